What follows belongs to an exercise in optimizing a design on an open flow for small area, a short achievable clock period and few clock cycles per item; a production flow would make more cautious choices. At most, simulation tests tie the RTL to the original design; equivalence was not proved. The runs stand in the order in which they began. Some may have run side by side, so a run need not build on the results above it, and the first need not be the original design. The series may have gaps, and a smaller design here may also do less where the tests do not look. The RTL of runs 2, 4, 6 to 11, 13, 18 and 20 was laid out without a check of its function.

$ cat flow/run.sh
#!/bin/bash
# synth_recipe.tcl (not shown) runs the flow's synth.tcl, then flattens the netlist and writes it again
# the make line also repeats each setting of config.mk as NAME=value (left out here)
make -C /OpenROAD-flow-scripts/flow DESIGN_CONFIG=/design/flow/config.mk WORK_HOME=/design/flow/orfs CLKGATE_MAP_FILE= SYNTH_SCRIPT=/design/flow/synth_recipe.tcl finish
$ cat flow/config.mk
export PLATFORM = sky130hd
export DESIGN_NAME = fe_mul51_core
export DESIGN_NICKNAME = fe_mul51_core
export VERILOG_FILES = /design/flow/design.v
export SDC_FILE = /design/flow/constraint.sdc
export NUM_CORES = 8
export LEC_CHECK = 0
export CAP_MARGIN = 20
export CORE_MARGIN = 2
export CORE_UTILIZATION = 40
export SLEW_MARGIN = 20
$ cat flow/constraint.sdc
create_clock -name core_clock -period 21.0 [get_ports {clk}]
set_input_delay 4.2000 -clock core_clock [delete_from_list [all_inputs] [get_ports {clk}]]
set_output_delay 4.2000 -clock core_clock [all_outputs]
set_load 0.01 [all_outputs]
$ cat flow/design.v
typedef logic [63:0] limb_t;
typedef limb_t [4:0] fe51_t;
typedef struct packed {
    fe51_t X;
    fe51_t Y;
    fe51_t Z;
    fe51_t T;
} point_ext_t;
module mul_schedule_rom (
    input  wire [4:0] k,
    output reg  [2:0] i_out,
    output reg  [2:0] j_out
);
    always @(*) begin
        case (k)
            5'd0:  begin i_out = 0; j_out = 0; end
            5'd1:  begin i_out = 0; j_out = 1; end
            5'd2:  begin i_out = 0; j_out = 2; end
            5'd3:  begin i_out = 0; j_out = 3; end
            5'd4:  begin i_out = 0; j_out = 4; end
            5'd5:  begin i_out = 1; j_out = 0; end
            5'd6:  begin i_out = 1; j_out = 1; end
            5'd7:  begin i_out = 1; j_out = 2; end
            5'd8:  begin i_out = 1; j_out = 3; end
            5'd9:  begin i_out = 1; j_out = 4; end
            5'd10: begin i_out = 2; j_out = 0; end
            5'd11: begin i_out = 2; j_out = 1; end
            5'd12: begin i_out = 2; j_out = 2; end
            5'd13: begin i_out = 2; j_out = 3; end
            5'd14: begin i_out = 2; j_out = 4; end
            5'd15: begin i_out = 3; j_out = 0; end
            5'd16: begin i_out = 3; j_out = 1; end
            5'd17: begin i_out = 3; j_out = 2; end
            5'd18: begin i_out = 3; j_out = 3; end
            5'd19: begin i_out = 3; j_out = 4; end
            5'd20: begin i_out = 4; j_out = 0; end
            5'd21: begin i_out = 4; j_out = 1; end
            5'd22: begin i_out = 4; j_out = 2; end
            5'd23: begin i_out = 4; j_out = 3; end
            5'd24: begin i_out = 4; j_out = 4; end
            default: begin i_out = 0; j_out = 0; end
        endcase
    end
endmodule
module fe_mul51_core (
    input  wire         clk,
    input  wire         rst_n,
    input  wire         start,
    input  wire [319:0] a,
    input  wire [319:0] b,
    output reg          ready,
    output wire [319:0] out
);
    localparam [63:0] LIMB_MASK = 64'h0007FFFFFFFFFFFF;  
    fe51_t a_l, b_l, out_l;
    assign a_l = a;
    assign b_l = b;
    assign out = out_l;
    reg [127:0] acc [0:8];
    wire [2:0] sched_i, sched_j;
    reg  [4:0] step_cnt;
    localparam S_IDLE    = 3'd0,
               S_ACCUM   = 3'd1,
               S_FOLD    = 3'd2,
               S_CARRY1  = 3'd3,
               S_CARRY2  = 3'd4,
               S_DONE    = 3'd5;
    reg [2:0] state;
    mul_schedule_rom u_sched (
        .k(step_cnt),
        .i_out(sched_i),
        .j_out(sched_j)
    );
    reg [127:0] c [0:4];
    reg [127:0] carry;
    reg         top_carry;    
    reg [255:0] fr_v;
    reg [255:0] fr_w;
    integer idx;
    always @(posedge clk or negedge rst_n) begin
        if (!rst_n) begin
            state     <= S_IDLE;
            ready     <= 1'b0;
            step_cnt  <= 5'd0;
            top_carry <= 1'b0;
            for (idx = 0; idx < 9; idx = idx + 1) acc[idx] <= 128'd0;
            for (idx = 0; idx < 5; idx = idx + 1) begin
                c[idx]     <= 128'd0;
                out_l[idx] <= 64'd0;
            end
        end else begin
            case (state)
                S_IDLE: begin
                    ready <= 1'b0;
                    if (start) begin
                        step_cnt <= 5'd0;
                        for (idx = 0; idx < 9; idx = idx + 1) acc[idx] <= 128'd0;
                        state <= S_ACCUM;
                    end
                end
                S_ACCUM: begin
                    acc[{1'b0, sched_i} + {1'b0, sched_j}] <= acc[{1'b0, sched_i} + {1'b0, sched_j}] + (a_l[sched_i] * b_l[sched_j]);
                    if (step_cnt == 5'd24) begin
                        state <= S_FOLD;
                    end else begin
                        step_cnt <= step_cnt + 1'b1;
                    end
                end
                S_FOLD: begin
                    c[0] <= acc[0] + 128'd19 * acc[5];
                    c[1] <= acc[1] + 128'd19 * acc[6];
                    c[2] <= acc[2] + 128'd19 * acc[7];
                    c[3] <= acc[3] + 128'd19 * acc[8];
                    c[4] <= acc[4];  
                    state <= S_CARRY1;
                end
                S_CARRY1: begin
                    carry = c[0] >> 51; c[0] = c[0] & {64'd0, LIMB_MASK};
                    c[1] = c[1] + carry;
                    carry = c[1] >> 51; c[1] = c[1] & {64'd0, LIMB_MASK};
                    c[2] = c[2] + carry;
                    carry = c[2] >> 51; c[2] = c[2] & {64'd0, LIMB_MASK};
                    c[3] = c[3] + carry;
                    carry = c[3] >> 51; c[3] = c[3] & {64'd0, LIMB_MASK};
                    c[4] = c[4] + carry;
                    carry = c[4] >> 51; c[4] = c[4] & {64'd0, LIMB_MASK};
                    c[0] = c[0] + carry * 128'd19;
                    state <= S_CARRY2;
                end
                S_CARRY2: begin
                    carry = c[0] >> 51;
                    out_l[0] <= c[0][63:0] & LIMB_MASK;
                    c[1] = c[1] + carry;
                    carry = c[1] >> 51;
                    out_l[1] <= c[1][63:0] & LIMB_MASK;
                    c[2] = c[2] + carry;
                    carry = c[2] >> 51;
                    out_l[2] <= c[2][63:0] & LIMB_MASK;
                    c[3] = c[3] + carry;
                    carry = c[3] >> 51;
                    out_l[3] <= c[3][63:0] & LIMB_MASK;
                    c[4] = c[4] + carry;
                    out_l[4] <= c[4][63:0] & LIMB_MASK;
                    top_carry <= c[4][51];
                    state <= S_DONE;
                end
                S_DONE: begin
                    fr_v = {1'b0, out_l[4][50:0], out_l[3][50:0], out_l[2][50:0],
                            out_l[1][50:0], out_l[0][50:0]} + (top_carry ? 256'd19 : 256'd0);
                    fr_w = fr_v + 256'd19;
                    if (fr_w[255]) fr_v = {1'b0, fr_w[254:0]};
                    for (idx = 0; idx < 5; idx = idx + 1)
                        out_l[idx] <= {13'd0, fr_v[51*idx +: 51]};
                    ready <= 1'b1;
                    state <= S_IDLE;
                end
            endcase
        end
    end
endmodule
==> results of run 1 <==
==> area by class of cell <==
type                       instances  area, µm²  area share
multi-input combinational      28730     249300      0.6691
sequential                      2057      51490      0.1382
timing repair buffer            3725      31240     0.08383
inverter                        4370      16420     0.04405
tap                            10590      13250     0.03557
clock buffer                     378       8064     0.02164
clock inverter                   140       2133    0.005725
antenna                          284      710.7    0.001907
==> path summary, 6_finish.rpt <==
| kind | end | startpoint | cells after the start | slack (ns) |
|---|---|---|---|---|
| setup / recovery | c[0][74] | c[1][1] | 95 | 0.49 |
| hold / removal | c[1][45] | c[1][45] | 2 | 0.49 |
| setup reg to reg | c[0][74] | c[1][1] | 95 | 0.49 |
| hold reg to reg | c[1][45] | c[1][45] | 2 | 0.49 |
| max in group asynchronous | acc[5][38] | rst_n | 5 | 14.16 |
| min in group asynchronous | out_l[263] | rst_n | 1 | 3.01 |
==> registers in the layout, summed over array words and instances, names as in the netlist <==
register,cells
acc,1152
c,640
out_l,255
ready,1
state,3
step_cnt,5
top_carry,1
==> per-stage QoR <==
step	TNS, ns	instance area (µm²)	hold slack, ns	utilization	cells
detailed placement	-97.07	360600	0.4804	0.4492	49460
CTS	0	371100	0.4921	0.4623	49980
global route	-0.7494	372100	0.5151	0.4636	50080
floorplan	0	322400	0.4538	-	37610
global placement	-150.55	360400	0.4686	0.4490	49450
finish	0	372600	0.4933	0.4642	50280
==> cells in the mapped netlist (69+ instances only) <==
library cell and number:
sky130_fd_sc_hd__a22o_1 306, sky130_fd_sc_hd__or3_1 136, sky130_fd_sc_hd__buf_1 117, sky130_fd_sc_hd__and3_1 289, sky130_fd_sc_hd__nand3_1 685, sky130_fd_sc_hd__ha_1 2207, sky130_fd_sc_hd__fa_1 5054, sky130_fd_sc_hd__and4_1 102
sky130_fd_sc_hd__a41oi_1 90, sky130_fd_sc_hd__o31ai_1 361, sky130_fd_sc_hd__nor4_1 179, sky130_fd_sc_hd__or4_1 73, sky130_fd_sc_hd__a21boi_0 69, sky130_fd_sc_hd__xor2_1 610, sky130_fd_sc_hd__o22ai_1 121, sky130_fd_sc_hd__nand2b_1 164
sky130_fd_sc_hd__o21a_1 124, sky130_fd_sc_hd__nand4_1 574, sky130_fd_sc_hd__xnor2_1 886, sky130_fd_sc_hd__dfrtp_1 2057, sky130_fd_sc_hd__a31oi_1 304, sky130_fd_sc_hd__inv_1 4366, sky130_fd_sc_hd__a211oi_1 144, sky130_fd_sc_hd__and2_1 248
sky130_fd_sc_hd__a21o_1 801, sky130_fd_sc_hd__nand2_1 6704, sky130_fd_sc_hd__o211ai_1 88, sky130_fd_sc_hd__nor2_1 2312, sky130_fd_sc_hd__nor3_1 355, sky130_fd_sc_hd__o21bai_1 232, sky130_fd_sc_hd__a21oi_1 1873, sky130_fd_sc_hd__clkbuf_1 2238
sky130_fd_sc_hd__a22oi_1 266, sky130_fd_sc_hd__o21ai_0 1987, sky130_fd_sc_hd__a221oi_1 307, sky130_fd_sc_hd__nor2b_1 122
==> what timing repair did <==
item                                    in CTS  in global routing
endpoints found under the setup margin      68                 49
endpoints found under the hold margin        0                  0
resized for setup                           63                 97
pin swaps                                   13                 34
setup buffers                                2                  8
==> worst max-delay path, delay by kind of cell, from the launching register on <==
| kind | cells | cell delay, ns |
|---|---|---|
| xor gates and xnor gates | 6 | 0.93 |
| buffers and inverters | 21 | 3.36 |
| DFF | 1 | 0.40 |
| and+or+nand+nor | 16 | 3.92 |
| AOI/OAI and AO/OA | 44 | 9.07 |
| adders and majority gates | 8 | 2.65 |
==> layout by cell type (no fill, tap or decap), types with 122 or more instances in the layout <==
cell type / instances
sky130_fd_sc_hd__nand2_1: 6653
sky130_fd_sc_hd__fa_1: 5054
sky130_fd_sc_hd__inv_1: 4361
sky130_fd_sc_hd__buf_4: 2742
sky130_fd_sc_hd__nor2_1: 2272
sky130_fd_sc_hd__ha_1: 2204
sky130_fd_sc_hd__dfrtp_1: 2048
sky130_fd_sc_hd__o21ai_0: 1952
sky130_fd_sc_hd__a21oi_1: 1807
sky130_fd_sc_hd__clkdlybuf4s50_1: 897
sky130_fd_sc_hd__a21o_1: 778
sky130_fd_sc_hd__xnor2_1: 746
sky130_fd_sc_hd__nand3_1: 679
sky130_fd_sc_hd__nand4_1: 574
sky130_fd_sc_hd__xor2_1: 538
sky130_fd_sc_hd__o31ai_1: 348
sky130_fd_sc_hd__nor3_1: 336
sky130_fd_sc_hd__a221oi_1: 303
sky130_fd_sc_hd__a31oi_1: 296
sky130_fd_sc_hd__a22o_1: 295
sky130_fd_sc_hd__clkbuf_16: 295
sky130_fd_sc_hd__and3_1: 287
sky130_fd_sc_hd__diode_2: 284
sky130_fd_sc_hd__a22oi_1: 255
sky130_fd_sc_hd__and2_1: 233
sky130_fd_sc_hd__o21bai_1: 230
sky130_fd_sc_hd__nand2b_1: 162
sky130_fd_sc_hd__nor4_1: 162
sky130_fd_sc_hd__a211oi_1: 135
sky130_fd_sc_hd__or3_1: 135
sky130_fd_sc_hd__xnor2_2: 134
sky130_fd_sc_hd__o21a_1: 122
sky130_fd_sc_hd__nor2b_1: 122
==> kinds of logic after synthesis <==
| family | count (synthesis) | share of synthesized area |
|---|---|---|
| simple gates | 12140 | 0.1637 |
| compound gates | 7707 | 0.1538 |
| fa+ha+maj | 7261 | 0.3997 |
| buf+inv | 6825 | 0.08042 |
| flops | 2057 | 0.1598 |
| xor+xnor | 1496 | 0.04067 |
| mux | 58 | 0.001876 |
| other cells | 1 | 0.00001164 |
==> metal layers <==
metal	part of all wire	GRT usage	vias to the layer above
li1	-	-	127400
met1	0.37	0.5757	160900
met2	0.41	0.6601	21180
met3	0.13	0.1736	5097
met4	0.089	0.3275	222
met5	0.0016	0.009675	-
==> run notes, run 1 <==
- Worst Max-Slew Pin Slew: 1.442 ns
* Count of final hold-check violations: 0
- Worst setup timing slack at the placement stage: -2.878 ns
* Clock Pin Slew Worst Setup and Hold Paths: 0.06 ns
- Slowest cell delay on critical path: 0.57 ns
- Count of mapped cells out of synthesis: 37.55k
- DRC Markers: 0
- STA classifies the critical path endpoint as a flop.
- Once routing completed, OpenROAD measured the worst setup slack at 0.4889 ns.
- In the post-synthesis netlist, the biggest area contributors are sky130_fd_sc_hd__fa_1 (31%), sky130_fd_sc_hd__dfrtp_1 (16%), sky130_fd_sc_hd__ha_1 (8.6%).
- Measured against its own limit, the worst slew margin works out to 0.03193.
- Post-synth ARST share: 1.000
- The floorplan step defined a die boundary enclosing 0.8126 mm².
* Count of boundary I/O pins: 964
- Initial antenna violation count: 343
* Combined global-route utilization of all metal layers: 0.4628
- For this block, the initial DRC count from the detailed router was 38.67k.
- The first global-routing pass estimated 2617 mm of wire.
- The floorplan has 329 rows.
- Wirelength, routed: 1922 mm
* Post-layout minimum cycle time: 20.51 ns
* Number of enable-type register cells in the synthesized netlist: 0
* Library cell occupying the most area in the post-synthesis netlist: sky130_fd_sc_hd__fa_1
- Input and output buffers added on the ports amount to 898.
- Final setup violation count: 0
* CORE AREA: 0.8027 mm²
* Number of vias per cell after detailed routing: 6.262
* Maximum level of the CTS H-tree: 5
- Share of final-layout standard cells stronger than drive strength 1: 0.1038
* DIE WIDTH: 901.5 µm
- First drt pass iteration count: 14
* Gp weighted congestion: 1.118
- Netlist area before placement: 0.3222 mm²
- Mean cell area of the mapped netlist: 8.581 µm²
* Final-report max-slew violation count: 0
- Measured along the y axis, the die boundary spans 901.5 µm.
* Average routed wire per standard cell: 38.24 µm
- Hold-fix buffers at CTS: 0
* Cell seen most often among critical-path stages: sky130_fd_sc_hd__buf_4
- Slowest stage cell, crit path: sky130_fd_sc_hd__or4_1
- Detailed placement finished with a half-perimeter wire length of 1610 mm.
- F_max: 48.75 MHz
- Dividing the final minimum period by the clock period gives 0.9767.
- Total number of vias: 314.8k
* Vias in the first global route: 310.0k
* Clock tree from TritonCTS: yes
* Largest net degree at the start of global routing: 157
- Synth-to-layout area growth: 15.66%
- Leftover overflow at the end of global routing: 0
* Clock skew after layout: 0.1762 ns
* Launching element type of the critical path: flop
- Filler instances: 78.52k
- Final net count: 47.08k
- The synthesized netlist contains 93 unique library cells.
* Number of buffers between clock root and the deepest sink: 4
* HP Class: reg -> reg
- The root buffer cell chosen for the clock tree is sky130_fd_sc_hd__clkbuf_16.
* Antenna-violating nets left: 0
- In the synthesized netlist the dominant register cell turns out to be sky130_fd_sc_hd__dfrtp_1.
- At the worst endpoint, the required time is 21.95 ns.
* Effective utilization at floorplan: 0.4014
- Of the post-synthesis cell area, the dominant cell type holds 0.3140.
* Arrival time worst endpoint: 21.46 ns
* Number of sinks driven by the clock tree: 2,057
- Clock latency (worst-skew pair): 1.11 ns
- In this run, synthesis produced a sequential element count of 2,057.
* Synth warnings: 4
* Total clock buffers created by CTS: 292
* Sequential-to-total area share from yosys stat: 0.1598
* Critical path fanouts, max: 5
* Worst Path Class, Setup: reg -> reg
* Max-cap violation count: 0
* Run status: no timing/DRC/antenna violations
Testbench counts, summed over its fixed seeds: cycles 28,800, ops 960.
Power of run 1 is not shown: default switching activity piles up to over one toggle a cycle in this logic, so the estimate is an artifact.
==> run 2: too many edits to list; what changed since run 1 <==
flow/design.v: 160 -> 12897 lines; modules unchanged: 1
  fe_mul51_core: edited, 116 -> 12845 lines, shown in part
  csa_fa: new, 4 lines
  csa_ha: new, 4 lines
==> module fe_mul51_core as of run 2, first 66 of 12845 lines <==
module fe_mul51_core (
    input  wire         clk,
    input  wire         rst_n,
    input  wire         start,
    input  wire [319:0] a,
    input  wire [319:0] b,
    output reg          ready,
    output wire [319:0] out
);
  wire [254:0] av, bv;
  assign av[50:0] = a[50:0];
  assign bv[50:0] = b[50:0];
  assign av[101:51] = a[114:64];
  assign bv[101:51] = b[114:64];
  assign av[152:102] = a[178:128];
  assign bv[152:102] = b[178:128];
  assign av[203:153] = a[242:192];
  assign bv[203:153] = b[242:192];
  assign av[254:204] = a[306:256];
  assign bv[254:204] = b[306:256];
  reg [254:0] R;
  assign out = {13'd0, R[254:204], 13'd0, R[203:153], 13'd0, R[152:102], 13'd0, R[101:51], 13'd0, R[50:0]};
  reg busy;
  reg [3:0] cnt;
  reg [31:0] D;
  reg [287:0] S, C;
  reg [1:0] uq;
  wire go   = start & ~busy;
  wire step = busy & (cnt != 4'd0) & (cnt <= 4'd8);
  wire cv1  = busy & (cnt == 4'd9);
  wire cv2  = busy & (cnt == 4'd10);
  always @(posedge clk or negedge rst_n) begin
    if (!rst_n) begin
      busy  <= 1'b0;
      cnt   <= 4'd0;
      ready <= 1'b0;
    end else begin
      ready <= cv2;
      if (go) begin
        busy <= 1'b1;
        cnt  <= 4'd1;
      end else if (cv2) begin
        busy <= 1'b0;
        cnt  <= 4'd0;
      end else if (busy) begin
        cnt  <= cnt + 4'd1;
      end
    end
  end
  reg [31:0] dnext;
  always @(*) begin
    dnext = 32'd0;
    if (go) dnext = bv[254:224];
    else case (cnt)
      4'd1: dnext = bv[223:192];
      4'd2: dnext = bv[191:160];
      4'd3: dnext = bv[159:128];
      4'd4: dnext = bv[127:96];
      4'd5: dnext = bv[95:64];
      4'd6: dnext = bv[63:32];
      4'd7: dnext = bv[31:0];
      default: dnext = D;
    endcase
  end
  always @(posedge clk) D <= dnext;
  wire one0 = D[0] ^ 1'b0;
==> module csa_fa as of run 2 <==
module csa_fa (input wire x, input wire y, input wire z, output wire s, output wire c);
  assign s = x ^ y ^ z;
  assign c = (x & y) | (z & (x ^ y));
endmodule
==> module csa_ha as of run 2 <==
module csa_ha (input wire x, input wire y, output wire s, output wire c);
  assign s = x ^ y;
  assign c = x & y;
endmodule
--- a/flow/config.mk
+++ b/flow/config.mk
@@ -9,3 +9,5 @@
 export CORE_MARGIN = 2
 export CORE_UTILIZATION = 40
 export SLEW_MARGIN = 20
+export SYNTH_HIERARCHICAL = 1
+export SYNTH_MINIMUM_KEEP_SIZE = 0
==> run 2 against run 1 <==
  * Critical path depth fell by 68
  * Via count decreased by 36%
  * Core utilization decreased by 3.3 points
  * Maximum frequency up 77%
  * Sequential share of layout area shrank 5.6 points
  * Synthesized cell count is 41% lower
  * Worst hold slack better by 0.11 ns
  * Setup slack gained 8.9 ns
  * Cell count decreased by 43%
  * Critical endpoint is now R[68]
  * Largest cell class unchanged
==> run notes, run 2 <==
- The flow ran to the end and the layout has no timing, DRC or antenna violations.
- Master cell of the clock root buffer: sky130_fd_sc_hd__clkbuf_16
- Min-Delay Path Depth: 1 (-1)
- The post-route antenna net violation count was 0 (unchanged).
- Combined global-route utilization of all metal layers: 0.4055 (-0.05731)
- The Yosys warning count is 7 (+3).
* Commonest cells after routing, fill and taps aside: sky130_fd_sc_hd__fa_1 (4,973), sky130_fd_sc_hd__xnor2_1 (4,031), sky130_fd_sc_hd__a22oi_1 (3,904)
- Final clock period utilization by the worst path: 0.5534 (-0.4234)
- The number of cells upsized or downsized after cts came to 0 (-100%).
- Mean cell area of the mapped netlist: 10.35 µm² (+21%)
- The die width was 763.3 µm (-15%).
* Placement Rows: 278 (-16%)
- The tightest min-delay check is of the reg -> reg type.
- Count of final hold-check violations: 0 (unchanged)
* Most numerous cell in the Yosys netlist: sky130_fd_sc_hd__fa_1
- Number of sinks driven by the clock tree: 870 (-58%)
* Maximum level of the CTS H-tree: 3 (-2)
* Flop and latch count out of synthesis: 870 (-58%)
- Leftover overflow at the end of global routing: 0 (unchanged)
- Clock Pin Slew Worst Setup and Hold Paths: 0.07 ns (about the same)
- The count of boundary I/O pins is 964 (unchanged).
- Worst Path Class, Setup: reg -> reg
- The remaining design rule violation count was 0 (unchanged).
* Synth-to-layout area growth: 7.351%
* Effective utilization at floorplan: 0.4020 (+0.0006656)
* Share of final-layout standard cells stronger than drive strength 1: 0.04415 (-0.05966)
* F_max: 86.05 MHz (+77%)
- Slowest stage cell, crit path: sky130_fd_sc_hd__nor3_1
- Total clock buffers created by CTS: 123 (-58%)
* Largest net degree at the start of global routing: 220 (+40%)
- The area share of the largest cell type after synthesis is 0.4317 (+0.1177).
* Die extent in y: 763.3 µm (-15%)
* Library cell occupying the most area in the post-synthesis netlist: sky130_fd_sc_hd__fa_1
- Leaving out fill and tap cells, the most frequent cell in the layout is sky130_fd_sc_hd__fa_1.
* Final Hold Slack: 0.5993 ns (+0.1060 ns)
- Worst Max-Slew Pin Slew: 1.363 ns (-0.07918 ns)
- Count of mapped cells out of synthesis: 22.27k (-41%)
- Ranked by total cell area, the synthesized netlist is headed by sky130_fd_sc_hd__fa_1 (43%), sky130_fd_sc_hd__xnor2_1 (15%), sky130_fd_sc_hd__a22oi_1 (13%).
- Wirelength, routed: 1213 mm (-37%)
- The number of buffers on the longest clock path was 4 (unchanged).
- The clock tree skew after final layout is 0.1345 ns (-0.04169 ns).
- Half-perimeter wire length after detailed placement: 816.8 mm (-49%)
- Final Instance Count excl. Fillers: 28.85k (-43%)
* Launching element type of the critical path: flop
* Area of the die: 0.5826 mm² (-28%)
* Arrival time worst endpoint: 12.50 ns (-8.96 ns)
- Starting DRC count in detailed routing: 32.53k (-16%)
* Post-synth ARST share: 0.006897 (-0.9931)
* Crit path required time: 21.87 ns (-0.08 ns)
- The number of global-route vias before repair came to 206.8k (-33%).
* Relative slew margins: 0.09163 (+0.05969)
- First drt pass iteration count: 10 (-4)
- The time the final worst path needs with I/O delays and setup was 11.62 ns (-8.891 ns).
- The global placer's final weighted congestion came to 1.021 (-8.7%).
* CORE AREA: 0.5736 mm² (-29%)
- The number of distinct library cells after synthesis was 76 (-18%).
- Unrepaired setup endpoints after global routing: false
* Top reg by flops: S
- Leading registers by flop count: S (288), C (287), R (255)
- The final setup violation count was 0 (unchanged).
- Total number of vias: 201.6k (-36%)
* Max-cap violation count: 0 (unchanged)
- Buffers added on ports: 768 (-14%)
- The routed length per instance came to 42.03 µm (+9.9%).
- Most used DFF post-synth: sky130_fd_sc_hd__dfxtp_1
* Hold-fix buffers at CTS: 0 (unchanged)
- The peak per-stage delay on the critical path came to 1.12 ns (+0.55 ns).
* Count of placed standard cells including taps: 28.51k (-42%)
* # Post-CTS Setup Buffers: 0 (-2)
- The area of the mapped netlist is 0.2306 mm² (-28%).
- Depth of the most critical reg-to-reg path: 27 (-72%)
* Critical path fanouts, max: 40 (+35)
- First-pass GRT wire length: 1664 mm (-36%)
- The setup TNS came to 0 ns (unchanged).
* Clock tree from TritonCTS: yes
- Post-layout util: 0.4316 (-0.03262)
- Initial antenna violation count: 141 (-59%)
- The count of nets after finishing is 27.51k (-42%).
- Sequential-to-total area share from yosys stat: 0.08816 (-0.07161)
- The final max-slew violation count was 0 (unchanged).
* Number of vias per cell after detailed routing: 6.987 (+12%)
- The number of synthesized flops with an enable pin is 288 (+288).
- The filler cell count is 54.17k (-31%).
* Flip-flop count of the largest register after layout: 288 (-75%)
* Clock latency (worst-skew pair): 1.07 ns (-0.04 ns)
* Critical Path End Type: flop
* Most frequent cells after synthesis: sky130_fd_sc_hd__fa_1 (4,973), sky130_fd_sc_hd__xnor2_1 (4,032), sky130_fd_sc_hd__a22oi_1 (3,906)
-- run 2: changes by cell type in the layout (fill, tap and decap cells not counted), sizes merged, moves of 436 or more --
cell   previous run  this run
a21o            801       107
a21oi          1873       389
a22oi           266      3906
buf            2828       637
dfrtp          2057         6
dfxtp             0       576
ha             2207       812
inv            4390       680
nand2          6704       937
nand4           575        94
nor2           2312       334
o21ai          2021       563
xnor2           886      4032
xor2            610       174
-- run 2: final timing paths --
path / start / end / slack, ns
min reg2reg: cnt[0] / cnt[0] / 0.60
max reg2reg: R[75] / R[68] / 9.38
max in group asynchronous: rst_n / busy / 17.34
min: cnt[0] / cnt[0] / 0.60
max: R[75] / R[68] / 9.38
min in group asynchronous: rst_n / ready / 3.11
-- run 2: cell families after synthesis --
logic type / Yosys count / synth area share
compound gates: 5164 / 0.1579
xor+xnor: 4206 / 0.1597
fa+ha+maj: 5785 / 0.4758
buf+inv: 3458 / 0.05766
flops: 870 / 0.08816
mux: 23 / 0.001085
other cells: 2 / 0.00003257
simple gates: 2763 / 0.05959
-- run 2: layer usage --
layer / part of all wire / vias to the layer above / GRT usage
li1: - / 73040 / -
met1: 0.34 / 102700 / 0.4823
met2: 0.40 / 20390 / 0.5555
met3: 0.17 / 5340 / 0.2025
met4: 0.098 / 117 / 0.3091
met5: 0.0012 / - / 0.005898
-- run 2: final cells by class --
cell class	count	area [µm²]	area share
Sequential cell	870	20340	0.08215
Timing Repair Buffer	1404	12830	0.05184
Tap cell	7560	9459	0.03821
Antenna cell	107	267.8	0.001082
Inverter	668	2522	0.01019
Multi-Input combinational cell	18010	197800	0.7992
Clock buffer	167	3600	0.01454
Clock inverter	59	685.7	0.002770
-- run 2: worst max-delay path: cells and delay by family, from the launching register on --
kind / cells / cell delay (ns)
AND/OR/NAND/NOR: 11 / 6.50
buffers and inverters: 4 / 1.32
adder cells (fa/ha/maj): 5 / 1.84
XOR/XNOR: 2 / 0.29
AO/OA/AOI/OAI: 5 / 1.14
flip-flops: 1 / 0.32
-- run 2: metrics by stage --
step / instance area [µm²] / setup slack (ns)
global placement: 243000 / 10.17
detailed placement: 243000 / 10.11
global route: 247300 / 9.417
finish: 247600 / 9.380
CTS: 247300 / 10.11
floorplan: 230900 / 9.457
-- run 2: Yosys stat by module (local to each module, per instance) --
module	copies in the design	cells	cell area, µm²
csa_ha	369	1	12.51
fe_mul51_core	1	17060	129000
csa_fa	4842	1	20.02
Power of run 2 is left out for the same reason.
## Run 3: large edit since run 2, in outline
flow/design.v: 12897 -> 13361 lines; modules unchanged: 3
  fe_mul51_core: edited, 12845 -> 13254 lines, shown in part
  bctl: new, 51 lines
  pg_node: new, 4 lines
==> module fe_mul51_core, changes in run 3, first 59 of 11721 lines <==
@@ -19,27 +19,25 @@
   assign av[254:204] = a[306:256];
   assign bv[254:204] = b[306:256];
   reg [254:0] R;
-  assign out = {13'd0, R[254:204], 13'd0, R[203:153], 13'd0, R[152:102], 13'd0, R[101:51], 13'd0, R[50:0]};
+  reg [254:0] Q;    
+  assign out = {13'd0, Q[254:204], 13'd0, Q[203:153], 13'd0, Q[152:102], 13'd0, Q[101:51], 13'd0, Q[50:0]};
   reg busy;
   reg [3:0] cnt;
-  reg [31:0] D;
   reg [287:0] S, C;
-  reg [1:0] uq;
   wire go   = start & ~busy;
-  wire step = busy & (cnt != 4'd0) & (cnt <= 4'd8);
-  wire cv1  = busy & (cnt == 4'd9);
-  wire cv2  = busy & (cnt == 4'd10);
+  wire step = busy & (cnt <= 4'd8);
+  wire cv   = busy & (cnt == 4'd9);
   always @(posedge clk or negedge rst_n) begin
     if (!rst_n) begin
       busy  <= 1'b0;
       cnt   <= 4'd0;
       ready <= 1'b0;
     end else begin
-      ready <= cv2;
+      ready <= cv;
       if (go) begin
         busy <= 1'b1;
         cnt  <= 4'd1;
-      end else if (cv2) begin
+      end else if (cv) begin
         busy <= 1'b0;
         cnt  <= 4'd0;
       end else if (busy) begin
@@ -49,8 +47,7 @@
   end
   reg [31:0] dnext;
   always @(*) begin
-    dnext = 32'd0;
-    if (go) dnext = bv[254:224];
+    if (!busy) dnext = bv[254:224];
     else case (cnt)
       4'd1: dnext = bv[223:192];
       4'd2: dnext = bv[191:160];
@@ -59,1071 +56,1157 @@
       4'd5: dnext = bv[95:64];
       4'd6: dnext = bv[63:32];
       4'd7: dnext = bv[31:0];
-      default: dnext = D;
+      default: dnext = bv[31:0];
     endcase
   end
-  always @(posedge clk) D <= dnext;
-  wire one0 = D[0] ^ 1'b0;
-  wire two0 = D[1] ? (~D[0] & ~1'b0) : (D[0] & 1'b0);
-  wire neg0 = D[1];
-  wire [255:0] pp0;
-  assign pp0 = (({1'b0, R} & {256{one0}}) | ({R, 1'b0} & {256{two0}})) ^ {256{neg0}};
-  wire one1 = D[2] ^ D[1];
==> module bctl as of run 3 <==
module bctl (input wire [31:0] d, output wire [48:0] e);
  assign e[0] = d[0] ^ 1'b0;
  assign e[1] = d[1] ? (~d[0] & ~1'b0) : (d[0] & 1'b0);
  assign e[2] = d[1];
  assign e[3] = d[2] ^ d[1];
  assign e[4] = d[3] ? (~d[2] & ~d[1]) : (d[2] & d[1]);
  assign e[5] = d[3];
  assign e[6] = d[4] ^ d[3];
  assign e[7] = d[5] ? (~d[4] & ~d[3]) : (d[4] & d[3]);
  assign e[8] = d[5];
  assign e[9] = d[6] ^ d[5];
  assign e[10] = d[7] ? (~d[6] & ~d[5]) : (d[6] & d[5]);
  assign e[11] = d[7];
  assign e[12] = d[8] ^ d[7];
  assign e[13] = d[9] ? (~d[8] & ~d[7]) : (d[8] & d[7]);
  assign e[14] = d[9];
  assign e[15] = d[10] ^ d[9];
  assign e[16] = d[11] ? (~d[10] & ~d[9]) : (d[10] & d[9]);
  assign e[17] = d[11];
  assign e[18] = d[12] ^ d[11];
  assign e[19] = d[13] ? (~d[12] & ~d[11]) : (d[12] & d[11]);
  assign e[20] = d[13];
  assign e[21] = d[14] ^ d[13];
  assign e[22] = d[15] ? (~d[14] & ~d[13]) : (d[14] & d[13]);
  assign e[23] = d[15];
  assign e[24] = d[16] ^ d[15];
  assign e[25] = d[17] ? (~d[16] & ~d[15]) : (d[16] & d[15]);
  assign e[26] = d[17];
  assign e[27] = d[18] ^ d[17];
  assign e[28] = d[19] ? (~d[18] & ~d[17]) : (d[18] & d[17]);
  assign e[29] = d[19];
  assign e[30] = d[20] ^ d[19];
  assign e[31] = d[21] ? (~d[20] & ~d[19]) : (d[20] & d[19]);
  assign e[32] = d[21];
  assign e[33] = d[22] ^ d[21];
  assign e[34] = d[23] ? (~d[22] & ~d[21]) : (d[22] & d[21]);
  assign e[35] = d[23];
  assign e[36] = d[24] ^ d[23];
  assign e[37] = d[25] ? (~d[24] & ~d[23]) : (d[24] & d[23]);
  assign e[38] = d[25];
  assign e[39] = d[26] ^ d[25];
  assign e[40] = d[27] ? (~d[26] & ~d[25]) : (d[26] & d[25]);
  assign e[41] = d[27];
  assign e[42] = d[28] ^ d[27];
  assign e[43] = d[29] ? (~d[28] & ~d[27]) : (d[28] & d[27]);
  assign e[44] = d[29];
  assign e[45] = d[30] ^ d[29];
  assign e[46] = d[31] ? (~d[30] & ~d[29]) : (d[30] & d[29]);
  assign e[47] = d[31];
  assign e[48] = d[31];
endmodule
==> module pg_node as of run 3 <==
module pg_node (input wire gi, input wire pi, input wire gj, input wire pj, output wire g, output wire p);
  assign g = gi | (pi & gj);
  assign p = pi & pj;
endmodule
removed: flow/run.sh
==> flow/flow/run.sh (new file) <==
#!/bin/bash
# Own flow: the standard layout (standard.sh) unchanged, except that
# repair_timing is asked to keep a setup slack margin of 15 ns, so that it
# optimises towards a shorter period than the constraint. The SDC, the clock
# period and all other settings are the standard flow's.
set -euo pipefail
export SETUP_SLACK_MARGIN=15
bash standard.sh > standard.log 2>&1
==> flow/standard.sh (new file) <==
#!/bin/bash
# synth_recipe.tcl (not shown) runs the flow's synth.tcl, then flattens the netlist and writes it again
# the make line also repeats each setting of config.mk as NAME=value (left out here)
make -C /OpenROAD-flow-scripts/flow DESIGN_CONFIG=/design/flow/config.mk WORK_HOME=/design/flow/orfs CLKGATE_MAP_FILE= SYNTH_SCRIPT=/design/flow/synth_recipe.tcl "${@:-finish}"
==> run 3 against run 2 <==
  * Setup slack improved by 5.2 ns
  * Core utilization rose by 1.1 points
  * Area after synthesis rose by 7.0%
  * Global-route usage fell by 4.7 points
  * Wire length fell by 4.5%
  * Maximum frequency rose by 81%
  * Cell count rose by 2.4%
  * Worst hold slack improved by 0.0034 ns
  * Largest cell class unchanged
==> run notes, run 3 <==
- The clock tree skew after final layout was 0.1246 ns (-0.009968 ns).
* Synth warnings: 7 (unchanged)
- The sink count of the clock tree came to 1,483 (+70%).
- The via count of the routed design came to 196.0k (-2.8%).
* Worst Path Class, Setup: reg -> reg
- The worst max-slew margin expressed relative to the limit is 0.1096 (+0.01793).
- Min-Delay Path Depth: 2 (+1)
- Run status: no timing/DRC/antenna violations
- Maximum level of the CTS H-tree: 4 (+1)
- Die extent in y: 789.5 µm (+3.4%)
- The post-route antenna net violation count came to 0 (unchanged).
* Final clock period utilization by the worst path: 0.3058 (-0.2475)
- Clock tree from TritonCTS: yes
- The global-route wire length before repair came to 1591 mm (-4.4%).
* Count of mapped cells out of synthesis: 21.99k (-1.3%)
* Leading registers by flop count: S (288), C (287)
- Filler instances: 56.94k (+5.1%)
- Worst Max-Slew Pin Slew: 1.336 ns (-0.02689 ns)
- The die width came to 789.5 µm (+3.4%).
- F_max: 155.7 MHz (+81%)
* Number of vias per cell after detailed routing: 6.635 (-5.0%)
* Total clock buffers created by CTS: 201 (+63%)
* Commonest cells after routing, fill and taps aside: sky130_fd_sc_hd__fa_1 (4,811), sky130_fd_sc_hd__xnor2_1 (4,281), sky130_fd_sc_hd__a22oi_1 (4,067)
* Critical path fanouts, max: 8 (-80%)
- Top reg by flops: S
- DRC Markers: 0 (unchanged)
* Critical Path End Type: flop
- The number of I/O port buffers came to 768 (unchanged).
- Number of buffers between clock root and the deepest sink: 4 (unchanged)
- Initial antenna violation count: 130 (-7.8%)
* Crit path required time: 21.73 ns (-0.14 ns)
- Slowest stage cell, crit path: sky130_fd_sc_hd__dfxtp_1
- Final setup violation count: 0 (unchanged)
* Gp weighted congestion: 1.001 (-1.9%)
- By instance count, the cell type seen most on the critical path is sky130_fd_sc_hd__a21o_1.
* Hold-fix buffers at CTS: 0 (unchanged)
* Unrepaired setup endpoints after global routing: true
- Average routed wire per standard cell: 39.19 µm (-6.8%)
* Mean cell area of the mapped netlist: 11.22 µm² (+8.4%)
* Final-report max-slew violation count: 0 (unchanged)
* Multi-input gate area: 0.2065 mm² (+4.4%)
- Placement Rows: 288 (+3.6%)
* Clock latency (worst-skew pair): 1.08 ns (about the same)
- Leaving out fill and tap cells, the most frequent cell in the layout is sky130_fd_sc_hd__fa_1.
- Slowest cell delay on critical path: 0.64 ns (-0.48 ns)
- Effective utilization at floorplan: 0.4013 (-0.0007611)
- The area of the mapped netlist was 0.2468 mm² (+7.0%).
- The area growth from synthesis to layout is 10.41%.
- Starting DRC count in detailed routing: 27.97k (-14%)
- The flip-flop count of the largest register after layout came to 288 (unchanged).
* Wirelength, routed: 1158 mm (-4.5%)
* CORE AREA: 0.6151 mm² (+7.2%)
- The number of cells traversed by the worst register-to-register path is 26 (-3.7%).
- Share of final-layout standard cells stronger than drive strength 1: 0.1106 (+0.06643)
- The global-route usage over all layers was 0.3587 (-0.04676).
- Arrival time worst endpoint: 7.16 ns (-5.34 ns)
- The detailed placer's ending HPWL was 764.2 mm (-6.4%).
- STA classifies the critical path startpoint as a flop.
* Master cell of the clock root buffer: sky130_fd_sc_hd__clkbuf_16
- The count of nets after finishing was 27.86k (+1.3%).
- HP Class: reg -> reg
* Post-layout minimum cycle time: 6.422 ns (-5.198 ns)
- Leftover overflow at the end of global routing: 0 (unchanged)
* Max-cap violation count: 0 (unchanged)
- The number of global-route vias before repair came to 206.3k (-0.23%).
- The final-report hold violation count came to 0 (unchanged).
- The sequential cell area was 0.03325 mm² (+63%).
- The clock edge transition at the registers on the reported setup and hold paths was 0.06 ns (about the same).
* First drt pass iteration count: 10 (unchanged)
- The largest net degree at the start of global routing is 129 (-41%).
- The count of boundary I/O pins came to 964 (unchanged).
- The setup TNS was 0 ns (unchanged).
- The die area is 0.6234 mm² (+7.0%).
## run 3: worst max-delay path, delay by kind of cell (launching register included)
family	cells	cell delay, ns
compound gates	14	2.80
buf+inv	7	1.15
fa+ha+maj	3	0.94
flops	1	0.64
xor+xnor	1	0.39
simple gates	1	0.13
## run 3: area by class of cell
cell class / instances / area share
timing repair buffer: 1549 / 0.05321
clock buffer: 265 / 0.02083
inverter: 272 / 0.003746
sequential: 1483 / 0.1220
antenna: 106 / 0.0009733
clock inverter: 106 / 0.004421
tap: 8120 / 0.03728
multi-input combinational: 17640 / 0.7576
## run 3: stage by stage
step	utilization	cell area [µm²]	hold WS, ns	setup slack (ns)	std cells
finish	0.4431	272500	0.6027	14.58	29540
global route	0.4428	272400	0.6391	14.58	29490
CTS	0.4386	269800	0.6032	14.61	29360
detailed placement	0.4212	259100	0.5882	11.40	28850
global placement	0.4212	259100	0.5657	11.40	28850
floorplan	-	247300	0.5167	15.00	22070
## run 3: path summary, 6_finish.rpt
check,from,endpoint,slack (ns)
max,C[159],Q[175],14.58
min,cnt[1],cnt[1],0.60
max reg2reg,C[159],Q[175],14.58
min reg2reg,cnt[1],cnt[1],0.60
max in group asynchronous,rst_n,busy,17.27
min in group asynchronous,rst_n,ready,3.45
## run 3: metal layers
layer	share of wire	up-vias	track usage
met5	0.0011	-	0.007858
met4	0.097	107	0.2746
met3	0.16	4834	0.1772
met2	0.40	17870	0.5028
met1	0.34	100400	0.4177
li1	-	72850	-
## run 3: what timing repair did
action	CTS	global route
setup endpoints to repair	727	348
buffers inserted	117	63
hold endpoints to repair	0	0
gates resized for setup	1061	288
cloned	22	14
pin swaps	166	127
Testbench counts for the RTL of run 3, summed over its fixed seeds: cycles 9,600, ops 960.
Power of run 3 is left out for the same reason.
--- run 4: outline of the changes from run 3 ---
flow/design.v: 13361 -> 12602 lines; modules unchanged: 4
  fe_mul51_core: edited, 13254 -> 12486 lines, shown in part
  bctl: edited, 51 -> 50 lines
  hold_mux: new, 3 lines
  rbit: new, 3 lines
  tsel: new, 4 lines
==> module fe_mul51_core, changes in run 4, first 31 of 20481 lines <==
@@ -45,51 +45,76 @@
       end
     end
   end
-  reg [31:0] dnext;
-  always @(*) begin
-    if (!busy) dnext = bv[254:224];
-    else case (cnt)
-      4'd1: dnext = bv[223:192];
-      4'd2: dnext = bv[191:160];
-      4'd3: dnext = bv[159:128];
-      4'd4: dnext = bv[127:96];
-      4'd5: dnext = bv[95:64];
-      4'd6: dnext = bv[63:32];
-      4'd7: dnext = bv[31:0];
-      default: dnext = bv[31:0];
-    endcase
+  reg [7:0] dsel;    
+  always @(posedge clk or negedge rst_n) begin
+    if (!rst_n) dsel <= 8'd128;
+    else dsel <= go ? 8'd64 : ((busy & ~cv) ? (dsel >> 1) : 8'd128);
   end
-  wire [48:0] enc0;
-  bctl u_bctl0 (.d(dnext), .e(enc0));
-  reg [48:0] E0;
+  wire [31:0] dnext;
+  assign dnext[0] = (dsel[0] & bv[0]) | (dsel[1] & bv[32]) | (dsel[2] & bv[64]) | (dsel[3] & bv[96]) | (dsel[4] & bv[128]) | (dsel[5] & bv[160]) | (dsel[6] & bv[192]) | (dsel[7] & bv[224]);
+  assign dnext[1] = (dsel[0] & bv[1]) | (dsel[1] & bv[33]) | (dsel[2] & bv[65]) | (dsel[3] & bv[97]) | (dsel[4] & bv[129]) | (dsel[5] & bv[161]) | (dsel[6] & bv[193]) | (dsel[7] & bv[225]);
+  assign dnext[2] = (dsel[0] & bv[2]) | (dsel[1] & bv[34]) | (dsel[2] & bv[66]) | (dsel[3] & bv[98]) | (dsel[4] & bv[130]) | (dsel[5] & bv[162]) | (dsel[6] & bv[194]) | (dsel[7] & bv[226]);
+  assign dnext[3] = (dsel[0] & bv[3]) | (dsel[1] & bv[35]) | (dsel[2] & bv[67]) | (dsel[3] & bv[99]) | (dsel[4] & bv[131]) | (dsel[5] & bv[163]) | (dsel[6] & bv[195]) | (dsel[7] & bv[227]);
+  assign dnext[4] = (dsel[0] & bv[4]) | (dsel[1] & bv[36]) | (dsel[2] & bv[68]) | (dsel[3] & bv[100]) | (dsel[4] & bv[132]) | (dsel[5] & bv[164]) | (dsel[6] & bv[196]) | (dsel[7] & bv[228]);
==> module bctl as of run 4 <==
module bctl (input wire [32:0] d, output wire [47:0] e);
  assign e[0] = d[1] ^ d[0];
  assign e[1] = d[2] ? (~d[1] & ~d[0]) : (d[1] & d[0]);
  assign e[2] = d[2];
  assign e[3] = d[3] ^ d[2];
  assign e[4] = d[4] ? (~d[3] & ~d[2]) : (d[3] & d[2]);
  assign e[5] = d[4];
  assign e[6] = d[5] ^ d[4];
  assign e[7] = d[6] ? (~d[5] & ~d[4]) : (d[5] & d[4]);
  assign e[8] = d[6];
  assign e[9] = d[7] ^ d[6];
  assign e[10] = d[8] ? (~d[7] & ~d[6]) : (d[7] & d[6]);
  assign e[11] = d[8];
  assign e[12] = d[9] ^ d[8];
  assign e[13] = d[10] ? (~d[9] & ~d[8]) : (d[9] & d[8]);
  assign e[14] = d[10];
  assign e[15] = d[11] ^ d[10];
  assign e[16] = d[12] ? (~d[11] & ~d[10]) : (d[11] & d[10]);
  assign e[17] = d[12];
  assign e[18] = d[13] ^ d[12];
  assign e[19] = d[14] ? (~d[13] & ~d[12]) : (d[13] & d[12]);
  assign e[20] = d[14];
  assign e[21] = d[15] ^ d[14];
  assign e[22] = d[16] ? (~d[15] & ~d[14]) : (d[15] & d[14]);
  assign e[23] = d[16];
  assign e[24] = d[17] ^ d[16];
  assign e[25] = d[18] ? (~d[17] & ~d[16]) : (d[17] & d[16]);
  assign e[26] = d[18];
  assign e[27] = d[19] ^ d[18];
  assign e[28] = d[20] ? (~d[19] & ~d[18]) : (d[19] & d[18]);
  assign e[29] = d[20];
  assign e[30] = d[21] ^ d[20];
  assign e[31] = d[22] ? (~d[21] & ~d[20]) : (d[21] & d[20]);
  assign e[32] = d[22];
  assign e[33] = d[23] ^ d[22];
  assign e[34] = d[24] ? (~d[23] & ~d[22]) : (d[23] & d[22]);
  assign e[35] = d[24];
  assign e[36] = d[25] ^ d[24];
  assign e[37] = d[26] ? (~d[25] & ~d[24]) : (d[25] & d[24]);
  assign e[38] = d[26];
  assign e[39] = d[27] ^ d[26];
  assign e[40] = d[28] ? (~d[27] & ~d[26]) : (d[27] & d[26]);
  assign e[41] = d[28];
  assign e[42] = d[29] ^ d[28];
  assign e[43] = d[30] ? (~d[29] & ~d[28]) : (d[29] & d[28]);
  assign e[44] = d[30];
  assign e[45] = d[31] ^ d[30];
  assign e[46] = d[32] ? (~d[31] & ~d[30]) : (d[31] & d[30]);
  assign e[47] = d[32];
endmodule
==> module hold_mux as of run 4 <==
module hold_mux (input wire s, input wire [254:0] a, input wire [254:0] b, output wire [254:0] y);
  assign y = s ? a : b;
endmodule
==> module rbit as of run 4 <==
module rbit (input wire u, input wire g, input wire p, input wire t, output wire r);
  assign r = u ^ (g | (p & t));
endmodule
==> module tsel as of run 4 <==
module tsel (input wire ty, input wire tx, input wire g, input wire p, output wire y, output wire t);
  assign y = g | (p & ty);
  assign t = y ? ty : tx;
endmodule
==> flow/flow/run.sh (replaced) <==
#!/bin/bash
# Own flow: the standard layout (standard.sh: same synthesis, same SDC and
# clock period, same steps), with three optimisation settings changed:
#  - repair_timing keeps a setup slack margin of 15 ns, so that it optimises
#    towards a shorter period than the constraint;
#  - the port buffers that the flow inserts on every input and output are
#    sky130_fd_sc_hd__buf_2 instead of the delay cell buffer_ports picks by default;
#  - MATCH_CELL_FOOTPRINT=0 lets the resizer change a cell's size freely.
# Tool output goes to standard.log here and to ORFS's logs under orfs/logs.
set -euo pipefail
export SETUP_SLACK_MARGIN=15
export BUFFER_PORTS_ARGS="-buffer_cell sky130_fd_sc_hd__buf_2"
bash standard.sh MATCH_CELL_FOOTPRINT=0 finish > standard.log 2>&1
==> run 4 against run 3 <==
  * Wire length shrank 3.2%
  * Die area shrank 1.7%
  * Cell count shrank 1.1%
  * Critical path type unchanged
==> run notes, run 4 <==
- Total clock buffers created by CTS: 198 (-1.5%)
- Count of mapped cells out of synthesis: 21.64k (-1.6%)
- Gp weighted congestion: 0.9825 (-1.9%)
- The worst max-slew margin expressed relative to the limit is 0.1211 (+0.01152).
- The global-route wire length before repair is 1554 mm (-2.3%).
* Post-layout minimum cycle time: 6.362 ns (-0.05980 ns)
- Total number of vias: 192.4k (-1.8%)
* Ordered list of cells on the worst path: ha_4 -> fa_1 -> fa_1 -> fa_1 -> fa_1 -> ha_1 -> ha_4 -> and2_1 -> and2_1 -> a21o_1 -> a21o_1 -> a21o_4 -> nor2_4 -> a21oi_2 -> o32a_4 -> buf_12 -> o21ai_4 -> o21ai_4 -> buf_12 -> buf_4 -> a21oi_4 -> xnor2_4 -> mux2_2
* Vias in the first global route: 199.5k (-3.3%)
- For hold timing, the worst endpoint is Q[40].
* Share of final-layout standard cells stronger than drive strength 1: 0.1542 (+0.04363)
- The largest net degree at the start of global routing is 97 (-25%).
- The filler cell count was 56.98k (+0.068%).
- The detailed placer's ending HPWL was 750.6 mm (-1.8%).
- Crit path required time: 21.85 ns (+0.12 ns)
* Synth-to-layout area growth: 7.333%
- Combined global-route utilization of all metal layers: 0.3547 (-0.004078)
- Arrival time worst endpoint: 7.21 ns (+0.05 ns)
- Leftover overflow at the end of global routing: 0 (unchanged)
- Final-report max-slew violation count: 0 (unchanged)
- The largest registers in the layout are S (287), C (286).
- Flip-flop count of the largest register after layout: 287 (-0.35%)
* Cell seen most often among critical-path stages: sky130_fd_sc_hd__fa_1
- Clock tree from TritonCTS: yes
* Mean cell area of the mapped netlist: 11.21 µm² (-0.11%)
- The count of boundary I/O pins is 964 (unchanged).
- The number of antenna violations at the first check in global routing is 149 (+15%).
* Max-cap violation count: 0 (unchanged)
* Slowest stage cell, crit path: sky130_fd_sc_hd__fa_1
* Slowest cell delay on critical path: 0.59 ns (-0.05 ns)
- The H-tree depth came to 4 (unchanged).
* Clock skew after layout: 0.1488 ns (+0.02420 ns)
- Die extent in y: 782.8 µm (-0.85%)
- The post-route antenna net violation count was 0 (unchanged).
- Count of final hold-check violations: 0 (unchanged)
* Depth of the most critical reg-to-reg path: 23 (-12%)
- Launching element type of the critical path: flop
* Worst Path Class, Setup: reg -> reg
- The transition at the pin with the smallest max-transition slack is 1.318 ns (-0.01729 ns).
- Final setup violation count: 0 (unchanged)
- Starting DRC count in detailed routing: 27.24k (-2.6%)
- End of the worst register-to-register path: Q[252]
- Average routed wire per standard cell: 38.35 µm (-2.1%)
* Final clock period utilization by the worst path: 0.3030 (-0.002848)
- Unrepaired setup endpoints after global routing: true
* Hold-fix buffers at CTS: 0 (unchanged)
- The worst register-to-register path begins at S[254].
* First drt pass iteration count: 12 (+2)
* Run status: no timing/DRC/antenna violations
- The worst hold path begins at Q[40].
- The area of the mapped netlist was 0.2426 mm² (-1.7%).
- Top reg by flops: S
* Number of sinks driven by the clock tree: 1,482 (-0.067%)
- Critical Path End Type: flop
- The critical path buffer and inverter count is 3 (-4).
* Min-Delay Path Depth: 1 (-1)
- Placement Rows: 286 (-0.69%)
* Sequential cell area: 0.03045 mm² (-8.4%)
- The multi-input gate area in the final layout was 0.2030 mm² (-1.7%).
* Commonest cells after routing, fill and taps aside: sky130_fd_sc_hd__fa_1 (4,590), sky130_fd_sc_hd__xnor2_1 (4,293), sky130_fd_sc_hd__a22oi_1 (4,132)
- Number of buffers between clock root and the deepest sink: 4 (unchanged)
- The placeable core region is 0.6055 mm² (-1.6%).
- Leaving out fill and tap cells, the most frequent cell in the layout is sky130_fd_sc_hd__fa_1.
- Effective utilization at floorplan: 0.4007 (-0.0005840)
* Wirelength, routed: 1120 mm (-3.2%)
- The setup TNS is 0 ns (unchanged).
- DIE WIDTH: 782.8 µm (-0.85%)
* HP Class: reg -> reg
* Number of vias per cell after detailed routing: 6.586 (-0.74%)
* Master cell of the clock root buffer: sky130_fd_sc_hd__clkbuf_16
* Area of the die: 0.6128 mm² (-1.7%)
- Clock Pin Slew Worst Setup and Hold Paths: 0.06 ns (about the same)
* F_max: 157.2 MHz (+0.94%)
- Register-to-register path setup slack: 14.64 ns (+0.06 ns)
- DRC Markers: 0 (unchanged)
- Final net count: 27.10k (-2.7%)
* Family of cells with the greatest summed delay on the critical path: adder cells
- The Yosys warning count came to 7 (unchanged).
* Buffers added on ports: 768 (unchanged)
- Critical path fanouts, max: 8 (unchanged)
* Clock latency (worst-skew pair): 1.08 ns (about the same)
==> run 4: final cells by class <==
class	count	area share
multi-input combinational	17580	0.7794
sequential	1482	0.1169
clock inverter	120	0.006155
timing repair buffer	1288	0.03234
tap	8064	0.03875
inverter	294	0.004262
clock buffer	246	0.02080
antenna	140	0.001345
==> run 4: worst max-delay path by stage <==
stage,startpoint,to,slack (ns),depth (start not counted)
6_report,S[254],Q[252],14.64,23
3_5_place_dp,C[254],Q[120],13.34,23
3_3_place_gp,C[254],Q[120],13.36,23
4_1_cts,S[254],Q[250],14.76,24
2_1_floorplan,C[254],Q[100],14.26,21
5_1_grt,S[286],Q[252],14.59,23
==> run 4: per-layer routing <==
| metal | up-vias | part of all wire | global-route usage |
|---|---|---|---|
| met4 | 80 | 0.089 | 0.2543 |
| met5 | - | 0.00075 | 0.001018 |
| met2 | 17030 | 0.41 | 0.4960 |
| met1 | 98590 | 0.35 | 0.4289 |
| met3 | 4483 | 0.15 | 0.1628 |
| li1 | 72230 | - | - |
==> run 4: worst reg2reg max path, cell delays in order (launching register included) <==
cell,delay [ns]
sky130_fd_sc_hd__dfxtp_2,0.34
sky130_fd_sc_hd__ha_4,0.16
sky130_fd_sc_hd__fa_1,0.41
sky130_fd_sc_hd__fa_1,0.54
sky130_fd_sc_hd__fa_1,0.45
sky130_fd_sc_hd__fa_1,0.59
sky130_fd_sc_hd__ha_1,0.48
sky130_fd_sc_hd__ha_4,0.27
sky130_fd_sc_hd__and2_1,0.16
sky130_fd_sc_hd__and2_1,0.19
sky130_fd_sc_hd__a21o_1,0.25
sky130_fd_sc_hd__a21o_1,0.22
sky130_fd_sc_hd__a21o_4,0.28
sky130_fd_sc_hd__nor2_4,0.12
sky130_fd_sc_hd__a21oi_2,0.04
sky130_fd_sc_hd__o32a_4,0.25
sky130_fd_sc_hd__buf_12,0.17
sky130_fd_sc_hd__o21ai_4,0.09
sky130_fd_sc_hd__o21ai_4,0.19
sky130_fd_sc_hd__buf_12,0.23
sky130_fd_sc_hd__buf_4,0.18
sky130_fd_sc_hd__a21oi_4,0.17
sky130_fd_sc_hd__xnor2_4,0.15
sky130_fd_sc_hd__mux2_2,0.29
==> run 4: through the flow <==
stage	utilization	cell area, µm²	setup WS, ns	hold slack, ns	std cells
final	0.4301	260400	14.64	0.4740	29220
after global placement	0.4116	249200	13.36	0.4591	28660
after global routing	0.4299	260300	14.59	0.4901	29170
after CTS	0.4273	258700	14.76	0.4788	29060
after detailed placement	0.4117	249200	13.34	0.4648	28660
after floorplan	-	243500	14.26	0.4507	21730
==> run 4: timing repair <==
action / in CTS / in global routing
cloned: 14 / 3
buffers inserted: 24 / 7
pin swaps: 25 / 44
resized for setup: 354 / 210
endpoints found under the setup margin: 365 / 285
Power of run 4 is left out for the same reason.
==> run 5: changes to the inputs <==
--- a/flow/design.v
+++ b/flow/design.v
@@ -12252,7 +12252,7 @@
   wire ty1 = (ky1 >= 3'd2) | ((ky1 == 3'd1) & cp[41]);
   wire ty = lyxg10457 ? ty1 : ty0;
   wire by = lyxg10457 ? ky1[0] : ky0[0];
-  wire [7:0] ysel, tsel;
+  wire [15:0] ysel, tsel;
   tsel u_tsel0 (.ty(ty), .tx(tx), .g(uqg11747), .p(uqp11748), .y(ysel[0]), .t(tsel[0]));
   tsel u_tsel1 (.ty(ty), .tx(tx), .g(uqg11747), .p(uqp11748), .y(ysel[1]), .t(tsel[1]));
   tsel u_tsel2 (.ty(ty), .tx(tx), .g(uqg11747), .p(uqp11748), .y(ysel[2]), .t(tsel[2]));
@@ -12261,6 +12261,14 @@
   tsel u_tsel5 (.ty(ty), .tx(tx), .g(uqg11747), .p(uqp11748), .y(ysel[5]), .t(tsel[5]));
   tsel u_tsel6 (.ty(ty), .tx(tx), .g(uqg11747), .p(uqp11748), .y(ysel[6]), .t(tsel[6]));
   tsel u_tsel7 (.ty(ty), .tx(tx), .g(uqg11747), .p(uqp11748), .y(ysel[7]), .t(tsel[7]));
+  tsel u_tsel8 (.ty(ty), .tx(tx), .g(uqg11747), .p(uqp11748), .y(ysel[8]), .t(tsel[8]));
+  tsel u_tsel9 (.ty(ty), .tx(tx), .g(uqg11747), .p(uqp11748), .y(ysel[9]), .t(tsel[9]));
+  tsel u_tsel10 (.ty(ty), .tx(tx), .g(uqg11747), .p(uqp11748), .y(ysel[10]), .t(tsel[10]));
+  tsel u_tsel11 (.ty(ty), .tx(tx), .g(uqg11747), .p(uqp11748), .y(ysel[11]), .t(tsel[11]));
+  tsel u_tsel12 (.ty(ty), .tx(tx), .g(uqg11747), .p(uqp11748), .y(ysel[12]), .t(tsel[12]));
+  tsel u_tsel13 (.ty(ty), .tx(tx), .g(uqg11747), .p(uqp11748), .y(ysel[13]), .t(tsel[13]));
+  tsel u_tsel14 (.ty(ty), .tx(tx), .g(uqg11747), .p(uqp11748), .y(ysel[14]), .t(tsel[14]));
+  tsel u_tsel15 (.ty(ty), .tx(tx), .g(uqg11747), .p(uqp11748), .y(ysel[15]), .t(tsel[15]));
   wire [254:0] res;
   assign res[0] = ysel[0] ? lys[0] : lxs[0];
   assign res[1] = ysel[0] ? lys[1] : lxs[1];
@@ -12278,245 +12286,245 @@
   assign res[13] = ysel[0] ? lys[13] : lxs[13];
   assign res[14] = ysel[0] ? lys[14] : lxs[14];
   assign res[15] = ysel[0] ? lys[15] : lxs[15];
-  assign res[16] = ysel[0] ? lys[16] : lxs[16];
-  assign res[17] = ysel[0] ? lys[17] : lxs[17];
-  assign res[18] = ysel[0] ? lys[18] : lxs[18];
-  assign res[19] = ysel[0] ? lys[19] : lxs[19];
-  assign res[20] = ysel[0] ? lys[20] : lxs[20];
-  assign res[21] = ysel[0] ? lys[21] : lxs[21];
-  assign res[22] = ysel[0] ? lys[22] : lxs[22];
-  assign res[23] = ysel[0] ? lys[23] : lxs[23];
-  assign res[24] = ysel[0] ? lys[24] : lxs[24];
-  assign res[25] = ysel[0] ? lys[25] : lxs[25];
-  assign res[26] = ysel[0] ? lys[26] : lxs[26];
-  assign res[27] = ysel[0] ? lys[27] : lxs[27];
-  assign res[28] = ysel[0] ? lys[28] : lxs[28];
-  assign res[29] = ysel[0] ? lys[29] : lxs[29];
-  assign res[30] = ysel[0] ? lys[30] : lxs[30];
-  assign res[31] = ysel[0] ? lys[31] : lxs[31];
-  assign res[32] = ysel[1] ? lys[32] : lxs[32];
-  assign res[33] = ysel[1] ? lys[33] : lxs[33];
-  assign res[34] = ysel[1] ? lys[34] : lxs[34];
-  assign res[35] = ysel[1] ? lys[35] : lxs[35];
-  assign res[36] = ysel[1] ? lys[36] : lxs[36];
-  assign res[37] = ysel[1] ? lys[37] : lxs[37];
-  assign res[38] = ysel[1] ? lys[38] : lxs[38];
-  assign res[39] = ysel[1] ? lys[39] : lxs[39];
-  assign res[40] = ysel[1] ? lys[40] : lxs[40];
-  assign res[41] = cp[41] ^ (ysel[1] ? by : bx);
-  assign res[42] = up[0] ^ tsel[1];
-  rbit u_rbit1 (.u(up[1]), .g(ug[0]), .p(up[0]), .t(tsel[1]), .r(res[43]));
-  rbit u_rbit2 (.u(up[2]), .g(uqg10463), .p(uqp10464), .t(tsel[1]), .r(res[44]));
-  rbit u_rbit3 (.u(up[3]), .g(uqg10675), .p(uqp10676), .t(tsel[1]), .r(res[45]));
-  rbit u_rbit4 (.u(up[4]), .g(uqg10677), .p(uqp10678), .t(tsel[1]), .r(res[46]));
-  rbit u_rbit5 (.u(up[5]), .g(uqg10887), .p(uqp10888), .t(tsel[1]), .r(res[47]));
-  rbit u_rbit6 (.u(up[6]), .g(uqg10889), .p(uqp10890), .t(tsel[1]), .r(res[48]));
-  rbit u_rbit7 (.u(up[7]), .g(uqg10891), .p(uqp10892), .t(tsel[1]), .r(res[49]));
-  rbit u_rbit8 (.u(up[8]), .g(uqg10893), .p(uqp10894), .t(tsel[1]), .r(res[50]));
-  rbit u_rbit9 (.u(up[9]), .g(uqg11097), .p(uqp11098), .t(tsel[1]), .r(res[51]));
-  rbit u_rbit10 (.u(up[10]), .g(uqg11099), .p(uqp11100), .t(tsel[1]), .r(res[52]));
-  rbit u_rbit11 (.u(up[11]), .g(uqg11101), .p(uqp11102), .t(tsel[1]), .r(res[53]));
-  rbit u_rbit12 (.u(up[12]), .g(uqg11103), .p(uqp11104), .t(tsel[1]), .r(res[54]));
-  rbit u_rbit13 (.u(up[13]), .g(uqg11105), .p(uqp11106), .t(tsel[1]), .r(res[55]));
-  rbit u_rbit14 (.u(up[14]), .g(uqg11107), .p(uqp11108), .t(tsel[1]), .r(res[56]));
-  rbit u_rbit15 (.u(up[15]), .g(uqg11109), .p(uqp11110), .t(tsel[1]), .r(res[57]));
-  rbit u_rbit16 (.u(up[16]), .g(uqg11111), .p(uqp11112), .t(tsel[1]), .r(res[58]));
-  rbit u_rbit17 (.u(up[17]), .g(uqg11355), .p(uqp11356), .t(tsel[1]), .r(res[59]));
-  rbit u_rbit18 (.u(up[18]), .g(uqg11357), .p(uqp11358), .t(tsel[1]), .r(res[60]));
-  rbit u_rbit19 (.u(up[19]), .g(uqg11359), .p(uqp11360), .t(tsel[1]), .r(res[61]));
-  rbit u_rbit20 (.u(up[20]), .g(uqg11361), .p(uqp11362), .t(tsel[1]), .r(res[62]));
-  rbit u_rbit21 (.u(up[21]), .g(uqg11363), .p(uqp11364), .t(tsel[1]), .r(res[63]));
-  rbit u_rbit22 (.u(up[22]), .g(uqg11365), .p(uqp11366), .t(tsel[2]), .r(res[64]));
-  rbit u_rbit23 (.u(up[23]), .g(uqg11367), .p(uqp11368), .t(tsel[2]), .r(res[65]));
-  rbit u_rbit24 (.u(up[24]), .g(uqg11369), .p(uqp11370), .t(tsel[2]), .r(res[66]));
-  rbit u_rbit25 (.u(up[25]), .g(uqg11371), .p(uqp11372), .t(tsel[2]), .r(res[67]));
-  rbit u_rbit26 (.u(up[26]), .g(uqg11373), .p(uqp11374), .t(tsel[2]), .r(res[68]));
-  rbit u_rbit27 (.u(up[27]), .g(uqg11375), .p(uqp11376), .t(tsel[2]), .r(res[69]));
-  rbit u_rbit28 (.u(up[28]), .g(uqg11377), .p(uqp11378), .t(tsel[2]), .r(res[70]));
-  rbit u_rbit29 (.u(up[29]), .g(uqg11379), .p(uqp11380), .t(tsel[2]), .r(res[71]));
-  rbit u_rbit30 (.u(up[30]), .g(uqg11381), .p(uqp11382), .t(tsel[2]), .r(res[72]));
-  rbit u_rbit31 (.u(up[31]), .g(uqg11383), .p(uqp11384), .t(tsel[2]), .r(res[73]));
-  rbit u_rbit32 (.u(up[32]), .g(uqg11385), .p(uqp11386), .t(tsel[2]), .r(res[74]));
-  rbit u_rbit33 (.u(up[33]), .g(uqg11387), .p(uqp11388), .t(tsel[2]), .r(res[75]));
-  rbit u_rbit34 (.u(up[34]), .g(uqg11389), .p(uqp11390), .t(tsel[2]), .r(res[76]));
-  rbit u_rbit35 (.u(up[35]), .g(uqg11391), .p(uqp11392), .t(tsel[2]), .r(res[77]));
-  rbit u_rbit36 (.u(up[36]), .g(uqg11393), .p(uqp11394), .t(tsel[2]), .r(res[78]));
-  rbit u_rbit37 (.u(up[37]), .g(uqg11395), .p(uqp11396), .t(tsel[2]), .r(res[79]));
-  rbit u_rbit38 (.u(up[38]), .g(uqg11397), .p(uqp11398), .t(tsel[2]), .r(res[80]));
-  rbit u_rbit39 (.u(up[39]), .g(uqg11399), .p(uqp11400), .t(tsel[2]), .r(res[81]));
-  rbit u_rbit40 (.u(up[40]), .g(uqg11401), .p(uqp11402), .t(tsel[2]), .r(res[82]));
-  rbit u_rbit41 (.u(up[41]), .g(uqg11403), .p(uqp11404), .t(tsel[2]), .r(res[83]));
-  rbit u_rbit42 (.u(up[42]), .g(uqg11405), .p(uqp11406), .t(tsel[2]), .r(res[84]));
-  rbit u_rbit43 (.u(up[43]), .g(uqg11407), .p(uqp11408), .t(tsel[2]), .r(res[85]));
-  rbit u_rbit44 (.u(up[44]), .g(uqg11409), .p(uqp11410), .t(tsel[2]), .r(res[86]));
-  rbit u_rbit45 (.u(up[45]), .g(uqg11411), .p(uqp11412), .t(tsel[2]), .r(res[87]));
-  rbit u_rbit46 (.u(up[46]), .g(uqg11413), .p(uqp11414), .t(tsel[2]), .r(res[88]));
-  rbit u_rbit47 (.u(up[47]), .g(uqg11415), .p(uqp11416), .t(tsel[2]), .r(res[89]));
-  rbit u_rbit48 (.u(up[48]), .g(uqg11417), .p(uqp11418), .t(tsel[2]), .r(res[90]));
-  rbit u_rbit49 (.u(up[49]), .g(uqg11419), .p(uqp11420), .t(tsel[2]), .r(res[91]));
-  rbit u_rbit50 (.u(up[50]), .g(uqg11421), .p(uqp11422), .t(tsel[2]), .r(res[92]));
-  rbit u_rbit51 (.u(up[51]), .g(uqg11423), .p(uqp11424), .t(tsel[2]), .r(res[93]));
-  rbit u_rbit52 (.u(up[52]), .g(uqg11425), .p(uqp11426), .t(tsel[2]), .r(res[94]));
-  rbit u_rbit53 (.u(up[53]), .g(uqg11427), .p(uqp11428), .t(tsel[2]), .r(res[95]));
-  rbit u_rbit54 (.u(up[54]), .g(uqg11429), .p(uqp11430), .t(tsel[3]), .r(res[96]));
-  rbit u_rbit55 (.u(up[55]), .g(uqg11431), .p(uqp11432), .t(tsel[3]), .r(res[97]));
-  rbit u_rbit56 (.u(up[56]), .g(uqg11433), .p(uqp11434), .t(tsel[3]), .r(res[98]));
-  rbit u_rbit57 (.u(up[57]), .g(uqg11435), .p(uqp11436), .t(tsel[3]), .r(res[99]));
-  rbit u_rbit58 (.u(up[58]), .g(uqg11437), .p(uqp11438), .t(tsel[3]), .r(res[100]));
-  rbit u_rbit59 (.u(up[59]), .g(uqg11439), .p(uqp11440), .t(tsel[3]), .r(res[101]));
-  rbit u_rbit60 (.u(up[60]), .g(uqg11441), .p(uqp11442), .t(tsel[3]), .r(res[102]));
-  rbit u_rbit61 (.u(up[61]), .g(uqg11443), .p(uqp11444), .t(tsel[3]), .r(res[103]));
-  rbit u_rbit62 (.u(up[62]), .g(uqg11445), .p(uqp11446), .t(tsel[3]), .r(res[104]));
-  rbit u_rbit63 (.u(up[63]), .g(uqg11447), .p(uqp11448), .t(tsel[3]), .r(res[105]));
-  rbit u_rbit64 (.u(up[64]), .g(uqg11449), .p(uqp11450), .t(tsel[3]), .r(res[106]));
-  rbit u_rbit65 (.u(up[65]), .g(uqg11451), .p(uqp11452), .t(tsel[3]), .r(res[107]));
-  rbit u_rbit66 (.u(up[66]), .g(uqg11453), .p(uqp11454), .t(tsel[3]), .r(res[108]));
-  rbit u_rbit67 (.u(up[67]), .g(uqg11455), .p(uqp11456), .t(tsel[3]), .r(res[109]));
-  rbit u_rbit68 (.u(up[68]), .g(uqg11457), .p(uqp11458), .t(tsel[3]), .r(res[110]));
-  rbit u_rbit69 (.u(up[69]), .g(uqg11459), .p(uqp11460), .t(tsel[3]), .r(res[111]));
-  rbit u_rbit70 (.u(up[70]), .g(uqg11461), .p(uqp11462), .t(tsel[3]), .r(res[112]));
-  rbit u_rbit71 (.u(up[71]), .g(uqg11463), .p(uqp11464), .t(tsel[3]), .r(res[113]));
-  rbit u_rbit72 (.u(up[72]), .g(uqg11465), .p(uqp11466), .t(tsel[3]), .r(res[114]));
-  rbit u_rbit73 (.u(up[73]), .g(uqg11467), .p(uqp11468), .t(tsel[3]), .r(res[115]));
-  rbit u_rbit74 (.u(up[74]), .g(uqg11469), .p(uqp11470), .t(tsel[3]), .r(res[116]));
-  rbit u_rbit75 (.u(up[75]), .g(uqg11471), .p(uqp11472), .t(tsel[3]), .r(res[117]));
-  rbit u_rbit76 (.u(up[76]), .g(uqg11473), .p(uqp11474), .t(tsel[3]), .r(res[118]));
-  rbit u_rbit77 (.u(up[77]), .g(uqg11475), .p(uqp11476), .t(tsel[3]), .r(res[119]));
-  rbit u_rbit78 (.u(up[78]), .g(uqg11477), .p(uqp11478), .t(tsel[3]), .r(res[120]));
-  rbit u_rbit79 (.u(up[79]), .g(uqg11479), .p(uqp11480), .t(tsel[3]), .r(res[121]));
-  rbit u_rbit80 (.u(up[80]), .g(uqg11481), .p(uqp11482), .t(tsel[3]), .r(res[122]));
-  rbit u_rbit81 (.u(up[81]), .g(uqg11483), .p(uqp11484), .t(tsel[3]), .r(res[123]));
-  rbit u_rbit82 (.u(up[82]), .g(uqg11485), .p(uqp11486), .t(tsel[3]), .r(res[124]));
-  rbit u_rbit83 (.u(up[83]), .g(uqg11487), .p(uqp11488), .t(tsel[3]), .r(res[125]));
-  rbit u_rbit84 (.u(up[84]), .g(uqg11489), .p(uqp11490), .t(tsel[3]), .r(res[126]));
-  rbit u_rbit85 (.u(up[85]), .g(uqg11491), .p(uqp11492), .t(tsel[3]), .r(res[127]));
-  rbit u_rbit86 (.u(up[86]), .g(uqg11493), .p(uqp11494), .t(tsel[4]), .r(res[128]));
-  rbit u_rbit87 (.u(up[87]), .g(uqg11495), .p(uqp11496), .t(tsel[4]), .r(res[129]));
-  rbit u_rbit88 (.u(up[88]), .g(uqg11497), .p(uqp11498), .t(tsel[4]), .r(res[130]));
-  rbit u_rbit89 (.u(up[89]), .g(uqg11499), .p(uqp11500), .t(tsel[4]), .r(res[131]));
-  rbit u_rbit90 (.u(up[90]), .g(uqg11501), .p(uqp11502), .t(tsel[4]), .r(res[132]));
-  rbit u_rbit91 (.u(up[91]), .g(uqg11503), .p(uqp11504), .t(tsel[4]), .r(res[133]));
-  rbit u_rbit92 (.u(up[92]), .g(uqg11505), .p(uqp11506), .t(tsel[4]), .r(res[134]));
-  rbit u_rbit93 (.u(up[93]), .g(uqg11507), .p(uqp11508), .t(tsel[4]), .r(res[135]));
-  rbit u_rbit94 (.u(up[94]), .g(uqg11509), .p(uqp11510), .t(tsel[4]), .r(res[136]));
-  rbit u_rbit95 (.u(up[95]), .g(uqg11511), .p(uqp11512), .t(tsel[4]), .r(res[137]));
-  rbit u_rbit96 (.u(up[96]), .g(uqg11513), .p(uqp11514), .t(tsel[4]), .r(res[138]));
-  rbit u_rbit97 (.u(up[97]), .g(uqg11515), .p(uqp11516), .t(tsel[4]), .r(res[139]));
-  rbit u_rbit98 (.u(up[98]), .g(uqg11517), .p(uqp11518), .t(tsel[4]), .r(res[140]));
-  rbit u_rbit99 (.u(up[99]), .g(uqg11519), .p(uqp11520), .t(tsel[4]), .r(res[141]));
-  rbit u_rbit100 (.u(up[100]), .g(uqg11521), .p(uqp11522), .t(tsel[4]), .r(res[142]));
-  rbit u_rbit101 (.u(up[101]), .g(uqg11523), .p(uqp11524), .t(tsel[4]), .r(res[143]));
-  rbit u_rbit102 (.u(up[102]), .g(uqg11525), .p(uqp11526), .t(tsel[4]), .r(res[144]));
-  rbit u_rbit103 (.u(up[103]), .g(uqg11527), .p(uqp11528), .t(tsel[4]), .r(res[145]));
-  rbit u_rbit104 (.u(up[104]), .g(uqg11529), .p(uqp11530), .t(tsel[4]), .r(res[146]));
-  rbit u_rbit105 (.u(up[105]), .g(uqg11531), .p(uqp11532), .t(tsel[4]), .r(res[147]));
-  rbit u_rbit106 (.u(up[106]), .g(uqg11533), .p(uqp11534), .t(tsel[4]), .r(res[148]));
-  rbit u_rbit107 (.u(up[107]), .g(uqg11535), .p(uqp11536), .t(tsel[4]), .r(res[149]));
-  rbit u_rbit108 (.u(up[108]), .g(uqg11537), .p(uqp11538), .t(tsel[4]), .r(res[150]));
-  rbit u_rbit109 (.u(up[109]), .g(uqg11539), .p(uqp11540), .t(tsel[4]), .r(res[151]));
-  rbit u_rbit110 (.u(up[110]), .g(uqg11541), .p(uqp11542), .t(tsel[4]), .r(res[152]));
-  rbit u_rbit111 (.u(up[111]), .g(uqg11543), .p(uqp11544), .t(tsel[4]), .r(res[153]));
-  rbit u_rbit112 (.u(up[112]), .g(uqg11545), .p(uqp11546), .t(tsel[4]), .r(res[154]));
-  rbit u_rbit113 (.u(up[113]), .g(uqg11547), .p(uqp11548), .t(tsel[4]), .r(res[155]));
-  rbit u_rbit114 (.u(up[114]), .g(uqg11549), .p(uqp11550), .t(tsel[4]), .r(res[156]));
-  rbit u_rbit115 (.u(up[115]), .g(uqg11551), .p(uqp11552), .t(tsel[4]), .r(res[157]));
-  rbit u_rbit116 (.u(up[116]), .g(uqg11553), .p(uqp11554), .t(tsel[4]), .r(res[158]));
-  rbit u_rbit117 (.u(up[117]), .g(uqg11555), .p(uqp11556), .t(tsel[4]), .r(res[159]));
-  rbit u_rbit118 (.u(up[118]), .g(uqg11557), .p(uqp11558), .t(tsel[5]), .r(res[160]));
-  rbit u_rbit119 (.u(up[119]), .g(uqg11559), .p(uqp11560), .t(tsel[5]), .r(res[161]));
-  rbit u_rbit120 (.u(up[120]), .g(uqg11561), .p(uqp11562), .t(tsel[5]), .r(res[162]));
-  rbit u_rbit121 (.u(up[121]), .g(uqg11563), .p(uqp11564), .t(tsel[5]), .r(res[163]));
-  rbit u_rbit122 (.u(up[122]), .g(uqg11565), .p(uqp11566), .t(tsel[5]), .r(res[164]));
-  rbit u_rbit123 (.u(up[123]), .g(uqg11567), .p(uqp11568), .t(tsel[5]), .r(res[165]));
-  rbit u_rbit124 (.u(up[124]), .g(uqg11569), .p(uqp11570), .t(tsel[5]), .r(res[166]));
-  rbit u_rbit125 (.u(up[125]), .g(uqg11571), .p(uqp11572), .t(tsel[5]), .r(res[167]));
-  rbit u_rbit126 (.u(up[126]), .g(uqg11573), .p(uqp11574), .t(tsel[5]), .r(res[168]));
-  rbit u_rbit127 (.u(up[127]), .g(uqg11575), .p(uqp11576), .t(tsel[5]), .r(res[169]));
-  rbit u_rbit128 (.u(up[128]), .g(uqg11577), .p(uqp11578), .t(tsel[5]), .r(res[170]));
-  rbit u_rbit129 (.u(up[129]), .g(uqg11579), .p(uqp11580), .t(tsel[5]), .r(res[171]));
-  rbit u_rbit130 (.u(up[130]), .g(uqg11581), .p(uqp11582), .t(tsel[5]), .r(res[172]));
-  rbit u_rbit131 (.u(up[131]), .g(uqg11583), .p(uqp11584), .t(tsel[5]), .r(res[173]));
-  rbit u_rbit132 (.u(up[132]), .g(uqg11585), .p(uqp11586), .t(tsel[5]), .r(res[174]));
-  rbit u_rbit133 (.u(up[133]), .g(uqg11587), .p(uqp11588), .t(tsel[5]), .r(res[175]));
-  rbit u_rbit134 (.u(up[134]), .g(uqg11589), .p(uqp11590), .t(tsel[5]), .r(res[176]));
-  rbit u_rbit135 (.u(up[135]), .g(uqg11591), .p(uqp11592), .t(tsel[5]), .r(res[177]));
-  rbit u_rbit136 (.u(up[136]), .g(uqg11593), .p(uqp11594), .t(tsel[5]), .r(res[178]));
-  rbit u_rbit137 (.u(up[137]), .g(uqg11595), .p(uqp11596), .t(tsel[5]), .r(res[179]));
-  rbit u_rbit138 (.u(up[138]), .g(uqg11597), .p(uqp11598), .t(tsel[5]), .r(res[180]));
-  rbit u_rbit139 (.u(up[139]), .g(uqg11599), .p(uqp11600), .t(tsel[5]), .r(res[181]));
-  rbit u_rbit140 (.u(up[140]), .g(uqg11601), .p(uqp11602), .t(tsel[5]), .r(res[182]));
-  rbit u_rbit141 (.u(up[141]), .g(uqg11603), .p(uqp11604), .t(tsel[5]), .r(res[183]));
-  rbit u_rbit142 (.u(up[142]), .g(uqg11605), .p(uqp11606), .t(tsel[5]), .r(res[184]));
-  rbit u_rbit143 (.u(up[143]), .g(uqg11607), .p(uqp11608), .t(tsel[5]), .r(res[185]));
-  rbit u_rbit144 (.u(up[144]), .g(uqg11609), .p(uqp11610), .t(tsel[5]), .r(res[186]));
-  rbit u_rbit145 (.u(up[145]), .g(uqg11611), .p(uqp11612), .t(tsel[5]), .r(res[187]));
-  rbit u_rbit146 (.u(up[146]), .g(uqg11613), .p(uqp11614), .t(tsel[5]), .r(res[188]));
-  rbit u_rbit147 (.u(up[147]), .g(uqg11615), .p(uqp11616), .t(tsel[5]), .r(res[189]));
-  rbit u_rbit148 (.u(up[148]), .g(uqg11617), .p(uqp11618), .t(tsel[5]), .r(res[190]));
-  rbit u_rbit149 (.u(up[149]), .g(uqg11619), .p(uqp11620), .t(tsel[5]), .r(res[191]));
-  rbit u_rbit150 (.u(up[150]), .g(uqg11621), .p(uqp11622), .t(tsel[6]), .r(res[192]));
-  rbit u_rbit151 (.u(up[151]), .g(uqg11623), .p(uqp11624), .t(tsel[6]), .r(res[193]));
-  rbit u_rbit152 (.u(up[152]), .g(uqg11625), .p(uqp11626), .t(tsel[6]), .r(res[194]));
-  rbit u_rbit153 (.u(up[153]), .g(uqg11627), .p(uqp11628), .t(tsel[6]), .r(res[195]));
-  rbit u_rbit154 (.u(up[154]), .g(uqg11629), .p(uqp11630), .t(tsel[6]), .r(res[196]));
-  rbit u_rbit155 (.u(up[155]), .g(uqg11631), .p(uqp11632), .t(tsel[6]), .r(res[197]));
-  rbit u_rbit156 (.u(up[156]), .g(uqg11633), .p(uqp11634), .t(tsel[6]), .r(res[198]));
-  rbit u_rbit157 (.u(up[157]), .g(uqg11635), .p(uqp11636), .t(tsel[6]), .r(res[199]));
-  rbit u_rbit158 (.u(up[158]), .g(uqg11637), .p(uqp11638), .t(tsel[6]), .r(res[200]));
-  rbit u_rbit159 (.u(up[159]), .g(uqg11639), .p(uqp11640), .t(tsel[6]), .r(res[201]));
-  rbit u_rbit160 (.u(up[160]), .g(uqg11641), .p(uqp11642), .t(tsel[6]), .r(res[202]));
-  rbit u_rbit161 (.u(up[161]), .g(uqg11643), .p(uqp11644), .t(tsel[6]), .r(res[203]));
-  rbit u_rbit162 (.u(up[162]), .g(uqg11645), .p(uqp11646), .t(tsel[6]), .r(res[204]));
-  rbit u_rbit163 (.u(up[163]), .g(uqg11647), .p(uqp11648), .t(tsel[6]), .r(res[205]));
-  rbit u_rbit164 (.u(up[164]), .g(uqg11649), .p(uqp11650), .t(tsel[6]), .r(res[206]));
-  rbit u_rbit165 (.u(up[165]), .g(uqg11651), .p(uqp11652), .t(tsel[6]), .r(res[207]));
-  rbit u_rbit166 (.u(up[166]), .g(uqg11653), .p(uqp11654), .t(tsel[6]), .r(res[208]));
-  rbit u_rbit167 (.u(up[167]), .g(uqg11655), .p(uqp11656), .t(tsel[6]), .r(res[209]));
-  rbit u_rbit168 (.u(up[168]), .g(uqg11657), .p(uqp11658), .t(tsel[6]), .r(res[210]));
-  rbit u_rbit169 (.u(up[169]), .g(uqg11659), .p(uqp11660), .t(tsel[6]), .r(res[211]));
-  rbit u_rbit170 (.u(up[170]), .g(uqg11661), .p(uqp11662), .t(tsel[6]), .r(res[212]));
-  rbit u_rbit171 (.u(up[171]), .g(uqg11663), .p(uqp11664), .t(tsel[6]), .r(res[213]));
-  rbit u_rbit172 (.u(up[172]), .g(uqg11665), .p(uqp11666), .t(tsel[6]), .r(res[214]));
-  rbit u_rbit173 (.u(up[173]), .g(uqg11667), .p(uqp11668), .t(tsel[6]), .r(res[215]));
-  rbit u_rbit174 (.u(up[174]), .g(uqg11669), .p(uqp11670), .t(tsel[6]), .r(res[216]));
-  rbit u_rbit175 (.u(up[175]), .g(uqg11671), .p(uqp11672), .t(tsel[6]), .r(res[217]));
-  rbit u_rbit176 (.u(up[176]), .g(uqg11673), .p(uqp11674), .t(tsel[6]), .r(res[218]));
-  rbit u_rbit177 (.u(up[177]), .g(uqg11675), .p(uqp11676), .t(tsel[6]), .r(res[219]));
-  rbit u_rbit178 (.u(up[178]), .g(uqg11677), .p(uqp11678), .t(tsel[6]), .r(res[220]));
-  rbit u_rbit179 (.u(up[179]), .g(uqg11679), .p(uqp11680), .t(tsel[6]), .r(res[221]));
-  rbit u_rbit180 (.u(up[180]), .g(uqg11681), .p(uqp11682), .t(tsel[6]), .r(res[222]));
-  rbit u_rbit181 (.u(up[181]), .g(uqg11683), .p(uqp11684), .t(tsel[6]), .r(res[223]));
-  rbit u_rbit182 (.u(up[182]), .g(uqg11685), .p(uqp11686), .t(tsel[7]), .r(res[224]));
-  rbit u_rbit183 (.u(up[183]), .g(uqg11687), .p(uqp11688), .t(tsel[7]), .r(res[225]));
-  rbit u_rbit184 (.u(up[184]), .g(uqg11689), .p(uqp11690), .t(tsel[7]), .r(res[226]));
-  rbit u_rbit185 (.u(up[185]), .g(uqg11691), .p(uqp11692), .t(tsel[7]), .r(res[227]));
-  rbit u_rbit186 (.u(up[186]), .g(uqg11693), .p(uqp11694), .t(tsel[7]), .r(res[228]));
-  rbit u_rbit187 (.u(up[187]), .g(uqg11695), .p(uqp11696), .t(tsel[7]), .r(res[229]));
-  rbit u_rbit188 (.u(up[188]), .g(uqg11697), .p(uqp11698), .t(tsel[7]), .r(res[230]));
-  rbit u_rbit189 (.u(up[189]), .g(uqg11699), .p(uqp11700), .t(tsel[7]), .r(res[231]));
-  rbit u_rbit190 (.u(up[190]), .g(uqg11701), .p(uqp11702), .t(tsel[7]), .r(res[232]));
-  rbit u_rbit191 (.u(up[191]), .g(uqg11703), .p(uqp11704), .t(tsel[7]), .r(res[233]));
-  rbit u_rbit192 (.u(up[192]), .g(uqg11705), .p(uqp11706), .t(tsel[7]), .r(res[234]));
-  rbit u_rbit193 (.u(up[193]), .g(uqg11707), .p(uqp11708), .t(tsel[7]), .r(res[235]));
-  rbit u_rbit194 (.u(up[194]), .g(uqg11709), .p(uqp11710), .t(tsel[7]), .r(res[236]));
-  rbit u_rbit195 (.u(up[195]), .g(uqg11711), .p(uqp11712), .t(tsel[7]), .r(res[237]));
-  rbit u_rbit196 (.u(up[196]), .g(uqg11713), .p(uqp11714), .t(tsel[7]), .r(res[238]));
-  rbit u_rbit197 (.u(up[197]), .g(uqg11715), .p(uqp11716), .t(tsel[7]), .r(res[239]));
-  rbit u_rbit198 (.u(up[198]), .g(uqg11717), .p(uqp11718), .t(tsel[7]), .r(res[240]));
-  rbit u_rbit199 (.u(up[199]), .g(uqg11719), .p(uqp11720), .t(tsel[7]), .r(res[241]));
-  rbit u_rbit200 (.u(up[200]), .g(uqg11721), .p(uqp11722), .t(tsel[7]), .r(res[242]));
-  rbit u_rbit201 (.u(up[201]), .g(uqg11723), .p(uqp11724), .t(tsel[7]), .r(res[243]));
-  rbit u_rbit202 (.u(up[202]), .g(uqg11725), .p(uqp11726), .t(tsel[7]), .r(res[244]));
-  rbit u_rbit203 (.u(up[203]), .g(uqg11727), .p(uqp11728), .t(tsel[7]), .r(res[245]));
-  rbit u_rbit204 (.u(up[204]), .g(uqg11729), .p(uqp11730), .t(tsel[7]), .r(res[246]));
-  rbit u_rbit205 (.u(up[205]), .g(uqg11731), .p(uqp11732), .t(tsel[7]), .r(res[247]));
-  rbit u_rbit206 (.u(up[206]), .g(uqg11733), .p(uqp11734), .t(tsel[7]), .r(res[248]));
-  rbit u_rbit207 (.u(up[207]), .g(uqg11735), .p(uqp11736), .t(tsel[7]), .r(res[249]));
-  rbit u_rbit208 (.u(up[208]), .g(uqg11737), .p(uqp11738), .t(tsel[7]), .r(res[250]));
-  rbit u_rbit209 (.u(up[209]), .g(uqg11739), .p(uqp11740), .t(tsel[7]), .r(res[251]));
-  rbit u_rbit210 (.u(up[210]), .g(uqg11741), .p(uqp11742), .t(tsel[7]), .r(res[252]));
-  rbit u_rbit211 (.u(up[211]), .g(uqg11743), .p(uqp11744), .t(tsel[7]), .r(res[253]));
-  rbit u_rbit212 (.u(up[212]), .g(uqg11745), .p(uqp11746), .t(tsel[7]), .r(res[254]));
+  assign res[16] = ysel[1] ? lys[16] : lxs[16];
+  assign res[17] = ysel[1] ? lys[17] : lxs[17];
+  assign res[18] = ysel[1] ? lys[18] : lxs[18];
+  assign res[19] = ysel[1] ? lys[19] : lxs[19];
+  assign res[20] = ysel[1] ? lys[20] : lxs[20];
+  assign res[21] = ysel[1] ? lys[21] : lxs[21];
+  assign res[22] = ysel[1] ? lys[22] : lxs[22];
+  assign res[23] = ysel[1] ? lys[23] : lxs[23];
+  assign res[24] = ysel[1] ? lys[24] : lxs[24];
+  assign res[25] = ysel[1] ? lys[25] : lxs[25];
+  assign res[26] = ysel[1] ? lys[26] : lxs[26];
+  assign res[27] = ysel[1] ? lys[27] : lxs[27];
+  assign res[28] = ysel[1] ? lys[28] : lxs[28];
+  assign res[29] = ysel[1] ? lys[29] : lxs[29];
+  assign res[30] = ysel[1] ? lys[30] : lxs[30];
+  assign res[31] = ysel[1] ? lys[31] : lxs[31];
+  assign res[32] = ysel[2] ? lys[32] : lxs[32];
+  assign res[33] = ysel[2] ? lys[33] : lxs[33];
+  assign res[34] = ysel[2] ? lys[34] : lxs[34];
+  assign res[35] = ysel[2] ? lys[35] : lxs[35];
+  assign res[36] = ysel[2] ? lys[36] : lxs[36];
+  assign res[37] = ysel[2] ? lys[37] : lxs[37];
+  assign res[38] = ysel[2] ? lys[38] : lxs[38];
+  assign res[39] = ysel[2] ? lys[39] : lxs[39];
+  assign res[40] = ysel[2] ? lys[40] : lxs[40];
+  assign res[41] = cp[41] ^ (ysel[2] ? by : bx);
+  assign res[42] = up[0] ^ tsel[2];
+  rbit u_rbit1 (.u(up[1]), .g(ug[0]), .p(up[0]), .t(tsel[2]), .r(res[43]));
+  rbit u_rbit2 (.u(up[2]), .g(uqg10463), .p(uqp10464), .t(tsel[2]), .r(res[44]));
+  rbit u_rbit3 (.u(up[3]), .g(uqg10675), .p(uqp10676), .t(tsel[2]), .r(res[45]));
+  rbit u_rbit4 (.u(up[4]), .g(uqg10677), .p(uqp10678), .t(tsel[2]), .r(res[46]));
+  rbit u_rbit5 (.u(up[5]), .g(uqg10887), .p(uqp10888), .t(tsel[2]), .r(res[47]));
+  rbit u_rbit6 (.u(up[6]), .g(uqg10889), .p(uqp10890), .t(tsel[3]), .r(res[48]));
+  rbit u_rbit7 (.u(up[7]), .g(uqg10891), .p(uqp10892), .t(tsel[3]), .r(res[49]));
+  rbit u_rbit8 (.u(up[8]), .g(uqg10893), .p(uqp10894), .t(tsel[3]), .r(res[50]));
+  rbit u_rbit9 (.u(up[9]), .g(uqg11097), .p(uqp11098), .t(tsel[3]), .r(res[51]));
+  rbit u_rbit10 (.u(up[10]), .g(uqg11099), .p(uqp11100), .t(tsel[3]), .r(res[52]));
+  rbit u_rbit11 (.u(up[11]), .g(uqg11101), .p(uqp11102), .t(tsel[3]), .r(res[53]));
+  rbit u_rbit12 (.u(up[12]), .g(uqg11103), .p(uqp11104), .t(tsel[3]), .r(res[54]));
+  rbit u_rbit13 (.u(up[13]), .g(uqg11105), .p(uqp11106), .t(tsel[3]), .r(res[55]));
+  rbit u_rbit14 (.u(up[14]), .g(uqg11107), .p(uqp11108), .t(tsel[3]), .r(res[56]));
+  rbit u_rbit15 (.u(up[15]), .g(uqg11109), .p(uqp11110), .t(tsel[3]), .r(res[57]));
+  rbit u_rbit16 (.u(up[16]), .g(uqg11111), .p(uqp11112), .t(tsel[3]), .r(res[58]));
+  rbit u_rbit17 (.u(up[17]), .g(uqg11355), .p(uqp11356), .t(tsel[3]), .r(res[59]));
+  rbit u_rbit18 (.u(up[18]), .g(uqg11357), .p(uqp11358), .t(tsel[3]), .r(res[60]));
+  rbit u_rbit19 (.u(up[19]), .g(uqg11359), .p(uqp11360), .t(tsel[3]), .r(res[61]));
+  rbit u_rbit20 (.u(up[20]), .g(uqg11361), .p(uqp11362), .t(tsel[3]), .r(res[62]));
+  rbit u_rbit21 (.u(up[21]), .g(uqg11363), .p(uqp11364), .t(tsel[3]), .r(res[63]));
+  rbit u_rbit22 (.u(up[22]), .g(uqg11365), .p(uqp11366), .t(tsel[4]), .r(res[64]));
+  rbit u_rbit23 (.u(up[23]), .g(uqg11367), .p(uqp11368), .t(tsel[4]), .r(res[65]));
+  rbit u_rbit24 (.u(up[24]), .g(uqg11369), .p(uqp11370), .t(tsel[4]), .r(res[66]));
+  rbit u_rbit25 (.u(up[25]), .g(uqg11371), .p(uqp11372), .t(tsel[4]), .r(res[67]));
+  rbit u_rbit26 (.u(up[26]), .g(uqg11373), .p(uqp11374), .t(tsel[4]), .r(res[68]));
+  rbit u_rbit27 (.u(up[27]), .g(uqg11375), .p(uqp11376), .t(tsel[4]), .r(res[69]));
+  rbit u_rbit28 (.u(up[28]), .g(uqg11377), .p(uqp11378), .t(tsel[4]), .r(res[70]));
+  rbit u_rbit29 (.u(up[29]), .g(uqg11379), .p(uqp11380), .t(tsel[4]), .r(res[71]));
+  rbit u_rbit30 (.u(up[30]), .g(uqg11381), .p(uqp11382), .t(tsel[4]), .r(res[72]));
+  rbit u_rbit31 (.u(up[31]), .g(uqg11383), .p(uqp11384), .t(tsel[4]), .r(res[73]));
+  rbit u_rbit32 (.u(up[32]), .g(uqg11385), .p(uqp11386), .t(tsel[4]), .r(res[74]));
+  rbit u_rbit33 (.u(up[33]), .g(uqg11387), .p(uqp11388), .t(tsel[4]), .r(res[75]));
+  rbit u_rbit34 (.u(up[34]), .g(uqg11389), .p(uqp11390), .t(tsel[4]), .r(res[76]));
+  rbit u_rbit35 (.u(up[35]), .g(uqg11391), .p(uqp11392), .t(tsel[4]), .r(res[77]));
+  rbit u_rbit36 (.u(up[36]), .g(uqg11393), .p(uqp11394), .t(tsel[4]), .r(res[78]));
+  rbit u_rbit37 (.u(up[37]), .g(uqg11395), .p(uqp11396), .t(tsel[4]), .r(res[79]));
+  rbit u_rbit38 (.u(up[38]), .g(uqg11397), .p(uqp11398), .t(tsel[5]), .r(res[80]));
+  rbit u_rbit39 (.u(up[39]), .g(uqg11399), .p(uqp11400), .t(tsel[5]), .r(res[81]));
+  rbit u_rbit40 (.u(up[40]), .g(uqg11401), .p(uqp11402), .t(tsel[5]), .r(res[82]));
+  rbit u_rbit41 (.u(up[41]), .g(uqg11403), .p(uqp11404), .t(tsel[5]), .r(res[83]));
+  rbit u_rbit42 (.u(up[42]), .g(uqg11405), .p(uqp11406), .t(tsel[5]), .r(res[84]));
+  rbit u_rbit43 (.u(up[43]), .g(uqg11407), .p(uqp11408), .t(tsel[5]), .r(res[85]));
+  rbit u_rbit44 (.u(up[44]), .g(uqg11409), .p(uqp11410), .t(tsel[5]), .r(res[86]));
+  rbit u_rbit45 (.u(up[45]), .g(uqg11411), .p(uqp11412), .t(tsel[5]), .r(res[87]));
+  rbit u_rbit46 (.u(up[46]), .g(uqg11413), .p(uqp11414), .t(tsel[5]), .r(res[88]));
+  rbit u_rbit47 (.u(up[47]), .g(uqg11415), .p(uqp11416), .t(tsel[5]), .r(res[89]));
+  rbit u_rbit48 (.u(up[48]), .g(uqg11417), .p(uqp11418), .t(tsel[5]), .r(res[90]));
+  rbit u_rbit49 (.u(up[49]), .g(uqg11419), .p(uqp11420), .t(tsel[5]), .r(res[91]));
+  rbit u_rbit50 (.u(up[50]), .g(uqg11421), .p(uqp11422), .t(tsel[5]), .r(res[92]));
+  rbit u_rbit51 (.u(up[51]), .g(uqg11423), .p(uqp11424), .t(tsel[5]), .r(res[93]));
+  rbit u_rbit52 (.u(up[52]), .g(uqg11425), .p(uqp11426), .t(tsel[5]), .r(res[94]));
+  rbit u_rbit53 (.u(up[53]), .g(uqg11427), .p(uqp11428), .t(tsel[5]), .r(res[95]));
+  rbit u_rbit54 (.u(up[54]), .g(uqg11429), .p(uqp11430), .t(tsel[6]), .r(res[96]));
+  rbit u_rbit55 (.u(up[55]), .g(uqg11431), .p(uqp11432), .t(tsel[6]), .r(res[97]));
+  rbit u_rbit56 (.u(up[56]), .g(uqg11433), .p(uqp11434), .t(tsel[6]), .r(res[98]));
+  rbit u_rbit57 (.u(up[57]), .g(uqg11435), .p(uqp11436), .t(tsel[6]), .r(res[99]));
+  rbit u_rbit58 (.u(up[58]), .g(uqg11437), .p(uqp11438), .t(tsel[6]), .r(res[100]));
+  rbit u_rbit59 (.u(up[59]), .g(uqg11439), .p(uqp11440), .t(tsel[6]), .r(res[101]));
+  rbit u_rbit60 (.u(up[60]), .g(uqg11441), .p(uqp11442), .t(tsel[6]), .r(res[102]));
+  rbit u_rbit61 (.u(up[61]), .g(uqg11443), .p(uqp11444), .t(tsel[6]), .r(res[103]));
+  rbit u_rbit62 (.u(up[62]), .g(uqg11445), .p(uqp11446), .t(tsel[6]), .r(res[104]));
+  rbit u_rbit63 (.u(up[63]), .g(uqg11447), .p(uqp11448), .t(tsel[6]), .r(res[105]));
+  rbit u_rbit64 (.u(up[64]), .g(uqg11449), .p(uqp11450), .t(tsel[6]), .r(res[106]));
+  rbit u_rbit65 (.u(up[65]), .g(uqg11451), .p(uqp11452), .t(tsel[6]), .r(res[107]));
+  rbit u_rbit66 (.u(up[66]), .g(uqg11453), .p(uqp11454), .t(tsel[6]), .r(res[108]));
+  rbit u_rbit67 (.u(up[67]), .g(uqg11455), .p(uqp11456), .t(tsel[6]), .r(res[109]));
+  rbit u_rbit68 (.u(up[68]), .g(uqg11457), .p(uqp11458), .t(tsel[6]), .r(res[110]));
+  rbit u_rbit69 (.u(up[69]), .g(uqg11459), .p(uqp11460), .t(tsel[6]), .r(res[111]));
+  rbit u_rbit70 (.u(up[70]), .g(uqg11461), .p(uqp11462), .t(tsel[7]), .r(res[112]));
+  rbit u_rbit71 (.u(up[71]), .g(uqg11463), .p(uqp11464), .t(tsel[7]), .r(res[113]));
+  rbit u_rbit72 (.u(up[72]), .g(uqg11465), .p(uqp11466), .t(tsel[7]), .r(res[114]));
+  rbit u_rbit73 (.u(up[73]), .g(uqg11467), .p(uqp11468), .t(tsel[7]), .r(res[115]));
+  rbit u_rbit74 (.u(up[74]), .g(uqg11469), .p(uqp11470), .t(tsel[7]), .r(res[116]));
+  rbit u_rbit75 (.u(up[75]), .g(uqg11471), .p(uqp11472), .t(tsel[7]), .r(res[117]));
+  rbit u_rbit76 (.u(up[76]), .g(uqg11473), .p(uqp11474), .t(tsel[7]), .r(res[118]));
+  rbit u_rbit77 (.u(up[77]), .g(uqg11475), .p(uqp11476), .t(tsel[7]), .r(res[119]));
+  rbit u_rbit78 (.u(up[78]), .g(uqg11477), .p(uqp11478), .t(tsel[7]), .r(res[120]));
+  rbit u_rbit79 (.u(up[79]), .g(uqg11479), .p(uqp11480), .t(tsel[7]), .r(res[121]));
+  rbit u_rbit80 (.u(up[80]), .g(uqg11481), .p(uqp11482), .t(tsel[7]), .r(res[122]));
+  rbit u_rbit81 (.u(up[81]), .g(uqg11483), .p(uqp11484), .t(tsel[7]), .r(res[123]));
+  rbit u_rbit82 (.u(up[82]), .g(uqg11485), .p(uqp11486), .t(tsel[7]), .r(res[124]));
+  rbit u_rbit83 (.u(up[83]), .g(uqg11487), .p(uqp11488), .t(tsel[7]), .r(res[125]));
+  rbit u_rbit84 (.u(up[84]), .g(uqg11489), .p(uqp11490), .t(tsel[7]), .r(res[126]));
+  rbit u_rbit85 (.u(up[85]), .g(uqg11491), .p(uqp11492), .t(tsel[7]), .r(res[127]));
+  rbit u_rbit86 (.u(up[86]), .g(uqg11493), .p(uqp11494), .t(tsel[8]), .r(res[128]));
+  rbit u_rbit87 (.u(up[87]), .g(uqg11495), .p(uqp11496), .t(tsel[8]), .r(res[129]));
+  rbit u_rbit88 (.u(up[88]), .g(uqg11497), .p(uqp11498), .t(tsel[8]), .r(res[130]));
+  rbit u_rbit89 (.u(up[89]), .g(uqg11499), .p(uqp11500), .t(tsel[8]), .r(res[131]));
+  rbit u_rbit90 (.u(up[90]), .g(uqg11501), .p(uqp11502), .t(tsel[8]), .r(res[132]));
+  rbit u_rbit91 (.u(up[91]), .g(uqg11503), .p(uqp11504), .t(tsel[8]), .r(res[133]));
+  rbit u_rbit92 (.u(up[92]), .g(uqg11505), .p(uqp11506), .t(tsel[8]), .r(res[134]));
+  rbit u_rbit93 (.u(up[93]), .g(uqg11507), .p(uqp11508), .t(tsel[8]), .r(res[135]));
+  rbit u_rbit94 (.u(up[94]), .g(uqg11509), .p(uqp11510), .t(tsel[8]), .r(res[136]));
+  rbit u_rbit95 (.u(up[95]), .g(uqg11511), .p(uqp11512), .t(tsel[8]), .r(res[137]));
+  rbit u_rbit96 (.u(up[96]), .g(uqg11513), .p(uqp11514), .t(tsel[8]), .r(res[138]));
+  rbit u_rbit97 (.u(up[97]), .g(uqg11515), .p(uqp11516), .t(tsel[8]), .r(res[139]));
+  rbit u_rbit98 (.u(up[98]), .g(uqg11517), .p(uqp11518), .t(tsel[8]), .r(res[140]));
+  rbit u_rbit99 (.u(up[99]), .g(uqg11519), .p(uqp11520), .t(tsel[8]), .r(res[141]));
+  rbit u_rbit100 (.u(up[100]), .g(uqg11521), .p(uqp11522), .t(tsel[8]), .r(res[142]));
+  rbit u_rbit101 (.u(up[101]), .g(uqg11523), .p(uqp11524), .t(tsel[8]), .r(res[143]));
+  rbit u_rbit102 (.u(up[102]), .g(uqg11525), .p(uqp11526), .t(tsel[9]), .r(res[144]));
+  rbit u_rbit103 (.u(up[103]), .g(uqg11527), .p(uqp11528), .t(tsel[9]), .r(res[145]));
+  rbit u_rbit104 (.u(up[104]), .g(uqg11529), .p(uqp11530), .t(tsel[9]), .r(res[146]));
+  rbit u_rbit105 (.u(up[105]), .g(uqg11531), .p(uqp11532), .t(tsel[9]), .r(res[147]));
+  rbit u_rbit106 (.u(up[106]), .g(uqg11533), .p(uqp11534), .t(tsel[9]), .r(res[148]));
+  rbit u_rbit107 (.u(up[107]), .g(uqg11535), .p(uqp11536), .t(tsel[9]), .r(res[149]));
+  rbit u_rbit108 (.u(up[108]), .g(uqg11537), .p(uqp11538), .t(tsel[9]), .r(res[150]));
+  rbit u_rbit109 (.u(up[109]), .g(uqg11539), .p(uqp11540), .t(tsel[9]), .r(res[151]));
+  rbit u_rbit110 (.u(up[110]), .g(uqg11541), .p(uqp11542), .t(tsel[9]), .r(res[152]));
+  rbit u_rbit111 (.u(up[111]), .g(uqg11543), .p(uqp11544), .t(tsel[9]), .r(res[153]));
+  rbit u_rbit112 (.u(up[112]), .g(uqg11545), .p(uqp11546), .t(tsel[9]), .r(res[154]));
+  rbit u_rbit113 (.u(up[113]), .g(uqg11547), .p(uqp11548), .t(tsel[9]), .r(res[155]));
+  rbit u_rbit114 (.u(up[114]), .g(uqg11549), .p(uqp11550), .t(tsel[9]), .r(res[156]));
+  rbit u_rbit115 (.u(up[115]), .g(uqg11551), .p(uqp11552), .t(tsel[9]), .r(res[157]));
+  rbit u_rbit116 (.u(up[116]), .g(uqg11553), .p(uqp11554), .t(tsel[9]), .r(res[158]));
+  rbit u_rbit117 (.u(up[117]), .g(uqg11555), .p(uqp11556), .t(tsel[9]), .r(res[159]));
+  rbit u_rbit118 (.u(up[118]), .g(uqg11557), .p(uqp11558), .t(tsel[10]), .r(res[160]));
+  rbit u_rbit119 (.u(up[119]), .g(uqg11559), .p(uqp11560), .t(tsel[10]), .r(res[161]));
+  rbit u_rbit120 (.u(up[120]), .g(uqg11561), .p(uqp11562), .t(tsel[10]), .r(res[162]));
+  rbit u_rbit121 (.u(up[121]), .g(uqg11563), .p(uqp11564), .t(tsel[10]), .r(res[163]));
+  rbit u_rbit122 (.u(up[122]), .g(uqg11565), .p(uqp11566), .t(tsel[10]), .r(res[164]));
+  rbit u_rbit123 (.u(up[123]), .g(uqg11567), .p(uqp11568), .t(tsel[10]), .r(res[165]));
+  rbit u_rbit124 (.u(up[124]), .g(uqg11569), .p(uqp11570), .t(tsel[10]), .r(res[166]));
+  rbit u_rbit125 (.u(up[125]), .g(uqg11571), .p(uqp11572), .t(tsel[10]), .r(res[167]));
+  rbit u_rbit126 (.u(up[126]), .g(uqg11573), .p(uqp11574), .t(tsel[10]), .r(res[168]));
+  rbit u_rbit127 (.u(up[127]), .g(uqg11575), .p(uqp11576), .t(tsel[10]), .r(res[169]));
+  rbit u_rbit128 (.u(up[128]), .g(uqg11577), .p(uqp11578), .t(tsel[10]), .r(res[170]));
+  rbit u_rbit129 (.u(up[129]), .g(uqg11579), .p(uqp11580), .t(tsel[10]), .r(res[171]));
+  rbit u_rbit130 (.u(up[130]), .g(uqg11581), .p(uqp11582), .t(tsel[10]), .r(res[172]));
+  rbit u_rbit131 (.u(up[131]), .g(uqg11583), .p(uqp11584), .t(tsel[10]), .r(res[173]));
+  rbit u_rbit132 (.u(up[132]), .g(uqg11585), .p(uqp11586), .t(tsel[10]), .r(res[174]));
+  rbit u_rbit133 (.u(up[133]), .g(uqg11587), .p(uqp11588), .t(tsel[10]), .r(res[175]));
+  rbit u_rbit134 (.u(up[134]), .g(uqg11589), .p(uqp11590), .t(tsel[11]), .r(res[176]));
+  rbit u_rbit135 (.u(up[135]), .g(uqg11591), .p(uqp11592), .t(tsel[11]), .r(res[177]));
+  rbit u_rbit136 (.u(up[136]), .g(uqg11593), .p(uqp11594), .t(tsel[11]), .r(res[178]));
+  rbit u_rbit137 (.u(up[137]), .g(uqg11595), .p(uqp11596), .t(tsel[11]), .r(res[179]));
+  rbit u_rbit138 (.u(up[138]), .g(uqg11597), .p(uqp11598), .t(tsel[11]), .r(res[180]));
+  rbit u_rbit139 (.u(up[139]), .g(uqg11599), .p(uqp11600), .t(tsel[11]), .r(res[181]));
+  rbit u_rbit140 (.u(up[140]), .g(uqg11601), .p(uqp11602), .t(tsel[11]), .r(res[182]));
+  rbit u_rbit141 (.u(up[141]), .g(uqg11603), .p(uqp11604), .t(tsel[11]), .r(res[183]));
+  rbit u_rbit142 (.u(up[142]), .g(uqg11605), .p(uqp11606), .t(tsel[11]), .r(res[184]));
+  rbit u_rbit143 (.u(up[143]), .g(uqg11607), .p(uqp11608), .t(tsel[11]), .r(res[185]));
+  rbit u_rbit144 (.u(up[144]), .g(uqg11609), .p(uqp11610), .t(tsel[11]), .r(res[186]));
+  rbit u_rbit145 (.u(up[145]), .g(uqg11611), .p(uqp11612), .t(tsel[11]), .r(res[187]));
+  rbit u_rbit146 (.u(up[146]), .g(uqg11613), .p(uqp11614), .t(tsel[11]), .r(res[188]));
+  rbit u_rbit147 (.u(up[147]), .g(uqg11615), .p(uqp11616), .t(tsel[11]), .r(res[189]));
+  rbit u_rbit148 (.u(up[148]), .g(uqg11617), .p(uqp11618), .t(tsel[11]), .r(res[190]));
+  rbit u_rbit149 (.u(up[149]), .g(uqg11619), .p(uqp11620), .t(tsel[11]), .r(res[191]));
+  rbit u_rbit150 (.u(up[150]), .g(uqg11621), .p(uqp11622), .t(tsel[12]), .r(res[192]));
+  rbit u_rbit151 (.u(up[151]), .g(uqg11623), .p(uqp11624), .t(tsel[12]), .r(res[193]));
+  rbit u_rbit152 (.u(up[152]), .g(uqg11625), .p(uqp11626), .t(tsel[12]), .r(res[194]));
+  rbit u_rbit153 (.u(up[153]), .g(uqg11627), .p(uqp11628), .t(tsel[12]), .r(res[195]));
+  rbit u_rbit154 (.u(up[154]), .g(uqg11629), .p(uqp11630), .t(tsel[12]), .r(res[196]));
+  rbit u_rbit155 (.u(up[155]), .g(uqg11631), .p(uqp11632), .t(tsel[12]), .r(res[197]));
+  rbit u_rbit156 (.u(up[156]), .g(uqg11633), .p(uqp11634), .t(tsel[12]), .r(res[198]));
+  rbit u_rbit157 (.u(up[157]), .g(uqg11635), .p(uqp11636), .t(tsel[12]), .r(res[199]));
+  rbit u_rbit158 (.u(up[158]), .g(uqg11637), .p(uqp11638), .t(tsel[12]), .r(res[200]));
+  rbit u_rbit159 (.u(up[159]), .g(uqg11639), .p(uqp11640), .t(tsel[12]), .r(res[201]));
+  rbit u_rbit160 (.u(up[160]), .g(uqg11641), .p(uqp11642), .t(tsel[12]), .r(res[202]));
+  rbit u_rbit161 (.u(up[161]), .g(uqg11643), .p(uqp11644), .t(tsel[12]), .r(res[203]));
+  rbit u_rbit162 (.u(up[162]), .g(uqg11645), .p(uqp11646), .t(tsel[12]), .r(res[204]));
+  rbit u_rbit163 (.u(up[163]), .g(uqg11647), .p(uqp11648), .t(tsel[12]), .r(res[205]));
+  rbit u_rbit164 (.u(up[164]), .g(uqg11649), .p(uqp11650), .t(tsel[12]), .r(res[206]));
+  rbit u_rbit165 (.u(up[165]), .g(uqg11651), .p(uqp11652), .t(tsel[12]), .r(res[207]));
+  rbit u_rbit166 (.u(up[166]), .g(uqg11653), .p(uqp11654), .t(tsel[13]), .r(res[208]));
+  rbit u_rbit167 (.u(up[167]), .g(uqg11655), .p(uqp11656), .t(tsel[13]), .r(res[209]));
+  rbit u_rbit168 (.u(up[168]), .g(uqg11657), .p(uqp11658), .t(tsel[13]), .r(res[210]));
+  rbit u_rbit169 (.u(up[169]), .g(uqg11659), .p(uqp11660), .t(tsel[13]), .r(res[211]));
+  rbit u_rbit170 (.u(up[170]), .g(uqg11661), .p(uqp11662), .t(tsel[13]), .r(res[212]));
+  rbit u_rbit171 (.u(up[171]), .g(uqg11663), .p(uqp11664), .t(tsel[13]), .r(res[213]));
+  rbit u_rbit172 (.u(up[172]), .g(uqg11665), .p(uqp11666), .t(tsel[13]), .r(res[214]));
+  rbit u_rbit173 (.u(up[173]), .g(uqg11667), .p(uqp11668), .t(tsel[13]), .r(res[215]));
+  rbit u_rbit174 (.u(up[174]), .g(uqg11669), .p(uqp11670), .t(tsel[13]), .r(res[216]));
+  rbit u_rbit175 (.u(up[175]), .g(uqg11671), .p(uqp11672), .t(tsel[13]), .r(res[217]));
+  rbit u_rbit176 (.u(up[176]), .g(uqg11673), .p(uqp11674), .t(tsel[13]), .r(res[218]));
+  rbit u_rbit177 (.u(up[177]), .g(uqg11675), .p(uqp11676), .t(tsel[13]), .r(res[219]));
+  rbit u_rbit178 (.u(up[178]), .g(uqg11677), .p(uqp11678), .t(tsel[13]), .r(res[220]));
+  rbit u_rbit179 (.u(up[179]), .g(uqg11679), .p(uqp11680), .t(tsel[13]), .r(res[221]));
+  rbit u_rbit180 (.u(up[180]), .g(uqg11681), .p(uqp11682), .t(tsel[13]), .r(res[222]));
+  rbit u_rbit181 (.u(up[181]), .g(uqg11683), .p(uqp11684), .t(tsel[13]), .r(res[223]));
+  rbit u_rbit182 (.u(up[182]), .g(uqg11685), .p(uqp11686), .t(tsel[14]), .r(res[224]));
+  rbit u_rbit183 (.u(up[183]), .g(uqg11687), .p(uqp11688), .t(tsel[14]), .r(res[225]));
+  rbit u_rbit184 (.u(up[184]), .g(uqg11689), .p(uqp11690), .t(tsel[14]), .r(res[226]));
+  rbit u_rbit185 (.u(up[185]), .g(uqg11691), .p(uqp11692), .t(tsel[14]), .r(res[227]));
+  rbit u_rbit186 (.u(up[186]), .g(uqg11693), .p(uqp11694), .t(tsel[14]), .r(res[228]));
+  rbit u_rbit187 (.u(up[187]), .g(uqg11695), .p(uqp11696), .t(tsel[14]), .r(res[229]));
+  rbit u_rbit188 (.u(up[188]), .g(uqg11697), .p(uqp11698), .t(tsel[14]), .r(res[230]));
+  rbit u_rbit189 (.u(up[189]), .g(uqg11699), .p(uqp11700), .t(tsel[14]), .r(res[231]));
+  rbit u_rbit190 (.u(up[190]), .g(uqg11701), .p(uqp11702), .t(tsel[14]), .r(res[232]));
+  rbit u_rbit191 (.u(up[191]), .g(uqg11703), .p(uqp11704), .t(tsel[14]), .r(res[233]));
+  rbit u_rbit192 (.u(up[192]), .g(uqg11705), .p(uqp11706), .t(tsel[14]), .r(res[234]));
+  rbit u_rbit193 (.u(up[193]), .g(uqg11707), .p(uqp11708), .t(tsel[14]), .r(res[235]));
+  rbit u_rbit194 (.u(up[194]), .g(uqg11709), .p(uqp11710), .t(tsel[14]), .r(res[236]));
+  rbit u_rbit195 (.u(up[195]), .g(uqg11711), .p(uqp11712), .t(tsel[14]), .r(res[237]));
+  rbit u_rbit196 (.u(up[196]), .g(uqg11713), .p(uqp11714), .t(tsel[14]), .r(res[238]));
+  rbit u_rbit197 (.u(up[197]), .g(uqg11715), .p(uqp11716), .t(tsel[14]), .r(res[239]));
+  rbit u_rbit198 (.u(up[198]), .g(uqg11717), .p(uqp11718), .t(tsel[15]), .r(res[240]));
+  rbit u_rbit199 (.u(up[199]), .g(uqg11719), .p(uqp11720), .t(tsel[15]), .r(res[241]));
+  rbit u_rbit200 (.u(up[200]), .g(uqg11721), .p(uqp11722), .t(tsel[15]), .r(res[242]));
+  rbit u_rbit201 (.u(up[201]), .g(uqg11723), .p(uqp11724), .t(tsel[15]), .r(res[243]));
+  rbit u_rbit202 (.u(up[202]), .g(uqg11725), .p(uqp11726), .t(tsel[15]), .r(res[244]));
+  rbit u_rbit203 (.u(up[203]), .g(uqg11727), .p(uqp11728), .t(tsel[15]), .r(res[245]));
+  rbit u_rbit204 (.u(up[204]), .g(uqg11729), .p(uqp11730), .t(tsel[15]), .r(res[246]));
+  rbit u_rbit205 (.u(up[205]), .g(uqg11731), .p(uqp11732), .t(tsel[15]), .r(res[247]));
+  rbit u_rbit206 (.u(up[206]), .g(uqg11733), .p(uqp11734), .t(tsel[15]), .r(res[248]));
+  rbit u_rbit207 (.u(up[207]), .g(uqg11735), .p(uqp11736), .t(tsel[15]), .r(res[249]));
+  rbit u_rbit208 (.u(up[208]), .g(uqg11737), .p(uqp11738), .t(tsel[15]), .r(res[250]));
+  rbit u_rbit209 (.u(up[209]), .g(uqg11739), .p(uqp11740), .t(tsel[15]), .r(res[251]));
+  rbit u_rbit210 (.u(up[210]), .g(uqg11741), .p(uqp11742), .t(tsel[15]), .r(res[252]));
+  rbit u_rbit211 (.u(up[211]), .g(uqg11743), .p(uqp11744), .t(tsel[15]), .r(res[253]));
+  rbit u_rbit212 (.u(up[212]), .g(uqg11745), .p(uqp11746), .t(tsel[15]), .r(res[254]));
   wire [254:0] qnext;
   hold_mux u_qmux (.s(cv), .a(res), .b(Q), .y(qnext));
   always @(posedge clk) begin
--- a/flow/config.mk
+++ b/flow/config.mk
@@ -7,7 +7,8 @@
 export LEC_CHECK = 0
 export CAP_MARGIN = 20
 export CORE_MARGIN = 2
-export CORE_UTILIZATION = 40
+export CORE_UTILIZATION = 55
+export PLACE_DENSITY = 0.65
 export SLEW_MARGIN = 20
 export SYNTH_HIERARCHICAL = 1
 export SYNTH_MINIMUM_KEEP_SIZE = 0
==> run 5 against run 4 <==
  * Design area decreased by 1.6%
  * Cell count decreased by 7.7%
  * Non-clock buffer count decreased by 21
  * Sequential share of layout area increased by 0.24 points
  * Worst hold slack improved by 0.0015 ns
  * Highest routed layer unchanged
  * Setup slack improved by 0.28 ns
  * Maximum frequency increased by 4.6%
==> run notes, run 5 <==
* Run status: no timing/DRC/antenna violations
- Min-Delay Path Depth: 1 (unchanged)
- Half-perimeter wire length after detailed placement: 693.6 mm (-7.6%)
- STA classifies the critical path endpoint as a flop.
* Startpoint of the most critical register-to-register path: C[254]
* Commonest non-fill, non-tap cell in the layout: sky130_fd_sc_hd__fa_1
* Worst Path Class, Setup: reg -> reg
* Count of boundary I/O pins: 964 (unchanged)
- The worst hold path terminates at Q[83].
* Antenna-violating nets left: 0 (unchanged)
* Final-report max-slew violation count: 0 (unchanged)
- The die height is 668.3 µm (-15%).
- Relative slew margins: 0.1123 (-0.008767)
- Mean cell area of the mapped netlist: 11.20 µm² (about the same)
- Number of sinks driven by the clock tree: 1,482 (unchanged)
- Gp weighted congestion: 1.006 (+2.4%)
- Met1 Track Usage GR: 0.5505 (+0.1216)
- The clock edge transition at the registers on the reported setup and hold paths came to 0.06 ns (about the same).
* Number of buffers between clock root and the deepest sink: 4 (unchanged)
* Crit path buf inv count: 5 (+2)
- The via count of the routed design is 197.0k (+2.4%).
- The number of antenna violations at the first check in global routing is 115 (-23%).
- Final setup violation count: 0 (unchanged)
- Starting DRC count in detailed routing: 29.64k (+8.8%)
- Count of final hold-check violations: 0 (unchanged)
* CORE AREA: 0.4387 mm² (-28%)
- The critical path arrival was 6.95 ns (-0.26 ns).
- The die width is 668.3 µm (-15%).
* Clock latency (worst-skew pair): 1.04 ns (-0.04 ns)
- The slowest stage of the critical path is the sky130_fd_sc_hd__fa_1 cell.
* First-pass GRT wire length: 1504 mm (-3.2%)
- The register with the most flip-flops in the final layout is S.
* Register-to-register path setup slack: 14.92 ns (+0.28 ns)
- Top Usage Layer GRT: met2
* Area of the die: 0.4466 mm² (-27%)
- Critical path fanouts, max: 8 (unchanged)
- Largest net degree at the start of global routing: 131 (+35%)
- Clock skew after layout: 0.1108 ns (-0.03794 ns)
- Count of mapped cells out of synthesis: 21.66k (+0.10%)
- The time the final worst path needs with I/O delays and setup came to 6.081 ns (-0.2814 ns).
- DRC Markers: 0 (unchanged)
* F_max: 164.5 MHz (+4.6%)
- The multi-input gate area in the final layout was 0.2023 mm² (-0.35%).
- The met3 layer usage reported by global route was 0.2591 (+0.09630).
* Flip-flop count of the largest register after layout: 287 (unchanged)
- Final clock period utilization by the worst path: 0.2896 (-0.01340)
* Wirelength, routed: 1080 mm (-3.6%)
- Crit path required time: 21.87 ns (+0.02 ns)
- Unrepaired setup endpoints after global routing: true
- Netlist area before placement: 0.2427 mm² (about the same)
* Vias in the first global route: 204.1k (+2.3%)
- The number of buffers inserted during clock tree synthesis was 193 (-2.5%).
- Filler instances: 36.95k (-35%)
* Placement Rows: 243 (-15%)
* Average routed wire per standard cell: 40.03 µm (+4.4%)
* Buffers added on ports: 768 (unchanged)
- Max-cap violation count: 0 (unchanged)
- End of the worst register-to-register path: Q[179]
* Depth of the most critical reg-to-reg path: 24 (+4.3%)
* Slowest cell delay on critical path: 0.58 ns (about the same)
- Share of final-layout standard cells stronger than drive strength 1: 0.1482 (-0.006050)
- The setup TNS was 0 ns (unchanged).
- HP Class: reg -> reg
* Synth-to-layout area growth: 5.609%
* First drt pass iteration count: 13 (+1)
- Final net count: 27.10k (unchanged)
- Worst Max-Slew Pin Slew: 1.332 ns (+0.01315 ns)
* Master cell of the clock root buffer: sky130_fd_sc_hd__clkbuf_16
* Clock tree from TritonCTS: yes
- The met2 layer usage reported by global route came to 0.6278 (+0.1318).
- Sequential cell area: 0.03059 mm² (+0.44%)
* Leftover overflow at the end of global routing: 0 (unchanged)
- The largest registers in the layout are S (287), C (286).
- In this design, the largest share of critical-path delay is due to adder cells.
- Maximum level of the CTS H-tree: 4 (unchanged)
- The signal on the critical path passes through ha_4 -> fa_1 -> fa_1 -> fa_1 -> fa_1 -> inv_2 -> ha_4 -> inv_2 -> ha_4 -> a21o_1 -> a21o_1 -> a21o_1 -> a21o_1 -> a21o_4 -> a21oi_2 -> o32a_4 -> buf_12 -> clkbuf_16 -> o21ai_4 -> o21ai_4 -> buf_12 -> a21oi_4 -> xnor2_1 -> mux2_2.
- In this run the most critical hold path is launched from Q[83].
- The worst setup path is launched from a flop.
- The initial core utilization came to 0.5532 (+0.1525).
* Synth warnings: 7 (unchanged)
- Leaving out fill and tap cells, the most frequent cells in the layout are sky130_fd_sc_hd__fa_1 (4,578), sky130_fd_sc_hd__xnor2_1 (4,315), sky130_fd_sc_hd__a22oi_1 (4,157).
- Combined global-route utilization of all metal layers: 0.4730 (+0.1183)
- The via-per-instance ratio was 7.302 (+11%).
-- run 5: metrics by stage --
step | setup slack [ns] | cells | cell area (µm²) | utilization | hold WS [ns]
after floorplan | 14.73 | 21750 | 243300 | - | 0.4960
after global placement | 12.74 | 26450 | 245900 | 0.5605 | 0.4598
after detailed placement | 12.86 | 26450 | 245900 | 0.5606 | 0.4640
after CTS | 15.00 | 26850 | 254400 | 0.5799 | 0.4770
after global routing | 14.85 | 26910 | 256100 | 0.5838 | 0.4849
final | 14.92 | 26980 | 256300 | 0.5842 | 0.4754
-- run 5: timing repair --
action / in CTS / in global routing
pin swaps: 26 / 75
endpoints found under the setup margin: 335 / 321
gates resized for setup: 275 / 205
gates cloned: 6 / 8
setup buffers: 36 / 28
hold buffers: 0 / 0
-- run 5: worst max path at each step --
stage | slack [ns] | to | start | cells past startpoint
4_1_cts | 15.00 | Q[220] | C[254] | 24
5_1_grt | 14.85 | Q[188] | C[29] | 22
6_report | 14.92 | Q[179] | C[254] | 24
3_3_place_gp | 12.74 | Q[247] | C[42] | 18
3_5_place_dp | 12.86 | Q[154] | C[42] | 19
2_1_floorplan | 14.73 | E0[16] | b[86] | 4
-- run 5: cell type report --
type	instances	share of cell area
well taps	5880	0.02870
diodes	93	0.0009080
clock inverters	111	0.005067
multi-input cells	17600	0.7891
flip-flops and latches	1482	0.1193
repair buffers	1267	0.03192
inverters	302	0.004423
clock buffers	244	0.02057
-- run 5: worst reg2reg max path, cell delays in order, from the launching register on --
cell                        delay (ns)
sky130_fd_sc_hd__dfxtp_2          0.33
sky130_fd_sc_hd__ha_4             0.17
sky130_fd_sc_hd__fa_1             0.45
sky130_fd_sc_hd__fa_1             0.51
sky130_fd_sc_hd__fa_1             0.45
sky130_fd_sc_hd__fa_1             0.58
sky130_fd_sc_hd__inv_2            0.06
sky130_fd_sc_hd__ha_4             0.30
sky130_fd_sc_hd__inv_2            0.05
sky130_fd_sc_hd__ha_4             0.22
sky130_fd_sc_hd__a21o_1           0.18
sky130_fd_sc_hd__a21o_1           0.17
sky130_fd_sc_hd__a21o_1           0.17
sky130_fd_sc_hd__a21o_1           0.20
sky130_fd_sc_hd__a21o_4           0.25
sky130_fd_sc_hd__a21oi_2          0.16
sky130_fd_sc_hd__o32a_4           0.21
sky130_fd_sc_hd__buf_12           0.15
sky130_fd_sc_hd__clkbuf_16        0.35
sky130_fd_sc_hd__o21ai_4          0.12
sky130_fd_sc_hd__o21ai_4          0.16
sky130_fd_sc_hd__buf_12           0.23
sky130_fd_sc_hd__a21oi_4          0.09
sky130_fd_sc_hd__xnor2_1          0.15
sky130_fd_sc_hd__mux2_2           0.27
-- run 5: metal layers --
metal	vias up	wire length (µm)
met5	-	1320
met1	98740	358600
met4	116	115800
met3	6090	184600
li1	72200	-
met2	19860	419500
Testbench counts for the RTL of run 5, summed over its fixed seeds: cycles 9,600, ops 960.
Power of run 5 is left out for the same reason.
==> run 6: too many edits to list; what changed since run 5 <==
flow/design.v: 12610 -> 13615 lines; modules unchanged: 8
  fe_mul51_core: edited, 12494 -> 13486 lines, shown in part
  go_gate: new, 3 lines
  tselq: new, 5 lines
  rbitq: new, 5 lines
==> module fe_mul51_core, changes in run 6, first 38 of 4830 lines <==
@@ -244,14 +244,606 @@
   wire [31:0] pp15_5 = ((R[191:160] & {32{E5[45]}}) | (R[190:159] & {32{E5[46]}})) ^ {32{E5[47]}};
   wire [31:0] pp15_6 = ((R[223:192] & {32{E6[45]}}) | (R[222:191] & {32{E6[46]}})) ^ {32{E6[47]}};
   wire [31:0] pp15_7 = (({1'b0, R[254:224]} & {32{E7[45]}}) | (R[254:223] & {32{E7[46]}})) ^ {32{E7[47]}};
-  reg first;
+  wire [15:0] gos;
+  reg [15:0] first;
+  go_gate u_go0 (.s(start), .b(busy), .g(gos[0]));
+  go_gate u_go1 (.s(start), .b(busy), .g(gos[1]));
+  go_gate u_go2 (.s(start), .b(busy), .g(gos[2]));
+  go_gate u_go3 (.s(start), .b(busy), .g(gos[3]));
+  go_gate u_go4 (.s(start), .b(busy), .g(gos[4]));
+  go_gate u_go5 (.s(start), .b(busy), .g(gos[5]));
+  go_gate u_go6 (.s(start), .b(busy), .g(gos[6]));
+  go_gate u_go7 (.s(start), .b(busy), .g(gos[7]));
+  go_gate u_go8 (.s(start), .b(busy), .g(gos[8]));
+  go_gate u_go9 (.s(start), .b(busy), .g(gos[9]));
+  go_gate u_go10 (.s(start), .b(busy), .g(gos[10]));
+  go_gate u_go11 (.s(start), .b(busy), .g(gos[11]));
+  go_gate u_go12 (.s(start), .b(busy), .g(gos[12]));
+  go_gate u_go13 (.s(start), .b(busy), .g(gos[13]));
+  go_gate u_go14 (.s(start), .b(busy), .g(gos[14]));
+  go_gate u_go15 (.s(start), .b(busy), .g(gos[15]));
   always @(posedge clk or negedge rst_n) begin
-    if (!rst_n) first <= 1'b0;
-    else first <= go;
+    if (!rst_n) first <= 16'd0;
+    else first <= gos;
   end
   localparam [287:0] INIT = 288'h2aaaaaaaaaaaaaaaaaaaaaaaaaaaaaaaaaaaaaaaaaaaaaaaaaaaaaaaaaaaaa98;
-  wire [287:0] sa = first ? INIT : S;
-  wire [287:0] ca = first ? 288'd0 : C;
+  wire [287:0] sa, ca;
+  assign sa[0] = first[0] ? 1'b0 : S[0];
+  assign ca[0] = ~first[0] & C[0];
+  assign sa[1] = first[0] ? 1'b0 : S[1];
+  assign ca[1] = ~first[0] & C[1];
+  assign sa[2] = first[0] ? 1'b0 : S[2];
==> module go_gate as of run 6 <==
module go_gate (input wire s, input wire b, output wire g);
  assign g = s & ~b;
endmodule
==> module tselq as of run 6 <==
module tselq (input wire ty, input wire tx, input wire g, input wire p, input wire cv, output wire y, output wire yq, output wire t);
  assign y = g | (p & ty);
  assign yq = cv & y;
  assign t = cv & (y ? ty : tx);
endmodule
==> module rbitq as of run 6 <==
module rbitq (input wire u, input wire g, input wire p, input wire t, input wire q, input wire cv, output wire r);
  wire uq = cv ? u : q;
  wire gq = cv & g;
  assign r = uq ^ (gq | (p & t));
endmodule
==> run 6 against run 5 <==
  * Critical path depth is 18 lower
  * Setup slack better by 0.060 ns
  * Non-clock buffer count is 24 lower
  * Clock skew increased by 0.025 ns
  * Sequential share of layout area about the same
  * Still clean on timing, DRC and antenna
  * Core utilization shrank 0.46 points
  * Synthesized cell count grew 2.8%
  * Highest routed layer unchanged
==> run notes, run 6 <==
* Clock Pin Slew Worst Setup and Hold Paths: 0.06 ns (about the same)
* Final clock period utilization by the worst path: 0.2867 (-0.002838)
* Antenna-violating nets left: 0 (unchanged)
- TritonCTS built the clock tree.
* Count of boundary I/O pins: 964 (unchanged)
* Netlist area before placement: 0.2499 mm² (+3.0%)
* Combined global-route utilization of all metal layers: 0.4609 (-0.01210)
- Buffers added on ports: 768 (unchanged)
* F_max: 166.1 MHz (+0.99%)
- Die extent in y: 678.1 µm (+1.5%)
- Total clock buffers created by CTS: 194 (+0.52%)
* Critical Path End Type: flop
* Largest net degree at the start of global routing: 66 (-50%)
- The final setup violation count came to 0 (unchanged).
- The number of maximum-capacitance constraint violations came to 0 (unchanged).
* Slowest stage cell, crit path: sky130_fd_sc_hd__nand4_1
- CORE AREA: 0.4524 mm² (+3.1%)
- Hold-fix buffers at CTS: 0 (unchanged)
* Synth-to-layout area growth: 4.945%
- The setup TNS came to 0 ns (unchanged).
- The critical path buffer and inverter count is 2 (-3).
* Flip-flop count of the largest register after layout: 287 (unchanged)
* Depth of the most critical reg-to-reg path: 19 (-21%)
* Arrival time worst endpoint: 6.83 ns (-0.12 ns)
- The detailed placer's ending HPWL is 724.3 mm (+4.4%).
- The min-delay analysis places its worst path in the category reg -> reg.
* Post-layout minimum cycle time: 6.021 ns (-0.05960 ns)
* Average routed wire per standard cell: 38.86 µm (-2.9%)
- Leftover overflow at the end of global routing: 0 (unchanged)
- The global-route wire length before repair was 1522 mm (+1.2%).
- Family of cells with the greatest summed delay on the critical path: simple AND/OR/NAND/NOR gates
- Final net count: 27.97k (+3.2%)
* Worst Path Class, Setup: in -> reg
- Number of sinks driven by the clock tree: 1,497 (+1.0%)
- The via count of the routed design is 198.2k (+0.58%).
- Leaving out fill and tap cells, the most frequent cells in the layout are sky130_fd_sc_hd__fa_1 (4,792), sky130_fd_sc_hd__a22oi_1 (4,144), sky130_fd_sc_hd__xnor2_1 (4,137).
- Worst Max-Slew Pin Slew: 1.330 ns (-0.001139 ns)
- Area of the die: 0.4598 mm² (+2.9%)
* Gp weighted congestion: 1.038 (+3.2%)
* Number of vias per cell after detailed routing: 7.138 (-2.2%)
- The remaining design rule violation count came to 0 (unchanged).
* Wirelength, routed: 1079 mm (-0.11%)
- Effective utilization at floorplan: 0.5523 (-0.0008500)
- Launching element type of the critical path: primary input
- The final-report hold violation count was 0 (unchanged).
- Critical path fanouts, max: 27 (+19)
- DIE WIDTH: 678.1 µm (+1.5%)
- Unrepaired setup endpoints after global routing: false
* Placement Rows: 247 (+1.6%)
* Path length in cells of the critical path: 6 (-75%)
- The number of stages on the worst hold path is 1 (unchanged).
- The number of global-route vias before repair is 207.3k (+1.6%).
* Run status: no timing/DRC/antenna violations
* Clock skew after layout: 0.1359 ns (+0.02506 ns)
- Final-report max-slew violation count: 0 (unchanged)
- The DRC violation total after the first TritonRoute iteration was 28.26k (-4.7%).
- The H-tree depth was 4 (unchanged).
* Relative slew margins: 0.1131 (+0.0007600)
- Top reg by flops: S
- The peak per-stage delay on the critical path is 0.94 ns (+0.36 ns).
- Number of buffers between clock root and the deepest sink: 4 (unchanged)
- The number of instances in the synthesized netlist was 22.27k (+2.8%).
- Clock latency (worst-skew pair): 1.03 ns (about the same)
- Crit path required time: 21.81 ns (-0.06 ns)
- Synth warnings: 7 (unchanged)
- The average cell area after synthesis was 11.22 µm² (+0.15%).
- Walking the worst path, the cells encountered are buf_2 -> a22oi_2 -> nand4_1 -> buf_4 -> ha_1 -> mux2_4.
- First drt pass iteration count: 12 (-1)
- The proportion of layout cells with a drive suffix above 1 was 0.1300 (-0.01812).
- Initial antenna violation count: 133 (+16%)
- Leading registers by flop count: S (287), C (286)
- The tree is rooted in a sky130_fd_sc_hd__clkbuf_16.
- The library cell used most frequently in the layout, excluding fill and tap cells, is sky130_fd_sc_hd__fa_1.
==> run 6: cell types whose count changed in the layout (fill, tap and decap cells not counted), sizes merged, moves of 16 or more <==
cell and change:
dfxtp -42, mux2 -254, nor2b -63, diode +43, mux2i +214, fa +201, xor2 +425, xnor2 -212
inv -18, edfxtp +42, ha +36, and2b +77, buf -16, nand2 +226
==> run 6: worst paths after layout <==
kind                            slack, ns  endpoint  startpoint
max in group asynchronous           16.85   dsel[1]       rst_n
worst min register to register       0.53    cnt[3]      cnt[3]
worst max register to register      15.04      Q[0]       C[42]
worst max-delay path                14.98    E7[19]       b[43]
worst min-delay path                 0.53    cnt[3]      cnt[3]
min in group asynchronous            3.38  first[3]       rst_n
==> run 6: layer usage <==
metal | GRT usage | vias to the layer above | part of all wire
met4 | 0.3758 | 78 | 0.10
met3 | 0.2167 | 5139 | 0.16
met2 | 0.6327 | 18320 | 0.40
met1 | 0.5472 | 100400 | 0.34
li1 | - | 74260 | -
met5 | 0.01208 | - | 0.0010
==> run 6: cell type report <==
cell class,instances,area [µm²]
diodes,136,340.3
clock buffers,247,5436
clock inverters,115,1535
fillers,38500,190200
inverters,285,1086
multi-input cells,18260,207300
flip-flops and latches,1497,31370
well taps,5976,7477
repair buffers,1243,7751
==> run 6: stage by stage <==
step | area (µm²) | hold slack [ns] | instances | worst slack [ns] | utilization
after global placement | 254000 | 0.5181 | 27220 | 13.77 | 0.5614
final | 262300 | 0.5316 | 27760 | 14.98 | 0.5796
after CTS | 261600 | 0.5277 | 27610 | 15.00 | 0.5781
after detailed placement | 254000 | 0.5189 | 27220 | 13.72 | 0.5614
after global routing | 262100 | 0.5654 | 27700 | 14.99 | 0.5793
after floorplan | 250600 | 0.4949 | 22360 | 14.73 | -
==> run 6: what timing repair did <==
item                                    4_1_cts  5_1_grt
endpoints found under the setup margin      317      296
pin swaps                                    15        2
setup buffers                                25        6
hold endpoints to repair                      0        0
cloned                                        4        1
gates resized for setup                     128       88
Power of run 6 is left out for the same reason.
==> run 7: changes to the inputs <==
--- a/flow/design.v
+++ b/flow/design.v
@@ -13304,219 +13304,432 @@
   assign qnext[39] = yqsel[2] ? lys[39] : qlx[39];
   assign qnext[40] = yqsel[2] ? lys[40] : qlx[40];
   assign qnext[41] = cv ? (cp[41] ^ (ysel[2] ? by : bx)) : Q[41];
-  rbitq u_rbitq0 (.u(up[0]), .g(1'b0), .p(1'b1), .t(tsel[2]), .q(Q[42]), .cv(cv), .r(qnext[42]));
-  rbitq u_rbitq1 (.u(up[1]), .g(ug[0]), .p(up[0]), .t(tsel[2]), .q(Q[43]), .cv(cv), .r(qnext[43]));
-  rbitq u_rbitq2 (.u(up[2]), .g(uqg10947), .p(uqp10948), .t(tsel[2]), .q(Q[44]), .cv(cv), .r(qnext[44]));
-  rbitq u_rbitq3 (.u(up[3]), .g(uqg11159), .p(uqp11160), .t(tsel[2]), .q(Q[45]), .cv(cv), .r(qnext[45]));
-  rbitq u_rbitq4 (.u(up[4]), .g(uqg11161), .p(uqp11162), .t(tsel[2]), .q(Q[46]), .cv(cv), .r(qnext[46]));
-  rbitq u_rbitq5 (.u(up[5]), .g(uqg11371), .p(uqp11372), .t(tsel[2]), .q(Q[47]), .cv(cv), .r(qnext[47]));
-  rbitq u_rbitq6 (.u(up[6]), .g(uqg11373), .p(uqp11374), .t(tsel[3]), .q(Q[48]), .cv(cv), .r(qnext[48]));
-  rbitq u_rbitq7 (.u(up[7]), .g(uqg11375), .p(uqp11376), .t(tsel[3]), .q(Q[49]), .cv(cv), .r(qnext[49]));
-  rbitq u_rbitq8 (.u(up[8]), .g(uqg11377), .p(uqp11378), .t(tsel[3]), .q(Q[50]), .cv(cv), .r(qnext[50]));
-  rbitq u_rbitq9 (.u(up[9]), .g(uqg11581), .p(uqp11582), .t(tsel[3]), .q(Q[51]), .cv(cv), .r(qnext[51]));
-  rbitq u_rbitq10 (.u(up[10]), .g(uqg11583), .p(uqp11584), .t(tsel[3]), .q(Q[52]), .cv(cv), .r(qnext[52]));
-  rbitq u_rbitq11 (.u(up[11]), .g(uqg11585), .p(uqp11586), .t(tsel[3]), .q(Q[53]), .cv(cv), .r(qnext[53]));
-  rbitq u_rbitq12 (.u(up[12]), .g(uqg11587), .p(uqp11588), .t(tsel[3]), .q(Q[54]), .cv(cv), .r(qnext[54]));
-  rbitq u_rbitq13 (.u(up[13]), .g(uqg11589), .p(uqp11590), .t(tsel[3]), .q(Q[55]), .cv(cv), .r(qnext[55]));
-  rbitq u_rbitq14 (.u(up[14]), .g(uqg11591), .p(uqp11592), .t(tsel[3]), .q(Q[56]), .cv(cv), .r(qnext[56]));
-  rbitq u_rbitq15 (.u(up[15]), .g(uqg11593), .p(uqp11594), .t(tsel[3]), .q(Q[57]), .cv(cv), .r(qnext[57]));
-  rbitq u_rbitq16 (.u(up[16]), .g(uqg11595), .p(uqp11596), .t(tsel[3]), .q(Q[58]), .cv(cv), .r(qnext[58]));
-  rbitq u_rbitq17 (.u(up[17]), .g(uqg11839), .p(uqp11840), .t(tsel[3]), .q(Q[59]), .cv(cv), .r(qnext[59]));
-  rbitq u_rbitq18 (.u(up[18]), .g(uqg11841), .p(uqp11842), .t(tsel[3]), .q(Q[60]), .cv(cv), .r(qnext[60]));
-  rbitq u_rbitq19 (.u(up[19]), .g(uqg11843), .p(uqp11844), .t(tsel[3]), .q(Q[61]), .cv(cv), .r(qnext[61]));
-  rbitq u_rbitq20 (.u(up[20]), .g(uqg11845), .p(uqp11846), .t(tsel[3]), .q(Q[62]), .cv(cv), .r(qnext[62]));
-  rbitq u_rbitq21 (.u(up[21]), .g(uqg11847), .p(uqp11848), .t(tsel[3]), .q(Q[63]), .cv(cv), .r(qnext[63]));
-  rbitq u_rbitq22 (.u(up[22]), .g(uqg11849), .p(uqp11850), .t(tsel[4]), .q(Q[64]), .cv(cv), .r(qnext[64]));
-  rbitq u_rbitq23 (.u(up[23]), .g(uqg11851), .p(uqp11852), .t(tsel[4]), .q(Q[65]), .cv(cv), .r(qnext[65]));
-  rbitq u_rbitq24 (.u(up[24]), .g(uqg11853), .p(uqp11854), .t(tsel[4]), .q(Q[66]), .cv(cv), .r(qnext[66]));
-  rbitq u_rbitq25 (.u(up[25]), .g(uqg11855), .p(uqp11856), .t(tsel[4]), .q(Q[67]), .cv(cv), .r(qnext[67]));
-  rbitq u_rbitq26 (.u(up[26]), .g(uqg11857), .p(uqp11858), .t(tsel[4]), .q(Q[68]), .cv(cv), .r(qnext[68]));
-  rbitq u_rbitq27 (.u(up[27]), .g(uqg11859), .p(uqp11860), .t(tsel[4]), .q(Q[69]), .cv(cv), .r(qnext[69]));
-  rbitq u_rbitq28 (.u(up[28]), .g(uqg11861), .p(uqp11862), .t(tsel[4]), .q(Q[70]), .cv(cv), .r(qnext[70]));
-  rbitq u_rbitq29 (.u(up[29]), .g(uqg11863), .p(uqp11864), .t(tsel[4]), .q(Q[71]), .cv(cv), .r(qnext[71]));
-  rbitq u_rbitq30 (.u(up[30]), .g(uqg11865), .p(uqp11866), .t(tsel[4]), .q(Q[72]), .cv(cv), .r(qnext[72]));
-  rbitq u_rbitq31 (.u(up[31]), .g(uqg11867), .p(uqp11868), .t(tsel[4]), .q(Q[73]), .cv(cv), .r(qnext[73]));
-  rbitq u_rbitq32 (.u(up[32]), .g(uqg11869), .p(uqp11870), .t(tsel[4]), .q(Q[74]), .cv(cv), .r(qnext[74]));
-  rbitq u_rbitq33 (.u(up[33]), .g(uqg11871), .p(uqp11872), .t(tsel[4]), .q(Q[75]), .cv(cv), .r(qnext[75]));
-  rbitq u_rbitq34 (.u(up[34]), .g(uqg11873), .p(uqp11874), .t(tsel[4]), .q(Q[76]), .cv(cv), .r(qnext[76]));
-  rbitq u_rbitq35 (.u(up[35]), .g(uqg11875), .p(uqp11876), .t(tsel[4]), .q(Q[77]), .cv(cv), .r(qnext[77]));
-  rbitq u_rbitq36 (.u(up[36]), .g(uqg11877), .p(uqp11878), .t(tsel[4]), .q(Q[78]), .cv(cv), .r(qnext[78]));
-  rbitq u_rbitq37 (.u(up[37]), .g(uqg11879), .p(uqp11880), .t(tsel[4]), .q(Q[79]), .cv(cv), .r(qnext[79]));
-  rbitq u_rbitq38 (.u(up[38]), .g(uqg11881), .p(uqp11882), .t(tsel[5]), .q(Q[80]), .cv(cv), .r(qnext[80]));
-  rbitq u_rbitq39 (.u(up[39]), .g(uqg11883), .p(uqp11884), .t(tsel[5]), .q(Q[81]), .cv(cv), .r(qnext[81]));
-  rbitq u_rbitq40 (.u(up[40]), .g(uqg11885), .p(uqp11886), .t(tsel[5]), .q(Q[82]), .cv(cv), .r(qnext[82]));
-  rbitq u_rbitq41 (.u(up[41]), .g(uqg11887), .p(uqp11888), .t(tsel[5]), .q(Q[83]), .cv(cv), .r(qnext[83]));
-  rbitq u_rbitq42 (.u(up[42]), .g(uqg11889), .p(uqp11890), .t(tsel[5]), .q(Q[84]), .cv(cv), .r(qnext[84]));
-  rbitq u_rbitq43 (.u(up[43]), .g(uqg11891), .p(uqp11892), .t(tsel[5]), .q(Q[85]), .cv(cv), .r(qnext[85]));
-  rbitq u_rbitq44 (.u(up[44]), .g(uqg11893), .p(uqp11894), .t(tsel[5]), .q(Q[86]), .cv(cv), .r(qnext[86]));
-  rbitq u_rbitq45 (.u(up[45]), .g(uqg11895), .p(uqp11896), .t(tsel[5]), .q(Q[87]), .cv(cv), .r(qnext[87]));
-  rbitq u_rbitq46 (.u(up[46]), .g(uqg11897), .p(uqp11898), .t(tsel[5]), .q(Q[88]), .cv(cv), .r(qnext[88]));
-  rbitq u_rbitq47 (.u(up[47]), .g(uqg11899), .p(uqp11900), .t(tsel[5]), .q(Q[89]), .cv(cv), .r(qnext[89]));
-  rbitq u_rbitq48 (.u(up[48]), .g(uqg11901), .p(uqp11902), .t(tsel[5]), .q(Q[90]), .cv(cv), .r(qnext[90]));
-  rbitq u_rbitq49 (.u(up[49]), .g(uqg11903), .p(uqp11904), .t(tsel[5]), .q(Q[91]), .cv(cv), .r(qnext[91]));
-  rbitq u_rbitq50 (.u(up[50]), .g(uqg11905), .p(uqp11906), .t(tsel[5]), .q(Q[92]), .cv(cv), .r(qnext[92]));
-  rbitq u_rbitq51 (.u(up[51]), .g(uqg11907), .p(uqp11908), .t(tsel[5]), .q(Q[93]), .cv(cv), .r(qnext[93]));
-  rbitq u_rbitq52 (.u(up[52]), .g(uqg11909), .p(uqp11910), .t(tsel[5]), .q(Q[94]), .cv(cv), .r(qnext[94]));
-  rbitq u_rbitq53 (.u(up[53]), .g(uqg11911), .p(uqp11912), .t(tsel[5]), .q(Q[95]), .cv(cv), .r(qnext[95]));
-  rbitq u_rbitq54 (.u(up[54]), .g(uqg11913), .p(uqp11914), .t(tsel[6]), .q(Q[96]), .cv(cv), .r(qnext[96]));
-  rbitq u_rbitq55 (.u(up[55]), .g(uqg11915), .p(uqp11916), .t(tsel[6]), .q(Q[97]), .cv(cv), .r(qnext[97]));
-  rbitq u_rbitq56 (.u(up[56]), .g(uqg11917), .p(uqp11918), .t(tsel[6]), .q(Q[98]), .cv(cv), .r(qnext[98]));
-  rbitq u_rbitq57 (.u(up[57]), .g(uqg11919), .p(uqp11920), .t(tsel[6]), .q(Q[99]), .cv(cv), .r(qnext[99]));
-  rbitq u_rbitq58 (.u(up[58]), .g(uqg11921), .p(uqp11922), .t(tsel[6]), .q(Q[100]), .cv(cv), .r(qnext[100]));
-  rbitq u_rbitq59 (.u(up[59]), .g(uqg11923), .p(uqp11924), .t(tsel[6]), .q(Q[101]), .cv(cv), .r(qnext[101]));
-  rbitq u_rbitq60 (.u(up[60]), .g(uqg11925), .p(uqp11926), .t(tsel[6]), .q(Q[102]), .cv(cv), .r(qnext[102]));
-  rbitq u_rbitq61 (.u(up[61]), .g(uqg11927), .p(uqp11928), .t(tsel[6]), .q(Q[103]), .cv(cv), .r(qnext[103]));
-  rbitq u_rbitq62 (.u(up[62]), .g(uqg11929), .p(uqp11930), .t(tsel[6]), .q(Q[104]), .cv(cv), .r(qnext[104]));
-  rbitq u_rbitq63 (.u(up[63]), .g(uqg11931), .p(uqp11932), .t(tsel[6]), .q(Q[105]), .cv(cv), .r(qnext[105]));
-  rbitq u_rbitq64 (.u(up[64]), .g(uqg11933), .p(uqp11934), .t(tsel[6]), .q(Q[106]), .cv(cv), .r(qnext[106]));
-  rbitq u_rbitq65 (.u(up[65]), .g(uqg11935), .p(uqp11936), .t(tsel[6]), .q(Q[107]), .cv(cv), .r(qnext[107]));
-  rbitq u_rbitq66 (.u(up[66]), .g(uqg11937), .p(uqp11938), .t(tsel[6]), .q(Q[108]), .cv(cv), .r(qnext[108]));
-  rbitq u_rbitq67 (.u(up[67]), .g(uqg11939), .p(uqp11940), .t(tsel[6]), .q(Q[109]), .cv(cv), .r(qnext[109]));
-  rbitq u_rbitq68 (.u(up[68]), .g(uqg11941), .p(uqp11942), .t(tsel[6]), .q(Q[110]), .cv(cv), .r(qnext[110]));
-  rbitq u_rbitq69 (.u(up[69]), .g(uqg11943), .p(uqp11944), .t(tsel[6]), .q(Q[111]), .cv(cv), .r(qnext[111]));
-  rbitq u_rbitq70 (.u(up[70]), .g(uqg11945), .p(uqp11946), .t(tsel[7]), .q(Q[112]), .cv(cv), .r(qnext[112]));
-  rbitq u_rbitq71 (.u(up[71]), .g(uqg11947), .p(uqp11948), .t(tsel[7]), .q(Q[113]), .cv(cv), .r(qnext[113]));
-  rbitq u_rbitq72 (.u(up[72]), .g(uqg11949), .p(uqp11950), .t(tsel[7]), .q(Q[114]), .cv(cv), .r(qnext[114]));
-  rbitq u_rbitq73 (.u(up[73]), .g(uqg11951), .p(uqp11952), .t(tsel[7]), .q(Q[115]), .cv(cv), .r(qnext[115]));
-  rbitq u_rbitq74 (.u(up[74]), .g(uqg11953), .p(uqp11954), .t(tsel[7]), .q(Q[116]), .cv(cv), .r(qnext[116]));
-  rbitq u_rbitq75 (.u(up[75]), .g(uqg11955), .p(uqp11956), .t(tsel[7]), .q(Q[117]), .cv(cv), .r(qnext[117]));
-  rbitq u_rbitq76 (.u(up[76]), .g(uqg11957), .p(uqp11958), .t(tsel[7]), .q(Q[118]), .cv(cv), .r(qnext[118]));
-  rbitq u_rbitq77 (.u(up[77]), .g(uqg11959), .p(uqp11960), .t(tsel[7]), .q(Q[119]), .cv(cv), .r(qnext[119]));
-  rbitq u_rbitq78 (.u(up[78]), .g(uqg11961), .p(uqp11962), .t(tsel[7]), .q(Q[120]), .cv(cv), .r(qnext[120]));
-  rbitq u_rbitq79 (.u(up[79]), .g(uqg11963), .p(uqp11964), .t(tsel[7]), .q(Q[121]), .cv(cv), .r(qnext[121]));
-  rbitq u_rbitq80 (.u(up[80]), .g(uqg11965), .p(uqp11966), .t(tsel[7]), .q(Q[122]), .cv(cv), .r(qnext[122]));
-  rbitq u_rbitq81 (.u(up[81]), .g(uqg11967), .p(uqp11968), .t(tsel[7]), .q(Q[123]), .cv(cv), .r(qnext[123]));
-  rbitq u_rbitq82 (.u(up[82]), .g(uqg11969), .p(uqp11970), .t(tsel[7]), .q(Q[124]), .cv(cv), .r(qnext[124]));
-  rbitq u_rbitq83 (.u(up[83]), .g(uqg11971), .p(uqp11972), .t(tsel[7]), .q(Q[125]), .cv(cv), .r(qnext[125]));
-  rbitq u_rbitq84 (.u(up[84]), .g(uqg11973), .p(uqp11974), .t(tsel[7]), .q(Q[126]), .cv(cv), .r(qnext[126]));
-  rbitq u_rbitq85 (.u(up[85]), .g(uqg11975), .p(uqp11976), .t(tsel[7]), .q(Q[127]), .cv(cv), .r(qnext[127]));
-  rbitq u_rbitq86 (.u(up[86]), .g(uqg11977), .p(uqp11978), .t(tsel[8]), .q(Q[128]), .cv(cv), .r(qnext[128]));
-  rbitq u_rbitq87 (.u(up[87]), .g(uqg11979), .p(uqp11980), .t(tsel[8]), .q(Q[129]), .cv(cv), .r(qnext[129]));
-  rbitq u_rbitq88 (.u(up[88]), .g(uqg11981), .p(uqp11982), .t(tsel[8]), .q(Q[130]), .cv(cv), .r(qnext[130]));
-  rbitq u_rbitq89 (.u(up[89]), .g(uqg11983), .p(uqp11984), .t(tsel[8]), .q(Q[131]), .cv(cv), .r(qnext[131]));
-  rbitq u_rbitq90 (.u(up[90]), .g(uqg11985), .p(uqp11986), .t(tsel[8]), .q(Q[132]), .cv(cv), .r(qnext[132]));
-  rbitq u_rbitq91 (.u(up[91]), .g(uqg11987), .p(uqp11988), .t(tsel[8]), .q(Q[133]), .cv(cv), .r(qnext[133]));
-  rbitq u_rbitq92 (.u(up[92]), .g(uqg11989), .p(uqp11990), .t(tsel[8]), .q(Q[134]), .cv(cv), .r(qnext[134]));
-  rbitq u_rbitq93 (.u(up[93]), .g(uqg11991), .p(uqp11992), .t(tsel[8]), .q(Q[135]), .cv(cv), .r(qnext[135]));
-  rbitq u_rbitq94 (.u(up[94]), .g(uqg11993), .p(uqp11994), .t(tsel[8]), .q(Q[136]), .cv(cv), .r(qnext[136]));
-  rbitq u_rbitq95 (.u(up[95]), .g(uqg11995), .p(uqp11996), .t(tsel[8]), .q(Q[137]), .cv(cv), .r(qnext[137]));
-  rbitq u_rbitq96 (.u(up[96]), .g(uqg11997), .p(uqp11998), .t(tsel[8]), .q(Q[138]), .cv(cv), .r(qnext[138]));
-  rbitq u_rbitq97 (.u(up[97]), .g(uqg11999), .p(uqp12000), .t(tsel[8]), .q(Q[139]), .cv(cv), .r(qnext[139]));
-  rbitq u_rbitq98 (.u(up[98]), .g(uqg12001), .p(uqp12002), .t(tsel[8]), .q(Q[140]), .cv(cv), .r(qnext[140]));
-  rbitq u_rbitq99 (.u(up[99]), .g(uqg12003), .p(uqp12004), .t(tsel[8]), .q(Q[141]), .cv(cv), .r(qnext[141]));
-  rbitq u_rbitq100 (.u(up[100]), .g(uqg12005), .p(uqp12006), .t(tsel[8]), .q(Q[142]), .cv(cv), .r(qnext[142]));
-  rbitq u_rbitq101 (.u(up[101]), .g(uqg12007), .p(uqp12008), .t(tsel[8]), .q(Q[143]), .cv(cv), .r(qnext[143]));
-  rbitq u_rbitq102 (.u(up[102]), .g(uqg12009), .p(uqp12010), .t(tsel[9]), .q(Q[144]), .cv(cv), .r(qnext[144]));
-  rbitq u_rbitq103 (.u(up[103]), .g(uqg12011), .p(uqp12012), .t(tsel[9]), .q(Q[145]), .cv(cv), .r(qnext[145]));
-  rbitq u_rbitq104 (.u(up[104]), .g(uqg12013), .p(uqp12014), .t(tsel[9]), .q(Q[146]), .cv(cv), .r(qnext[146]));
-  rbitq u_rbitq105 (.u(up[105]), .g(uqg12015), .p(uqp12016), .t(tsel[9]), .q(Q[147]), .cv(cv), .r(qnext[147]));
-  rbitq u_rbitq106 (.u(up[106]), .g(uqg12017), .p(uqp12018), .t(tsel[9]), .q(Q[148]), .cv(cv), .r(qnext[148]));
-  rbitq u_rbitq107 (.u(up[107]), .g(uqg12019), .p(uqp12020), .t(tsel[9]), .q(Q[149]), .cv(cv), .r(qnext[149]));
-  rbitq u_rbitq108 (.u(up[108]), .g(uqg12021), .p(uqp12022), .t(tsel[9]), .q(Q[150]), .cv(cv), .r(qnext[150]));
-  rbitq u_rbitq109 (.u(up[109]), .g(uqg12023), .p(uqp12024), .t(tsel[9]), .q(Q[151]), .cv(cv), .r(qnext[151]));
-  rbitq u_rbitq110 (.u(up[110]), .g(uqg12025), .p(uqp12026), .t(tsel[9]), .q(Q[152]), .cv(cv), .r(qnext[152]));
-  rbitq u_rbitq111 (.u(up[111]), .g(uqg12027), .p(uqp12028), .t(tsel[9]), .q(Q[153]), .cv(cv), .r(qnext[153]));
-  rbitq u_rbitq112 (.u(up[112]), .g(uqg12029), .p(uqp12030), .t(tsel[9]), .q(Q[154]), .cv(cv), .r(qnext[154]));
-  rbitq u_rbitq113 (.u(up[113]), .g(uqg12031), .p(uqp12032), .t(tsel[9]), .q(Q[155]), .cv(cv), .r(qnext[155]));
-  rbitq u_rbitq114 (.u(up[114]), .g(uqg12033), .p(uqp12034), .t(tsel[9]), .q(Q[156]), .cv(cv), .r(qnext[156]));
-  rbitq u_rbitq115 (.u(up[115]), .g(uqg12035), .p(uqp12036), .t(tsel[9]), .q(Q[157]), .cv(cv), .r(qnext[157]));
-  rbitq u_rbitq116 (.u(up[116]), .g(uqg12037), .p(uqp12038), .t(tsel[9]), .q(Q[158]), .cv(cv), .r(qnext[158]));
-  rbitq u_rbitq117 (.u(up[117]), .g(uqg12039), .p(uqp12040), .t(tsel[9]), .q(Q[159]), .cv(cv), .r(qnext[159]));
-  rbitq u_rbitq118 (.u(up[118]), .g(uqg12041), .p(uqp12042), .t(tsel[10]), .q(Q[160]), .cv(cv), .r(qnext[160]));
-  rbitq u_rbitq119 (.u(up[119]), .g(uqg12043), .p(uqp12044), .t(tsel[10]), .q(Q[161]), .cv(cv), .r(qnext[161]));
-  rbitq u_rbitq120 (.u(up[120]), .g(uqg12045), .p(uqp12046), .t(tsel[10]), .q(Q[162]), .cv(cv), .r(qnext[162]));
-  rbitq u_rbitq121 (.u(up[121]), .g(uqg12047), .p(uqp12048), .t(tsel[10]), .q(Q[163]), .cv(cv), .r(qnext[163]));
-  rbitq u_rbitq122 (.u(up[122]), .g(uqg12049), .p(uqp12050), .t(tsel[10]), .q(Q[164]), .cv(cv), .r(qnext[164]));
-  rbitq u_rbitq123 (.u(up[123]), .g(uqg12051), .p(uqp12052), .t(tsel[10]), .q(Q[165]), .cv(cv), .r(qnext[165]));
-  rbitq u_rbitq124 (.u(up[124]), .g(uqg12053), .p(uqp12054), .t(tsel[10]), .q(Q[166]), .cv(cv), .r(qnext[166]));
-  rbitq u_rbitq125 (.u(up[125]), .g(uqg12055), .p(uqp12056), .t(tsel[10]), .q(Q[167]), .cv(cv), .r(qnext[167]));
-  rbitq u_rbitq126 (.u(up[126]), .g(uqg12057), .p(uqp12058), .t(tsel[10]), .q(Q[168]), .cv(cv), .r(qnext[168]));
-  rbitq u_rbitq127 (.u(up[127]), .g(uqg12059), .p(uqp12060), .t(tsel[10]), .q(Q[169]), .cv(cv), .r(qnext[169]));
-  rbitq u_rbitq128 (.u(up[128]), .g(uqg12061), .p(uqp12062), .t(tsel[10]), .q(Q[170]), .cv(cv), .r(qnext[170]));
-  rbitq u_rbitq129 (.u(up[129]), .g(uqg12063), .p(uqp12064), .t(tsel[10]), .q(Q[171]), .cv(cv), .r(qnext[171]));
-  rbitq u_rbitq130 (.u(up[130]), .g(uqg12065), .p(uqp12066), .t(tsel[10]), .q(Q[172]), .cv(cv), .r(qnext[172]));
-  rbitq u_rbitq131 (.u(up[131]), .g(uqg12067), .p(uqp12068), .t(tsel[10]), .q(Q[173]), .cv(cv), .r(qnext[173]));
-  rbitq u_rbitq132 (.u(up[132]), .g(uqg12069), .p(uqp12070), .t(tsel[10]), .q(Q[174]), .cv(cv), .r(qnext[174]));
-  rbitq u_rbitq133 (.u(up[133]), .g(uqg12071), .p(uqp12072), .t(tsel[10]), .q(Q[175]), .cv(cv), .r(qnext[175]));
-  rbitq u_rbitq134 (.u(up[134]), .g(uqg12073), .p(uqp12074), .t(tsel[11]), .q(Q[176]), .cv(cv), .r(qnext[176]));
-  rbitq u_rbitq135 (.u(up[135]), .g(uqg12075), .p(uqp12076), .t(tsel[11]), .q(Q[177]), .cv(cv), .r(qnext[177]));
-  rbitq u_rbitq136 (.u(up[136]), .g(uqg12077), .p(uqp12078), .t(tsel[11]), .q(Q[178]), .cv(cv), .r(qnext[178]));
-  rbitq u_rbitq137 (.u(up[137]), .g(uqg12079), .p(uqp12080), .t(tsel[11]), .q(Q[179]), .cv(cv), .r(qnext[179]));
-  rbitq u_rbitq138 (.u(up[138]), .g(uqg12081), .p(uqp12082), .t(tsel[11]), .q(Q[180]), .cv(cv), .r(qnext[180]));
-  rbitq u_rbitq139 (.u(up[139]), .g(uqg12083), .p(uqp12084), .t(tsel[11]), .q(Q[181]), .cv(cv), .r(qnext[181]));
-  rbitq u_rbitq140 (.u(up[140]), .g(uqg12085), .p(uqp12086), .t(tsel[11]), .q(Q[182]), .cv(cv), .r(qnext[182]));
-  rbitq u_rbitq141 (.u(up[141]), .g(uqg12087), .p(uqp12088), .t(tsel[11]), .q(Q[183]), .cv(cv), .r(qnext[183]));
-  rbitq u_rbitq142 (.u(up[142]), .g(uqg12089), .p(uqp12090), .t(tsel[11]), .q(Q[184]), .cv(cv), .r(qnext[184]));
-  rbitq u_rbitq143 (.u(up[143]), .g(uqg12091), .p(uqp12092), .t(tsel[11]), .q(Q[185]), .cv(cv), .r(qnext[185]));
-  rbitq u_rbitq144 (.u(up[144]), .g(uqg12093), .p(uqp12094), .t(tsel[11]), .q(Q[186]), .cv(cv), .r(qnext[186]));
-  rbitq u_rbitq145 (.u(up[145]), .g(uqg12095), .p(uqp12096), .t(tsel[11]), .q(Q[187]), .cv(cv), .r(qnext[187]));
-  rbitq u_rbitq146 (.u(up[146]), .g(uqg12097), .p(uqp12098), .t(tsel[11]), .q(Q[188]), .cv(cv), .r(qnext[188]));
-  rbitq u_rbitq147 (.u(up[147]), .g(uqg12099), .p(uqp12100), .t(tsel[11]), .q(Q[189]), .cv(cv), .r(qnext[189]));
-  rbitq u_rbitq148 (.u(up[148]), .g(uqg12101), .p(uqp12102), .t(tsel[11]), .q(Q[190]), .cv(cv), .r(qnext[190]));
-  rbitq u_rbitq149 (.u(up[149]), .g(uqg12103), .p(uqp12104), .t(tsel[11]), .q(Q[191]), .cv(cv), .r(qnext[191]));
-  rbitq u_rbitq150 (.u(up[150]), .g(uqg12105), .p(uqp12106), .t(tsel[12]), .q(Q[192]), .cv(cv), .r(qnext[192]));
-  rbitq u_rbitq151 (.u(up[151]), .g(uqg12107), .p(uqp12108), .t(tsel[12]), .q(Q[193]), .cv(cv), .r(qnext[193]));
-  rbitq u_rbitq152 (.u(up[152]), .g(uqg12109), .p(uqp12110), .t(tsel[12]), .q(Q[194]), .cv(cv), .r(qnext[194]));
-  rbitq u_rbitq153 (.u(up[153]), .g(uqg12111), .p(uqp12112), .t(tsel[12]), .q(Q[195]), .cv(cv), .r(qnext[195]));
-  rbitq u_rbitq154 (.u(up[154]), .g(uqg12113), .p(uqp12114), .t(tsel[12]), .q(Q[196]), .cv(cv), .r(qnext[196]));
-  rbitq u_rbitq155 (.u(up[155]), .g(uqg12115), .p(uqp12116), .t(tsel[12]), .q(Q[197]), .cv(cv), .r(qnext[197]));
-  rbitq u_rbitq156 (.u(up[156]), .g(uqg12117), .p(uqp12118), .t(tsel[12]), .q(Q[198]), .cv(cv), .r(qnext[198]));
-  rbitq u_rbitq157 (.u(up[157]), .g(uqg12119), .p(uqp12120), .t(tsel[12]), .q(Q[199]), .cv(cv), .r(qnext[199]));
-  rbitq u_rbitq158 (.u(up[158]), .g(uqg12121), .p(uqp12122), .t(tsel[12]), .q(Q[200]), .cv(cv), .r(qnext[200]));
-  rbitq u_rbitq159 (.u(up[159]), .g(uqg12123), .p(uqp12124), .t(tsel[12]), .q(Q[201]), .cv(cv), .r(qnext[201]));
-  rbitq u_rbitq160 (.u(up[160]), .g(uqg12125), .p(uqp12126), .t(tsel[12]), .q(Q[202]), .cv(cv), .r(qnext[202]));
-  rbitq u_rbitq161 (.u(up[161]), .g(uqg12127), .p(uqp12128), .t(tsel[12]), .q(Q[203]), .cv(cv), .r(qnext[203]));
-  rbitq u_rbitq162 (.u(up[162]), .g(uqg12129), .p(uqp12130), .t(tsel[12]), .q(Q[204]), .cv(cv), .r(qnext[204]));
-  rbitq u_rbitq163 (.u(up[163]), .g(uqg12131), .p(uqp12132), .t(tsel[12]), .q(Q[205]), .cv(cv), .r(qnext[205]));
-  rbitq u_rbitq164 (.u(up[164]), .g(uqg12133), .p(uqp12134), .t(tsel[12]), .q(Q[206]), .cv(cv), .r(qnext[206]));
-  rbitq u_rbitq165 (.u(up[165]), .g(uqg12135), .p(uqp12136), .t(tsel[12]), .q(Q[207]), .cv(cv), .r(qnext[207]));
-  rbitq u_rbitq166 (.u(up[166]), .g(uqg12137), .p(uqp12138), .t(tsel[13]), .q(Q[208]), .cv(cv), .r(qnext[208]));
-  rbitq u_rbitq167 (.u(up[167]), .g(uqg12139), .p(uqp12140), .t(tsel[13]), .q(Q[209]), .cv(cv), .r(qnext[209]));
-  rbitq u_rbitq168 (.u(up[168]), .g(uqg12141), .p(uqp12142), .t(tsel[13]), .q(Q[210]), .cv(cv), .r(qnext[210]));
-  rbitq u_rbitq169 (.u(up[169]), .g(uqg12143), .p(uqp12144), .t(tsel[13]), .q(Q[211]), .cv(cv), .r(qnext[211]));
-  rbitq u_rbitq170 (.u(up[170]), .g(uqg12145), .p(uqp12146), .t(tsel[13]), .q(Q[212]), .cv(cv), .r(qnext[212]));
-  rbitq u_rbitq171 (.u(up[171]), .g(uqg12147), .p(uqp12148), .t(tsel[13]), .q(Q[213]), .cv(cv), .r(qnext[213]));
-  rbitq u_rbitq172 (.u(up[172]), .g(uqg12149), .p(uqp12150), .t(tsel[13]), .q(Q[214]), .cv(cv), .r(qnext[214]));
-  rbitq u_rbitq173 (.u(up[173]), .g(uqg12151), .p(uqp12152), .t(tsel[13]), .q(Q[215]), .cv(cv), .r(qnext[215]));
-  rbitq u_rbitq174 (.u(up[174]), .g(uqg12153), .p(uqp12154), .t(tsel[13]), .q(Q[216]), .cv(cv), .r(qnext[216]));
-  rbitq u_rbitq175 (.u(up[175]), .g(uqg12155), .p(uqp12156), .t(tsel[13]), .q(Q[217]), .cv(cv), .r(qnext[217]));
-  rbitq u_rbitq176 (.u(up[176]), .g(uqg12157), .p(uqp12158), .t(tsel[13]), .q(Q[218]), .cv(cv), .r(qnext[218]));
-  rbitq u_rbitq177 (.u(up[177]), .g(uqg12159), .p(uqp12160), .t(tsel[13]), .q(Q[219]), .cv(cv), .r(qnext[219]));
-  rbitq u_rbitq178 (.u(up[178]), .g(uqg12161), .p(uqp12162), .t(tsel[13]), .q(Q[220]), .cv(cv), .r(qnext[220]));
-  rbitq u_rbitq179 (.u(up[179]), .g(uqg12163), .p(uqp12164), .t(tsel[13]), .q(Q[221]), .cv(cv), .r(qnext[221]));
-  rbitq u_rbitq180 (.u(up[180]), .g(uqg12165), .p(uqp12166), .t(tsel[13]), .q(Q[222]), .cv(cv), .r(qnext[222]));
-  rbitq u_rbitq181 (.u(up[181]), .g(uqg12167), .p(uqp12168), .t(tsel[13]), .q(Q[223]), .cv(cv), .r(qnext[223]));
-  rbitq u_rbitq182 (.u(up[182]), .g(uqg12169), .p(uqp12170), .t(tsel[14]), .q(Q[224]), .cv(cv), .r(qnext[224]));
-  rbitq u_rbitq183 (.u(up[183]), .g(uqg12171), .p(uqp12172), .t(tsel[14]), .q(Q[225]), .cv(cv), .r(qnext[225]));
-  rbitq u_rbitq184 (.u(up[184]), .g(uqg12173), .p(uqp12174), .t(tsel[14]), .q(Q[226]), .cv(cv), .r(qnext[226]));
-  rbitq u_rbitq185 (.u(up[185]), .g(uqg12175), .p(uqp12176), .t(tsel[14]), .q(Q[227]), .cv(cv), .r(qnext[227]));
-  rbitq u_rbitq186 (.u(up[186]), .g(uqg12177), .p(uqp12178), .t(tsel[14]), .q(Q[228]), .cv(cv), .r(qnext[228]));
-  rbitq u_rbitq187 (.u(up[187]), .g(uqg12179), .p(uqp12180), .t(tsel[14]), .q(Q[229]), .cv(cv), .r(qnext[229]));
-  rbitq u_rbitq188 (.u(up[188]), .g(uqg12181), .p(uqp12182), .t(tsel[14]), .q(Q[230]), .cv(cv), .r(qnext[230]));
-  rbitq u_rbitq189 (.u(up[189]), .g(uqg12183), .p(uqp12184), .t(tsel[14]), .q(Q[231]), .cv(cv), .r(qnext[231]));
-  rbitq u_rbitq190 (.u(up[190]), .g(uqg12185), .p(uqp12186), .t(tsel[14]), .q(Q[232]), .cv(cv), .r(qnext[232]));
-  rbitq u_rbitq191 (.u(up[191]), .g(uqg12187), .p(uqp12188), .t(tsel[14]), .q(Q[233]), .cv(cv), .r(qnext[233]));
-  rbitq u_rbitq192 (.u(up[192]), .g(uqg12189), .p(uqp12190), .t(tsel[14]), .q(Q[234]), .cv(cv), .r(qnext[234]));
-  rbitq u_rbitq193 (.u(up[193]), .g(uqg12191), .p(uqp12192), .t(tsel[14]), .q(Q[235]), .cv(cv), .r(qnext[235]));
-  rbitq u_rbitq194 (.u(up[194]), .g(uqg12193), .p(uqp12194), .t(tsel[14]), .q(Q[236]), .cv(cv), .r(qnext[236]));
-  rbitq u_rbitq195 (.u(up[195]), .g(uqg12195), .p(uqp12196), .t(tsel[14]), .q(Q[237]), .cv(cv), .r(qnext[237]));
-  rbitq u_rbitq196 (.u(up[196]), .g(uqg12197), .p(uqp12198), .t(tsel[14]), .q(Q[238]), .cv(cv), .r(qnext[238]));
-  rbitq u_rbitq197 (.u(up[197]), .g(uqg12199), .p(uqp12200), .t(tsel[14]), .q(Q[239]), .cv(cv), .r(qnext[239]));
-  rbitq u_rbitq198 (.u(up[198]), .g(uqg12201), .p(uqp12202), .t(tsel[15]), .q(Q[240]), .cv(cv), .r(qnext[240]));
-  rbitq u_rbitq199 (.u(up[199]), .g(uqg12203), .p(uqp12204), .t(tsel[15]), .q(Q[241]), .cv(cv), .r(qnext[241]));
-  rbitq u_rbitq200 (.u(up[200]), .g(uqg12205), .p(uqp12206), .t(tsel[15]), .q(Q[242]), .cv(cv), .r(qnext[242]));
-  rbitq u_rbitq201 (.u(up[201]), .g(uqg12207), .p(uqp12208), .t(tsel[15]), .q(Q[243]), .cv(cv), .r(qnext[243]));
-  rbitq u_rbitq202 (.u(up[202]), .g(uqg12209), .p(uqp12210), .t(tsel[15]), .q(Q[244]), .cv(cv), .r(qnext[244]));
-  rbitq u_rbitq203 (.u(up[203]), .g(uqg12211), .p(uqp12212), .t(tsel[15]), .q(Q[245]), .cv(cv), .r(qnext[245]));
-  rbitq u_rbitq204 (.u(up[204]), .g(uqg12213), .p(uqp12214), .t(tsel[15]), .q(Q[246]), .cv(cv), .r(qnext[246]));
-  rbitq u_rbitq205 (.u(up[205]), .g(uqg12215), .p(uqp12216), .t(tsel[15]), .q(Q[247]), .cv(cv), .r(qnext[247]));
-  rbitq u_rbitq206 (.u(up[206]), .g(uqg12217), .p(uqp12218), .t(tsel[15]), .q(Q[248]), .cv(cv), .r(qnext[248]));
-  rbitq u_rbitq207 (.u(up[207]), .g(uqg12219), .p(uqp12220), .t(tsel[15]), .q(Q[249]), .cv(cv), .r(qnext[249]));
-  rbitq u_rbitq208 (.u(up[208]), .g(uqg12221), .p(uqp12222), .t(tsel[15]), .q(Q[250]), .cv(cv), .r(qnext[250]));
-  rbitq u_rbitq209 (.u(up[209]), .g(uqg12223), .p(uqp12224), .t(tsel[15]), .q(Q[251]), .cv(cv), .r(qnext[251]));
-  rbitq u_rbitq210 (.u(up[210]), .g(uqg12225), .p(uqp12226), .t(tsel[15]), .q(Q[252]), .cv(cv), .r(qnext[252]));
-  rbitq u_rbitq211 (.u(up[211]), .g(uqg12227), .p(uqp12228), .t(tsel[15]), .q(Q[253]), .cv(cv), .r(qnext[253]));
-  rbitq u_rbitq212 (.u(up[212]), .g(uqg12229), .p(uqp12230), .t(tsel[15]), .q(Q[254]), .cv(cv), .r(qnext[254]));
+  wire [212:0] uq = cv ? up[212:0] : Q[254:42];
+  rbit u_rbitq0 (.u(uq[0]), .g(1'b0), .p(1'b1), .t(tsel[2]), .r(qnext[42]));
+  wire gq1 = cv & ug[0];
+  rbit u_rbitq1 (.u(uq[1]), .g(gq1), .p(up[0]), .t(tsel[2]), .r(qnext[43]));
+  wire gq2 = cv & uqg10947;
+  rbit u_rbitq2 (.u(uq[2]), .g(gq2), .p(uqp10948), .t(tsel[2]), .r(qnext[44]));
+  wire gq3 = cv & uqg11159;
+  rbit u_rbitq3 (.u(uq[3]), .g(gq3), .p(uqp11160), .t(tsel[2]), .r(qnext[45]));
+  wire gq4 = cv & uqg11161;
+  rbit u_rbitq4 (.u(uq[4]), .g(gq4), .p(uqp11162), .t(tsel[2]), .r(qnext[46]));
+  wire gq5 = cv & uqg11371;
+  rbit u_rbitq5 (.u(uq[5]), .g(gq5), .p(uqp11372), .t(tsel[2]), .r(qnext[47]));
+  wire gq6 = cv & uqg11373;
+  rbit u_rbitq6 (.u(uq[6]), .g(gq6), .p(uqp11374), .t(tsel[3]), .r(qnext[48]));
+  wire gq7 = cv & uqg11375;
+  rbit u_rbitq7 (.u(uq[7]), .g(gq7), .p(uqp11376), .t(tsel[3]), .r(qnext[49]));
+  wire gq8 = cv & uqg11377;
+  rbit u_rbitq8 (.u(uq[8]), .g(gq8), .p(uqp11378), .t(tsel[3]), .r(qnext[50]));
+  wire gq9 = cv & uqg11581;
+  rbit u_rbitq9 (.u(uq[9]), .g(gq9), .p(uqp11582), .t(tsel[3]), .r(qnext[51]));
+  wire gq10 = cv & uqg11583;
+  rbit u_rbitq10 (.u(uq[10]), .g(gq10), .p(uqp11584), .t(tsel[3]), .r(qnext[52]));
+  wire gq11 = cv & uqg11585;
+  rbit u_rbitq11 (.u(uq[11]), .g(gq11), .p(uqp11586), .t(tsel[3]), .r(qnext[53]));
+  wire gq12 = cv & uqg11587;
+  rbit u_rbitq12 (.u(uq[12]), .g(gq12), .p(uqp11588), .t(tsel[3]), .r(qnext[54]));
+  wire gq13 = cv & uqg11589;
+  rbit u_rbitq13 (.u(uq[13]), .g(gq13), .p(uqp11590), .t(tsel[3]), .r(qnext[55]));
+  wire gq14 = cv & uqg11591;
+  rbit u_rbitq14 (.u(uq[14]), .g(gq14), .p(uqp11592), .t(tsel[3]), .r(qnext[56]));
+  wire gq15 = cv & uqg11593;
+  rbit u_rbitq15 (.u(uq[15]), .g(gq15), .p(uqp11594), .t(tsel[3]), .r(qnext[57]));
+  wire gq16 = cv & uqg11595;
+  rbit u_rbitq16 (.u(uq[16]), .g(gq16), .p(uqp11596), .t(tsel[3]), .r(qnext[58]));
+  wire gq17 = cv & uqg11839;
+  rbit u_rbitq17 (.u(uq[17]), .g(gq17), .p(uqp11840), .t(tsel[3]), .r(qnext[59]));
+  wire gq18 = cv & uqg11841;
+  rbit u_rbitq18 (.u(uq[18]), .g(gq18), .p(uqp11842), .t(tsel[3]), .r(qnext[60]));
+  wire gq19 = cv & uqg11843;
+  rbit u_rbitq19 (.u(uq[19]), .g(gq19), .p(uqp11844), .t(tsel[3]), .r(qnext[61]));
+  wire gq20 = cv & uqg11845;
+  rbit u_rbitq20 (.u(uq[20]), .g(gq20), .p(uqp11846), .t(tsel[3]), .r(qnext[62]));
+  wire gq21 = cv & uqg11847;
+  rbit u_rbitq21 (.u(uq[21]), .g(gq21), .p(uqp11848), .t(tsel[3]), .r(qnext[63]));
+  wire gq22 = cv & uqg11849;
+  rbit u_rbitq22 (.u(uq[22]), .g(gq22), .p(uqp11850), .t(tsel[4]), .r(qnext[64]));
+  wire gq23 = cv & uqg11851;
+  rbit u_rbitq23 (.u(uq[23]), .g(gq23), .p(uqp11852), .t(tsel[4]), .r(qnext[65]));
+  wire gq24 = cv & uqg11853;
+  rbit u_rbitq24 (.u(uq[24]), .g(gq24), .p(uqp11854), .t(tsel[4]), .r(qnext[66]));
+  wire gq25 = cv & uqg11855;
+  rbit u_rbitq25 (.u(uq[25]), .g(gq25), .p(uqp11856), .t(tsel[4]), .r(qnext[67]));
+  wire gq26 = cv & uqg11857;
+  rbit u_rbitq26 (.u(uq[26]), .g(gq26), .p(uqp11858), .t(tsel[4]), .r(qnext[68]));
+  wire gq27 = cv & uqg11859;
+  rbit u_rbitq27 (.u(uq[27]), .g(gq27), .p(uqp11860), .t(tsel[4]), .r(qnext[69]));
+  wire gq28 = cv & uqg11861;
+  rbit u_rbitq28 (.u(uq[28]), .g(gq28), .p(uqp11862), .t(tsel[4]), .r(qnext[70]));
+  wire gq29 = cv & uqg11863;
+  rbit u_rbitq29 (.u(uq[29]), .g(gq29), .p(uqp11864), .t(tsel[4]), .r(qnext[71]));
+  wire gq30 = cv & uqg11865;
+  rbit u_rbitq30 (.u(uq[30]), .g(gq30), .p(uqp11866), .t(tsel[4]), .r(qnext[72]));
+  wire gq31 = cv & uqg11867;
+  rbit u_rbitq31 (.u(uq[31]), .g(gq31), .p(uqp11868), .t(tsel[4]), .r(qnext[73]));
+  wire gq32 = cv & uqg11869;
+  rbit u_rbitq32 (.u(uq[32]), .g(gq32), .p(uqp11870), .t(tsel[4]), .r(qnext[74]));
+  wire gq33 = cv & uqg11871;
+  rbit u_rbitq33 (.u(uq[33]), .g(gq33), .p(uqp11872), .t(tsel[4]), .r(qnext[75]));
+  wire gq34 = cv & uqg11873;
+  rbit u_rbitq34 (.u(uq[34]), .g(gq34), .p(uqp11874), .t(tsel[4]), .r(qnext[76]));
+  wire gq35 = cv & uqg11875;
+  rbit u_rbitq35 (.u(uq[35]), .g(gq35), .p(uqp11876), .t(tsel[4]), .r(qnext[77]));
+  wire gq36 = cv & uqg11877;
+  rbit u_rbitq36 (.u(uq[36]), .g(gq36), .p(uqp11878), .t(tsel[4]), .r(qnext[78]));
+  wire gq37 = cv & uqg11879;
+  rbit u_rbitq37 (.u(uq[37]), .g(gq37), .p(uqp11880), .t(tsel[4]), .r(qnext[79]));
+  wire gq38 = cv & uqg11881;
+  rbit u_rbitq38 (.u(uq[38]), .g(gq38), .p(uqp11882), .t(tsel[5]), .r(qnext[80]));
+  wire gq39 = cv & uqg11883;
+  rbit u_rbitq39 (.u(uq[39]), .g(gq39), .p(uqp11884), .t(tsel[5]), .r(qnext[81]));
+  wire gq40 = cv & uqg11885;
+  rbit u_rbitq40 (.u(uq[40]), .g(gq40), .p(uqp11886), .t(tsel[5]), .r(qnext[82]));
+  wire gq41 = cv & uqg11887;
+  rbit u_rbitq41 (.u(uq[41]), .g(gq41), .p(uqp11888), .t(tsel[5]), .r(qnext[83]));
+  wire gq42 = cv & uqg11889;
+  rbit u_rbitq42 (.u(uq[42]), .g(gq42), .p(uqp11890), .t(tsel[5]), .r(qnext[84]));
+  wire gq43 = cv & uqg11891;
+  rbit u_rbitq43 (.u(uq[43]), .g(gq43), .p(uqp11892), .t(tsel[5]), .r(qnext[85]));
+  wire gq44 = cv & uqg11893;
+  rbit u_rbitq44 (.u(uq[44]), .g(gq44), .p(uqp11894), .t(tsel[5]), .r(qnext[86]));
+  wire gq45 = cv & uqg11895;
+  rbit u_rbitq45 (.u(uq[45]), .g(gq45), .p(uqp11896), .t(tsel[5]), .r(qnext[87]));
+  wire gq46 = cv & uqg11897;
+  rbit u_rbitq46 (.u(uq[46]), .g(gq46), .p(uqp11898), .t(tsel[5]), .r(qnext[88]));
+  wire gq47 = cv & uqg11899;
+  rbit u_rbitq47 (.u(uq[47]), .g(gq47), .p(uqp11900), .t(tsel[5]), .r(qnext[89]));
+  wire gq48 = cv & uqg11901;
+  rbit u_rbitq48 (.u(uq[48]), .g(gq48), .p(uqp11902), .t(tsel[5]), .r(qnext[90]));
+  wire gq49 = cv & uqg11903;
+  rbit u_rbitq49 (.u(uq[49]), .g(gq49), .p(uqp11904), .t(tsel[5]), .r(qnext[91]));
+  wire gq50 = cv & uqg11905;
+  rbit u_rbitq50 (.u(uq[50]), .g(gq50), .p(uqp11906), .t(tsel[5]), .r(qnext[92]));
+  wire gq51 = cv & uqg11907;
+  rbit u_rbitq51 (.u(uq[51]), .g(gq51), .p(uqp11908), .t(tsel[5]), .r(qnext[93]));
+  wire gq52 = cv & uqg11909;
+  rbit u_rbitq52 (.u(uq[52]), .g(gq52), .p(uqp11910), .t(tsel[5]), .r(qnext[94]));
+  wire gq53 = cv & uqg11911;
+  rbit u_rbitq53 (.u(uq[53]), .g(gq53), .p(uqp11912), .t(tsel[5]), .r(qnext[95]));
+  wire gq54 = cv & uqg11913;
+  rbit u_rbitq54 (.u(uq[54]), .g(gq54), .p(uqp11914), .t(tsel[6]), .r(qnext[96]));
+  wire gq55 = cv & uqg11915;
+  rbit u_rbitq55 (.u(uq[55]), .g(gq55), .p(uqp11916), .t(tsel[6]), .r(qnext[97]));
+  wire gq56 = cv & uqg11917;
+  rbit u_rbitq56 (.u(uq[56]), .g(gq56), .p(uqp11918), .t(tsel[6]), .r(qnext[98]));
+  wire gq57 = cv & uqg11919;
+  rbit u_rbitq57 (.u(uq[57]), .g(gq57), .p(uqp11920), .t(tsel[6]), .r(qnext[99]));
+  wire gq58 = cv & uqg11921;
+  rbit u_rbitq58 (.u(uq[58]), .g(gq58), .p(uqp11922), .t(tsel[6]), .r(qnext[100]));
+  wire gq59 = cv & uqg11923;
+  rbit u_rbitq59 (.u(uq[59]), .g(gq59), .p(uqp11924), .t(tsel[6]), .r(qnext[101]));
+  wire gq60 = cv & uqg11925;
+  rbit u_rbitq60 (.u(uq[60]), .g(gq60), .p(uqp11926), .t(tsel[6]), .r(qnext[102]));
+  wire gq61 = cv & uqg11927;
+  rbit u_rbitq61 (.u(uq[61]), .g(gq61), .p(uqp11928), .t(tsel[6]), .r(qnext[103]));
+  wire gq62 = cv & uqg11929;
+  rbit u_rbitq62 (.u(uq[62]), .g(gq62), .p(uqp11930), .t(tsel[6]), .r(qnext[104]));
+  wire gq63 = cv & uqg11931;
+  rbit u_rbitq63 (.u(uq[63]), .g(gq63), .p(uqp11932), .t(tsel[6]), .r(qnext[105]));
+  wire gq64 = cv & uqg11933;
+  rbit u_rbitq64 (.u(uq[64]), .g(gq64), .p(uqp11934), .t(tsel[6]), .r(qnext[106]));
+  wire gq65 = cv & uqg11935;
+  rbit u_rbitq65 (.u(uq[65]), .g(gq65), .p(uqp11936), .t(tsel[6]), .r(qnext[107]));
+  wire gq66 = cv & uqg11937;
+  rbit u_rbitq66 (.u(uq[66]), .g(gq66), .p(uqp11938), .t(tsel[6]), .r(qnext[108]));
+  wire gq67 = cv & uqg11939;
+  rbit u_rbitq67 (.u(uq[67]), .g(gq67), .p(uqp11940), .t(tsel[6]), .r(qnext[109]));
+  wire gq68 = cv & uqg11941;
+  rbit u_rbitq68 (.u(uq[68]), .g(gq68), .p(uqp11942), .t(tsel[6]), .r(qnext[110]));
+  wire gq69 = cv & uqg11943;
+  rbit u_rbitq69 (.u(uq[69]), .g(gq69), .p(uqp11944), .t(tsel[6]), .r(qnext[111]));
+  wire gq70 = cv & uqg11945;
+  rbit u_rbitq70 (.u(uq[70]), .g(gq70), .p(uqp11946), .t(tsel[7]), .r(qnext[112]));
+  wire gq71 = cv & uqg11947;
+  rbit u_rbitq71 (.u(uq[71]), .g(gq71), .p(uqp11948), .t(tsel[7]), .r(qnext[113]));
+  wire gq72 = cv & uqg11949;
+  rbit u_rbitq72 (.u(uq[72]), .g(gq72), .p(uqp11950), .t(tsel[7]), .r(qnext[114]));
+  wire gq73 = cv & uqg11951;
+  rbit u_rbitq73 (.u(uq[73]), .g(gq73), .p(uqp11952), .t(tsel[7]), .r(qnext[115]));
+  wire gq74 = cv & uqg11953;
+  rbit u_rbitq74 (.u(uq[74]), .g(gq74), .p(uqp11954), .t(tsel[7]), .r(qnext[116]));
+  wire gq75 = cv & uqg11955;
+  rbit u_rbitq75 (.u(uq[75]), .g(gq75), .p(uqp11956), .t(tsel[7]), .r(qnext[117]));
+  wire gq76 = cv & uqg11957;
+  rbit u_rbitq76 (.u(uq[76]), .g(gq76), .p(uqp11958), .t(tsel[7]), .r(qnext[118]));
+  wire gq77 = cv & uqg11959;
+  rbit u_rbitq77 (.u(uq[77]), .g(gq77), .p(uqp11960), .t(tsel[7]), .r(qnext[119]));
+  wire gq78 = cv & uqg11961;
+  rbit u_rbitq78 (.u(uq[78]), .g(gq78), .p(uqp11962), .t(tsel[7]), .r(qnext[120]));
+  wire gq79 = cv & uqg11963;
+  rbit u_rbitq79 (.u(uq[79]), .g(gq79), .p(uqp11964), .t(tsel[7]), .r(qnext[121]));
+  wire gq80 = cv & uqg11965;
+  rbit u_rbitq80 (.u(uq[80]), .g(gq80), .p(uqp11966), .t(tsel[7]), .r(qnext[122]));
+  wire gq81 = cv & uqg11967;
+  rbit u_rbitq81 (.u(uq[81]), .g(gq81), .p(uqp11968), .t(tsel[7]), .r(qnext[123]));
+  wire gq82 = cv & uqg11969;
+  rbit u_rbitq82 (.u(uq[82]), .g(gq82), .p(uqp11970), .t(tsel[7]), .r(qnext[124]));
+  wire gq83 = cv & uqg11971;
+  rbit u_rbitq83 (.u(uq[83]), .g(gq83), .p(uqp11972), .t(tsel[7]), .r(qnext[125]));
+  wire gq84 = cv & uqg11973;
+  rbit u_rbitq84 (.u(uq[84]), .g(gq84), .p(uqp11974), .t(tsel[7]), .r(qnext[126]));
+  wire gq85 = cv & uqg11975;
+  rbit u_rbitq85 (.u(uq[85]), .g(gq85), .p(uqp11976), .t(tsel[7]), .r(qnext[127]));
+  wire gq86 = cv & uqg11977;
+  rbit u_rbitq86 (.u(uq[86]), .g(gq86), .p(uqp11978), .t(tsel[8]), .r(qnext[128]));
+  wire gq87 = cv & uqg11979;
+  rbit u_rbitq87 (.u(uq[87]), .g(gq87), .p(uqp11980), .t(tsel[8]), .r(qnext[129]));
+  wire gq88 = cv & uqg11981;
+  rbit u_rbitq88 (.u(uq[88]), .g(gq88), .p(uqp11982), .t(tsel[8]), .r(qnext[130]));
+  wire gq89 = cv & uqg11983;
+  rbit u_rbitq89 (.u(uq[89]), .g(gq89), .p(uqp11984), .t(tsel[8]), .r(qnext[131]));
+  wire gq90 = cv & uqg11985;
+  rbit u_rbitq90 (.u(uq[90]), .g(gq90), .p(uqp11986), .t(tsel[8]), .r(qnext[132]));
+  wire gq91 = cv & uqg11987;
+  rbit u_rbitq91 (.u(uq[91]), .g(gq91), .p(uqp11988), .t(tsel[8]), .r(qnext[133]));
+  wire gq92 = cv & uqg11989;
+  rbit u_rbitq92 (.u(uq[92]), .g(gq92), .p(uqp11990), .t(tsel[8]), .r(qnext[134]));
+  wire gq93 = cv & uqg11991;
+  rbit u_rbitq93 (.u(uq[93]), .g(gq93), .p(uqp11992), .t(tsel[8]), .r(qnext[135]));
+  wire gq94 = cv & uqg11993;
+  rbit u_rbitq94 (.u(uq[94]), .g(gq94), .p(uqp11994), .t(tsel[8]), .r(qnext[136]));
+  wire gq95 = cv & uqg11995;
+  rbit u_rbitq95 (.u(uq[95]), .g(gq95), .p(uqp11996), .t(tsel[8]), .r(qnext[137]));
+  wire gq96 = cv & uqg11997;
+  rbit u_rbitq96 (.u(uq[96]), .g(gq96), .p(uqp11998), .t(tsel[8]), .r(qnext[138]));
+  wire gq97 = cv & uqg11999;
+  rbit u_rbitq97 (.u(uq[97]), .g(gq97), .p(uqp12000), .t(tsel[8]), .r(qnext[139]));
+  wire gq98 = cv & uqg12001;
+  rbit u_rbitq98 (.u(uq[98]), .g(gq98), .p(uqp12002), .t(tsel[8]), .r(qnext[140]));
+  wire gq99 = cv & uqg12003;
+  rbit u_rbitq99 (.u(uq[99]), .g(gq99), .p(uqp12004), .t(tsel[8]), .r(qnext[141]));
+  wire gq100 = cv & uqg12005;
+  rbit u_rbitq100 (.u(uq[100]), .g(gq100), .p(uqp12006), .t(tsel[8]), .r(qnext[142]));
+  wire gq101 = cv & uqg12007;
+  rbit u_rbitq101 (.u(uq[101]), .g(gq101), .p(uqp12008), .t(tsel[8]), .r(qnext[143]));
+  wire gq102 = cv & uqg12009;
+  rbit u_rbitq102 (.u(uq[102]), .g(gq102), .p(uqp12010), .t(tsel[9]), .r(qnext[144]));
+  wire gq103 = cv & uqg12011;
+  rbit u_rbitq103 (.u(uq[103]), .g(gq103), .p(uqp12012), .t(tsel[9]), .r(qnext[145]));
+  wire gq104 = cv & uqg12013;
+  rbit u_rbitq104 (.u(uq[104]), .g(gq104), .p(uqp12014), .t(tsel[9]), .r(qnext[146]));
+  wire gq105 = cv & uqg12015;
+  rbit u_rbitq105 (.u(uq[105]), .g(gq105), .p(uqp12016), .t(tsel[9]), .r(qnext[147]));
+  wire gq106 = cv & uqg12017;
+  rbit u_rbitq106 (.u(uq[106]), .g(gq106), .p(uqp12018), .t(tsel[9]), .r(qnext[148]));
+  wire gq107 = cv & uqg12019;
+  rbit u_rbitq107 (.u(uq[107]), .g(gq107), .p(uqp12020), .t(tsel[9]), .r(qnext[149]));
+  wire gq108 = cv & uqg12021;
+  rbit u_rbitq108 (.u(uq[108]), .g(gq108), .p(uqp12022), .t(tsel[9]), .r(qnext[150]));
+  wire gq109 = cv & uqg12023;
+  rbit u_rbitq109 (.u(uq[109]), .g(gq109), .p(uqp12024), .t(tsel[9]), .r(qnext[151]));
+  wire gq110 = cv & uqg12025;
+  rbit u_rbitq110 (.u(uq[110]), .g(gq110), .p(uqp12026), .t(tsel[9]), .r(qnext[152]));
+  wire gq111 = cv & uqg12027;
+  rbit u_rbitq111 (.u(uq[111]), .g(gq111), .p(uqp12028), .t(tsel[9]), .r(qnext[153]));
+  wire gq112 = cv & uqg12029;
+  rbit u_rbitq112 (.u(uq[112]), .g(gq112), .p(uqp12030), .t(tsel[9]), .r(qnext[154]));
+  wire gq113 = cv & uqg12031;
+  rbit u_rbitq113 (.u(uq[113]), .g(gq113), .p(uqp12032), .t(tsel[9]), .r(qnext[155]));
+  wire gq114 = cv & uqg12033;
+  rbit u_rbitq114 (.u(uq[114]), .g(gq114), .p(uqp12034), .t(tsel[9]), .r(qnext[156]));
+  wire gq115 = cv & uqg12035;
+  rbit u_rbitq115 (.u(uq[115]), .g(gq115), .p(uqp12036), .t(tsel[9]), .r(qnext[157]));
+  wire gq116 = cv & uqg12037;
+  rbit u_rbitq116 (.u(uq[116]), .g(gq116), .p(uqp12038), .t(tsel[9]), .r(qnext[158]));
+  wire gq117 = cv & uqg12039;
+  rbit u_rbitq117 (.u(uq[117]), .g(gq117), .p(uqp12040), .t(tsel[9]), .r(qnext[159]));
+  wire gq118 = cv & uqg12041;
+  rbit u_rbitq118 (.u(uq[118]), .g(gq118), .p(uqp12042), .t(tsel[10]), .r(qnext[160]));
+  wire gq119 = cv & uqg12043;
+  rbit u_rbitq119 (.u(uq[119]), .g(gq119), .p(uqp12044), .t(tsel[10]), .r(qnext[161]));
+  wire gq120 = cv & uqg12045;
+  rbit u_rbitq120 (.u(uq[120]), .g(gq120), .p(uqp12046), .t(tsel[10]), .r(qnext[162]));
+  wire gq121 = cv & uqg12047;
+  rbit u_rbitq121 (.u(uq[121]), .g(gq121), .p(uqp12048), .t(tsel[10]), .r(qnext[163]));
+  wire gq122 = cv & uqg12049;
+  rbit u_rbitq122 (.u(uq[122]), .g(gq122), .p(uqp12050), .t(tsel[10]), .r(qnext[164]));
+  wire gq123 = cv & uqg12051;
+  rbit u_rbitq123 (.u(uq[123]), .g(gq123), .p(uqp12052), .t(tsel[10]), .r(qnext[165]));
+  wire gq124 = cv & uqg12053;
+  rbit u_rbitq124 (.u(uq[124]), .g(gq124), .p(uqp12054), .t(tsel[10]), .r(qnext[166]));
+  wire gq125 = cv & uqg12055;
+  rbit u_rbitq125 (.u(uq[125]), .g(gq125), .p(uqp12056), .t(tsel[10]), .r(qnext[167]));
+  wire gq126 = cv & uqg12057;
+  rbit u_rbitq126 (.u(uq[126]), .g(gq126), .p(uqp12058), .t(tsel[10]), .r(qnext[168]));
+  wire gq127 = cv & uqg12059;
+  rbit u_rbitq127 (.u(uq[127]), .g(gq127), .p(uqp12060), .t(tsel[10]), .r(qnext[169]));
+  wire gq128 = cv & uqg12061;
+  rbit u_rbitq128 (.u(uq[128]), .g(gq128), .p(uqp12062), .t(tsel[10]), .r(qnext[170]));
+  wire gq129 = cv & uqg12063;
+  rbit u_rbitq129 (.u(uq[129]), .g(gq129), .p(uqp12064), .t(tsel[10]), .r(qnext[171]));
+  wire gq130 = cv & uqg12065;
+  rbit u_rbitq130 (.u(uq[130]), .g(gq130), .p(uqp12066), .t(tsel[10]), .r(qnext[172]));
+  wire gq131 = cv & uqg12067;
+  rbit u_rbitq131 (.u(uq[131]), .g(gq131), .p(uqp12068), .t(tsel[10]), .r(qnext[173]));
+  wire gq132 = cv & uqg12069;
+  rbit u_rbitq132 (.u(uq[132]), .g(gq132), .p(uqp12070), .t(tsel[10]), .r(qnext[174]));
+  wire gq133 = cv & uqg12071;
+  rbit u_rbitq133 (.u(uq[133]), .g(gq133), .p(uqp12072), .t(tsel[10]), .r(qnext[175]));
+  wire gq134 = cv & uqg12073;
+  rbit u_rbitq134 (.u(uq[134]), .g(gq134), .p(uqp12074), .t(tsel[11]), .r(qnext[176]));
+  wire gq135 = cv & uqg12075;
+  rbit u_rbitq135 (.u(uq[135]), .g(gq135), .p(uqp12076), .t(tsel[11]), .r(qnext[177]));
+  wire gq136 = cv & uqg12077;
+  rbit u_rbitq136 (.u(uq[136]), .g(gq136), .p(uqp12078), .t(tsel[11]), .r(qnext[178]));
+  wire gq137 = cv & uqg12079;
+  rbit u_rbitq137 (.u(uq[137]), .g(gq137), .p(uqp12080), .t(tsel[11]), .r(qnext[179]));
+  wire gq138 = cv & uqg12081;
+  rbit u_rbitq138 (.u(uq[138]), .g(gq138), .p(uqp12082), .t(tsel[11]), .r(qnext[180]));
+  wire gq139 = cv & uqg12083;
+  rbit u_rbitq139 (.u(uq[139]), .g(gq139), .p(uqp12084), .t(tsel[11]), .r(qnext[181]));
+  wire gq140 = cv & uqg12085;
+  rbit u_rbitq140 (.u(uq[140]), .g(gq140), .p(uqp12086), .t(tsel[11]), .r(qnext[182]));
+  wire gq141 = cv & uqg12087;
+  rbit u_rbitq141 (.u(uq[141]), .g(gq141), .p(uqp12088), .t(tsel[11]), .r(qnext[183]));
+  wire gq142 = cv & uqg12089;
+  rbit u_rbitq142 (.u(uq[142]), .g(gq142), .p(uqp12090), .t(tsel[11]), .r(qnext[184]));
+  wire gq143 = cv & uqg12091;
+  rbit u_rbitq143 (.u(uq[143]), .g(gq143), .p(uqp12092), .t(tsel[11]), .r(qnext[185]));
+  wire gq144 = cv & uqg12093;
+  rbit u_rbitq144 (.u(uq[144]), .g(gq144), .p(uqp12094), .t(tsel[11]), .r(qnext[186]));
+  wire gq145 = cv & uqg12095;
+  rbit u_rbitq145 (.u(uq[145]), .g(gq145), .p(uqp12096), .t(tsel[11]), .r(qnext[187]));
+  wire gq146 = cv & uqg12097;
+  rbit u_rbitq146 (.u(uq[146]), .g(gq146), .p(uqp12098), .t(tsel[11]), .r(qnext[188]));
+  wire gq147 = cv & uqg12099;
+  rbit u_rbitq147 (.u(uq[147]), .g(gq147), .p(uqp12100), .t(tsel[11]), .r(qnext[189]));
+  wire gq148 = cv & uqg12101;
+  rbit u_rbitq148 (.u(uq[148]), .g(gq148), .p(uqp12102), .t(tsel[11]), .r(qnext[190]));
+  wire gq149 = cv & uqg12103;
+  rbit u_rbitq149 (.u(uq[149]), .g(gq149), .p(uqp12104), .t(tsel[11]), .r(qnext[191]));
+  wire gq150 = cv & uqg12105;
+  rbit u_rbitq150 (.u(uq[150]), .g(gq150), .p(uqp12106), .t(tsel[12]), .r(qnext[192]));
+  wire gq151 = cv & uqg12107;
+  rbit u_rbitq151 (.u(uq[151]), .g(gq151), .p(uqp12108), .t(tsel[12]), .r(qnext[193]));
+  wire gq152 = cv & uqg12109;
+  rbit u_rbitq152 (.u(uq[152]), .g(gq152), .p(uqp12110), .t(tsel[12]), .r(qnext[194]));
+  wire gq153 = cv & uqg12111;
+  rbit u_rbitq153 (.u(uq[153]), .g(gq153), .p(uqp12112), .t(tsel[12]), .r(qnext[195]));
+  wire gq154 = cv & uqg12113;
+  rbit u_rbitq154 (.u(uq[154]), .g(gq154), .p(uqp12114), .t(tsel[12]), .r(qnext[196]));
+  wire gq155 = cv & uqg12115;
+  rbit u_rbitq155 (.u(uq[155]), .g(gq155), .p(uqp12116), .t(tsel[12]), .r(qnext[197]));
+  wire gq156 = cv & uqg12117;
+  rbit u_rbitq156 (.u(uq[156]), .g(gq156), .p(uqp12118), .t(tsel[12]), .r(qnext[198]));
+  wire gq157 = cv & uqg12119;
+  rbit u_rbitq157 (.u(uq[157]), .g(gq157), .p(uqp12120), .t(tsel[12]), .r(qnext[199]));
+  wire gq158 = cv & uqg12121;
+  rbit u_rbitq158 (.u(uq[158]), .g(gq158), .p(uqp12122), .t(tsel[12]), .r(qnext[200]));
+  wire gq159 = cv & uqg12123;
+  rbit u_rbitq159 (.u(uq[159]), .g(gq159), .p(uqp12124), .t(tsel[12]), .r(qnext[201]));
+  wire gq160 = cv & uqg12125;
+  rbit u_rbitq160 (.u(uq[160]), .g(gq160), .p(uqp12126), .t(tsel[12]), .r(qnext[202]));
+  wire gq161 = cv & uqg12127;
+  rbit u_rbitq161 (.u(uq[161]), .g(gq161), .p(uqp12128), .t(tsel[12]), .r(qnext[203]));
+  wire gq162 = cv & uqg12129;
+  rbit u_rbitq162 (.u(uq[162]), .g(gq162), .p(uqp12130), .t(tsel[12]), .r(qnext[204]));
+  wire gq163 = cv & uqg12131;
+  rbit u_rbitq163 (.u(uq[163]), .g(gq163), .p(uqp12132), .t(tsel[12]), .r(qnext[205]));
+  wire gq164 = cv & uqg12133;
+  rbit u_rbitq164 (.u(uq[164]), .g(gq164), .p(uqp12134), .t(tsel[12]), .r(qnext[206]));
+  wire gq165 = cv & uqg12135;
+  rbit u_rbitq165 (.u(uq[165]), .g(gq165), .p(uqp12136), .t(tsel[12]), .r(qnext[207]));
+  wire gq166 = cv & uqg12137;
+  rbit u_rbitq166 (.u(uq[166]), .g(gq166), .p(uqp12138), .t(tsel[13]), .r(qnext[208]));
+  wire gq167 = cv & uqg12139;
+  rbit u_rbitq167 (.u(uq[167]), .g(gq167), .p(uqp12140), .t(tsel[13]), .r(qnext[209]));
+  wire gq168 = cv & uqg12141;
+  rbit u_rbitq168 (.u(uq[168]), .g(gq168), .p(uqp12142), .t(tsel[13]), .r(qnext[210]));
+  wire gq169 = cv & uqg12143;
+  rbit u_rbitq169 (.u(uq[169]), .g(gq169), .p(uqp12144), .t(tsel[13]), .r(qnext[211]));
+  wire gq170 = cv & uqg12145;
+  rbit u_rbitq170 (.u(uq[170]), .g(gq170), .p(uqp12146), .t(tsel[13]), .r(qnext[212]));
+  wire gq171 = cv & uqg12147;
+  rbit u_rbitq171 (.u(uq[171]), .g(gq171), .p(uqp12148), .t(tsel[13]), .r(qnext[213]));
+  wire gq172 = cv & uqg12149;
+  rbit u_rbitq172 (.u(uq[172]), .g(gq172), .p(uqp12150), .t(tsel[13]), .r(qnext[214]));
+  wire gq173 = cv & uqg12151;
+  rbit u_rbitq173 (.u(uq[173]), .g(gq173), .p(uqp12152), .t(tsel[13]), .r(qnext[215]));
+  wire gq174 = cv & uqg12153;
+  rbit u_rbitq174 (.u(uq[174]), .g(gq174), .p(uqp12154), .t(tsel[13]), .r(qnext[216]));
+  wire gq175 = cv & uqg12155;
+  rbit u_rbitq175 (.u(uq[175]), .g(gq175), .p(uqp12156), .t(tsel[13]), .r(qnext[217]));
+  wire gq176 = cv & uqg12157;
+  rbit u_rbitq176 (.u(uq[176]), .g(gq176), .p(uqp12158), .t(tsel[13]), .r(qnext[218]));
+  wire gq177 = cv & uqg12159;
+  rbit u_rbitq177 (.u(uq[177]), .g(gq177), .p(uqp12160), .t(tsel[13]), .r(qnext[219]));
+  wire gq178 = cv & uqg12161;
+  rbit u_rbitq178 (.u(uq[178]), .g(gq178), .p(uqp12162), .t(tsel[13]), .r(qnext[220]));
+  wire gq179 = cv & uqg12163;
+  rbit u_rbitq179 (.u(uq[179]), .g(gq179), .p(uqp12164), .t(tsel[13]), .r(qnext[221]));
+  wire gq180 = cv & uqg12165;
+  rbit u_rbitq180 (.u(uq[180]), .g(gq180), .p(uqp12166), .t(tsel[13]), .r(qnext[222]));
+  wire gq181 = cv & uqg12167;
+  rbit u_rbitq181 (.u(uq[181]), .g(gq181), .p(uqp12168), .t(tsel[13]), .r(qnext[223]));
+  wire gq182 = cv & uqg12169;
+  rbit u_rbitq182 (.u(uq[182]), .g(gq182), .p(uqp12170), .t(tsel[14]), .r(qnext[224]));
+  wire gq183 = cv & uqg12171;
+  rbit u_rbitq183 (.u(uq[183]), .g(gq183), .p(uqp12172), .t(tsel[14]), .r(qnext[225]));
+  wire gq184 = cv & uqg12173;
+  rbit u_rbitq184 (.u(uq[184]), .g(gq184), .p(uqp12174), .t(tsel[14]), .r(qnext[226]));
+  wire gq185 = cv & uqg12175;
+  rbit u_rbitq185 (.u(uq[185]), .g(gq185), .p(uqp12176), .t(tsel[14]), .r(qnext[227]));
+  wire gq186 = cv & uqg12177;
+  rbit u_rbitq186 (.u(uq[186]), .g(gq186), .p(uqp12178), .t(tsel[14]), .r(qnext[228]));
+  wire gq187 = cv & uqg12179;
+  rbit u_rbitq187 (.u(uq[187]), .g(gq187), .p(uqp12180), .t(tsel[14]), .r(qnext[229]));
+  wire gq188 = cv & uqg12181;
+  rbit u_rbitq188 (.u(uq[188]), .g(gq188), .p(uqp12182), .t(tsel[14]), .r(qnext[230]));
+  wire gq189 = cv & uqg12183;
+  rbit u_rbitq189 (.u(uq[189]), .g(gq189), .p(uqp12184), .t(tsel[14]), .r(qnext[231]));
+  wire gq190 = cv & uqg12185;
+  rbit u_rbitq190 (.u(uq[190]), .g(gq190), .p(uqp12186), .t(tsel[14]), .r(qnext[232]));
+  wire gq191 = cv & uqg12187;
+  rbit u_rbitq191 (.u(uq[191]), .g(gq191), .p(uqp12188), .t(tsel[14]), .r(qnext[233]));
+  wire gq192 = cv & uqg12189;
+  rbit u_rbitq192 (.u(uq[192]), .g(gq192), .p(uqp12190), .t(tsel[14]), .r(qnext[234]));
+  wire gq193 = cv & uqg12191;
+  rbit u_rbitq193 (.u(uq[193]), .g(gq193), .p(uqp12192), .t(tsel[14]), .r(qnext[235]));
+  wire gq194 = cv & uqg12193;
+  rbit u_rbitq194 (.u(uq[194]), .g(gq194), .p(uqp12194), .t(tsel[14]), .r(qnext[236]));
+  wire gq195 = cv & uqg12195;
+  rbit u_rbitq195 (.u(uq[195]), .g(gq195), .p(uqp12196), .t(tsel[14]), .r(qnext[237]));
+  wire gq196 = cv & uqg12197;
+  rbit u_rbitq196 (.u(uq[196]), .g(gq196), .p(uqp12198), .t(tsel[14]), .r(qnext[238]));
+  wire gq197 = cv & uqg12199;
+  rbit u_rbitq197 (.u(uq[197]), .g(gq197), .p(uqp12200), .t(tsel[14]), .r(qnext[239]));
+  wire gq198 = cv & uqg12201;
+  rbit u_rbitq198 (.u(uq[198]), .g(gq198), .p(uqp12202), .t(tsel[15]), .r(qnext[240]));
+  wire gq199 = cv & uqg12203;
+  rbit u_rbitq199 (.u(uq[199]), .g(gq199), .p(uqp12204), .t(tsel[15]), .r(qnext[241]));
+  wire gq200 = cv & uqg12205;
+  rbit u_rbitq200 (.u(uq[200]), .g(gq200), .p(uqp12206), .t(tsel[15]), .r(qnext[242]));
+  wire gq201 = cv & uqg12207;
+  rbit u_rbitq201 (.u(uq[201]), .g(gq201), .p(uqp12208), .t(tsel[15]), .r(qnext[243]));
+  wire gq202 = cv & uqg12209;
+  rbit u_rbitq202 (.u(uq[202]), .g(gq202), .p(uqp12210), .t(tsel[15]), .r(qnext[244]));
+  wire gq203 = cv & uqg12211;
+  rbit u_rbitq203 (.u(uq[203]), .g(gq203), .p(uqp12212), .t(tsel[15]), .r(qnext[245]));
+  wire gq204 = cv & uqg12213;
+  rbit u_rbitq204 (.u(uq[204]), .g(gq204), .p(uqp12214), .t(tsel[15]), .r(qnext[246]));
+  wire gq205 = cv & uqg12215;
+  rbit u_rbitq205 (.u(uq[205]), .g(gq205), .p(uqp12216), .t(tsel[15]), .r(qnext[247]));
+  wire gq206 = cv & uqg12217;
+  rbit u_rbitq206 (.u(uq[206]), .g(gq206), .p(uqp12218), .t(tsel[15]), .r(qnext[248]));
+  wire gq207 = cv & uqg12219;
+  rbit u_rbitq207 (.u(uq[207]), .g(gq207), .p(uqp12220), .t(tsel[15]), .r(qnext[249]));
+  wire gq208 = cv & uqg12221;
+  rbit u_rbitq208 (.u(uq[208]), .g(gq208), .p(uqp12222), .t(tsel[15]), .r(qnext[250]));
+  wire gq209 = cv & uqg12223;
+  rbit u_rbitq209 (.u(uq[209]), .g(gq209), .p(uqp12224), .t(tsel[15]), .r(qnext[251]));
+  wire gq210 = cv & uqg12225;
+  rbit u_rbitq210 (.u(uq[210]), .g(gq210), .p(uqp12226), .t(tsel[15]), .r(qnext[252]));
+  wire gq211 = cv & uqg12227;
+  rbit u_rbitq211 (.u(uq[211]), .g(gq211), .p(uqp12228), .t(tsel[15]), .r(qnext[253]));
+  wire gq212 = cv & uqg12229;
+  rbit u_rbitq212 (.u(uq[212]), .g(gq212), .p(uqp12230), .t(tsel[15]), .r(qnext[254]));
   wire [254:0] res;
   assign res = qnext;
   always @(posedge clk) begin
==> run 7 against run 6 <==
  * First-iteration DRC count fell by 0.69%
  * Clock skew increased by 0.0094 ns
  * Maximum frequency is 0.27% lower
  * Die area shrank 1.2%
  * Register-to-register slack worse by 0.02 ns
  * Via count is 0.71% lower
  * Area after synthesis decreased by 1.2%
  * Largest cell class unchanged
  * Highest routed layer unchanged
==> run notes, run 7 <==
- DIE WIDTH: 674.0 µm (-0.60%)
- The number of buffers inserted during clock tree synthesis was 193 (-0.52%).
- Clock tree from TritonCTS: yes
- The via-per-instance ratio is 7.073 (-0.91%).
- The global-route usage over all layers came to 0.4620 (+0.001151).
- The largest registers in the layout are S (287), C (286).
* Final setup margin: 14.96 ns (-0.01650 ns)
* Filler instances: 38.14k (-0.96%)
* Count of boundary I/O pins: 964 (unchanged)
- The post-route antenna net violation count is 0 (unchanged).
- Cell area after placement: 0.2522 mm² (-0.71%)
- Effective utilization at floorplan: 0.5513 (-0.001016)
* Slowest cell delay on critical path: 0.58 ns (-0.36 ns)
* Gp weighted congestion: 1.039 (about the same)
- Vias in the first global route: 204.4k (-1.4%)
- Wirelength, routed: 1063 mm (-1.5%)
* Family of cells with the greatest summed delay on the critical path: flip-flops
- Crit path buf inv count: 1 (-1)
- Final-report max-slew violation count: 0 (unchanged)
* Final standard cell area without fillers: 0.2597 mm² (-0.98%)
* Final clock period utilization by the worst path: 0.2875 (+0.0007857)
- The largest net degree at the start of global routing was 141 (+110%).
* Sequential cell area: 0.03130 mm² (-0.22%)
* Leftover overflow at the end of global routing: 0 (unchanged)
- Master cell of the clock root buffer: sky130_fd_sc_hd__clkbuf_16
* Flip-flop count of the largest register after layout: 287 (unchanged)
- The highest attainable clock frequency was 165.6 MHz (-0.27%).
* Die extent in y: 674.0 µm (-0.60%)
- The via count of the routed design was 196.8k (-0.71%).
- In this run the worst hold path is classified as reg -> reg.
- Half-perimeter wire length after detailed placement: 735.2 mm (+1.5%)
- Final Instance Count excl. Fillers: 27.82k (+0.21%)
- First-pass GRT wire length: 1501 mm (-1.4%)
* Multi-input gate area: 0.2055 mm² (-0.83%)
- Relative slew margins: 0.1170 (+0.003903)
* Clock latency (worst-skew pair): 1.06 ns (+0.03 ns)
- Critical path fanouts, max: 2 (-93%)
* Maximum level of the CTS H-tree: 4 (unchanged)
- The number of antenna violations at the first check in global routing is 83 (-38%).
- The DRC violation total after the first TritonRoute iteration was 28.06k (-0.69%).
* Hold-fix buffers at CTS: 0 (unchanged)
- Worst setup timing slack at the placement stage: 14.04 ns (+0.3125 ns)
- The count of nets after finishing came to 28.14k (+0.58%).
* Netlist area before placement: 0.2469 mm² (-1.2%)
* Number of buffers between clock root and the deepest sink: 4 (unchanged)
- Walking the worst path, the cells encountered are buf_2.
- The setup TNS is 0 ns (unchanged).
- The critical path arrival is 1.84 ns (-4.99 ns).
- Average routed wire per standard cell: 38.21 µm (-1.7%)
- Commonest cells after routing, fill and taps aside: sky130_fd_sc_hd__fa_1 (4,792), sky130_fd_sc_hd__xnor2_1 (4,350), sky130_fd_sc_hd__a22oi_1 (4,186)
- The flow ran to the end and the layout has no timing, DRC or antenna violations.
- The clock edge transition at the registers on the reported setup and hold paths is 0.06 ns (about the same).
- Share of final-layout standard cells stronger than drive strength 1: 0.1224 (-0.007643)
- The remaining design rule violation count was 0 (unchanged).
- Final setup violation count: 0 (unchanged)
- Number of sinks driven by the clock tree: 1,497 (unchanged)
- Launching element type of the critical path: flop
- The placeable core region is 0.4478 mm² (-1.0%).
- The time the final worst path needs with I/O delays and setup was 6.038 ns (+0.01650 ns).
* Placement Rows: 246 (-0.40%)
- Unrepaired setup endpoints after global routing: true
- Slowest stage cell, crit path: sky130_fd_sc_hd__dfxtp_1
* Count of placed standard cells including taps: 27.39k (+0.62%)
- The number of instances in the synthesized netlist is 22.56k (+1.3%).
- The number of I/O port buffers came to 768 (unchanged).
- The required time at the endpoint of the critical path was 16.80 ns (-5.01 ns).
* Worst Max-Slew Pin Slew: 1.325 ns (-0.005855 ns)
- The number of maximum-capacitance constraint violations was 0 (unchanged).
- The clock tree skew after final layout is 0.1453 ns (+0.009428 ns).
- The critical path in this run is classified as reg -> out.
- Count of final hold-check violations: 0 (unchanged)
* Critical Path End Type: primary output
- Commonest non-fill, non-tap cell in the layout: sky130_fd_sc_hd__fa_1
- First drt pass iteration count: 13 (+1)
* Synth-to-layout area growth: 5.180%
- The Yosys warning count was 7 (unchanged).
- Mean cell area of the mapped netlist: 10.95 µm² (-2.4%)
* Top reg by flops: S
- The die area is 0.4543 mm² (-1.2%).
==> run 7: final timing paths <==
path / start / endpoint / slack [ns] / cells after the start
setup / recovery: Q[105] / out[131] / 14.96 / 1
hold / removal: cnt[3] / cnt[3] / 0.52 / 1
setup reg to reg: S[122] / Q[0] / 15.02 / 17
hold reg to reg: cnt[3] / cnt[3] / 0.52 / 1
max in group asynchronous: rst_n / first[0] / 16.96 / 2
min in group asynchronous: rst_n / first[3] / 3.35 / 2
==> run 7: stage by stage <==
step	utilization	hold WS [ns]
after CTS	0.5794	0.5141
after floorplan	-	0.4718
final	0.5799	0.5164
after global placement	0.5631	0.4895
after global routing	0.5797	0.5332
after detailed placement	0.5632	0.5061
==> run 7: timing repair <==
item                                    in CTS  in global routing
setup buffers                               11                  0
endpoints found under the setup margin     308                135
gates cloned                                 0                  0
resized for setup                           95                 25
pin swaps                                    6                  0
==> run 7: layout make-up <==
| type | count | area share |
|---|---|---|
| well taps | 5952 | 0.02868 |
| multi-input cells | 18470 | 0.7915 |
| repair buffers | 1201 | 0.02774 |
| clock inverters | 126 | 0.006890 |
| inverters | 285 | 0.004182 |
| clock buffers | 231 | 0.01994 |
| diodes | 59 | 0.0005685 |
| flip-flops and latches | 1497 | 0.1205 |
==> run 7: layer usage <==
| layer | part of all wire | track usage |
|---|---|---|
| met3 | 0.15 | 0.2017 |
| met4 | 0.099 | 0.3681 |
| met1 | 0.35 | 0.5604 |
| met2 | 0.40 | 0.6366 |
| met5 | 0.00068 | 0.01095 |
Power of run 7 is left out for the same reason.
## Run 8: large edit since run 7, in outline
flow/design.v: 13828 -> 13988 lines; modules unchanged: 11
  fe_mul51_core: edited, 13699 -> 13859 lines, shown in part
==> module fe_mul51_core, changes in run 8, first 21 of 5150 lines <==
@@ -116,134 +116,294 @@
   bctl u_bctl7 (.d({dnext, dlow}), .e(enc7));
   reg [47:0] E7;
   always @(posedge clk) E7 <= enc7;
-  wire [31:0] pp0_0 = ((R[31:0] & {32{E0[0]}}) | ({R[30:0], 1'b0} & {32{E0[1]}})) ^ {32{E0[2]}};
-  wire [31:0] pp0_1 = ((R[63:32] & {32{E1[0]}}) | (R[62:31] & {32{E1[1]}})) ^ {32{E1[2]}};
-  wire [31:0] pp0_2 = ((R[95:64] & {32{E2[0]}}) | (R[94:63] & {32{E2[1]}})) ^ {32{E2[2]}};
-  wire [31:0] pp0_3 = ((R[127:96] & {32{E3[0]}}) | (R[126:95] & {32{E3[1]}})) ^ {32{E3[2]}};
-  wire [31:0] pp0_4 = ((R[159:128] & {32{E4[0]}}) | (R[158:127] & {32{E4[1]}})) ^ {32{E4[2]}};
-  wire [31:0] pp0_5 = ((R[191:160] & {32{E5[0]}}) | (R[190:159] & {32{E5[1]}})) ^ {32{E5[2]}};
-  wire [31:0] pp0_6 = ((R[223:192] & {32{E6[0]}}) | (R[222:191] & {32{E6[1]}})) ^ {32{E6[2]}};
-  wire [31:0] pp0_7 = (({1'b0, R[254:224]} & {32{E7[0]}}) | (R[254:223] & {32{E7[1]}})) ^ {32{E7[2]}};
-  wire [31:0] pp1_0 = ((R[31:0] & {32{E0[3]}}) | ({R[30:0], 1'b0} & {32{E0[4]}})) ^ {32{E0[5]}};
-  wire [31:0] pp1_1 = ((R[63:32] & {32{E1[3]}}) | (R[62:31] & {32{E1[4]}})) ^ {32{E1[5]}};
-  wire [31:0] pp1_2 = ((R[95:64] & {32{E2[3]}}) | (R[94:63] & {32{E2[4]}})) ^ {32{E2[5]}};
-  wire [31:0] pp1_3 = ((R[127:96] & {32{E3[3]}}) | (R[126:95] & {32{E3[4]}})) ^ {32{E3[5]}};
-  wire [31:0] pp1_4 = ((R[159:128] & {32{E4[3]}}) | (R[158:127] & {32{E4[4]}})) ^ {32{E4[5]}};
-  wire [31:0] pp1_5 = ((R[191:160] & {32{E5[3]}}) | (R[190:159] & {32{E5[4]}})) ^ {32{E5[5]}};
-  wire [31:0] pp1_6 = ((R[223:192] & {32{E6[3]}}) | (R[222:191] & {32{E6[4]}})) ^ {32{E6[5]}};
-  wire [31:0] pp1_7 = (({1'b0, R[254:224]} & {32{E7[3]}}) | (R[254:223] & {32{E7[4]}})) ^ {32{E7[5]}};
-  wire [31:0] pp2_0 = ((R[31:0] & {32{E0[6]}}) | ({R[30:0], 1'b0} & {32{E0[7]}})) ^ {32{E0[8]}};
==> run 8 against run 7 <==
  * Die area increased by 6.4%
  * Critical endpoint is now E1[46]
  * Cell count increased by 5.3%
  * Sequential share of layout area up 2.0 points
  * Largest cell class unchanged
  * Area after synthesis increased by 6.4%
  * Core utilization fell by 0.24 points
  * Global-route usage down 3.4 points
  * Still clean
  * Register-to-register slack improved by 0.03 ns
  * Critical path depth increased by 8
  * Clock-buffer cell count is 70 higher
==> run notes, run 8 <==
- The Yosys warning count was 7 (unchanged).
* Gp weighted congestion: 1.038 (-0.14%)
- Worst setup timing slack at the placement stage: 13.69 ns (-0.3501 ns)
* Combined global-route utilization of all metal layers: 0.4279 (-0.03413)
- Clock Pin Slew Worst Setup and Hold Paths: 0.06 ns (about the same)
- Slowest stage cell, crit path: sky130_fd_sc_hd__buf_4
- Final setup margin: 14.99 ns (+0.02500 ns)
* Final standard cell area without fillers: 0.2744 mm² (+5.7%)
- Final-report max-slew violation count: 0 (unchanged)
- The critical path goes through buf_2 -> a22oi_2 -> nand4_1 -> buf_6 -> buf_6 -> buf_4 -> inv_1 -> ha_1 -> mux2_4.
* Starting DRC count in detailed routing: 25.48k (-9.2%)
* Maximum level of the CTS H-tree: 4 (unchanged)
- Setup repair after global routing could not meet its margin everywhere.
* Post-layout minimum cycle time: 6.013 ns (-0.02500 ns)
- The number of I/O port buffers came to 768 (unchanged).
- The clock latency reported for the late side of the worst-skew pair is 1.06 ns (about the same).
- Leading registers by flop count: S (287), C (286)
- The routed length per instance is 35.63 µm (-6.7%).
- Initial antenna violation count: 141 (+70%)
- Total number of vias: 195.7k (-0.54%)
- CP endpoint: E1[46]
- The number of buffers inserted for hold repair after clock tree synthesis came to 0 (unchanged).
- Leftover overflow at the end of global routing: 0 (unchanged)
- Register-to-register path setup slack: 15.05 ns (+0.03 ns)
- Setup tns final: 0 ns (unchanged)
- Worst Path Class, Setup: in -> reg
- The largest net degree at the start of global routing is 110 (-22%).
- The number of cell rows was 253 (+2.8%).
- The via-per-instance ratio came to 6.680 (-5.6%).
- Max-cap violation count: 0 (unchanged)
- Die extent in y: 695.1 µm (+3.1%)
- The final-report hold violation count was 0 (unchanged).
* Top reg by flops: S
* Cell area after placement: 0.2657 mm² (+5.3%)
- Area of the die: 0.4832 mm² (+6.4%)
* Half-perimeter wire length after detailed placement: 786.5 mm (+7.0%)
* Critical path fanouts, max: 28 (+26)
* Run status: no timing/DRC/antenna violations
- In this run the critical register-to-register path is captured at Q[68].
* Synth-to-layout area growth: 4.439%
* Commonest non-fill, non-tap cell in the layout: sky130_fd_sc_hd__fa_1
- The flip-flop count of the largest register after layout is 287 (unchanged).
* Count of boundary I/O pins: 964 (unchanged)
* Share of final-layout standard cells stronger than drive strength 1: 0.1077 (-0.01472)
* Multi-input gate area: 0.2109 mm² (+2.6%)
* Number of buffers between clock root and the deepest sink: 4 (unchanged)
- The peak per-stage delay on the critical path came to 0.60 ns (+0.02 ns).
- Worst Max-Slew Pin Slew: 1.223 ns (-0.1016 ns)
* Startpoint of the worst setup timing path: b[151]
- Clock skew after layout: 0.1137 ns (-0.03164 ns)
- The number of buffers inserted during clock tree synthesis was 230 (+19%).
* DRC Markers: 0 (unchanged)
* Critical Path End Type: flop
* Effective utilization at floorplan: 0.5529 (+0.001589)
- Final net count: 29.37k (+4.4%)
* Startpoint of the most critical register-to-register path: C[109]
- The tree is rooted in a sky130_fd_sc_hd__clkbuf_16.
* Clock tree from TritonCTS: yes
- First-pass GRT wire length: 1486 mm (-1.0%)
* Launching element type of the critical path: primary input
- Antenna-violating nets left: 0 (unchanged)
- The number of stages on the worst hold path came to 1 (unchanged).
- The area of the mapped netlist is 0.2627 mm² (+6.4%).
* Crit path required time: 21.88 ns (+5.08 ns)
- In this design, the critical path's most frequently occurring cell is sky130_fd_sc_hd__buf_6.
* Relative slew margins: 0.1847 (+0.06770)
- The filler cell count is 40.50k (+6.2%).
* Sequential cell area: 0.03858 mm² (+23%)
- The library cells used most frequently in the layout, excluding fill and tap cells, are sky130_fd_sc_hd__fa_1 (4,792), sky130_fd_sc_hd__xnor2_1 (4,350), sky130_fd_sc_hd__a22oi_1 (4,141).
* Mean cell area of the mapped netlist: 10.98 µm² (+0.28%)
- The critical path arrival came to 6.89 ns (+5.05 ns).
- The wire length after detailed routing was 1044 mm (-1.8%).
- Count of mapped cells out of synthesis: 23.93k (+6.1%)
- Final setup violation count: 0 (unchanged)
- The number of cells traversed by the worst register-to-register path came to 18 (+1).
- The highest attainable clock frequency was 166.3 MHz (+0.42%).
- Vias in the first global route: 200.4k (-1.9%)
* HP Class: reg -> reg
- The final worst-path cycle share is 0.2863 (-0.001190).
* Number of sinks driven by the clock tree: 1,881 (+26%)
- DIE WIDTH: 695.1 µm (+3.1%)
- The placeable core region is 0.4751 mm² (+6.1%).
- First drt pass iteration count: 9 (-4)
-- run 8: cell types whose count changed in the layout (fill, tap and decap cells not counted), moves of 95 or more --
| cell | change |
|---|---|
| sky130_fd_sc_hd__inv_1 | +256 |
| sky130_fd_sc_hd__dfxtp_2 | -337 |
| sky130_fd_sc_hd__mux2_4 | +128 |
| sky130_fd_sc_hd__ha_1 | +287 |
| sky130_fd_sc_hd__buf_4 | -95 |
| sky130_fd_sc_hd__dfxtp_1 | +717 |
-- run 8: worst min path at each step --
stage | from | endpoint | slack (ns)
5_1_grt | cnt[3] | cnt[3] | 0.53
4_1_cts | cnt[3] | cnt[3] | 0.51
2_1_floorplan | cnt[3] | cnt[3] | 0.47
3_3_place_gp | cnt[3] | cnt[3] | 0.49
3_5_place_dp | cnt[3] | cnt[3] | 0.50
6_report | cnt[3] | cnt[3] | 0.51
-- run 8: area by class of cell --
cell class                 instances  share of cell area
clock buffer                     301             0.02346
clock inverter                   123            0.005518
tap                             6375             0.02907
sequential                      1881              0.1406
multi-input combinational      18850              0.7686
antenna                          109           0.0009941
timing repair buffer            1113             0.02432
inverter                         541            0.007460
-- run 8: per-stage QoR --
step                        util  hold slack, ns  instances
final                     0.5775          0.5070      29300
after CTS                 0.5766          0.5068      29190
after floorplan                -          0.4718      24020
after global placement    0.5591          0.4868      28750
after detailed placement  0.5591          0.4986      28750
after global routing      0.5771          0.5315      29230
-- run 8: critical path, delay by kind of cell --
kind	cells	cell delay [ns]
AO/OA/AOI/OAI	1	0.06
adder cells (fa/ha/maj)	1	0.21
buffers and inverters	5	1.82
multiplexers	1	0.25
AND/OR/NAND/NOR	1	0.15
-- run 8: what timing repair did --
| item | CTS | global route |
|---|---|---|
| buffers inserted | 10 | 0 |
| resized for setup | 131 | 45 |
| cloned | 1 | 0 |
| setup endpoints to repair | 347 | 226 |
| pin swaps | 5 | 1 |
-- run 8: routing by layer --
metal  GRT usage  wire [µm]
met2      0.6095     439200
met3      0.1591     137500
met4      0.2812      83740
met1      0.5443     382800
met5           0        508
Power of run 8 is left out for the same reason.
==> run 9: changes to the inputs <==
==> flow/design.v: back to that of run 7 <==
==> flow/flow/run.sh (replaced) <==
#!/bin/bash
# Own flow: the standard layout (standard.sh: same synthesis, same SDC and
# clock period, same steps), with three optimisation settings changed:
#  - repair_timing keeps a setup slack margin of 15.5 ns, so that it optimises
#    towards a shorter period than the constraint;
#  - the port buffers that the flow inserts on every input and output are
#    sky130_fd_sc_hd__buf_2 instead of the delay cell buffer_ports picks by default;
#  - MATCH_CELL_FOOTPRINT=0 lets the resizer change a cell's size freely.
# Tool output goes to standard.log here and to ORFS's logs under orfs/logs.
set -euo pipefail
export SETUP_SLACK_MARGIN=15.5
export BUFFER_PORTS_ARGS="-buffer_cell sky130_fd_sc_hd__buf_2"
bash standard.sh MATCH_CELL_FOOTPRINT=0 finish > standard.log 2>&1
==> run 9 against run 8 <==
  * Sequential share of layout area fell by 2.0 points
  * Synthesized cell count fell by 5.7%
  * Global-route usage rose by 3.3 points
  * Still clean
  * Largest cell class unchanged
  * Worst hold slack got worse by 0.00076 ns
  * Highest routed layer unchanged
==> run notes, run 9 <==
- DIE WIDTH: 674.0 µm (-3.0%)
- The count of nets after finishing came to 28.37k (-3.4%).
* Netlist area before placement: 0.2469 mm² (-6.0%)
- Synth-to-layout area growth: 7.629%
- The placeable core region came to 0.4478 mm² (-5.7%).
- The number of cells traversed by the worst register-to-register path is 16 (-2).
- Min-Delay Path Depth: 1 (unchanged)
- Clock tree from TritonCTS: yes
- Vias in the first global route: 204.0k (+1.8%)
- The largest net degree at the start of global routing was 99 (-10%).
* Antenna-violating nets left: 0 (unchanged)
- Setup tns final: 0 ns (unchanged)
* HP Class: reg -> reg
* Max-cap violation count: 0 (unchanged)
- Commonest cells after routing, fill and taps aside: sky130_fd_sc_hd__fa_1 (4,709), sky130_fd_sc_hd__xnor2_1 (4,346), sky130_fd_sc_hd__a22oi_1 (4,176)
* Clock skew after layout: 0.1070 ns (-0.006721 ns)
- The final max-slew violation count was 0 (unchanged).
- Die extent in y: 674.0 µm (-3.0%)
- The clock latency reported for the late side of the worst-skew pair is 1.03 ns (-0.03 ns).
- The proportion of layout cells with a drive suffix above 1 was 0.1530 (+0.04537).
- DRC Markers: 0 (unchanged)
- The average cell area after synthesis is 10.95 µm² (-0.28%).
- The worst setup path is captured at a primary output.
- The count of boundary I/O pins was 964 (unchanged).
- The detailed placer's ending HPWL was 726.4 mm (-7.6%).
- The final-report hold violation count is 0 (unchanged).
- The flow ran to the end and the layout has no timing, DRC or antenna violations.
- The critical path arrival came to 1.61 ns (-5.28 ns).
* Clock Pin Slew Worst Setup and Hold Paths: 0.06 ns (about the same)
* Commonest non-fill, non-tap cell in the layout: sky130_fd_sc_hd__fa_1
* Combined global-route utilization of all metal layers: 0.4611 (+0.03326)
* Number of sinks driven by the clock tree: 1,497 (-20%)
* Total clock buffers created by CTS: 194 (-16%)
- The transition at the pin with the smallest max-transition slack is 1.363 ns (+0.1405 ns).
- Number of vias per cell after detailed routing: 7.081 (+6.0%)
* Effective utilization at floorplan: 0.5513 (-0.001589)
* Placement Rows: 246 (-2.8%)
- The required time at the endpoint of the critical path is 16.80 ns (-5.08 ns).
* Relative slew margins: 0.08913 (-0.09555)
- First-pass GRT wire length: 1501 mm (+0.98%)
- The number of buffers inserted for hold repair after clock tree synthesis was 0 (unchanged).
* F_max: 172.0 MHz (+3.4%)
- Leading registers by flop count: S (287), C (286)
- Setup repair after global routing could not meet its margin everywhere.
- Launching element type of the critical path: flop
- The critical path in this run is classified as reg -> out.
- Filler instances: 37.45k (-7.5%)
- Starting DRC count in detailed routing: 28.67k (+12%)
- Top reg by flops: S
* Crit path buf inv count: 1 (-4)
- Number of buffers between clock root and the deepest sink: 4 (unchanged)
- Master cell of the clock root buffer: sky130_fd_sc_hd__clkbuf_16
* Buffers added on ports: 768 (unchanged)
* Final setup violation count: 0 (unchanged)
* Critical path fanouts, max: 1 (-96%)
* Area of the die: 0.4543 mm² (-6.0%)
- The number of stages on the worst setup path was 1 (-8).
* Gp weighted congestion: 1.027 (-0.98%)
- The H-tree depth is 4 (unchanged).
* Count of mapped cells out of synthesis: 22.56k (-5.7%)
* First drt pass iteration count: 15 (+6)
- The final worst-path cycle share came to 0.2769 (-0.009433).
* Flip-flop count of the largest register after layout: 287 (unchanged)
- The wire length after detailed routing came to 1068 mm (+2.3%).
* Leftover overflow at the end of global routing: 0 (unchanged)
- The time the final worst path needs with I/O delays and setup was 5.815 ns (-0.1981 ns).
* Ordered list of cells on the worst path: buf_6
- The number of antenna violations at the first check in global routing is 92 (-35%).
* Family of cells with the greatest summed delay on the critical path: flip-flops
- Slowest cell delay on critical path: 0.49 ns (-0.11 ns)
- Total number of vias: 198.5k (+1.4%)
- The Yosys warning count is 7 (unchanged).
- Slowest stage cell, crit path: sky130_fd_sc_hd__dfrtp_2
- The routed length per instance is 38.09 µm (+6.9%).
[run 9: cell count changes in the layout (fill, tap and decap cells not counted), sizes merged]
cell	delta
diode	-64
buf	+308
clkinv	-3
nand2b	+2
clkbuf	-49
bufinv	-1
inv	-253
clkinvlp	-12
ha	-256
and2	+6
mux2	-128
dfxtp	-384
[run 9: metrics by stage]
stage,area [µm²],utilization,hold slack [ns],cells,setup slack (ns)
2_1_floorplan,247500,-,0.4718,22650,14.73
3_3_place_gp,252300,0.5635,0.4868,27410,13.68
3_5_place_dp,252400,0.5636,0.5018,27410,13.67
4_1_cts,262700,0.5865,0.5093,27850,15.16
5_1_grt,265700,0.5932,0.5510,28000,15.19
6_report,265700,0.5934,0.5063,28040,15.19
[run 9: final timing paths]
check / start / endpoint / slack, ns
max: ready / ready / 15.19
min: cnt[3] / cnt[3] / 0.51
max reg2reg: C[122] / Q[17] / 15.43
min reg2reg: cnt[3] / cnt[3] / 0.51
max in group asynchronous: rst_n / busy / 16.72
min in group asynchronous: rst_n / first[7] / 3.40
[run 9: repair_timing]
action | CTS | global route
cloned | 9 | 5
setup buffers | 70 | 142
resized for setup | 938 | 381
pin swaps | 35 | 152
setup endpoints to repair | 559 | 579
[run 9: metal layers]
| metal | GRT usage | vias to the layer above | wire length (µm) |
|---|---|---|---|
| met2 | 0.6353 | 17900 | 429900 |
| met1 | 0.5684 | 101200 | 371800 |
| met3 | 0.1976 | 4480 | 163400 |
| met5 | 0.006909 | - | 921 |
| li1 | - | 74910 | - |
| met4 | 0.3519 | 86 | 101900 |
[run 9: area by class of cell]
type / count / area [µm²] / area share
Clock inverter: 110 / 1423 / 0.005353
Tap cell: 5952 / 7447 / 0.02802
Inverter: 285 / 1086 / 0.004087
Timing Repair Buffer: 1424 / 10880 / 0.04096
Sequential cell: 1497 / 31960 / 0.1203
Multi-Input combinational cell: 18480 / 207400 / 0.7804
Clock buffer: 249 / 5438 / 0.02046
Antenna cell: 45 / 112.6 / 0.0004238
Power of run 9 is left out for the same reason.
==> run 10: too many edits to list; what changed since run 9 <==
flow/design.v: 13828 -> 13748 lines; modules unchanged: 11
  fe_mul51_core: edited, 13699 -> 13619 lines, shown in part
==> module fe_mul51_core, changes in run 10, first 32 of 4562 lines <==
@@ -100,150 +100,70 @@
   bctl u_bctl3 (.d({dnext, dlow}), .e(enc3));
   reg [47:0] E3;
   always @(posedge clk) E3 <= enc3;
-  wire [47:0] enc4;
-  bctl u_bctl4 (.d({dnext, dlow}), .e(enc4));
-  reg [47:0] E4;
-  always @(posedge clk) E4 <= enc4;
-  wire [47:0] enc5;
-  bctl u_bctl5 (.d({dnext, dlow}), .e(enc5));
-  reg [47:0] E5;
-  always @(posedge clk) E5 <= enc5;
-  wire [47:0] enc6;
-  bctl u_bctl6 (.d({dnext, dlow}), .e(enc6));
-  reg [47:0] E6;
-  always @(posedge clk) E6 <= enc6;
-  wire [47:0] enc7;
-  bctl u_bctl7 (.d({dnext, dlow}), .e(enc7));
-  reg [47:0] E7;
-  always @(posedge clk) E7 <= enc7;
-  wire [31:0] pp0_0 = ((R[31:0] & {32{E0[0]}}) | ({R[30:0], 1'b0} & {32{E0[1]}})) ^ {32{E0[2]}};
-  wire [31:0] pp0_1 = ((R[63:32] & {32{E1[0]}}) | (R[62:31] & {32{E1[1]}})) ^ {32{E1[2]}};
-  wire [31:0] pp0_2 = ((R[95:64] & {32{E2[0]}}) | (R[94:63] & {32{E2[1]}})) ^ {32{E2[2]}};
-  wire [31:0] pp0_3 = ((R[127:96] & {32{E3[0]}}) | (R[126:95] & {32{E3[1]}})) ^ {32{E3[2]}};
-  wire [31:0] pp0_4 = ((R[159:128] & {32{E4[0]}}) | (R[158:127] & {32{E4[1]}})) ^ {32{E4[2]}};
-  wire [31:0] pp0_5 = ((R[191:160] & {32{E5[0]}}) | (R[190:159] & {32{E5[1]}})) ^ {32{E5[2]}};
-  wire [31:0] pp0_6 = ((R[223:192] & {32{E6[0]}}) | (R[222:191] & {32{E6[1]}})) ^ {32{E6[2]}};
-  wire [31:0] pp0_7 = (({1'b0, R[254:224]} & {32{E7[0]}}) | (R[254:223] & {32{E7[1]}})) ^ {32{E7[2]}};
-  wire [31:0] pp1_0 = ((R[31:0] & {32{E0[3]}}) | ({R[30:0], 1'b0} & {32{E0[4]}})) ^ {32{E0[5]}};
-  wire [31:0] pp1_1 = ((R[63:32] & {32{E1[3]}}) | (R[62:31] & {32{E1[4]}})) ^ {32{E1[5]}};
-  wire [31:0] pp1_2 = ((R[95:64] & {32{E2[3]}}) | (R[94:63] & {32{E2[4]}})) ^ {32{E2[5]}};
-  wire [31:0] pp1_3 = ((R[127:96] & {32{E3[3]}}) | (R[126:95] & {32{E3[4]}})) ^ {32{E3[5]}};
==> flow/flow/run.sh (replaced) <==
#!/bin/bash
# Own flow: the standard layout (standard.sh: same synthesis, same SDC and
# clock period, same steps), with three optimisation settings changed:
#  - repair_timing keeps a setup slack margin of 15 ns, so that it optimises
#    towards a shorter period than the constraint;
#  - the port buffers that the flow inserts on every input and output are
#    sky130_fd_sc_hd__buf_2 instead of the delay cell buffer_ports picks by default;
#  - MATCH_CELL_FOOTPRINT=0 lets the resizer change a cell's size freely.
# Tool output goes to standard.log here and to ORFS's logs under orfs/logs.
set -euo pipefail
export SETUP_SLACK_MARGIN=15
export BUFFER_PORTS_ARGS="-buffer_cell sky130_fd_sc_hd__buf_2"
bash standard.sh MATCH_CELL_FOOTPRINT=0 finish > standard.log 2>&1
==> run 10 against run 9 <==
  * Still clean on timing, DRC and antenna
  * Design area is 5.1% lower
  * Setup slack worse by 0.21 ns
  * Die area is 2.8% lower
  * Critical endpoint is now Q[0]
==> run notes, run 10 <==
- In this run the critical register-to-register path is captured at Q[0].
- The proportion of layout cells with a drive suffix above 1 is 0.1128 (-0.04027).
* Final-report max-slew violation count: 0 (unchanged)
* Buffers added on ports: 768 (unchanged)
- The detailed-routing iteration count for the pre-antenna-repair pass is 14 (-1).
- The detailed placer's ending HPWL came to 707.7 mm (-2.6%).
- Leftover overflow at the end of global routing: 0 (unchanged)
* First-pass GRT wire length: 1506 mm (+0.39%)
- The H-tree depth is 4 (unchanged).
- Leaving out fill and tap cells, the most frequent cells in the layout are sky130_fd_sc_hd__fa_1 (4,792), sky130_fd_sc_hd__xnor2_1 (4,350), sky130_fd_sc_hd__a22oi_1 (4,191).
- The number of non-filler instances in the completed layout was 27.11k (-3.3%).
* Mean cell area of the mapped netlist: 10.89 µm² (-0.53%)
* Total clock buffers created by CTS: 178 (-8.2%)
- The number of maximum-capacitance constraint violations came to 0 (unchanged).
* Vias in the first global route: 207.4k (+1.7%)
- The count of boundary I/O pins is 964 (unchanged).
* Count of placed standard cells including taps: 26.73k (-2.5%)
* Min-Delay Path Depth: 1 (unchanged)
- Placement Rows: 242 (-1.6%)
* Number of sinks driven by the clock tree: 1,305 (-13%)
- Synth-to-layout area growth: 5.065%
* HP Class: reg -> reg
* Run status: no timing/DRC/antenna violations
* Relative slew margins: 0.1248 (+0.03571)
- CORE AREA: 0.4345 mm² (-3.0%)
- Count of mapped cells out of synthesis: 22.04k (-2.3%)
* Register-to-register path setup slack: 14.98 ns (-0.45 ns)
- F_max: 166.0 MHz (-3.5%)
* Die extent in y: 664.6 µm (-1.4%)
- The number of buffers inserted for hold repair after clock tree synthesis is 0 (unchanged).
- Final setup violation count: 0 (unchanged)
- The largest registers in the layout are S (287), C (286).
* Clock tree from TritonCTS: yes
- Worst Max-Slew Pin Slew: 1.313 ns (-0.05076 ns)
- Master cell of the clock root buffer: sky130_fd_sc_hd__clkbuf_16
- Depth of the most critical reg-to-reg path: 16 (unchanged)
- The die area is 0.4417 mm² (-2.8%).
- Worst-case hold path end point: cnt[3]
- Count of final hold-check violations: 0 (unchanged)
- The via count of the routed design was 198.3k (-0.12%).
- Synth warnings: 7 (unchanged)
- Commonest non-fill, non-tap cell in the layout: sky130_fd_sc_hd__fa_1
- The largest driver fanout on the critical path came to 33 (+32).
- Clock latency (worst-skew pair): 1.03 ns (about the same)
- STA classifies the critical path endpoint as a flop.
- Final net count: 27.55k (-2.9%)
- Antenna-violating nets left: 0 (unchanged)
* Largest net degree at the start of global routing: 213 (+120%)
* Combined global-route utilization of all metal layers: 0.4739 (+0.01274)
- Min-Delay Startpoint: cnt[3]
- Number of vias per cell after detailed routing: 7.314 (+3.3%)
- The DRC violation total after the first TritonRoute iteration came to 32.09k (+12%).
- Wirelength, routed: 1069 mm (+0.12%)
- Unrepaired setup endpoints after global routing: false
* Crit path required time: 21.64 ns (+4.84 ns)
- The register with the most flip-flops in the final layout is S.
- Startpoint of the most critical register-to-register path: S[189]
- The number of antenna violations at the first check in global routing was 96 (+4.3%).
* Setup tns final: 0 ns (unchanged)
* Average routed wire per standard cell: 39.44 µm (+3.5%)
- Netlist area before placement: 0.2400 mm² (-2.8%)
- Final clock period utilization by the worst path: 0.2869 (+0.009976)
- Filler instances: 36.79k (-1.8%)
- Worst Path Class, Setup: reg -> reg
- Clock skew after layout: 0.1429 ns (+0.03599 ns)
* Effective utilization at floorplan: 0.5524 (+0.001109)
- Launching element type of the critical path: flop
- The most critical setup path has its startpoint at S[189].
* DIE WIDTH: 664.6 µm (-1.4%)
- The flip-flop count of the largest register after layout is 287 (unchanged).
- The number of buffers on the longest clock path was 4 (unchanged).
- The time the final worst path needs with I/O delays and setup is 6.024 ns (+0.2095 ns).
- The remaining design rule violation count came to 0 (unchanged).
- The critical path arrival is 6.67 ns (+5.06 ns).
* Gp weighted congestion: 1.016 (-1.1%)
* Clock Pin Slew Worst Setup and Hold Paths: 0.06 ns (about the same)
-- run 10: cell types whose count changed in the layout (fill, tap and decap cells not counted), moves of 35 or more --
| cell | change |
|---|---|
| sky130_fd_sc_hd__buf_2 | +216 |
| sky130_fd_sc_hd__fa_1 | +83 |
| sky130_fd_sc_hd__inv_1 | -128 |
| sky130_fd_sc_hd__dfxtp_4 | -82 |
| sky130_fd_sc_hd__mux2_4 | -65 |
| sky130_fd_sc_hd__a21oi_4 | -49 |
| sky130_fd_sc_hd__dfxtp_2 | -360 |
| sky130_fd_sc_hd__ha_1 | -35 |
| sky130_fd_sc_hd__fa_2 | -83 |
| sky130_fd_sc_hd__ha_4 | -59 |
| sky130_fd_sc_hd__dfxtp_1 | +250 |
| sky130_fd_sc_hd__buf_4 | -140 |
| sky130_fd_sc_hd__a21oi_2 | +49 |
| sky130_fd_sc_hd__buf_6 | -183 |
-- run 10: how the worst max path moves through the flow --
stage          endpoint  slack, ns  cells after the start
3_3_place_gp       Q[0]      14.23                     17
2_1_floorplan    E0[16]      15.34                      4
5_1_grt          Q[254]      14.99                     18
4_1_cts          Q[206]      15.00                     18
6_report           Q[0]      14.98                     16
3_5_place_dp     Q[154]      14.14                     17
-- run 10: area by class of cell --
class                   count  area [µm²]  area share
clock buffers             222        4872     0.01932
repair buffers           1264        7909     0.03136
clock inverters           102        1225    0.004857
multi-input cells       18280      202900      0.8046
flip-flops and latches   1305       27370      0.1085
well taps                5734        7174     0.02845
inverters                 157       605.6    0.002401
diodes                     48       120.1   0.0004763
-- run 10: critical path, cell delays in order, from the launching register on --
cell and delay [ns]:
sky130_fd_sc_hd__dfxtp_1 0.72, sky130_fd_sc_hd__ha_1 0.41, sky130_fd_sc_hd__ha_1 0.35, sky130_fd_sc_hd__and2_1 0.15, sky130_fd_sc_hd__and2_1 0.21, sky130_fd_sc_hd__and2_1 0.38
sky130_fd_sc_hd__and2_1 0.25, sky130_fd_sc_hd__and2_1 0.62, sky130_fd_sc_hd__and2_1 0.34, sky130_fd_sc_hd__and2_1 0.33, sky130_fd_sc_hd__and2_1 0.31, sky130_fd_sc_hd__and2_2 0.20
sky130_fd_sc_hd__buf_6 0.43, sky130_fd_sc_hd__a21o_1 0.18, sky130_fd_sc_hd__and2_1 0.13, sky130_fd_sc_hd__buf_6 0.24, sky130_fd_sc_hd__mux2_2 0.37
-- run 10: what timing repair did --
item / 4_1_cts / 5_1_grt
endpoints found under the hold margin: 0 / 0
pin swaps: 2 / 1
endpoints found under the setup margin: 314 / 314
cloned: 2 / 1
setup buffers: 1 / 2
gates resized for setup: 85 / 65
-- run 10: per-layer routing --
metal / GRT usage / wire length [µm] / vias to the layer above
met4: 0.3854 / 109500 / 99
met1: 0.5700 / 359800 / 99120
met3: 0.2254 / 176600 / 5672
met2: 0.6407 / 422000 / 20410
li1: - / - / 73000
met5: 0.01129 / 1202 / -
-- run 10: per-stage QoR --
| stage | area [µm²] | utilization | hold WS [ns] | worst slack [ns] |
|---|---|---|---|---|
| 2_1_floorplan | 240400 | - | 0.4718 | 15.34 |
| 3_3_place_gp | 245300 | 0.5646 | 0.4911 | 14.23 |
| 3_5_place_dp | 245400 | 0.5647 | 0.5036 | 14.14 |
| 4_1_cts | 251700 | 0.5792 | 0.5113 | 15.00 |
| 5_1_grt | 252100 | 0.5802 | 0.5444 | 14.99 |
| 6_report | 252200 | 0.5804 | 0.5131 | 14.98 |
Power of run 10 is left out for the same reason.
==> run 11: changes to the inputs <==
==> flow/design.v: back to that of run 7 <==
==> flow/flow/run.sh (replaced) <==
#!/bin/bash
# Own flow: the standard layout (standard.sh: same synthesis, same SDC and
# clock period, same steps), with three optimisation settings changed:
#  - repair_timing keeps a setup slack margin of 16 ns, so that it optimises
#    towards a shorter period than the constraint;
#  - the port buffers that the flow inserts on every input and output are
#    sky130_fd_sc_hd__buf_2 instead of the delay cell buffer_ports picks by default;
#  - MATCH_CELL_FOOTPRINT=0 lets the resizer change a cell's size freely.
# Tool output goes to standard.log here and to ORFS's logs under orfs/logs.
set -euo pipefail
export SETUP_SLACK_MARGIN=16
export BUFFER_PORTS_ARGS="-buffer_cell sky130_fd_sc_hd__buf_2"
bash standard.sh MATCH_CELL_FOOTPRINT=0 finish > standard.log 2>&1
==> run 11 against run 10 <==
  * Still clean
  * Worst hold slack barely moved
  * Wire length is 2.0% higher
  * Non-clock buffer count up 241
  * Clock skew decreased by 0.012 ns
  * Design area up 7.3%
  * Die area up 2.8%
  * Via count grew 0.49%
  * Synthesized cell count increased by 2.3%
==> run notes, run 11 <==
* Run status: no timing/DRC/antenna violations
- The remaining design rule violation count came to 0 (unchanged).
- The die area is 0.4543 mm² (+2.8%).
* Commonest non-fill, non-tap cell in the layout: sky130_fd_sc_hd__fa_1
* First-pass GRT wire length: 1515 mm (+0.56%)
- The tightest min-delay check is of the reg -> reg type.
- Maximum level of the CTS H-tree: 4 (unchanged)
* Largest net degree at the start of global routing: 161 (-24%)
- The sink count of the clock tree came to 1,497 (+15%).
* Combined global-route utilization of all metal layers: 0.4660 (-0.007932)
* First drt pass iteration count: 13 (-1)
- Initial antenna violation count: 81 (-16%)
- Total number of vias: 199.3k (+0.49%)
* Master cell of the clock root buffer: sky130_fd_sc_hd__clkbuf_16
- Leading registers by flop count: S (287), C (286)
- The worst setup path is captured at a primary output.
- Number of vias per cell after detailed routing: 7.079 (-3.2%)
* Flip-flop count of the largest register after layout: 287 (unchanged)
- Starting DRC count in detailed routing: 28.00k (-13%)
* Synth-to-layout area growth: 9.576%
- Mean cell area of the mapped netlist: 10.95 µm² (+0.53%)
- Synth warnings: 7 (unchanged)
- Clock skew after layout: 0.1306 ns (-0.01232 ns)
- Hold-fix buffers at CTS: 0 (unchanged)
* Arrival time worst endpoint: 1.64 ns (-5.03 ns)
- The number of stages on the worst setup path came to 1 (-15).
* Depth of the most critical reg-to-reg path: 24 (+8)
- TritonCTS built the clock tree.
* Slowest cell delay on critical path: 0.48 ns (-0.24 ns)
- Final standard cell area without fillers: 0.2705 mm² (+7.3%)
- By startpoint and endpoint, the worst setup path is classified as reg -> out.
- The final worst-path cycle share came to 0.2781 (-0.008767).
- The critical path buffer and inverter count came to 1 (-1).
- The worst max-slew margin expressed relative to the limit came to 0.1801 (+0.05529).
- Worst Max-Slew Pin Slew: 1.230 ns (-0.08294 ns)
* Setup tns final: 0 ns (unchanged)
- Wirelength, routed: 1090 mm (+2.0%)
- Average routed wire per standard cell: 38.73 µm (-1.8%)
* Clock latency (worst-skew pair): 1.06 ns (+0.03 ns)
* Top reg by flops: S
* End of the worst register-to-register path: Q[117]
- The post-route antenna net violation count came to 0 (unchanged).
- The proportion of layout cells with a drive suffix above 1 came to 0.1606 (+0.04783).
* Final-report max-slew violation count: 0 (unchanged)
- Buffers added on ports: 768 (unchanged)
* Final setup violation count: 0 (unchanged)
- Worst setup timing slack at the placement stage: 13.54 ns (-0.6024 ns)
- The number of instances in the synthesized netlist was 22.56k (+2.3%).
* Count of boundary I/O pins: 964 (unchanged)
* Commonest cells after routing, fill and taps aside: sky130_fd_sc_hd__fa_1 (4,683), sky130_fd_sc_hd__xnor2_1 (4,329), sky130_fd_sc_hd__a22oi_1 (4,164)
- Count of final hold-check violations: 0 (unchanged)
- Slowest stage cell, crit path: sky130_fd_sc_hd__dfxtp_4
- Register-to-register path setup slack: 15.40 ns (+0.42 ns)
* Post-layout minimum cycle time: 5.840 ns (-0.1841 ns)
- The clock edge transition at the registers on the reported setup and hold paths is 0.07 ns (about the same).
- Vias in the first global route: 207.6k (+0.091%)
- DIE WIDTH: 674.0 µm (+1.4%)
- The placeable core region came to 0.4478 mm² (+3.1%).
* Final setup margin: 15.16 ns (+0.1841 ns)
- Final net count: 28.46k (+3.3%)
* Critical path fanouts, max: 2 (-94%)
* Effective utilization at floorplan: 0.5513 (-0.001109)
* Die extent in y: 674.0 µm (+1.4%)
* CP endpoint: out[173]
* Family of cells with the greatest summed delay on the critical path: flip-flops
* Total clock buffers created by CTS: 196 (+10%)
* Cell area after placement: 0.2529 mm² (+3.1%)
- The critical path goes through buf_6.
- Min-Delay Startpoint: cnt[3]
- Leftover overflow at the end of global routing: 0 (unchanged)
- The global placer's final weighted congestion is 1.014 (-0.20%).
* Startpoint of the most critical register-to-register path: C[282]
- Crit path required time: 16.80 ns (-4.84 ns)
* Number of buffers between clock root and the deepest sink: 4 (unchanged)
* Startpoint of the worst setup timing path: Q[147]
- Netlist area before placement: 0.2469 mm² (+2.9%)
- The number of maximum-capacitance constraint violations is 0 (unchanged).
* F_max: 171.2 MHz (+3.2%)
* Placement Rows: 246 (+1.7%)
- Unrepaired setup endpoints after global routing: true
* Launching element type of the critical path: flop
* Half-perimeter wire length after detailed placement: 731.0 mm (+3.3%)
run 11: worst min-delay path by stage:
stage	slack, ns	end	depth (start not counted)
after floorplan	0.47	cnt[3]	1
after global placement	0.49	cnt[3]	1
after detailed placement	0.49	cnt[3]	1
after CTS	0.51	cnt[3]	1
after global routing	0.54	cnt[3]	1
final	0.51	cnt[3]	1
run 11: timing repair:
item | 4_1_cts | 5_1_grt
setup endpoints to repair | 760 | 715
endpoints found under the hold margin | 0 | 0
resized for setup | 1394 | 506
cloned | 17 | 26
setup buffers | 159 | 108
pin swaps | 99 | 107
run 11: per-stage QoR:
step	instances	hold slack (ns)	util
3_5_place_dp	27410	0.4943	0.5648
2_1_floorplan	22650	0.4718	-
4_1_cts	27940	0.5110	0.5950
6_report	28150	0.5128	0.6041
3_3_place_gp	27410	0.4899	0.5647
5_1_grt	28100	0.5421	0.6039
run 11: area by class of cell:
cell class	instances	area, µm²
multi-input cells	18480	209100
inverters	285	1086
clock buffers	243	5323
clock inverters	114	1421
fillers	36860	177300
repair buffers	1505	13850
flip-flops and latches	1497	32180
well taps	5952	7447
diodes	74	185.2
run 11: layer usage:
metal | share of wire | GRT usage | vias up
met3 | 0.15 | 0.2050 | 4642
met1 | 0.34 | 0.5596 | 101500
met2 | 0.40 | 0.6441 | 17890
li1 | - | - | 75120
met5 | 0.0014 | 0.02158 | -
met4 | 0.10 | 0.3758 | 77
Power of run 11 is left out for the same reason.
## Run 12: large edit since run 11, in outline
flow/design.v: 13828 -> 13756 lines; modules unchanged: 11
  fe_mul51_core: edited, 13699 -> 13621 lines, shown in part
  hold_mux_low: new, 3 lines
  hold_mux1: new, 3 lines
==> module fe_mul51_core, changes in run 12, first 32 of 4582 lines <==
@@ -100,150 +100,70 @@
   bctl u_bctl3 (.d({dnext, dlow}), .e(enc3));
   reg [47:0] E3;
   always @(posedge clk) E3 <= enc3;
-  wire [47:0] enc4;
-  bctl u_bctl4 (.d({dnext, dlow}), .e(enc4));
-  reg [47:0] E4;
-  always @(posedge clk) E4 <= enc4;
-  wire [47:0] enc5;
-  bctl u_bctl5 (.d({dnext, dlow}), .e(enc5));
-  reg [47:0] E5;
-  always @(posedge clk) E5 <= enc5;
-  wire [47:0] enc6;
-  bctl u_bctl6 (.d({dnext, dlow}), .e(enc6));
-  reg [47:0] E6;
-  always @(posedge clk) E6 <= enc6;
-  wire [47:0] enc7;
-  bctl u_bctl7 (.d({dnext, dlow}), .e(enc7));
-  reg [47:0] E7;
-  always @(posedge clk) E7 <= enc7;
-  wire [31:0] pp0_0 = ((R[31:0] & {32{E0[0]}}) | ({R[30:0], 1'b0} & {32{E0[1]}})) ^ {32{E0[2]}};
-  wire [31:0] pp0_1 = ((R[63:32] & {32{E1[0]}}) | (R[62:31] & {32{E1[1]}})) ^ {32{E1[2]}};
-  wire [31:0] pp0_2 = ((R[95:64] & {32{E2[0]}}) | (R[94:63] & {32{E2[1]}})) ^ {32{E2[2]}};
-  wire [31:0] pp0_3 = ((R[127:96] & {32{E3[0]}}) | (R[126:95] & {32{E3[1]}})) ^ {32{E3[2]}};
-  wire [31:0] pp0_4 = ((R[159:128] & {32{E4[0]}}) | (R[158:127] & {32{E4[1]}})) ^ {32{E4[2]}};
-  wire [31:0] pp0_5 = ((R[191:160] & {32{E5[0]}}) | (R[190:159] & {32{E5[1]}})) ^ {32{E5[2]}};
-  wire [31:0] pp0_6 = ((R[223:192] & {32{E6[0]}}) | (R[222:191] & {32{E6[1]}})) ^ {32{E6[2]}};
-  wire [31:0] pp0_7 = (({1'b0, R[254:224]} & {32{E7[0]}}) | (R[254:223] & {32{E7[1]}})) ^ {32{E7[2]}};
-  wire [31:0] pp1_0 = ((R[31:0] & {32{E0[3]}}) | ({R[30:0], 1'b0} & {32{E0[4]}})) ^ {32{E0[5]}};
-  wire [31:0] pp1_1 = ((R[63:32] & {32{E1[3]}}) | (R[62:31] & {32{E1[4]}})) ^ {32{E1[5]}};
-  wire [31:0] pp1_2 = ((R[95:64] & {32{E2[3]}}) | (R[94:63] & {32{E2[4]}})) ^ {32{E2[5]}};
-  wire [31:0] pp1_3 = ((R[127:96] & {32{E3[3]}}) | (R[126:95] & {32{E3[4]}})) ^ {32{E3[5]}};
==> module hold_mux_low as of run 12 <==
module hold_mux_low (input wire s, input wire [40:0] a, input wire [40:0] b, output wire [40:0] y);
  assign y = s ? a : b;
endmodule
==> module hold_mux1 as of run 12 <==
module hold_mux1 (input wire s, input wire a, input wire b, output wire y);
  assign y = s ? a : b;
endmodule
==> flow/flow/run.sh (replaced) <==
#!/bin/bash
# Own flow: the standard layout (standard.sh: same synthesis, same SDC and
# clock period, same steps), with three optimisation settings changed:
#  - repair_timing keeps a setup slack margin of 15.5 ns, so that it optimises
#    towards a shorter period than the constraint;
#  - the port buffers that the flow inserts on every input and output are
#    sky130_fd_sc_hd__buf_2 instead of the delay cell buffer_ports picks by default;
#  - MATCH_CELL_FOOTPRINT=0 lets the resizer change a cell's size freely.
# Tool output goes to standard.log here and to ORFS's logs under orfs/logs.
set -euo pipefail
export SETUP_SLACK_MARGIN=15.5
export BUFFER_PORTS_ARGS="-buffer_cell sky130_fd_sc_hd__buf_2"
bash standard.sh MATCH_CELL_FOOTPRINT=0 finish > standard.log 2>&1
==> run 12 against run 11 <==
  * Die area down 2.7%
  * Synthesized cell count down 2.1%
  * Non-clock buffer count down 42
  * Clock skew down 0.031 ns
  * Sequential cell count down 192
  * Critical path type unchanged
  * Largest cell class unchanged
==> run notes, run 12 <==
- The transition at the pin with the smallest max-transition slack is 1.393 ns (+0.1627 ns).
- The met3 layer usage reported by global route was 0.2300 (+0.02503).
- Commonest non-fill, non-tap cell in the layout: sky130_fd_sc_hd__fa_1
- The time the final worst path needs with I/O delays and setup is 5.807 ns (-0.03310 ns).
- Relative slew margins: 0.07165 (-0.1085)
- In this run the critical register-to-register path is launched from S[254].
- The highest attainable clock frequency was 172.2 MHz (+0.57%).
- The count of nets after finishing came to 27.78k (-2.4%).
- HP Class: reg -> reg
- Count of final hold-check violations: 0 (unchanged)
- Total number of vias: 200.3k (+0.51%)
* Final setup violation count: 0 (unchanged)
- Half-perimeter wire length after detailed placement: 717.5 mm (-1.8%)
- The clock latency reported for the late side of the worst-skew pair is 1.02 ns (-0.04 ns).
* Crit path buf inv count: 1 (unchanged)
- The average cell area after synthesis came to 10.88 µm² (-0.63%).
- Slowest cell delay on critical path: 0.45 ns (-0.03 ns)
* Share of final-layout standard cells stronger than drive strength 1: 0.1476 (-0.01295)
- The Yosys warning count was 7 (unchanged).
- The placed instance count is 26.78k (-2.3%).
* Number of vias per cell after detailed routing: 7.327 (+3.5%)
* Number of sinks driven by the clock tree: 1,305 (-13%)
- The reg-to-reg setup timing slack was 15.31 ns (-0.09 ns).
- In this run the critical register-to-register path is captured at Q[208].
- The number of buffers inserted during clock tree synthesis was 175 (-11%).
* Area of the die: 0.4421 mm² (-2.7%)
* Starting DRC count in detailed routing: 31.32k (+12%)
- TritonCTS built the clock tree.
* Commonest cells after routing, fill and taps aside: sky130_fd_sc_hd__fa_1 (4,742), sky130_fd_sc_hd__xnor2_1 (4,341), sky130_fd_sc_hd__a22oi_1 (4,130)
- Flip-flop count of the largest register after layout: 287 (unchanged)
* Leading registers by flop count: S (287), C (286)
* Vias in the first global route: 210.0k (+1.1%)
* Min-Delay Path Depth: 3 (+2)
* DIE WIDTH: 664.9 µm (-1.3%)
- In this run the clock root is driven by a sky130_fd_sc_hd__clkbuf_16.
- The slowest stage of the critical path belongs to the cell sky130_fd_sc_hd__dfxtp_4.
* First drt pass iteration count: 13 (unchanged)
* Placement Rows: 242 (-1.6%)
- The remaining design rule violation count was 0 (unchanged).
- The number of maximum-capacitance constraint violations is 0 (unchanged).
- Wirelength, routed: 1088 mm (-0.25%)
- The number of cells traversed by the worst register-to-register path came to 20 (-17%).
- The path with the worst hold slack has its endpoint at Q[105].
* Run status: no timing/DRC/antenna violations
- Clock skew after layout: 0.09981 ns (-0.03082 ns)
- Crit path required time: 16.80 ns (about the same)
* Launching element type of the critical path: flop
- Compared with the post-synthesis result, the final layout area differs by 8.117%.
- Combined global-route utilization of all metal layers: 0.4813 (+0.01534)
- Netlist area before placement: 0.2403 mm² (-2.7%)
- Top reg by flops: S
* Final Instance Count excl. Fillers: 27.34k (-2.9%)
- M2 GR Usage: 0.6545 (+0.01043)
- Arrival time worst endpoint: 1.61 ns (-0.03 ns)
- By startpoint and endpoint, the worst setup path is classified as reg -> out.
- The largest driver fanout on the critical path was 2 (unchanged).
* Initial antenna violation count: 73 (-9.9%)
- The setup TNS was 0 ns (unchanged).
- First-pass GRT wire length: 1526 mm (+0.76%)
- Final-report max-slew violation count: 0 (unchanged)
* Min-Delay Startpoint: Q[105]
* Clock Pin Slew Worst Setup and Hold Paths: 0.07 ns (about the same)
* Gp weighted congestion: 1.017 (+0.32%)
* Final Hold Slack: 0.5465 ns (+0.03366 ns)
- The initial core utilization was 0.5526 (+0.001231).
* Final clock period utilization by the worst path: 0.2765 (-0.001576)
- Hold-fix buffers at CTS: 0 (unchanged)
- Critical Path End Type: primary output
* Unrepaired setup endpoints after global routing: true
* Maximum level of the CTS H-tree: 4 (unchanged)
- The count of boundary I/O pins is 964 (unchanged).
* Average routed wire per standard cell: 39.79 µm (+2.7%)
- Number of buffers between clock root and the deepest sink: 4 (unchanged)
- The number of instances in the synthesized netlist came to 22.09k (-2.1%).
- Leftover overflow at the end of global routing: 0 (unchanged)
* Met1 Track Usage GR: 0.5763 (+0.01666)
- Buffers added on ports: 768 (unchanged)
* Die extent in y: 664.9 µm (-1.3%)
* Largest net degree at the start of global routing: 88 (-45%)
* Top Usage Layer GRT: met2
- The cell family contributing the most delay on the critical path is flip-flops.
* Ordered list of cells on the worst path: buf_6
- The post-route antenna net violation count came to 0 (unchanged).
* CORE AREA: 0.4348 mm² (-2.9%)
==> run 12: changes by cell type in the layout (fill, tap and decap cells not counted), sizes merged, moves of 13 or more <==
cell	delta
diode	-30
nor2	+40
buf	-13
dfxtp	-150
o21ai	-40
nand2	-40
inv	-130
clkinv	-17
clkbuf	-46
ha	-128
a21oi	+40
edfxtp	-42
mux2	-22
==> run 12: worst register-to-register path: stages, from the launching register on <==
cell and delay (ns):
sky130_fd_sc_hd__dfxtp_2 0.34, sky130_fd_sc_hd__ha_4 0.22, sky130_fd_sc_hd__buf_6 0.14, sky130_fd_sc_hd__fa_1 0.48, sky130_fd_sc_hd__fa_1 0.58, sky130_fd_sc_hd__fa_1 0.45, sky130_fd_sc_hd__fa_2 0.61, sky130_fd_sc_hd__ha_4 0.23
sky130_fd_sc_hd__a21o_1 0.18, sky130_fd_sc_hd__a21o_1 0.19, sky130_fd_sc_hd__a21o_1 0.21, sky130_fd_sc_hd__a21o_4 0.22, sky130_fd_sc_hd__a21o_4 0.23, sky130_fd_sc_hd__maj3_4 0.45, sky130_fd_sc_hd__buf_12 0.23, sky130_fd_sc_hd__buf_4 0.20
sky130_fd_sc_hd__nand2_1 0.08, sky130_fd_sc_hd__o21ai_2 0.08, sky130_fd_sc_hd__buf_12 0.17, sky130_fd_sc_hd__a21oi_4 0.21, sky130_fd_sc_hd__xnor2_1 0.13
==> run 12: area by class of cell <==
class / count / area [µm²]
multi-input combinational: 18320 / 206000
fill: 36470 / 175100
sequential: 1305 / 27720
timing repair buffer: 1463 / 12110
tap: 5734 / 7174
clock buffer: 226 / 4885
clock inverter: 90 / 1129
inverter: 157 / 596.8
antenna: 44 / 110.1
==> run 12: how the worst max path moves through the flow <==
| stage | from | to | slack, ns | cells past startpoint |
|---|---|---|---|---|
| final | Q[163] | out[202] | 15.19 | 1 |
| after global routing | Q[237] | out[289] | 15.20 | 1 |
| after CTS | Q[163] | out[202] | 15.20 | 1 |
| after detailed placement | C[254] | Q[154] | 14.15 | 17 |
| after global placement | C[254] | Q[154] | 14.13 | 17 |
| after floorplan | b[141] | E0[31] | 15.39 | 4 |
==> run 12: routing by layer <==
layer | routed length, µm | up-vias
met3 | 178200 | 5787
li1 | - | 73510
met1 | 365400 | 100700
met5 | 733 | -
met4 | 112200 | 67
met2 | 431100 | 20220
==> run 12: timing repair <==
action	in CTS	in global routing
gates cloned	5	7
setup buffers	73	114
pin swaps	27	73
endpoints found under the setup margin	604	666
resized for setup	1113	452
==> run 12: per-stage QoR <==
stage / utilization / setup WS (ns) / area, µm²
finish: 0.5974 / 15.19 / 259800
global route: 0.5972 / 15.20 / 259700
CTS: 0.5894 / 15.20 / 256300
detailed placement: 0.5659 / 14.15 / 246100
global placement: 0.5658 / 14.13 / 246000
floorplan: - / 15.39 / 241100
Testbench counts for the RTL of run 12, summed over its fixed seeds: cycles 9,600, ops 960.
Power of run 12 is left out for the same reason.
==> run 13: too many edits to list; what changed since run 12 <==
flow/design.v: 13756 -> 13716 lines; modules unchanged: 13
  fe_mul51_core: edited, 13621 -> 13581 lines, shown in part
==> module fe_mul51_core, changes in run 13, first 26 of 3875 lines <==
@@ -92,78 +92,38 @@
   bctl u_bctl1 (.d({dnext, dlow}), .e(enc1));
   reg [47:0] E1;
   always @(posedge clk) E1 <= enc1;
-  wire [47:0] enc2;
-  bctl u_bctl2 (.d({dnext, dlow}), .e(enc2));
-  reg [47:0] E2;
-  always @(posedge clk) E2 <= enc2;
-  wire [47:0] enc3;
-  bctl u_bctl3 (.d({dnext, dlow}), .e(enc3));
-  reg [47:0] E3;
-  always @(posedge clk) E3 <= enc3;
-  wire [63:0] pp0_0 = ((R[63:0] & {64{E0[0]}}) | ({R[62:0], 1'b0} & {64{E0[1]}})) ^ {64{E0[2]}};
-  wire [63:0] pp0_1 = ((R[127:64] & {64{E1[0]}}) | (R[126:63] & {64{E1[1]}})) ^ {64{E1[2]}};
-  wire [63:0] pp0_2 = ((R[191:128] & {64{E2[0]}}) | (R[190:127] & {64{E2[1]}})) ^ {64{E2[2]}};
-  wire [63:0] pp0_3 = (({1'b0, R[254:192]} & {64{E3[0]}}) | (R[254:191] & {64{E3[1]}})) ^ {64{E3[2]}};
-  wire [63:0] pp1_0 = ((R[63:0] & {64{E0[3]}}) | ({R[62:0], 1'b0} & {64{E0[4]}})) ^ {64{E0[5]}};
-  wire [63:0] pp1_1 = ((R[127:64] & {64{E1[3]}}) | (R[126:63] & {64{E1[4]}})) ^ {64{E1[5]}};
-  wire [63:0] pp1_2 = ((R[191:128] & {64{E2[3]}}) | (R[190:127] & {64{E2[4]}})) ^ {64{E2[5]}};
-  wire [63:0] pp1_3 = (({1'b0, R[254:192]} & {64{E3[3]}}) | (R[254:191] & {64{E3[4]}})) ^ {64{E3[5]}};
-  wire [63:0] pp2_0 = ((R[63:0] & {64{E0[6]}}) | ({R[62:0], 1'b0} & {64{E0[7]}})) ^ {64{E0[8]}};
-  wire [63:0] pp2_1 = ((R[127:64] & {64{E1[6]}}) | (R[126:63] & {64{E1[7]}})) ^ {64{E1[8]}};
-  wire [63:0] pp2_2 = ((R[191:128] & {64{E2[6]}}) | (R[190:127] & {64{E2[7]}})) ^ {64{E2[8]}};
-  wire [63:0] pp2_3 = (({1'b0, R[254:192]} & {64{E3[6]}}) | (R[254:191] & {64{E3[7]}})) ^ {64{E3[8]}};
-  wire [63:0] pp3_0 = ((R[63:0] & {64{E0[9]}}) | ({R[62:0], 1'b0} & {64{E0[10]}})) ^ {64{E0[11]}};
-  wire [63:0] pp3_1 = ((R[127:64] & {64{E1[9]}}) | (R[126:63] & {64{E1[10]}})) ^ {64{E1[11]}};
==> run 13 against run 12 <==
  * Via count hardly changed
  * Area after synthesis is 1.4% lower
  * Critical path depth is 17 higher
  * Wire length is 1.2% higher
  * Setup slack worse by 0.017 ns
  * Clock skew is 0.022 ns lower
  * Synthesized cell count is 1.2% lower
  * Core utilization is 0.21 points higher
  * Maximum frequency is 0.30% lower
  * Largest cell class unchanged
==> run notes, run 13 <==
* Clock latency (worst-skew pair): 1.01 ns (about the same)
- Critical path fanouts, max: 21 (+19)
* Area of the die: 0.4358 mm² (-1.4%)
* Leading registers by flop count: S (287), C (286)
- The run finished with no timing, DRC or antenna violations.
- Clock skew after layout: 0.07738 ns (-0.02243 ns)
* Wirelength, routed: 1101 mm (+1.2%)
- F_max: 171.7 MHz (-0.30%)
* Commonest cells after routing, fill and taps aside: sky130_fd_sc_hd__fa_1 (4,760), sky130_fd_sc_hd__xnor2_1 (4,350), sky130_fd_sc_hd__a22oi_1 (4,192)
- The number of buffers inserted during clock tree synthesis came to 165 (-5.7%).
* Worst Max-Slew Pin Slew: 1.304 ns (-0.08877 ns)
- Count of mapped cells out of synthesis: 21.81k (-1.2%)
- Half-perimeter wire length after detailed placement: 700.4 mm (-2.4%)
- First drt pass iteration count: 12 (-1)
- Antenna-violating nets left: 0 (unchanged)
- Top reg by flops: S
- Buffers added on ports: 768 (unchanged)
- Arrival time worst endpoint: 6.68 ns (+5.07 ns)
* Placement Rows: 240 (-0.83%)
- The required time at the endpoint of the critical path is 21.86 ns (+5.06 ns).
* Netlist area before placement: 0.2368 mm² (-1.4%)
- Vias in the first global route: 207.2k (-1.3%)
* Post-layout minimum cycle time: 5.824 ns (+0.01720 ns)
* Master cell of the clock root buffer: sky130_fd_sc_hd__clkbuf_16
- The number of buffers on the longest clock path was 4 (unchanged).
- Setup repair after global routing could not meet its margin everywhere.
- Clock Pin Slew Worst Setup and Hold Paths: 0.06 ns (about the same)
* Critical Path End Type: flop
* Clock tree from TritonCTS: yes
- The worst hold path belongs to the class reg -> reg.
- The worst max-slew margin expressed relative to the limit was 0.1308 (+0.05918).
* First-pass GRT wire length: 1525 mm (about the same)
* Final clock period utilization by the worst path: 0.2773 (+0.0008190)
* Starting DRC count in detailed routing: 32.41k (+3.5%)
- The setup path with the least slack is of type reg -> reg.
- Mean cell area of the mapped netlist: 10.86 µm² (-0.20%)
- The number of antenna violations at the first check in global routing was 70 (-4.1%).
- DIE WIDTH: 660.2 µm (-0.71%)
- The setup TNS was 0 ns (unchanged).
- The sink count of the clock tree is 1,209 (-7.4%).
* Final net count: 27.45k (-1.2%)
* Effective utilization at floorplan: 0.5534 (+0.0008616)
- The cell that appears most often on the critical path is sky130_fd_sc_hd__and2_1.
- CORE AREA: 0.4279 mm² (-1.6%)
* Max-cap violation count: 0 (unchanged)
* Synth warnings: 7 (unchanged)
- Synth-to-layout area growth: 8.322%
* Number of vias per cell after detailed routing: 7.399 (+0.98%)
* Crit path buf inv count: 4 (+3)
- The global placer's final weighted congestion was 1.010 (-0.70%).
* Average routed wire per standard cell: 40.64 µm (+2.2%)
- The proportion of layout cells with a drive suffix above 1 is 0.1372 (-0.01042).
- The final max-slew violation count was 0 (unchanged).
* DRC Markers: 0 (unchanged)
- Count of boundary I/O pins: 964 (unchanged)
- Hold-fix buffers at CTS: 0 (unchanged)
- Commonest non-fill, non-tap cell in the layout: sky130_fd_sc_hd__fa_1
- The global-route usage over all layers is 0.4903 (+0.009010).
* Slowest cell delay on critical path: 0.91 ns (+0.46 ns)
- Count of final hold-check violations: 0 (unchanged)
- Die extent in y: 660.2 µm (-0.71%)
- Final setup violation count: 0 (unchanged)
- The via count of the routed design is 200.4k (+0.044%).
* Launching element type of the critical path: flop
* Leftover overflow at the end of global routing: 0 (unchanged)
- The flip-flop count of the largest register after layout was 287 (unchanged).
- Largest net degree at the start of global routing: 129 (+47%)
* Maximum level of the CTS H-tree: 4 (unchanged)
- Family of cells with the greatest summed delay on the critical path: simple AND/OR/NAND/NOR gates
- Ordered list of cells on the worst path: ha_1 -> ha_1 -> and2_1 -> and2_1 -> and2_1 -> and2_1 -> and2_1 -> and2_1 -> buf_4 -> and2_1 -> buf_6 -> and2_1 -> and2_2 -> buf_12 -> a21o_1 -> and2_4 -> buf_12 -> mux2_2
- Slowest stage cell, crit path: sky130_fd_sc_hd__dfxtp_1
[run 13: area by class of cell]
class                      count  area (µm²)
antenna                      110       275.3
clock buffer                 208        4661
clock inverter                94        1217
fill                       35810      171400
inverter                      93       356.6
multi-input combinational  18220      203300
sequential                  1209       25690
tap                         5687        7116
timing repair buffer        1459       13890
[run 13: path summary, 6_finish.rpt]
path                       depth (start not counted)  slack (ns)   from  endpoint
max reg2reg                                       18       15.18  C[92]      Q[0]
max                                               18       15.18  C[92]      Q[0]
max in group asynchronous                          2       16.77  rst_n      busy
min in group asynchronous                          2        3.45  rst_n  first[6]
min                                                1        0.50  Q[41]     Q[41]
min reg2reg                                        1        0.50  Q[41]     Q[41]
[run 13: metal layers]
layer | track usage | up-vias | share of wire
met5 | 0.03790 | - | 0.0022
met4 | 0.3946 | 67 | 0.10
met3 | 0.2511 | 5956 | 0.17
met2 | 0.6633 | 20950 | 0.39
met1 | 0.5769 | 100600 | 0.33
li1 | - | 72810 | -
[run 13: metrics by stage]
step                      std cells  hold slack [ns]    util  cell area [µm²]  setup slack (ns)
final                         27080           0.4966  0.5995           256500             15.18
after global routing          27020           0.5106  0.5991           256400             15.11
after CTS                     26820           0.4944  0.5905           252700             15.20
after detailed placement      26420           0.4701  0.5652           241900             14.06
after global placement        26420           0.4701  0.5652           241900             14.07
after floorplan               21910           0.5071       -           237200             15.61
[run 13: timing repair]
| action | CTS | global route |
|---|---|---|
| setup endpoints to repair | 984 | 753 |
| setup buffers | 85 | 137 |
| gates resized for setup | 1099 | 502 |
| cloned | 12 | 12 |
| endpoints found under the hold margin | 0 | 0 |
| pin swaps | 9 | 92 |
Power of run 13 is left out for the same reason.
## Run 14: large edit since run 13, in outline
flow/design.v: 13716 -> 13836 lines; modules unchanged: 13
  fe_mul51_core: edited, 13581 -> 13701 lines, shown in part
==> module fe_mul51_core, changes in run 14, first 19 of 4538 lines <==
@@ -92,38 +92,158 @@
   bctl u_bctl1 (.d({dnext, dlow}), .e(enc1));
   reg [47:0] E1;
   always @(posedge clk) E1 <= enc1;
-  wire [127:0] pp0_0 = ((R[127:0] & {128{E0[0]}}) | ({R[126:0], 1'b0} & {128{E0[1]}})) ^ {128{E0[2]}};
-  wire [127:0] pp0_1 = (({1'b0, R[254:128]} & {128{E1[0]}}) | (R[254:127] & {128{E1[1]}})) ^ {128{E1[2]}};
-  wire [127:0] pp1_0 = ((R[127:0] & {128{E0[3]}}) | ({R[126:0], 1'b0} & {128{E0[4]}})) ^ {128{E0[5]}};
-  wire [127:0] pp1_1 = (({1'b0, R[254:128]} & {128{E1[3]}}) | (R[254:127] & {128{E1[4]}})) ^ {128{E1[5]}};
-  wire [127:0] pp2_0 = ((R[127:0] & {128{E0[6]}}) | ({R[126:0], 1'b0} & {128{E0[7]}})) ^ {128{E0[8]}};
-  wire [127:0] pp2_1 = (({1'b0, R[254:128]} & {128{E1[6]}}) | (R[254:127] & {128{E1[7]}})) ^ {128{E1[8]}};
-  wire [127:0] pp3_0 = ((R[127:0] & {128{E0[9]}}) | ({R[126:0], 1'b0} & {128{E0[10]}})) ^ {128{E0[11]}};
-  wire [127:0] pp3_1 = (({1'b0, R[254:128]} & {128{E1[9]}}) | (R[254:127] & {128{E1[10]}})) ^ {128{E1[11]}};
-  wire [127:0] pp4_0 = ((R[127:0] & {128{E0[12]}}) | ({R[126:0], 1'b0} & {128{E0[13]}})) ^ {128{E0[14]}};
-  wire [127:0] pp4_1 = (({1'b0, R[254:128]} & {128{E1[12]}}) | (R[254:127] & {128{E1[13]}})) ^ {128{E1[14]}};
-  wire [127:0] pp5_0 = ((R[127:0] & {128{E0[15]}}) | ({R[126:0], 1'b0} & {128{E0[16]}})) ^ {128{E0[17]}};
-  wire [127:0] pp5_1 = (({1'b0, R[254:128]} & {128{E1[15]}}) | (R[254:127] & {128{E1[16]}})) ^ {128{E1[17]}};
-  wire [127:0] pp6_0 = ((R[127:0] & {128{E0[18]}}) | ({R[126:0], 1'b0} & {128{E0[19]}})) ^ {128{E0[20]}};
-  wire [127:0] pp6_1 = (({1'b0, R[254:128]} & {128{E1[18]}}) | (R[254:127] & {128{E1[19]}})) ^ {128{E1[20]}};
-  wire [127:0] pp7_0 = ((R[127:0] & {128{E0[21]}}) | ({R[126:0], 1'b0} & {128{E0[22]}})) ^ {128{E0[23]}};
==> run 14 against run 13 <==
  * Design area grew 3.5%
  * Wire length decreased by 2.8%
  * Worst hold slack improved by 0.053 ns
  * Maximum frequency barely moved
  * Sequential share of layout area up 1.9 points
  * Non-clock buffer count shrank 54
  * Critical path depth decreased by 17
  * Cell count grew 3.6%
==> run notes, run 14 <==
- Antenna-violating nets left: 0 (unchanged)
- The time the final worst path needs with I/O delays and setup came to 5.822 ns (-0.001800 ns).
- The average cell area after synthesis was 10.94 µm² (+0.73%).
* Count of final hold-check violations: 0 (unchanged)
- Count of placed standard cells including taps: 27.43k (+3.8%)
* Number of buffers between clock root and the deepest sink: 4 (unchanged)
- Area of the die: 0.4547 mm² (+4.3%)
- Critical Path End Type: primary output
- Synth-to-layout area growth: 7.451%
* Final standard cell area without fillers: 0.2655 mm² (+3.5%)
- Run status: no timing/DRC/antenna violations
* Effective utilization at floorplan: 0.5514 (-0.001985)
- Starting DRC count in detailed routing: 28.69k (-11%)
- Clock skew after layout: 0.1278 ns (+0.05038 ns)
* Family of cells with the greatest summed delay on the critical path: flip-flops
- The clock edge transition at the registers on the reported setup and hold paths is 0.07 ns (about the same).
* Number of vias per cell after detailed routing: 7.064 (-4.5%)
- The H-tree depth is 4 (unchanged).
- The flip-flop count of the largest register after layout is 287 (unchanged).
* Final setup violation count: 0 (unchanged)
- The remaining design rule violation count is 0 (unchanged).
- The total global routing overflow is 0 (unchanged).
- Crit path required time: 16.80 ns (-5.06 ns)
- The number of antenna violations at the first check in global routing came to 87 (+24%).
* Slowest stage cell, crit path: sky130_fd_sc_hd__dfxtp_4
- Commonest cells after routing, fill and taps aside: sky130_fd_sc_hd__fa_1 (4,713), sky130_fd_sc_hd__xnor2_1 (4,345), sky130_fd_sc_hd__a22oi_1 (4,169)
- The worst max-slew margin expressed relative to the limit was 0.1525 (+0.02169).
* Leading registers by flop count: S (287), C (286)
- The number of maximum-capacitance constraint violations came to 0 (unchanged).
- Unrepaired setup endpoints after global routing: true
- HP Class: reg -> reg
- Ordered list of cells on the worst path: buf_6
* Die extent in y: 674.3 µm (+2.1%)
- The detailed-routing iteration count for the pre-antenna-repair pass was 13 (+1).
- Arrival time worst endpoint: 1.62 ns (-5.06 ns)
- Largest net degree at the start of global routing: 97 (-25%)
- Slowest cell delay on critical path: 0.53 ns (-0.38 ns)
* Count of mapped cells out of synthesis: 22.60k (+3.6%)
- Final Instance Count excl. Fillers: 28.07k (+3.6%)
* Filler instances: 37.57k (+4.9%)
* Final Hold Slack: 0.5492 ns (+0.05258 ns)
- Clock tree from TritonCTS: yes
- The sink count of the clock tree came to 1,497 (+24%).
* Netlist area before placement: 0.2471 mm² (+4.4%)
- The critical path buffer and inverter count is 1 (-3).
- The wire length after detailed routing was 1070 mm (-2.8%).
- The count of boundary I/O pins is 964 (unchanged).
- Worst Path Class, Setup: reg -> out
- The routed length per instance is 38.12 µm (-6.2%).
- CORE AREA: 0.4482 mm² (+4.7%)
- Buffers added on ports: 768 (unchanged)
* Share of final-layout standard cells stronger than drive strength 1: 0.1536 (+0.01639)
- DIE WIDTH: 674.3 µm (+2.1%)
* Cell area after placement: 0.2525 mm² (+4.4%)
* Clock latency (worst-skew pair): 1.04 ns (+0.03 ns)
- Final net count: 28.39k (+3.4%)
- The worst setup path is launched from a flop.
* Critical path fanouts, max: 2 (-90%)
* Worst Max-Slew Pin Slew: 1.271 ns (-0.03254 ns)
* Placement Rows: 246 (+2.5%)
- Gp weighted congestion: 1.020 (+0.99%)
* Setup tns final: 0 ns (unchanged)
- First-pass GRT wire length: 1509 mm (-1.0%)
* F_max: 171.8 MHz (about the same)
- Combined global-route utilization of all metal layers: 0.4627 (-0.02761)
- Final-report max-slew violation count: 0 (unchanged)
* Master cell of the clock root buffer: sky130_fd_sc_hd__clkbuf_16
- Top reg by flops: S
* Total clock buffers created by CTS: 195 (+18%)
- The via count of the routed design came to 198.3k (-1.1%).
* Synth warnings: 7 (unchanged)
* Commonest non-fill, non-tap cell in the layout: sky130_fd_sc_hd__fa_1
- The final worst-path cycle share came to 0.2773 (about the same).
- Vias in the first global route: 206.8k (-0.20%)
* Half-perimeter wire length after detailed placement: 732.4 mm (+4.6%)
[run 14: cell type report]
class / count / area (µm²) / area share
Clock inverter: 98 / 1226 / 0.004618
Multi-Input combinational cell: 18510 / 207600 / 0.7819
Inverter: 285 / 1077 / 0.004057
Sequential cell: 1497 / 31630 / 0.1191
Antenna cell: 60 / 150.1 / 0.0005654
Tap cell: 5952 / 7447 / 0.02805
Clock buffer: 258 / 5560 / 0.02094
Timing Repair Buffer: 1405 / 10820 / 0.04074
[run 14: worst paths after layout]
| check | from | end | slack [ns] | depth (start not counted) |
|---|---|---|---|---|
| max reg2reg | C[144] | Q[41] | 15.46 | 17 |
| min reg2reg | Q[167] | Q[167] | 0.55 | 3 |
| max in group asynchronous | rst_n | busy | 16.58 | 2 |
| min in group asynchronous | rst_n | first[3] | 3.30 | 1 |
| min | Q[167] | Q[167] | 0.55 | 3 |
| max | Q[248] | out[300] | 15.18 | 1 |
[run 14: timing repair]
action | in CTS | in global routing
buffers inserted | 77 | 129
gates resized for setup | 1020 | 307
cloned | 2 | 8
pin swaps | 32 | 139
hold buffers | 0 | 0
setup endpoints to repair | 577 | 531
[run 14: stage by stage]
stage,setup slack [ns],util
6_report,15.18,0.5925
5_1_grt,15.18,0.5923
4_1_cts,15.16,0.5865
3_5_place_dp,13.92,0.5634
3_3_place_gp,13.92,0.5633
2_1_floorplan,14.73,-
[run 14: routing by layer]
metal,part of all wire,vias to the layer above,global-route usage
li1,-,74990,-
met5,0.0011,-,0.01339
met4,0.10,78,0.3745
met3,0.15,4470,0.2059
met1,0.35,100900,0.5597
met2,0.40,17850,0.6330
Testbench counts for the RTL of run 14, summed over its fixed seeds: cycles 9,600, ops 960.
Power of run 14 is left out for the same reason.
==> run 15: changes to the inputs <==
==> flow/design.v: back to that of run 12 <==
--- a/flow/config.mk
+++ b/flow/config.mk
@@ -7,8 +7,8 @@
 export LEC_CHECK = 0
 export CAP_MARGIN = 20
 export CORE_MARGIN = 2
-export CORE_UTILIZATION = 55
-export PLACE_DENSITY = 0.65
+export CORE_UTILIZATION = 62
+export PLACE_DENSITY = 0.7
 export SLEW_MARGIN = 20
 export SYNTH_HIERARCHICAL = 1
 export SYNTH_MINIMUM_KEEP_SIZE = 0
==> run 15 against run 14 <==
  * Design area fell by 2.2%
  * Register-to-register slack worse by 0.10 ns
  * Setup slack better by 0.032 ns
  * Global-route usage grew 8.2 points
  * Critical path type unchanged
  * Critical endpoint is now out[295]
  * Largest cell class unchanged
==> run notes, run 15 <==
* Run status: no timing/DRC/antenna violations
- Cell area after placement: 0.2452 mm² (-2.9%)
- Clock latency (worst-skew pair): 1.07 ns (+0.03 ns)
- The count of boundary I/O pins is 964 (unchanged).
* Register-to-register path setup slack: 15.36 ns (-0.10 ns)
- The number of I/O port buffers was 768 (unchanged).
- The clock edge transition at the registers on the reported setup and hold paths was 0.06 ns (about the same).
- The global placer's final weighted congestion came to 1.032 (+1.1%).
- STA classifies the critical path endpoint as a primary output.
* Netlist area before placement: 0.2403 mm² (-2.8%)
* Crit path buf inv count: 1 (unchanged)
- Clock skew after layout: 0.1373 ns (+0.009571 ns)
* Wirelength, routed: 1092 mm (+2.1%)
* Final net count: 27.77k (-2.2%)
* Placement Rows: 228 (-7.3%)
- Initial antenna violation count: 88 (+1.1%)
* Crit path required time: 16.80 ns (about the same)
- Flip-flop count of the largest register after layout: 287 (unchanged)
* Total number of vias: 205.7k (+3.8%)
- Average routed wire per standard cell: 40.73 µm (+6.8%)
- The DRC violation total after the first TritonRoute iteration is 36.03k (+26%).
- Antenna-violating nets left: 0 (unchanged)
- Critical path fanouts, max: 2 (unchanged)
* Largest net degree at the start of global routing: 134 (+38%)
- Commonest non-fill, non-tap cell in the layout: sky130_fd_sc_hd__fa_1
* Leading registers by flop count: S (287), C (286)
- Synth warnings: 7 (unchanged)
* Effective utilization at floorplan: 0.6229 (+0.07149)
- First-pass GRT wire length: 1522 mm (+0.83%)
- The remaining design rule violation count was 0 (unchanged).
* Ordered list of cells on the worst path: buf_6
- Area of the die: 0.3925 mm² (-14%)
- The transition at the pin with the smallest max-transition slack is 1.424 ns (+0.1528 ns).
* Half-perimeter wire length after detailed placement: 692.4 mm (-5.5%)
* Master cell of the clock root buffer: sky130_fd_sc_hd__clkbuf_16
- Count of mapped cells out of synthesis: 22.09k (-2.3%)
- The met2 layer usage reported by global route was 0.7145 (+0.08153).
- Arrival time worst endpoint: 1.59 ns (-0.03 ns)
* Maximum level of the CTS H-tree: 4 (unchanged)
- The placeable core region is 0.3857 mm² (-14%).
* Slowest cell delay on critical path: 0.46 ns (-0.07 ns)
- Family of cells with the greatest summed delay on the critical path: flip-flops
- F_max: 172.7 MHz (+0.55%)
* Final standard cell area without fillers: 0.2596 mm² (-2.2%)
- The via-per-instance ratio came to 7.671 (+8.6%).
- The final worst-path cycle share was 0.2757 (-0.001524).
* Unrepaired setup endpoints after global routing: true
- GR Util met3: 0.3178 (+0.1119)
* Top reg by flops: S
- Number of sinks driven by the clock tree: 1,305 (-13%)
- Count of final hold-check violations: 0 (unchanged)
- STA classifies the critical path startpoint as a flop.
- Top Usage Layer GRT: met2
- First drt pass iteration count: 22 (+9)
- Combined global-route utilization of all metal layers: 0.5449 (+0.08217)
- Die extent in y: 626.5 µm (-7.1%)
- Vias in the first global route: 211.9k (+2.4%)
- The total global routing overflow was 0 (unchanged).
- The global-route track usage on met1 came to 0.6287 (+0.06900).
- Leaving out fill and tap cells, the most frequent cells in the layout are sky130_fd_sc_hd__fa_1 (4,756), sky130_fd_sc_hd__xnor2_1 (4,344), sky130_fd_sc_hd__a22oi_1 (4,131).
- Worst Path Class, Setup: reg -> out
- The proportion of layout cells with a drive suffix above 1 came to 0.1480 (-0.005636).
- In this run the worst hold path is classified as reg -> reg.
- DIE WIDTH: 626.5 µm (-7.1%)
* Post-layout minimum cycle time: 5.790 ns (-0.03200 ns)
- Clock tree from TritonCTS: yes
- The fraction of the core area covered by cells at the end of the flow came to 0.6731 (+0.08054).
* Number of buffers between clock root and the deepest sink: 4 (unchanged)
- Relative slew margins: 0.05064 (-0.1019)
- The number of maximum-capacitance constraint violations came to 0 (unchanged).
- The setup TNS is 0 ns (unchanged).
- The average cell area after synthesis came to 10.88 µm² (-0.53%).
- Final setup violation count: 0 (unchanged)
- Total clock buffers created by CTS: 178 (-8.7%)
- The final max-slew violation count was 0 (unchanged).
- Slowest stage cell, crit path: sky130_fd_sc_hd__dfxtp_4
* Synth-to-layout area growth: 8.049%
run 15: final cells by class:
cell class,instances,area (µm²)
Fill cell,29940,126100
Inverter,157,596.8
Antenna cell,85,212.7
Sequential cell,1305,27740
Clock inverter,103,1395
Clock buffer,224,4964
Timing Repair Buffer,1453,12250
Multi-Input combinational cell,18320,206000
Tap cell,5175,6475
run 15: routing by layer:
layer  part of all wire  routed length [µm]
met1               0.32              347800
met2               0.38              417700
met3               0.18              202000
met4               0.11              122500
met5             0.0021                2283
run 15: path summary, 6_finish.rpt:
path,from,endpoint,cells past startpoint
max,Q[243],out[295],1
min,Q[68],Q[68],3
max reg2reg,C[254],Q[96],19
min reg2reg,Q[68],Q[68],3
max in group asynchronous,rst_n,first[14],2
min in group asynchronous,rst_n,first[7],2
run 15: through the flow:
| stage | instances | setup slack [ns] | hold WS [ns] |
|---|---|---|---|
| floorplan | 22180 | 15.39 | 0.5071 |
| global placement | 26190 | 13.84 | 0.4728 |
| detailed placement | 26190 | 13.79 | 0.4742 |
| CTS | 26610 | 15.21 | 0.5476 |
| global route | 26750 | 15.24 | 0.5667 |
| finish | 26820 | 15.21 | 0.5394 |
run 15: what timing repair did:
item	4_1_cts	5_1_grt
resized for setup	1086	423
endpoints found under the hold margin	0	0
hold buffers	0	0
buffers inserted	87	110
endpoints found under the setup margin	605	691
cloned	2	9
pin swaps	38	100
Testbench counts for the RTL of run 15, summed over its fixed seeds: cycles 9,600, ops 960.
Power of run 15 is left out for the same reason.
==> run 16: changes to the inputs <==
==> flow/flow/run.sh (replaced) <==
#!/bin/bash
# Own flow: the standard layout (standard.sh: same synthesis, same SDC and
# clock period, same steps), with three optimisation settings changed:
#  - repair_timing keeps a setup slack margin of 15.25 ns, so that it optimises
#    towards a shorter period than the constraint;
#  - the port buffers that the flow inserts on every input and output are
#    sky130_fd_sc_hd__buf_2 instead of the delay cell buffer_ports picks by default;
#  - MATCH_CELL_FOOTPRINT=0 lets the resizer change a cell's size freely.
# Tool output goes to standard.log here and to ORFS's logs under orfs/logs.
set -euo pipefail
export SETUP_SLACK_MARGIN=15.25
export BUFFER_PORTS_ARGS="-buffer_cell sky130_fd_sc_hd__buf_2"
bash standard.sh MATCH_CELL_FOOTPRINT=0 finish > standard.log 2>&1
--- a/flow/config.mk
+++ b/flow/config.mk
@@ -7,8 +7,8 @@
 export LEC_CHECK = 0
 export CAP_MARGIN = 20
 export CORE_MARGIN = 2
-export CORE_UTILIZATION = 62
-export PLACE_DENSITY = 0.7
+export CORE_UTILIZATION = 55
+export PLACE_DENSITY = 0.65
 export SLEW_MARGIN = 20
 export SYNTH_HIERARCHICAL = 1
 export SYNTH_MINIMUM_KEEP_SIZE = 0
==> run 16 against run 15 <==
  * Clock skew up 0.0061 ns
  * Setup slack worse by 0.084 ns
  * Clock-buffer cell count down 12
  * Cell count up 1.5%
  * First-iteration DRC count down 9.3%
  * Worst hold slack worse by 0.055 ns
  * Largest cell class unchanged
==> run notes, run 16 <==
- The average cell area after synthesis came to 10.88 µm² (unchanged).
- Buffers added on ports: 768 (unchanged)
- Final setup violation count: 0 (unchanged)
- Crit path required time: 21.83 ns (+5.03 ns)
* DIE WIDTH: 664.9 µm (+6.1%)
* Gp weighted congestion: 1.021 (-1.1%)
* Routed metal-1 wirelength: 371.2 mm (+6.7%)
- DRC Markers: 0 (unchanged)
* Count of mapped cells out of synthesis: 22.09k (unchanged)
- The critical path goes through ha_1 -> ha_1 -> and2_1 -> and2_1 -> and2_1 -> and2_1 -> and2_1 -> and2_1 -> a21o_2 -> a21o_2 -> a21o_4 -> buf_12 -> a21o_1 -> and2_1 -> buf_4 -> mux2_2.
* Half-perimeter wire length after detailed placement: 724.9 mm (+4.7%)
- Setup tns final: 0 ns (unchanged)
- Vias in the first global route: 209.4k (-1.1%)
- Critical path fanouts, max: 31 (+29)
* F_max: 170.2 MHz (-1.4%)
- The final max-slew violation count is 0 (unchanged).
* Synth-to-layout area growth: 5.593%
- The final worst-path cycle share was 0.2797 (+0.003990).
* Wirelength, routed: 1096 mm (+0.33%)
- The post-route antenna net violation count came to 0 (unchanged).
* Family of cells with the greatest summed delay on the critical path: simple AND/OR/NAND/NOR gates
- The critical path arrival is 6.71 ns (+5.12 ns).
- For this design, the slowest cell found on the critical path is sky130_fd_sc_hd__and2_1.
- The via count of the routed design was 200.2k (-2.7%).
* Count of final hold-check violations: 0 (unchanged)
* Leading registers by flop count: S (287), C (286)
- Clock latency (worst-skew pair): 1.06 ns (about the same)
- Highest metal layer used by the detailed router: met5
* Multi-input gate area: 0.2036 mm² (-1.2%)
- The path class of the tightest hold or removal check is reg -> reg.
* Clock tree from TritonCTS: yes
- Worst Path Class, Setup: reg -> reg
* Clock Pin Slew Worst Setup and Hold Paths: 0.06 ns (about the same)
- STA classifies the critical path startpoint as a flop.
* Synth warnings: 7 (unchanged)
- The total global routing overflow was 0 (unchanged).
- Total clock buffers created by CTS: 178 (unchanged)
- The filler cell count came to 37.06k (+24%).
- The clock tree skew after final layout was 0.1434 ns (+0.006063 ns).
- Relative slew margins: 0.1089 (+0.05822)
- Effective utilization at floorplan: 0.5526 (-0.07037)
- The peak per-stage delay on the critical path was 0.63 ns (+0.17 ns).
- The sequential cell area came to 0.02738 mm² (-1.3%).
* Final net count: 27.63k (-0.52%)
* CORE AREA: 0.4348 mm² (+13%)
- First-pass GRT wire length: 1538 mm (+1.0%)
- The number of cell rows came to 242 (+6.1%).
* Met3 WL post-DR: 177.2 mm (-12%)
- Netlist area before placement: 0.2403 mm² (unchanged)
* Top reg by flops: S
* Master cell of the clock root buffer: sky130_fd_sc_hd__clkbuf_16
- The sink count of the clock tree is 1,305 (unchanged).
* Number of buffers between clock root and the deepest sink: 4 (unchanged)
* Worst Max-Slew Pin Slew: 1.337 ns (-0.08734 ns)
- Commonest non-fill, non-tap cell in the layout: sky130_fd_sc_hd__fa_1
- Crit path buf inv count: 2 (+1)
- Number of vias per cell after detailed routing: 7.355 (-4.1%)
* Count of boundary I/O pins: 964 (unchanged)
- Average routed wire per standard cell: 40.26 µm (-1.2%)
- The H-tree depth came to 4 (unchanged).
- The die area was 0.4421 mm² (+13%).
- Die extent in y: 664.9 µm (+6.1%)
* Flip-flop count of the largest register after layout: 287 (unchanged)
- The detailed-routing iteration count for the pre-antenna-repair pass came to 15 (-32%).
- In the layout the commonest cells are sky130_fd_sc_hd__fa_1 (4,791), sky130_fd_sc_hd__xnor2_1 (4,350), sky130_fd_sc_hd__a22oi_1 (4,188).
- Critical Path End Type: flop
- Hold-fix buffers at CTS: 0 (unchanged)
- In this design, the critical path's most frequently occurring cell is sky130_fd_sc_hd__and2_1.
- Max-cap violation count: 0 (unchanged)
- The largest net degree at the start of global routing came to 89 (-34%).
- The met2 wire length was 430.2 mm (+3.0%).
- Setup repair after global routing could not meet its margin everywhere.
* Post-layout minimum cycle time: 5.874 ns (+0.08380 ns)
* Initial antenna violation count: 87 (-1.1%)
* Run status: no timing/DRC/antenna violations
- Share of final-layout standard cells stronger than drive strength 1: 0.1214 (-0.02656)
* Combined global-route utilization of all metal layers: 0.4857 (-0.05917)
- The DRC violation total after the first TritonRoute iteration came to 32.68k (-9.3%).
==> run 16: metrics by stage <==
step	area [µm²]	utilization	worst slack (ns)	hold WS, ns	cells
floorplan	240600	-	15.34	0.5071	22180
global route	253600	0.5832	15.20	0.5216	27180
global placement	245700	0.5650	14.19	0.4694	26790
detailed placement	245700	0.5651	14.11	0.4728	26790
CTS	252900	0.5817	15.22	0.4860	27130
finish	253700	0.5835	15.13	0.4843	27220
==> run 16: layout make-up <==
cell class / instances / area share
repair buffers: 1309 / 0.03444
clock buffers: 212 / 0.01894
well taps: 5734 / 0.02828
multi-input cells: 18320 / 0.8024
inverters: 157 / 0.002353
clock inverters: 115 / 0.004976
diodes: 74 / 0.0007299
flip-flops and latches: 1305 / 0.1079
==> run 16: path summary, 6_finish.rpt <==
path,slack (ns),from,cells past startpoint,endpoint
setup / recovery,15.13,C[154],16,Q[0]
hold / removal,0.48,Q[41],1,Q[41]
setup reg to reg,15.13,C[154],16,Q[0]
hold reg to reg,0.48,Q[41],1,Q[41]
max in group asynchronous,16.63,rst_n,2,busy
min in group asynchronous,3.44,rst_n,2,first[9]
==> run 16: per-layer routing <==
metal	vias up	GRT usage
li1	73230	-
met1	100600	0.5838
met2	20470	0.6570
met3	5866	0.2271
met4	61	0.4024
met5	-	0.009550
==> run 16: what timing repair did <==
item	in CTS	in global routing
cloned	1	0
hold endpoints to repair	0	0
buffers inserted	17	10
gates resized for setup	380	141
pin swaps	8	5
endpoints found under the setup margin	389	314
Power of run 16 is left out for the same reason.
==> run 17: changes to the inputs <==
==> flow/flow/run.sh (replaced) <==
#!/bin/bash
# Own flow: the standard layout (standard.sh: same synthesis, same SDC and
# clock period, same steps), with three optimisation settings changed:
#  - repair_timing keeps a setup slack margin of 15.5 ns, so that it optimises
#    towards a shorter period than the constraint;
#  - the port buffers that the flow inserts on every input and output are
#    sky130_fd_sc_hd__buf_2 instead of the delay cell buffer_ports picks by default;
#  - MATCH_CELL_FOOTPRINT=0 lets the resizer change a cell's size freely.
# Tool output goes to standard.log here and to ORFS's logs under orfs/logs.
set -euo pipefail
export SETUP_SLACK_MARGIN=15.5
export BUFFER_PORTS_ARGS="-buffer_cell sky130_fd_sc_hd__buf_2"
bash standard.sh MATCH_CELL_FOOTPRINT=0 finish > standard.log 2>&1
--- a/flow/config.mk
+++ b/flow/config.mk
@@ -8,6 +8,8 @@
 export CAP_MARGIN = 20
 export CORE_MARGIN = 2
 export CORE_UTILIZATION = 55
+export CTS_CLUSTER_DIAMETER = 100
+export CTS_CLUSTER_SIZE = 20
 export PLACE_DENSITY = 0.65
 export SLEW_MARGIN = 20
 export SYNTH_HIERARCHICAL = 1
==> run 17 against run 16 <==
  * Still clean on timing, DRC and antenna
  * First-iteration DRC count decreased by 1.9%
  * Area after synthesis unchanged
  * Cell count about the same
  * Core utilization increased by 0.89 points
  * Non-clock buffer count increased by 163
  * Critical endpoint is now out[202]
  * Highest routed layer unchanged
==> run notes, run 17 <==
- The global placer's final weighted congestion came to 1.017 (-0.31%).
- The register with the most flip-flops in the final layout is S.
- Filler instances: 36.68k (-1.0%)
- Clock skew after layout: 0.1305 ns (-0.01285 ns)
- The flip-flop count of the largest register after layout came to 287 (unchanged).
* Unrepaired setup endpoints after global routing: true
- DIE WIDTH: 664.9 µm (unchanged)
- The time the final worst path needs with I/O delays and setup came to 5.853 ns (-0.02110 ns).
- The largest driver fanout on the critical path is 2 (-94%).
- Crit path required time: 16.80 ns (-5.03 ns)
- Antenna-violating nets left: 0 (unchanged)
- The final-report hold violation count came to 0 (unchanged).
- The tree is rooted in a sky130_fd_sc_hd__clkbuf_16.
* Total clock buffers created by CTS: 110 (-38%)
- Synth-to-layout area growth: 7.202%
- The via-per-instance ratio was 7.331 (-0.32%).
* Register-to-register path setup slack: 15.37 ns (+0.24 ns)
- The routed length per instance is 39.72 µm (-1.3%).
- The area of the mapped netlist came to 0.2403 mm² (unchanged).
* Placement Rows: 242 (unchanged)
- Area of the die: 0.4421 mm² (unchanged)
* Commonest non-fill, non-tap cell in the layout: sky130_fd_sc_hd__fa_1
* First drt pass iteration count: 13 (-2)
- Final net count: 27.73k (+0.37%)
- The worst register-to-register path begins at R[23].
* Final setup violation count: 0 (unchanged)
- The critical path buffer and inverter count is 1 (-1).
- The remaining design rule violation count came to 0 (unchanged).
- In this run the most critical hold path is launched from Q[105].
- The standard cell area after detailed placement was 0.2461 mm² (+0.14%).
- The critical path goes through buf_6.
- The number of maximum-capacitance constraint violations is 0 (unchanged).
- The total global routing overflow came to 0 (unchanged).
- The number of instances in the synthesized netlist came to 22.09k (unchanged).
- The worst max-slew margin expressed relative to the limit is 0.1433 (+0.03446).
* CORE AREA: 0.4348 mm² (unchanged)
- Largest net degree at the start of global routing: 88 (-1.1%)
* Critical Path End Type: primary output
* Wirelength, routed: 1082 mm (-1.2%)
* HP Class: reg -> reg
* End of the worst register-to-register path: C[36]
* Min-Delay Path Depth: 3 (+2)
- Combined global-route utilization of all metal layers: 0.4793 (-0.006436)
- Slowest stage cell, crit path: sky130_fd_sc_hd__dfxtp_4
- The via count of the routed design is 199.7k (-0.23%).
- Mean cell area of the mapped netlist: 10.88 µm² (unchanged)
- The DRC violation total after the first TritonRoute iteration is 32.05k (-1.9%).
* Worst Path Class, Setup: reg -> out
- The worst hold path terminates at Q[105].
- The final worst-path cycle share is 0.2787 (-0.001005).
- TritonCTS built the clock tree.
* Run status: no timing/DRC/antenna violations
- The final max-slew violation count was 0 (unchanged).
- Among cell families on the critical path, the largest total delay comes from flip-flops.
- The number of cells traversed by the worst register-to-register path was 9 (-7).
* Commonest cells after routing, fill and taps aside: sky130_fd_sc_hd__fa_1 (4,732), sky130_fd_sc_hd__xnor2_1 (4,347), sky130_fd_sc_hd__a22oi_1 (4,130)
* Die extent in y: 664.9 µm (unchanged)
* Clock latency (worst-skew pair): 1.04 ns (-0.02 ns)
- The transition at the pin with the smallest max-transition slack is 1.285 ns (-0.05170 ns).
- Number of sinks driven by the clock tree: 1,305 (unchanged)
- The critical path arrival came to 1.65 ns (-5.06 ns).
* Synth warnings: 7 (unchanged)
* Launching element type of the critical path: flop
- The setup TNS is 0 ns (unchanged).
- The clock edge transition at the registers on the reported setup and hold paths came to 0.08 ns (+0.02 ns).
- The number of buffers inserted for hold repair after clock tree synthesis came to 0 (unchanged).
- The proportion of layout cells with a drive suffix above 1 was 0.1457 (+0.02432).
- The worst hold margin is 0.5484 ns (+0.06409 ns).
* Maximum level of the CTS H-tree: 3 (-1)
- Number of buffers between clock root and the deepest sink: 4 (unchanged)
* Count of boundary I/O pins: 964 (unchanged)
- The largest registers in the layout are S (287), C (286).
- Vias in the first global route: 209.0k (-0.19%)
- Final standard cell area without fillers: 0.2576 mm² (+1.5%)
- Buffers added on ports: 768 (unchanged)
- The peak per-stage delay on the critical path was 0.45 ns (-0.18 ns).
- Path length in cells of the critical path: 1 (-15)
- The number of antenna violations at the first check in global routing is 76 (-13%).
- The highest attainable clock frequency came to 170.8 MHz (+0.36%).
- The global-route wire length before repair is 1520 mm (-1.1%).
* Half-perimeter wire length after detailed placement: 717.5 mm (-1.0%)
- The initial core utilization came to 0.5526 (unchanged).
run 17: layout make-up:
cell class / count / area [µm²] / area share
timing repair buffer: 1472 / 12150 / 0.04719
clock inverter: 59 / 883.3 / 0.003430
antenna: 65 / 162.7 / 0.0006315
tap: 5734 / 7174 / 0.02786
clock buffer: 135 / 2919 / 0.01133
multi-input combinational: 18320 / 205900 / 0.7994
inverter: 157 / 596.8 / 0.002317
sequential: 1305 / 27770 / 0.1078
run 17: worst max-delay path by stage:
stage	startpoint	to	slack, ns
after floorplan	b[141]	E0[31]	15.39
after global placement	C[254]	Q[154]	14.13
after detailed placement	C[254]	Q[154]	14.15
after CTS	Q[163]	out[202]	15.14
after global routing	Q[163]	out[202]	15.17
final	Q[163]	out[202]	15.15
run 17: worst reg2reg max path, stage by stage (launching register included):
cell and delay (ns):
sky130_fd_sc_hd__dfxtp_2 1.04, sky130_fd_sc_hd__a22oi_1 0.39, sky130_fd_sc_hd__xnor2_1 0.29, sky130_fd_sc_hd__fa_1 0.48, sky130_fd_sc_hd__fa_1 0.65, sky130_fd_sc_hd__fa_1 0.46, sky130_fd_sc_hd__fa_1 0.49, sky130_fd_sc_hd__fa_1 0.45
sky130_fd_sc_hd__fa_1 0.54, sky130_fd_sc_hd__fa_1 0.72
run 17: layer usage:
metal	vias up	part of all wire	track usage
met5	-	0.00043	0.006620
met4	64	0.10	0.3931
met3	5703	0.16	0.2278
met2	20120	0.40	0.6500
met1	100500	0.34	0.5740
li1	73350	-	-
run 17: timing repair:
action                                  in CTS  in global routing
resized for setup                         1103                492
endpoints found under the setup margin     609                702
pin swaps                                   30                119
cloned                                       4                 10
hold endpoints to repair                     0                  0
buffers inserted                            95                102
run 17: per-stage QoR:
step                  util  worst slack (ns)  cells
floorplan                -             15.39  22180
finish              0.5923             15.15  27250
global placement    0.5658             14.13  26780
detailed placement  0.5659             14.15  26780
global route        0.5921             15.17  27210
CTS                 0.5844             15.14  27070
Power of run 17 is left out for the same reason.
## Run 18: large edit since run 17, in outline
flow/design.v: 13756 -> 13296 lines; modules unchanged: 13
  fe_mul51_core: edited, 13621 -> 13161 lines, shown in part
==> module fe_mul51_core, changes in run 18, first 23 of 2273 lines <==
@@ -12033,1079 +12033,619 @@
   wire uqg11157, uqp11158;
   pg_node u_uqg11157 (.gi(ug[211]), .pi(up[211]), .gj(ug[210]), .pj(up[210]), .g(uqg11157), .p(uqp11158));
   wire uqg11159, uqp11160;
-  pg_node u_uqg11159 (.gi(ug[2]), .pi(up[2]), .gj(uqg10947), .pj(uqp10948), .g(uqg11159), .p(uqp11160));
+  pg_node u_uqg11159 (.gi(uqg10949), .pi(uqp10950), .gj(uqg10947), .pj(uqp10948), .g(uqg11159), .p(uqp11160));
   wire uqg11161, uqp11162;
-  pg_node u_uqg11161 (.gi(uqg10949), .pi(uqp10950), .gj(uqg10947), .pj(uqp10948), .g(uqg11161), .p(uqp11162));
+  pg_node u_uqg11161 (.gi(uqg10953), .pi(uqp10954), .gj(uqg10951), .pj(uqp10952), .g(uqg11161), .p(uqp11162));
   wire uqg11163, uqp11164;
-  pg_node u_uqg11163 (.gi(ug[6]), .pi(up[6]), .gj(uqg10951), .pj(uqp10952), .g(uqg11163), .p(uqp11164));
+  pg_node u_uqg11163 (.gi(uqg10957), .pi(uqp10958), .gj(uqg10955), .pj(uqp10956), .g(uqg11163), .p(uqp11164));
   wire uqg11165, uqp11166;
-  pg_node u_uqg11165 (.gi(uqg10953), .pi(uqp10954), .gj(uqg10951), .pj(uqp10952), .g(uqg11165), .p(uqp11166));
+  pg_node u_uqg11165 (.gi(uqg10961), .pi(uqp10962), .gj(uqg10959), .pj(uqp10960), .g(uqg11165), .p(uqp11166));
   wire uqg11167, uqp11168;
-  pg_node u_uqg11167 (.gi(ug[10]), .pi(up[10]), .gj(uqg10955), .pj(uqp10956), .g(uqg11167), .p(uqp11168));
+  pg_node u_uqg11167 (.gi(uqg10965), .pi(uqp10966), .gj(uqg10963), .pj(uqp10964), .g(uqg11167), .p(uqp11168));
   wire uqg11169, uqp11170;
-  pg_node u_uqg11169 (.gi(uqg10957), .pi(uqp10958), .gj(uqg10955), .pj(uqp10956), .g(uqg11169), .p(uqp11170));
+  pg_node u_uqg11169 (.gi(uqg10969), .pi(uqp10970), .gj(uqg10967), .pj(uqp10968), .g(uqg11169), .p(uqp11170));
   wire uqg11171, uqp11172;
-  pg_node u_uqg11171 (.gi(ug[14]), .pi(up[14]), .gj(uqg10959), .pj(uqp10960), .g(uqg11171), .p(uqp11172));
==> run 18 against run 17 <==
  * Still clean
  * Area after synthesis decreased by 1.3%
  * Core utilization is 0.083 points higher
  * Critical path depth stayed put
  * Register-to-register slack worse by 0.08 ns
  * Critical endpoint is now out[292]
==> run notes, run 18 <==
- The run finished with no timing, DRC or antenna violations.
- The count of boundary I/O pins was 964 (unchanged).
* Buffers added on ports: 768 (unchanged)
* Effective utilization at floorplan: 0.5515 (-0.001082)
- Final setup violation count: 0 (unchanged)
* Vias in the first global route: 206.7k (-1.1%)
- Setup repair after global routing could not meet its margin everywhere.
* Clock latency (worst-skew pair): 1.04 ns (about the same)
- Ordered list of cells on the worst path: buf_6
- The detailed-routing iteration count for the pre-antenna-repair pass was 10 (-3).
- Arrival time worst endpoint: 1.65 ns (about the same)
- Family of cells with the greatest summed delay on the critical path: flip-flops
- Commonest non-fill, non-tap cell in the layout: sky130_fd_sc_hd__fa_1
- Master cell of the clock root buffer: sky130_fd_sc_hd__clkbuf_16
- The transition at the pin with the smallest max-transition slack was 1.329 ns (+0.04417 ns).
* Commonest cells after routing, fill and taps aside: sky130_fd_sc_hd__fa_1 (4,756), sky130_fd_sc_hd__xnor2_1 (4,342), sky130_fd_sc_hd__a22oi_1 (4,129)
- Placement Rows: 241 (-0.41%)
- The post-route antenna net violation count is 0 (unchanged).
* First-pass GRT wire length: 1539 mm (+1.3%)
- Number of vias per cell after detailed routing: 7.428 (+1.3%)
- Total number of vias: 199.0k (-0.37%)
- The number of instances in the synthesized netlist was 21.63k (-2.1%).
- The detailed placer's ending HPWL is 715.6 mm (-0.27%).
- Flip-flop count of the largest register after layout: 287 (unchanged)
- The highest attainable clock frequency is 170.9 MHz (about the same).
* Clock tree from TritonCTS: yes
- The filler cell count came to 36.09k (-1.6%).
- Launching element type of the critical path: flop
- The worst max-slew margin expressed relative to the limit was 0.1139 (-0.02945).
* Leftover overflow at the end of global routing: 0 (unchanged)
* Top reg by flops: S
- The number of antenna violations at the first check in global routing is 77 (+1.3%).
* Count of final hold-check violations: 0 (unchanged)
* Max-cap violation count: 0 (unchanged)
- The routed length per instance is 41.57 µm (+4.7%).
* Combined global-route utilization of all metal layers: 0.4984 (+0.01910)
- The DRC violation total after the first TritonRoute iteration was 32.33k (+0.88%).
- The required time at the endpoint of the critical path is 16.80 ns (about the same).
* Critical path fanouts, max: 2 (unchanged)
* Synth-to-layout area growth: 7.563%
* Final net count: 27.29k (-1.6%)
- Final setup margin: 15.15 ns (+0.002100 ns)
- Wirelength, routed: 1114 mm (+2.9%)
- For this design, the slowest cell found on the critical path is sky130_fd_sc_hd__dfxtp_4.
- Maximum level of the CTS H-tree: 3 (unchanged)
- Netlist area before placement: 0.2371 mm² (-1.3%)
- Clock Pin Slew Worst Setup and Hold Paths: 0.09 ns (about the same)
* Number of buffers between clock root and the deepest sink: 4 (unchanged)
- Worst setup timing slack at the placement stage: 13.85 ns (-0.2933 ns)
- The Yosys warning count is 7 (unchanged).
* Die extent in y: 660.6 µm (-0.65%)
- Final-report max-slew violation count: 0 (unchanged)
- The average cell area after synthesis is 10.96 µm² (+0.77%).
- Slowest cell delay on critical path: 0.48 ns (+0.03 ns)
* Post-layout util: 0.5932 (+0.0008300)
- The die area came to 0.4364 mm² (-1.3%).
* Crit path buf inv count: 1 (unchanged)
* CORE AREA: 0.4300 mm² (-1.1%)
* Clock skew after layout: 0.1129 ns (-0.01761 ns)
* Largest net degree at the start of global routing: 192 (+120%)
- Number of sinks driven by the clock tree: 1,305 (unchanged)
* Final Hold Slack: 0.5444 ns (-0.003929 ns)
* Post-layout minimum cycle time: 5.851 ns (-0.002100 ns)
- Setup tns final: 0 ns (unchanged)
- Worst Path Class, Setup: reg -> out
* DIE WIDTH: 660.6 µm (-0.65%)
- Share of final-layout standard cells stronger than drive strength 1: 0.1464 (+0.0007072)
- Gp weighted congestion: 1.028 (+1.0%)
- The remaining design rule violation count is 0 (unchanged).
- Critical Path End Type: primary output
- The final worst-path cycle share was 0.2786 (about the same).
* HP Class: reg -> reg
- Total clock buffers created by CTS: 108 (-1.8%)
- The largest registers in the layout are S (287), C (286).
-- run 18: final timing paths --
check / from / endpoint / slack (ns) / cells after the start
max: Q[240] / out[292] / 15.15 / 1
min: Q[70] / Q[70] / 0.54 / 3
max reg2reg: E1[22] / C[95] / 15.29 / 9
min reg2reg: Q[70] / Q[70] / 0.54 / 3
max in group asynchronous: rst_n / first[3] / 16.97 / 2
min in group asynchronous: rst_n / first[10] / 3.37 / 2
-- run 18: final cells by class --
type,count,area [µm²],area share
clock buffer,128,2850,0.01117
timing repair buffer,1483,12660,0.04963
multi-input combinational,17870,203000,0.7958
inverter,157,596.8,0.002340
clock inverter,63,875.8,0.003434
sequential,1305,27780,0.1089
antenna,76,190.2,0.0007456
tap,5710,7144,0.02801
-- run 18: repair_timing --
item / 4_1_cts / 5_1_grt
setup endpoints to repair: 627 / 705
buffers inserted: 117 / 70
pin swaps: 50 / 72
gates cloned: 8 / 10
hold buffers: 0 / 0
resized for setup: 1233 / 374
-- run 18: metrics by stage --
step                instance area, µm²  std cells
floorplan                       238000      21720
global placement                243000      26310
detailed placement              243000      26320
CTS                             251900      26630
global route                    255000      26750
finish                          255100      26790
-- run 18: metal layers --
metal / global-route usage / vias up / part of all wire
li1: - / 71800 / -
met1: 0.5869 / 99770 / 0.33
met2: 0.6639 / 21090 / 0.39
met3: 0.2598 / 6281 / 0.17
met4: 0.4184 / 74 / 0.11
met5: 0.01840 / - / 0.0011
Power of run 18 is left out for the same reason.
==> run 19: changes to the inputs <==
==> flow/design.v: back to that of run 12 <==
==> flow/flow/run.sh (replaced) <==
#!/bin/bash
# Own flow: the standard layout (standard.sh: same synthesis, same SDC and
# clock period, same steps), with three optimisation settings changed:
#  - repair_timing keeps a setup slack margin of 15.5 ns, so that it optimises
#    towards a shorter period than the constraint;
#  - the port buffers that the flow inserts on every input and output are
#    sky130_fd_sc_hd__buf_1 instead of the delay cell buffer_ports picks by default;
#  - MATCH_CELL_FOOTPRINT=0 lets the resizer change a cell's size freely.
# Tool output goes to standard.log here and to ORFS's logs under orfs/logs.
set -euo pipefail
export SETUP_SLACK_MARGIN=15.5
export BUFFER_PORTS_ARGS="-buffer_cell sky130_fd_sc_hd__buf_1"
bash standard.sh MATCH_CELL_FOOTPRINT=0 finish > standard.log 2>&1
==> run 19 against run 18 <==
  * Synthesized cell count is 2.1% higher
  * Sequential share of layout area is 0.074 points lower
  * Global-route usage is 1.7 points lower
  * Die area is 1.3% higher
  * Register-to-register slack worse by 0.05 ns
  * Highest routed layer unchanged
  * Still clean
==> run notes, run 19 <==
- Family of cells with the greatest summed delay on the critical path: flip-flops
- Clock skew after layout: 0.1171 ns (+0.004159 ns)
- Total clock buffers created by CTS: 110 (+1.9%)
- For hold timing, the worst endpoint is Q[49].
* Die extent in y: 664.9 µm (+0.65%)
- The DRC violation total after the first TritonRoute iteration was 31.04k (-4.0%).
- The number of global-route vias before repair came to 208.4k (+0.84%).
- STA classifies the critical path startpoint as a flop.
- Startpoint of the worst setup timing path: Q[163]
* Filler instances: 36.38k (+0.80%)
- Register-to-register path setup slack: 15.24 ns (-0.05 ns)
- The global placer's final weighted congestion was 1.027 (about the same).
- Walking the worst path, the cells encountered are buf_6.
- Count of placed standard cells including taps: 26.79k (+1.8%)
* First-pass GRT wire length: 1524 mm (-1.0%)
- The setup slack of the critical path after layout was 15.13 ns (-0.02040 ns).
- The slowest stage of the critical path belongs to the cell sky130_fd_sc_hd__dfxtp_4.
- The number of non-filler instances in the completed layout was 27.21k (+1.6%).
- HP Class: reg -> reg
- The post-route antenna net violation count is 0 (unchanged).
- Ranked by flip-flop count, first place goes to S.
* Master cell of the clock root buffer: sky130_fd_sc_hd__clkbuf_16
- The average cell area after synthesis was 10.88 µm² (-0.77%).
* First drt pass iteration count: 12 (+2)
* Leftover overflow at the end of global routing: 0 (unchanged)
* Maximum level of the CTS H-tree: 3 (unchanged)
- Crit path buf inv count: 1 (unchanged)
- Final net count: 27.69k (+1.5%)
* Final setup violation count: 0 (unchanged)
* Combined global-route utilization of all metal layers: 0.4813 (-0.01710)
* Netlist area before placement: 0.2403 mm² (+1.3%)
- Count of mapped cells out of synthesis: 22.09k (+2.1%)
* Clock latency (worst-skew pair): 1.05 ns (about the same)
- The highest attainable clock frequency came to 170.3 MHz (-0.35%).
- The wire length on met1 was 367.0 mm (-0.23%).
- In this run the critical register-to-register path is captured at Q[234].
* Count of final hold-check violations: 0 (unchanged)
* Min-Delay Startpoint: Q[49]
- Number of vias per cell after detailed routing: 7.350 (-1.1%)
* Met3 WL post-DR: 178.0 mm (-5.9%)
- Final-report max-slew violation count: 0 (unchanged)
* Run status: no timing/DRC/antenna violations
- The critical path arrival was 1.67 ns (+0.02 ns).
- The clock edge transition at the registers on the reported setup and hold paths came to 0.09 ns (about the same).
- The met2 wire length is 430.3 mm (-1.0%).
- Placement Rows: 242 (+0.41%)
- In the layout the commonest cells are sky130_fd_sc_hd__fa_1 (4,766), sky130_fd_sc_hd__xnor2_1 (4,345), sky130_fd_sc_hd__a22oi_1 (4,130).
- Number of buffers between clock root and the deepest sink: 4 (unchanged)
- The number of antenna violations at the first check in global routing came to 72 (-6.5%).
* Synth warnings: 7 (unchanged)
- The number of buffers inserted for hold repair after clock tree synthesis came to 0 (unchanged).
* DRC Markers: 0 (unchanged)
- TritonCTS built the clock tree.
* Unrepaired setup endpoints after global routing: true
* Total number of vias: 200.0k (+0.49%)
- The final worst-path cycle share came to 0.2796 (+0.0009714).
- Flip-flop count of the largest register after layout: 287 (unchanged)
* Max-cap violation count: 0 (unchanged)
* Highest metal layer used by the detailed router: met5
* Worst Path Class, Setup: reg -> out
* Buffers added on ports: 768 (unchanged)
- The sink count of the clock tree is 1,305 (unchanged).
* Commonest non-fill, non-tap cell in the layout: sky130_fd_sc_hd__fa_1
- The proportion of layout cells with a drive suffix above 1 came to 0.1179 (-0.02855).
* Count of boundary I/O pins: 964 (unchanged)
* Critical path fanouts, max: 2 (unchanged)
* Largest net degree at the start of global routing: 133 (-31%)
- The peak per-stage delay on the critical path is 0.47 ns (about the same).
- Half-perimeter wire length after detailed placement: 715.0 mm (about the same)
* Min-Delay Path Depth: 3 (unchanged)
- Startpoint of the most critical register-to-register path: S[254]
- The transition at the pin with the smallest max-transition slack is 1.309 ns (-0.02010 ns).
- Relative slew margins: 0.1273 (+0.01340)
- Worst setup timing slack at the placement stage: 14.09 ns (+0.2403 ns)
- The required time at the endpoint of the critical path was 16.80 ns (about the same).
- CORE AREA: 0.4348 mm² (+1.1%)
- STA classifies the critical path endpoint as a primary output.
* Leading registers by flop count: S (287), C (286)
- Setup tns final: 0 ns (unchanged)
- The die width was 664.9 µm (+0.65%).
- Effective utilization at floorplan: 0.5526 (+0.001082)
- The routed length per instance is 40.11 µm (-3.5%).
* Depth of the most critical reg-to-reg path: 19 (+10)
- Synth-to-layout area growth: 6.820%
- The wire length after detailed routing is 1091 mm (-2.0%).
- The die area was 0.4421 mm² (+1.3%).
- Post-layout minimum cycle time: 5.871 ns (+0.02040 ns)
## run 19: how the worst max path moves through the flow
stage,cells after the start,endpoint,slack (ns)
final,1,out[202],15.13
after global routing,1,out[202],15.14
after CTS,1,out[202],15.14
after detailed placement,17,Q[154],14.09
after global placement,17,Q[154],14.15
after floorplan,4,E0[31],15.39
## run 19: final cells by class
type | instances | area, µm² | area share
clock inverter | 61 | 842.1 | 0.003281
tap | 5734 | 7174 | 0.02796
multi-input combinational | 18320 | 205700 | 0.8016
sequential | 1305 | 27760 | 0.1082
clock buffer | 134 | 2925 | 0.01140
antenna | 67 | 167.7 | 0.0006533
inverter | 157 | 596.8 | 0.002326
timing repair buffer | 1431 | 11460 | 0.04467
## run 19: tightest hold or removal path, stage by stage, from the launching register on
cell and delay [ns]:
sky130_fd_sc_hd__dfxtp_2 0.34, sky130_fd_sc_hd__nand2_1 0.05, sky130_fd_sc_hd__nand2_1 0.07, sky130_fd_sc_hd__xnor2_1 0.06
## run 19: stage by stage
| stage | instance area [µm²] | hold WS, ns | util |
|---|---|---|---|
| CTS | 253900 | 0.5523 | 0.5840 |
| global placement | 245100 | 0.4758 | 0.5638 |
| detailed placement | 245200 | 0.4824 | 0.5638 |
| finish | 256600 | 0.5512 | 0.5902 |
| floorplan | 241100 | 0.5071 | - |
| global route | 256500 | 0.5730 | 0.5899 |
## run 19: per-layer routing
metal,global-route usage,vias up
met3,0.2310,5969
met4,0.3987,62
met5,0.01346,-
met2,0.6509,20260
li1,-,73300
met1,0.5742,100400
## run 19: repair_timing
item	4_1_cts	5_1_grt
setup endpoints to repair	605	667
setup buffers	79	62
resized for setup	1656	417
endpoints found under the hold margin	0	0
pin swaps	34	69
cloned	9	7
Testbench counts for the RTL of run 19, summed over its fixed seeds: cycles 9,600, ops 960.
Power of run 19 is left out for the same reason.
==> run 20: changes to the inputs <==
==> flow/design.v: back to that of run 18 <==
==> run 20 against run 19 <==
  * Clock-buffer cell count shrank 5
  * Setup slack lost 0.0056 ns
  * Die area shrank 1.3%
  * Global-route usage grew 0.80 points
  * Synthesized cell count shrank 2.1%
  * Cell count shrank 1.4%
  * Highest routed layer unchanged
  * Sequential share of layout area grew 0.12 points
  * Design area shrank 0.85%
  * Via count shrank 1.2%
  * Critical path depth is the same
==> run notes, run 20 <==
- Clock latency (worst-skew pair): 1.05 ns (about the same)
- Antenna-violating nets left: 0 (unchanged)
- Final net count: 27.29k (-1.4%)
- Effective utilization at floorplan: 0.5515 (-0.001082)
* Final setup violation count: 0 (unchanged)
- Number of vias per cell after detailed routing: 7.366 (+0.23%)
- Final Instance Count excl. Fillers: 26.82k (-1.4%)
- Synth warnings: 7 (unchanged)
- The post-route cell area was 0.2545 mm² (-0.85%).
- The placeable core region is 0.4300 mm² (-1.1%).
* Met1 Track Usage GR: 0.5722 (-0.002032)
- Setup repair after global routing could not meet its margin everywhere.
- The highest attainable clock frequency was 170.2 MHz (about the same).
* Clock Pin Slew Worst Setup and Hold Paths: 0.09 ns (about the same)
* Count of final hold-check violations: 0 (unchanged)
- The number of buffers inserted for hold repair after clock tree synthesis is 0 (unchanged).
- Crit path required time: 16.80 ns (about the same)
- Die extent in y: 660.6 µm (-0.65%)
- Total clock buffers created by CTS: 110 (unchanged)
* Crit path buf inv count: 1 (unchanged)
- The transition at the pin with the smallest max-transition slack came to 1.297 ns (-0.01197 ns).
- GR Util met3: 0.2592 (+0.02816)
- Synth-to-layout area growth: 7.310%
- The wire length after detailed routing is 1090 mm (-0.14%).
- TritonCTS built the clock tree.
- The run finished with no timing, DRC or antenna violations.
- The final worst-path cycle share came to 0.2799 (about the same).
- The worst hold margin is 0.5413 ns (-0.009890 ns).
* Initial antenna violation count: 89 (+24%)
- The global-route usage over all layers was 0.4893 (+0.008009).
- HP Class: reg -> reg
- Half-perimeter wire length after detailed placement: 708.8 mm (-0.87%)
- Area of the die: 0.4364 mm² (-1.3%)
* Top Usage Layer GRT: met2
* Final-report max-slew violation count: 0 (unchanged)
* Worst Path Class, Setup: reg -> out
* Leftover overflow at the end of global routing: 0 (unchanged)
- The standard cell area after detailed placement came to 0.2420 mm² (-1.3%).
* Slowest stage cell, crit path: sky130_fd_sc_hd__dfxtp_4
- Netlist area before placement: 0.2371 mm² (-1.3%)
* Buffers added on ports: 768 (unchanged)
- The H-tree depth was 3 (unchanged).
- The largest registers in the layout are S (287), C (286).
- The peak per-stage delay on the critical path was 0.48 ns (about the same).
- Clock skew after layout: 0.1447 ns (+0.02762 ns)
* Average routed wire per standard cell: 40.63 µm (+1.3%)
- Vias in the first global route: 205.1k (-1.6%)
* Setup tns final: 0 ns (unchanged)
- STA classifies the critical path startpoint as a flop.
* Count of mapped cells out of synthesis: 21.63k (-2.1%)
* Family of cells with the greatest summed delay on the critical path: flip-flops
- The critical path arrival came to 1.68 ns (about the same).
- The count of boundary I/O pins came to 964 (unchanged).
* Mean cell area of the mapped netlist: 10.96 µm² (+0.77%)
- DIE WIDTH: 660.6 µm (-0.65%)
* Commonest cells after routing, fill and taps aside: sky130_fd_sc_hd__fa_1 (4,737), sky130_fd_sc_hd__xnor2_1 (4,341), sky130_fd_sc_hd__a22oi_1 (4,129)
* Number of buffers between clock root and the deepest sink: 4 (unchanged)
- First drt pass iteration count: 22 (+10)
* Critical path fanouts, max: 3 (+1)
- The global-route wire length before repair is 1516 mm (-0.51%).
* Relative slew margins: 0.1353 (+0.007979)
- M2 GR Usage: 0.6542 (+0.003235)
- Post-layout minimum cycle time: 5.877 ns (+0.005600 ns)
- Traced cell by cell, the critical path runs through buf_6.
- Clock tree synthesis selected as its root buffer the cell sky130_fd_sc_hd__clkbuf_16.
* Number of sinks driven by the clock tree: 1,305 (unchanged)
- The remaining design rule violation count is 0 (unchanged).
* Commonest non-fill, non-tap cell in the layout: sky130_fd_sc_hd__fa_1
- The DRC violation total after the first TritonRoute iteration came to 31.21k (+0.52%).
* Share of final-layout standard cells stronger than drive strength 1: 0.1241 (+0.006208)
- The number of cell rows is 241 (-0.41%).
* Top reg by flops: S
* Gp weighted congestion: 1.020 (-0.75%)
- Flip-flop count of the largest register after layout: 287 (unchanged)
- STA classifies the critical path endpoint as a primary output.
- Largest net degree at the start of global routing: 190 (+43%)
- The via count of the routed design was 197.6k (-1.2%).
- Max-cap violation count: 0 (unchanged)
* Count of placed standard cells including taps: 26.30k (-1.8%)
-- run 20: final cells by class --
cell class,count,area [µm²]
Antenna cell,108,270.3
Clock buffer,129,2905
Clock inverter,65,872.1
Fill cell,36120,175500
Inverter,157,596.8
Multi-Input combinational cell,17860,202900
Sequential cell,1305,27840
Tap cell,5710,7144
Timing Repair Buffer,1489,11980
-- run 20: through the flow --
step	setup WS, ns	utilization
2_1_floorplan	15.39	-
3_3_place_gp	14.05	0.5626
3_5_place_dp	13.91	0.5627
4_1_cts	15.11	0.5841
5_1_grt	15.11	0.5915
6_report	15.12	0.5918
-- run 20: timing repair --
item | CTS | global route
buffers inserted | 119 | 86
setup endpoints to repair | 625 | 682
gates resized for setup | 1723 | 405
pin swaps | 73 | 106
cloned | 6 | 8
-- run 20: path summary, 6_finish.rpt --
path,startpoint,endpoint,slack [ns],cells after the start
hold reg to reg,Q[117],Q[117],0.54,3
min in group asynchronous,rst_n,first[10],3.30,2
setup reg to reg,S[17],Q[171],15.28,20
hold / removal,Q[117],Q[117],0.54,3
setup / recovery,Q[240],out[292],15.12,1
max in group asynchronous,rst_n,ready,17.06,2
-- run 20: per-layer routing --
metal | up-vias | wire length [µm]
met1 | 99050 | 359500
met4 | 62 | 116700
met3 | 5989 | 185700
met2 | 20660 | 426900
met5 | - | 953
li1 | 71830 | -
Power of run 20 is left out for the same reason.
## Run 21: large edit since run 20, in outline
flow/design.v: 13296 -> 12940 lines; modules unchanged: 13
  fe_mul51_core: edited, 13161 -> 12805 lines, shown in part
==> module fe_mul51_core, changes in run 21, first 23 of 4451 lines <==
@@ -10457,1359 +10457,1011 @@
   wire lxxg9683, lxxp9684;
   pg_node u_lxxg9683 (.gi(lxg[1]), .pi(lxp[1]), .gj(lxg[0]), .pj(lxp[0]), .g(lxxg9683), .p(lxxp9684));
   wire lxxg9685, lxxp9686;
-  pg_node u_lxxg9685 (.gi(lxg[2]), .pi(lxp[2]), .gj(lxg[1]), .pj(lxp[1]), .g(lxxg9685), .p(lxxp9686));
+  pg_node u_lxxg9685 (.gi(lxg[3]), .pi(lxp[3]), .gj(lxg[2]), .pj(lxp[2]), .g(lxxg9685), .p(lxxp9686));
   wire lxxg9687, lxxp9688;
-  pg_node u_lxxg9687 (.gi(lxg[3]), .pi(lxp[3]), .gj(lxg[2]), .pj(lxp[2]), .g(lxxg9687), .p(lxxp9688));
+  pg_node u_lxxg9687 (.gi(lxg[5]), .pi(lxp[5]), .gj(lxg[4]), .pj(lxp[4]), .g(lxxg9687), .p(lxxp9688));
   wire lxxg9689, lxxp9690;
-  pg_node u_lxxg9689 (.gi(lxg[4]), .pi(lxp[4]), .gj(lxg[3]), .pj(lxp[3]), .g(lxxg9689), .p(lxxp9690));
+  pg_node u_lxxg9689 (.gi(lxg[7]), .pi(lxp[7]), .gj(lxg[6]), .pj(lxp[6]), .g(lxxg9689), .p(lxxp9690));
   wire lxxg9691, lxxp9692;
-  pg_node u_lxxg9691 (.gi(lxg[5]), .pi(lxp[5]), .gj(lxg[4]), .pj(lxp[4]), .g(lxxg9691), .p(lxxp9692));
+  pg_node u_lxxg9691 (.gi(lxg[9]), .pi(lxp[9]), .gj(lxg[8]), .pj(lxp[8]), .g(lxxg9691), .p(lxxp9692));
   wire lxxg9693, lxxp9694;
-  pg_node u_lxxg9693 (.gi(lxg[6]), .pi(lxp[6]), .gj(lxg[5]), .pj(lxp[5]), .g(lxxg9693), .p(lxxp9694));
+  pg_node u_lxxg9693 (.gi(lxg[11]), .pi(lxp[11]), .gj(lxg[10]), .pj(lxp[10]), .g(lxxg9693), .p(lxxp9694));
   wire lxxg9695, lxxp9696;
-  pg_node u_lxxg9695 (.gi(lxg[7]), .pi(lxp[7]), .gj(lxg[6]), .pj(lxp[6]), .g(lxxg9695), .p(lxxp9696));
+  pg_node u_lxxg9695 (.gi(lxg[13]), .pi(lxp[13]), .gj(lxg[12]), .pj(lxp[12]), .g(lxxg9695), .p(lxxp9696));
   wire lxxg9697, lxxp9698;
-  pg_node u_lxxg9697 (.gi(lxg[8]), .pi(lxp[8]), .gj(lxg[7]), .pj(lxp[7]), .g(lxxg9697), .p(lxxp9698));
==> run 21 against run 20 <==
  * Sequential cell count stayed put
  * Critical path depth grew 18
  * Maximum frequency fell by 0.34%
  * Synthesized cell count is 1.6% lower
  * Core utilization grew 0.052 points
  * Cell count is 1.5% lower
  * Clock skew shrank 0.032 ns
  * Via count shrank 0.67%
  * Wire length shrank 1.0%
  * Critical path type is now reg -> reg
  * Highest routed layer unchanged
==> run notes, run 21 <==
- The number of cells traversed by the worst register-to-register path was 19 (-5.0%).
* Starting DRC count in detailed routing: 33.05k (+5.9%)
- Setup repair after global routing could not meet its margin everywhere.
- Count of mapped cells out of synthesis: 21.29k (-1.6%)
- Commonest non-fill, non-tap cell in the layout: sky130_fd_sc_hd__fa_1
* F_max: 169.6 MHz (-0.34%)
* Hold-fix buffers at CTS: 0 (unchanged)
- Max-cap violation count: 0 (unchanged)
* Run status: no timing/DRC/antenna violations
- The largest net degree at the start of global routing is 110 (-42%).
- The worst register-to-register path begins at S[254].
- Wirelength, routed: 1079 mm (-1.0%)
- Arrival time worst endpoint: 6.82 ns (+5.14 ns)
- STA classifies the critical path startpoint as a flop.
- Register-to-register path setup slack: 15.10 ns (-0.18 ns)
* Buffers added on ports: 768 (unchanged)
* Vias in the first global route: 203.4k (-0.80%)
- The final-report hold violation count came to 0 (unchanged).
* Number of buffers between clock root and the deepest sink: 4 (unchanged)
- Placement Rows: 239 (-0.83%)
- Die extent in y: 657.3 µm (-0.50%)
- Total number of vias: 196.3k (-0.67%)
- Counting flops per register, the top entry is S.
- Number of vias per cell after detailed routing: 7.432 (+0.89%)
* Commonest cells after routing, fill and taps aside: sky130_fd_sc_hd__fa_1 (4,782), sky130_fd_sc_hd__xnor2_1 (4,332), sky130_fd_sc_hd__a22oi_1 (4,185)
- In this run the worst hold path is classified as reg -> reg.
- The proportion of layout cells with a drive suffix above 1 came to 0.1157 (-0.008391).
- The path with the worst hold slack has its endpoint at Q[41].
- Mean cell area of the mapped netlist: 11.03 µm² (+0.61%)
* Area of the die: 0.4321 mm² (-1.0%)
- The area of the mapped netlist came to 0.2347 mm² (-1.0%).
- Leading registers by flop count: S (287), C (286)
- Worst Path Class, Setup: reg -> reg
* Gp weighted congestion: 1.042 (+2.2%)
- The placeable core region came to 0.4243 mm² (-1.3%).
* Leftover overflow at the end of global routing: 0 (unchanged)
- Clock tree from TritonCTS: yes
- Effective utilization at floorplan: 0.5532 (+0.001747)
- The detailed placer's ending HPWL came to 688.0 mm (-2.9%).
* Setup tns final: 0 ns (unchanged)
- Initial antenna violation count: 102 (+15%)
- The flip-flop count of the largest register after layout is 287 (unchanged).
- Min-Delay Startpoint: Q[41]
- Master cell of the clock root buffer: sky130_fd_sc_hd__clkbuf_16
- Final-report max-slew violation count: 0 (unchanged)
- Crit path required time: 21.92 ns (+5.12 ns)
- DIE WIDTH: 657.3 µm (-0.50%)
- First drt pass iteration count: 21 (-4.5%)
- Count of boundary I/O pins: 964 (unchanged)
* End of the worst register-to-register path: Q[169]
* Post-layout minimum cycle time: 5.897 ns (+0.01980 ns)
- The transition at the pin with the smallest max-transition slack was 1.330 ns (+0.03308 ns).
- The worst max-slew margin expressed relative to the limit is 0.1132 (-0.02205).
- The post-route antenna net violation count came to 0 (unchanged).
- Critical path fanouts, max: 6 (+3)
- The remaining design rule violation count came to 0 (unchanged).
- The global-route usage over all layers is 0.4886 (-0.0006180).
* Clock skew after layout: 0.1129 ns (-0.03184 ns)
- Maximum level of the CTS H-tree: 3 (unchanged)
* Synth-to-layout area growth: 7.065%
* Final net count: 26.93k (-1.3%)
- Critical Path End Type: flop
- The number of stages on the worst hold path is 1 (-2).
* Number of sinks driven by the clock tree: 1,305 (unchanged)
* First-pass GRT wire length: 1507 mm (-0.58%)
- The clock latency reported for the late side of the worst-skew pair is 1.06 ns (about the same).
* Final setup violation count: 0 (unchanged)
- The number of buffers inserted during clock tree synthesis is 115 (+4.5%).
- The routed length per instance was 40.85 µm (+0.54%).
- Clock Pin Slew Worst Setup and Hold Paths: 0.08 ns (about the same)
- Synth warnings: 7 (unchanged)
- Final clock period utilization by the worst path: 0.2808 (+0.0009429)
run 21: layer usage:
| metal | global-route usage | share of wire | vias up |
|---|---|---|---|
| li1 | - | - | 70600 |
| met3 | 0.2676 | 0.17 | 6273 |
| met2 | 0.6533 | 0.39 | 20950 |
| met1 | 0.5718 | 0.33 | 98370 |
| met4 | 0.3941 | 0.10 | 91 |
| met5 | 0.01673 | 0.0015 | - |
run 21: worst max-delay path by stage:
stage,slack (ns),depth (start not counted),start,to
after floorplan,15.34,4,b[13],E0[22]
after global placement,14.29,18,C[4],Q[169]
after detailed placement,14.25,18,S[4],Q[169]
after CTS,15.19,1,Q[229],out[281]
after global routing,15.12,18,S[260],Q[169]
final,15.10,19,S[254],Q[169]
run 21: final cells by class:
cell class,count,area (µm²)
Multi-Input combinational cell,17520,200200
Fill cell,35510,173000
Sequential cell,1305,27670
Timing Repair Buffer,1471,11630
Tap cell,5663,7086
Clock buffer,137,3023
Clock inverter,65,928.4
Inverter,157,596.8
Antenna cell,93,232.7
run 21: worst max-delay path: stages, from the launching register on:
cell	delay, ns
sky130_fd_sc_hd__dfxtp_2	0.34
sky130_fd_sc_hd__ha_4	0.19
sky130_fd_sc_hd__buf_6	0.12
sky130_fd_sc_hd__fa_1	0.49
sky130_fd_sc_hd__fa_1	0.52
sky130_fd_sc_hd__fa_2	0.38
sky130_fd_sc_hd__fa_1	0.60
sky130_fd_sc_hd__ha_4	0.22
sky130_fd_sc_hd__and2_4	0.13
sky130_fd_sc_hd__a21o_1	0.20
sky130_fd_sc_hd__a21o_4	0.23
sky130_fd_sc_hd__a21o_4	0.24
sky130_fd_sc_hd__a21o_4	0.24
sky130_fd_sc_hd__a21o_4	0.22
sky130_fd_sc_hd__maj3_4	0.48
sky130_fd_sc_hd__o211ai_1	0.21
sky130_fd_sc_hd__o21ai_4	0.13
sky130_fd_sc_hd__buf_12	0.19
sky130_fd_sc_hd__a21oi_4	0.49
sky130_fd_sc_hd__xnor2_1	0.13
run 21: per-stage QoR:
step / cells / cell area (µm²) / hold slack [ns] / worst slack, ns / util
2_1_floorplan: 21380 / 235300 / 0.5071 / 15.34 / -
3_3_place_gp: 25930 / 239300 / 0.4754 / 14.29 / 0.5639
3_5_place_dp: 25930 / 239300 / 0.4842 / 14.25 / 0.5640
4_1_cts: 26250 / 249200 / 0.5024 / 15.19 / 0.5872
5_1_grt: 26340 / 251200 / 0.5196 / 15.12 / 0.5919
6_report: 26410 / 251300 / 0.5043 / 15.10 / 0.5923
run 21: timing repair:
item	CTS	global route
pin swaps	77	48
hold endpoints to repair	0	0
setup endpoints to repair	616	710
cloned	18	7
setup buffers	98	59
resized for setup	1697	297
Testbench counts for the RTL of run 21, summed over its fixed seeds: cycles 9,600, ops 960.
Power of run 21 is left out for the same reason.
==> run 22: changes to the inputs <==
==> flow/flow/run.sh (replaced) <==
#!/bin/bash
# Own flow: the standard layout (standard.sh: same synthesis, same SDC and
# clock period, same steps), with three optimisation settings changed:
#  - repair_timing keeps a setup slack margin of 15.7 ns, so that it optimises
#    towards a shorter period than the constraint;
#  - the port buffers that the flow inserts on every input and output are
#    sky130_fd_sc_hd__buf_1 instead of the delay cell buffer_ports picks by default;
#  - MATCH_CELL_FOOTPRINT=0 lets the resizer change a cell's size freely.
# Tool output goes to standard.log here and to ORFS's logs under orfs/logs.
set -euo pipefail
export SETUP_SLACK_MARGIN=15.7
export BUFFER_PORTS_ARGS="-buffer_cell sky130_fd_sc_hd__buf_1"
bash standard.sh MATCH_CELL_FOOTPRINT=0 finish > standard.log 2>&1
==> run 22 against run 21 <==
  * Register-to-register slack better by 0.11 ns
  * Worst hold slack worse by 0.0024 ns
  * Sequential cell count stayed put
  * Area after synthesis stayed put
  * First-iteration DRC count is 3.7% lower
  * Non-clock buffer count is 58 higher
  * Clock skew is 0.0044 ns lower
  * Critical endpoint is now out[290]
  * Sequential share of layout area hardly changed
  * Via count is 0.65% lower
  * Critical path depth is 18 lower
==> run notes, run 22 <==
- The run finished with no timing, DRC or antenna violations.
* Master cell of the clock root buffer: sky130_fd_sc_hd__clkbuf_16
- The flip-flop count of the largest register after layout is 287 (unchanged).
- The worst setup path is captured at a primary output.
- F_max: 171.0 MHz (+0.81%)
* Leftover overflow at the end of global routing: 0 (unchanged)
- The die width is 657.3 µm (unchanged).
* Slowest stage cell, crit path: sky130_fd_sc_hd__dfxtp_4
- The final max-slew violation count is 0 (unchanged).
- The Yosys warning count came to 7 (unchanged).
* Clock latency (worst-skew pair): 1.06 ns (about the same)
* Final clock period utilization by the worst path: 0.2786 (-0.002248)
- The detailed-routing iteration count for the pre-antenna-repair pass is 12 (-43%).
- The count of nets after finishing came to 26.99k (+0.21%).
- The peak per-stage delay on the critical path came to 0.52 ns (-0.08 ns).
* Area of the die: 0.4321 mm² (unchanged)
* Vias in the first global route: 202.4k (-0.52%)
- The remaining design rule violation count is 0 (unchanged).
- Cell area after placement: 0.2392 mm² (about the same)
- Number of sinks driven by the clock tree: 1,305 (unchanged)
* Antenna-violating nets left: 0 (unchanged)
- The largest driver fanout on the critical path came to 2 (-4).
- The global-route usage over all layers came to 0.4882 (about the same).
- Compared with the post-synthesis result, the final layout area differs by 8.001%.
* Final standard cell area without fillers: 0.2535 mm² (+0.87%)
* Number of vias per cell after detailed routing: 7.375 (-0.76%)
- Wirelength, routed: 1089 mm (+0.95%)
* Depth of the most critical reg-to-reg path: 20 (+1)
- TritonCTS built the clock tree.
* CORE AREA: 0.4243 mm² (unchanged)
- The number of buffers inserted for hold repair after clock tree synthesis came to 0 (unchanged).
- The number of buffers inserted during clock tree synthesis was 115 (unchanged).
* Relative slew margins: 0.1165 (+0.003251)
- Mean cell area of the mapped netlist: 11.03 µm² (unchanged)
- Crit path required time: 16.80 ns (-5.12 ns)
- The via count of the routed design is 195.0k (-0.65%).
- The die height is 657.3 µm (unchanged).
- The largest registers in the layout are S (287), C (286).
* HP Class: reg -> reg
- Register-to-register path setup slack: 15.21 ns (+0.11 ns)
- Largest net degree at the start of global routing: 115 (+4.5%)
- The routed length per instance is 41.19 µm (+0.84%).
- Worst setup timing slack at the placement stage: 14.41 ns (+0.1578 ns)
- Count of final hold-check violations: 0 (unchanged)
- The global placer's final weighted congestion is 1.029 (-1.2%).
* Effective utilization at floorplan: 0.5532 (unchanged)
- Top reg by flops: S
* Launching element type of the critical path: flop
* Placement Rows: 239 (unchanged)
- Setup tns final: 0 ns (unchanged)
* Clock Pin Slew Worst Setup and Hold Paths: 0.08 ns (about the same)
- First-pass GRT wire length: 1504 mm (-0.24%)
* Initial antenna violation count: 96 (-5.9%)
- The critical path in this run is classified as reg -> out.
- Ordered list of cells on the worst path: buf_6
- The number of I/O port buffers is 768 (unchanged).
* Clock skew after layout: 0.1085 ns (-0.004364 ns)
- Arrival time worst endpoint: 1.65 ns (-5.17 ns)
- The library cell used most frequently in the layout, excluding fill and tap cells, is sky130_fd_sc_hd__fa_1.
* Family of cells with the greatest summed delay on the critical path: flip-flops
- Starting DRC count in detailed routing: 31.84k (-3.7%)
- The transition at the pin with the smallest max-transition slack is 1.325 ns (-0.004877 ns).
- The number of maximum-capacitance constraint violations came to 0 (unchanged).
* Number of buffers between clock root and the deepest sink: 4 (unchanged)
- The count of boundary I/O pins is 964 (unchanged).
- The number of stages on the worst setup path was 1 (-18).
- Final setup violation count: 0 (unchanged)
- Half-perimeter wire length after detailed placement: 690.2 mm (+0.33%)
* Maximum level of the CTS H-tree: 3 (unchanged)
- Filler instances: 35.06k (-1.3%)
- Unrepaired setup endpoints after global routing: true
- Netlist area before placement: 0.2347 mm² (unchanged)
- The setup slack of the critical path after layout came to 15.15 ns (+0.04720 ns).
* Count of mapped cells out of synthesis: 21.29k (unchanged)
* Post-layout minimum cycle time: 5.850 ns (-0.04720 ns)
* Commonest cells after routing, fill and taps aside: sky130_fd_sc_hd__fa_1 (4,769), sky130_fd_sc_hd__xnor2_1 (4,333), sky130_fd_sc_hd__a22oi_1 (4,185)
- Share of final-layout standard cells stronger than drive strength 1: 0.1210 (+0.005277)
* Min-Delay Path Depth: 1 (unchanged)
- Crit path buf inv count: 1 (-1)
* Final Hold Slack: 0.5019 ns (-0.002391 ns)
run 22: per-layer routing:
metal | routed length, µm | vias up | GRT usage
li1 | - | 70630 | -
met1 | 357800 | 97570 | 0.5764
met2 | 424100 | 20610 | 0.6546
met3 | 189500 | 6081 | 0.2533
met4 | 115600 | 102 | 0.3994
met5 | 1932 | - | 0.02039
run 22: cell type report:
| class | instances | area [µm²] | share of cell area |
|---|---|---|---|
| diodes | 63 | 157.7 | 0.0006218 |
| clock buffers | 132 | 3004 | 0.01185 |
| clock inverters | 72 | 1011 | 0.003988 |
| inverters | 157 | 596.8 | 0.002354 |
| multi-input cells | 17520 | 200300 | 0.7900 |
| flip-flops and latches | 1305 | 27830 | 0.1098 |
| well taps | 5663 | 7086 | 0.02795 |
| repair buffers | 1529 | 13550 | 0.05345 |
run 22: metrics by stage:
step,utilization,std cells
final,0.5975,26440
after global placement,0.5637,25900
after global routing,0.5973,26400
after floorplan,-,21380
after CTS,0.5891,26240
after detailed placement,0.5638,25910
run 22: repair_timing:
item                                   in CTS  in global routing
setup endpoints to repair                 900                797
endpoints found under the hold margin       0                  0
cloned                                     22                 14
resized for setup                        1938                391
pin swaps                                  73                 83
setup buffers                             107                117
run 22: worst paths after layout:
check | from | to
hold reg to reg | Q[41] | Q[41]
hold / removal | Q[41] | Q[41]
min in group asynchronous | rst_n | first[6]
max in group asynchronous | rst_n | dsel[3]
setup reg to reg | C[254] | Q[166]
setup / recovery | Q[238] | out[290]
Power of run 22 is left out for the same reason.
==> run 23: changes to the inputs <==
==> flow/flow/run.sh (replaced) <==
#!/bin/bash
# Own flow: the standard layout (standard.sh: same synthesis, same SDC and
# clock period, same steps), with three optimisation settings changed:
#  - repair_timing keeps a setup slack margin of 15.5 ns, so that it optimises
#    towards a shorter period than the constraint;
#  - the port buffers that the flow inserts on every input and output are
#    sky130_fd_sc_hd__buf_1 instead of the delay cell buffer_ports picks by default;
#  - MATCH_CELL_FOOTPRINT=0 lets the resizer change a cell's size freely.
# Tool output goes to standard.log here and to ORFS's logs under orfs/logs.
set -euo pipefail
export SETUP_SLACK_MARGIN=15.5
export BUFFER_PORTS_ARGS="-buffer_cell sky130_fd_sc_hd__buf_1"
bash standard.sh MATCH_CELL_FOOTPRINT=0 finish > standard.log 2>&1
--- a/flow/config.mk
+++ b/flow/config.mk
@@ -9,7 +9,7 @@
 export CORE_MARGIN = 2
 export CORE_UTILIZATION = 55
 export CTS_CLUSTER_DIAMETER = 100
-export CTS_CLUSTER_SIZE = 20
+export CTS_CLUSTER_SIZE = 24
 export PLACE_DENSITY = 0.65
 export SLEW_MARGIN = 20
 export SYNTH_HIERARCHICAL = 1
==> run 23 against run 22 <==
  * Still clean
  * Die area unchanged
  * First-iteration DRC count increased by 2.2%
  * Global-route usage about the same
  * Clock skew increased by 0.020 ns
  * Via count increased by 0.40%
  * Core utilization decreased by 0.48 points
  * Critical path depth increased by 18
  * Design area decreased by 0.81%
  * Critical path type is now reg -> reg
==> run notes, run 23 <==
* Total number of vias: 195.8k (+0.40%)
- The average cell area after synthesis was 11.03 µm² (unchanged).
* Relative slew margins: 0.1148 (-0.001627)
- The initial core utilization was 0.5532 (unchanged).
* GR Util met3: 0.2677 (+0.01438)
* Slowest stage cell, crit path: sky130_fd_sc_hd__ha_1
* Launching element type of the critical path: flop
* Area of the die: 0.4321 mm² (unchanged)
* Depth of the most critical reg-to-reg path: 19 (-5.0%)
- Min-Delay Path Depth: 1 (unchanged)
- The required time at the endpoint of the critical path is 21.84 ns (+5.04 ns).
- Clock tree from TritonCTS: yes
- The tree is rooted in a sky130_fd_sc_hd__clkbuf_16.
- The worst slack at placement was 14.25 ns (-0.1578 ns).
* CORE AREA: 0.4243 mm² (unchanged)
* Run status: no timing/DRC/antenna violations
* Die extent in y: 657.3 µm (unchanged)
- The number of I/O port buffers was 768 (unchanged).
- The global-route wire length before repair is 1507 mm (+0.20%).
- The endpoint identified for the worst register-to-register timing path is Q[0].
* HP Class: reg -> reg
- The number of antenna violations at the first check in global routing was 108 (+13%).
- The Yosys warning count came to 7 (unchanged).
* F_max: 171.0 MHz (about the same)
* Final net count: 26.93k (-0.20%)
- Half-perimeter wire length after detailed placement: 688.0 mm (-0.33%)
* Final setup violation count: 0 (unchanged)
- Filler instances: 35.44k (+1.1%)
* Vias in the first global route: 203.2k (+0.42%)
* Ordered list of cells on the worst path: ha_1 -> ha_1 -> and2_1 -> and2_1 -> and2_1 -> and2_2 -> and2_1 -> and2_4 -> and2_1 -> buf_4 -> and2_4 -> and2_2 -> and2_1 -> and2_1 -> buf_4 -> a21o_1 -> and2_4 -> buf_12 -> mux2_4
* Antenna-violating nets left: 0 (unchanged)
* Hold-fix buffers at CTS: 0 (unchanged)
- Leaving out fill and tap cells, the most frequent cell in the layout is sky130_fd_sc_hd__fa_1.
- The clock edge transition at the registers on the reported setup and hold paths is 0.09 ns (about the same).
- The final max-slew violation count was 0 (unchanged).
* Maximum level of the CTS H-tree: 3 (unchanged)
- Post-layout util: 0.5926 (-0.004836)
- Average routed wire per standard cell: 40.85 µm (-0.84%)
* Critical path fanouts, max: 9 (+7)
- Counting stages on the worst path, the most repeated cell is sky130_fd_sc_hd__and2_1.
- The DRC violation total after the first TritonRoute iteration came to 32.55k (+2.2%).
* Combined global-route utilization of all metal layers: 0.4884 (about the same)
- The final-report hold violation count is 0 (unchanged).
* Post-layout minimum cycle time: 5.848 ns (-0.001800 ns)
* Largest net degree at the start of global routing: 110 (-4.3%)
- The flip-flop count of the largest register after layout came to 287 (unchanged).
- The count of boundary I/O pins was 964 (unchanged).
- The sink count of the clock tree came to 1,305 (unchanged).
- Register-to-register path setup slack: 15.15 ns (-0.06 ns)
- Final Hold Slack: 0.5019 ns (-0.000007000 ns)
- Share of final-layout standard cells stronger than drive strength 1: 0.1170 (-0.004006)
- Family of cells with the greatest summed delay on the critical path: simple AND/OR/NAND/NOR gates
- The top cell types in the final layout, fill and taps aside, are sky130_fd_sc_hd__fa_1 (4,778), sky130_fd_sc_hd__xnor2_1 (4,335), sky130_fd_sc_hd__a22oi_1 (4,185).
- The die width came to 657.3 µm (unchanged).
- The clock latency reported for the late side of the worst-skew pair was 1.03 ns (-0.03 ns).
* Met1 Track Usage GR: 0.5721 (-0.004339)
- Worst Path Class, Setup: reg -> reg
* Slowest cell delay on critical path: 0.52 ns (about the same)
* Worst Max-Slew Pin Slew: 1.328 ns (+0.002441 ns)
* Leftover overflow at the end of global routing: 0 (unchanged)
- The number of buffers inserted during clock tree synthesis is 107 (-7.0%).
- The met2 layer usage reported by global route came to 0.6540 (about the same).
- Count of mapped cells out of synthesis: 21.29k (unchanged)
* Arrival time worst endpoint: 6.69 ns (+5.04 ns)
- Final setup margin: 15.15 ns (+0.001800 ns)
- The wire length after detailed routing was 1078 mm (-1.0%).
- First drt pass iteration count: 13 (+1)
* Clock skew after layout: 0.1289 ns (+0.02036 ns)
* Setup tns final: 0 ns (unchanged)
- The area growth from synthesis to layout is 7.127%.
- Crit path buf inv count: 3 (+2)
* Top Usage Layer GRT: met2
- Leading registers by flop count: S (287), C (286)
* Number of vias per cell after detailed routing: 7.417 (+0.57%)
- Unrepaired setup endpoints after global routing: true
* Number of buffers between clock root and the deepest sink: 4 (unchanged)
- The path with the worst hold slack has its endpoint at Q[41].
* DRC Markers: 0 (unchanged)
- The worst hold path begins at Q[41].
* Final clock period utilization by the worst path: 0.2785 (about the same)
- The number of maximum-capacitance constraint violations was 0 (unchanged).
- Gp weighted congestion: 1.042 (+1.2%)
- The number of cell rows is 239 (unchanged).
* Startpoint of the most critical register-to-register path: C[86]
* Critical Path End Type: flop
* Netlist area before placement: 0.2347 mm² (unchanged)
- Counting flops per register, the top entry is S.
==> run 23: how the worst max path moves through the flow <==
stage	startpoint	slack [ns]	depth (start not counted)	endpoint
after CTS	Q[240]	15.17	1	out[292]
final	C[86]	15.15	19	Q[0]
after detailed placement	S[4]	14.25	18	Q[169]
after global placement	C[4]	14.29	18	Q[169]
after global routing	Q[240]	15.17	1	out[292]
after floorplan	b[13]	15.34	4	E0[22]
==> run 23: area by class of cell <==
cell class,instances,area [µm²],area share
diodes,78,195.2,0.0007762
repair buffers,1480,11730,0.04665
clock buffers,124,2808,0.01116
flip-flops and latches,1305,27680,0.1101
inverters,157,596.8,0.002373
well taps,5663,7086,0.02818
multi-input cells,17520,200200,0.7960
clock inverters,67,1205,0.004791
==> run 23: layer usage <==
metal	vias up	part of all wire	routed length (µm)
met5	-	0.0014	1527
met4	93	0.10	111000
met2	20720	0.39	421500
met3	6170	0.17	188000
li1	70560	-	-
met1	98230	0.33	356000
==> run 23: worst register-to-register path: cells and delay by family, from the launching register on <==
family	cells	cell delay, ns
compound gates	1	0.21
fa+ha+maj	2	0.82
buf+inv	3	0.91
flops	1	0.33
mux	1	0.32
simple gates	12	3.15
==> run 23: metrics by stage <==
stage | instances | area, µm²
detailed placement | 25930 | 239300
floorplan | 21380 | 235300
global placement | 25930 | 239300
CTS | 26240 | 249200
finish | 26390 | 251500
global route | 26330 | 251300
==> run 23: repair_timing <==
item	4_1_cts	5_1_grt
buffers inserted	102	65
endpoints found under the setup margin	618	742
pin swaps	71	73
cloned	18	5
gates resized for setup	1709	310
Power of run 23 is left out for the same reason.
==> run 24: changes to the inputs <==
--- a/flow/config.mk
+++ b/flow/config.mk
@@ -9,8 +9,8 @@
 export CORE_MARGIN = 2
 export CORE_UTILIZATION = 55
 export CTS_CLUSTER_DIAMETER = 100
-export CTS_CLUSTER_SIZE = 24
-export PLACE_DENSITY = 0.65
+export CTS_CLUSTER_SIZE = 20
+export PLACE_DENSITY = 0.72
 export SLEW_MARGIN = 20
 export SYNTH_HIERARCHICAL = 1
 export SYNTH_MINIMUM_KEEP_SIZE = 0
==> run 24 against run 23 <==
  * Die area is the same
  * Sequential share of layout area is essentially flat
  * Sequential cell count did not move
  * Via count up 2.3%
  * First-iteration DRC count grew 15%
  * Wire length up 0.68%
  * Global-route usage about the same
  * Synthesized cell count did not move
  * Largest cell class unchanged
  * Highest routed layer unchanged
==> run notes, run 24 <==
- DIE WIDTH: 657.3 µm (unchanged)
- The area of the mapped netlist was 0.2347 mm² (unchanged).
- The die area came to 0.4321 mm² (unchanged).
- The die height was 657.3 µm (unchanged).
- Met3 WL post-DR: 201.6 mm (+7.2%)
- The critical path arrival came to 1.70 ns (-4.99 ns).
* Mean cell area of the mapped netlist: 11.03 µm² (unchanged)
- Ranked by flip-flop count, first place goes to S.
- In this design, the largest share of critical-path delay is due to flip-flops.
- The count of nets after finishing came to 26.89k (-0.15%).
- Routed signal wires occupy layers up through met5.
* Initial antenna violation count: 125 (+16%)
- The total global routing overflow is 0 (unchanged).
- The global-route usage over all layers is 0.4883 (about the same).
* Routed metal-1 wirelength: 343.6 mm (-3.5%)
- Worst Path Class, Setup: reg -> out
- Slowest stage cell, crit path: sky130_fd_sc_hd__dfxtp_4
- Placement Rows: 239 (unchanged)
- Final clock period utilization by the worst path: 0.2811 (+0.002662)
- Wirelength, routed: 1085 mm (+0.68%)
- Setup repair after global routing could not meet its margin everywhere.
- Flip-flop count of the largest register after layout: 287 (unchanged)
- The largest registers in the layout are S (287), C (286).
- The routed length per instance was 41.08 µm (+0.57%).
- The clock latency reported for the late side of the worst-skew pair was 1.08 ns (+0.05 ns).
- The final-report hold violation count was 0 (unchanged).
- The final max-slew violation count came to 0 (unchanged).
* Worst Max-Slew Pin Slew: 1.377 ns (+0.04883 ns)
- Max-cap violation count: 0 (unchanged)
* Effective utilization at floorplan: 0.5532 (unchanged)
- Count of mapped cells out of synthesis: 21.29k (unchanged)
- F_max: 169.4 MHz (-0.95%)
- The H-tree depth came to 3 (unchanged).
* Clock skew after layout: 0.1424 ns (+0.01357 ns)
* Master cell of the clock root buffer: sky130_fd_sc_hd__clkbuf_16
* CORE AREA: 0.4243 mm² (unchanged)
- Gp weighted congestion: 1.049 (+0.69%)
- The worst setup path is captured at a primary output.
- The critical path buffer and inverter count came to 1 (-2).
- Number of sinks driven by the clock tree: 1,305 (unchanged)
* Post-layout minimum cycle time: 5.904 ns (+0.05590 ns)
- The number of I/O port buffers is 768 (unchanged).
- Ordered list of cells on the worst path: buf_6
* Half-perimeter wire length after detailed placement: 683.4 mm (-0.66%)
- Share of final-layout standard cells stronger than drive strength 1: 0.1177 (+0.0007122)
* Vias in the first global route: 206.9k (+1.8%)
- The Yosys warning count was 7 (unchanged).
- The peak per-stage delay on the critical path came to 0.47 ns (-0.05 ns).
* Setup tns final: 0 ns (unchanged)
- Crit path required time: 16.80 ns (-5.04 ns)
* First-pass GRT wire length: 1505 mm (about the same)
- Leaving out fill and tap cells, the most frequent cell in the layout is sky130_fd_sc_hd__fa_1.
- First drt pass iteration count: 15 (+2)
- The largest net degree at the start of global routing came to 221 (+100%).
* Launching element type of the critical path: flop
- Number of buffers between clock root and the deepest sink: 4 (unchanged)
* DR WL met2: 416.6 mm (-1.2%)
- Relative to the synthesized area, the layout overhead comes to 7.245%.
* Total clock buffers created by CTS: 113 (+5.6%)
- The via-per-instance ratio came to 7.581 (+2.2%).
- Commonest cells after routing, fill and taps aside: sky130_fd_sc_hd__fa_1 (4,777), sky130_fd_sc_hd__xnor2_1 (4,324), sky130_fd_sc_hd__a22oi_1 (4,182)
- Starting DRC count in detailed routing: 37.44k (+15%)
- TritonCTS built the clock tree.
- The number of buffers inserted for hold repair after clock tree synthesis was 0 (unchanged).
- Count of boundary I/O pins: 964 (unchanged)
- Total number of vias: 200.3k (+2.3%)
- HP Class: reg -> reg
- The post-route antenna net violation count is 0 (unchanged).
- The final setup violation count came to 0 (unchanged).
* Relative slew margins: 0.08038 (-0.03444)
- Clock Pin Slew Worst Setup and Hold Paths: 0.10 ns (about the same)
* Run status: no timing/DRC/antenna violations
- The remaining design rule violation count is 0 (unchanged).
- Critical path fanouts, max: 2 (-7)
[run 24: path summary, 6_finish.rpt]
check	start	endpoint	depth (start not counted)	slack, ns
worst max-delay path	Q[171]	out[210]	1	15.10
worst min-delay path	Q[229]	Q[229]	3	0.55
worst max register to register	C[43]	Q[41]	21	15.23
worst min register to register	Q[229]	Q[229]	3	0.55
max in group asynchronous	rst_n	busy	2	16.85
min in group asynchronous	rst_n	first[4]	1	3.16
[run 24: per-stage QoR]
stage | cells | area (µm²) | worst slack (ns) | utilization | hold slack (ns)
4_1_cts | 26180 | 248000 | 15.15 | 0.5846 | 0.5518
2_1_floorplan | 21380 | 235300 | 15.34 | - | 0.5071
3_3_place_gp | 25860 | 238900 | 14.04 | 0.5629 | 0.5031
6_report | 26420 | 251800 | 15.10 | 0.5933 | 0.5487
5_1_grt | 26310 | 251500 | 15.11 | 0.5926 | 0.5780
3_5_place_dp | 25860 | 238900 | 14.00 | 0.5631 | 0.5050
[run 24: final cells by class]
type / count / area (µm²)
tap: 5663 / 7086
clock buffer: 130 / 2934
antenna: 148 / 370.4
fill: 34910 / 172600
clock inverter: 68 / 909.6
timing repair buffer: 1435 / 11740
multi-input combinational: 17520 / 200400
sequential: 1305 / 27720
inverter: 157 / 596.8
[run 24: metal layers]
metal / GRT usage / vias to the layer above
met4: 0.4088 / 143
met2: 0.6415 / 23170
li1: - / 70590
met3: 0.2999 / 7653
met5: 0.02948 / -
met1: 0.5525 / 98760
[run 24: timing repair]
| item | 4_1_cts | 5_1_grt |
|---|---|---|
| resized for setup | 1628 | 452 |
| pin swaps | 46 | 86 |
| endpoints found under the setup margin | 651 | 764 |
| buffers inserted | 104 | 77 |
| gates cloned | 17 | 12 |
Power of run 24 is left out for the same reason.

==> separate check: timing with driven ports <==
No port has a modelled driver above. Below, the same layouts with a new extraction and two added sets of constraints. Step 1 sets driving cells, clkbuf_16 on the clock port and buf_2 on the other inputs (assumed; they add their load-dependent delay and slew). Step 2, shift: input delay + t, output delay - t, t = (earliest + latest rising clock arrival at the registers) / 2. This alone moves slack from input paths to output paths. Slacks: ideal ports / drivers / drivers and shift; pairs: ideal ports / drivers.
| run | t, ns | setup WS [ns] | worst slew at a driven data input, ns |
|---|---|---|---|
| run 1 | 1.204 | 0.489 / 0.489 / 0.489 | 0.52 |
| run 2 | 1.116 | 9.380 / 9.380 / 9.380 | 0.41 |
| run 3 | 1.157 | 14.578 / 14.538 / 13.924 | 0.32 |
| run 4 | 1.153 | 14.638 / 14.638 / 14.196 | 0.30 |
| run 5 | 1.111 | 14.919 / 14.919 / 14.420 | 0.71 |
| run 6 | 1.101 | 14.979 / 14.850 / 13.993 | 0.31 |
| run 7 | 1.112 | 14.962 / 14.837 / 14.525 | 0.10 |
| run 8 | 1.146 | 14.987 / 14.873 / 13.957 | 0.31 |
| run 9 | 1.116 | 15.185 / 15.050 / 14.685 | 0.15 |
| run 10 | 1.097 | 14.976 / 14.879 / 14.433 | 0.28 |
| run 11 | 1.118 | 15.160 / 15.031 / 14.990 | 0.10 |
| run 12 | 1.110 | 15.193 / 15.053 / 14.420 | 0.16 |
| run 13 | 1.109 | 15.176 / 15.069 / 14.507 | 0.22 |
| run 14 | 1.103 | 15.178 / 15.053 / 14.439 | 0.12 |
| run 15 | 1.132 | 15.210 / 15.079 / 14.488 | 0.23 |
| run 16 | 1.115 | 15.126 / 15.048 / 14.436 | 0.19 |
| run 17 | 1.116 | 15.147 / 15.007 / 14.512 | 0.16 |
| run 18 | 1.114 | 15.149 / 15.017 / 14.525 | 0.17 |
| run 19 | 1.127 | 15.129 / 14.997 / 14.636 | 0.17 |
| run 20 | 1.124 | 15.123 / 14.982 / 14.643 | 0.18 |
| run 21 | 1.125 | 15.103 / 15.042 / 14.495 | 0.12 |
| run 22 | 1.131 | 15.150 / 15.024 / 14.701 | 0.17 |
| run 23 | 1.093 | 15.152 / 15.026 / 14.582 | 0.13 |
| run 24 | 1.146 | 15.096 / 14.965 / 14.504 | 0.69 |
After both steps every run listed still meets setup and hold. The setup slack of run 8, which loses most, moves by -0.114 ns with the drivers and by -1.030 ns with both steps.
